Source: an optimization exercise on an open RTL-to-GDS flow (aim: small area). Production flows keep margins and buffers that such runs may drop.
Where RTL was checked, it was by simulation tests only, not by an equivalence proof against the original.
The runs stand in the order in which they began. Some may have run side by side, so a run need not build on the results above it, and the first need not be the original design.
Not every run is shown, and edits may drop behaviour that the tests do not exercise.
The RTL of runs 4 to 9 was laid out without a check of its function.
Power and IR drop assume default switching activity.

File: flow/config.mk
export PLATFORM = sky130hd
export DESIGN_NAME = uart_16550
export DESIGN_NICKNAME = uart_16550
export VERILOG_FILES = /design/flow/design.v
export SDC_FILE = /design/flow/constraint.sdc
export NUM_CORES = 4
export LEC_CHECK = 0
export CAP_MARGIN = 20
export CORE_MARGIN = 2
export CORE_UTILIZATION = 40
export PLACE_DENSITY = 0.6
export SLEW_MARGIN = 20
File: flow/constraint.sdc
create_clock -name core_clock -period 6.0 [get_ports {clk}]
set_input_delay 1.2000 -clock core_clock [delete_from_list [all_inputs] [get_ports {clk}]]
set_output_delay 1.2000 -clock core_clock [all_outputs]
set_load 0.01 [all_outputs]
File: flow/design.v
module fifo_lite #(
    parameter WIDTH = 8,
    parameter DEPTH = 16,
    localparam ADDR_WIDTH = $clog2(DEPTH)
)(
    input  logic              clk,
    input  logic              rst,
    input  logic              wr_en,
    input  logic [WIDTH-1:0]  wr_data,
    input  logic              rd_en,
    output logic [WIDTH-1:0]  rd_data,
    output logic              rd_valid,
    output logic              empty,
    output logic              full
);
    logic [WIDTH-1:0] mem [0:DEPTH-1];
    logic [ADDR_WIDTH-1:0] wr_ptr, rd_ptr;
    logic [ADDR_WIDTH:0]   count;
    logic do_wr, do_rd;
    assign empty = (count == 0);
    assign full  = (count == DEPTH);
    assign do_wr = wr_en && !full;
    assign do_rd = rd_en && !empty;
    always_ff @(posedge clk) begin
        if (do_wr)
            mem[wr_ptr] <= wr_data;
    end
    always_ff @(posedge clk or posedge rst) begin
        if (rst) begin
            wr_ptr   <= 0;
            rd_ptr   <= 0;
            count    <= 0;
            rd_data  <= '0;
            rd_valid <= 0;
        end else begin
            rd_valid <= 0;
            if (do_wr)
                wr_ptr <= wr_ptr + 1;
            if (do_rd) begin
                rd_data  <= mem[rd_ptr];
                rd_ptr   <= rd_ptr + 1;
                rd_valid <= 1;
            end
            case ({do_wr, do_rd})
                2'b10: count <= count + 1;
                2'b01: count <= count - 1;
                default: count <= count;
            endcase
        end
    end
endmodule
module shift_mult #(
  parameter MULTIPLICAND_WIDTH = 16,
  parameter MULTIPLIER_WIDTH = 8,
  localparam PRODUCT_WIDTH = MULTIPLICAND_WIDTH + MULTIPLIER_WIDTH
) (
  input  logic [MULTIPLICAND_WIDTH-1:0] multiplicand,
  input  logic [MULTIPLIER_WIDTH-1:0]   multiplier,
  input  logic     start,
  input  logic     clk,
  input  logic     rst_n,
  output logic [PRODUCT_WIDTH-1:0] product,
  output logic     busy
);
  logic [PRODUCT_WIDTH-1:0]    cur_acc, nxt_acc;
  logic [PRODUCT_WIDTH-1:0]    cur_mcand, nxt_mcand;  
  logic [MULTIPLIER_WIDTH-1:0] cur_mplier, nxt_mplier;
  logic                        cur_op, nxt_op;
  always_ff @(posedge clk) begin
    cur_acc    <= nxt_acc;
    cur_mcand  <= nxt_mcand;
    cur_mplier <= nxt_mplier;
    cur_op     <= nxt_op;
  end
  always_comb begin
    nxt_acc    = cur_acc;
    nxt_mcand  = cur_mcand;
    nxt_mplier = cur_mplier;
    nxt_op     = cur_op;
    if (start) begin
      nxt_acc    = '0;
      nxt_mcand  = {{MULTIPLIER_WIDTH{1'b0}}, multiplicand};
      nxt_mplier = multiplier;
      if (multiplier > 0) nxt_op = 1'b1;
    end
    else if (nxt_op) begin
      if (nxt_mplier[0]) nxt_acc = nxt_acc + nxt_mcand;
      nxt_mcand  = nxt_mcand << 1;
      nxt_mplier = nxt_mplier >> 1;
      if (nxt_mplier == 0) nxt_op = 1'b0;
    end
    if (!rst_n) begin
      nxt_acc    = '0;
      nxt_mcand  = '0;
      nxt_mplier = '0;
      nxt_op     = 1'b0;
    end
  end
  assign product = cur_acc;
  assign busy    = cur_op;
endmodule
module baud_gen #(
	parameter DL_WIDTH = 16,
	parameter PSD_WIDTH = 4
) (
	input  logic                 clk,
	input  logic                 reset,              
	input  logic [DL_WIDTH-1:0]  divisor_latch,      
	input  logic [PSD_WIDTH-1:0] psd,                
	input  logic                 new_baud,           
	input  logic                 enable_sample,      
	input  logic                 enable_baud,        
	output logic        baud_tick,          
	output logic        sample_tick,        
	output logic        active              
);
	localparam SAMPLE_WIDTH  = DL_WIDTH + PSD_WIDTH + 1;
	localparam DIVISOR_WIDTH = SAMPLE_WIDTH + 4;
	logic [DIVISOR_WIDTH-1:0] baud_divisor;        
	logic [SAMPLE_WIDTH-1:0]  sample_divisor;      
	logic [DL_WIDTH:0]        dl_wrk;
	logic [PSD_WIDTH:0]       psd_wrk;
	logic start_mult;
	logic mult_busy;
	logic [DL_WIDTH+PSD_WIDTH+1:0] mult_full;
	logic [SAMPLE_WIDTH-1:0] mult_product;
	logic mult_done;
	logic stale;
	localparam logic [2:0] IDLE = 3'd0, MULT = 3'd1, PROC = 3'd2, DONE = 3'd3;
	logic [2:0] state, next_state;
	assign dl_wrk  = (divisor_latch == '0) ? {1'b1, {DL_WIDTH{1'b0}}} : {1'b0, divisor_latch};
	assign psd_wrk = {1'b0, psd} + 1'b1;
	shift_mult #(
		.MULTIPLICAND_WIDTH(DL_WIDTH + 1),
		.MULTIPLIER_WIDTH(PSD_WIDTH + 1)
	) mult1 (
		.multiplicand(dl_wrk),
		.multiplier(psd_wrk),
		.start(start_mult),
		.clk(clk),
		.rst_n(!reset),
		.product(mult_full),
		.busy(mult_busy)
	);
	assign mult_product = mult_full[SAMPLE_WIDTH-1:0];
	always_ff @(posedge clk)
		state <= next_state;
	always_comb begin
		next_state = state;
		start_mult = 0;
		case (state)
			IDLE:
				if (!mult_done) begin
					next_state = MULT;
					start_mult = 1;
				end
			MULT:
				if (!mult_busy)
					next_state = PROC;
			PROC:
				next_state = DONE;
			DONE:
				next_state = IDLE;
			default: ;
		endcase
		if (reset) next_state = IDLE;
	end
	always_ff @(posedge clk or posedge reset) begin
		if (reset) begin
			sample_divisor <= '0;
			baud_divisor   <= '0;
		end else if (state == PROC) begin
			sample_divisor <= mult_product - 1'b1;
			baud_divisor   <= {mult_product, 4'd0} - 1'b1;
		end
	end
	always_ff @(posedge clk or posedge reset) begin
		if (reset)
			stale <= 0;
		else if (state == IDLE)
			stale <= 0;
		else if (new_baud)
			stale <= 1;
	end
	always_ff @(posedge clk or posedge reset) begin
		if (reset)
			mult_done <= 0;
		else if (new_baud)
			mult_done <= 0;
		else if (state == DONE && !stale)
			mult_done <= 1;
	end
	assign active = (mult_done);
	logic [SAMPLE_WIDTH-1:0]  sample_counter;
	logic [DIVISOR_WIDTH-1:0] baud_counter;
	always_ff @(posedge clk or posedge reset) begin
		if (reset) begin
			sample_counter <= '0;
			baud_counter   <= '0;
			sample_tick    <= 0;
			baud_tick      <= 0;
		end else if (~active) begin
			sample_counter <= sample_divisor;
			baud_counter   <= baud_divisor;
			sample_tick    <= 0;
			baud_tick      <= 0;
		end else begin
			if (enable_sample) begin
				if (sample_counter == 0) begin
					sample_tick    <= 1;
					sample_counter <= sample_divisor;
				end else begin
					sample_tick    <= 0;
					sample_counter <= sample_counter - 1;
				end
			end
			else begin
				sample_counter <= sample_divisor;
			end
			if (enable_baud) begin
				if (baud_counter == 0) begin
					baud_tick    <= 1;
					baud_counter <= baud_divisor;
				end else begin
					baud_tick    <= 0;
					baud_counter <= baud_counter - 1;
				end
			end
			else begin
				baud_counter <= baud_divisor;
			end
		end
	end
endmodule
module uart_tx (
    input  logic        clk,
    input  logic        rst,
    input  logic [7:0]  tx_data,
    input  logic        tx_start,
    output logic        tx_busy,
    input  logic [3:0]  data_bits,
    input  logic        parity_en,
    input  logic        parity_even,
    input  logic [1:0]  stop_bits,
    input  logic        tick,
    output logic        txd,
    output logic        enable_baud
);
    localparam logic [2:0] IDLE = 3'd0, START = 3'd1, DATA = 3'd2, PARITY = 3'd3, STOP = 3'd4;
    logic [2:0] state;
    logic [7:0] shift_reg;
    logic [3:0] bit_cnt;
    logic       parity_bit;
    logic       stop_phase;
    logic       tx_pending;
    logic       tx_active;
    logic [7:0] data_mask;
    assign txd =
        (state == START)  ? 1'b0 :
        (state == DATA)   ? shift_reg[0] :
        (state == PARITY) ? parity_bit :
                            1'b1;
    assign tx_busy = tx_active || tx_pending;
    assign enable_baud = tx_busy;
    assign data_mask = 8'hFF >> (4'd8 - data_bits);
    always_ff @(posedge clk or posedge rst) begin
        if (rst) begin
            state       <= IDLE;
            shift_reg   <= 8'd0;
            bit_cnt     <= 0;
            parity_bit  <= 0;
            stop_phase  <= 0;
            tx_pending  <= 0;
            tx_active   <= 0;
        end else begin
            if (!tx_active && tx_start)
                tx_pending <= 1;
            if (tick) begin
                case (state)
                    IDLE: begin
                        if (tx_pending) begin
                            shift_reg  <= tx_data;
                            bit_cnt    <= 0;
                            parity_bit <= (^(tx_data & data_mask)) ^ !parity_even;
                            stop_phase <= 0;
                            tx_active  <= 1;
                            tx_pending <= 0;
                            state      <= START;
                        end
                    end
                    START: begin
                        state <= DATA;
                    end
                    DATA: begin
                        shift_reg <= {1'b0, shift_reg[7:1]};
                        bit_cnt <= bit_cnt + 1;
                        if (bit_cnt == data_bits - 1)
                            state <= (parity_en ? PARITY : STOP);
                    end
                    PARITY: begin
                        state <= STOP;
                    end
                    STOP: begin
                        if (stop_bits == 2'd2 && !stop_phase) begin
                            stop_phase <= 1;
                        end else begin
                            stop_phase <= 0;
                            tx_active  <= 0;
                            state      <= IDLE;
                        end
                    end
                    default: ;
                endcase
            end
        end
    end
endmodule
module uart_rx (
    input  logic        clk,
    input  logic        rst,
    input  logic        rxd,
    input  logic        sample_tick,
    input  logic        stop_bits,
    input  logic        parity_en,
    input  logic        parity_even,
    input  logic [3:0]  data_bits,
    input  logic        enable,
    output logic        enable_sample,
    output logic        data_ready,
    output logic [7:0]  data_out,
    output logic        parity_err,
    output logic        framing_err
);
    localparam logic [2:0] IDLE = 3'd0, START = 3'd1, DATA = 3'd2, PARITY = 3'd3, STOP = 3'd4;
    logic [2:0] state, next_state;
    logic [3:0] bit_count;
    logic [3:0] sample_count;
    logic [7:0] shift_reg;
    logic       sampled_parity;
    logic       stop_sampled;
    logic       stop_phase;
    logic [7:0] rx_word;
    logic       rx_parity;
    assign rx_word   = shift_reg >> (4'd8 - data_bits);
    assign rx_parity = (^rx_word) ^ !parity_even;
    always_ff @(posedge clk or posedge rst) begin
        if (rst)
            enable_sample <= 0;
        else if (state == IDLE && !rxd)
            enable_sample <= 1;
        else if (state == STOP && next_state == IDLE)
            enable_sample <= 0;
    end
    always_ff @(posedge clk)
        state <= next_state;
    always_ff @(posedge clk or posedge rst) begin
        if (rst) begin
            next_state      <= IDLE;
            bit_count       <= 0;
            sample_count    <= 0;
            shift_reg       <= 0;
            data_ready      <= 0;
            parity_err      <= 0;
            framing_err     <= 0;
            stop_sampled    <= 0;
            stop_phase      <= 0;
            data_out        <= 0;
            sampled_parity  <= 0;
        end else if (sample_tick) begin
            case (state)
                IDLE: begin
                    bit_count     <= 0;
                    sample_count  <= 0;
                    if (enable_sample)
                        next_state <= START;
                    else
                        next_state <= IDLE;
                end
                START: begin
                    if (sample_count == 7) begin
                        if (!rxd) begin
                            sample_count <= 0;
                            next_state <= DATA;
                        end else begin
                            next_state <= IDLE;
                        end
                    end else begin
                        sample_count <= sample_count + 1;
                        next_state <= START;
                    end
                end
                DATA: begin
                    if (sample_count == 15) begin
                        shift_reg <= {rxd, shift_reg[7:1]};
                        sample_count <= 0;
                        bit_count <= bit_count + 1;
                        if (bit_count == data_bits - 1)
                            next_state <= (parity_en ? PARITY : STOP);
                        else
                            next_state <= DATA;
                    end else begin
                        sample_count <= sample_count + 1;
                        next_state <= DATA;
                    end
                end
                PARITY: begin
                    if (sample_count == 15) begin
                        sampled_parity <= rxd;
                        sample_count <= 0;
                        next_state <= STOP;
                    end else begin
                        sample_count <= sample_count + 1;
                        next_state <= PARITY;
                    end
                end
                STOP: begin
                    if (sample_count == 15) begin
                        sample_count <= 0;
                        stop_sampled <= rxd;
                        stop_phase <= ~stop_phase;
                        if ((stop_bits && stop_phase == 1) || !stop_bits) begin
                            data_out <= rx_word;
                            if (stop_bits)
                                framing_err <= ~(stop_sampled & rxd);
                            else
                                framing_err <= ~rxd;
                            if (parity_en)
                                parity_err <= (sampled_parity != rx_parity);
                            else
                                parity_err <= 0;
                            data_ready   <= 1;
                            next_state   <= IDLE;
                            stop_phase   <= 0;
                            stop_sampled <= 0;
                        end else begin
                            next_state <= STOP;
                        end
                    end else begin
                        sample_count <= sample_count + 1;
                        next_state <= STOP;
                    end
                end
                default: ;
            endcase
        end else begin
            data_ready <= 0;
        end
    end
endmodule
module uart_top #(
    parameter DL_WIDTH = 16,
    parameter PSD_WIDTH = 4,
    parameter FIFO_DEPTH = 16
)(
    input  logic clk,
    input  logic rst,
    input  logic rxd,
    output logic txd,
    input  logic        wr_en,
    input  logic [7:0]  wr_data,
    output logic        tx_ready,
    input  logic        rd_en,
    output logic [7:0]  rd_data,
    output logic        rx_ready,
    output logic        rx_valid,
    output logic        parity_err,
    output logic        framing_err,
    output logic        overrun_err,
    input  logic [1:0]  stop_bits,
    input  logic        parity_en,
    input  logic        parity_even,
    input  logic [3:0]  data_bits,
    input  logic [DL_WIDTH-1:0]  divisor_latch,
    input  logic [PSD_WIDTH-1:0] psd,
    input  logic                 new_baud
);
    logic baud_tick, sample_tick;
    logic enable_baud, enable_sample;
    logic [7:0] tx_data;
    logic       tx_start, tx_busy;
    logic       tx_fifo_empty, tx_fifo_full;
    logic       tx_rd_valid;
    logic [7:0] tx_fifo_rd_data;
    logic [7:0] rx_data_out;
    logic       rx_data_ready;
    logic       rx_parity_err, rx_framing_err;
    logic       rx_fifo_full, rx_fifo_empty;
    logic         rx_fifo_wr_en; 
    logic [7:0] rx_fifo_rd_data;
    assign tx_ready = ~tx_fifo_full;
    assign rx_ready = ~rx_fifo_empty;
    assign rd_data  = rx_fifo_rd_data;
    assign tx_data  = tx_fifo_rd_data;
    assign rx_fifo_wr_en = rx_data_ready && ~rx_fifo_full;
    fifo_lite #(.WIDTH(8), .DEPTH(FIFO_DEPTH)) tx_fifo (
        .clk(clk),
        .rst(rst),
        .wr_en(wr_en),
        .wr_data(wr_data),
        .rd_en(tx_start),
        .rd_data(tx_fifo_rd_data),
        .rd_valid(tx_rd_valid),
        .full(tx_fifo_full),
        .empty(tx_fifo_empty)
    );
    fifo_lite #(.WIDTH(8), .DEPTH(FIFO_DEPTH)) rx_fifo (
        .clk(clk),
        .rst(rst),
        .wr_en(rx_fifo_wr_en),
        .wr_data(rx_data_out),
        .rd_en(rd_en),
        .rd_data(rx_fifo_rd_data),
        .rd_valid(rx_valid),
        .full(rx_fifo_full),
        .empty(rx_fifo_empty)
    );
    baud_gen #(
        .DL_WIDTH(DL_WIDTH),
        .PSD_WIDTH(PSD_WIDTH)
    ) baud_gen_inst (
        .clk(clk),
        .reset(rst),
        .divisor_latch(divisor_latch),
        .psd(psd),
        .new_baud(new_baud),
        .enable_sample(enable_sample),
        .enable_baud(enable_baud),
        .baud_tick(baud_tick),
        .sample_tick(sample_tick),
        .active()
    );
    uart_tx tx_inst (
        .clk(clk),
        .rst(rst),
        .tx_data(tx_data),
        .tx_start(tx_start),
        .tx_busy(tx_busy),
        .data_bits(data_bits),
        .parity_en(parity_en),
        .parity_even(parity_even),
        .stop_bits(stop_bits[0] ? 2'd2 : 2'd1),
        .tick(baud_tick),
        .txd(txd),
        .enable_baud(enable_baud)
    );
    uart_rx rx_inst (
        .clk(clk),
        .rst(rst),
        .rxd(rxd),
        .sample_tick(sample_tick),
        .stop_bits(stop_bits[0]),
        .parity_en(parity_en),
        .parity_even(parity_even),
        .data_bits(data_bits),
        .enable(1'b1),
        .enable_sample(enable_sample),
        .data_ready(rx_data_ready),
        .data_out(rx_data_out),
        .parity_err(rx_parity_err),
        .framing_err(rx_framing_err)
    );
    always_ff @(posedge clk or posedge rst) begin
        if (rst) begin
            tx_start <= 0;
        end else begin
            if (~tx_busy && ~tx_fifo_empty && !tx_start)
                tx_start <= 1;
            else
                tx_start <= 0;
        end
    end
    always_ff @(posedge clk or posedge rst) begin
        if (rst) begin
            parity_err   <= 0;
            framing_err  <= 0;
            overrun_err  <= 0;
        end else begin
            parity_err   <= rx_data_ready && rx_parity_err;
            framing_err  <= rx_data_ready && rx_framing_err;
            overrun_err  <= rx_data_ready && rx_fifo_full;
        end
    end
endmodule
module axi_ui #(
    parameter DL_WIDTH = 16,
    parameter PSD_WIDTH = 4,
    parameter FIFO_DEPTH = 16
)(
    input  logic clk,
    input  logic rst,
    input  logic [31:0] awaddr,
    input  logic        awvalid,
    output logic        awready,
    input  logic [31:0] wdata,
    input  logic [3:0]  wstrb,
    input  logic        wvalid,
    output logic        wready,
    output logic        bvalid,
    output logic [1:0]  bresp,
    input  logic        bready,
    input  logic [31:0] araddr,
    input  logic        arvalid,
    output logic        arready,
    output logic [31:0] rdata,
    output logic        rvalid,
    output logic [1:0]  rresp,
    input  logic        rready,
    output logic [7:0]  thr_out,
    output logic [7:0]  lcr_out,
    output logic [7:0]  dll_out,
    output logic [7:0]  dlm_out,
    output logic [7:0]  psd_out,
    output logic        wr_en,
    output logic        rd_en,
    input  logic [7:0]  rd_data,
    input  logic        tx_ready,
    input  logic        rx_ready,
    input  logic        rx_valid,
    input  logic        parity_err,
    input  logic        framing_err,
    input  logic        overrun_err,
    output logic        new_baud,
    output logic irq,
    output logic irq_n
);
    localparam logic [1:0] AXI_RESP_OKAY = 2'b00;
    logic [7:0] thr;     
    logic [7:0] ier;     
    logic [7:0] fcr;     
    logic [7:0] lcr;     
    logic [7:0] mcr;     
    logic [7:0] spr;     
    logic [7:0] dll;     
    logic [7:0] dlm;     
    logic [7:0] psd;     
    logic lsr_data_ready, lsr_overrun_err, lsr_parity_err, lsr_framing_err;
    logic lsr_thr_empty, lsr_tx_empty;
    logic [7:0] lsr;
    logic [3:0] isr_int_id;
    logic       isr_int_status;
    logic dlab;
    logic [2:0] axi_rd_addr;
    logic [7:0] axi_wr_data;
    logic axi_wr_en, axi_rd_en;
    logic [2:0] wr_addr_latched;
    logic wr_handshake;
    logic rhr_has_data;
    logic rhr_read;
    logic [7:0] reg_rd;
    assign dlab    = lcr[7];
    assign thr_out = thr;
    assign lcr_out = lcr;
    assign dll_out = dll;
    assign dlm_out = dlm;
    assign psd_out = psd;
    assign lsr = {1'b0, lsr_tx_empty, lsr_thr_empty, 1'b0,
                  lsr_framing_err, lsr_parity_err, lsr_overrun_err, lsr_data_ready};
    assign irq = (isr_int_id != 4'b0001);
    assign irq_n = ~irq;
    assign wr_handshake = awvalid && wvalid && awready && wready;
    assign rd_en = (rx_ready && !rhr_has_data && !rx_valid);
    always_comb begin
        case (axi_rd_addr)
            3'd0: reg_rd = dlab ? dll : rd_data;
            3'd1: reg_rd = dlab ? dlm : ier;
            3'd2: reg_rd = {3'b000, isr_int_id, isr_int_status};
            3'd3: reg_rd = lcr;
            3'd4: reg_rd = mcr;
            3'd5: reg_rd = dlab ? psd : lsr;
            3'd6: reg_rd = 8'h00;
            default: reg_rd = spr;
        endcase
    end
    assign rhr_read = axi_rd_en && (axi_rd_addr == 3'd0) && !dlab;
    always_ff @(posedge clk) begin
        if (wr_handshake) begin
            wr_addr_latched <= awaddr[2:0];
            axi_wr_data     <= wdata[7:0];
        end
    end
    always_ff @(posedge clk or posedge rst) begin
        if (rst) begin
            awready <= 0;
            wready  <= 0;
            bvalid  <= 0;
            bresp   <= AXI_RESP_OKAY;
            axi_wr_en <= 0;
            wr_en <= 0;
            new_baud <= 0;
            thr <= 8'h00;
            ier <= 8'h00;
            fcr <= 8'h00;
            lcr <= 8'h03;
            mcr <= 8'h00;
            spr <= 8'h00;
            dll <= 8'h01;
            dlm <= 8'h00;
            psd <= 8'h00;
        end else begin
            awready <= !awready && awvalid;
            wready  <= !wready  && wvalid;
            axi_wr_en <= wr_handshake;
            wr_en <= 0;
            new_baud <= 0;
            if (axi_wr_en) begin
                case (wr_addr_latched)
                    3'd0: if (dlab) dll <= axi_wr_data; else thr <= axi_wr_data;
                    3'd1: if (dlab) dlm <= axi_wr_data; else ier <= axi_wr_data;
                    3'd2: fcr <= axi_wr_data;
                    3'd3: lcr <= axi_wr_data;
                    3'd4: mcr <= axi_wr_data;
                    3'd5: if (dlab) psd <= axi_wr_data;
                    default: spr <= axi_wr_data;
                endcase
                if (wr_addr_latched == 3'd0 && !dlab)
                    wr_en <= 1;
                if (dlab && (wr_addr_latched == 3'd0 || wr_addr_latched == 3'd1 || wr_addr_latched == 3'd5))
                    new_baud <= 1;
            end
            if (axi_wr_en) begin
                bvalid <= 1;
                bresp  <= AXI_RESP_OKAY;
            end else if (bvalid && bready) begin
                bvalid <= 0;
            end
        end
    end
    always_ff @(posedge clk) begin
        if (arvalid && !arready)
            axi_rd_addr <= araddr[2:0];
    end
    always_ff @(posedge clk or posedge rst) begin
        if (rst) begin
            arready <= 0;
            rvalid  <= 0;
            rdata   <= 0;
            rresp   <= AXI_RESP_OKAY;
            axi_rd_en <= 0;
        end else begin
            arready <= arvalid && !arready;
            axi_rd_en <= arvalid && !arready;
            if (axi_rd_en) begin
                rvalid <= 1;
                rresp  <= AXI_RESP_OKAY;
                rdata  <= {24'd0, reg_rd};
            end else if (rvalid && rready) begin
                rvalid <= 0;
            end
        end
    end
    always_ff @(posedge clk or posedge rst) begin
        if (rst) begin
            rhr_has_data <= 0;
        end else if (rhr_read) begin
            rhr_has_data <= 0;
        end else if (rx_valid) begin
            rhr_has_data <= 1;
        end
    end
    always_ff @(posedge clk or posedge rst) begin
        if (rst) begin
            lsr_data_ready  <= 0;
            lsr_overrun_err <= 0;
            lsr_parity_err  <= 0;
            lsr_framing_err <= 0;
            lsr_thr_empty   <= 1;
            lsr_tx_empty    <= 1;
        end else begin
            lsr_data_ready  <= rhr_has_data;
            lsr_overrun_err <= overrun_err;
            lsr_parity_err  <= parity_err;
            lsr_framing_err <= framing_err;
            lsr_thr_empty   <= tx_ready;
            lsr_tx_empty    <= tx_ready;
        end
    end
    always_ff @(posedge clk or posedge rst) begin
        if (rst) begin
            isr_int_id     <= 4'b0001;
            isr_int_status <= 1'b1;
        end else begin
            if (ier[2] && (parity_err || framing_err || overrun_err)) begin
                isr_int_id     <= 4'b0110;
                isr_int_status <= 1'b0;
            end else if (ier[0] && rhr_has_data) begin
                isr_int_id     <= 4'b0100;
                isr_int_status <= 1'b0;
            end else if (ier[1] && tx_ready) begin
                isr_int_id     <= 4'b0010;
                isr_int_status <= 1'b0;
            end else begin
                isr_int_id     <= 4'b0001;
                isr_int_status <= 1'b1;
            end
        end
    end
endmodule
module uart_16550 #(
    parameter DL_WIDTH = 16,
    parameter PSD_WIDTH = 4,
    parameter FIFO_DEPTH = 16
)(
    input  logic clk,
    input  logic rst,
    input  logic [31:0] awaddr,
    input  logic        awvalid,
    output logic        awready,
    input  logic [31:0] wdata,
    input  logic [3:0]  wstrb,
    input  logic        wvalid,
    output logic        wready,
    output logic        bvalid,
    output logic [1:0]  bresp,
    input  logic        bready,
    input  logic [31:0] araddr,
    input  logic        arvalid,
    output logic        arready,
    output logic [31:0] rdata,
    output logic        rvalid,
    output logic [1:0]  rresp,
    input  logic        rready,
    output logic irq,
    output logic irq_n,
    input  logic rxd,
    output logic txd
);
    logic [7:0] thr, lcr, dll, dlm, psd;
    logic wr_en, rd_en;
    logic [7:0] rd_data;
    logic tx_ready, rx_ready, rx_valid;
    logic parity_err, framing_err, overrun_err;
    logic new_baud;
    logic [3:0] data_bits;
    assign data_bits = 4'd5 + {2'b00, lcr[1:0]};
    uart_top #(
        .DL_WIDTH(DL_WIDTH),
        .PSD_WIDTH(PSD_WIDTH),
        .FIFO_DEPTH(FIFO_DEPTH)
    ) uart_core (
        .clk(clk),
        .rst(rst),
        .rxd(rxd),
        .txd(txd),
        .wr_en(wr_en),
        .wr_data(thr),
        .tx_ready(tx_ready),
        .rd_en(rd_en),
        .rd_data(rd_data),
        .rx_ready(rx_ready),
        .rx_valid(rx_valid),
        .parity_err(parity_err),
        .framing_err(framing_err),
        .overrun_err(overrun_err),
        .stop_bits({1'b0, lcr[2]}),
        .parity_en(lcr[3]),
        .parity_even(lcr[4]),
        .data_bits(data_bits),
        .divisor_latch({dlm, dll}),
        .psd(psd[3:0]),
        .new_baud(new_baud)
    );
    axi_ui #(
        .DL_WIDTH(DL_WIDTH),
        .PSD_WIDTH(PSD_WIDTH),
        .FIFO_DEPTH(FIFO_DEPTH)
    ) ui (
        .clk(clk),
        .rst(rst),
        .awaddr(awaddr),
        .awvalid(awvalid),
        .awready(awready),
        .wdata(wdata),
        .wvalid(wvalid),
        .wstrb(wstrb),
        .wready(wready),
        .bvalid(bvalid),
        .bresp(bresp),
        .bready(bready),
        .araddr(araddr),
        .arvalid(arvalid),
        .arready(arready),
        .rdata(rdata),
        .rvalid(rvalid),
        .rresp(rresp),
        .rready(rready),
        .thr_out(thr),
        .lcr_out(lcr),
        .dll_out(dll),
        .dlm_out(dlm),
        .psd_out(psd),
        .wr_en(wr_en),
        .rd_en(rd_en),
        .rd_data(rd_data),
        .tx_ready(tx_ready),
        .rx_ready(rx_ready),
        .rx_valid(rx_valid),
        .parity_err(parity_err),
        .framing_err(framing_err),
        .overrun_err(overrun_err),
        .new_baud(new_baud),
        .irq(irq),
        .irq_n(irq_n)
    );
endmodule
File: flow/run.sh
#!/bin/bash
# synth_recipe.tcl (not shown) runs the flow's synth.tcl, then flattens the netlist and writes it again
# the make line also repeats each setting of config.mk as NAME=value (left out here)
make -C /OpenROAD-flow-scripts/flow DESIGN_CONFIG=/design/flow/config.mk WORK_HOME=/design/flow/orfs CLKGATE_MAP_FILE= SYNTH_SCRIPT=/design/flow/synth_recipe.tcl finish
==> qor.csv, run 1 <==
stage;metric;value;unit
status;status;no timing/DRC/antenna violations;
die;die width;260;um
flow_run;Max-Cap Viols;0;
clock_tree;PostCTS Resize Cnt;0;
yosys;Post-Syn Area;26200;sq um
global_routing;grt total ovfl;0;
global_routing;initial antenna violation count;0;
clock_tree;CTS Buffer Depth;3;
clock_tree;Root Buffer;clkbuf_16;
detailed_routing;DRT Wirelength;56.0;mm
sta;Final Skew;72.8;ps
worst_setup_path;CP max stage delay;910;ps
hold_path;HP Start;uart_core.overrun_err$_DFF_PP0_;
yosys;Adder-Cell Fraction of Synth Area;0.0280;
die;Die H;260;um
worst_setup_path;startpoint types;register;
worst_setup_path;CP max stage cell;dfrtp_1;
yosys;dominant synthesized flop cell;edfxtp_1;
worst_setup_path;reg2reg setup slack;2780;ps
worst_setup_path;critical path endpoint category;output port;
cells_and_area;most common cell after layout, fill and taps aside;edfxtp_1;
die;core area;64700;sq um
cells_and_area;fin nets;2222;
sta;max frequency;289;MHz
die;Top Ports;152;
detailed_routing;violation count after the first detailed-routing iteration;1122;
cells_and_area;filler cell count;5770;
cells_and_area;number of diodes;0;
yosys;asr flop ratio synth;0.447;
placement;DPL Wire Length;37.4;mm
cells_and_area;Regs by FF count;uart_core.rx_fifo.mem: 128 flops, uart_core.tx_fifo.mem: 128 flops, uart_core.baud_gen_inst.baud_counter: 25 flops;
worst_setup_path;R2R cell count;12;
pwr;Sw Pwr;0.00297;W
pwr;worst vdd ir;0.322;mV
cells_and_area;synth-to-layout area growth;12.1;%
detailed_routing;vias;15700;
die;Initial Util;0.406;
yosys;Yosys Warn Count;7;
worst_setup_path;worst-path fanout max;17;
sta;final critical-path share of the clock period;0.576;
global_routing;Global Route Usage Sum;0.167;
worst_setup_path;CP Cell Sequence;clkdlybuf4s50_1;
sta;Final Max Tran Viols;0;
detailed_routing;WL met1;25.8;mm
worst_setup_path;WS Path Type;reg2out;
detailed_routing;Via-to-Cell Ratio;5.31;
pwr;switching part of the total;0.283;
die;row count;93;
detailed_routing;routed wl met3;2.83;mm
worst_setup_path;worst r2r dst;uart_core.rx_fifo.count[4]$_DFFE_PP0P_;
yosys;Yosys cell types;76;
hold_path;end of the worst hold path;ui.lsr_overrun_err$_DFF_PP0_;
hold_path;hold crit path type;reg2reg;
sta;Final setup viols;0;
clock_tree;CTS Buf Count;61;
detailed_routing;Detail Route Antenna Nets;0;
clock_tree;Worst-path clk slew;60;ps
sta;final hold vios;0;
yosys;mux share of post-synthesis cell area;0.129;
yosys;XOR/XNOR Fraction of Synth Area;0.0394;
yosys;number of synthesized flops with an enable pin;270;
pwr;Total Power;0.0105;W
die;Die Area;67700;sq um
yosys;largest family of logic cells by synthesized area;multiplexers;
worst_setup_path;Reg-to-Reg Start;uart_core.rx_fifo.count[0]$_DFFE_PP0P_;
clock_tree;CTS HTree Levels;2;
clock_tree;CTS tree;yes;
hold_path;Worst Hold Path Cells;0;
detailed_routing;routed wl met2;26.0;mm
pwr;clock power share;0.367;
worst_setup_path;Worst EP required;4800;ps
detailed_routing;wire per inst;18.9;um
yosys;simple logic cell fraction of the synthesized area;0.0984;
detailed_routing;Post-route DRC;0;
pwr;Leak;11.1;nW
cells_and_area;layout cells sized above 1;0.158;
detailed_routing;Pre-antenna DRT Iters;5;
pwr;power share of the combinational group;0.165;
yosys;sequential share of the synthesized area;0.598;
sta;fin crit period;3460;ps
global_routing;largest net degree at the start of global routing;167;
detailed_routing;top routing layer in use;met4;
cells_and_area;post-route cell area;29400;sq um
worst_setup_path;CP arrival;2260;ps
placement;I/O Buffers;37;
sta;Slew @ Worst Pin;1070;ps
worst_setup_path;CP delay by family, top;flip-flops;
clock_tree;cts hold-fix bufs;0;
yosys;FF+latch count, synth;584;
sta;Max-slew headroom;0.280;
clock_tree;post-CTS setup buffer count;0;
global_routing;first-pass GRT wire length;88.5;mm
pwr;part of the power in registers;0.468;
worst_setup_path;critical path depth;1;
yosys;Post-Syn Instances;2032;
clock_tree;clock latency (worst-skew pair);670;ps
cells_and_area;most frequent cells in the layout;edfxtp_1 (270), dfrtp_1 (252), nand2_1 (202);
placement;Placer Congestion;0.862;
sta;RSZ-0062 raised after global routing;false;
pwr;PwrDens;356;nW/um^2
yosys;syn avg cell area;12.9;sq um
placement;Area after DPL;27300;sq um
sta;hold_ws;385;ps
global_routing;number of global-route vias before repair;15700;
pwr;P_int;0.00752;W
clock_tree;Clock Sinks;584;
yosys;Compound-Gate Fraction of Synth Area;0.0745;
worst_setup_path;crit path buf inv count;1;
## stage by stage
step | std cells | TNS, ps | worst slack, ps | util
3_3_place_gp | 2848 | 0 | 2070 | 0.422
4_1_cts | 2964 | 0 | 2510 | 0.454
2_1_floorplan | 2059 | -8090 | -597 | -
6_report | 2965 | 0 | 2540 | 0.455
3_5_place_dp | 2848 | 0 | 2060 | 0.423
5_1_grt | 2965 | 0 | 2470 | 0.455
## logic make-up after synthesis
| kind of cell | count (synthesis) |
|---|---|
| flip-flops | 584 |
| AND/OR/NAND/NOR | 542 |
| AO/OA/AOI/OAI | 331 |
| multiplexers | 217 |
| buffers and inverters | 182 |
| XOR/XNOR | 118 |
| adder cells (fa/ha/maj) | 57 |
| other | 1 |
## power by group through the flow
stage                     Clock (W)  Combinational [W]  Sequential [W]
final                       0.00385            0.00173         0.00490
after global routing        0.00409            0.00196         0.00495
after CTS                   0.00394            0.00176         0.00491
after detailed placement          0            0.00175         0.00498
after global placement            0            0.00170         0.00497
after floorplan                   0            0.00148         0.00484
## area by class of cell
class | count | area (sq um) | area share
tap | 855 | 1070 | 0.0364
clock inverter | 35 | 412 | 0.0140
clock buffer | 81 | 1650 | 0.0561
timing repair buffer | 57 | 533 | 0.0181
inverter | 60 | 229 | 0.00778
multi-input combinational | 1293 | 9810 | 0.333
sequential | 584 | 15700 | 0.534
## metal layers
layer | global-route usage | up-vias
li1 | - | 7417
met1 | 0.234 | 7910
met2 | 0.265 | 338
met3 | 0.0279 | 84
met4 | 0.0508 | 0
met5 | 0 | -
## synth_stat cells, drive strengths merged, types with 33 or more instances
master,instances,area (sq um)
mux4,87,1960
dfrtp,256,6410
mux2,97,1090
inv,60,225
a21oi,108,541
edfxtp,270,8110
nor3,36,190
mux2i,33,330
xor2,42,368
buf,55,373
nand2,202,758
clkbuf,67,251
o21ai,110,551
ha,54,676
dfxtp,53,1060
xnor2,76,666
nor2,147,554
## worst max path at each step
| stage | from | to |
|---|---|---|
| 2_1_floorplan | rst | uart_core.baud_gen_inst.mult1.cur_acc[19]$_SDFFE_PP0P_ |
| 3_3_place_gp | rst | uart_core.baud_gen_inst.mult1.cur_acc[19]$_SDFFE_PP0P_ |
| 3_5_place_dp | rst | uart_core.baud_gen_inst.mult1.cur_acc[19]$_SDFFE_PP0P_ |
| 4_1_cts | ui.arready$_DFF_PP0_ | arready |
| 5_1_grt | ui.arready$_DFF_PP0_ | arready |
| 6_report | ui.arready$_DFF_PP0_ | arready |
==> run 2: changes to the inputs <==
==> flow/design.v (replaced) <==
module fifo_lite #(
    parameter WIDTH = 8,
    parameter DEPTH = 16,
    localparam ADDR_WIDTH = $clog2(DEPTH)
)(
    input  logic              clk,
    input  logic              rst,
    input  logic              wr_en,
    input  logic [WIDTH-1:0]  wr_data,
    input  logic              rd_en,
    output logic [WIDTH-1:0]  head,      
    output logic              empty,
    output logic              full
);
    logic [WIDTH-1:0] mem [0:DEPTH-1];
    logic [ADDR_WIDTH:0] last;    
    logic do_wr, do_rd;
    assign empty = last[ADDR_WIDTH];
    assign full  = (last == DEPTH - 1);
    assign do_wr = wr_en && !full;
    assign do_rd = rd_en && !empty;
    assign head = mem[last[ADDR_WIDTH-1:0]];
    always_ff @(posedge clk) begin
        if (do_wr) begin
            mem[0] <= wr_data;
            for (int i = 1; i < DEPTH; i++)
                mem[i] <= mem[i-1];
        end
    end
    always_ff @(posedge clk or posedge rst) begin
        if (rst)
            last <= '1;
        else if (do_wr && !do_rd)
            last <= last + 1'b1;
        else if (do_rd && !do_wr)
            last <= last - 1'b1;
    end
endmodule
module baud_gen #(
	parameter DL_WIDTH = 16,
	parameter PSD_WIDTH = 4
) (
	input  logic                 clk,
	input  logic                 reset,              
	input  logic [DL_WIDTH-1:0]  divisor_latch,      
	input  logic [PSD_WIDTH-1:0] psd,                
	input  logic                 new_baud,           
	input  logic                 enable_sample,      
	input  logic                 enable_baud,        
	output logic        baud_tick,          
	output logic        sample_tick,        
	output logic        active              
);
	logic [3:0] seq;         
	logic       stale;
	logic       mult_done;
	logic [3:0] seq_len;
	always_comb begin
		casez (psd)
			4'b0000: seq_len = 4'd4;
			4'b000?: seq_len = 4'd5;
			4'b0010: seq_len = 4'd5;
			4'b0???: seq_len = (psd == 4'b0111) ? 4'd7 : 4'd6;
			4'b1111: seq_len = 4'd8;
			default: seq_len = 4'd7;
		endcase
	end
	always_ff @(posedge clk or posedge reset) begin
		if (reset)
			seq <= '0;
		else if (seq != 0)
			seq <= seq - 1'b1;
		else if (!mult_done)
			seq <= seq_len;
	end
	always_ff @(posedge clk or posedge reset) begin
		if (reset)
			stale <= 0;
		else if (seq == 0)
			stale <= 0;
		else if (new_baud)
			stale <= 1;
	end
	always_ff @(posedge clk or posedge reset) begin
		if (reset)
			mult_done <= 0;
		else if (new_baud)
			mult_done <= 0;
		else if (seq == 4'd1 && !stale)
			mult_done <= 1;
	end
	assign active = mult_done;
	logic [PSD_WIDTH-1:0] s_pc;
	logic [DL_WIDTH-1:0]  s_dc;
	logic s_pz, s_end;
	assign s_pz  = (s_pc == 0);
	assign s_end = s_pz && (s_dc == 1);
	always_ff @(posedge clk) begin
		if (!mult_done || !enable_sample || s_end) begin
			s_pc <= psd;
			s_dc <= divisor_latch;
		end else if (s_pz) begin
			s_pc <= psd;
			s_dc <= s_dc - 1'b1;
		end else begin
			s_pc <= s_pc - 1'b1;
		end
	end
	always_ff @(posedge clk) begin
		if (!mult_done)
			sample_tick <= 0;
		else if (enable_sample)
			sample_tick <= s_end;
	end
	logic [3:0]           b_sc;
	logic [PSD_WIDTH-1:0] b_pc;
	logic [DL_WIDTH-1:0]  b_dc;
	logic b_sz, b_pz, b_end;
	assign b_sz  = (b_sc == 0);
	assign b_pz  = b_sz && (b_pc == 0);
	assign b_end = b_pz && (b_dc == 1);
	always_ff @(posedge clk) begin
		if (!mult_done || !enable_baud || b_end) begin
			b_sc <= 4'd15;
			b_pc <= psd;
			b_dc <= divisor_latch;
		end else begin
			b_sc <= b_sc - 1'b1;
			if (b_sz)
				b_pc <= b_pz ? psd : b_pc - 1'b1;
			if (b_pz)
				b_dc <= b_dc - 1'b1;
		end
	end
	always_ff @(posedge clk) begin
		if (!mult_done)
			baud_tick <= 0;
		else if (enable_baud)
			baud_tick <= b_end;
	end
endmodule
module uart_tx (
    input  logic        clk,
    input  logic        rst,
    input  logic [7:0]  tx_data,       
    input  logic        fifo_empty,
    output logic        tx_start,      
    input  logic [1:0]  data_len,      
    input  logic        parity_en,
    input  logic        parity_even,
    input  logic        two_stop,
    input  logic        tick,
    output logic        txd,
    output logic        enable_baud
);
    localparam logic [2:0] IDLE = 3'd0, POP = 3'd1, PEND = 3'd3, START = 3'd2,
                           DATA = 3'd6, PARITY = 3'd7, STOP1 = 3'd5, STOP2 = 3'd4;
    logic [2:0] state;
    logic [7:0] shift_reg;
    logic [3:0] bit_cnt;
    logic       parity_bit;
    logic [7:0] data_mask;
    assign txd =
        (state == START)  ? 1'b0 :
        (state == DATA)   ? shift_reg[0] :
        (state == PARITY) ? parity_bit :
                            1'b1;
    assign tx_start    = (state == POP);
    assign enable_baud = (state != IDLE) && (state != POP);
    assign data_mask = {data_len == 2'd3, data_len[1], data_len != 2'd0, 5'h1F};
    always_ff @(posedge clk) begin
        if (tx_start)
            shift_reg <= tx_data;
        else if (tick && state == DATA)
            shift_reg <= {1'b0, shift_reg[7:1]};
    end
    always_ff @(posedge clk) begin
        if (tick && state == PEND) begin
            bit_cnt    <= 0;
            parity_bit <= (^(shift_reg & data_mask)) ^ !parity_even;
        end else if (tick && state == DATA) begin
            bit_cnt <= bit_cnt + 1;
        end
    end
    always_ff @(posedge clk or posedge rst) begin
        if (rst) begin
            state <= IDLE;
        end else begin
            case (state)
                IDLE: if (!fifo_empty) state <= POP;
                POP:  state <= PEND;
                default: ;
            endcase
            if (tick) begin
                case (state)
                    PEND: state <= START;
                    START: state <= DATA;
                    DATA: begin
                        if (bit_cnt == {2'b01, data_len})
                            state <= (parity_en ? PARITY : STOP1);
                    end
                    PARITY: state <= STOP1;
                    STOP1: state <= two_stop ? STOP2 : IDLE;
                    STOP2: state <= IDLE;
                    default: ;
                endcase
            end
        end
    end
endmodule
module uart_rx (
    input  logic        clk,
    input  logic        rst,
    input  logic        rxd,
    input  logic        sample_tick,
    input  logic        stop_bits,
    input  logic        parity_en,
    input  logic        parity_even,
    input  logic [3:0]  data_bits,
    input  logic        enable,
    output logic        enable_sample,
    output logic        data_ready,
    output logic [7:0]  data_out,
    output logic        parity_err,
    output logic        framing_err
);
    localparam logic [2:0] IDLE = 3'd0, START = 3'd1, DATA = 3'd2, PARITY = 3'd3, STOP = 3'd4;
    logic [2:0] state, next_state;
    logic [3:0] bit_count;
    logic [3:0] sample_count;
    logic [7:0] shift_reg;
    logic       sampled_parity;
    logic       stop_sampled;
    logic       stop_phase;
    logic [7:0] rx_word;
    logic       rx_parity;
    assign rx_word   = shift_reg >> (4'd8 - data_bits);
    assign rx_parity = (^rx_word) ^ !parity_even;
    always_ff @(posedge clk or posedge rst) begin
        if (rst)
            enable_sample <= 0;
        else if (state == IDLE && !rxd)
            enable_sample <= 1;
        else if (state == STOP && next_state == IDLE)
            enable_sample <= 0;
    end
    always_ff @(posedge clk)
        state <= next_state;
    always_ff @(posedge clk or posedge rst) begin
        if (rst) begin
            next_state      <= IDLE;
            bit_count       <= 0;
            sample_count    <= 0;
            shift_reg       <= 0;
            data_ready      <= 0;
            parity_err      <= 0;
            framing_err     <= 0;
            stop_sampled    <= 0;
            stop_phase      <= 0;
            data_out        <= 0;
            sampled_parity  <= 0;
        end else if (sample_tick) begin
            case (state)
                IDLE: begin
                    bit_count     <= 0;
                    sample_count  <= 0;
                    if (enable_sample)
                        next_state <= START;
                    else
                        next_state <= IDLE;
                end
                START: begin
                    if (sample_count == 7) begin
                        if (!rxd) begin
                            sample_count <= 0;
                            next_state <= DATA;
                        end else begin
                            next_state <= IDLE;
                        end
                    end else begin
                        sample_count <= sample_count + 1;
                        next_state <= START;
                    end
                end
                DATA: begin
                    if (sample_count == 15) begin
                        shift_reg <= {rxd, shift_reg[7:1]};
                        sample_count <= 0;
                        bit_count <= bit_count + 1;
                        if (bit_count == data_bits - 1)
                            next_state <= (parity_en ? PARITY : STOP);
                        else
                            next_state <= DATA;
                    end else begin
                        sample_count <= sample_count + 1;
                        next_state <= DATA;
                    end
                end
                PARITY: begin
                    if (sample_count == 15) begin
                        sampled_parity <= rxd;
                        sample_count <= 0;
                        next_state <= STOP;
                    end else begin
                        sample_count <= sample_count + 1;
                        next_state <= PARITY;
                    end
                end
                STOP: begin
                    if (sample_count == 15) begin
                        sample_count <= 0;
                        stop_sampled <= rxd;
                        stop_phase <= ~stop_phase;
                        if ((stop_bits && stop_phase == 1) || !stop_bits) begin
                            data_out <= rx_word;
                            if (stop_bits)
                                framing_err <= ~(stop_sampled & rxd);
                            else
                                framing_err <= ~rxd;
                            if (parity_en)
                                parity_err <= (sampled_parity != rx_parity);
                            else
                                parity_err <= 0;
                            data_ready   <= 1;
                            next_state   <= IDLE;
                            stop_phase   <= 0;
                            stop_sampled <= 0;
                        end else begin
                            next_state <= STOP;
                        end
                    end else begin
                        sample_count <= sample_count + 1;
                        next_state <= STOP;
                    end
                end
                default: ;
            endcase
        end else begin
            data_ready <= 0;
        end
    end
endmodule
module uart_top #(
    parameter DL_WIDTH = 16,
    parameter PSD_WIDTH = 4,
    parameter FIFO_DEPTH = 16
)(
    input  logic clk,
    input  logic rst,
    input  logic rxd,
    output logic txd,
    input  logic        wr_en,
    input  logic [7:0]  wr_data,
    output logic        tx_ready,
    input  logic        rd_en,
    output logic [7:0]  rd_data,
    output logic        rx_ready,
    output logic        rx_valid,
    output logic        parity_err,
    output logic        framing_err,
    output logic        overrun_err,
    input  logic [7:0]  lcr,
    input  logic [DL_WIDTH-1:0]  divisor_latch,
    input  logic [PSD_WIDTH-1:0] psd,
    input  logic                 new_baud
);
    logic baud_tick, sample_tick;
    logic enable_baud, enable_sample;
    logic       tx_start;
    logic       tx_fifo_empty, tx_fifo_full;
    logic [7:0] tx_head;
    logic [7:0] rx_data_out;
    logic       rx_data_ready;
    logic       rx_parity_err, rx_framing_err;
    logic       rx_fifo_full, rx_fifo_empty;
    logic       rx_fifo_wr_en;
    logic [7:0] rx_head;
    logic       do_rd;
    assign tx_ready = ~tx_fifo_full;
    assign rx_ready = ~rx_fifo_empty;
    assign rx_fifo_wr_en = rx_data_ready && ~rx_fifo_full;
    assign do_rd = rd_en && ~rx_fifo_empty;
    fifo_lite #(.WIDTH(8), .DEPTH(FIFO_DEPTH)) tx_fifo (
        .clk(clk),
        .rst(rst),
        .wr_en(wr_en),
        .wr_data(wr_data),
        .rd_en(tx_start),
        .head(tx_head),
        .full(tx_fifo_full),
        .empty(tx_fifo_empty)
    );
    fifo_lite #(.WIDTH(8), .DEPTH(FIFO_DEPTH)) rx_fifo (
        .clk(clk),
        .rst(rst),
        .wr_en(rx_fifo_wr_en),
        .wr_data(rx_data_out),
        .rd_en(rd_en),
        .head(rx_head),
        .full(rx_fifo_full),
        .empty(rx_fifo_empty)
    );
    always_ff @(posedge clk or posedge rst) begin
        if (rst) begin
            rd_data  <= '0;
            rx_valid <= 0;
        end else begin
            rx_valid <= do_rd;
            if (do_rd)
                rd_data <= rx_head;
        end
    end
    baud_gen #(
        .DL_WIDTH(DL_WIDTH),
        .PSD_WIDTH(PSD_WIDTH)
    ) baud_gen_inst (
        .clk(clk),
        .reset(rst),
        .divisor_latch(divisor_latch),
        .psd(psd),
        .new_baud(new_baud),
        .enable_sample(enable_sample),
        .enable_baud(enable_baud),
        .baud_tick(baud_tick),
        .sample_tick(sample_tick),
        .active()
    );
    uart_tx tx_inst (
        .clk(clk),
        .rst(rst),
        .tx_data(tx_head),
        .fifo_empty(tx_fifo_empty),
        .tx_start(tx_start),
        .data_len(lcr[1:0]),
        .parity_en(lcr[3]),
        .parity_even(lcr[4]),
        .two_stop(lcr[2]),
        .tick(baud_tick),
        .txd(txd),
        .enable_baud(enable_baud)
    );
    uart_rx rx_inst (
        .clk(clk),
        .rst(rst),
        .rxd(rxd),
        .sample_tick(sample_tick),
        .stop_bits(lcr[2]),
        .parity_en(lcr[3]),
        .parity_even(lcr[4]),
        .data_bits(4'd5 + {2'b00, lcr[1:0]}),
        .enable(1'b1),
        .enable_sample(enable_sample),
        .data_ready(rx_data_ready),
        .data_out(rx_data_out),
        .parity_err(rx_parity_err),
        .framing_err(rx_framing_err)
    );
    always_ff @(posedge clk or posedge rst) begin
        if (rst) begin
            parity_err   <= 0;
            framing_err  <= 0;
            overrun_err  <= 0;
        end else begin
            parity_err   <= rx_data_ready && rx_parity_err;
            framing_err  <= rx_data_ready && rx_framing_err;
            overrun_err  <= rx_data_ready && rx_fifo_full;
        end
    end
endmodule
module axi_ui #(
    parameter DL_WIDTH = 16,
    parameter PSD_WIDTH = 4,
    parameter FIFO_DEPTH = 16
)(
    input  logic clk,
    input  logic rst,
    input  logic [31:0] awaddr,
    input  logic        awvalid,
    output logic        awready,
    input  logic [31:0] wdata,
    input  logic [3:0]  wstrb,
    input  logic        wvalid,
    output logic        wready,
    output logic        bvalid,
    output logic [1:0]  bresp,
    input  logic        bready,
    input  logic [31:0] araddr,
    input  logic        arvalid,
    output logic        arready,
    output logic [31:0] rdata,
    output logic        rvalid,
    output logic [1:0]  rresp,
    input  logic        rready,
    output logic [7:0]  thr_out,
    output logic [7:0]  lcr_out,
    output logic [7:0]  dll_out,
    output logic [7:0]  dlm_out,
    output logic [7:0]  psd_out,
    output logic        wr_en,
    input  logic [7:0]  rd_data,
    input  logic        tx_ready,
    input  logic        rx_ready,
    input  logic        rx_valid,
    output logic        rd_en,
    input  logic        parity_err,
    input  logic        framing_err,
    input  logic        overrun_err,
    output logic        new_baud,
    output logic irq,
    output logic irq_n
);
    logic [7:0] ier;     
    logic [7:0] lcr;     
    logic [7:0] mcr;     
    logic [7:0] spr;     
    logic [7:0] dll;     
    logic [7:0] dlm;     
    logic [7:0] psd;     
    logic lsr_data_ready, lsr_overrun_err, lsr_parity_err, lsr_framing_err;
    logic lsr_thr_empty;
    logic [7:0] lsr;
    logic isr_a, isr_b, isr_none;
    logic dlab;
    logic [2:0] axi_rd_addr;
    logic [7:0] axi_wr_data;
    logic axi_wr_en, axi_rd_en;
    logic [2:0] wr_addr_latched;
    logic rhr_has_data;
    logic rhr_read;
    logic [7:0] reg_rd;
    assign dlab    = lcr[7];
    assign thr_out = axi_wr_data;
    assign lcr_out = lcr;
    assign dll_out = dll;
    assign dlm_out = dlm;
    assign psd_out = psd;
    assign lsr = {1'b0, lsr_thr_empty, lsr_thr_empty, 1'b0,
                  lsr_framing_err, lsr_parity_err, lsr_overrun_err, lsr_data_ready};
    assign isr_none = !(isr_a || isr_b);
    assign irq   = !isr_none;
    assign irq_n = isr_none;
    assign bresp = 2'b00;
    assign rresp = 2'b00;
    logic [7:0] rdata_q;
    assign rdata = {24'd0, rdata_q};
    assign wready = awready;
    assign rd_en = (rx_ready && !rhr_has_data && !rx_valid);
    always_comb begin
        case (axi_rd_addr)
            3'd0: reg_rd = dlab ? dll : rd_data;
            3'd1: reg_rd = dlab ? dlm : ier;
            3'd2: reg_rd = {3'b000, 1'b0, isr_a, isr_b, isr_none, isr_none};
            3'd3: reg_rd = lcr;
            3'd4: reg_rd = mcr;
            3'd5: reg_rd = dlab ? psd : lsr;
            3'd6: reg_rd = 8'h00;
            default: reg_rd = spr;
        endcase
    end
    assign rhr_read = axi_rd_en && (axi_rd_addr == 3'd0) && !dlab;
    always_ff @(posedge clk) begin
        if (awready) begin
            wr_addr_latched <= awaddr[2:0];
            axi_wr_data     <= wdata[7:0];
        end
    end
    always_ff @(posedge clk or posedge rst) begin
        if (rst) begin
            awready   <= 0;
            bvalid    <= 0;
            axi_wr_en <= 0;
            wr_en     <= 0;
            new_baud  <= 0;
        end else begin
            awready   <= !awready && awvalid;
            axi_wr_en <= awready;
            wr_en     <= axi_wr_en && wr_addr_latched == 3'd0 && !dlab;
            new_baud  <= axi_wr_en && dlab && (wr_addr_latched == 3'd0 || wr_addr_latched == 3'd1 || wr_addr_latched == 3'd5);
            if (axi_wr_en)
                bvalid <= 1;
            else if (bready)
                bvalid <= 0;
        end
    end
    always_ff @(posedge clk or posedge rst) begin
        if (rst) begin
            ier <= 8'h00;
            lcr <= 8'h03;
            mcr <= 8'h00;
            spr <= 8'h00;
            dll <= 8'h01;
            dlm <= 8'h00;
            psd <= 8'h00;
        end else if (axi_wr_en) begin
            case (wr_addr_latched)
                3'd0: if (dlab) dll <= axi_wr_data;
                3'd1: if (dlab) dlm <= axi_wr_data; else ier <= axi_wr_data;
                3'd2: ;
                3'd3: lcr <= axi_wr_data;
                3'd4: mcr <= axi_wr_data;
                3'd5: if (dlab) psd <= axi_wr_data;
                default: spr <= axi_wr_data;
            endcase
        end
    end
    always_ff @(posedge clk) begin
        if (arvalid && !arready)
            axi_rd_addr <= araddr[2:0];
    end
    assign axi_rd_en = arready;
    always_ff @(posedge clk or posedge rst) begin
        if (rst) begin
            arready    <= 0;
            rvalid     <= 0;
            rdata_q <= 0;
        end else begin
            arready <= arvalid && !arready;
            if (axi_rd_en) begin
                rvalid     <= 1;
                rdata_q <= reg_rd;
            end else if (rready) begin
                rvalid <= 0;
            end
        end
    end
    always_ff @(posedge clk or posedge rst) begin
        if (rst) begin
            rhr_has_data <= 0;
        end else if (rhr_read) begin
            rhr_has_data <= 0;
        end else if (rx_valid) begin
            rhr_has_data <= 1;
        end
    end
    always_ff @(posedge clk or posedge rst) begin
        if (rst) begin
            lsr_data_ready  <= 0;
            lsr_overrun_err <= 0;
            lsr_parity_err  <= 0;
            lsr_framing_err <= 0;
            lsr_thr_empty   <= 1;
        end else begin
            lsr_data_ready  <= rhr_has_data;
            lsr_overrun_err <= overrun_err;
            lsr_parity_err  <= parity_err;
            lsr_framing_err <= framing_err;
            lsr_thr_empty   <= tx_ready;
        end
    end
    always_ff @(posedge clk or posedge rst) begin
        if (rst) begin
            isr_a <= 0;
            isr_b <= 0;
        end else begin
            if (ier[2] && (parity_err || framing_err || overrun_err)) begin
                isr_a <= 1;
                isr_b <= 1;
            end else if (ier[0] && rhr_has_data) begin
                isr_a <= 1;
                isr_b <= 0;
            end else if (ier[1] && tx_ready) begin
                isr_a <= 0;
                isr_b <= 1;
            end else begin
                isr_a <= 0;
                isr_b <= 0;
            end
        end
    end
endmodule
module uart_16550 #(
    parameter DL_WIDTH = 16,
    parameter PSD_WIDTH = 4,
    parameter FIFO_DEPTH = 16
)(
    input  logic clk,
    input  logic rst,
    input  logic [31:0] awaddr,
    input  logic        awvalid,
    output logic        awready,
    input  logic [31:0] wdata,
    input  logic [3:0]  wstrb,
    input  logic        wvalid,
    output logic        wready,
    output logic        bvalid,
    output logic [1:0]  bresp,
    input  logic        bready,
    input  logic [31:0] araddr,
    input  logic        arvalid,
    output logic        arready,
    output logic [31:0] rdata,
    output logic        rvalid,
    output logic [1:0]  rresp,
    input  logic        rready,
    output logic irq,
    output logic irq_n,
    input  logic rxd,
    output logic txd
);
    logic [7:0] thr, lcr, dll, dlm, psd;
    logic wr_en, rd_en;
    logic [7:0] rd_data;
    logic tx_ready, rx_ready, rx_valid;
    logic parity_err, framing_err, overrun_err;
    logic new_baud;
    uart_top #(
        .DL_WIDTH(DL_WIDTH),
        .PSD_WIDTH(PSD_WIDTH),
        .FIFO_DEPTH(FIFO_DEPTH)
    ) uart_core (
        .clk(clk),
        .rst(rst),
        .rxd(rxd),
        .txd(txd),
        .wr_en(wr_en),
        .wr_data(thr),
        .tx_ready(tx_ready),
        .rd_en(rd_en),
        .rd_data(rd_data),
        .rx_ready(rx_ready),
        .rx_valid(rx_valid),
        .parity_err(parity_err),
        .framing_err(framing_err),
        .overrun_err(overrun_err),
        .lcr(lcr),
        .divisor_latch({dlm, dll}),
        .psd(psd[3:0]),
        .new_baud(new_baud)
    );
    axi_ui #(
        .DL_WIDTH(DL_WIDTH),
        .PSD_WIDTH(PSD_WIDTH),
        .FIFO_DEPTH(FIFO_DEPTH)
    ) ui (
        .clk(clk),
        .rst(rst),
        .awaddr(awaddr),
        .awvalid(awvalid),
        .awready(awready),
        .wdata(wdata),
        .wvalid(wvalid),
        .wstrb(wstrb),
        .wready(wready),
        .bvalid(bvalid),
        .bresp(bresp),
        .bready(bready),
        .araddr(araddr),
        .arvalid(arvalid),
        .arready(arready),
        .rdata(rdata),
        .rvalid(rvalid),
        .rresp(rresp),
        .rready(rready),
        .thr_out(thr),
        .lcr_out(lcr),
        .dll_out(dll),
        .dlm_out(dlm),
        .psd_out(psd),
        .wr_en(wr_en),
        .rd_en(rd_en),
        .rd_data(rd_data),
        .tx_ready(tx_ready),
        .rx_ready(rx_ready),
        .rx_valid(rx_valid),
        .parity_err(parity_err),
        .framing_err(framing_err),
        .overrun_err(overrun_err),
        .new_baud(new_baud),
        .irq(irq),
        .irq_n(irq_n)
    );
endmodule
==> qor.csv, run 2 <==
stage;metric;value;unit;change
detailed_routing;wire per inst;19.2;um;+1.6%
global_routing;Global Route Usage Sum;0.170;;+0.00333
yosys;sequential share of the synthesized area;0.635;;+0.0367
sta;Final Max Tran Viols;0;;unchanged
detailed_routing;vias;13200;;-16%
global_routing;initial antenna violation count;0;;unchanged
detailed_routing;Via-to-Cell Ratio;5.46;;+2.8%
hold_path;HP Start;uart_core.baud_gen_inst.b_sc[0]$_SDFF_PP1_;;
pwr;PwrDens;394;nW/um^2;+11%
sta;Slew @ Worst Pin;1030;ps;-38.3 ps
yosys;Post-Syn Instances;1664;;-18%
yosys;number of synthesized flops with an enable pin;315;;+17%
die;die width;234;um;-10%
die;Top Ports;152;;unchanged
clock_tree;Worst-path clk slew;60;ps;about the same
cells_and_area;most frequent cells in the layout;edfxtp_1 (315), nand2_1 (153), dfrtp_1 (130);;
placement;Placer Congestion;0.826;;-4.2%
yosys;Compound-Gate Fraction of Synth Area;0.109;;+0.0346
worst_setup_path;CP delay by family, top;flip-flops;;
sta;final hold vios;0;;unchanged
sta;final critical-path share of the clock period;0.600;;+0.0236
worst_setup_path;Worst EP required;6520;ps;+1720 ps
yosys;Post-Syn Area;21100;sq um;-19%
worst_setup_path;reg2reg setup slack;2400;ps;-380 ps
worst_setup_path;CP arrival;4120;ps;+1860 ps
sta;Final setup viols;0;;unchanged
clock_tree;post-CTS setup buffer count;0;;unchanged
worst_setup_path;crit path buf inv count;1;;unchanged
yosys;syn avg cell area;12.7;sq um;-1.7%
pwr;Leak;8.22;nW;-26%
worst_setup_path;startpoint types;register;;
clock_tree;cts hold-fix bufs;0;;unchanged
yosys;Adder-Cell Fraction of Synth Area;0.0161;;-0.0119
yosys;mux share of post-synthesis cell area;0.0812;;-0.0476
detailed_routing;violation count after the first detailed-routing iteration;1088;;-3.0%
worst_setup_path;critical path endpoint category;register;;
worst_setup_path;WS Path Type;reg2reg;;
yosys;most common cell in the netlist;edfxtp_1;;
yosys;simple logic cell fraction of the synthesized area;0.0964;;-0.00199
die;core area;52400;sq um;-19%
global_routing;largest net degree at the start of global routing;112;;-33%
yosys;dominant synthesized flop cell;edfxtp_1;;
worst_setup_path;Reg-to-Reg Start;uart_core.rx_fifo.last[0]$_DFFE_PP1P_;;
pwr;worst vdd ir;0.279;mV;-13%
sta;RSZ-0062 raised after global routing;false;;
global_routing;first-pass GRT wire length;72.8;mm;-18%
die;row count;84;;-9.7%
cells_and_area;most common cell after layout, fill and taps aside;edfxtp_1;;
sta;hold_ws;397;ps;+11.9 ps
clock_tree;CTS HTree Levels;2;;unchanged
cells_and_area;synth-to-layout area growth;12.3;%;
yosys;Synth area leaders;edfxtp_1 (45%), dfrtp_1 (15%), mux2_2 (4.9%);;
clock_tree;CTS Buf Count;50;;-18%
sta;fin crit period;3600;ps;+141 ps
cells_and_area;post-layout util;0.452;;-0.00234
worst_setup_path;worst-path fanout max;41;;+24
cells_and_area;fin nets;1813;;-18%
yosys;asr flop ratio synth;0.303;;-0.144
detailed_routing;Post-route DRC;0;;unchanged
status;status;no timing/DRC/antenna violations;;
detailed_routing;Pre-antenna DRT Iters;5;;unchanged
detailed_routing;Detail Route Antenna Nets;0;;unchanged
die;Initial Util;0.403;;-0.00280
yosys;Yosys Warn Count;7;;unchanged
yosys;leading area contributor after synthesis;edfxtp_1;;
sta;max frequency;278;MHz;-3.9%
die;Die Area;54700;sq um;-19%
flow_run;Max-Cap Viols;0;;unchanged
worst_setup_path;CP Cell Sequence;nand2_1, nor3_1, nor2_4, ha_1, inv_1, ha_1, a21o_1, a21oi_1, xnor2_1, nor2_1, xor2_1;;
placement;DPL Wire Length;30.1;mm;-20%
sta;Max-slew headroom;0.310;;+0.0298
worst_setup_path;CP max stage delay;1090;ps;+180 ps
sta;Final Skew;23.4;ps;-49.4 ps
yosys;Synth top area share;0.448;;+0.139
cells_and_area;number of diodes;0;;unchanged
worst_setup_path;CP max stage cell;dfstp_2;;
clock_tree;clock latency (worst-skew pair);600;ps;-70 ps
placement;I/O Buffers;36;;-2.7%
clock_tree;CTS Buffer Depth;3;;unchanged
yosys;FF+latch count, synth;476;;-18%
sta;Setup TNS;0;ps;unchanged
global_routing;number of global-route vias before repair;13000;;-18%
clock_tree;Clock Sinks;476;;-18%
hold_path;hold crit path type;reg2reg;;
yosys;Yosys cell types;72;;-5.3%
yosys;largest family of logic cells by synthesized area;compound AO/OA/AOI/OAI gates;;
worst_setup_path;Worst path most repeated cell;ha_1;;
clock_tree;Root Buffer;clkbuf_16;;
worst_setup_path;Critical Path Source;uart_core.rx_fifo.last[0]$_DFFE_PP1P_;;
cells_and_area;layout cells sized above 1;0.132;;-0.0253
detailed_routing;DRT Wirelength;46.3;mm;-17%
clock_tree;PostCTS Resize Cnt;0;;unchanged
yosys;top cells by count, synth;edfxtp_1 (315), nand2_1 (153), dfrtp_1 (130), nor2_1 (124), mux2_2 (92);;
pwr;Total Power;0.00935;W;-11%
yosys;XOR/XNOR Fraction of Synth Area;0.0277;;-0.0117
die;Die H;234;um;-10%
global_routing;grt total ovfl;0;;unchanged
clock_tree;CTS tree;yes;;
cells_and_area;Regs by FF count;uart_core.rx_fifo.mem: 128 flops, uart_core.tx_fifo.mem: 128 flops;;
## run 2: changes by cell type after synthesis, sizes merged, moves of 27 or more
| cell | previous run | this run |
|---|---|---|
| ha | 54 | 24 |
| dfrtp | 256 | 130 |
| a21oi | 108 | 78 |
| xnor2 | 76 | 49 |
| dfxtp | 53 | 17 |
| edfxtp | 270 | 315 |
| mux4 | 87 | 15 |
| nand2 | 202 | 153 |
## run 2: stage by stage
step                      setup slack (ps)  cells  instance area, sq um
after floorplan                        184   1691                 21200
after global placement                2420   2315                 22000
after detailed placement              2420   2315                 22000
after CTS                             2220   2409                 23700
after global routing                  2040   2409                 23700
final                                 2400   2409                 23700
## run 2: worst reg2reg max path: stages, from the launching register on
cell	delay, ps
dfstp_2	1090
nand2_1	350
nor3_1	370
nor2_4	260
ha_1	310
inv_1	150
ha_1	290
a21o_1	190
a21oi_1	160
xnor2_1	80
nor2_1	110
xor2_1	170
## run 2: layout make-up
| type | instances | area, sq um |
|---|---|---|
| tap | 688 | 861 |
| clock buffer | 76 | 1460 |
| timing repair buffer | 52 | 484 |
| sequential | 476 | 13400 |
| inverter | 41 | 161 |
| multi-input combinational | 1058 | 7100 |
| clock inverter | 18 | 238 |
| fill | 4727 | 28700 |
## run 2: final timing paths
| check | endpoint | cells after the start |
|---|---|---|
| max | uart_core.rx_fifo.last[4]$_DFFE_PP1P_ | 11 |
| min | uart_core.baud_gen_inst.b_sc[0]$_SDFF_PP1_ | 1 |
| max reg2reg | uart_core.rx_fifo.last[4]$_DFFE_PP1P_ | 11 |
| min reg2reg | uart_core.baud_gen_inst.b_sc[0]$_SDFF_PP1_ | 1 |
| max in group asynchronous | ui.lcr[1]$_DFFE_PP1P_ | 3 |
| min in group asynchronous | ui.spr[7]$_DFFE_PP0P_ | 2 |
## run 2: cells by family after synthesis
family | after synthesis
DFF | 476
muxes | 141
AOI/OAI and AO/OA | 358
and+or+nand+nor | 440
buffers and inverters | 157
other | 1
xor gates and xnor gates | 65
adders and majority gates | 26
## run 2: layer usage
| layer | GRT usage | routed length (um) |
|---|---|---|
| met1 | 0.246 | 21800 |
| met2 | 0.265 | 21400 |
| met5 | 0 | 0 |
| met3 | 0.0252 | 2010 |
| met4 | 0.0512 | 1100 |
## run 2: power breakdown
group / switching (W) / total (W) / internal, W
sequential: 0.000337 / 0.00426 / 0.00392
clock: 0.00128 / 0.00318 / 0.00189
combinational: 0.00112 / 0.00191 / 0.000782
==> run 3: changes to the inputs <==
--- a/flow/config.mk
+++ b/flow/config.mk
@@ -5,6 +5,7 @@
 export SDC_FILE = /design/flow/constraint.sdc
 export NUM_CORES = 4
 export LEC_CHECK = 0
+export ABC_AREA = 1
 export CAP_MARGIN = 20
 export CORE_MARGIN = 2
 export CORE_UTILIZATION = 40
==> qor.csv, run 3 <==
stage;metric;value;unit;change
status;status;no timing/DRC/antenna violations;;
yosys;mux share of post-synthesis cell area;0;;-0.0812
yosys;FF+latch count, synth;476;;unchanged
worst_setup_path;critical path endpoint category;register;;
sta;Final Skew;31.4;ps;+8.01 ps
clock_tree;Worst-path clk slew;60;ps;about the same
global_routing;Global Route Usage Sum;0.181;;+0.0112
clock_tree;Clock Sinks;476;;unchanged
global_routing;GR Util met1;0.259;;+0.0130
sta;RSZ-0062 raised after global routing;false;;
worst_setup_path;CP arrival;4680;ps;+560 ps
clock_tree;CTS HTree Levels;2;;unchanged
sta;final hold vios;0;;unchanged
die;row count;84;;unchanged
detailed_routing;vias;14600;;+11%
die;Initial Util;0.403;;about the same
detailed_routing;DRT Wirelength;48.6;mm;+4.9%
cells_and_area;layout cells sized above 1;0.0699;;-0.0626
yosys;number of synthesized flops with an enable pin;315;;unchanged
clock_tree;clock latency (worst-skew pair);620;ps;+20 ps
detailed_routing;Via-to-Cell Ratio;5.16;;-5.6%
flow_run;Max-Cap Viols;0;;unchanged
hold_path;hold crit path type;reg2reg;;
clock_tree;CTS tree;yes;;
yosys;Adder-Cell Fraction of Synth Area;0.0162;;+0.0000469
clock_tree;CTS Buf Count;52;;+4.0%
global_routing;grt total ovfl;0;;unchanged
yosys;top cells by count, synth;nand2_1 (525), edfxtp_1 (315), inv_1 (187), nand3_1 (172), o21ai_0 (155);;
clock_tree;Root Buffer;clkbuf_16;;
yosys;Yosys cell types;53;;-26%
cells_and_area;most frequent cells in the layout;nand2_1 (525), edfxtp_1 (315), inv_1 (186);;
yosys;simple logic cell fraction of the synthesized area;0.194;;+0.0980
global_routing;initial antenna violation count;0;;unchanged
sta;fin crit period;4130;ps;+536 ps
sta;max frequency;242;MHz;-13%
detailed_routing;violation count after the first detailed-routing iteration;1180;;+8.5%
clock_tree;PostCTS Resize Cnt;0;;unchanged
die;die width;234;um;-0.14%
yosys;dominant synthesized flop cell;edfxtp_1;;
sta;Setup TNS;0;ps;unchanged
detailed_routing;Detail Route Antenna Nets;0;;unchanged
die;core area;52300;sq um;-0.20%
yosys;asr flop ratio synth;0.303;;unchanged
global_routing;routing usage on met3;0.0322;;+0.00706
yosys;Compound-Gate Fraction of Synth Area;0.0763;;-0.0328
die;Top Ports;152;;unchanged
global_routing;first-pass GRT wire length;77.4;mm;+6.3%
yosys;largest family of logic cells by synthesized area;simple AND/OR/NAND/NOR gates;;
sta;Final setup viols;0;;unchanged
global_routing;GR Util met2;0.279;;+0.0144
yosys;Synth top area share;0.449;;+0.00130
cells_and_area;most common cell after layout, fill and taps aside;nand2_1;;
sta;final critical-path share of the clock period;0.689;;+0.0893
die;Die Area;54500;sq um;-0.29%
pwr;worst vdd ir;0.232;mV;-17%
global_routing;number of global-route vias before repair;14100;;+8.5%
yosys;sequential share of the synthesized area;0.637;;+0.00185
yosys;Yosys Warn Count;7;;unchanged
die;Die H;234;um;-0.14%
placement;cell count after placement;2736;;+18%
pwr;PwrDens;387;nW/um^2;-1.7%
yosys;Synth area leaders;edfxtp_1 (45%), dfrtp_1 (15%), nand2_1 (9.4%);;
yosys;Post-Syn Instances;2054;;+23%
cells_and_area;Final Non-Filler Cells;2835;;+18%
yosys;XOR/XNOR Fraction of Synth Area;0.0170;;-0.0106
placement;Placer Congestion;0.892;;+7.9%
sta;Final Max Tran Viols;0;;unchanged
detailed_routing;wire per inst;17.1;um;-11%
worst_setup_path;WS Path Type;reg2reg;;
global_routing;busiest grt layer;met2;;
worst_setup_path;worst-path fanout max;75;;+83%
cells_and_area;synth-to-layout area growth;12.8;%;
placement;I/O Buffers;36;;unchanged
yosys;leading area contributor after synthesis;edfxtp_1;;
sta;Max-slew headroom;0.317;;+0.00726
detailed_routing;Post-route DRC;0;;unchanged
clock_tree;CTS Buffer Depth;3;;unchanged
placement;DPL Wire Length;32.5;mm;+8.1%
cells_and_area;fin nets;2237;;+23%
pwr;Leak;9.11;nW;+11%
detailed_routing;Pre-antenna DRT Iters;8;;+3
worst_setup_path;startpoint types;register;;
yosys;most common cell in the netlist;nand2_1;;
cells_and_area;number of diodes;0;;unchanged
yosys;Post-Syn Area;21100;sq um;-0.29%
cells_and_area;Regs by FF count;uart_core.rx_fifo.mem: 128 flops, uart_core.tx_fifo.mem: 128 flops;;
global_routing;largest net degree at the start of global routing;111;;-0.89%
yosys;syn avg cell area;10.3;sq um;-19%
clock_tree;post-CTS setup buffer count;0;;unchanged
clock_tree;cts hold-fix bufs;0;;unchanged
worst_setup_path;Worst EP required;6550;ps;+30 ps
sta;Slew @ Worst Pin;1020;ps;-16.3 ps
run 3: cell count changes after synthesis, sizes merged, moves of 32 or more:
| cell | change |
|---|---|
| nand2 | +377 |
| inv | +158 |
| nand3 | +138 |
| mux2 | -94 |
| o21ai | +64 |
| clkbuf | -42 |
| nor2 | +38 |
| a21oi | -37 |
| mux2i | -32 |
run 3: report_power, final:
group | total [W] | internal, W | switching (W)
clock | 0.00323 | 0.00188 | 0.00135
sequential | 0.00422 | 0.00391 | 0.000311
combinational | 0.00175 | 0.000584 | 0.00116
total | 0.00920 | 0.00638 | 0.00282
run 3: per-layer routing:
layer	wire, um	vias to the layer above
met1	22600	7089
met4	1240	0
li1	-	7062
met3	2680	82
met2	22000	384
met5	0	-
run 3: stage by stage:
| step | cell area (sq um) | power (W) | util | hold WS, ps | worst slack, ps |
|---|---|---|---|---|---|
| 2_1_floorplan | 21200 | 0.00547 | - | 354 | 45.4 |
| 3_3_place_gp | 22000 | 0.00596 | 0.420 | 363 | 1920 |
| 5_1_grt | 23800 | 0.00971 | 0.454 | 392 | 1430 |
| 6_report | 23800 | 0.00920 | 0.454 | 372 | 1870 |
| 3_5_place_dp | 22000 | 0.00601 | 0.420 | 361 | 1860 |
| 4_1_cts | 23700 | 0.00927 | 0.453 | 374 | 1840 |
run 3: final cells by class:
| cell class | instances | area [sq um] |
|---|---|---|
| fill | 4878 | 28600 |
| timing repair buffer | 46 | 435 |
| clock inverter | 31 | 335 |
| sequential | 476 | 13400 |
| multi-input combinational | 1327 | 6540 |
| tap | 688 | 861 |
| clock buffer | 67 | 1410 |
| inverter | 200 | 758 |
run 3: worst paths after layout:
path / from / slack [ps] / cells after the start / endpoint
setup / recovery: uart_core.tx_fifo.last[0]$_DFFE_PP1P_ / 1870 / 15 / uart_core.tx_fifo.last[4]$_DFFE_PP1P_
hold / removal: uart_core.framing_err$_DFF_PP0_ / 370 / 0 / ui.lsr_framing_err$_DFF_PP0_
setup reg to reg: uart_core.tx_fifo.last[0]$_DFFE_PP1P_ / 1870 / 15 / uart_core.tx_fifo.last[4]$_DFFE_PP1P_
hold reg to reg: uart_core.framing_err$_DFF_PP0_ / 370 / 0 / ui.lsr_framing_err$_DFF_PP0_
max in group asynchronous: rst / 3740 / 3 / ui.lcr[1]$_DFFE_PP1P_
min in group asynchronous: rst / 1170 / 2 / uart_core.rx_inst.data_out[4]$_DFFE_PP0P_
run 3: worst max-delay path, cell delays in order (launching register included):
cell	delay, ps
dfstp_2	660
nand2_1	150
nor2_1	760
inv_1	120
nor2_1	430
nor2_4	30
buf_4	410
ha_1	360
inv_1	160
ha_1	290
a21oi_1	160
nor2_1	50
nor2_1	110
nor2_1	50
nor2_1	130
xor2_1	150
run 3: logic make-up (layout without fill, tap and decap cells):
logic type      Yosys count  in the layout
fa+ha+maj                26             26
compound gates          282            282
other cells               1             28
xor+xnor                 41             41
buf+inv                 278            344
flops                   476            476
simple gates            950            950
==> run 4: changes to the inputs <==
--- a/flow/design.v
+++ b/flow/design.v
@@ -234,8 +234,12 @@
     logic       stop_phase;
     logic [7:0] rx_word;
     logic       rx_parity;
+    logic       mid;           
+    logic       last_stop;     
     assign rx_word   = shift_reg >> (4'd8 - data_bits);
     assign rx_parity = (^rx_word) ^ !parity_even;
+    assign mid       = (sample_count == 15);
+    assign last_stop = (stop_bits && stop_phase == 1) || !stop_bits;
     always_ff @(posedge clk or posedge rst) begin
         if (rst)
             enable_sample <= 0;
@@ -249,69 +253,79 @@
     always_ff @(posedge clk or posedge rst) begin
         if (rst) begin
             next_state      <= IDLE;
-            bit_count       <= 0;
-            sample_count    <= 0;
             shift_reg       <= 0;
             data_ready      <= 0;
-            parity_err      <= 0;
-            framing_err     <= 0;
-            stop_sampled    <= 0;
             stop_phase      <= 0;
-            data_out        <= 0;
             sampled_parity  <= 0;
         end else if (sample_tick) begin
             case (state)
-                IDLE: begin
-                    bit_count     <= 0;
-                    sample_count  <= 0;
-                    if (enable_sample)
-                        next_state <= START;
+                IDLE:
+                    next_state <= enable_sample ? START : IDLE;
+                START:
+                    if (sample_count == 7)
+                        next_state <= rxd ? IDLE : DATA;
                     else
-                        next_state <= IDLE;
-                end
-                START: begin
-                    if (sample_count == 7) begin
-                        if (!rxd) begin
-                            sample_count <= 0;
-                            next_state <= DATA;
-                        end else begin
-                            next_state <= IDLE;
-                        end
-                    end else begin
-                        sample_count <= sample_count + 1;
                         next_state <= START;
-                    end
-                end
-                DATA: begin
-                    if (sample_count == 15) begin
+                DATA:
+                    if (mid) begin
                         shift_reg <= {rxd, shift_reg[7:1]};
-                        sample_count <= 0;
-                        bit_count <= bit_count + 1;
                         if (bit_count == data_bits - 1)
                             next_state <= (parity_en ? PARITY : STOP);
                         else
                             next_state <= DATA;
                     end else begin
-                        sample_count <= sample_count + 1;
                         next_state <= DATA;
                     end
-                end
-                PARITY: begin
-                    if (sample_count == 15) begin
+                PARITY:
+                    if (mid) begin
                         sampled_parity <= rxd;
-                        sample_count <= 0;
                         next_state <= STOP;
                     end else begin
-                        sample_count <= sample_count + 1;
                         next_state <= PARITY;
                     end
+                STOP:
+                    if (mid) begin
+                        stop_phase <= ~stop_phase;
+                        if (last_stop) begin
+                            data_ready <= 1;
+                            next_state <= IDLE;
+                            stop_phase <= 0;
+                        end else begin
+                            next_state <= STOP;
+                        end
+                    end else begin
+                        next_state <= STOP;
+                    end
+                default: ;
+            endcase
+        end else begin
+            data_ready <= 0;
+        end
+    end
+    always_ff @(posedge clk) begin
+        if (sample_tick) begin
+            case (state)
+                IDLE: begin
+                    bit_count    <= 0;
+                    sample_count <= 0;
+                end
+                START:
+                    if (sample_count == 7) begin
+                        if (!rxd)
+                            sample_count <= 0;
+                    end else begin
+                        sample_count <= sample_count + 1;
+                    end
+                DATA, PARITY: begin
+                    sample_count <= sample_count + 1;
+                    if (mid && state == DATA)
+                        bit_count <= bit_count + 1;
                 end
                 STOP: begin
-                    if (sample_count == 15) begin
-                        sample_count <= 0;
+                    sample_count <= sample_count + 1;
+                    if (mid) begin
                         stop_sampled <= rxd;
-                        stop_phase <= ~stop_phase;
-                        if ((stop_bits && stop_phase == 1) || !stop_bits) begin
+                        if (last_stop) begin
                             data_out <= rx_word;
                             if (stop_bits)
                                 framing_err <= ~(stop_sampled & rxd);
@@ -321,22 +335,12 @@
                                 parity_err <= (sampled_parity != rx_parity);
                             else
                                 parity_err <= 0;
-                            data_ready   <= 1;
-                            next_state   <= IDLE;
-                            stop_phase   <= 0;
                             stop_sampled <= 0;
-                        end else begin
-                            next_state <= STOP;
                         end
-                    end else begin
-                        sample_count <= sample_count + 1;
-                        next_state <= STOP;
                     end
                 end
                 default: ;
             endcase
-        end else begin
-            data_ready <= 0;
         end
     end
 endmodule
@@ -400,16 +404,14 @@
         .full(rx_fifo_full),
         .empty(rx_fifo_empty)
     );
-    always_ff @(posedge clk or posedge rst) begin
-        if (rst) begin
-            rd_data  <= '0;
-            rx_valid <= 0;
-        end else begin
-            rx_valid <= do_rd;
-            if (do_rd)
-                rd_data <= rx_head;
-        end
+    always_ff @(posedge clk) begin
+        if (rst)
+            rd_data <= '0;
+        else if (do_rd)
+            rd_data <= rx_head;
     end
+    always_ff @(posedge clk)
+        rx_valid <= do_rd;
     baud_gen #(
         .DL_WIDTH(DL_WIDTH),
         .PSD_WIDTH(PSD_WIDTH)
@@ -455,16 +457,10 @@
         .parity_err(rx_parity_err),
         .framing_err(rx_framing_err)
     );
-    always_ff @(posedge clk or posedge rst) begin
-        if (rst) begin
-            parity_err   <= 0;
-            framing_err  <= 0;
-            overrun_err  <= 0;
-        end else begin
-            parity_err   <= rx_data_ready && rx_parity_err;
-            framing_err  <= rx_data_ready && rx_framing_err;
-            overrun_err  <= rx_data_ready && rx_fifo_full;
-        end
+    always_ff @(posedge clk) begin
+        parity_err   <= rx_data_ready && rx_parity_err;
+        framing_err  <= rx_data_ready && rx_framing_err;
+        overrun_err  <= rx_data_ready && rx_fifo_full;
     end
 endmodule
 module axi_ui #(
@@ -582,7 +578,7 @@
                 bvalid <= 0;
         end
     end
-    always_ff @(posedge clk or posedge rst) begin
+    always_ff @(posedge clk) begin
         if (rst) begin
             ier <= 8'h00;
             lcr <= 8'h03;
@@ -632,20 +628,12 @@
             rhr_has_data <= 1;
         end
     end
-    always_ff @(posedge clk or posedge rst) begin
-        if (rst) begin
-            lsr_data_ready  <= 0;
-            lsr_overrun_err <= 0;
-            lsr_parity_err  <= 0;
-            lsr_framing_err <= 0;
-            lsr_thr_empty   <= 1;
-        end else begin
-            lsr_data_ready  <= rhr_has_data;
-            lsr_overrun_err <= overrun_err;
-            lsr_parity_err  <= parity_err;
-            lsr_framing_err <= framing_err;
-            lsr_thr_empty   <= tx_ready;
-        end
+    always_ff @(posedge clk) begin
+        lsr_data_ready  <= rhr_has_data;
+        lsr_overrun_err <= overrun_err;
+        lsr_parity_err  <= parity_err;
+        lsr_framing_err <= framing_err;
+        lsr_thr_empty   <= tx_ready;
     end
     always_ff @(posedge clk or posedge rst) begin
         if (rst) begin
--- a/flow/config.mk
+++ b/flow/config.mk
@@ -5,9 +5,9 @@
 export SDC_FILE = /design/flow/constraint.sdc
 export NUM_CORES = 4
 export LEC_CHECK = 0
-export ABC_AREA = 1
 export CAP_MARGIN = 20
 export CORE_MARGIN = 2
 export CORE_UTILIZATION = 40
+export CTS_BUF_LIST = sky130_fd_sc_hd__clkbuf_8
 export PLACE_DENSITY = 0.6
 export SLEW_MARGIN = 20
==> qor.csv, run 4 <==
stage;metric;value;unit;change
sta;max frequency;258;MHz;+6.6%
sta;hold_ws;387;ps;+14.6 ps
yosys;Synth area leaders;edfxtp_1 (48%), dfxtp_1 (8.6%), dfrtp_1 (5.0%);;
die;row count;83;;-1.2%
cells_and_area;area of the multi-input gates;7170;sq um;+9.6%
die;core area;51500;sq um;-1.6%
clock_tree;PostCTS Resize Cnt;0;;unchanged
die;Top Ports;152;;unchanged
worst_setup_path;CP Cell Sequence;inv_1, ha_1, or3b_1, o311a_1, or4_4, o311ai_2, a21oi_2, or4_1, a21boi_1;;
placement;DPL Wire Length;30.9;mm;-5.1%
cells_and_area;register area;13100;sq um;-2.1%
detailed_routing;DRT Wirelength;48.4;mm;-0.23%
status;status;no timing/DRC/antenna violations;;
die;Die Area;54200;sq um;-0.65%
global_routing;Global Route Usage Sum;0.181;;-0.000475
yosys;dominant synthesized flop cell;edfxtp_1;;
global_routing;grt total ovfl;0;;unchanged
global_routing;busiest grt layer;met2;;
clock_tree;CTS Buf Count;83;;+60%
global_routing;first-pass GRT wire length;76.4;mm;-1.3%
yosys;Yosys Warn Count;7;;unchanged
worst_setup_path;crit path buf inv count;1;;-2
detailed_routing;Post-route DRC;0;;unchanged
yosys;top cells by count, synth;edfxtp_1 (334), nor2_1 (183), nand2_1 (133), a21oi_1 (118), dfxtp_1 (90);;
worst_setup_path;CP max stage cell;dfxtp_1;;
clock_tree;clock latency (worst-skew pair);670;ps;+50 ps
pwr;worst vdd ir;0.190;mV;-18%
pwr;PwrDens;342;nW/um^2;-12%
placement;Area after DPL;21800;sq um;-0.64%
worst_setup_path;Worst EP required;6530;ps;-20 ps
yosys;leading area contributor after synthesis;edfxtp_1;;
worst_setup_path;WS Path Type;reg2reg;;
sta;Setup TNS;0;ps;unchanged
worst_setup_path;worst-path fanout max;17;;-77%
cells_and_area;fin nets;1897;;-15%
placement;I/O Buffers;36;;unchanged
detailed_routing;vias;13800;;-5.9%
sta;Final Max Tran Viols;0;;unchanged
sta;Final Skew;22.4;ps;-9.08 ps
yosys;Post-Syn Area;20900;sq um;-0.67%
detailed_routing;Detail Route Antenna Nets;0;;unchanged
cells_and_area;Regs by FF count;uart_core.rx_fifo.mem: 128 flops, uart_core.tx_fifo.mem: 128 flops;;
yosys;Yosys cell types;77;;+45%
global_routing;initial antenna violation count;0;;unchanged
sta;Max-slew headroom;0.304;;-0.0137
cells_and_area;most frequent cells in the layout;edfxtp_1 (334), nor2_1 (183), nand2_1 (133);;
detailed_routing;Pre-antenna DRT Iters;5;;-3
yosys;sequential share of the synthesized area;0.628;;-0.00889
global_routing;routing usage on met3;0.0373;;+0.00503
global_routing;largest net degree at the start of global routing;95;;-14%
cells_and_area;post-route cell area;23500;sq um;-1.2%
clock_tree;cts hold-fix bufs;0;;unchanged
cells_and_area;most common cell after layout, fill and taps aside;edfxtp_1;;
sta;fin crit period;3880;ps;-257 ps
placement;Placer Congestion;0.802;;-10%
cells_and_area;filler cell count;4717;;-3.3%
pwr;Leak;8.46;nW;-7.1%
detailed_routing;violation count after the first detailed-routing iteration;1142;;-3.2%
worst_setup_path;CP max stage delay;800;ps;+40 ps
global_routing;GR Util met1;0.258;;-0.00142
clock_tree;Root Buffer;clkbuf_8;;
sta;Slew @ Worst Pin;1040;ps;+25.8 ps
global_routing;GR Util met2;0.271;;-0.00847
clock_tree;post-CTS setup buffer count;0;;unchanged
cells_and_area;layout cells sized above 1;0.110;;+0.0404
cells_and_area;post-layout util;0.456;;+0.00183
yosys;Synth top area share;0.479;;+0.0303
global_routing;number of global-route vias before repair;13400;;-4.4%
detailed_routing;Via-to-Cell Ratio;5.47;;+6.2%
flow_run;Max-Cap Viols;0;;unchanged
yosys;most common cell in the netlist;edfxtp_1;;
die;die width;233;um;-0.33%
yosys;number of synthesized flops with an enable pin;334;;+6.0%
yosys;Post-Syn Instances;1715;;-17%
clock_tree;CTS HTree Levels;3;;+1
clock_tree;Clock Sinks;476;;unchanged
worst_setup_path;CP delay by family, top;simple AND/OR/NAND/NOR gates;;
yosys;syn avg cell area;12.2;sq um;+19%
detailed_routing;wire per inst;19.3;um;+13%
sta;RSZ-0062 raised after global routing;false;;
die;Die H;233;um;-0.33%
sta;setup ws final;2120;ps;+257 ps
clock_tree;CTS tree;yes;;
clock_tree;CTS Buffer Depth;3;;unchanged
cells_and_area;synth-to-layout area growth;12.2;%;
hold_path;hold crit path type;reg2reg;;
placement;pre-CTS WS;2080;ps;+223 ps
die;Initial Util;0.406;;+0.00377
worst_setup_path;CP arrival;4400;ps;-280 ps
yosys;asr flop ratio synth;0.109;;-0.193
sta;final hold vios;0;;unchanged
clock_tree;Worst-path clk slew;60;ps;about the same
sta;final critical-path share of the clock period;0.646;;-0.0429
worst_setup_path;critical path endpoint category;register;;
worst_setup_path;startpoint types;register;;
yosys;FF+latch count, synth;476;;unchanged
sta;Final setup viols;0;;unchanged
==> run 4: cells by family (layout without fill, tap and decap cells) <==
family                     Yosys count  count (layout)  share of synthesized area
buffers and inverters              169             259                     0.0358
DFF                                476             476                      0.628
other                                1              29                   0.000179
AOI/OAI and AO/OA                  355             355                      0.110
adders and majority gates           27              27                     0.0167
muxes                              129             129                     0.0722
xor gates and xnor gates            67              67                     0.0280
and+or+nand+nor                    491             491                      0.109
==> run 4: path summary, 6_finish.rpt <==
kind | from | endpoint | slack (ps) | cells after the start
worst max-delay path | ui.lcr[0]$_SDFFE_PP1P_ | uart_core.rx_inst.parity_err$_SDFFCE_PN0P_ | 2120 | 9
worst min register to register | uart_core.overrun_err$_DFF_P_ | ui.lsr_overrun_err$_DFF_P_ | 390 | 0
worst min-delay path | uart_core.overrun_err$_DFF_P_ | ui.lsr_overrun_err$_DFF_P_ | 390 | 0
worst max register to register | ui.lcr[0]$_SDFFE_PP1P_ | uart_core.rx_inst.parity_err$_SDFFCE_PN0P_ | 2120 | 9
min in group asynchronous | rst | ui.rvalid$_DFFE_PP0P_ | 1100 | 3
max in group asynchronous | rst | uart_core.rx_fifo.last[3]$_DFFE_PP1P_ | 3970 | 4
==> run 4: layer usage <==
metal	wire (um)	share of wire
met5	0	0
met4	1320	0.027
met1	22400	0.46
met3	2490	0.051
met2	22200	0.46
==> run 4: area by class of cell <==
cell class / instances / share of cell area
Antenna cell: 1 / 0.000107
Clock buffer: 94 / 0.0551
Timing Repair Buffer: 58 / 0.0223
Inverter: 47 / 0.00752
Tap cell: 680 / 0.0362
Multi-Input combinational cell: 1097 / 0.305
Sequential cell: 476 / 0.560
Clock inverter: 60 / 0.0134
==> run 4: power by group <==
part | total, W | internal [W] | switching (W)
registers | 0.00384 | 0.00370 | 0.000142
logic | 0.00132 | 0.000512 | 0.000808
clock network | 0.00287 | 0.00152 | 0.00134
total | 0.00803 | 0.00573 | 0.00229
==> run 4: per-stage QoR <==
stage	std cells	total power (W)
6_report	2513	0.00803
5_1_grt	2512	0.00843
3_5_place_dp	2358	0.00523
3_3_place_gp	2358	0.00519
4_1_cts	2512	0.00813
2_1_floorplan	1742	0.00485
==> run 5: changes to the inputs <==
--- a/flow/config.mk
+++ b/flow/config.mk
@@ -8,6 +8,6 @@
 export CAP_MARGIN = 20
 export CORE_MARGIN = 2
 export CORE_UTILIZATION = 40
-export CTS_BUF_LIST = sky130_fd_sc_hd__clkbuf_8
+export CTS_BUF_LIST = sky130_fd_sc_hd__clkbuf_4
 export PLACE_DENSITY = 0.6
 export SLEW_MARGIN = 20
==> qor.csv, run 5 <==
stage;metric;value;unit;change
clock_tree;cts hold-fix bufs;0;;unchanged
yosys;sequential share of the synthesized area;0.628;;unchanged
pwr;switching part of the total;0.282;;-0.00363
detailed_routing;Via-to-Cell Ratio;5.41;;-1.3%
global_routing;initial antenna violation count;2;;+2
die;core area;51500;sq um;unchanged
cells_and_area;Regs by FF count;uart_core.rx_fifo.mem: 128 flops, uart_core.tx_fifo.mem: 128 flops;;
yosys;dominant synthesized flop cell;edfxtp_1;;
sta;Setup TNS;0;ps;unchanged
yosys;Synth area leaders;edfxtp_1 (48%), dfxtp_1 (8.6%), dfrtp_1 (5.0%);;
pwr;Leak;8.57;nW;+1.2%
placement;Area after DPL;21800;sq um;unchanged
yosys;Yosys Warn Count;7;;unchanged
clock_tree;clock latency (worst-skew pair);940;ps;+270 ps
pwr;PwrDens;349;nW/um^2;+2.0%
cells_and_area;filler cell count;4769;;+1.1%
hold_path;hold crit path type;reg2reg;;
worst_setup_path;CP max stage cell;clkdlybuf4s50_1;;
sta;final hold vios;0;;unchanged
die;Die Area;54200;sq um;unchanged
sta;max frequency;246;MHz;-4.7%
yosys;Yosys cell types;77;;unchanged
die;Initial Util;0.406;;unchanged
global_routing;Global Route Usage Sum;0.184;;+0.00359
detailed_routing;Post-route DRC;0;;unchanged
die;Die H;233;um;unchanged
yosys;top cells by count, synth;edfxtp_1 (334), nor2_1 (183), nand2_1 (133), a21oi_1 (118), dfxtp_1 (90);;
worst_setup_path;worst r2r dst;uart_core.rx_inst.parity_err$_SDFFCE_PN0P_;;
worst_setup_path;CP endpoint;txd;;
clock_tree;CTS HTree Levels;4;;+1
yosys;syn avg cell area;12.2;sq um;unchanged
yosys;number of synthesized flops with an enable pin;334;;unchanged
global_routing;first-pass GRT wire length;77.0;mm;+0.90%
worst_setup_path;R2R cell count;9;;unchanged
cells_and_area;most frequent cells in the layout;edfxtp_1 (334), clkbuf_4 (203), nor2_1 (183);;
worst_setup_path;CP max stage delay;640;ps;-160 ps
clock_tree;Clock Sinks;476;;unchanged
cells_and_area;layout cells sized above 1;0.160;;+0.0494
detailed_routing;Pre-antenna DRT Iters;7;;+2
die;die width;233;um;unchanged
global_routing;largest net degree at the start of global routing;95;;unchanged
worst_setup_path;startpoint types;register;;
cells_and_area;synth-to-layout area growth;13.0;%;
yosys;Post-Syn Instances;1715;;unchanged
worst_setup_path;Reg-to-Reg Start;ui.lcr[0]$_SDFFE_PP1P_;;
yosys;FF+latch count, synth;476;;unchanged
flow_run;Max-Cap Viols;0;;unchanged
sta;fin crit period;4070;ps;+190 ps
worst_setup_path;CP Cell Sequence;inv_1, nor3b_1, o21ai_0, clkdlybuf4s50_1;;
sta;setup ws final;1930;ps;-190 ps
sta;Max-slew headroom;0.287;;-0.0164
detailed_routing;Detail Route Antenna Nets;0;;unchanged
worst_setup_path;critical path depth;4;;-5
yosys;Synth top area share;0.479;;unchanged
clock_tree;post-CTS setup buffer count;0;;unchanged
pwr;clock power share;0.374;;+0.017
yosys;leading area contributor after synthesis;edfxtp_1;;
worst_setup_path;critical path endpoint category;output port;;
sta;RSZ-0062 raised after global routing;false;;
worst_setup_path;Worst EP required;4800;ps;-1730 ps
worst_setup_path;Critical Path Source;uart_core.tx_inst.state[0]$_DFF_PP0_;;
pwr;power share of the combinational group;0.160;;-0.004
worst_setup_path;reg2reg setup slack;2110;ps;about the same
detailed_routing;wire per inst;18.8;um;-2.7%
global_routing;number of global-route vias before repair;13900;;+3.3%
clock_tree;CTS tree;yes;;
cells_and_area;most common cell after layout, fill and taps aside;edfxtp_1;;
placement;DPL Wire Length;30.9;mm;unchanged
sta;Slew @ Worst Pin;1070;ps;+24.5 ps
sta;Final Max Tran Viols;0;;unchanged
sta;Final Skew;56.0;ps;+33.6 ps
clock_tree;CTS Buffer Depth;3;;unchanged
clock_tree;Root Buffer;clkbuf_4;;
pwr;part of the power in registers;0.465;;-0.014
clock_tree;PostCTS Resize Cnt;0;;unchanged
detailed_routing;violation count after the first detailed-routing iteration;1219;;+6.7%
yosys;most common cell in the netlist;edfxtp_1;;
clock_tree;CTS Buf Count;132;;+59%
worst_setup_path;worst-path fanout max;14;;-3
detailed_routing;DRT Wirelength;48.8;mm;+0.66%
clock_tree;Worst-path clk slew;70;ps;about the same
worst_setup_path;WS Path Type;reg2out;;
global_routing;grt total ovfl;0;;unchanged
yosys;asr flop ratio synth;0.109;;unchanged
sta;Final setup viols;0;;unchanged
placement;pre-CTS WS;2080;ps;unchanged
yosys;Post-Syn Area;20900;sq um;unchanged
cells_and_area;fin nets;1946;;+2.6%
pwr;Sw Pwr;0.00233;W;+1.4%
status;status;no timing/DRC/antenna violations;;
worst_setup_path;crit path buf inv count;2;;+1
detailed_routing;vias;14100;;+2.2%
cells_and_area;post-layout util;0.459;;+0.00328
sta;final critical-path share of the clock period;0.678;;+0.0317
placement;I/O Buffers;36;;unchanged
pwr;P_int;0.00592;W;+3.3%
die;Top Ports;152;;unchanged
worst_setup_path;CP delay by family, top;buffers and inverters;;
placement;Placer Congestion;0.802;;unchanged
pwr;worst vdd ir;0.205;mV;+8.0%
die;row count;83;;unchanged
worst_setup_path;CP arrival;2870;ps;-1530 ps
cells_and_area;post-route cell area;23600;sq um;+0.72%
==> run 5: cell counts after synthesis <==
Identical to the previous run, type by type.
==> run 5: how the worst min path moves through the flow <==
stage / depth (start not counted) / startpoint / slack, ps / end
floorplan: 0 / uart_core.framing_err$_DFF_P_ / 330 / ui.lsr_framing_err$_DFF_P_
global placement: 0 / uart_core.framing_err$_DFF_P_ / 370 / ui.lsr_framing_err$_DFF_P_
detailed placement: 0 / uart_core.framing_err$_DFF_P_ / 370 / ui.lsr_framing_err$_DFF_P_
CTS: 0 / uart_core.parity_err$_DFF_P_ / 370 / ui.lsr_parity_err$_DFF_P_
global route: 0 / uart_core.overrun_err$_DFF_P_ / 370 / ui.lsr_overrun_err$_DFF_P_
finish: 0 / uart_core.parity_err$_DFF_P_ / 350 / ui.lsr_parity_err$_DFF_P_
==> run 5: layout make-up <==
cell class                      instances  area (sq um)  share of cell area
Sequential cell                       476         13100               0.556
Multi-Input combinational cell       1097          7170               0.303
Clock buffer                          203          1520              0.0645
Tap cell                              680           851              0.0360
Timing Repair Buffer                   58           524              0.0222
Clock inverter                         35           245              0.0104
Inverter                               47           176             0.00746
Antenna cell                            4          10.0            0.000423
==> run 5: layer usage <==
| metal | part of all wire | vias to the layer above | wire length [um] | track usage |
|---|---|---|---|---|
| li1 | - | 6581 | - | - |
| met1 | 0.46 | 6964 | 22300 | 0.255 |
| met2 | 0.45 | 405 | 22200 | 0.270 |
| met3 | 0.055 | 103 | 2670 | 0.0458 |
| met4 | 0.033 | 0 | 1600 | 0.0888 |
| met5 | 0 | - | 0 | 0 |
==> run 5: logic make-up after synthesis <==
family          after synthesis  share of synthesized area
flops                       476                      0.628
simple gates                491                      0.109
mux                         129                     0.0722
xor+xnor                     67                     0.0280
other cells                   1                   0.000179
buf+inv                     169                     0.0358
fa+ha+maj                    27                     0.0167
compound gates              355                      0.110
==> run 5: per-stage QoR <==
step | hold slack [ps] | std cells | total power, W
3_5_place_dp | 373 | 2358 | 0.00523
3_3_place_gp | 372 | 2358 | 0.00519
2_1_floorplan | 331 | 1742 | 0.00485
5_1_grt | 366 | 2598 | 0.00871
6_report | 352 | 2600 | 0.00825
4_1_cts | 371 | 2596 | 0.00837
==> run 5: power by group through the flow <==
stage	combinational (W)	sequential, W	clock [W]
2_1_floorplan	0.000981	0.00387	0
3_5_place_dp	0.00132	0.00391	0
3_3_place_gp	0.00129	0.00390	0
4_1_cts	0.00133	0.00384	0.00320
6_report	0.00132	0.00384	0.00309
5_1_grt	0.00147	0.00386	0.00337
==> run 6: changes to the inputs <==
--- a/flow/design.v
+++ b/flow/design.v
@@ -578,26 +578,28 @@
                 bvalid <= 0;
         end
     end
+    logic [7:0] wd_z;        
+    logic [7:0] wd_lcr;      
+    logic [7:0] wd_dll;      
+    logic       we_dll, we_dlm, we_ier, we_lcr, we_mcr, we_psd, we_spr;
+    assign wd_z   = axi_wr_data & {8{!rst}};
+    assign wd_lcr = {wd_z[7:2], axi_wr_data[1:0] | {2{rst}}};
+    assign wd_dll = {wd_z[7:1], axi_wr_data[0] | rst};
+    assign we_dll = rst || (axi_wr_en && wr_addr_latched == 3'd0 && dlab);
+    assign we_dlm = rst || (axi_wr_en && wr_addr_latched == 3'd1 && dlab);
+    assign we_ier = rst || (axi_wr_en && wr_addr_latched == 3'd1 && !dlab);
+    assign we_lcr = rst || (axi_wr_en && wr_addr_latched == 3'd3);
+    assign we_mcr = rst || (axi_wr_en && wr_addr_latched == 3'd4);
+    assign we_psd = rst || (axi_wr_en && wr_addr_latched == 3'd5 && dlab);
+    assign we_spr = rst || (axi_wr_en && wr_addr_latched[2:1] == 2'b11);
     always_ff @(posedge clk) begin
-        if (rst) begin
-            ier <= 8'h00;
-            lcr <= 8'h03;
-            mcr <= 8'h00;
-            spr <= 8'h00;
-            dll <= 8'h01;
-            dlm <= 8'h00;
-            psd <= 8'h00;
-        end else if (axi_wr_en) begin
-            case (wr_addr_latched)
-                3'd0: if (dlab) dll <= axi_wr_data;
-                3'd1: if (dlab) dlm <= axi_wr_data; else ier <= axi_wr_data;
-                3'd2: ;
-                3'd3: lcr <= axi_wr_data;
-                3'd4: mcr <= axi_wr_data;
-                3'd5: if (dlab) psd <= axi_wr_data;
-                default: spr <= axi_wr_data;
-            endcase
-        end
+        if (we_dll) dll <= wd_dll;
+        if (we_dlm) dlm <= wd_z;
+        if (we_ier) ier <= wd_z;
+        if (we_lcr) lcr <= wd_lcr;
+        if (we_mcr) mcr <= wd_z;
+        if (we_psd) psd <= wd_z;
+        if (we_spr) spr <= wd_z;
     end
     always_ff @(posedge clk) begin
         if (arvalid && !arready)
--- a/flow/config.mk
+++ b/flow/config.mk
@@ -8,6 +8,8 @@
 export CAP_MARGIN = 20
 export CORE_MARGIN = 2
 export CORE_UTILIZATION = 40
-export CTS_BUF_LIST = sky130_fd_sc_hd__clkbuf_4
+export CTS_BUF_LIST = sky130_fd_sc_hd__clkbuf_16
+export CTS_CLUSTER_DIAMETER = 80
+export CTS_CLUSTER_SIZE = 30
 export PLACE_DENSITY = 0.6
 export SLEW_MARGIN = 20
==> qor.csv, run 6 <==
stage;metric;value;unit;change
status;status;no timing/DRC/antenna violations;;
hold_path;hold crit path type;reg2reg;;
cells_and_area;layout cells sized above 1;0.0894;;-0.0703
placement;DPL Wire Length;30.4;mm;-1.5%
global_routing;routing usage on met3;0.0246;;-0.0213
detailed_routing;Via-to-Cell Ratio;5.57;;+3.1%
worst_setup_path;R2R cell count;8;;-1
die;Die H;232;um;-0.18%
cells_and_area;fin nets;1734;;-11%
placement;Placer Congestion;0.813;;+1.4%
worst_setup_path;Reg-to-Reg Start;ui.lcr[0]$_DFFE_PP_;;
clock_tree;Root Buffer;clkbuf_16;;
cells_and_area;area of the multi-input gates;6540;sq um;-8.8%
worst_setup_path;WS Path Type;reg2reg;;
yosys;top cells by count, synth;edfxtp_1 (390), nor2_1 (127), nand2_1 (105), a21oi_1 (93), o21ai_0 (64);;
detailed_routing;vias;12800;;-8.7%
yosys;asr flop ratio synth;0.109;;unchanged
worst_setup_path;crit path buf inv count;1;;-1
yosys;Post-Syn Area;20900;sq um;-0.37%
placement;cell count after placement;2249;;-4.6%
die;Initial Util;0.406;;-0.000688
yosys;Yosys Warn Count;7;;unchanged
placement;pre-CTS WS;2110;ps;+29.1 ps
cells_and_area;most frequent cells in the layout;edfxtp_1 (390), nor2_1 (127), nand2_1 (105);;
cells_and_area;synth-to-layout area growth;9.76;%;
worst_setup_path;worst-path fanout max;24;;+10
clock_tree;CTS HTree Levels;1;;-3
cells_and_area;Regs by FF count;uart_core.rx_fifo.mem: 128 flops, uart_core.tx_fifo.mem: 128 flops;;
worst_setup_path;critical path depth;8;;+4
global_routing;GR Util met1;0.255;;-0.000343
detailed_routing;Post-route DRC;0;;unchanged
worst_setup_path;CP max stage delay;940;ps;+300 ps
clock_tree;Worst-path clk slew;90;ps;+20 ps
yosys;number of synthesized flops with an enable pin;390;;+17%
clock_tree;clock latency (worst-skew pair);600;ps;-340 ps
pwr;worst vdd ir;0.244;mV;+19%
worst_setup_path;Critical Path Source;ui.lcr[0]$_DFFE_PP_;;
sta;setup ws final;2070;ps;+140 ps
yosys;leading area contributor after synthesis;edfxtp_1;;
sta;fin crit period;3930;ps;-140 ps
yosys;Synth top area share;0.562;;+0.0824
clock_tree;CTS tree;yes;;
sta;Final Skew;23.4;ps;-32.6 ps
sta;max frequency;255;MHz;+3.6%
yosys;Synth area leaders;edfxtp_1 (56%), dfrtp_1 (5.0%), dfxtp_1 (3.3%);;
global_routing;initial antenna violation count;1;;-1
global_routing;first-pass GRT wire length;71.8;mm;-6.9%
cells_and_area;filler cell count;4627;;-3.0%
detailed_routing;Detail Route Antenna Nets;0;;unchanged
worst_setup_path;reg2reg setup slack;2070;ps;-40 ps
yosys;sequential share of the synthesized area;0.657;;+0.0292
yosys;most common cell in the netlist;edfxtp_1;;
yosys;syn avg cell area;13.1;sq um;+7.1%
sta;Max-slew headroom;0.305;;+0.0173
clock_tree;CTS Buffer Depth;3;;unchanged
global_routing;number of global-route vias before repair;12300;;-11%
flow_run;Max-Cap Viols;0;;unchanged
sta;Final setup viols;0;;unchanged
global_routing;largest net degree at the start of global routing;96;;+1.1%
pwr;Leak;7.47;nW;-13%
detailed_routing;Pre-antenna DRT Iters;5;;-2
yosys;dominant synthesized flop cell;edfxtp_1;;
yosys;FF+latch count, synth;476;;unchanged
worst_setup_path;critical path endpoint category;register;;
yosys;Post-Syn Instances;1596;;-6.9%
sta;hold_ws;365;ps;+12.7 ps
cells_and_area;Final Non-Filler Cells;2302;;-11%
clock_tree;CTS Buf Count;29;;-78%
worst_setup_path;CP arrival;4260;ps;+1390 ps
global_routing;GR Util met2;0.256;;-0.0140
worst_setup_path;CP endpoint;uart_core.rx_inst.parity_err$_SDFFCE_PN0P_;;
clock_tree;Clock Sinks;476;;unchanged
sta;Slew @ Worst Pin;1040;ps;-27.2 ps
worst_setup_path;CP max stage cell;edfxtp_1;;
cells_and_area;register area;13700;sq um;+4.3%
die;Die Area;54000;sq um;-0.36%
yosys;Yosys cell types;80;;+3.9%
global_routing;Global Route Usage Sum;0.169;;-0.0153
cells_and_area;most common cell after layout, fill and taps aside;edfxtp_1;;
sta;final hold vios;0;;unchanged
clock_tree;post-CTS setup buffer count;0;;unchanged
die;Top Ports;152;;unchanged
pwr;PwrDens;350;nW/um^2;+0.46%
placement;I/O Buffers;36;;unchanged
detailed_routing;DRT Wirelength;45.8;mm;-6.1%
worst_setup_path;CP delay by family, top;flip-flops;;
global_routing;grt total ovfl;0;;unchanged
sta;Setup TNS;0;ps;unchanged
sta;final critical-path share of the clock period;0.655;;-0.0233
worst_setup_path;worst r2r dst;uart_core.rx_inst.parity_err$_SDFFCE_PN0P_;;
sta;RSZ-0062 raised after global routing;false;;
clock_tree;PostCTS Resize Cnt;0;;unchanged
die;die width;232;um;-0.18%
die;core area;51400;sq um;-0.20%
worst_setup_path;CP Cell Sequence;inv_1, ha_1, mux4_1, xor2_1, xnor2_2, xnor3_1, o21ai_0, o31ai_1;;
die;row count;83;;unchanged
worst_setup_path;Worst EP required;6340;ps;+1540 ps
detailed_routing;wire per inst;19.9;um;+6.0%
worst_setup_path;startpoint types;register;;
detailed_routing;violation count after the first detailed-routing iteration;1520;;+25%
global_routing;busiest grt layer;met2;;
cells_and_area;number of diodes;0;;-4
clock_tree;cts hold-fix bufs;0;;unchanged
sta;Final Max Tran Viols;0;;unchanged
-- run 6: worst min-delay path by stage --
stage                     slack (ps)                           from                          to  cells past startpoint
after floorplan                  330  uart_core.framing_err$_DFF_P_  ui.lsr_framing_err$_DFF_P_                      0
final                            360  uart_core.framing_err$_DFF_P_  ui.lsr_framing_err$_DFF_P_                      0
after global routing             370  uart_core.framing_err$_DFF_P_  ui.lsr_framing_err$_DFF_P_                      0
after detailed placement         360  uart_core.framing_err$_DFF_P_  ui.lsr_framing_err$_DFF_P_                      0
after CTS                        370  uart_core.framing_err$_DFF_P_  ui.lsr_framing_err$_DFF_P_                      0
after global placement           340   uart_core.parity_err$_DFF_P_   ui.lsr_parity_err$_DFF_P_                      0
-- run 6: cells by family (layout without fill, tap and decap cells) --
group / count (synthesis) / in the layout / synth area share
adders and majority gates: 26 / 26 / 0.0163
and+or+nand+nor: 436 / 436 / 0.103
muxes: 79 / 79 / 0.0458
buffers and inverters: 158 / 157 / 0.0358
xor gates and xnor gates: 65 / 65 / 0.0283
DFF: 476 / 476 / 0.657
AOI/OAI and AO/OA: 355 / 355 / 0.114
other: 1 / 28 / 0.000180
-- run 6: metal layers --
metal,vias to the layer above,wire (um)
met5,-,0
met1,6427,21100
li1,5965,-
met4,0,868
met3,48,3060
met2,387,20700
-- run 6: final cells by class --
type	count	area share
flip-flops and latches	476	0.599
clock buffers	29	0.0317
clock inverters	24	0.0166
repair buffers	54	0.0218
multi-input cells	989	0.286
well taps	680	0.0372
inverters	50	0.00820
-- run 6: per-stage QoR --
step / cell area (sq um) / util / total power, W
3_3_place_gp: 21800 / 0.423 / 0.00570
3_5_place_dp: 21800 / 0.423 / 0.00574
6_report: 22900 / 0.445 / 0.00802
4_1_cts: 22900 / 0.445 / 0.00810
2_1_floorplan: 21000 / - / 0.00528
5_1_grt: 22900 / 0.445 / 0.00842
-- run 6: report_power, final --
part | total, W | switching (W) | internal, W
logic | 0.00151 | 0.000913 | 0.000594
clock network | 0.00235 | 0.00125 | 0.00110
registers | 0.00416 | 0.000270 | 0.00389
total | 0.00802 | 0.00243 | 0.00559
==> run 7: changes to the inputs <==
--- a/flow/config.mk
+++ b/flow/config.mk
@@ -7,9 +7,9 @@
 export LEC_CHECK = 0
 export CAP_MARGIN = 20
 export CORE_MARGIN = 2
-export CORE_UTILIZATION = 40
+export CORE_UTILIZATION = 65
 export CTS_BUF_LIST = sky130_fd_sc_hd__clkbuf_16
 export CTS_CLUSTER_DIAMETER = 80
 export CTS_CLUSTER_SIZE = 30
-export PLACE_DENSITY = 0.6
+export PLACE_DENSITY = 0.75
 export SLEW_MARGIN = 20
==> qor.csv, run 7 <==
stage;metric;value;unit;change
hold_path;Worst Hold Path Cells;0;;unchanged
cells_and_area;Regs by FF count;uart_core.rx_fifo.mem: 128 flops, uart_core.tx_fifo.mem: 128 flops;;
global_routing;grt total ovfl;0;;unchanged
pwr;Leak;7.27;nW;-2.7%
cells_and_area;most common cell after layout, fill and taps aside;edfxtp_1;;
clock_tree;Clock Sinks;476;;unchanged
sta;Final Max Tran Viols;0;;unchanged
detailed_routing;Detail Route Antenna Nets;0;;unchanged
clock_tree;CTS tree;yes;;
worst_setup_path;CP max stage delay;1040;ps;+100 ps
yosys;syn avg cell area;13.1;sq um;unchanged
yosys;number of synthesized flops with an enable pin;390;;unchanged
worst_setup_path;CP max stage cell;dfstp_2;;
worst_setup_path;WS Path Type;reg2reg;;
pwr;worst vdd ir;0.305;mV;+25%
worst_setup_path;CP Cell Sequence;nand2_1, or3_1, and2_4, ha_1, inv_1, ha_1, a21o_1, a21oi_1, xnor2_1, nor2_1, xnor2_1;;
worst_setup_path;CP arrival;4360;ps;+100 ps
clock_tree;Worst-path clk slew;110;ps;+20 ps
yosys;dominant synthesized flop cell;edfxtp_1;;
die;die width;183;um;-21%
placement;I/O Buffers;36;;unchanged
clock_tree;CTS Buffer Depth;3;;unchanged
flow_run;Max-Cap Viols;0;;unchanged
hold_path;end of the worst hold path;ui.lsr_framing_err$_DFF_P_;;
detailed_routing;vias;12900;;+0.61%
yosys;Post-Syn Area;20900;sq um;unchanged
yosys;sequential share of the synthesized area;0.657;;unchanged
detailed_routing;Post-route DRC;0;;unchanged
worst_setup_path;CP delay by family, top;simple AND/OR/NAND/NOR gates;;
clock_tree;Root Buffer;clkbuf_16;;
detailed_routing;wire per inst;21.6;um;+8.8%
clock_tree;clock latency (worst-skew pair);550;ps;-50 ps
hold_path;HP Start;uart_core.framing_err$_DFF_P_;;
sta;fin crit period;3870;ps;-56.7 ps
yosys;Yosys cell types;80;;unchanged
worst_setup_path;worst r2r dst;uart_core.tx_fifo.last[4]$_DFFE_PP1P_;;
yosys;FF+latch count, synth;476;;unchanged
cells_and_area;filler cell count;2135;;-54%
status;status;no timing/DRC/antenna violations;;
yosys;Synth top area share;0.562;;unchanged
sta;Final Skew;18.6;ps;-4.75 ps
placement;Placer Congestion;0.855;;+5.1%
clock_tree;cts hold-fix bufs;0;;unchanged
die;Initial Util;0.661;;+0.255
worst_setup_path;startpoint types;register;;
sta;Slew @ Worst Pin;966;ps;-72.8 ps
global_routing;Global Route Usage Sum;0.261;;+0.0919
clock_tree;post-CTS setup buffer count;0;;unchanged
sta;RSZ-0062 raised after global routing;false;;
global_routing;initial antenna violation count;0;;-1
yosys;top cells by count, synth;edfxtp_1 (390), nor2_1 (127), nand2_1 (105), a21oi_1 (93), o21ai_0 (64);;
clock_tree;CTS Buf Count;21;;-28%
yosys;asr flop ratio synth;0.109;;unchanged
sta;final hold vios;0;;unchanged
detailed_routing;Via-to-Cell Ratio;6.44;;+16%
sta;Setup TNS;0;ps;unchanged
sta;max frequency;258;MHz;+1.5%
yosys;most common cell in the netlist;edfxtp_1;;
die;row count;65;;-22%
cells_and_area;number of diodes;0;;unchanged
die;Die H;183;um;-21%
clock_tree;CTS HTree Levels;1;;unchanged
die;core area;31600;sq um;-39%
global_routing;first-pass GRT wire length;68.2;mm;-4.9%
yosys;leading area contributor after synthesis;edfxtp_1;;
worst_setup_path;reg2reg setup slack;2130;ps;+60 ps
hold_path;hold crit path type;reg2reg;;
worst_setup_path;R2R cell count;11;;+3
yosys;Post-Syn Instances;1596;;unchanged
yosys;Synth area leaders;edfxtp_1 (56%), dfrtp_1 (5.0%), dfxtp_1 (3.3%);;
global_routing;number of global-route vias before repair;12200;;-0.72%
worst_setup_path;Reg-to-Reg Start;uart_core.tx_fifo.last[0]$_DFFE_PP1P_;;
worst_setup_path;Worst EP required;6490;ps;+150 ps
detailed_routing;violation count after the first detailed-routing iteration;1416;;-6.8%
cells_and_area;synth-to-layout area growth;5.66;%;
cells_and_area;layout cells sized above 1;0.0725;;-0.0169
die;Top Ports;152;;unchanged
placement;DPL Wire Length;29.2;mm;-3.9%
pwr;PwrDens;334;nW/um^2;-4.7%
detailed_routing;DRT Wirelength;43.4;mm;-5.3%
die;Die Area;33500;sq um;-38%
cells_and_area;fin nets;1720;;-0.81%
sta;Max-slew headroom;0.339;;+0.0344
worst_setup_path;worst-path fanout max;68;;+180%
sta;final critical-path share of the clock period;0.645;;-0.00945
worst_setup_path;crit path buf inv count;1;;unchanged
clock_tree;PostCTS Resize Cnt;0;;unchanged
global_routing;largest net degree at the start of global routing;75;;-22%
worst_setup_path;critical path endpoint category;register;;
detailed_routing;Pre-antenna DRT Iters;5;;unchanged
yosys;Yosys Warn Count;7;;unchanged
pwr;Total Power;0.00736;W;-8.3%
sta;Final setup viols;0;;unchanged
cells_and_area;most frequent cells in the layout;edfxtp_1 (390), nor2_1 (127), nand2_1 (105);;
## run 7: cell counts after synthesis
Identical to the previous run, type by type.
## run 7: kinds of logic (layout without fill, tap and decap cells)
| logic type | count (synthesis) | after routing | synth area share |
|---|---|---|---|
| flops | 476 | 476 | 0.657 |
| simple gates | 436 | 436 | 0.103 |
| compound gates | 355 | 355 | 0.114 |
| buf+inv | 158 | 136 | 0.0358 |
| mux | 79 | 79 | 0.0458 |
| xor+xnor | 65 | 65 | 0.0283 |
| fa+ha+maj | 26 | 26 | 0.0163 |
| other cells | 1 | 28 | 0.000180 |
## run 7: where the power goes
part	total (W)	switching (W)	leakage, nW	internal [W]
combinational	0.00139	0.000807	2.86	0.000583
sequential	0.00428	0.000381	4.06	0.00390
clock	0.00169	0.00102	0.351	0.000674
## run 7: layout make-up
cell class | count | area, sq um | share of cell area
tap | 402 | 503 | 0.0228
clock buffer | 21 | 526 | 0.0239
inverter | 50 | 188 | 0.00852
multi-input combinational | 989 | 6540 | 0.297
clock inverter | 17 | 125 | 0.00568
sequential | 476 | 13700 | 0.622
timing repair buffer | 48 | 450 | 0.0204
## run 7: worst max-delay path by stage
| stage | startpoint | to | slack [ps] | depth (start not counted) |
|---|---|---|---|---|
| floorplan | uart_core.tx_fifo.last[2]$_DFFE_PP1P_ | uart_core.tx_fifo.last[4]$_DFFE_PP1P_ | 80 | 14 |
| global placement | uart_core.tx_fifo.last[0]$_DFFE_PP1P_ | uart_core.tx_fifo.last[4]$_DFFE_PP1P_ | 2190 | 11 |
| detailed placement | uart_core.tx_fifo.last[0]$_DFFE_PP1P_ | uart_core.tx_fifo.last[4]$_DFFE_PP1P_ | 2130 | 11 |
| CTS | uart_core.tx_fifo.last[0]$_DFFE_PP1P_ | uart_core.tx_fifo.last[4]$_DFFE_PP1P_ | 2120 | 11 |
| global route | uart_core.tx_fifo.last[0]$_DFFE_PP1P_ | uart_core.tx_fifo.last[4]$_DFFE_PP1P_ | 1810 | 11 |
| finish | uart_core.tx_fifo.last[0]$_DFFE_PP1P_ | uart_core.tx_fifo.last[4]$_DFFE_PP1P_ | 2130 | 11 |
## run 7: stage by stage
step / hold slack, ps / setup slack (ps) / utilization / cells / cell area [sq um]
6_report: 363 / 2130 / 0.698 / 2003 / 22000
5_1_grt: 384 / 1810 / 0.698 / 2003 / 22000
4_1_cts: 367 / 2120 / 0.698 / 2003 / 22000
3_5_place_dp: 356 / 2130 / 0.677 / 1965 / 21400
3_3_place_gp: 355 / 2190 / 0.677 / 1965 / 21400
2_1_floorplan: 331 / 82.8 / - / 1623 / 21000
## run 7: per-layer routing
layer  share of wire  vias up  routed length (um)  GRT usage
li1                -     5912                   -          -
met1            0.45     6470               19500      0.402
met2            0.47      456               20200      0.406
met3           0.062       67                2700     0.0298
met4           0.021        0                 911     0.0608
met5               0        -                   0          0
==> run 8: changes to the inputs <==
--- a/flow/config.mk
+++ b/flow/config.mk
@@ -8,8 +8,8 @@
 export CAP_MARGIN = 20
 export CORE_MARGIN = 2
 export CORE_UTILIZATION = 65
-export CTS_BUF_LIST = sky130_fd_sc_hd__clkbuf_16
-export CTS_CLUSTER_DIAMETER = 80
-export CTS_CLUSTER_SIZE = 30
+export CTS_BUF_LIST = sky130_fd_sc_hd__clkbuf_8
+export CTS_CLUSTER_DIAMETER = 40
+export CTS_CLUSTER_SIZE = 16
 export PLACE_DENSITY = 0.75
 export SLEW_MARGIN = 20
==> qor.csv, run 8 <==
stage;metric;value;unit;change
status;status;no timing/DRC/antenna violations;;
worst_setup_path;Worst EP required;6560;ps;+70 ps
die;Die H;183;um;unchanged
worst_setup_path;CP max stage cell;dfstp_2;;
sta;hold_ws;374;ps;+11.6 ps
worst_setup_path;critical path endpoint category;register;;
global_routing;number of global-route vias before repair;12600;;+3.3%
cells_and_area;register area;13700;sq um;unchanged
cells_and_area;synth-to-layout area growth;8.21;%;
worst_setup_path;CP max stage delay;1080;ps;+40 ps
global_routing;Global Route Usage Sum;0.268;;+0.00719
pwr;worst vdd ir;0.325;mV;+6.3%
yosys;syn avg cell area;13.1;sq um;unchanged
yosys;asr flop ratio synth;0.109;;unchanged
cells_and_area;Regs by FF count;uart_core.rx_fifo.mem: 128 flops, uart_core.tx_fifo.mem: 128 flops;;
detailed_routing;Pre-antenna DRT Iters;5;;unchanged
cells_and_area;number of diodes;0;;unchanged
die;Top Ports;152;;unchanged
yosys;Post-Syn Area;20900;sq um;unchanged
worst_setup_path;CP delay by family, top;simple AND/OR/NAND/NOR gates;;
detailed_routing;violation count after the first detailed-routing iteration;1498;;+5.8%
clock_tree;CTS Buf Count;53;;+150%
clock_tree;Worst-path clk slew;90;ps;-20 ps
cells_and_area;post-route cell area;22600;sq um;+2.4%
die;core area;31600;sq um;unchanged
sta;Final Skew;33.9;ps;+15.3 ps
cells_and_area;filler cell count;2105;;-1.4%
hold_path;hold crit path type;reg2reg;;
cells_and_area;area of the multi-input gates;6540;sq um;unchanged
pwr;Leak;7.52;nW;+3.5%
detailed_routing;routed wl met3;3.05;mm;+13%
die;row count;65;;unchanged
global_routing;largest net degree at the start of global routing;75;;unchanged
detailed_routing;routed wl met2;20.3;mm;+0.56%
detailed_routing;Via-to-Cell Ratio;6.43;;-0.13%
clock_tree;CTS tree;yes;;
clock_tree;post-CTS setup buffer count;0;;unchanged
worst_setup_path;Critical Path Source;uart_core.tx_fifo.last[3]$_DFFE_PP1P_;;
yosys;FF+latch count, synth;476;;unchanged
detailed_routing;Post-route DRC;0;;unchanged
sta;Max-slew headroom;0.321;;-0.0180
yosys;Post-Syn Instances;1596;;unchanged
worst_setup_path;CP Cell Sequence;nand2_1, or3_1, and2_4, ha_1, inv_1, ha_1, a21o_1, a21oi_1, xnor2_1, nor2_1, xnor2_1;;
sta;Final setup viols;0;;unchanged
detailed_routing;wire per inst;21.5;um;-0.55%
sta;Setup TNS;0;ps;unchanged
yosys;sequential share of the synthesized area;0.657;;unchanged
sta;max frequency;258;MHz;-0.18%
clock_tree;CTS Buffer Depth;3;;unchanged
clock_tree;Root Buffer;clkbuf_8;;
detailed_routing;DRT Wirelength;44.4;mm;+2.5%
hold_path;HP Start;uart_core.parity_err$_DFF_P_;;
worst_setup_path;worst-path fanout max;68;;unchanged
placement;Area after DPL;21400;sq um;unchanged
placement;pre-CTS WS;2130;ps;unchanged
worst_setup_path;startpoint types;register;;
sta;fin crit period;3880;ps;+7.14 ps
yosys;dominant synthesized flop cell;edfxtp_1;;
yosys;most common cell in the netlist;edfxtp_1;;
yosys;top cells by count, synth;edfxtp_1 (390), nor2_1 (127), nand2_1 (105), a21oi_1 (93), o21ai_0 (64);;
sta;setup ws final;2120;ps;-7.14 ps
yosys;Yosys Warn Count;7;;unchanged
placement;DPL Wire Length;29.2;mm;unchanged
pwr;PwrDens;357;nW/um^2;+6.8%
worst_setup_path;Reg-to-Reg Start;uart_core.tx_fifo.last[3]$_DFFE_PP1P_;;
sta;RSZ-0062 raised after global routing;false;;
global_routing;initial antenna violation count;0;;unchanged
yosys;Synth area leaders;edfxtp_1 (56%), dfrtp_1 (5.0%), dfxtp_1 (3.3%);;
clock_tree;PostCTS Resize Cnt;0;;unchanged
global_routing;first-pass GRT wire length;69.9;mm;+2.4%
yosys;Synth top area share;0.562;;unchanged
yosys;number of synthesized flops with an enable pin;390;;unchanged
detailed_routing;vias;13300;;+2.9%
sta;Slew @ Worst Pin;1020;ps;+51.9 ps
cells_and_area;most common cell after layout, fill and taps aside;edfxtp_1;;
sta;Final Max Tran Viols;0;;unchanged
clock_tree;CTS HTree Levels;2;;+1
clock_tree;Clock Sinks;476;;unchanged
detailed_routing;WL met1;19.8;mm;+1.4%
worst_setup_path;WS Path Type;reg2reg;;
sta;final hold vios;0;;unchanged
clock_tree;clock latency (worst-skew pair);630;ps;+80 ps
detailed_routing;Detail Route Antenna Nets;0;;unchanged
flow_run;Max-Cap Viols;0;;unchanged
sta;final critical-path share of the clock period;0.646;;+0.00119
pwr;Total Power;0.00805;W;+9.4%
cells_and_area;layout cells sized above 1;0.110;;+0.0371
die;die width;183;um;unchanged
placement;Placer Congestion;0.855;;unchanged
global_routing;grt total ovfl;0;;unchanged
worst_setup_path;crit path buf inv count;1;;unchanged
placement;I/O Buffers;36;;unchanged
yosys;Yosys cell types;80;;unchanged
clock_tree;cts hold-fix bufs;0;;unchanged
die;Initial Util;0.661;;unchanged
detailed_routing;top routing layer in use;met4;;
die;Die Area;33500;sq um;unchanged
worst_setup_path;CP arrival;4430;ps;+70 ps
cells_and_area;fin nets;1752;;+1.9%
yosys;leading area contributor after synthesis;edfxtp_1;;
cells_and_area;most frequent cells in the layout;edfxtp_1 (390), nor2_1 (127), nand2_1 (105);;
## run 8: cell types whose count changed in the layout (fill, tap and decap cells not counted), sizes merged
cell      previous run  this run
inv                 57        66
bufinv               0         3
clkbuf              21        56
clkinvlp             0         5
clkinv              10        19
## run 8: cell families (layout without fill, tap and decap cells)
| kind of cell | count (synthesis) | in the layout | share of synthesized area |
|---|---|---|---|
| flip-flops | 476 | 476 | 0.657 |
| AND/OR/NAND/NOR | 436 | 436 | 0.103 |
| AO/OA/AOI/OAI | 355 | 355 | 0.114 |
| buffers and inverters | 158 | 197 | 0.0358 |
| multiplexers | 79 | 79 | 0.0458 |
| XOR/XNOR | 65 | 65 | 0.0283 |
| adder cells (fa/ha/maj) | 26 | 26 | 0.0163 |
| other | 1 | 28 | 0.000180 |
## run 8: power breakdown
group          total [W]  switching, W  leakage, nW  internal, W
Sequential       0.00428      0.000381         4.06      0.00390
Clock            0.00237       0.00130        0.604      0.00108
Combinational    0.00140      0.000813         2.86     0.000583
## run 8: area by class of cell
| type | count | share of cell area |
|---|---|---|
| timing repair buffer | 48 | 0.0200 |
| inverter | 50 | 0.00832 |
| tap | 402 | 0.0223 |
| multi-input combinational | 989 | 0.290 |
| sequential | 476 | 0.607 |
| clock buffer | 56 | 0.0342 |
| clock inverter | 43 | 0.0182 |
## run 8: metrics by stage
stage / cells / utilization
floorplan: 1623 / -
global placement: 1965 / 0.677
detailed placement: 1965 / 0.677
CTS: 2064 / 0.715
global route: 2064 / 0.715
finish: 2064 / 0.715
## run 8: layer usage
metal / global-route usage / up-vias
met3: 0.0381 / 91
met5: 0 / -
met1: 0.405 / 6589
met4: 0.0877 / 0
li1: - / 6011
met2: 0.408 / 590
## run 8: path summary, 6_finish.rpt
kind | end | slack (ps) | depth (start not counted)
min | ui.lsr_parity_err$_DFF_P_ | 370 | 0
max | uart_core.tx_fifo.last[4]$_DFFE_PP1P_ | 2120 | 11
max in group asynchronous | ui.arready$_DFF_PP0_ | 3580 | 3
min reg2reg | ui.lsr_parity_err$_DFF_P_ | 370 | 0
min in group asynchronous | ui.isr_b$_DFF_PP0_ | 1430 | 2
max reg2reg | uart_core.tx_fifo.last[4]$_DFFE_PP1P_ | 2120 | 11
==> run 9: changes to the inputs <==
--- a/flow/design.v
+++ b/flow/design.v
@@ -517,10 +517,9 @@
     logic [7:0] lsr;
     logic isr_a, isr_b, isr_none;
     logic dlab;
-    logic [2:0] axi_rd_addr;
+    logic [2:0] addr;        
     logic [7:0] axi_wr_data;
-    logic axi_wr_en, axi_rd_en;
-    logic [2:0] wr_addr_latched;
+    logic axi_wr_en, axi_wr_en_d, axi_rd_en;
     logic rhr_has_data;
     logic rhr_read;
     logic [7:0] reg_rd;
@@ -542,7 +541,7 @@
     assign wready = awready;
     assign rd_en = (rx_ready && !rhr_has_data && !rx_valid);
     always_comb begin
-        case (axi_rd_addr)
+        case (addr)
             3'd0: reg_rd = dlab ? dll : rd_data;
             3'd1: reg_rd = dlab ? dlm : ier;
             3'd2: reg_rd = {3'b000, 1'b0, isr_a, isr_b, isr_none, isr_none};
@@ -553,25 +552,27 @@
             default: reg_rd = spr;
         endcase
     end
-    assign rhr_read = axi_rd_en && (axi_rd_addr == 3'd0) && !dlab;
+    assign rhr_read = axi_rd_en && (addr == 3'd0) && !dlab;
     always_ff @(posedge clk) begin
-        if (awready) begin
-            wr_addr_latched <= awaddr[2:0];
-            axi_wr_data     <= wdata[7:0];
-        end
+        if (awready)
+            axi_wr_data <= wdata[7:0];
+        if (awready)
+            addr <= awaddr[2:0];
+        else if (arvalid && !arready)
+            addr <= araddr[2:0];
+    end
+    always_ff @(posedge clk) begin
+        axi_wr_en   <= awready;
+        axi_wr_en_d <= axi_wr_en;
     end
+    assign wr_en    = axi_wr_en_d && addr == 3'd0 && !dlab;
+    assign new_baud = axi_wr_en_d && dlab && (addr == 3'd0 || addr == 3'd1 || addr == 3'd5);
     always_ff @(posedge clk or posedge rst) begin
         if (rst) begin
-            awready   <= 0;
-            bvalid    <= 0;
-            axi_wr_en <= 0;
-            wr_en     <= 0;
-            new_baud  <= 0;
+            awready <= 0;
+            bvalid  <= 0;
         end else begin
-            awready   <= !awready && awvalid;
-            axi_wr_en <= awready;
-            wr_en     <= axi_wr_en && wr_addr_latched == 3'd0 && !dlab;
-            new_baud  <= axi_wr_en && dlab && (wr_addr_latched == 3'd0 || wr_addr_latched == 3'd1 || wr_addr_latched == 3'd5);
+            awready <= !awready && awvalid;
             if (axi_wr_en)
                 bvalid <= 1;
             else if (bready)
@@ -585,13 +586,13 @@
     assign wd_z   = axi_wr_data & {8{!rst}};
     assign wd_lcr = {wd_z[7:2], axi_wr_data[1:0] | {2{rst}}};
     assign wd_dll = {wd_z[7:1], axi_wr_data[0] | rst};
-    assign we_dll = rst || (axi_wr_en && wr_addr_latched == 3'd0 && dlab);
-    assign we_dlm = rst || (axi_wr_en && wr_addr_latched == 3'd1 && dlab);
-    assign we_ier = rst || (axi_wr_en && wr_addr_latched == 3'd1 && !dlab);
-    assign we_lcr = rst || (axi_wr_en && wr_addr_latched == 3'd3);
-    assign we_mcr = rst || (axi_wr_en && wr_addr_latched == 3'd4);
-    assign we_psd = rst || (axi_wr_en && wr_addr_latched == 3'd5 && dlab);
-    assign we_spr = rst || (axi_wr_en && wr_addr_latched[2:1] == 2'b11);
+    assign we_dll = rst || (axi_wr_en && addr == 3'd0 && dlab);
+    assign we_dlm = rst || (axi_wr_en && addr == 3'd1 && dlab);
+    assign we_ier = rst || (axi_wr_en && addr == 3'd1 && !dlab);
+    assign we_lcr = rst || (axi_wr_en && addr == 3'd3);
+    assign we_mcr = rst || (axi_wr_en && addr == 3'd4);
+    assign we_psd = rst || (axi_wr_en && addr == 3'd5 && dlab);
+    assign we_spr = rst || (axi_wr_en && addr[2:1] == 2'b11);
     always_ff @(posedge clk) begin
         if (we_dll) dll <= wd_dll;
         if (we_dlm) dlm <= wd_z;
@@ -601,10 +602,6 @@
         if (we_psd) psd <= wd_z;
         if (we_spr) spr <= wd_z;
     end
-    always_ff @(posedge clk) begin
-        if (arvalid && !arready)
-            axi_rd_addr <= araddr[2:0];
-    end
     assign axi_rd_en = arready;
     always_ff @(posedge clk or posedge rst) begin
         if (rst) begin
==> flow/flow/run.sh (new file) <==
#!/bin/bash
# The standard layout (standard.sh), with three changes:
#  - the logic is mapped by an area-oriented ABC script (flow/area.script);
#    synthesis is otherwise the standard flow's own (flow/synth_area.tcl repeats
#    synth_recipe.tcl and only swaps the ABC script),
#  - ports are buffered with the smallest buffer,
#  - clock tree synthesis inserts no dummy loads.
# Each tool's output goes to its ORFS log under orfs/logs; make's output
# goes to standard.log here.
set -euo pipefail
here=$(pwd)
diff <(tail -n +2 synth_recipe.tcl) <(grep -v '^ *#' flow/synth_area.tcl | sed -n '/^source/,$p') > synth_diff.log || true
bash standard.sh \
  SYNTH_SCRIPT=$here/flow/synth_area.tcl \
  "BUFFER_PORTS_ARGS=-buffer_cell sky130_fd_sc_hd__buf_1" \
  "CTS_ARGS=-sink_clustering_enable -repair_clock_nets -sink_clustering_size 30 -sink_clustering_max_diameter 80 -buf_list sky130_fd_sc_hd__clkbuf_16 -dont_use_dummy_load" \
  finish > standard.log 2>&1
==> flow/flow/area.script (new file) <==
strash
&get -n
&fraig -x
&put
scorr
dc2
dretime
strash
&get -n
&syn2
&dch -f
&nf -a -R 1000
&put
==> flow/flow/synth_area.tcl (new file) <==
proc synth {args} { yosys synth -nofsm -noshare {*}$args }
# Map the logic with an area-oriented ABC script (the flip-flops are mapped
# before this step and are left as the standard synthesis makes them)
set ::area_abc_script [file join [file dirname [file normalize [info script]]] area.script]
proc abc {args} {
  set i [lsearch -exact $args -script]
  if { $i >= 0 } { lset args [expr { $i + 1 }] $::area_abc_script }
  yosys abc {*}$args
}
source $::env(SCRIPTS_DIR)/synth.tcl
# left out here: clear keep_hierarchy, flatten, clean up, hide names made inside functions, write 1_2_yosys.v
==> flow/standard.sh (new file) <==
#!/bin/bash
# synth_recipe.tcl (not shown) runs the flow's synth.tcl, then flattens the netlist and writes it again
# the make line also repeats each setting of config.mk as NAME=value (left out here)
make -C /OpenROAD-flow-scripts/flow DESIGN_CONFIG=/design/flow/config.mk WORK_HOME=/design/flow/orfs CLKGATE_MAP_FILE= SYNTH_SCRIPT=/design/flow/synth_recipe.tcl "${@:-finish}"
--- a/flow/config.mk
+++ b/flow/config.mk
@@ -8,8 +8,8 @@
 export CAP_MARGIN = 20
 export CORE_MARGIN = 2
 export CORE_UTILIZATION = 65
-export CTS_BUF_LIST = sky130_fd_sc_hd__clkbuf_8
-export CTS_CLUSTER_DIAMETER = 40
-export CTS_CLUSTER_SIZE = 16
+export CTS_BUF_LIST = sky130_fd_sc_hd__clkbuf_16
+export CTS_CLUSTER_DIAMETER = 80
+export CTS_CLUSTER_SIZE = 30
 export PLACE_DENSITY = 0.75
 export SLEW_MARGIN = 20
removed: flow/run.sh
==> qor.csv, run 9 <==
stage;metric;value;unit;change
status;status;no timing/DRC/antenna violations;;
clock_tree;cts hold-fix bufs;0;;unchanged
clock_tree;CTS HTree Levels;1;;-1
pwr;worst vdd ir;0.236;mV;-27%
die;die width;178;um;-2.9%
yosys;asr flop ratio synth;0.104;;-0.00543
yosys;number of synthesized flops with an enable pin;387;;-0.77%
cells_and_area;register area;13600;sq um;-0.91%
sta;Final Max Tran Viols;0;;unchanged
placement;I/O Buffers;36;;unchanged
flow_run;Max-Cap Viols;0;;unchanged
clock_tree;PostCTS Resize Cnt;0;;unchanged
global_routing;first-pass GRT wire length;66.8;mm;-4.4%
worst_setup_path;WS Path Type;reg2reg;;
clock_tree;post-CTS setup buffer count;0;;unchanged
yosys;top cells by count, synth;edfxtp_1 (387), nor2_1 (123), nand2_1 (116), o21ai_0 (71), a21oi_1 (53);;
detailed_routing;vias;12300;;-7.1%
detailed_routing;DRT Wirelength;43.3;mm;-2.6%
worst_setup_path;startpoint types;register;;
sta;Final setup viols;0;;unchanged
sta;Max-slew headroom;0.261;;-0.0596
cells_and_area;layout cells sized above 1;0.0320;;-0.0776
worst_setup_path;Worst path most repeated cell;nor2_1;;
worst_setup_path;CP max stage delay;900;ps;-180 ps
cells_and_area;post-route cell area;20700;sq um;-8.2%
yosys;Synth area leaders;edfxtp_1 (59%), dfrtp_1 (5.0%), dfxtp_1 (3.7%);;
clock_tree;Worst-path clk slew;110;ps;+20 ps
detailed_routing;Post-route DRC;0;;unchanged
yosys;Yosys cell types;58;;-28%
detailed_routing;wire per inst;23.3;um;+8.0%
die;row count;63;;-3.1%
worst_setup_path;Worst EP required;6490;ps;-70 ps
detailed_routing;Detail Route Antenna Nets;0;;unchanged
yosys;Yosys Warn Count;7;;unchanged
detailed_routing;Pre-antenna DRT Iters;6;;+1
yosys;syn avg cell area;13.9;sq um;+6.6%
cells_and_area;area of the multi-input gates;5820;sq um;-11%
sta;hold_ws;359;ps;-15.3 ps
clock_tree;Clock Sinks;472;;-0.84%
die;Die Area;31600;sq um;-5.8%
die;core area;29600;sq um;-6.1%
hold_path;Worst Hold Path Cells;0;;unchanged
cells_and_area;synth-to-layout area growth;5.63;%;
cells_and_area;most frequent cells in the layout;edfxtp_1 (387), nor2_1 (122), nand2_1 (116);;
pwr;Leak;6.89;nW;-8.3%
detailed_routing;violation count after the first detailed-routing iteration;1648;;+10%
yosys;Synth top area share;0.593;;+0.0309
worst_setup_path;CP arrival;4540;ps;+110 ps
sta;Slew @ Worst Pin;1110;ps;+87.2 ps
worst_setup_path;critical path depth;11;;unchanged
cells_and_area;Regs by FF count;uart_core.rx_fifo.mem: 128 flops, uart_core.tx_fifo.mem: 128 flops;;
worst_setup_path;CP max stage cell;and3_4;;
worst_setup_path;R2R cell count;11;;unchanged
sta;final critical-path share of the clock period;0.674;;+0.0277
yosys;most common cell in the netlist;edfxtp_1;;
global_routing;grt total ovfl;0;;unchanged
yosys;Post-Syn Area;19600;sq um;-5.9%
cells_and_area;filler cell count;2044;;-2.9%
worst_setup_path;critical path endpoint category;register;;
cells_and_area;most common cell after layout, fill and taps aside;edfxtp_1;;
clock_tree;clock latency (worst-skew pair);540;ps;-90 ps
die;Initial Util;0.662;;+0.000942
sta;fin crit period;4040;ps;+166 ps
pwr;PwrDens;358;nW/um^2;+0.35%
placement;Placer Congestion;0.904;;+5.7%
clock_tree;CTS Buffer Depth;3;;unchanged
global_routing;initial antenna violation count;1;;+1
yosys;FF+latch count, synth;472;;-0.84%
hold_path;hold crit path type;reg2reg;;
clock_tree;CTS Buf Count;21;;-60%
global_routing;largest net degree at the start of global routing;79;;+5.3%
die;Die H;178;um;-2.9%
yosys;sequential share of the synthesized area;0.692;;+0.0351
sta;max frequency;247;MHz;-4.1%
global_routing;Global Route Usage Sum;0.278;;+0.0104
sta;RSZ-0062 raised after global routing;false;;
yosys;leading area contributor after synthesis;edfxtp_1;;
global_routing;number of global-route vias before repair;11700;;-6.9%
sta;final hold vios;0;;unchanged
placement;DPL Wire Length;29.5;mm;+1.0%
worst_setup_path;CP Cell Sequence;or3_1, nor2_1, and3_4, ha_1, clkinv_1, fa_1, a21o_1, a21oi_1, xnor2_1, nor2_1, xor2_1;;
detailed_routing;Via-to-Cell Ratio;6.63;;+3.0%
placement;Area after DPL;20200;sq um;-5.5%
worst_setup_path;CP delay by family, top;simple AND/OR/NAND/NOR gates;;
sta;Final Skew;36.4;ps;+2.51 ps
die;Top Ports;152;;unchanged
cells_and_area;number of diodes;0;;unchanged
yosys;dominant synthesized flop cell;edfxtp_1;;
clock_tree;CTS tree;yes;;
worst_setup_path;worst-path fanout max;78;;+15%
yosys;Post-Syn Instances;1408;;-12%
worst_setup_path;crit path buf inv count;1;;unchanged
clock_tree;Root Buffer;clkbuf_16;;
sta;Setup TNS;0;ps;unchanged
cells_and_area;fin nets;1606;;-8.3%
==> run 9: changes by cell type after synthesis, moves of 18 or more <==
| cell | change |
|---|---|
| clkinv_1 | +24 |
| a21oi_1 | -40 |
| mux2_2 | -37 |
| buf_2 | -26 |
| clkbuf_1 | -47 |
| nand3_1 | -18 |
| inv_1 | -45 |
| a22oi_1 | +20 |
| mux2_1 | +21 |
==> run 9: worst paths after layout <==
kind | startpoint | to | slack, ps
setup / recovery | ui.addr[1]$_DFFE_PP_ | uart_core.tx_fifo.last[4]$_DFFE_PP1P_ | 1960
hold / removal | uart_core.framing_err$_DFF_P_ | ui.lsr_framing_err$_DFF_P_ | 360
setup reg to reg | ui.addr[1]$_DFFE_PP_ | uart_core.tx_fifo.last[4]$_DFFE_PP1P_ | 1960
hold reg to reg | uart_core.framing_err$_DFF_P_ | ui.lsr_framing_err$_DFF_P_ | 360
max in group asynchronous | rst | uart_core.rx_fifo.last[4]$_DFFE_PP1P_ | 4130
min in group asynchronous | rst | ui.awready$_DFF_PP0_ | 930
==> run 9: kinds of logic after synthesis <==
kind of cell,share of synthesized area
AOI/OAI and AO/OA,0.117
xor gates and xnor gates,0.0284
adders and majority gates,0.0167
buffers and inverters,0.0167
DFF,0.692
muxes,0.0296
other,0.000191
and+or+nand+nor,0.0989
==> run 9: cell type report <==
class	instances	area share
multi-input cells	905	0.281
repair buffers	44	0.00942
well taps	390	0.0236
inverters	29	0.00525
flip-flops and latches	472	0.656
clock buffers	21	0.0254
==> run 9: power by group <==
part	total, W	leakage (nW)	internal [W]	switching, W
combinational	0.00146	2.16	0.000570	0.000894
sequential	0.00440	4.48	0.00394	0.000452
clock	0.00155	0.259	0.000631	0.000923
total	0.00741	6.89	0.00515	0.00227
==> run 9: per-layer routing <==
layer | vias to the layer above | wire [um] | GRT usage
met5 | - | 0 | 0
met4 | 0 | 1180 | 0.0844
met3 | 84 | 3380 | 0.0409
met2 | 590 | 20300 | 0.434
met1 | 6131 | 18400 | 0.412
li1 | 5529 | - | -
==> run 9: stage by stage <==
| stage | setup WS (ps) | utilization | power (W) | std cells |
|---|---|---|---|---|
| 5_1_grt | 1600 | 0.699 | 0.00777 | 1861 |
| 3_5_place_dp | 1930 | 0.681 | 0.00591 | 1840 |
| 3_3_place_gp | 2000 | 0.681 | 0.00584 | 1840 |
| 6_report | 1960 | 0.699 | 0.00741 | 1861 |
| 2_1_floorplan | 18.2 | - | 0.00539 | 1435 |
| 4_1_cts | 1930 | 0.699 | 0.00743 | 1861 |
==> run 10: changes to the inputs <==
--- a/flow/design.v
+++ b/flow/design.v
@@ -92,19 +92,19 @@
 	assign active = mult_done;
 	logic [PSD_WIDTH-1:0] s_pc;
 	logic [DL_WIDTH-1:0]  s_dc;
-	logic s_pz, s_end;
-	assign s_pz  = (s_pc == 0);
-	assign s_end = s_pz && (s_dc == 1);
+	logic s_dz, s_end, s_reload;
+	assign s_dz     = (s_dc == 1);
+	assign s_end    = s_dz && (s_pc == 0);
+	assign s_reload = !mult_done || !enable_sample || s_end;
 	always_ff @(posedge clk) begin
-		if (!mult_done || !enable_sample || s_end) begin
-			s_pc <= psd;
+		if (s_reload || s_dz)
 			s_dc <= divisor_latch;
-		end else if (s_pz) begin
-			s_pc <= psd;
+		else
 			s_dc <= s_dc - 1'b1;
-		end else begin
+		if (s_reload)
+			s_pc <= psd;
+		else if (s_dz)
 			s_pc <= s_pc - 1'b1;
-		end
 	end
 	always_ff @(posedge clk) begin
 		if (!mult_done)
@@ -115,22 +115,24 @@
 	logic [3:0]           b_sc;
 	logic [PSD_WIDTH-1:0] b_pc;
 	logic [DL_WIDTH-1:0]  b_dc;
-	logic b_sz, b_pz, b_end;
-	assign b_sz  = (b_sc == 0);
-	assign b_pz  = b_sz && (b_pc == 0);
-	assign b_end = b_pz && (b_dc == 1);
+	logic b_dz, b_pz, b_end, b_reload;
+	assign b_dz     = (b_dc == 1);
+	assign b_pz     = b_dz && (b_pc == 0);
+	assign b_end    = b_pz && (b_sc == 0);
+	assign b_reload = !mult_done || !enable_baud || b_end;
 	always_ff @(posedge clk) begin
-		if (!mult_done || !enable_baud || b_end) begin
-			b_sc <= 4'd15;
-			b_pc <= psd;
+		if (b_reload || b_dz)
 			b_dc <= divisor_latch;
-		end else begin
+		else
+			b_dc <= b_dc - 1'b1;
+		if (b_reload || b_pz)
+			b_pc <= psd;
+		else if (b_dz)
+			b_pc <= b_pc - 1'b1;
+		if (b_reload)
+			b_sc <= 4'd15;
+		else if (b_pz)
 			b_sc <= b_sc - 1'b1;
-			if (b_sz)
-				b_pc <= b_pz ? psd : b_pc - 1'b1;
-			if (b_pz)
-				b_dc <= b_dc - 1'b1;
-		end
 	end
 	always_ff @(posedge clk) begin
 		if (!mult_done)
==> flow/run.sh (new file) <==
#!/bin/bash
# synth_recipe.tcl (not shown) runs the flow's synth.tcl, then flattens the netlist and writes it again
# the make line also repeats each setting of config.mk as NAME=value (left out here)
make -C /OpenROAD-flow-scripts/flow DESIGN_CONFIG=/design/flow/config.mk WORK_HOME=/design/flow/orfs CLKGATE_MAP_FILE= SYNTH_SCRIPT=/design/flow/synth_recipe.tcl finish
removed: flow/flow/run.sh
removed: flow/flow/area.script
removed: flow/flow/synth_area.tcl
removed: flow/standard.sh
==> qor.csv, run 10 <==
stage;metric;value;unit;change
detailed_routing;Post-route DRC;0;;unchanged
sta;Slew @ Worst Pin;1120;ps;+15.0 ps
detailed_routing;DRT Wirelength;41.8;mm;-3.5%
clock_tree;CTS Buffer Depth;3;;unchanged
placement;DPL Wire Length;27.9;mm;-5.4%
die;Top Ports;152;;unchanged
detailed_routing;vias;12300;;+0.032%
yosys;most common cell in the netlist;edfxtp_1;;
detailed_routing;violation count after the first detailed-routing iteration;1487;;-9.8%
worst_setup_path;worst-path fanout max;63;;-19%
die;Die H;182;um;+2.2%
sta;Final Max Tran Viols;0;;unchanged
global_routing;number of global-route vias before repair;11900;;+1.5%
worst_setup_path;startpoint types;register;;
die;row count;65;;+3.2%
yosys;Yosys cell types;79;;+36%
yosys;simple logic cell fraction of the synthesized area;0.107;;+0.00810
die;Die Area;33000;sq um;+4.4%
clock_tree;Clock Sinks;472;;unchanged
status;status;no timing/DRC/antenna violations;;
sta;fin crit period;4150;ps;+102 ps
yosys;asr flop ratio synth;0.104;;unchanged
global_routing;grt total ovfl;0;;unchanged
worst_setup_path;Worst EP required;6480;ps;about the same
worst_setup_path;WS Path Type;reg2reg;;
yosys;mux share of post-synthesis cell area;0.0565;;+0.0268
yosys;top cells by count, synth;edfxtp_1 (359), nand2_1 (135), o21ai_0 (98), nor2_1 (83), dfxtp_1 (64);;
worst_setup_path;critical path endpoint category;register;;
cells_and_area;most frequent cells in the layout;edfxtp_1 (359), nand2_1 (134), o21ai_0 (94);;
hold_path;hold crit path type;reg2reg;;
global_routing;initial antenna violation count;1;;unchanged
clock_tree;Worst-path clk slew;110;ps;about the same
placement;I/O Buffers;36;;unchanged
placement;Area after DPL;21000;sq um;+4.0%
sta;Final Skew;19.2;ps;-17.2 ps
sta;final hold vios;0;;unchanged
cells_and_area;Regs by FF count;uart_core.rx_fifo.mem: 128 flops, uart_core.tx_fifo.mem: 128 flops;;
yosys;Yosys Warn Count;7;;unchanged
yosys;Adder-Cell Fraction of Synth Area;0.0172;;+0.000495
yosys;largest family of logic cells by synthesized area;simple AND/OR/NAND/NOR gates;;
cells_and_area;filler cell count;2110;;+3.2%
clock_tree;CTS Buf Count;20;;-4.8%
yosys;syn avg cell area;13.0;sq um;-6.8%
sta;final critical-path share of the clock period;0.691;;+0.0169
cells_and_area;layout cells sized above 1;0.0780;;+0.0460
cells_and_area;post-route cell area;21700;sq um;+4.7%
sta;RSZ-0062 raised after global routing;false;;
clock_tree;PostCTS Resize Cnt;0;;unchanged
sta;Max-slew headroom;0.251;;-0.0100
cells_and_area;number of diodes;0;;unchanged
pwr;worst vdd ir;0.234;mV;-0.79%
flow_run;Max-Cap Viols;0;;unchanged
clock_tree;Root Buffer;clkbuf_16;;
clock_tree;CTS HTree Levels;1;;unchanged
die;core area;31300;sq um;+5.6%
yosys;XOR/XNOR Fraction of Synth Area;0.0290;;+0.000660
yosys;FF+latch count, synth;472;;unchanged
yosys;sequential share of the synthesized area;0.649;;-0.0437
yosys;Post-Syn Area;20500;sq um;+4.5%
die;Initial Util;0.655;;-0.00694
global_routing;largest net degree at the start of global routing;87;;+10%
global_routing;first-pass GRT wire length;65.9;mm;-1.4%
yosys;Synth top area share;0.526;;-0.0667
cells_and_area;most common cell after layout, fill and taps aside;edfxtp_1;;
clock_tree;CTS tree;yes;;
detailed_routing;Detail Route Antenna Nets;0;;unchanged
cells_and_area;fin nets;1698;;+5.7%
sta;Final setup viols;0;;unchanged
worst_setup_path;CP arrival;4620;ps;+80 ps
detailed_routing;Via-to-Cell Ratio;6.23;;-5.9%
yosys;Post-Syn Instances;1579;;+12%
yosys;leading area contributor after synthesis;edfxtp_1;;
yosys;Compound-Gate Fraction of Synth Area;0.105;;-0.0117
pwr;PwrDens;338;nW/um^2;-5.6%
clock_tree;cts hold-fix bufs;0;;unchanged
cells_and_area;post-layout util;0.692;;-0.00654
cells_and_area;synth-to-layout area growth;5.75;%;
detailed_routing;wire per inst;21.1;um;-9.2%
sta;Setup TNS;0;ps;unchanged
pwr;Leak;7.36;nW;+6.8%
yosys;dominant synthesized flop cell;edfxtp_1;;
sta;max frequency;241;MHz;-2.5%
global_routing;Global Route Usage Sum;0.254;;-0.0246
clock_tree;post-CTS setup buffer count;0;;unchanged
yosys;number of synthesized flops with an enable pin;359;;-7.2%
clock_tree;clock latency (worst-skew pair);550;ps;about the same
die;die width;182;um;+2.2%
yosys;Synth area leaders;edfxtp_1 (53%), dfxtp_1 (6.2%), dfrtp_1 (4.8%);;
placement;Placer Congestion;0.867;;-4.0%
detailed_routing;Pre-antenna DRT Iters;5;;-1
## run 10: changes by cell type in the layout (fill, tap and decap cells not counted), sizes merged, moves of 24 or more
cell | previous run | this run
inv | 1 | 49
nor2 | 123 | 84
dfxtp | 36 | 64
o21ai | 71 | 98
nand3 | 21 | 46
clkdlybuf4s50 | 0 | 36
buf | 44 | 14
edfxtp | 387 | 359
clkinv | 28 | 4
## run 10: report_power, final
| group | internal, W | leakage (nW) | total, W | switching, W |
|---|---|---|---|---|
| clock network | 0.000767 | 0.360 | 0.00175 | 0.000978 |
| registers | 0.00377 | 4.13 | 0.00406 | 0.000294 |
| logic | 0.000620 | 2.87 | 0.00152 | 0.000897 |
## run 10: worst max-delay path, stage by stage, from the launching register on
cell	delay (ps)
dfstp_2	1030
and2_0	510
and2_1	340
nand2_1	200
and3_4	450
ha_1	340
inv_1	160
ha_1	290
a21o_1	190
a21oi_1	160
xnor2_1	150
nor2_1	70
xnor2_1	150
## run 10: path summary, 6_finish.rpt
| kind | start | to | slack (ps) | cells after the start |
|---|---|---|---|---|
| hold / removal | uart_core.framing_err$_DFF_P_ | ui.lsr_framing_err$_DFF_P_ | 380 | 0 |
| min in group asynchronous | rst | ui.rdata_q[3]$_DFFE_PP0P_ | 1260 | 3 |
| setup reg to reg | uart_core.tx_fifo.last[2]$_DFFE_PP1P_ | uart_core.tx_fifo.last[4]$_DFFE_PP1P_ | 1850 | 12 |
| setup / recovery | uart_core.tx_fifo.last[2]$_DFFE_PP1P_ | uart_core.tx_fifo.last[4]$_DFFE_PP1P_ | 1850 | 12 |
| hold reg to reg | uart_core.framing_err$_DFF_P_ | ui.lsr_framing_err$_DFF_P_ | 380 | 0 |
| max in group asynchronous | rst | uart_core.rx_inst.next_state[2]$_DFFE_PP0P_ | 3890 | 4 |
## run 10: cell type report
cell class / instances / area [sq um] / share of cell area
clock buffers: 22 / 551 / 0.0254
clock inverters: 14 / 126 / 0.00583
inverters: 41 / 154 / 0.00710
multi-input cells: 978 / 6580 / 0.304
flip-flops and latches: 472 / 13300 / 0.613
well taps: 402 / 503 / 0.0232
repair buffers: 50 / 465 / 0.0215
## run 10: cell families after synthesis
kind of cell,count (synthesis)
adder cells (fa/ha/maj),27
flip-flops,472
AO/OA/AOI/OAI,329
buffers and inverters,156
multiplexers,90
AND/OR/NAND/NOR,436
XOR/XNOR,68
other,1
## run 10: per-stage QoR
step / setup slack (ps) / total power (W) / cells / hold slack, ps
after floorplan: 19.7 / 0.00519 / 1606 / 331
after global placement: 2020 / 0.00557 / 1943 / 371
after detailed placement: 1910 / 0.00562 / 1943 / 369
after CTS: 1870 / 0.00735 / 1979 / 382
after global routing: 1590 / 0.00767 / 1979 / 390
final: 1850 / 0.00733 / 1979 / 383
## run 10: metal layers
layer,routed length (um),up-vias,track usage
met1,18400,6025,0.377
met2,19400,465,0.397
met3,2820,55,0.0375
li1,-,5791,-
met4,1030,2,0.0722
met5,13,-,0
==> run 11: changes to the inputs <==
==> flow/flow/run.sh (new file) <==
#!/bin/bash
# The standard layout (standard.sh), with three changes:
#  - the logic is mapped by an area-oriented ABC script (flow/area.script);
#    synthesis is otherwise the standard flow's own (flow/synth_area.tcl repeats
#    synth_recipe.tcl and only swaps the ABC script),
#  - ports are buffered with the smallest buffer,
#  - clock tree synthesis inserts no dummy loads.
# Each tool's output goes to its ORFS log under orfs/logs; make's output
# goes to standard.log here.
set -euo pipefail
here=$(pwd)
diff <(tail -n +2 synth_recipe.tcl) <(grep -v '^ *#' flow/synth_area.tcl | sed -n '/^source/,$p') > synth_diff.log || true
bash standard.sh \
  SYNTH_SCRIPT=$here/flow/synth_area.tcl \
  "BUFFER_PORTS_ARGS=-buffer_cell sky130_fd_sc_hd__buf_1" \
  "CTS_ARGS=-sink_clustering_enable -repair_clock_nets -sink_clustering_size 30 -sink_clustering_max_diameter 80 -buf_list sky130_fd_sc_hd__clkbuf_16 -dont_use_dummy_load" \
  finish > standard.log 2>&1
==> flow/flow/area.script (new file) <==
strash
&get -n
&fraig -x
&put
scorr
dc2
dretime
strash
&get -n
&syn2
&dch -f
&nf -a -R 1000
&put
==> flow/flow/synth_area.tcl (new file) <==
proc synth {args} { yosys synth -nofsm -noshare {*}$args }
# Map the logic with an area-oriented ABC script (the flip-flops are mapped
# before this step and are left as the standard synthesis makes them)
set ::area_abc_script [file join [file dirname [file normalize [info script]]] area.script]
proc abc {args} {
  set i [lsearch -exact $args -script]
  if { $i >= 0 } { lset args [expr { $i + 1 }] $::area_abc_script }
  yosys abc {*}$args
}
source $::env(SCRIPTS_DIR)/synth.tcl
# left out here: clear keep_hierarchy, flatten, clean up, hide names made inside functions, write 1_2_yosys.v
==> flow/standard.sh (new file) <==
#!/bin/bash
# synth_recipe.tcl (not shown) runs the flow's synth.tcl, then flattens the netlist and writes it again
# the make line also repeats each setting of config.mk as NAME=value (left out here)
make -C /OpenROAD-flow-scripts/flow DESIGN_CONFIG=/design/flow/config.mk WORK_HOME=/design/flow/orfs CLKGATE_MAP_FILE= SYNTH_SCRIPT=/design/flow/synth_recipe.tcl "${@:-finish}"
removed: flow/run.sh
==> qor.csv, run 11 <==
stage;metric;value;unit;change
cells_and_area;synth-to-layout area growth;6.12;%;
global_routing;largest net degree at the start of global routing;79;;-9.2%
placement;Area after DPL;20100;sq um;-4.2%
worst_setup_path;startpoint types;register;;
worst_setup_path;CP max stage delay;1000;ps;-30 ps
placement;Placer Congestion;0.907;;+4.5%
yosys;syn avg cell area;13.4;sq um;+3.3%
pwr;power share of the combinational group;0.189;;-0.018
detailed_routing;violation count after the first detailed-routing iteration;1467;;-1.3%
yosys;Yosys Warn Count;7;;unchanged
global_routing;initial antenna violation count;0;;-1
yosys;asr flop ratio synth;0.104;;unchanged
yosys;top cells by count, synth;edfxtp_1 (359), nor2_1 (150), nand2_1 (100), a21oi_1 (82), dfxtp_1 (64);;
cells_and_area;area of the multi-input gates;5900;sq um;-10%
placement;DPL Wire Length;29.4;mm;+5.2%
worst_setup_path;CP max stage cell;dfstp_2;;
hold_path;hold crit path type;reg2reg;;
yosys;sequential share of the synthesized area;0.685;;+0.0361
die;core area;29600;sq um;-5.6%
detailed_routing;Post-route DRC;0;;unchanged
cells_and_area;Regs by FF count;uart_core.rx_fifo.mem: 128 flops, uart_core.tx_fifo.mem: 128 flops;;
yosys;Yosys cell types;62;;-22%
placement;I/O Buffers;36;;unchanged
yosys;dominant synthesized flop cell;edfxtp_1;;
cells_and_area;layout cells sized above 1;0.0367;;-0.0413
sta;Final Skew;38.8;ps;+19.6 ps
detailed_routing;Detail Route Antenna Nets;0;;unchanged
cells_and_area;register area;13300;sq um;unchanged
cells_and_area;most common cell after layout, fill and taps aside;edfxtp_1;;
clock_tree;CTS tree;yes;;
detailed_routing;Via-to-Cell Ratio;6.51;;+4.4%
pwr;part of the power in registers;0.589;;+0.034
clock_tree;PostCTS Resize Cnt;0;;unchanged
clock_tree;Clock Sinks;472;;unchanged
clock_tree;clock latency (worst-skew pair);550;ps;about the same
clock_tree;Root Buffer;clkbuf_16;;
clock_tree;CTS Buf Count;20;;unchanged
detailed_routing;vias;12500;;+0.96%
pwr;Leak;6.73;nW;-8.6%
worst_setup_path;WS Path Type;reg2reg;;
yosys;Synth area leaders;edfxtp_1 (56%), dfxtp_1 (6.6%), dfrtp_1 (5.0%);;
pwr;clock power share;0.222;;-0.016
detailed_routing;wire per inst;22.6;um;+7.1%
die;Initial Util;0.657;;+0.00223
clock_tree;CTS HTree Levels;1;;unchanged
yosys;most common cell in the netlist;edfxtp_1;;
sta;final critical-path share of the clock period;0.704;;+0.0133
flow_run;Max-Cap Viols;0;;unchanged
worst_setup_path;worst r2r dst;uart_core.tx_fifo.last[4]$_DFFE_PP1P_;;
worst_setup_path;CP Cell Sequence;nand2_1, nor2_1, nand2_1, and3_4, ha_1, clkinv_1, ha_1, a21o_1, a21oi_1, xnor2_1, nor2_1, xnor2_1;;
worst_setup_path;Worst EP required;6470;ps;about the same
pwr;Total Power;0.00691;W;-5.6%
die;Die Area;31300;sq um;-5.2%
sta;Final Max Tran Viols;0;;unchanged
cells_and_area;post-route cell area;20600;sq um;-4.9%
sta;RSZ-0062 raised after global routing;false;;
global_routing;Global Route Usage Sum;0.277;;+0.0228
yosys;Post-Syn Area;19400;sq um;-5.3%
hold_path;end of the worst hold path;ui.lsr_parity_err$_DFF_P_;;
die;row count;63;;-3.1%
yosys;leading area contributor after synthesis;edfxtp_1;;
cells_and_area;most frequent cells in the layout;edfxtp_1 (359), nor2_1 (150), nand2_1 (100);;
worst_setup_path;critical path endpoint category;register;;
sta;Final setup viols;0;;unchanged
status;status;no timing/DRC/antenna violations;;
die;Die H;177;um;-2.6%
die;die width;177;um;-2.6%
pwr;switching part of the total;0.294;;-0.00228
detailed_routing;DRT Wirelength;43.3;mm;+3.6%
clock_tree;CTS Buffer Depth;3;;unchanged
clock_tree;Worst-path clk slew;110;ps;about the same
worst_setup_path;worst-path fanout max;52;;-17%
global_routing;first-pass GRT wire length;66.6;mm;+1.1%
die;Top Ports;152;;unchanged
sta;Slew @ Worst Pin;1110;ps;-15.1 ps
sta;Max-slew headroom;0.256;;+0.00479
hold_path;Worst Hold Path Cells;0;;unchanged
worst_setup_path;reg2reg setup slack;1770;ps;-80 ps
worst_setup_path;Reg-to-Reg Start;uart_core.tx_fifo.last[3]$_DFFE_PP1P_;;
yosys;number of synthesized flops with an enable pin;359;;unchanged
global_routing;grt total ovfl;0;;unchanged
yosys;FF+latch count, synth;472;;unchanged
sta;fin crit period;4230;ps;+80.0 ps
pwr;Sw Pwr;0.00203;W;-6.4%
clock_tree;post-CTS setup buffer count;0;;unchanged
sta;Setup TNS;0;ps;unchanged
hold_path;HP Start;uart_core.parity_err$_DFF_P_;;
clock_tree;cts hold-fix bufs;0;;unchanged
yosys;Post-Syn Instances;1448;;-8.3%
worst_setup_path;R2R cell count;12;;unchanged
sta;max frequency;237;MHz;-1.9%
worst_setup_path;CP arrival;4690;ps;+70 ps
pwr;P_int;0.00488;W;-5.3%
sta;final hold vios;0;;unchanged
cells_and_area;filler cell count;2087;;-1.1%
yosys;Synth top area share;0.555;;+0.0293
pwr;PwrDens;335;nW/um^2;-0.72%
detailed_routing;Pre-antenna DRT Iters;5;;unchanged
cells_and_area;number of diodes;0;;unchanged
cells_and_area;fin nets;1661;;-2.2%
global_routing;number of global-route vias before repair;11700;;-1.4%
pwr;worst vdd ir;0.298;mV;+27%
[run 11: final cells by class]
| type | count | area share |
|---|---|---|
| Sequential cell | 472 | 0.645 |
| Multi-Input combinational cell | 941 | 0.286 |
| Tap cell | 390 | 0.0237 |
| Clock buffer | 20 | 0.0243 |
| Inverter | 33 | 0.00601 |
| Timing Repair Buffer | 58 | 0.0146 |
[run 11: cell families after synthesis]
| group | count (synthesis) | synth area share |
|---|---|---|
| and+or+nand+nor | 445 | 0.108 |
| DFF | 472 | 0.685 |
| xor gates and xnor gates | 65 | 0.0293 |
| buffers and inverters | 62 | 0.0176 |
| AOI/OAI and AO/OA | 325 | 0.114 |
| other | 1 | 0.000193 |
| adders and majority gates | 27 | 0.0182 |
| muxes | 51 | 0.0279 |
[run 11: stage by stage]
stage | utilization | setup WS (ps) | hold slack (ps) | cells
6_report | 0.697 | 1770 | 365 | 1914
5_1_grt | 0.697 | 1610 | 378 | 1914
4_1_cts | 0.697 | 1850 | 368 | 1914
3_5_place_dp | 0.680 | 1870 | 353 | 1894
3_3_place_gp | 0.680 | 2040 | 348 | 1894
2_1_floorplan | - | 14.0 | 331 | 1475
[run 11: worst max-delay path: cells and delay by family, from the launching register on]
family          cells  cell delay [ps]
flops               1             1000
xor+xnor            2              290
fa+ha+maj           2              600
simple gates        5             1740
buf+inv             1              120
compound gates      2              380
[run 11: power groups by stage]
stage                     registers, W  clock network, W  logic [W]
final                          0.00407           0.00153    0.00131
after global placement         0.00412                 0    0.00124
after floorplan                0.00409                 0   0.000889
after CTS                      0.00406           0.00156    0.00129
after detailed placement       0.00414                 0    0.00128
after global routing           0.00411           0.00166    0.00145
[run 11: worst max path at each step]
stage / from / to / slack (ps) / cells past startpoint
after floorplan: uart_core.rx_fifo.last[3]$_DFFE_PP1P_ / uart_core.rx_fifo.last[4]$_DFFE_PP1P_ / 10 / 11
final: uart_core.tx_fifo.last[3]$_DFFE_PP1P_ / uart_core.tx_fifo.last[4]$_DFFE_PP1P_ / 1770 / 12
after global placement: uart_core.tx_fifo.last[3]$_DFFE_PP1P_ / uart_core.tx_fifo.last[4]$_DFFE_PP1P_ / 2040 / 12
after detailed placement: uart_core.tx_fifo.last[3]$_DFFE_PP1P_ / uart_core.tx_fifo.last[4]$_DFFE_PP1P_ / 1870 / 12
after CTS: uart_core.tx_fifo.last[3]$_DFFE_PP1P_ / uart_core.tx_fifo.last[4]$_DFFE_PP1P_ / 1850 / 12
after global routing: uart_core.tx_fifo.last[3]$_DFFE_PP1P_ / uart_core.tx_fifo.last[4]$_DFFE_PP1P_ / 1610 / 12
[run 11: metal layers]
| layer | global-route usage | up-vias | wire length, um |
|---|---|---|---|
| li1 | - | 5639 | - |
| met1 | 0.413 | 6139 | 18500 |
| met2 | 0.435 | 602 | 20300 |
| met3 | 0.0324 | 76 | 3320 |
| met4 | 0.0795 | 0 | 1170 |
| met5 | 0 | - | 0 |
==> run 12: changes to the inputs <==
--- a/flow/config.mk
+++ b/flow/config.mk
@@ -7,9 +7,9 @@
 export LEC_CHECK = 0
 export CAP_MARGIN = 20
 export CORE_MARGIN = 2
-export CORE_UTILIZATION = 65
+export CORE_UTILIZATION = 75
 export CTS_BUF_LIST = sky130_fd_sc_hd__clkbuf_16
 export CTS_CLUSTER_DIAMETER = 80
 export CTS_CLUSTER_SIZE = 30
-export PLACE_DENSITY = 0.75
+export PLACE_DENSITY = 0.85
 export SLEW_MARGIN = 20
==> qor.csv, run 12 <==
stage;metric;value;unit;change
global_routing;number of global-route vias before repair;11800;;+0.60%
yosys;leading area contributor after synthesis;edfxtp_1;;
pwr;worst vdd ir;0.335;mV;+12%
sta;Slew @ Worst Pin;1110;ps;+8.35 ps
clock_tree;clock latency (worst-skew pair);540;ps;about the same
pwr;PwrDens;336;nW/um^2;about the same
pwr;switching part of the total;0.294;;about the same
yosys;most common cell in the netlist;edfxtp_1;;
global_routing;GR Util met2;0.502;;+0.0663
global_routing;Global Route Usage Sum;0.318;;+0.0416
worst_setup_path;Reg-to-Reg Start;uart_core.tx_fifo.last[1]$_DFFE_PP1P_;;
pwr;clock power share;0.215;;-0.007
worst_setup_path;Worst EP required;6460;ps;about the same
die;Initial Util;0.767;;+0.110
detailed_routing;Via-to-Cell Ratio;6.91;;+6.2%
sta;Final Skew;14.4;ps;-24.4 ps
worst_setup_path;worst-path fanout max;64;;+23%
global_routing;grt total ovfl;0;;unchanged
die;row count;58;;-7.9%
yosys;FF+latch count, synth;472;;unchanged
pwr;Sw Pwr;0.00202;W;-0.47%
detailed_routing;wire per inst;23.4;um;+3.6%
yosys;Yosys Warn Count;7;;unchanged
cells_and_area;fin nets;1657;;-0.24%
pwr;P_int;0.00485;W;-0.57%
clock_tree;Worst-path clk slew;110;ps;about the same
cells_and_area;most common cell after layout, fill and taps aside;edfxtp_1;;
pwr;Total Power;0.00688;W;-0.54%
sta;max frequency;240;MHz;+1.4%
sta;Max-slew headroom;0.252;;-0.00448
clock_tree;cts hold-fix bufs;0;;unchanged
pwr;part of the power in registers;0.592;;+0.003
global_routing;routing usage on met3;0.0439;;+0.0115
flow_run;Max-Cap Viols;0;;unchanged
clock_tree;Root Buffer;clkbuf_16;;
yosys;asr flop ratio synth;0.104;;unchanged
worst_setup_path;CP arrival;4630;ps;-60 ps
yosys;Yosys cell types;62;;unchanged
detailed_routing;DRT Wirelength;43.3;mm;+0.14%
worst_setup_path;CP endpoint;uart_core.tx_fifo.last[4]$_DFFE_PP1P_;;
global_routing;busiest grt layer;met2;;
cells_and_area;synth-to-layout area growth;5.49;%;
status;status;no timing/DRC/antenna violations;;
yosys;Post-Syn Area;19400;sq um;unchanged
worst_setup_path;R2R cell count;12;;unchanged
worst_setup_path;WS Path Type;reg2reg;;
global_routing;GR Util met1;0.461;;+0.0474
clock_tree;Clock Sinks;472;;unchanged
sta;RSZ-0062 raised after global routing;false;;
detailed_routing;vias;12800;;+2.6%
cells_and_area;number of diodes;0;;unchanged
clock_tree;post-CTS setup buffer count;0;;unchanged
yosys;dominant synthesized flop cell;edfxtp_1;;
clock_tree;CTS HTree Levels;1;;unchanged
pwr;power share of the combinational group;0.193;;+0.004
yosys;number of synthesized flops with an enable pin;359;;unchanged
yosys;sequential share of the synthesized area;0.685;;unchanged
cells_and_area;layout cells sized above 1;0.0342;;-0.00253
sta;fin crit period;4170;ps;-58.5 ps
detailed_routing;Post-route DRC;0;;unchanged
die;core area;25300;sq um;-14%
worst_setup_path;Critical Path Source;uart_core.tx_fifo.last[1]$_DFFE_PP1P_;;
cells_and_area;Regs by FF count;uart_core.rx_fifo.mem: 128 flops, uart_core.tx_fifo.mem: 128 flops;;
cells_and_area;most frequent cells in the layout;edfxtp_1 (359), nor2_1 (150), nand2_1 (100);;
sta;Final setup viols;0;;unchanged
placement;Placer Congestion;0.931;;+2.7%
hold_path;hold crit path type;reg2reg;;
global_routing;initial antenna violation count;0;;unchanged
yosys;syn avg cell area;13.4;sq um;unchanged
sta;final hold vios;0;;unchanged
yosys;Synth top area share;0.555;;unchanged
detailed_routing;violation count after the first detailed-routing iteration;1715;;+17%
clock_tree;CTS Buffer Depth;3;;unchanged
sta;Setup TNS;0;ps;unchanged
clock_tree;CTS tree;yes;;
global_routing;first-pass GRT wire length;65.5;mm;-1.6%
detailed_routing;Pre-antenna DRT Iters;6;;+1
placement;DPL Wire Length;29.7;mm;+0.98%
sta;Final Max Tran Viols;0;;unchanged
worst_setup_path;critical path endpoint category;register;;
clock_tree;CTS Buf Count;19;;-5.0%
worst_setup_path;worst r2r dst;uart_core.tx_fifo.last[4]$_DFFE_PP1P_;;
pwr;Leak;6.70;nW;-0.38%
yosys;top cells by count, synth;edfxtp_1 (359), nor2_1 (150), nand2_1 (100), a21oi_1 (82), dfxtp_1 (64);;
placement;I/O Buffers;36;;unchanged
global_routing;largest net degree at the start of global routing;67;;-15%
die;Top Ports;152;;unchanged
worst_setup_path;reg2reg setup slack;1830;ps;+60 ps
detailed_routing;Detail Route Antenna Nets;0;;unchanged
worst_setup_path;startpoint types;register;;
hold_path;HP Start;uart_core.framing_err$_DFF_P_;;
die;Die H;165;um;-6.7%
yosys;Post-Syn Instances;1448;;unchanged
die;Die Area;27200;sq um;-13%
sta;final critical-path share of the clock period;0.694;;-0.00974
clock_tree;PostCTS Resize Cnt;0;;unchanged
die;die width;165;um;-6.7%
yosys;Synth area leaders;edfxtp_1 (56%), dfxtp_1 (6.6%), dfrtp_1 (5.0%);;
-- run 12: cell counts after synthesis --
No cell type changed its count.
-- run 12: metal layers --
layer / up-vias / share of wire
li1: 5626 / -
met1: 6210 / 0.40
met2: 814 / 0.47
met3: 135 / 0.094
met4: 0 / 0.039
met5: - / 0
-- run 12: metrics by stage --
step	setup slack, ps	cell area [sq um]	utilization	hold WS (ps)	instances
after floorplan	14.0	19500	-	331	1475
after global placement	2000	20000	0.790	352	1831
after detailed placement	1930	20000	0.790	353	1831
after CTS	1900	20500	0.809	374	1850
after global routing	1660	20500	0.809	377	1850
final	1830	20500	0.809	371	1850
-- run 12: cell type report --
class | count | area [sq um]
Clock buffer | 19 | 475
Fill cell | 1390 | 4840
Timing Repair Buffer | 55 | 278
Multi-Input combinational cell | 941 | 5900
Tap cell | 330 | 413
Inverter | 33 | 124
Sequential cell | 472 | 13300
-- run 12: logic make-up after synthesis --
kind of cell               share of synthesized area
AOI/OAI and AO/OA                              0.114
adders and majority gates                     0.0182
muxes                                         0.0279
buffers and inverters                         0.0176
DFF                                            0.685
xor gates and xnor gates                      0.0293
and+or+nand+nor                                0.108
other                                       0.000193
-- run 12: worst min-delay path by stage --
stage                                 endpoint  slack (ps)  cells after the start
floorplan           ui.lsr_framing_err$_DFF_P_         330                      0
global placement     ui.lsr_parity_err$_DFF_P_         350                      0
detailed placement  ui.lsr_framing_err$_DFF_P_         350                      0
CTS                 ui.lsr_framing_err$_DFF_P_         370                      0
global route         ui.lsr_parity_err$_DFF_P_         380                      0
finish              ui.lsr_framing_err$_DFF_P_         370                      0
-- run 12: worst max-delay path, cell delays in order, from the launching register on --
cell and delay (ps):
dfstp_2 940, nand2_1 250, nor2_1 690, nand2_1 240, and3_4 460, ha_1 340
clkinv_1 120, ha_1 290, a21o_1 190, a21oi_1 160, xnor2_1 140, nor2_1 70
xnor2_1 140
-- run 12: power groups by stage --
| stage | Combinational, W | Sequential, W | Clock, W |
|---|---|---|---|
| 4_1_cts | 0.00130 | 0.00406 | 0.00149 |
| 5_1_grt | 0.00145 | 0.00410 | 0.00158 |
| 2_1_floorplan | 0.000889 | 0.00409 | 0 |
| 6_report | 0.00133 | 0.00407 | 0.00148 |
| 3_5_place_dp | 0.00129 | 0.00413 | 0 |
| 3_3_place_gp | 0.00124 | 0.00411 | 0 |
==> run 13: changes to the inputs <==
--- a/flow/flow/run.sh
+++ b/flow/flow/run.sh
@@ -14,4 +14,5 @@
   SYNTH_SCRIPT=$here/flow/synth_area.tcl \
   "BUFFER_PORTS_ARGS=-buffer_cell sky130_fd_sc_hd__buf_1" \
   "CTS_ARGS=-sink_clustering_enable -repair_clock_nets -sink_clustering_size 30 -sink_clustering_max_diameter 80 -buf_list sky130_fd_sc_hd__clkbuf_16 -dont_use_dummy_load" \
+  RECOVER_POWER=100 SKIP_REPAIR_TIE_FANOUT=1 \
   finish > standard.log 2>&1
--- a/flow/config.mk
+++ b/flow/config.mk
@@ -7,9 +7,9 @@
 export LEC_CHECK = 0
 export CAP_MARGIN = 20
 export CORE_MARGIN = 2
-export CORE_UTILIZATION = 75
+export CORE_UTILIZATION = 65
 export CTS_BUF_LIST = sky130_fd_sc_hd__clkbuf_16
 export CTS_CLUSTER_DIAMETER = 80
 export CTS_CLUSTER_SIZE = 30
-export PLACE_DENSITY = 0.85
+export PLACE_DENSITY = 0.75
 export SLEW_MARGIN = 20
==> qor.csv, run 13 <==
stage;metric;value;unit;change
worst_setup_path;critical path endpoint category;register;;
sta;max frequency;201;MHz;-16%
yosys;mux share of post-synthesis cell area;0.0279;;unchanged
clock_tree;Worst-path clk slew;110;ps;about the same
pwr;Leak;6.57;nW;-1.9%
placement;DPL Wire Length;29.0;mm;-2.3%
worst_setup_path;startpoint types;register;;
hold_path;hold crit path type;reg2reg;;
worst_setup_path;CP arrival;4880;ps;+250 ps
die;core area;29600;sq um;+17%
global_routing;Global Route Usage Sum;0.275;;-0.0430
pwr;PwrDens;336;nW/um^2;+0.26%
yosys;asr flop ratio synth;0.104;;unchanged
global_routing;grt total ovfl;0;;unchanged
status;status;failed layout checks;;
yosys;number of synthesized flops with an enable pin;359;;unchanged
cells_and_area;most frequent cells in the layout;edfxtp_1 (359), nor2_1 (150), nand2_1 (100);;
sta;Slew @ Worst Pin;1860;ps;+742 ps
yosys;Compound-Gate Fraction of Synth Area;0.114;;unchanged
yosys;Yosys Warn Count;7;;unchanged
pwr;worst vdd ir;0.393;mV;+18%
global_routing;first-pass GRT wire length;66.2;mm;+1.0%
yosys;leading area contributor after synthesis;edfxtp_1;;
sta;Max-slew headroom;-0.237;;-0.489
placement;I/O Buffers;36;;unchanged
clock_tree;CTS Buffer Depth;3;;unchanged
sta;Final Max Tran Viols;171;;+171
global_routing;initial antenna violation count;1;;+1
yosys;largest family of logic cells by synthesized area;compound AO/OA/AOI/OAI gates;;
yosys;most common cell in the netlist;edfxtp_1;;
clock_tree;CTS HTree Levels;1;;unchanged
global_routing;largest net degree at the start of global routing;78;;+16%
yosys;Yosys cell types;62;;unchanged
die;die width;177;um;+7.2%
cells_and_area;Regs by FF count;uart_core.rx_fifo.mem: 128 flops, uart_core.tx_fifo.mem: 128 flops;;
placement;Placer Congestion;0.898;;-3.5%
flow_run;Max-Cap Viols;3;;+3
clock_tree;CTS Buf Count;20;;+1
yosys;Post-Syn Area;19400;sq um;unchanged
detailed_routing;Pre-antenna DRT Iters;5;;-1
cells_and_area;fin nets;1626;;-1.9%
yosys;simple logic cell fraction of the synthesized area;0.108;;unchanged
sta;Setup TNS;0;ps;unchanged
yosys;XOR/XNOR Fraction of Synth Area;0.0293;;unchanged
detailed_routing;vias;12300;;-3.5%
detailed_routing;DRT Wirelength;42.8;mm;-1.3%
yosys;Post-Syn Instances;1448;;unchanged
global_routing;number of global-route vias before repair;11800;;-0.52%
cells_and_area;layout cells sized above 1;0.0248;;-0.00936
yosys;FF+latch count, synth;472;;unchanged
sta;final critical-path share of the clock period;0.829;;+0.135
status;SO Viols;capacitance limit, slew limit;;
cells_and_area;synth-to-layout area growth;5.13;%;
detailed_routing;violation count after the first detailed-routing iteration;1556;;-9.3%
die;Die Area;31300;sq um;+15%
die;Initial Util;0.657;;-0.110
worst_setup_path;WS Path Type;reg2reg;;
yosys;Synth top area share;0.555;;unchanged
detailed_routing;wire per inst;22.8;um;-2.8%
die;Die H;177;um;+7.2%
clock_tree;cts hold-fix bufs;0;;unchanged
sta;RSZ-0062 raised after global routing;false;;
sta;fin crit period;4970;ps;+807 ps
worst_setup_path;Worst EP required;5900;ps;-560 ps
detailed_routing;Detail Route Antenna Nets;0;;unchanged
cells_and_area;number of diodes;0;;unchanged
clock_tree;Clock Sinks;472;;unchanged
yosys;syn avg cell area;13.4;sq um;unchanged
sta;setup ws final;1030;ps;-807 ps
sta;Final setup viols;0;;unchanged
sta;final hold vios;0;;unchanged
die;row count;63;;+8.6%
yosys;dominant synthesized flop cell;edfxtp_1;;
placement;pre-CTS WS;1870;ps;-60.6 ps
worst_setup_path;worst-path fanout max;77;;+20%
clock_tree;post-CTS setup buffer count;0;;unchanged
clock_tree;clock latency (worst-skew pair);550;ps;about the same
die;Top Ports;152;;unchanged
cells_and_area;most common cell after layout, fill and taps aside;edfxtp_1;;
yosys;sequential share of the synthesized area;0.685;;unchanged
yosys;Synth area leaders;edfxtp_1 (56%), dfxtp_1 (6.6%), dfrtp_1 (5.0%);;
detailed_routing;Post-route DRC;0;;unchanged
clock_tree;PostCTS Resize Cnt;0;;unchanged
yosys;Adder-Cell Fraction of Synth Area;0.0182;;unchanged
sta;Final Skew;40.2;ps;+25.8 ps
clock_tree;CTS tree;yes;;
yosys;top cells by count, synth;edfxtp_1 (359), nor2_1 (150), nand2_1 (100), a21oi_1 (82), dfxtp_1 (64);;
detailed_routing;Via-to-Cell Ratio;6.57;;-4.9%
clock_tree;Root Buffer;clkbuf_16;;
sta;hold_ws;364;ps;-7.06 ps
## run 13: cell counts after synthesis
Identical to the previous run, type by type.
## run 13: per-layer routing
metal  share of wire  global-route usage  up-vias
li1                -                   -     5604
met1            0.42               0.401     6065
met2            0.46               0.430      587
met3           0.088              0.0408       87
met4           0.033              0.0961        0
met5               0                   0        -
## run 13: layout make-up
type	instances	area, sq um
clock buffers	20	500
well taps	390	488
flip-flops and latches	472	13300
inverters	33	124
repair buffers	50	213
fillers	2116	9140
multi-input cells	914	5790
## run 13: through the flow
stage	power, W	util	instances	instance area (sq um)
finish	0.00687	0.691	1879	20400
CTS	0.00689	0.692	1879	20500
global route	0.00717	0.691	1879	20400
detailed placement	0.00540	0.675	1859	20000
global placement	0.00535	0.675	1858	19900
floorplan	0.00498	-	1448	19400
## run 13: kinds of logic (layout without fill, tap and decap cells)
family	Yosys count	count (layout)
buffers and inverters	62	103
AND/OR/NAND/NOR	445	445
multiplexers	51	51
XOR/XNOR	65	65
flip-flops	472	472
other	1	1
adder cells (fa/ha/maj)	27	27
AO/OA/AOI/OAI	325	325
## run 13: worst paths after layout
kind                                                        from  slack, ps                                             to  cells past startpoint
min in group asynchronous                                    rst       1040                    ui.rhr_has_data$_DFFE_PP0P_                      2
max in group asynchronous                                    rst       3850  uart_core.baud_gen_inst.mult_done$_DFFE_PP0P_                      3
max reg2reg                uart_core.tx_fifo.last[3]$_DFFE_PP1P_       1030         uart_core.tx_fifo.mem[12][7]$_DFFE_PP_                      5
max                        uart_core.tx_fifo.last[3]$_DFFE_PP1P_       1030         uart_core.tx_fifo.mem[12][7]$_DFFE_PP_                      5
min reg2reg                         uart_core.parity_err$_DFF_P_        360                      ui.lsr_parity_err$_DFF_P_                      0
min                                 uart_core.parity_err$_DFF_P_        360                      ui.lsr_parity_err$_DFF_P_                      0
## run 13: power by group
| group | total, W | internal (W) | switching, W |
|---|---|---|---|
| clock network | 0.00152 | 0.000602 | 0.000915 |
| logic | 0.00125 | 0.000480 | 0.000771 |
| registers | 0.00410 | 0.00378 | 0.000322 |
## run 13: worst max-delay path: stages (launching register included)
cell	delay, ps
dfstp_1	1330
nand2_1	420
nor2_1	670
nand2_1	290
and3_4	470
clkbuf_2	1060
==> run 14: changes to the inputs <==
--- a/flow/flow/run.sh
+++ b/flow/flow/run.sh
@@ -14,5 +14,4 @@
   SYNTH_SCRIPT=$here/flow/synth_area.tcl \
   "BUFFER_PORTS_ARGS=-buffer_cell sky130_fd_sc_hd__buf_1" \
   "CTS_ARGS=-sink_clustering_enable -repair_clock_nets -sink_clustering_size 30 -sink_clustering_max_diameter 80 -buf_list sky130_fd_sc_hd__clkbuf_16 -dont_use_dummy_load" \
-  RECOVER_POWER=100 SKIP_REPAIR_TIE_FANOUT=1 \
   finish > standard.log 2>&1
--- a/flow/config.mk
+++ b/flow/config.mk
@@ -11,5 +11,6 @@
 export CTS_BUF_LIST = sky130_fd_sc_hd__clkbuf_16
 export CTS_CLUSTER_DIAMETER = 80
 export CTS_CLUSTER_SIZE = 30
+export GPL_TIMING_DRIVEN = 0
 export PLACE_DENSITY = 0.75
 export SLEW_MARGIN = 20
==> qor.csv, run 14 <==
stage;metric;value;unit;change
worst_setup_path;Worst EP required;6470;ps;+570 ps
yosys;asr flop ratio synth;0.104;;unchanged
pwr;power share of the combinational group;0.178;;-0.004
global_routing;largest net degree at the start of global routing;57;;-27%
cells_and_area;post-route cell area;20900;sq um;+2.6%
hold_path;hold crit path type;reg2reg;;
clock_tree;cts hold-fix bufs;0;;unchanged
cells_and_area;Final Non-Filler Cells;1932;;+2.8%
worst_setup_path;startpoint types;register;;
detailed_routing;violation count after the first detailed-routing iteration;1487;;-4.4%
cells_and_area;register area;13300;sq um;unchanged
pwr;Sw Pwr;0.00202;W;+0.71%
cells_and_area;Regs by FF count;uart_core.rx_fifo.mem: 128 flops, uart_core.tx_fifo.mem: 128 flops;;
yosys;top cells by count, synth;edfxtp_1 (359), nor2_1 (150), nand2_1 (100), a21oi_1 (82), dfxtp_1 (64);;
die;die width;177;um;unchanged
yosys;Post-Syn Area;19400;sq um;unchanged
cells_and_area;area of the multi-input gates;5940;sq um;+2.5%
pwr;switching part of the total;0.292;;about the same
sta;fin crit period;4250;ps;-720 ps
placement;Area after DPL;20400;sq um;+2.5%
placement;cell count after placement;1912;;+2.9%
detailed_routing;Detail Route Antenna Nets;0;;unchanged
placement;I/O Buffers;36;;unchanged
worst_setup_path;WS Path Type;reg2reg;;
yosys;Yosys Warn Count;7;;unchanged
yosys;most common cell in the netlist;edfxtp_1;;
pwr;Leak;6.89;nW;+4.8%
yosys;number of synthesized flops with an enable pin;359;;unchanged
clock_tree;Clock Sinks;472;;unchanged
sta;Final Max Tran Viols;0;;-100%
yosys;Synth top area share;0.555;;unchanged
global_routing;number of global-route vias before repair;11800;;+0.28%
global_routing;grt total ovfl;0;;unchanged
global_routing;initial antenna violation count;0;;-1
detailed_routing;vias;12500;;+1.4%
sta;RSZ-0062 raised after global routing;false;;
clock_tree;post-CTS setup buffer count;0;;unchanged
detailed_routing;DRT Wirelength;42.8;mm;about the same
sta;Final Skew;35.2;ps;-4.99 ps
pwr;worst vdd ir;0.363;mV;-7.6%
pwr;Total Power;0.00691;W;+0.62%
yosys;sequential share of the synthesized area;0.685;;unchanged
die;row count;63;;unchanged
sta;max frequency;235;MHz;+17%
yosys;Yosys cell types;62;;unchanged
detailed_routing;wire per inst;22.2;um;-2.7%
detailed_routing;Post-route DRC;0;;unchanged
detailed_routing;Pre-antenna DRT Iters;5;;unchanged
yosys;syn avg cell area;13.4;sq um;unchanged
sta;final hold vios;0;;unchanged
detailed_routing;Via-to-Cell Ratio;6.48;;-1.4%
yosys;Synth area leaders;edfxtp_1 (56%), dfxtp_1 (6.6%), dfrtp_1 (5.0%);;
cells_and_area;most common cell after layout, fill and taps aside;edfxtp_1;;
clock_tree;CTS HTree Levels;1;;unchanged
clock_tree;CTS Buf Count;20;;unchanged
placement;Placer Congestion;0.900;;+0.22%
worst_setup_path;worst-path fanout max;36;;-53%
cells_and_area;most frequent cells in the layout;edfxtp_1 (359), nor2_1 (150), nand2_1 (100);;
clock_tree;CTS Buffer Depth;3;;unchanged
cells_and_area;synth-to-layout area growth;7.85;%;
sta;Slew @ Worst Pin;1050;ps;-802 ps
status;status;no timing/DRC/antenna violations;;
sta;Max-slew headroom;0.296;;+0.533
yosys;dominant synthesized flop cell;edfxtp_1;;
yosys;FF+latch count, synth;472;;unchanged
placement;DPL Wire Length;29.3;mm;+1.1%
die;Die Area;31300;sq um;unchanged
pwr;clock power share;0.222;;about the same
sta;Final setup viols;0;;unchanged
pwr;part of the power in registers;0.599;;+0.002
clock_tree;clock latency (worst-skew pair);550;ps;about the same
cells_and_area;filler cell count;2057;;-2.8%
clock_tree;CTS tree;yes;;
global_routing;Global Route Usage Sum;0.275;;about the same
cells_and_area;layout cells sized above 1;0.0525;;+0.0277
die;core area;29600;sq um;unchanged
worst_setup_path;critical path endpoint category;register;;
flow_run;Max-Cap Viols;0;;-3
cells_and_area;fin nets;1679;;+3.3%
clock_tree;Root Buffer;clkbuf_16;;
global_routing;first-pass GRT wire length;66.6;mm;+0.63%
die;Top Ports;152;;unchanged
sta;final critical-path share of the clock period;0.709;;-0.120
pwr;PwrDens;330;nW/um^2;-1.9%
die;Initial Util;0.657;;unchanged
clock_tree;Worst-path clk slew;110;ps;about the same
yosys;Post-Syn Instances;1448;;unchanged
cells_and_area;number of diodes;0;;unchanged
die;Die H;177;um;unchanged
clock_tree;PostCTS Resize Cnt;0;;unchanged
worst_setup_path;CP arrival;4720;ps;-160 ps
yosys;leading area contributor after synthesis;edfxtp_1;;
pwr;P_int;0.00489;W;+0.59%
[run 14: power groups by stage]
stage	registers (W)	clock network [W]	logic [W]
floorplan	0.00409	0	0.000889
global placement	0.00420	0	0.00116
detailed placement	0.00420	0	0.00122
CTS	0.00413	0.00156	0.00123
global route	0.00418	0.00166	0.00138
finish	0.00414	0.00154	0.00123
[run 14: worst paths after layout]
kind | depth (start not counted) | from | slack, ps | to
max reg2reg | 12 | uart_core.tx_fifo.last[2]$_DFFE_PP1P_ | 1750 | uart_core.tx_fifo.last[4]$_DFFE_PP1P_
max | 12 | uart_core.tx_fifo.last[2]$_DFFE_PP1P_ | 1750 | uart_core.tx_fifo.last[4]$_DFFE_PP1P_
min reg2reg | 0 | uart_core.overrun_err$_DFF_P_ | 370 | ui.lsr_overrun_err$_DFF_P_
min | 0 | uart_core.overrun_err$_DFF_P_ | 370 | ui.lsr_overrun_err$_DFF_P_
min in group asynchronous | 2 | rst | 1020 | ui.rdata_q[5]$_DFFE_PP0P_
max in group asynchronous | 3 | rst | 4330 | uart_core.tx_fifo.last[4]$_DFFE_PP1P_
[run 14: per-stage QoR]
stage / TNS (ps) / setup WS [ps] / util / hold WS [ps]
floorplan: 0 / 14.0 / - / 331
global placement: -5390 / -1500 / 0.682 / 343
detailed placement: 0 / 1890 / 0.691 / 342
CTS: 0 / 1820 / 0.708 / 372
global route: 0 / 1510 / 0.709 / 374
finish: 0 / 1750 / 0.709 / 369
[run 14: critical path: stages (launching register included)]
cell and delay (ps):
dfstp_2 1010, nand2_1 330, nor2_1 700, nand2_1 360, and3_4 390, ha_1 250, clkinv_1 110, ha_1 280
a21o_1 190, a21oi_1 170, xnor2_1 130, nor2_1 60, xnor2_1 140
[run 14: final cells by class]
class,count,area share
Clock buffer,20,0.0239
Multi-Input combinational cell,941,0.284
Buffer,29,0.0104
Sequential cell,472,0.635
Timing Repair Buffer,47,0.0179
Tap cell,390,0.0233
Inverter,33,0.00597
[run 14: cell families (layout without fill, tap and decap cells)]
family,count (synthesis),count (layout),share of synthesized area
AO/OA/AOI/OAI,325,325,0.114
XOR/XNOR,65,65,0.0293
adder cells (fa/ha/maj),27,27,0.0182
buffers and inverters,62,129,0.0176
flip-flops,472,472,0.685
multiplexers,51,51,0.0279
other,1,28,0.000193
AND/OR/NAND/NOR,445,445,0.108
[run 14: routing by layer]
metal,share of wire,up-vias,GRT usage,wire length (um)
met5,0,-,0,0
met3,0.084,92,0.0442,3600
met4,0.025,0,0.0771,1080
met2,0.46,618,0.420,19700
met1,0.43,6126,0.416,18400
li1,-,5683,-,-
==> run 15: changes to the inputs <==
--- a/flow/flow/run.sh
+++ b/flow/flow/run.sh
@@ -14,4 +14,5 @@
   SYNTH_SCRIPT=$here/flow/synth_area.tcl \
   "BUFFER_PORTS_ARGS=-buffer_cell sky130_fd_sc_hd__buf_1" \
   "CTS_ARGS=-sink_clustering_enable -repair_clock_nets -sink_clustering_size 30 -sink_clustering_max_diameter 80 -buf_list sky130_fd_sc_hd__clkbuf_16 -dont_use_dummy_load" \
+  SKIP_REPAIR_TIE_FANOUT=1 \
   finish > standard.log 2>&1
--- a/flow/config.mk
+++ b/flow/config.mk
@@ -11,6 +11,5 @@
 export CTS_BUF_LIST = sky130_fd_sc_hd__clkbuf_16
 export CTS_CLUSTER_DIAMETER = 80
 export CTS_CLUSTER_SIZE = 30
-export GPL_TIMING_DRIVEN = 0
 export PLACE_DENSITY = 0.75
 export SLEW_MARGIN = 20
==> qor.csv, run 15 <==
stage;metric;value;unit;change
yosys;dominant synthesized flop cell;edfxtp_1;;
pwr;PwrDens;336;nW/um^2;+1.9%
die;core area;29600;sq um;unchanged
yosys;top cells by count, synth;edfxtp_1 (359), nor2_1 (150), nand2_1 (100), a21oi_1 (82), dfxtp_1 (64);;
global_routing;number of global-route vias before repair;11800;;-0.28%
yosys;Post-Syn Area;19400;sq um;unchanged
sta;Final Max Tran Viols;0;;unchanged
sta;hold_ws;364;ps;-4.93 ps
detailed_routing;wire per inst;22.8;um;+2.9%
global_routing;first-pass GRT wire length;66.2;mm;-0.62%
worst_setup_path;Reg-to-Reg Start;uart_core.tx_fifo.last[3]$_DFFE_PP1P_;;
yosys;syn avg cell area;13.4;sq um;unchanged
yosys;Post-Syn Instances;1448;;unchanged
die;Die Area;31300;sq um;unchanged
detailed_routing;violation count after the first detailed-routing iteration;1478;;-0.61%
pwr;worst vdd ir;0.399;mV;+9.8%
hold_path;Worst Hold Path Cells;0;;unchanged
hold_path;hold crit path type;reg2reg;;
global_routing;Global Route Usage Sum;0.275;;about the same
detailed_routing;Via-to-Cell Ratio;6.58;;+1.5%
worst_setup_path;reg2reg setup slack;1770;ps;+20 ps
clock_tree;Root Buffer;clkbuf_16;;
clock_tree;cts hold-fix bufs;0;;unchanged
status;status;no timing/DRC/antenna violations;;
yosys;Synth top area share;0.555;;unchanged
worst_setup_path;Worst EP required;6470;ps;about the same
sta;Final Skew;45.1;ps;+9.93 ps
cells_and_area;number of diodes;0;;unchanged
die;Top Ports;152;;unchanged
worst_setup_path;Critical Path Source;uart_core.tx_fifo.last[3]$_DFFE_PP1P_;;
yosys;leading area contributor after synthesis;edfxtp_1;;
yosys;asr flop ratio synth;0.104;;unchanged
yosys;most common cell in the netlist;edfxtp_1;;
die;Die H;177;um;unchanged
clock_tree;post-CTS setup buffer count;0;;unchanged
clock_tree;clock latency (worst-skew pair);550;ps;about the same
cells_and_area;Regs by FF count;uart_core.rx_fifo.mem: 128 flops, uart_core.tx_fifo.mem: 128 flops;;
worst_setup_path;startpoint types;register;;
placement;Placer Congestion;0.898;;-0.22%
clock_tree;CTS Buffer Depth;3;;unchanged
sta;max frequency;236;MHz;+0.44%
placement;I/O Buffers;36;;unchanged
global_routing;initial antenna violation count;1;;+1
pwr;Leak;6.60;nW;-4.2%
clock_tree;Worst-path clk slew;100;ps;about the same
yosys;Yosys Warn Count;7;;unchanged
worst_setup_path;R2R cell count;12;;unchanged
worst_setup_path;critical path endpoint category;register;;
sta;Max-slew headroom;0.252;;-0.0438
worst_setup_path;CP endpoint;uart_core.tx_fifo.last[4]$_DFFE_PP1P_;;
clock_tree;CTS Buf Count;20;;unchanged
cells_and_area;filler cell count;2105;;+2.3%
detailed_routing;Detail Route Antenna Nets;0;;unchanged
cells_and_area;layout cells sized above 1;0.0329;;-0.0196
global_routing;grt total ovfl;0;;unchanged
worst_setup_path;WS Path Type;reg2reg;;
detailed_routing;vias;12400;;-1.3%
sta;Setup TNS;0;ps;unchanged
cells_and_area;synth-to-layout area growth;5.30;%;
yosys;Synth area leaders;edfxtp_1 (56%), dfxtp_1 (6.6%), dfrtp_1 (5.0%);;
sta;Final setup viols;0;;unchanged
sta;fin crit period;4230;ps;-18.8 ps
sta;Slew @ Worst Pin;1110;ps;+57.6 ps
detailed_routing;Pre-antenna DRT Iters;6;;+1
global_routing;largest net degree at the start of global routing;78;;+37%
detailed_routing;DRT Wirelength;42.8;mm;about the same
sta;final critical-path share of the clock period;0.706;;-0.00313
yosys;FF+latch count, synth;472;;unchanged
worst_setup_path;worst-path fanout max;53;;+47%
yosys;sequential share of the synthesized area;0.685;;unchanged
sta;RSZ-0062 raised after global routing;false;;
die;Initial Util;0.657;;unchanged
die;die width;177;um;unchanged
die;row count;63;;unchanged
yosys;number of synthesized flops with an enable pin;359;;unchanged
placement;DPL Wire Length;29.0;mm;-1.1%
cells_and_area;fin nets;1626;;-3.2%
detailed_routing;Post-route DRC;0;;unchanged
yosys;Yosys cell types;62;;unchanged
worst_setup_path;worst r2r dst;uart_core.tx_fifo.last[4]$_DFFE_PP1P_;;
clock_tree;PostCTS Resize Cnt;0;;unchanged
clock_tree;CTS HTree Levels;1;;unchanged
flow_run;Max-Cap Viols;0;;unchanged
clock_tree;CTS tree;yes;;
clock_tree;Clock Sinks;472;;unchanged
cells_and_area;most frequent cells in the layout;edfxtp_1 (359), nor2_1 (150), nand2_1 (100);;
worst_setup_path;CP arrival;4700;ps;-20 ps
sta;final hold vios;0;;unchanged
cells_and_area;most common cell after layout, fill and taps aside;edfxtp_1;;
## run 15: worst max-delay path, stage by stage, from the launching register on
cell	delay [ps]
dfstp_2	970
nand2_1	330
nor2_1	630
nand2_1	290
and3_4	470
ha_1	320
clkinv_1	110
ha_1	270
a21o_1	180
a21oi_1	170
xnor2_1	140
nor2_1	70
xnor2_1	130
## run 15: kinds of logic after synthesis
family          synth area share
compound gates             0.114
xor+xnor                  0.0293
fa+ha+maj                 0.0182
buf+inv                   0.0176
flops                      0.685
mux                       0.0279
other cells             0.000193
simple gates               0.108
## run 15: how the worst min path moves through the flow
| stage | startpoint | to |
|---|---|---|
| after floorplan | uart_core.framing_err$_DFF_P_ | ui.lsr_framing_err$_DFF_P_ |
| after global placement | uart_core.parity_err$_DFF_P_ | ui.lsr_parity_err$_DFF_P_ |
| after detailed placement | uart_core.parity_err$_DFF_P_ | ui.lsr_parity_err$_DFF_P_ |
| after CTS | uart_core.parity_err$_DFF_P_ | ui.lsr_parity_err$_DFF_P_ |
| after global routing | uart_core.parity_err$_DFF_P_ | ui.lsr_parity_err$_DFF_P_ |
| final | uart_core.parity_err$_DFF_P_ | ui.lsr_parity_err$_DFF_P_ |
## run 15: layout make-up
type / count / area (sq um) / share of cell area
inverter: 33 / 124 / 0.00606
multi-input combinational: 914 / 5800 / 0.284
clock buffer: 20 / 500 / 0.0245
tap: 390 / 488 / 0.0239
sequential: 472 / 13300 / 0.650
timing repair buffer: 50 / 238 / 0.0116
## run 15: metrics by stage
stage	setup WS, ps	instance area, sq um	cells	utilization	power [W]
after floorplan	14.0	19400	1448	-	0.00498
after global placement	1950	19900	1858	0.675	0.00535
after detailed placement	1870	20000	1859	0.675	0.00540
after CTS	1840	20500	1879	0.692	0.00689
after global routing	1540	20500	1879	0.692	0.00717
final	1770	20500	1879	0.692	0.00688
## run 15: per-layer routing
metal / wire length, um / share of wire / vias up / track usage
met2: 19800 / 0.46 / 592 / 0.430
li1: - / - / 5593 / -
met1: 18200 / 0.43 / 6078 / 0.401
met4: 1470 / 0.034 / 0 / 0.0961
met3: 3400 / 0.079 / 98 / 0.0408
met5: 0 / 0 / - / 0
## run 15: report_power, final
part | total, W | switching [W] | internal, W
clock network | 0.00152 | 0.000917 | 0.000602
registers | 0.00410 | 0.000322 | 0.00378
logic | 0.00126 | 0.000777 | 0.000480
total | 0.00688 | 0.00202 | 0.00486
==> run 16: changes to the inputs <==
--- a/flow/flow/run.sh
+++ b/flow/flow/run.sh
@@ -4,7 +4,8 @@
 #    synthesis is otherwise the standard flow's own (flow/synth_area.tcl repeats
 #    synth_recipe.tcl and only swaps the ABC script),
 #  - ports are buffered with the smallest buffer,
-#  - clock tree synthesis inserts no dummy loads.
+#  - clock tree synthesis inserts no dummy loads,
+#  - the constant outputs share one tie cell.
 # Each tool's output goes to its ORFS log under orfs/logs; make's output
 # goes to standard.log here.
 set -euo pipefail
==> qor.csv, run 16 <==
stage;metric;value;unit;change
status;status;no timing/DRC/antenna violations;;
clock_tree;post-CTS setup buffer count;0;;unchanged
yosys;top cells by count, synth;edfxtp_1 (359), nor2_1 (150), nand2_1 (100), a21oi_1 (82), dfxtp_1 (64);;
detailed_routing;wire per inst;22.8;um;unchanged
pwr;Leak;6.60;nW;unchanged
clock_tree;clock latency (worst-skew pair);550;ps;about the same
detailed_routing;Via-to-Cell Ratio;6.58;;unchanged
yosys;asr flop ratio synth;0.104;;unchanged
yosys;FF+latch count, synth;472;;unchanged
sta;final hold vios;0;;unchanged
cells_and_area;post-layout util;0.692;;unchanged
clock_tree;CTS HTree Levels;1;;unchanged
sta;Setup TNS;0;ps;unchanged
global_routing;first-pass GRT wire length;66.2;mm;unchanged
yosys;Yosys Warn Count;7;;unchanged
clock_tree;Root Buffer;clkbuf_16;;
die;Die Area;31300;sq um;unchanged
die;Initial Util;0.657;;unchanged
worst_setup_path;R2R cell count;12;;unchanged
worst_setup_path;critical path endpoint category;register;;
yosys;most common cell in the netlist;edfxtp_1;;
global_routing;number of global-route vias before repair;11800;;unchanged
sta;Slew @ Worst Pin;1110;ps;unchanged
sta;Final setup viols;0;;unchanged
cells_and_area;Regs by FF count;uart_core.rx_fifo.mem: 128 flops, uart_core.tx_fifo.mem: 128 flops;;
sta;Final Skew;45.1;ps;unchanged
worst_setup_path;Worst EP required;6470;ps;about the same
hold_path;Worst Hold Path Cells;0;;unchanged
cells_and_area;most frequent cells in the layout;edfxtp_1 (359), nor2_1 (150), nand2_1 (100);;
clock_tree;PostCTS Resize Cnt;0;;unchanged
placement;I/O Buffers;36;;unchanged
cells_and_area;Final Non-Filler Cells;1879;;unchanged
yosys;mux share of post-synthesis cell area;0.0279;;unchanged
worst_setup_path;startpoint types;register;;
yosys;syn avg cell area;13.4;sq um;unchanged
yosys;Compound-Gate Fraction of Synth Area;0.114;;unchanged
yosys;Post-Syn Instances;1448;;unchanged
yosys;Yosys cell types;62;;unchanged
yosys;number of synthesized flops with an enable pin;359;;unchanged
cells_and_area;layout cells sized above 1;0.0329;;unchanged
die;die width;177;um;unchanged
sta;Max-slew headroom;0.252;;unchanged
yosys;XOR/XNOR Fraction of Synth Area;0.0293;;unchanged
detailed_routing;Post-route DRC;0;;unchanged
global_routing;grt total ovfl;0;;unchanged
detailed_routing;vias;12400;;unchanged
detailed_routing;Detail Route Antenna Nets;0;;unchanged
cells_and_area;synth-to-layout area growth;5.30;%;unchanged
placement;cell count after placement;1859;;unchanged
worst_setup_path;CP arrival;4700;ps;about the same
detailed_routing;DRT Wirelength;42.8;mm;unchanged
placement;Placer Congestion;0.898;;unchanged
yosys;Adder-Cell Fraction of Synth Area;0.0182;;unchanged
yosys;sequential share of the synthesized area;0.685;;unchanged
yosys;Synth top area share;0.555;;unchanged
worst_setup_path;WS Path Type;reg2reg;;
worst_setup_path;worst-path fanout max;53;;unchanged
clock_tree;CTS tree;yes;;
die;core area;29600;sq um;unchanged
cells_and_area;most common cell after layout, fill and taps aside;edfxtp_1;;
pwr;PwrDens;336;nW/um^2;unchanged
cells_and_area;fin nets;1626;;unchanged
yosys;Synth area leaders;edfxtp_1 (56%), dfxtp_1 (6.6%), dfrtp_1 (5.0%);;
global_routing;largest net degree at the start of global routing;78;;unchanged
placement;DPL Wire Length;29.0;mm;unchanged
detailed_routing;violation count after the first detailed-routing iteration;1478;;unchanged
clock_tree;cts hold-fix bufs;0;;unchanged
global_routing;initial antenna violation count;1;;unchanged
cells_and_area;filler cell count;2105;;unchanged
clock_tree;Worst-path clk slew;100;ps;about the same
yosys;simple logic cell fraction of the synthesized area;0.108;;unchanged
clock_tree;CTS Buffer Depth;3;;unchanged
sta;final critical-path share of the clock period;0.706;;unchanged
flow_run;Max-Cap Viols;0;;unchanged
sta;fin crit period;4230;ps;unchanged
cells_and_area;number of diodes;0;;unchanged
hold_path;hold crit path type;reg2reg;;
sta;RSZ-0062 raised after global routing;false;;
yosys;leading area contributor after synthesis;edfxtp_1;;
pwr;worst vdd ir;0.399;mV;unchanged
global_routing;Global Route Usage Sum;0.275;;unchanged
die;Top Ports;152;;unchanged
detailed_routing;Pre-antenna DRT Iters;6;;unchanged
die;row count;63;;unchanged
yosys;dominant synthesized flop cell;edfxtp_1;;
sta;setup ws final;1770;ps;unchanged
die;Die H;177;um;unchanged
yosys;largest family of logic cells by synthesized area;compound AO/OA/AOI/OAI gates;;
clock_tree;CTS Buf Count;20;;unchanged
sta;Final Max Tran Viols;0;;unchanged
clock_tree;Clock Sinks;472;;unchanged
sta;max frequency;236;MHz;unchanged
placement;pre-CTS WS;1870;ps;unchanged
yosys;Post-Syn Area;19400;sq um;unchanged
sta;hold_ws;364;ps;unchanged
-- run 16: final timing paths --
path                                                       start                                       endpoint  slack, ps
min reg2reg                         uart_core.parity_err$_DFF_P_                      ui.lsr_parity_err$_DFF_P_        360
min                                 uart_core.parity_err$_DFF_P_                      ui.lsr_parity_err$_DFF_P_        360
min in group asynchronous                                    rst                    ui.rhr_has_data$_DFFE_PP0P_        920
max reg2reg                uart_core.tx_fifo.last[3]$_DFFE_PP1P_          uart_core.tx_fifo.last[4]$_DFFE_PP1P_       1770
max in group asynchronous                                    rst  uart_core.baud_gen_inst.mult_done$_DFFE_PP0P_       4090
max                        uart_core.tx_fifo.last[3]$_DFFE_PP1P_          uart_core.tx_fifo.last[4]$_DFFE_PP1P_       1770
-- run 16: metal layers --
layer / part of all wire / track usage
met5: 0 / 0
met2: 0.46 / 0.430
met1: 0.43 / 0.401
met4: 0.034 / 0.0961
met3: 0.079 / 0.0408
-- run 16: power breakdown --
part / internal, W / leakage, nW / total [W] / switching, W
Combinational: 0.000480 / 2.12 / 0.00126 / 0.000777
Clock: 0.000602 / 0.246 / 0.00152 / 0.000917
Sequential: 0.00378 / 4.23 / 0.00410 / 0.000322
Total: 0.00486 / 6.60 / 0.00688 / 0.00202
-- run 16: kinds of logic after synthesis --
kind of cell             Yosys count
multiplexers                      51
flip-flops                       472
XOR/XNOR                          65
other                              1
AND/OR/NAND/NOR                  445
AO/OA/AOI/OAI                    325
adder cells (fa/ha/maj)           27
buffers and inverters             62
-- run 16: layout make-up --
type | count | area, sq um | area share
Clock buffer | 20 | 500 | 0.0245
Inverter | 33 | 124 | 0.00606
Multi-Input combinational cell | 914 | 5800 | 0.284
Sequential cell | 472 | 13300 | 0.650
Tap cell | 390 | 488 | 0.0239
Timing Repair Buffer | 50 | 238 | 0.0116
-- run 16: metrics by stage --
step / instance area [sq um] / power, W
floorplan: 19400 / 0.00498
global placement: 19900 / 0.00535
detailed placement: 20000 / 0.00540
CTS: 20500 / 0.00689
global route: 20500 / 0.00717
finish: 20500 / 0.00688
-- run 16: worst max-delay path, stage by stage (launching register included) --
cell and delay [ps]:
dfstp_2 970, nand2_1 330, nor2_1 630, nand2_1 290
and3_4 470, ha_1 320, clkinv_1 110, ha_1 270
a21o_1 180, a21oi_1 170, xnor2_1 140, nor2_1 70
xnor2_1 130
==> run 17: changes to the inputs <==
--- a/flow/flow/run.sh
+++ b/flow/flow/run.sh
@@ -1,5 +1,5 @@
 #!/bin/bash
-# The standard layout (standard.sh), with three changes:
+# The standard layout (standard.sh), with four changes:
 #  - the logic is mapped by an area-oriented ABC script (flow/area.script);
 #    synthesis is otherwise the standard flow's own (flow/synth_area.tcl repeats
 #    synth_recipe.tcl and only swaps the ABC script),
--- a/flow/config.mk
+++ b/flow/config.mk
@@ -5,11 +5,11 @@
 export SDC_FILE = /design/flow/constraint.sdc
 export NUM_CORES = 4
 export LEC_CHECK = 0
-export CAP_MARGIN = 20
+export CAP_MARGIN = 5
 export CORE_MARGIN = 2
 export CORE_UTILIZATION = 65
 export CTS_BUF_LIST = sky130_fd_sc_hd__clkbuf_16
 export CTS_CLUSTER_DIAMETER = 80
 export CTS_CLUSTER_SIZE = 30
 export PLACE_DENSITY = 0.75
-export SLEW_MARGIN = 20
+export SLEW_MARGIN = 5
==> qor.csv, run 17 <==
stage;metric;value;unit;change
cells_and_area;number of diodes;0;;unchanged
worst_setup_path;CP max stage cell;dfstp_2;;
global_routing;number of global-route vias before repair;11800;;+0.034%
cells_and_area;synth-to-layout area growth;5.25;%;about the same
worst_setup_path;critical path endpoint category;register;;
clock_tree;clock latency (worst-skew pair);560;ps;about the same
global_routing;initial antenna violation count;0;;-1
sta;Final Skew;64.3;ps;+19.2 ps
cells_and_area;filler cell count;2110;;+0.24%
detailed_routing;Via-to-Cell Ratio;6.57;;about the same
yosys;Yosys Warn Count;7;;unchanged
sta;Slew @ Worst Pin;1280;ps;+171 ps
detailed_routing;vias;12300;;-0.15%
flow_run;Max-Cap Viols;0;;unchanged
cells_and_area;fin nets;1625;;-0.062%
die;Die H;177;um;unchanged
global_routing;first-pass GRT wire length;66.4;mm;+0.38%
worst_setup_path;Worst EP required;6460;ps;about the same
pwr;worst vdd ir;0.392;mV;-1.7%
worst_setup_path;CP max stage delay;960;ps;about the same
die;die width;177;um;unchanged
yosys;Post-Syn Instances;1448;;unchanged
cells_and_area;Regs by FF count;uart_core.rx_fifo.mem: 128 flops, uart_core.tx_fifo.mem: 128 flops;;
yosys;XOR/XNOR Fraction of Synth Area;0.0293;;unchanged
yosys;syn avg cell area;13.4;sq um;unchanged
yosys;mux share of post-synthesis cell area;0.0279;;unchanged
status;status;no timing/DRC/antenna violations;;
worst_setup_path;WS Path Type;reg2reg;;
detailed_routing;Detail Route Antenna Nets;0;;unchanged
clock_tree;Worst-path clk slew;110;ps;about the same
sta;final critical-path share of the clock period;0.720;;+0.0137
hold_path;HP Start;uart_core.parity_err$_DFF_P_;;
global_routing;largest net degree at the start of global routing;78;;unchanged
worst_setup_path;Critical Path Source;uart_core.tx_fifo.last[3]$_DFFE_PP1P_;;
clock_tree;Clock Sinks;472;;unchanged
detailed_routing;Pre-antenna DRT Iters;7;;+1
detailed_routing;routed wl met2;19.8;mm;+0.33%
sta;Setup TNS;0;ps;unchanged
pwr;P_int;0.00486;W;about the same
pwr;PwrDens;337;nW/um^2;about the same
sta;Max-slew headroom;0.136;;-0.116
pwr;Sw Pwr;0.00202;W;about the same
worst_setup_path;CP Cell Sequence;nand2_1, nor2_1, nand2_1, and3_4, ha_1, clkinv_1, ha_1, a21o_1, a21oi_1, xnor2_1, nor2_1, xnor2_1;;
yosys;Adder-Cell Fraction of Synth Area;0.0182;;unchanged
cells_and_area;layout cells sized above 1;0.0316;;-0.00132
clock_tree;CTS tree;yes;;
global_routing;Global Route Usage Sum;0.276;;+0.000559
pwr;Leak;6.60;nW;about the same
hold_path;hold crit path type;reg2reg;;
pwr;switching part of the total;0.293;;about the same
cells_and_area;post-layout util;0.692;;about the same
clock_tree;CTS Buffer Depth;3;;unchanged
clock_tree;post-CTS setup buffer count;0;;unchanged
yosys;Yosys cell types;62;;unchanged
yosys;number of synthesized flops with an enable pin;359;;unchanged
yosys;Synth top area share;0.555;;unchanged
detailed_routing;routed wl met3;3.48;mm;+2.5%
sta;RSZ-0062 raised after global routing;false;;
clock_tree;cts hold-fix bufs;0;;unchanged
yosys;Post-Syn Area;19400;sq um;unchanged
sta;max frequency;232;MHz;-1.9%
detailed_routing;DRT Wirelength;42.8;mm;-0.19%
yosys;top cells by count, synth;edfxtp_1 (359), nor2_1 (150), nand2_1 (100), a21oi_1 (82), dfxtp_1 (64);;
placement;I/O Buffers;36;;unchanged
sta;fin crit period;4320;ps;+82.3 ps
worst_setup_path;Reg-to-Reg Start;uart_core.tx_fifo.last[3]$_DFFE_PP1P_;;
yosys;FF+latch count, synth;472;;unchanged
cells_and_area;most frequent cells in the layout;edfxtp_1 (359), nor2_1 (150), nand2_1 (100);;
global_routing;grt total ovfl;0;;unchanged
placement;DPL Wire Length;29.0;mm;+0.12%
pwr;clock power share;0.222;;about the same
pwr;power share of the combinational group;0.182;;about the same
clock_tree;PostCTS Resize Cnt;0;;unchanged
yosys;most common cell in the netlist;edfxtp_1;;
die;Die Area;31300;sq um;unchanged
detailed_routing;top routing layer in use;met4;;
detailed_routing;wire per inst;22.8;um;-0.13%
worst_setup_path;worst-path fanout max;53;;unchanged
worst_setup_path;startpoint types;register;;
die;row count;63;;unchanged
die;Initial Util;0.657;;unchanged
detailed_routing;Post-route DRC;0;;unchanged
placement;Placer Congestion;0.898;;unchanged
worst_setup_path;CP arrival;4780;ps;+80 ps
sta;Final Max Tran Viols;0;;unchanged
yosys;largest family of logic cells by synthesized area;compound AO/OA/AOI/OAI gates;;
clock_tree;Root Buffer;clkbuf_16;;
yosys;leading area contributor after synthesis;edfxtp_1;;
sta;Final setup viols;0;;unchanged
clock_tree;CTS Buf Count;20;;unchanged
pwr;part of the power in registers;0.596;;about the same
detailed_routing;WL met1;18.1;mm;-0.42%
sta;final hold vios;0;;unchanged
yosys;asr flop ratio synth;0.104;;unchanged
yosys;Compound-Gate Fraction of Synth Area;0.114;;unchanged
yosys;Synth area leaders;edfxtp_1 (56%), dfxtp_1 (6.6%), dfrtp_1 (5.0%);;
yosys;dominant synthesized flop cell;edfxtp_1;;
cells_and_area;most common cell after layout, fill and taps aside;edfxtp_1;;
detailed_routing;violation count after the first detailed-routing iteration;1653;;+12%
yosys;sequential share of the synthesized area;0.685;;unchanged
die;core area;29600;sq um;unchanged
die;Top Ports;152;;unchanged
clock_tree;CTS HTree Levels;1;;unchanged
yosys;simple logic cell fraction of the synthesized area;0.108;;unchanged
[run 17: cell counts after synthesis]
No cell type changed its count.
[run 17: critical path: cells and delay by family (launching register included)]
| family | cells | cell delay [ps] |
|---|---|---|
| AND/OR/NAND/NOR | 5 | 1860 |
| AO/OA/AOI/OAI | 2 | 380 |
| buffers and inverters | 1 | 110 |
| flip-flops | 1 | 960 |
| adder cells (fa/ha/maj) | 2 | 600 |
| XOR/XNOR | 2 | 280 |
[run 17: power groups by stage]
stage	Combinational [W]	Sequential, W	Clock [W]
floorplan	0.000889	0.00409	0
global placement	0.00120	0.00415	0
detailed placement	0.00123	0.00416	0
CTS	0.00124	0.00409	0.00156
global route	0.00139	0.00414	0.00164
finish	0.00126	0.00410	0.00152
[run 17: stage by stage]
stage	hold WS [ps]	instance area [sq um]	total power (W)	setup slack (ps)	instances
floorplan	331	19400	0.00498	14.0	1448
global placement	345	19900	0.00535	1950	1858
detailed placement	349	19900	0.00540	1820	1858
CTS	367	20400	0.00689	1780	1878
global route	371	20400	0.00717	1440	1878
finish	366	20400	0.00688	1680	1878
[run 17: layout make-up]
cell class,count,area [sq um],share of cell area
Timing Repair Buffer,49,233,0.0114
Sequential cell,472,13300,0.651
Inverter,33,124,0.00606
Tap cell,390,488,0.0239
Multi-Input combinational cell,914,5800,0.284
Clock buffer,20,500,0.0245
[run 17: cell families (layout without fill, tap and decap cells)]
logic type,Yosys count,count (layout)
AOI/OAI and AO/OA,325,325
xor gates and xnor gates,65,65
adders and majority gates,27,27
buffers and inverters,62,102
DFF,472,472
muxes,51,51
other,1,1
and+or+nand+nor,445,445
[run 17: path summary, 6_finish.rpt]
check                           slack, ps  cells past startpoint                                         to
worst max-delay path                 1680                     12      uart_core.tx_fifo.last[4]$_DFFE_PP1P_
worst min-delay path                  370                      0                  ui.lsr_parity_err$_DFF_P_
worst max register to register       1680                     12      uart_core.tx_fifo.last[4]$_DFFE_PP1P_
worst min register to register        370                      0                  ui.lsr_parity_err$_DFF_P_
max in group asynchronous            4100                      3  uart_core.baud_gen_inst.stale$_DFFE_PP0P_
min in group asynchronous             920                      2                ui.rhr_has_data$_DFFE_PP0P_
[run 17: layer usage]
metal / vias to the layer above / GRT usage
li1: 5594 / -
met1: 6091 / 0.406
met2: 576 / 0.433
met3: 82 / 0.0346
met4: 0 / 0.0906
met5: - / 0
==> run 18: changes to the inputs <==
==> flow/config.mk (replaced) <==
export PLATFORM = sky130hd
export DESIGN_NAME = uart_16550
export DESIGN_NICKNAME = uart_16550
export VERILOG_FILES = /design/flow/design.v
export SDC_FILE = /design/flow/constraint.sdc
export NUM_CORES = 4
export LEC_CHECK = 0
export CAP_MARGIN = 20
export CORE_MARGIN = 2
export CORE_UTILIZATION = 72
export CTS_BUF_LIST = sky130_fd_sc_hd__clkbuf_16
export CTS_CLUSTER_DIAMETER = 80
export CTS_CLUSTER_SIZE = 30
export PLACE_DENSITY = 0.82
export SLEW_MARGIN = 20
==> qor.csv, run 18 <==
stage;metric;value;unit;change
sta;max frequency;252;MHz;+8.7%
hold_path;HP Start;uart_core.parity_err$_DFF_P_;;
yosys;Yosys cell types;62;;unchanged
die;Die H;168;um;-4.9%
placement;pre-CTS WS;2070;ps;+244 ps
detailed_routing;Pre-antenna DRT Iters;6;;-1
yosys;Post-Syn Instances;1448;;unchanged
cells_and_area;most frequent cells in the layout;edfxtp_1 (359), nor2_1 (150), nand2_1 (100);;
sta;Final Max Tran Viols;0;;unchanged
sta;setup ws final;2030;ps;+346 ps
pwr;PwrDens;335;nW/um^2;-0.37%
global_routing;grt total ovfl;0;;unchanged
global_routing;initial antenna violation count;0;;unchanged
clock_tree;Worst-path clk slew;110;ps;about the same
placement;Placer Congestion;0.902;;+0.42%
die;Top Ports;152;;unchanged
die;core area;26700;sq um;-9.6%
die;row count;60;;-4.8%
hold_path;hold crit path type;reg2reg;;
yosys;syn avg cell area;13.4;sq um;unchanged
cells_and_area;post-route cell area;20400;sq um;-0.36%
clock_tree;CTS Buf Count;19;;-5.0%
pwr;worst vdd ir;0.256;mV;-35%
worst_setup_path;startpoint types;register;;
sta;final critical-path share of the clock period;0.662;;-0.0576
worst_setup_path;worst-path fanout max;36;;-32%
detailed_routing;violation count after the first detailed-routing iteration;1584;;-4.2%
yosys;leading area contributor after synthesis;edfxtp_1;;
detailed_routing;Detail Route Antenna Nets;0;;unchanged
clock_tree;post-CTS setup buffer count;0;;unchanged
clock_tree;PostCTS Resize Cnt;0;;unchanged
sta;Final setup viols;0;;unchanged
pwr;Leak;6.59;nW;-0.11%
clock_tree;CTS Buffer Depth;3;;unchanged
placement;Area after DPL;19900;sq um;-0.27%
sta;Setup TNS;0;ps;unchanged
cells_and_area;fin nets;1625;;unchanged
global_routing;number of global-route vias before repair;11800;;+0.68%
cells_and_area;most common cell after layout, fill and taps aside;edfxtp_1;;
cells_and_area;number of diodes;0;;unchanged
sta;RSZ-0062 raised after global routing;false;;
sta;Final Skew;41.6;ps;-22.7 ps
yosys;Synth top area share;0.555;;unchanged
detailed_routing;vias;12600;;+2.0%
placement;I/O Buffers;36;;unchanged
clock_tree;CTS HTree Levels;1;;unchanged
yosys;Synth area leaders;edfxtp_1 (56%), dfxtp_1 (6.6%), dfrtp_1 (5.0%);;
yosys;top cells by count, synth;edfxtp_1 (359), nor2_1 (150), nand2_1 (100), a21oi_1 (82), dfxtp_1 (64);;
detailed_routing;Post-route DRC;0;;unchanged
yosys;dominant synthesized flop cell;edfxtp_1;;
die;die width;168;um;-4.9%
clock_tree;Clock Sinks;472;;unchanged
detailed_routing;DRT Wirelength;42.3;mm;-1.0%
global_routing;first-pass GRT wire length;65.9;mm;-0.75%
worst_setup_path;R2R cell count;12;;unchanged
hold_path;end of the worst hold path;ui.lsr_parity_err$_DFF_P_;;
placement;DPL Wire Length;29.0;mm;-0.19%
detailed_routing;wire per inst;23.1;um;+1.6%
worst_setup_path;worst r2r dst;uart_core.tx_fifo.last[4]$_DFFE_PP1P_;;
worst_setup_path;WS Path Type;reg2reg;;
cells_and_area;Regs by FF count;uart_core.rx_fifo.mem: 128 flops, uart_core.tx_fifo.mem: 128 flops;;
clock_tree;cts hold-fix bufs;0;;unchanged
yosys;number of synthesized flops with an enable pin;359;;unchanged
sta;Max-slew headroom;0.282;;+0.146
yosys;Yosys Warn Count;7;;unchanged
sta;Slew @ Worst Pin;1070;ps;-208 ps
sta;fin crit period;3970;ps;-346 ps
cells_and_area;post-layout util;0.762;;+0.0706
worst_setup_path;reg2reg setup slack;2030;ps;+350 ps
cells_and_area;synth-to-layout area growth;4.87;%;
worst_setup_path;Worst EP required;6480;ps;+20 ps
clock_tree;Root Buffer;clkbuf_16;;
yosys;FF+latch count, synth;472;;unchanged
flow_run;Max-Cap Viols;0;;unchanged
yosys;most common cell in the netlist;edfxtp_1;;
yosys;asr flop ratio synth;0.104;;unchanged
global_routing;largest net degree at the start of global routing;82;;+5.1%
status;status;no timing/DRC/antenna violations;;
worst_setup_path;CP arrival;4450;ps;-330 ps
die;Die Area;28300;sq um;-9.5%
sta;final hold vios;0;;unchanged
pwr;Total Power;0.00683;W;-0.73%
worst_setup_path;Reg-to-Reg Start;uart_core.tx_fifo.last[1]$_DFFE_PP1P_;;
die;Initial Util;0.727;;+0.0697
clock_tree;clock latency (worst-skew pair);540;ps;-20 ps
cells_and_area;layout cells sized above 1;0.0323;;+0.000672
clock_tree;CTS tree;yes;;
global_routing;Global Route Usage Sum;0.300;;+0.0243
yosys;Post-Syn Area;19400;sq um;unchanged
detailed_routing;Via-to-Cell Ratio;6.88;;+4.8%
yosys;sequential share of the synthesized area;0.685;;unchanged
worst_setup_path;critical path endpoint category;register;;
hold_path;Worst Hold Path Cells;0;;unchanged
## run 18: how the worst max path moves through the flow
stage                     slack, ps                               endpoint                                   from  depth (start not counted)
final                          2030  uart_core.tx_fifo.last[4]$_DFFE_PP1P_  uart_core.tx_fifo.last[1]$_DFFE_PP1P_                         12
after floorplan                  10  uart_core.rx_fifo.last[4]$_DFFE_PP1P_  uart_core.rx_fifo.last[3]$_DFFE_PP1P_                         11
after detailed placement       2070  uart_core.tx_fifo.last[4]$_DFFE_PP1P_  uart_core.tx_fifo.last[1]$_DFFE_PP1P_                         12
after CTS                      2030  uart_core.tx_fifo.last[4]$_DFFE_PP1P_  uart_core.tx_fifo.last[1]$_DFFE_PP1P_                         12
after global routing           1770  uart_core.tx_fifo.last[4]$_DFFE_PP1P_  uart_core.tx_fifo.last[1]$_DFFE_PP1P_                         12
after global placement         2180  uart_core.tx_fifo.last[4]$_DFFE_PP1P_  uart_core.tx_fifo.last[1]$_DFFE_PP1P_                         12
## run 18: routing by layer
metal	track usage	vias to the layer above	routed length, um
met5	0	-	0
met4	0.105	0	1530
met3	0.0383	99	3850
met2	0.469	742	19700
met1	0.445	6150	17200
li1	-	5601	-
## run 18: cell families (layout without fill, tap and decap cells)
logic type	Yosys count	count (layout)	synth area share
XOR/XNOR	65	65	0.0293
adder cells (fa/ha/maj)	27	27	0.0182
buffers and inverters	62	102	0.0176
AO/OA/AOI/OAI	325	325	0.114
AND/OR/NAND/NOR	445	445	0.108
multiplexers	51	51	0.0279
other	1	1	0.000193
flip-flops	472	472	0.685
## run 18: through the flow
| stage | hold slack (ps) | instances |
|---|---|---|
| after floorplan | 331 | 1448 |
| after global placement | 362 | 1810 |
| after detailed placement | 358 | 1810 |
| after CTS | 373 | 1829 |
| after global routing | 376 | 1829 |
| final | 375 | 1829 |
## run 18: worst max-delay path, cell delays in order (launching register included)
cell and delay (ps):
dfstp_2 950, nand2_1 300, nor2_1 610, nand2_1 250, and3_4 380, ha_1 280, clkinv_1 120, ha_1 280
a21o_1 190, a21oi_1 170, xnor2_1 130, nor2_1 70, xnor2_1 140
## run 18: final cells by class
cell class,instances,area (sq um)
fillers,1659,6360
clock buffers,19,475
inverters,33,124
well taps,341,427
multi-input cells,914,5800
flip-flops and latches,472,13300
repair buffers,50,240
## run 18: report_power, final
part	internal [W]	switching (W)
sequential	0.00378	0.000318
combinational	0.000481	0.000772
clock	0.000575	0.000905
total	0.00484	0.00199
==> run 19: changes to the inputs <==
==> flow/flow/area.script (replaced) <==
strash
&get -n
&fraig -x
&put
scorr
dc2
dretime
strash
&get -n
&syn2
&dch -f
&nf -a -R 1000
&put
&get -n
&dch -f
&nf -a -R 1000
&put
--- a/flow/config.mk
+++ b/flow/config.mk
@@ -7,9 +7,9 @@
 export LEC_CHECK = 0
 export CAP_MARGIN = 20
 export CORE_MARGIN = 2
-export CORE_UTILIZATION = 72
+export CORE_UTILIZATION = 65
 export CTS_BUF_LIST = sky130_fd_sc_hd__clkbuf_16
 export CTS_CLUSTER_DIAMETER = 80
 export CTS_CLUSTER_SIZE = 30
-export PLACE_DENSITY = 0.82
+export PLACE_DENSITY = 0.75
 export SLEW_MARGIN = 20
==> qor.csv, run 19 <==
stage;metric;value;unit;change
yosys;asr flop ratio synth;0.104;;unchanged
detailed_routing;DRT Wirelength;42.4;mm;+0.26%
detailed_routing;Pre-antenna DRT Iters;8;;+2
cells_and_area;most common cell after layout, fill and taps aside;edfxtp_1;;
worst_setup_path;critical path endpoint category;register;;
cells_and_area;layout cells sized above 1;0.0352;;+0.00291
detailed_routing;Post-route DRC;0;;unchanged
sta;max frequency;260;MHz;+3.3%
placement;pre-CTS WS;2260;ps;+194 ps
pwr;PwrDens;350;nW/um^2;+4.4%
yosys;Yosys cell types;56;;-9.7%
sta;Setup TNS;0;ps;unchanged
global_routing;grt total ovfl;0;;unchanged
worst_setup_path;Reg-to-Reg Start;uart_core.rx_fifo.last[3]$_DFFE_PP1P_;;
cells_and_area;synth-to-layout area growth;5.33;%;
die;Die Area;31000;sq um;+9.5%
status;status;no timing/DRC/antenna violations;;
worst_setup_path;worst-path fanout max;54;;+50%
worst_setup_path;Worst EP required;6460;ps;-20 ps
cells_and_area;number of diodes;0;;unchanged
clock_tree;CTS Buf Count;20;;+1
detailed_routing;wire per inst;23.1;um;about the same
yosys;Synth area leaders;edfxtp_1 (56%), dfxtp_1 (6.7%), dfrtp_1 (5.1%);;
yosys;most common cell in the netlist;edfxtp_1;;
clock_tree;cts hold-fix bufs;0;;unchanged
yosys;sequential share of the synthesized area;0.692;;+0.00668
global_routing;number of global-route vias before repair;11700;;-1.2%
worst_setup_path;worst r2r dst;uart_core.rx_fifo.last[4]$_DFFE_PP1P_;;
clock_tree;CTS HTree Levels;1;;unchanged
cells_and_area;post-layout util;0.700;;-0.0620
yosys;top cells by count, synth;edfxtp_1 (359), nor2_1 (117), nand2_1 (110), a21oi_1 (65), o21ai_0 (65);;
detailed_routing;Via-to-Cell Ratio;6.63;;-3.7%
hold_path;HP Start;uart_core.parity_err$_DFF_P_;;
die;row count;62;;+3.3%
yosys;Synth top area share;0.560;;+0.00542
sta;fin crit period;3850;ps;-126 ps
yosys;FF+latch count, synth;472;;unchanged
die;core area;28900;sq um;+8.3%
yosys;number of synthesized flops with an enable pin;359;;unchanged
clock_tree;clock latency (worst-skew pair);560;ps;+20 ps
yosys;Yosys Warn Count;7;;unchanged
detailed_routing;violation count after the first detailed-routing iteration;1684;;+6.3%
pwr;Leak;6.83;nW;+3.7%
sta;final critical-path share of the clock period;0.641;;-0.0210
flow_run;Max-Cap Viols;0;;unchanged
sta;Final setup viols;0;;unchanged
placement;I/O Buffers;36;;unchanged
die;Top Ports;152;;unchanged
detailed_routing;vias;12200;;-3.4%
clock_tree;CTS tree;yes;;
die;die width;176;um;+4.6%
yosys;dominant synthesized flop cell;edfxtp_1;;
detailed_routing;Detail Route Antenna Nets;0;;unchanged
cells_and_area;most frequent cells in the layout;edfxtp_1 (359), nor2_1 (117), nand2_1 (109);;
global_routing;Global Route Usage Sum;0.277;;-0.0226
worst_setup_path;reg2reg setup slack;2150;ps;+130 ps
sta;setup ws final;2150;ps;+126 ps
global_routing;largest net degree at the start of global routing;77;;-6.1%
worst_setup_path;Critical Path Source;uart_core.rx_fifo.last[3]$_DFFE_PP1P_;;
clock_tree;Clock Sinks;472;;unchanged
yosys;Post-Syn Area;19200;sq um;-0.97%
placement;DPL Wire Length;28.7;mm;-0.93%
global_routing;initial antenna violation count;0;;unchanged
sta;Max-slew headroom;0.167;;-0.115
sta;RSZ-0062 raised after global routing;false;;
sta;Final Max Tran Viols;0;;unchanged
die;Initial Util;0.665;;-0.0620
yosys;Post-Syn Instances;1408;;-2.8%
sta;Final Skew;47.6;ps;+6.05 ps
worst_setup_path;R2R cell count;12;;unchanged
worst_setup_path;WS Path Type;reg2reg;;
sta;Slew @ Worst Pin;1220;ps;+143 ps
pwr;worst vdd ir;0.267;mV;+4.6%
clock_tree;post-CTS setup buffer count;0;;unchanged
die;Die H;176;um;+4.6%
worst_setup_path;startpoint types;register;;
placement;Placer Congestion;0.891;;-1.2%
hold_path;hold crit path type;reg2reg;;
hold_path;end of the worst hold path;ui.lsr_parity_err$_DFF_P_;;
global_routing;first-pass GRT wire length;66.3;mm;+0.54%
yosys;syn avg cell area;13.7;sq um;+1.8%
yosys;leading area contributor after synthesis;edfxtp_1;;
sta;final hold vios;0;;unchanged
clock_tree;PostCTS Resize Cnt;0;;unchanged
cells_and_area;Regs by FF count;uart_core.rx_fifo.mem: 128 flops, uart_core.tx_fifo.mem: 128 flops;;
clock_tree;Root Buffer;clkbuf_16;;
cells_and_area;fin nets;1587;;-2.3%
hold_path;Worst Hold Path Cells;0;;unchanged
clock_tree;Worst-path clk slew;110;ps;about the same
worst_setup_path;CP arrival;4300;ps;-150 ps
clock_tree;CTS Buffer Depth;3;;unchanged
-- run 19: cell types whose count changed after synthesis, sizes merged, moves of 6 or more --
cell / change
nor2: -33
a21oi: -17
o21ai: +14
nor3: +13
a221oi: +11
nand3: -11
nand2: +10
a31oi: -7
a32oi: -7
nor2b: -6
-- run 19: routing by layer --
layer / share of wire / global-route usage
met1: 0.43 / 0.411
met2: 0.46 / 0.437
met3: 0.074 / 0.0345
met4: 0.034 / 0.0882
met5: 0 / 0
-- run 19: layout make-up --
| cell class | instances | area [sq um] |
|---|---|---|
| clock buffers | 20 | 500 |
| fillers | 1994 | 8680 |
| inverters | 29 | 109 |
| multi-input cells | 878 | 5630 |
| flip-flops and latches | 472 | 13300 |
| well taps | 384 | 480 |
| repair buffers | 51 | 240 |
-- run 19: critical path: stages (launching register included) --
cell	delay, ps
dfstp_2	1030
nand2_1	250
nor3_1	570
nor2b_4	60
buf_4	340
ha_1	330
clkinv_1	130
ha_1	280
a21o_1	190
a21oi_1	170
xnor2_1	90
nor2_1	110
xor2_1	170
-- run 19: logic make-up (layout without fill, tap and decap cells) --
logic type | count (synthesis) | in the layout | synth area share
DFF | 472 | 472 | 0.692
and+or+nand+nor | 417 | 417 | 0.102
AOI/OAI and AO/OA | 316 | 316 | 0.113
xor gates and xnor gates | 65 | 65 | 0.0296
buffers and inverters | 58 | 100 | 0.0170
muxes | 52 | 52 | 0.0287
adders and majority gates | 27 | 27 | 0.0183
other | 1 | 1 | 0.000195
-- run 19: worst max path at each step --
stage / end / slack, ps
floorplan: uart_core.rx_fifo.last[4]$_DFFE_PP1P_ / 50
CTS: uart_core.rx_fifo.last[4]$_DFFE_PP1P_ / 2220
detailed placement: uart_core.rx_fifo.last[4]$_DFFE_PP1P_ / 2260
global placement: uart_core.rx_fifo.last[4]$_DFFE_PP1P_ / 2350
finish: uart_core.rx_fifo.last[4]$_DFFE_PP1P_ / 2150
global route: uart_core.rx_fifo.last[4]$_DFFE_PP1P_ / 2010
-- run 19: report_power, final --
part,leakage [nW],total (W),switching (W),internal [W]
registers,4.43,0.00421,0.000384,0.00383
clock network,0.246,0.00153,0.000926,0.000603
logic,2.15,0.00135,0.000823,0.000530
-- run 19: metrics by stage --
stage                     area (sq um)  hold slack (ps)  instances  power, W
after global routing             20300              378       1834   0.00742
after detailed placement         19700              359       1814   0.00561
after global placement           19700              342       1811   0.00555
final                            20300              371       1834   0.00709
after CTS                        20200              374       1834   0.00710
after floorplan                  19200              331       1408   0.00517
==> run 20: changes to the inputs <==
--- a/flow/flow/run.sh
+++ b/flow/flow/run.sh
@@ -14,6 +14,6 @@
 bash standard.sh \
   SYNTH_SCRIPT=$here/flow/synth_area.tcl \
   "BUFFER_PORTS_ARGS=-buffer_cell sky130_fd_sc_hd__buf_1" \
-  "CTS_ARGS=-sink_clustering_enable -repair_clock_nets -sink_clustering_size 30 -sink_clustering_max_diameter 80 -buf_list sky130_fd_sc_hd__clkbuf_16 -dont_use_dummy_load" \
+  "CTS_ARGS=-sink_clustering_enable -repair_clock_nets -sink_clustering_size 34 -sink_clustering_max_diameter 60 -buf_list sky130_fd_sc_hd__clkbuf_16 -dont_use_dummy_load" \
   SKIP_REPAIR_TIE_FANOUT=1 \
   finish > standard.log 2>&1
==> qor.csv, run 20 <==
stage;metric;value;unit;change
status;status;no timing/DRC/antenna violations;;
worst_setup_path;critical path endpoint category;register;;
placement;cell count after placement;1814;;unchanged
yosys;Post-Syn Area;19200;sq um;unchanged
clock_tree;CTS Buffer Depth;3;;unchanged
detailed_routing;DRT Wirelength;43.1;mm;+1.6%
die;row count;62;;unchanged
yosys;asr flop ratio synth;0.104;;unchanged
worst_setup_path;R2R cell count;12;;unchanged
worst_setup_path;Worst path most repeated cell;ha_1;;
detailed_routing;wire per inst;23.3;um;+0.78%
cells_and_area;register area;13300;sq um;unchanged
placement;I/O Buffers;36;;unchanged
sta;final hold vios;0;;unchanged
die;Top Ports;152;;unchanged
cells_and_area;post-layout util;0.712;;+0.0121
cells_and_area;layout cells sized above 1;0.0444;;+0.00923
clock_tree;CTS tree;yes;;
die;core area;28900;sq um;unchanged
clock_tree;Root Buffer;clkbuf_16;;
cells_and_area;area of the multi-input gates;5630;sq um;unchanged
detailed_routing;vias;12400;;+2.0%
sta;Max-slew headroom;0.238;;+0.0715
die;die width;176;um;unchanged
yosys;Synth area leaders;edfxtp_1 (56%), dfxtp_1 (6.7%), dfrtp_1 (5.1%);;
sta;Final setup viols;0;;unchanged
worst_setup_path;CP arrival;4290;ps;about the same
yosys;sequential share of the synthesized area;0.692;;unchanged
pwr;Leak;7.01;nW;+2.5%
sta;Final Skew;36.7;ps;-10.9 ps
placement;Area after DPL;19700;sq um;unchanged
yosys;number of synthesized flops with an enable pin;359;;unchanged
sta;max frequency;261;MHz;+0.36%
global_routing;first-pass GRT wire length;67.5;mm;+1.8%
worst_setup_path;CP delay by family, top;simple AND/OR/NAND/NOR gates;;
detailed_routing;WL met1;18.2;mm;+0.23%
hold_path;Worst Hold Path Cells;0;;unchanged
sta;RSZ-0062 raised after global routing;false;;
cells_and_area;number of diodes;0;;unchanged
detailed_routing;Via-to-Cell Ratio;6.71;;+1.2%
global_routing;Global Route Usage Sum;0.283;;+0.00571
worst_setup_path;Worst EP required;6450;ps;about the same
yosys;dominant synthesized flop cell;edfxtp_1;;
clock_tree;Worst-path clk slew;90;ps;-20 ps
detailed_routing;Post-route DRC;0;;unchanged
cells_and_area;synth-to-layout area growth;7.15;%;
yosys;most common cell in the netlist;edfxtp_1;;
clock_tree;post-CTS setup buffer count;0;;unchanged
pwr;worst vdd ir;0.276;mV;+3.4%
detailed_routing;routed wl met3;3.50;mm;+11%
detailed_routing;violation count after the first detailed-routing iteration;1659;;-1.5%
cells_and_area;post-route cell area;20600;sq um;+1.7%
pwr;PwrDens;369;nW/um^2;+5.2%
yosys;leading area contributor after synthesis;edfxtp_1;;
placement;DPL Wire Length;28.7;mm;unchanged
cells_and_area;filler cell count;1941;;-2.7%
cells_and_area;most frequent cells in the layout;edfxtp_1 (359), nor2_1 (117), nand2_1 (109);;
worst_setup_path;crit path buf inv count;2;;unchanged
worst_setup_path;WS Path Type;reg2reg;;
yosys;Yosys cell types;56;;unchanged
yosys;top cells by count, synth;edfxtp_1 (359), nor2_1 (117), nand2_1 (110), a21oi_1 (65), o21ai_0 (65);;
worst_setup_path;CP Cell Sequence;nand2_1, nor3_1, nor2b_4, buf_4, ha_1, clkinv_1, ha_1, a21o_1, a21oi_1, xnor2_1, nor2_1, xor2_1;;
cells_and_area;most common cell after layout, fill and taps aside;edfxtp_1;;
global_routing;largest net degree at the start of global routing;77;;unchanged
detailed_routing;Pre-antenna DRT Iters;8;;unchanged
global_routing;number of global-route vias before repair;12000;;+2.8%
clock_tree;PostCTS Resize Cnt;0;;unchanged
clock_tree;clock latency (worst-skew pair);530;ps;-30 ps
clock_tree;Clock Sinks;472;;unchanged
cells_and_area;Regs by FF count;uart_core.rx_fifo.mem: 128 flops, uart_core.tx_fifo.mem: 128 flops;;
die;Die Area;31000;sq um;unchanged
worst_setup_path;worst-path fanout max;54;;unchanged
yosys;Post-Syn Instances;1408;;unchanged
yosys;Synth top area share;0.560;;unchanged
flow_run;Max-Cap Viols;0;;unchanged
sta;Setup TNS;0;ps;unchanged
yosys;FF+latch count, synth;472;;unchanged
cells_and_area;Final Non-Filler Cells;1848;;+0.76%
worst_setup_path;critical path depth;12;;unchanged
die;Initial Util;0.665;;unchanged
die;Die H;176;um;unchanged
sta;final critical-path share of the clock period;0.639;;-0.00228
worst_setup_path;CP max stage delay;980;ps;-50 ps
worst_setup_path;CP max stage cell;dfstp_2;;
clock_tree;CTS Buf Count;34;;+70%
clock_tree;CTS HTree Levels;2;;+1
worst_setup_path;startpoint types;register;;
cells_and_area;fin nets;1601;;+0.88%
detailed_routing;routed wl met2;19.8;mm;+0.55%
detailed_routing;Detail Route Antenna Nets;0;;unchanged
clock_tree;cts hold-fix bufs;0;;unchanged
sta;hold_ws;369;ps;-1.67 ps
sta;Final Max Tran Viols;0;;unchanged
global_routing;grt total ovfl;0;;unchanged
yosys;syn avg cell area;13.7;sq um;unchanged
global_routing;initial antenna violation count;0;;unchanged
sta;fin crit period;3830;ps;-13.7 ps
placement;Placer Congestion;0.891;;unchanged
yosys;Yosys Warn Count;7;;unchanged
hold_path;hold crit path type;reg2reg;;
detailed_routing;top routing layer in use;met4;;
sta;Slew @ Worst Pin;1110;ps;-105 ps
-- run 20: changes by cell type in the layout (fill, tap and decap cells not counted), sizes merged --
| cell | delta |
|---|---|
| clkbuf | +14 |
-- run 20: where the power goes --
group	leakage, nW	internal, W	switching, W
combinational	2.15	0.000531	0.000830
clock	0.419	0.00101	0.00101
sequential	4.43	0.00383	0.000384
-- run 20: layout make-up --
| class | instances | share of cell area |
|---|---|---|
| Inverter | 29 | 0.00528 |
| Multi-Input combinational cell | 878 | 0.273 |
| Sequential cell | 472 | 0.645 |
| Tap cell | 384 | 0.0233 |
| Clock buffer | 34 | 0.0413 |
| Timing Repair Buffer | 51 | 0.0117 |
-- run 20: cells by family after synthesis --
family,Yosys count,synth area share
DFF,472,0.692
buffers and inverters,58,0.0170
xor gates and xnor gates,65,0.0296
other,1,0.000195
and+or+nand+nor,417,0.102
muxes,52,0.0287
AOI/OAI and AO/OA,316,0.113
adders and majority gates,27,0.0183
-- run 20: worst paths after layout --
| check | start | slack [ps] | to |
|---|---|---|---|
| setup / recovery | uart_core.rx_fifo.last[2]$_DFFE_PP1P_ | 2170 | uart_core.rx_fifo.last[4]$_DFFE_PP1P_ |
| hold / removal | uart_core.parity_err$_DFF_P_ | 370 | ui.lsr_parity_err$_DFF_P_ |
| setup reg to reg | uart_core.rx_fifo.last[2]$_DFFE_PP1P_ | 2170 | uart_core.rx_fifo.last[4]$_DFFE_PP1P_ |
| hold reg to reg | uart_core.parity_err$_DFF_P_ | 370 | ui.lsr_parity_err$_DFF_P_ |
| max in group asynchronous | rst | 4050 | uart_core.tx_fifo.last[1]$_DFFE_PP1P_ |
| min in group asynchronous | rst | 1000 | ui.rdata_q[2]$_DFFE_PP0P_ |
-- run 20: layer usage --
layer  vias to the layer above  track usage
met1                      6120        0.417
met5                         -            0
met4                         0        0.102
li1                       5508            -
met2                       661        0.442
met3                       119       0.0377
-- run 20: through the flow --
step                power [W]  setup WS (ps)
detailed placement    0.00561           2260
finish                0.00759           2170
global route          0.00794           2010
floorplan             0.00517           45.5
global placement      0.00555           2350
CTS                   0.00760           2230
-- run 20: worst register-to-register path: stages, from the launching register on --
cell,delay (ps)
dfstp_2,980
nand2_1,260
nor3_1,600
nor2b_4,60
buf_4,340
ha_1,380
clkinv_1,130
ha_1,290
a21o_1,190
a21oi_1,170
xnor2_1,90
nor2_1,110
xor2_1,170
==> run 21: changes to the inputs <==
--- a/flow/flow/run.sh
+++ b/flow/flow/run.sh
@@ -14,6 +14,6 @@
 bash standard.sh \
   SYNTH_SCRIPT=$here/flow/synth_area.tcl \
   "BUFFER_PORTS_ARGS=-buffer_cell sky130_fd_sc_hd__buf_1" \
-  "CTS_ARGS=-sink_clustering_enable -repair_clock_nets -sink_clustering_size 34 -sink_clustering_max_diameter 60 -buf_list sky130_fd_sc_hd__clkbuf_16 -dont_use_dummy_load" \
+  "CTS_ARGS=-sink_clustering_enable -repair_clock_nets -sink_clustering_size 30 -sink_clustering_max_diameter 80 -buf_list sky130_fd_sc_hd__clkbuf_16 -dont_use_dummy_load" \
   SKIP_REPAIR_TIE_FANOUT=1 \
   finish > standard.log 2>&1
--- a/flow/config.mk
+++ b/flow/config.mk
@@ -7,9 +7,9 @@
 export LEC_CHECK = 0
 export CAP_MARGIN = 20
 export CORE_MARGIN = 2
-export CORE_UTILIZATION = 65
+export CORE_UTILIZATION = 72
 export CTS_BUF_LIST = sky130_fd_sc_hd__clkbuf_16
 export CTS_CLUSTER_DIAMETER = 80
 export CTS_CLUSTER_SIZE = 30
-export PLACE_DENSITY = 0.75
+export PLACE_DENSITY = 0.82
 export SLEW_MARGIN = 20
==> qor.csv, run 21 <==
stage;metric;value;unit;change
worst_setup_path;CP Cell Sequence;or3_1, nor2_1, and3_4, ha_1, clkinv_1, fa_1, a21o_1, a21oi_1, xnor2_1, nor2_1, xor2_1;;
global_routing;Global Route Usage Sum;0.297;;+0.0142
sta;max frequency;265;MHz;+1.6%
global_routing;grt total ovfl;0;;unchanged
worst_setup_path;critical path endpoint category;register;;
clock_tree;CTS HTree Levels;1;;-1
detailed_routing;violation count after the first detailed-routing iteration;1599;;-3.6%
yosys;sequential share of the synthesized area;0.692;;unchanged
cells_and_area;layout cells sized above 1;0.0325;;-0.0119
placement;Placer Congestion;0.916;;+2.8%
yosys;Post-Syn Area;19200;sq um;unchanged
worst_setup_path;CP arrival;4260;ps;-30 ps
sta;Final Max Tran Viols;0;;unchanged
yosys;Yosys cell types;56;;unchanged
detailed_routing;Post-route DRC;0;;unchanged
yosys;asr flop ratio synth;0.104;;unchanged
cells_and_area;most common cell after layout, fill and taps aside;edfxtp_1;;
pwr;Leak;6.81;nW;-2.8%
sta;Setup TNS;0;ps;unchanged
yosys;most common cell in the netlist;edfxtp_1;;
yosys;Synth area leaders;edfxtp_1 (56%), dfxtp_1 (6.7%), dfrtp_1 (5.1%);;
detailed_routing;DRT Wirelength;41.7;mm;-3.3%
detailed_routing;vias;12100;;-2.5%
placement;pre-CTS WS;2310;ps;+50.1 ps
placement;DPL Wire Length;28.2;mm;-1.5%
die;Initial Util;0.736;;+0.0713
yosys;number of synthesized flops with an enable pin;359;;unchanged
status;status;no timing/DRC/antenna violations;;
global_routing;initial antenna violation count;0;;unchanged
sta;Final setup viols;0;;unchanged
worst_setup_path;WS Path Type;reg2reg;;
placement;I/O Buffers;36;;unchanged
clock_tree;CTS Buf Count;19;;-44%
clock_tree;Clock Sinks;472;;unchanged
worst_setup_path;CP max stage cell;and3_4;;
clock_tree;Root Buffer;clkbuf_16;;
sta;setup ws final;2230;ps;+58.6 ps
sta;final critical-path share of the clock period;0.629;;-0.00977
pwr;PwrDens;349;nW/um^2;-5.2%
clock_tree;Worst-path clk slew;100;ps;about the same
detailed_routing;Pre-antenna DRT Iters;17;;+9
pwr;worst vdd ir;0.314;mV;+14%
yosys;FF+latch count, synth;472;;unchanged
die;Die Area;28000;sq um;-9.5%
worst_setup_path;Worst EP required;6490;ps;+40 ps
clock_tree;PostCTS Resize Cnt;0;;unchanged
yosys;top cells by count, synth;edfxtp_1 (359), nor2_1 (117), nand2_1 (110), a21oi_1 (65), o21ai_0 (65);;
sta;RSZ-0062 raised after global routing;false;;
yosys;leading area contributor after synthesis;edfxtp_1;;
cells_and_area;number of diodes;0;;unchanged
detailed_routing;Via-to-Cell Ratio;6.79;;+1.1%
global_routing;number of global-route vias before repair;11700;;-3.0%
die;Die H;167;um;-4.9%
worst_setup_path;worst-path fanout max;43;;-20%
clock_tree;post-CTS setup buffer count;0;;unchanged
clock_tree;CTS tree;yes;;
sta;fin crit period;3770;ps;-58.6 ps
worst_setup_path;crit path buf inv count;1;;-1
worst_setup_path;CP max stage delay;630;ps;-350 ps
die;row count;59;;-4.8%
yosys;dominant synthesized flop cell;edfxtp_1;;
detailed_routing;wire per inst;23.4;um;+0.38%
flow_run;Max-Cap Viols;0;;unchanged
global_routing;largest net degree at the start of global routing;88;;+14%
global_routing;first-pass GRT wire length;64.7;mm;-4.1%
cells_and_area;fin nets;1583;;-1.1%
sta;Slew @ Worst Pin;1140;ps;+26.6 ps
sta;hold_ws;370;ps;+0.452 ps
cells_and_area;most frequent cells in the layout;edfxtp_1 (359), nor2_1 (117), nand2_1 (109);;
worst_setup_path;startpoint types;register;;
die;die width;167;um;-4.9%
worst_setup_path;Worst path most repeated cell;nor2_1;;
sta;Final Skew;49.2;ps;+12.5 ps
sta;Max-slew headroom;0.234;;-0.00438
yosys;syn avg cell area;13.7;sq um;unchanged
yosys;Yosys Warn Count;7;;unchanged
yosys;Synth top area share;0.560;;unchanged
cells_and_area;Regs by FF count;uart_core.rx_fifo.mem: 128 flops, uart_core.tx_fifo.mem: 128 flops;;
cells_and_area;synth-to-layout area growth;4.80;%;
die;Top Ports;152;;unchanged
clock_tree;CTS Buffer Depth;3;;unchanged
hold_path;hold crit path type;reg2reg;;
yosys;Post-Syn Instances;1408;;unchanged
clock_tree;cts hold-fix bufs;0;;unchanged
die;core area;26100;sq um;-9.7%
clock_tree;clock latency (worst-skew pair);550;ps;+20 ps
sta;final hold vios;0;;unchanged
worst_setup_path;CP delay by family, top;simple AND/OR/NAND/NOR gates;;
detailed_routing;Detail Route Antenna Nets;0;;unchanged
-- run 21: cell counts after synthesis --
No cell type changed its count.
-- run 21: cell type report --
| cell class | count | area, sq um |
|---|---|---|
| inverter | 29 | 109 |
| fill | 1557 | 5980 |
| sequential | 472 | 13300 |
| tap | 335 | 419 |
| clock buffer | 19 | 475 |
| timing repair buffer | 48 | 225 |
| multi-input combinational | 878 | 5630 |
-- run 21: stage by stage --
stage	instance area, sq um	instances	total power [W]	util
after floorplan	19200	1408	0.00517	-
after global placement	19700	1762	0.00553	0.753
after detailed placement	19700	1762	0.00561	0.753
after CTS	20100	1781	0.00704	0.771
after global routing	20200	1781	0.00734	0.771
final	20200	1781	0.00704	0.771
-- run 21: cell families (layout without fill, tap and decap cells) --
logic type / count (synthesis) / in the layout / synth area share
and+or+nand+nor: 417 / 417 / 0.102
AOI/OAI and AO/OA: 316 / 316 / 0.113
buffers and inverters: 58 / 96 / 0.0170
muxes: 52 / 52 / 0.0287
adders and majority gates: 27 / 27 / 0.0183
other: 1 / 1 / 0.000195
xor gates and xnor gates: 65 / 65 / 0.0296
DFF: 472 / 472 / 0.692
-- run 21: final timing paths --
path / to / slack (ps) / from / cells after the start
setup / recovery: uart_core.tx_fifo.last[4]$_DFFE_PP1P_ / 2230 / ui.addr[1]$_DFFE_PP_ / 11
max in group asynchronous: uart_core.tx_fifo.last[0]$_DFFE_PP1P_ / 4070 / rst / 3
min in group asynchronous: ui.bvalid$_DFFE_PP0P_ / 1020 / rst / 2
setup reg to reg: uart_core.tx_fifo.last[4]$_DFFE_PP1P_ / 2230 / ui.addr[1]$_DFFE_PP_ / 11
hold / removal: ui.lsr_parity_err$_DFF_P_ / 370 / uart_core.parity_err$_DFF_P_ / 0
hold reg to reg: ui.lsr_parity_err$_DFF_P_ / 370 / uart_core.parity_err$_DFF_P_ / 0
-- run 21: worst register-to-register path, delay by kind of cell (launching register included) --
family                     cells  cell delay (ps)
AOI/OAI and AO/OA              2              350
and+or+nand+nor                4             1600
xor gates and xnor gates       2              230
buffers and inverters          1              170
adders and majority gates      2              810
DFF                            1              550
-- run 21: power breakdown --
group | switching, W | internal (W) | leakage [nW]
Clock | 0.000896 | 0.000574 | 0.234
Combinational | 0.000822 | 0.000531 | 2.14
Sequential | 0.000388 | 0.00383 | 4.43
-- run 21: routing by layer --
metal | wire length (um) | GRT usage
met5 | 0 | 0
met4 | 1310 | 0.0907
met3 | 3710 | 0.0442
met2 | 19600 | 0.478
met1 | 17100 | 0.431
==> run 22: changes to the inputs <==
--- a/flow/flow/run.sh
+++ b/flow/flow/run.sh
@@ -15,5 +15,5 @@
   SYNTH_SCRIPT=$here/flow/synth_area.tcl \
   "BUFFER_PORTS_ARGS=-buffer_cell sky130_fd_sc_hd__buf_1" \
   "CTS_ARGS=-sink_clustering_enable -repair_clock_nets -sink_clustering_size 30 -sink_clustering_max_diameter 80 -buf_list sky130_fd_sc_hd__clkbuf_16 -dont_use_dummy_load" \
-  SKIP_REPAIR_TIE_FANOUT=1 \
+  SKIP_REPAIR_TIE_FANOUT=1 ADDER_MAP_FILE= \
   finish > standard.log 2>&1
--- a/flow/config.mk
+++ b/flow/config.mk
@@ -7,9 +7,9 @@
 export LEC_CHECK = 0
 export CAP_MARGIN = 20
 export CORE_MARGIN = 2
-export CORE_UTILIZATION = 72
+export CORE_UTILIZATION = 65
 export CTS_BUF_LIST = sky130_fd_sc_hd__clkbuf_16
 export CTS_CLUSTER_DIAMETER = 80
 export CTS_CLUSTER_SIZE = 30
-export PLACE_DENSITY = 0.82
+export PLACE_DENSITY = 0.75
 export SLEW_MARGIN = 20
==> qor.csv, run 22 <==
stage;metric;value;unit;change
clock_tree;clock latency (worst-skew pair);530;ps;-20 ps
cells_and_area;post-route cell area;19300;sq um;-4.1%
worst_setup_path;reg2reg setup slack;2820;ps;+600 ps
die;row count;61;;+3.4%
sta;RSZ-0062 raised after global routing;false;;
die;Top Ports;152;;unchanged
hold_path;hold crit path type;reg2reg;;
sta;Final Skew;25.4;ps;-23.8 ps
yosys;Yosys Warn Count;7;;unchanged
yosys;simple logic cell fraction of the synthesized area;0.0947;;-0.00741
detailed_routing;Detail Route Antenna Nets;0;;unchanged
global_routing;number of global-route vias before repair;10400;;-11%
placement;Area after DPL;18800;sq um;-4.3%
global_routing;Global Route Usage Sum;0.273;;-0.0239
yosys;syn avg cell area;14.4;sq um;+5.3%
yosys;Post-Syn Instances;1265;;-10%
placement;DPL Wire Length;26.2;mm;-7.2%
yosys;mux share of post-synthesis cell area;0.0186;;-0.0101
worst_setup_path;R2R cell count;5;;-6
placement;I/O Buffers;36;;unchanged
pwr;worst vdd ir;0.269;mV;-14%
sta;Slew @ Worst Pin;1050;ps;-87.0 ps
detailed_routing;DRT Wirelength;39.5;mm;-5.3%
sta;Final setup viols;0;;unchanged
cells_and_area;most common cell after layout, fill and taps aside;edfxtp_1;;
sta;hold_ws;362;ps;-8.29 ps
yosys;Synth area leaders;edfxtp_1 (59%), dfxtp_1 (7.0%), dfrtp_1 (5.4%);;
clock_tree;Root Buffer;clkbuf_16;;
yosys;FF+latch count, synth;472;;unchanged
yosys;largest family of logic cells by synthesized area;compound AO/OA/AOI/OAI gates;;
worst_setup_path;CP delay by family, top;simple AND/OR/NAND/NOR gates;;
global_routing;largest net degree at the start of global routing;85;;-3.4%
sta;final hold vios;0;;unchanged
global_routing;first-pass GRT wire length;60.7;mm;-6.3%
yosys;asr flop ratio synth;0.104;;unchanged
status;status;no timing/DRC/antenna violations;;
sta;Final Max Tran Viols;0;;unchanged
pwr;Leak;6.36;nW;-6.6%
clock_tree;CTS HTree Levels;1;;unchanged
cells_and_area;synth-to-layout area growth;6.15;%;
detailed_routing;vias;11200;;-7.4%
yosys;dominant synthesized flop cell;edfxtp_1;;
pwr;Total Power;0.00633;W;-10%
die;Die Area;29400;sq um;+4.7%
yosys;top cells by count, synth;edfxtp_1 (359), nand2_1 (107), nor2_1 (102), o21ai_0 (67), dfxtp_1 (64);;
yosys;number of synthesized flops with an enable pin;359;;unchanged
global_routing;initial antenna violation count;0;;unchanged
worst_setup_path;crit path buf inv count;2;;+1
yosys;XOR/XNOR Fraction of Synth Area;0.0241;;-0.00554
worst_setup_path;CP max stage delay;620;ps;about the same
global_routing;grt total ovfl;0;;unchanged
worst_setup_path;CP max stage cell;edfxtp_1;;
die;die width;171;um;+2.3%
die;Initial Util;0.657;;-0.0790
yosys;Synth top area share;0.592;;+0.0318
hold_path;end of the worst hold path;ui.lsr_framing_err$_DFF_P_;;
hold_path;Worst Hold Path Cells;0;;unchanged
worst_setup_path;CP arrival;3360;ps;-900 ps
worst_setup_path;Reg-to-Reg Start;ui.addr[1]$_DFFE_PP_;;
sta;max frequency;315;MHz;+19%
yosys;Post-Syn Area;18200;sq um;-5.4%
clock_tree;Worst-path clk slew;110;ps;about the same
clock_tree;CTS Buffer Depth;3;;unchanged
pwr;PwrDens;328;nW/um^2;-6.2%
worst_setup_path;worst-path fanout max;63;;+47%
clock_tree;PostCTS Resize Cnt;0;;unchanged
cells_and_area;Regs by FF count;uart_core.rx_fifo.mem: 128 flops, uart_core.tx_fifo.mem: 128 flops;;
yosys;leading area contributor after synthesis;edfxtp_1;;
detailed_routing;violation count after the first detailed-routing iteration;2018;;+26%
detailed_routing;wire per inst;23.3;um;-0.61%
worst_setup_path;CP Cell Sequence;or3_1, nor2_1, and3_4, buf_16, buf_4;;
detailed_routing;Via-to-Cell Ratio;6.60;;-2.8%
clock_tree;post-CTS setup buffer count;0;;unchanged
die;core area;27700;sq um;+6.0%
yosys;sequential share of the synthesized area;0.731;;+0.0392
cells_and_area;post-layout util;0.697;;-0.0740
worst_setup_path;WS Path Type;reg2reg;;
clock_tree;CTS Buf Count;19;;unchanged
detailed_routing;Pre-antenna DRT Iters;8;;-9
worst_setup_path;critical path endpoint category;register;;
placement;Placer Congestion;0.904;;-1.2%
cells_and_area;number of diodes;0;;unchanged
worst_setup_path;worst r2r dst;uart_core.tx_fifo.mem[11][3]$_DFFE_PP_;;
worst_setup_path;Worst EP required;6180;ps;-310 ps
cells_and_area;layout cells sized above 1;0.0478;;+0.0153
clock_tree;Clock Sinks;472;;unchanged
yosys;most common cell in the netlist;edfxtp_1;;
flow_run;Max-Cap Viols;0;;unchanged
sta;final critical-path share of the clock period;0.529;;-0.0996
sta;Setup TNS;0;ps;unchanged
yosys;Compound-Gate Fraction of Synth Area;0.115;;+0.00267
cells_and_area;fin nets;1429;;-9.7%
yosys;Yosys cell types;52;;-7.1%
worst_setup_path;startpoint types;register;;
clock_tree;cts hold-fix bufs;0;;unchanged
yosys;Adder-Cell Fraction of Synth Area;0;;-0.0183
clock_tree;CTS tree;yes;;
die;Die H;171;um;+2.3%
sta;fin crit period;3180;ps;-598 ps
detailed_routing;Post-route DRC;0;;unchanged
hold_path;HP Start;uart_core.framing_err$_DFF_P_;;
sta;Max-slew headroom;0.295;;+0.0613
cells_and_area;most frequent cells in the layout;edfxtp_1 (359), nand2_1 (107), nor2_1 (102);;
run 22: cell count changes in the layout (fill, tap and decap cells not counted), moves of 17 or more:
cell / previous run / this run
ha_1: 25 / 0
a21oi_1: 65 / 42
mux2i_1: 27 / 9
a222oi_1: 3 / 53
a32oi_1: 20 / 3
run 22: worst max path at each step:
| stage | cells past startpoint | slack (ps) | endpoint | startpoint |
|---|---|---|---|---|
| floorplan | 7 | 640 | uart_core.tx_fifo.last[3]$_DFFE_PP1P_ | ui.addr[1]$_DFFE_PP_ |
| detailed placement | 4 | 2580 | uart_core.tx_fifo.mem[13][0]$_DFFE_PP_ | ui.addr[1]$_DFFE_PP_ |
| finish | 5 | 2820 | uart_core.tx_fifo.mem[11][3]$_DFFE_PP_ | ui.addr[1]$_DFFE_PP_ |
| CTS | 4 | 2570 | uart_core.tx_fifo.mem[1][0]$_DFFE_PP_ | ui.addr[1]$_DFFE_PP_ |
| global placement | 4 | 2650 | uart_core.tx_fifo.mem[12][5]$_DFFE_PP_ | ui.addr[1]$_DFFE_PP_ |
| global route | 5 | 2630 | uart_core.tx_fifo.mem[1][0]$_DFFE_PP_ | ui.addr[1]$_DFFE_PP_ |
run 22: cell families after synthesis:
| kind of cell | after synthesis |
|---|---|
| muxes | 31 |
| and+or+nand+nor | 368 |
| buffers and inverters | 51 |
| AOI/OAI and AO/OA | 292 |
| DFF | 472 |
| other | 1 |
| xor gates and xnor gates | 50 |
run 22: metal layers:
metal  global-route usage  routed length [um]  vias up  part of all wire
li1                     -                   -     5046                 -
met1                0.419               16900     5513              0.43
met2                0.425               18200      576              0.46
met3               0.0324                3390       60             0.086
met4               0.0704                 996        0             0.025
met5                    0                   0        -                 0
run 22: worst reg2reg max path: cells and delay by family (launching register included):
family | cells | cell delay [ps]
buf+inv | 2 | 920
flops | 1 | 620
simple gates | 3 | 1270
run 22: layout make-up:
cell class | instances | area, sq um
inverter | 22 | 82.6
tap | 378 | 473
timing repair buffer | 64 | 365
clock buffer | 19 | 475
fill | 1883 | 8380
sequential | 472 | 13300
multi-input combinational | 742 | 4620
run 22: where the power goes:
group          total (W)  internal (W)  switching (W)
sequential       0.00397       0.00374       0.000230
clock            0.00148      0.000575       0.000910
combinational   0.000872      0.000353       0.000519
run 22: metrics by stage:
stage / worst slack, ps / cells
2_1_floorplan: 638 / 1265
3_3_place_gp: 2650 / 1677
3_5_place_dp: 2580 / 1677
4_1_cts: 2570 / 1696
5_1_grt: 2630 / 1697
6_report: 2820 / 1697
==> run 23: changes to the inputs <==
--- a/flow/flow/run.sh
+++ b/flow/flow/run.sh
@@ -1,8 +1,9 @@
 #!/bin/bash
-# The standard layout (standard.sh), with four changes:
+# The standard layout (standard.sh), with these changes:
 #  - the logic is mapped by an area-oriented ABC script (flow/area.script);
 #    synthesis is otherwise the standard flow's own (flow/synth_area.tcl repeats
 #    synth_recipe.tcl and only swaps the ABC script),
+#  - adders are left to ABC (no full/half adder extraction),
 #  - ports are buffered with the smallest buffer,
 #  - clock tree synthesis inserts no dummy loads,
 #  - the constant outputs share one tie cell.
--- a/flow/config.mk
+++ b/flow/config.mk
@@ -7,9 +7,9 @@
 export LEC_CHECK = 0
 export CAP_MARGIN = 20
 export CORE_MARGIN = 2
-export CORE_UTILIZATION = 65
+export CORE_UTILIZATION = 72
 export CTS_BUF_LIST = sky130_fd_sc_hd__clkbuf_16
 export CTS_CLUSTER_DIAMETER = 80
 export CTS_CLUSTER_SIZE = 30
-export PLACE_DENSITY = 0.75
+export PLACE_DENSITY = 0.82
 export SLEW_MARGIN = 20
==> qor.csv, run 23 <==
stage;metric;value;unit;change
status;status;no timing/DRC/antenna violations;;
detailed_routing;violation count after the first detailed-routing iteration;2026;;+0.40%
pwr;Sw Pwr;0.00168;W;+1.5%
pwr;switching part of the total;0.265;;+0.00297
sta;Max-slew headroom;0.276;;-0.0189
worst_setup_path;CP arrival;3670;ps;+310 ps
placement;pre-CTS WS;2550;ps;-29.8 ps
clock_tree;PostCTS Resize Cnt;0;;unchanged
placement;I/O Buffers;36;;unchanged
detailed_routing;Pre-antenna DRT Iters;10;;+2
flow_run;Max-Cap Viols;0;;unchanged
worst_setup_path;Worst EP required;6150;ps;-30 ps
yosys;Synth top area share;0.592;;unchanged
pwr;power share of the combinational group;0.141;;+0.003
hold_path;HP Start;uart_core.parity_err$_DFF_P_;;
worst_setup_path;startpoint types;register;;
clock_tree;Worst-path clk slew;110;ps;about the same
cells_and_area;fin nets;1429;;unchanged
cells_and_area;Regs by FF count;uart_core.rx_fifo.mem: 128 flops, uart_core.tx_fifo.mem: 128 flops;;
pwr;PwrDens;330;nW/um^2;+0.88%
worst_setup_path;R2R cell count;4;;-1
cells_and_area;most frequent cells in the layout;edfxtp_1 (359), nand2_1 (107), nor2_1 (102);;
global_routing;initial antenna violation count;1;;+1
worst_setup_path;CP max stage cell;and3_4;;
sta;Final setup viols;0;;unchanged
sta;final hold vios;0;;unchanged
cells_and_area;layout cells sized above 1;0.0462;;-0.00152
die;die width;163;um;-4.9%
cells_and_area;filler cell count;1478;;-22%
hold_path;hold crit path type;reg2reg;;
placement;Placer Congestion;0.886;;-2.0%
sta;final critical-path share of the clock period;0.586;;+0.0566
worst_setup_path;WS Path Type;reg2reg;;
yosys;Post-Syn Instances;1265;;unchanged
pwr;Leak;6.35;nW;-0.12%
worst_setup_path;critical path endpoint category;register;;
sta;max frequency;284;MHz;-9.7%
global_routing;first-pass GRT wire length;60.8;mm;+0.17%
cells_and_area;synth-to-layout area growth;5.65;%;
pwr;clock power share;0.233;;-0.002
die;core area;25000;sq um;-9.9%
sta;hold_ws;381;ps;+19.0 ps
sta;Slew @ Worst Pin;1080;ps;+28.2 ps
yosys;leading area contributor after synthesis;edfxtp_1;;
yosys;syn avg cell area;14.4;sq um;unchanged
worst_setup_path;CP max stage delay;840;ps;+220 ps
worst_setup_path;reg2reg setup slack;2490;ps;-340 ps
clock_tree;CTS Buffer Depth;3;;unchanged
yosys;Synth area leaders;edfxtp_1 (59%), dfxtp_1 (7.0%), dfrtp_1 (5.4%);;
global_routing;grt total ovfl;0;;unchanged
clock_tree;clock latency (worst-skew pair);540;ps;about the same
yosys;Yosys cell types;52;;unchanged
cells_and_area;number of diodes;0;;unchanged
die;Die Area;26600;sq um;-9.5%
hold_path;end of the worst hold path;ui.lsr_parity_err$_DFF_P_;;
hold_path;Worst Hold Path Cells;0;;unchanged
worst_setup_path;Critical Path Source;ui.addr[1]$_DFFE_PP_;;
clock_tree;post-CTS setup buffer count;0;;unchanged
cells_and_area;most common cell after layout, fill and taps aside;edfxtp_1;;
detailed_routing;Detail Route Antenna Nets;0;;unchanged
yosys;top cells by count, synth;edfxtp_1 (359), nand2_1 (107), nor2_1 (102), o21ai_0 (67), dfxtp_1 (64);;
detailed_routing;Via-to-Cell Ratio;6.97;;+5.7%
sta;setup ws final;2490;ps;-339 ps
yosys;FF+latch count, synth;472;;unchanged
clock_tree;Clock Sinks;472;;unchanged
die;row count;58;;-4.9%
clock_tree;CTS HTree Levels;1;;unchanged
worst_setup_path;CP Cell Sequence;or3_1, nor2_1, and3_4, buf_4;;
sta;RSZ-0062 raised after global routing;false;;
die;Die H;163;um;-4.9%
yosys;dominant synthesized flop cell;edfxtp_1;;
global_routing;number of global-route vias before repair;10700;;+3.5%
clock_tree;CTS Buf Count;19;;unchanged
clock_tree;cts hold-fix bufs;0;;unchanged
clock_tree;Root Buffer;clkbuf_16;;
worst_setup_path;worst-path fanout max;69;;+9.5%
sta;fin crit period;3510;ps;+339 ps
sta;Final Max Tran Viols;0;;unchanged
sta;Final Skew;30.8;ps;+5.41 ps
detailed_routing;wire per inst;24.5;um;+5.2%
yosys;sequential share of the synthesized area;0.731;;unchanged
die;Initial Util;0.729;;+0.0721
global_routing;largest net degree at the start of global routing;70;;-18%
pwr;P_int;0.00467;W;about the same
detailed_routing;Post-route DRC;0;;unchanged
global_routing;Global Route Usage Sum;0.303;;+0.0300
pwr;part of the power in registers;0.626;;-0.002
detailed_routing;DRT Wirelength;40.4;mm;+2.2%
yosys;asr flop ratio synth;0.104;;unchanged
yosys;most common cell in the netlist;edfxtp_1;;
sta;Setup TNS;0;ps;unchanged
yosys;Post-Syn Area;18200;sq um;unchanged
worst_setup_path;CP delay by family, top;simple AND/OR/NAND/NOR gates;;
worst_setup_path;crit path buf inv count;1;;-1
worst_setup_path;Reg-to-Reg Start;ui.addr[1]$_DFFE_PP_;;
die;Top Ports;152;;unchanged
yosys;number of synthesized flops with an enable pin;359;;unchanged
pwr;worst vdd ir;0.256;mV;-4.8%
clock_tree;CTS tree;yes;;
yosys;Yosys Warn Count;7;;unchanged
pwr;Total Power;0.00635;W;+0.40%
detailed_routing;vias;11500;;+2.7%
worst_setup_path;worst r2r dst;uart_core.tx_fifo.mem[1][7]$_DFFE_PP_;;
placement;DPL Wire Length;26.5;mm;+1.3%
[run 23: metrics by stage]
stage | util | area [sq um] | std cells
2_1_floorplan | - | 18200 | 1265
3_3_place_gp | 0.751 | 18800 | 1630
3_5_place_dp | 0.751 | 18800 | 1630
4_1_cts | 0.770 | 19200 | 1649
5_1_grt | 0.770 | 19200 | 1649
6_report | 0.770 | 19200 | 1649
[run 23: cell type report]
| type | instances | area (sq um) | share of cell area |
|---|---|---|---|
| clock buffer | 19 | 475 | 0.0247 |
| inverter | 22 | 82.6 | 0.00429 |
| multi-input combinational | 742 | 4610 | 0.240 |
| sequential | 472 | 13300 | 0.692 |
| tap | 330 | 413 | 0.0215 |
| timing repair buffer | 64 | 345 | 0.0180 |
[run 23: routing by layer]
layer,wire (um),vias to the layer above,global-route usage
li1,-,5043,-
met1,15500,5546,0.446
met2,19000,792,0.482
met3,4500,112,0.0397
met4,1360,0,0.0994
met5,0,-,0
[run 23: how the worst max path moves through the flow]
stage	end	slack, ps	cells after the start
CTS	uart_core.tx_fifo.mem[9][7]$_DFFE_PP_	2570	4
detailed placement	uart_core.tx_fifo.mem[8][7]$_DFFE_PP_	2550	4
global route	uart_core.tx_fifo.mem[4][0]$_DFFE_PP_	2290	4
floorplan	uart_core.tx_fifo.last[3]$_DFFE_PP1P_	640	7
global placement	uart_core.tx_fifo.mem[11][7]$_DFFE_PP_	2710	4
finish	uart_core.tx_fifo.mem[1][7]$_DFFE_PP_	2490	4
[run 23: logic make-up (layout without fill, tap and decap cells)]
group | Yosys count | count (layout) | share of synthesized area
flops | 472 | 472 | 0.731
xor+xnor | 50 | 50 | 0.0241
compound gates | 292 | 292 | 0.115
buf+inv | 51 | 105 | 0.0165
mux | 31 | 31 | 0.0186
other cells | 1 | 1 | 0.000206
simple gates | 368 | 368 | 0.0947
[run 23: power groups by stage]
stage / logic, W / registers [W] / clock network, W
final: 0.000898 / 0.00398 / 0.00148
after CTS: 0.000883 / 0.00397 / 0.00148
after floorplan: 0.000629 / 0.00398 / 0
after detailed placement: 0.000877 / 0.00404 / 0
after global placement: 0.000834 / 0.00402 / 0
after global routing: 0.000981 / 0.00400 / 0.00158
==> run 24: changes to the inputs <==
==> flow/flow/area.script (replaced) <==
strash
&get -n
&fraig -x
&put
scorr
dc2
dretime
strash
&get -n
&syn4
&dch -f
&nf -a -R 1000
&put
&get -n
&dch -f
&nf -a -R 1000
&put
==> qor.csv, run 24 <==
stage;metric;value;unit;change
detailed_routing;Detail Route Antenna Nets;0;;unchanged
sta;final critical-path share of the clock period;0.584;;-0.00199
global_routing;initial antenna violation count;0;;-1
die;Die H;163;um;-0.17%
yosys;leading area contributor after synthesis;edfxtp_1;;
detailed_routing;Pre-antenna DRT Iters;8;;-2
worst_setup_path;CP max stage delay;620;ps;-220 ps
clock_tree;CTS Buf Count;19;;unchanged
placement;pre-CTS WS;2130;ps;-419 ps
yosys;number of synthesized flops with an enable pin;359;;unchanged
global_routing;Global Route Usage Sum;0.302;;-0.00184
detailed_routing;vias;11400;;-0.44%
pwr;PwrDens;318;nW/um^2;-3.7%
cells_and_area;register area;13300;sq um;unchanged
clock_tree;Clock Sinks;472;;unchanged
hold_path;hold crit path type;reg2reg;;
sta;RSZ-0062 raised after global routing;false;;
cells_and_area;layout cells sized above 1;0.0393;;-0.00699
detailed_routing;Post-route DRC;0;;unchanged
detailed_routing;Via-to-Cell Ratio;7.02;;+0.79%
yosys;Synth top area share;0.594;;+0.00212
worst_setup_path;critical path endpoint category;register;;
yosys;dominant synthesized flop cell;edfxtp_1;;
cells_and_area;synth-to-layout area growth;5.22;%;
clock_tree;PostCTS Resize Cnt;0;;unchanged
detailed_routing;wire per inst;24.5;um;+0.24%
yosys;FF+latch count, synth;472;;unchanged
sta;max frequency;285;MHz;+0.34%
cells_and_area;number of diodes;0;;unchanged
clock_tree;post-CTS setup buffer count;0;;unchanged
global_routing;first-pass GRT wire length;60.6;mm;-0.34%
placement;I/O Buffers;36;;unchanged
cells_and_area;Final Non-Filler Cells;1629;;-1.2%
yosys;syn avg cell area;14.4;sq um;+0.36%
worst_setup_path;Worst EP required;6440;ps;+290 ps
die;Die Area;26500;sq um;-0.35%
flow_run;Max-Cap Viols;0;;unchanged
detailed_routing;violation count after the first detailed-routing iteration;2186;;+7.9%
global_routing;number of global-route vias before repair;10900;;+1.1%
clock_tree;CTS Buffer Depth;3;;unchanged
worst_setup_path;CP arrival;3940;ps;+270 ps
sta;Final Skew;15.4;ps;-15.3 ps
yosys;Yosys Warn Count;7;;unchanged
worst_setup_path;CP max stage cell;or4_1;;
sta;Final setup viols;0;;unchanged
pwr;Leak;6.15;nW;-3.2%
worst_setup_path;worst-path fanout max;36;;-48%
sta;Slew @ Worst Pin;1070;ps;-7.95 ps
yosys;Synth area leaders;edfxtp_1 (59%), dfxtp_1 (7.1%), dfrtp_1 (5.4%);;
detailed_routing;DRT Wirelength;40.0;mm;-0.98%
yosys;Post-Syn Area;18100;sq um;-0.36%
yosys;top cells by count, synth;edfxtp_1 (359), nand2_1 (109), nor2_1 (106), a222oi_1 (69), o21ai_0 (66);;
cells_and_area;Regs by FF count;uart_core.rx_fifo.mem: 128 flops, uart_core.tx_fifo.mem: 128 flops;;
die;core area;25000;sq um;unchanged
yosys;asr flop ratio synth;0.104;;unchanged
clock_tree;clock latency (worst-skew pair);530;ps;about the same
sta;Setup TNS;0;ps;unchanged
yosys;most common cell in the netlist;edfxtp_1;;
worst_setup_path;WS Path Type;reg2reg;;
cells_and_area;fin nets;1409;;-1.4%
die;Initial Util;0.726;;-0.00261
sta;final hold vios;0;;unchanged
placement;Placer Congestion;0.875;;-1.2%
yosys;Post-Syn Instances;1256;;-0.71%
clock_tree;Worst-path clk slew;110;ps;about the same
yosys;sequential share of the synthesized area;0.733;;+0.00262
global_routing;largest net degree at the start of global routing;87;;+24%
die;Top Ports;152;;unchanged
global_routing;grt total ovfl;0;;unchanged
cells_and_area;post-layout util;0.764;;-0.00586
die;row count;58;;unchanged
clock_tree;Root Buffer;clkbuf_16;;
cells_and_area;most common cell after layout, fill and taps aside;edfxtp_1;;
cells_and_area;most frequent cells in the layout;edfxtp_1 (359), nand2_1 (109), nor2_1 (106);;
yosys;Yosys cell types;50;;-3.8%
clock_tree;CTS HTree Levels;1;;unchanged
sta;setup ws final;2500;ps;+12.0 ps
worst_setup_path;CP Cell Sequence;or4_1, nor4_1, nand3_1, or3_1, or3_1, o21ai_0, nand2b_2, a21oi_1, a21o_1;;
sta;hold_ws;374;ps;-6.74 ps
clock_tree;CTS tree;yes;;
clock_tree;cts hold-fix bufs;0;;unchanged
sta;fin crit period;3500;ps;-12.0 ps
sta;Max-slew headroom;0.283;;+0.00642
cells_and_area;filler cell count;1503;;+1.7%
status;status;no timing/DRC/antenna violations;;
sta;Final Max Tran Viols;0;;unchanged
die;die width;163;um;-0.17%
pwr;worst vdd ir;0.309;mV;+20%
placement;DPL Wire Length;26.5;mm;-0.25%
worst_setup_path;Worst path most repeated cell;or3_1;;
worst_setup_path;startpoint types;register;;
placement;cell count after placement;1610;;-1.2%
cells_and_area;area of the multi-input gates;4580;sq um;-0.73%
==> run 24: layout make-up <==
type                    count  share of cell area
well taps                 330              0.0216
flip-flops and latches    472               0.697
inverters                  14             0.00275
multi-input cells         741               0.240
clock buffers              19              0.0249
repair buffers             53              0.0138
==> run 24: metal layers <==
layer | vias up | GRT usage | wire, um
li1 | 5024 | - | -
met1 | 5584 | 0.437 | 15500
met2 | 741 | 0.489 | 19100
met3 | 94 | 0.0372 | 4030
met4 | 0 | 0.0977 | 1260
met5 | - | 0 | 0
==> run 24: cells by family (layout without fill, tap and decap cells) <==
group	Yosys count	count (layout)	share of synthesized area
AO/OA/AOI/OAI	297	297	0.120
XOR/XNOR	54	54	0.0261
buffers and inverters	43	86	0.0149
flip-flops	472	472	0.733
multiplexers	18	18	0.0109
other	1	1	0.000207
AND/OR/NAND/NOR	371	371	0.0949
==> run 24: path summary, 6_finish.rpt <==
path                                                    startpoint                                 endpoint  slack (ps)  depth (start not counted)
hold reg to reg                       uart_core.parity_err$_DFF_P_                ui.lsr_parity_err$_DFF_P_         370                          0
setup reg to reg           uart_core.baud_gen_inst.b_dc[1]$_DFF_P_  uart_core.baud_gen_inst.b_dc[6]$_DFF_P_        2500                          9
setup / recovery           uart_core.baud_gen_inst.b_dc[1]$_DFF_P_  uart_core.baud_gen_inst.b_dc[6]$_DFF_P_        2500                          9
max in group asynchronous                                      rst    uart_core.tx_fifo.last[0]$_DFFE_PP1P_        4170                          4
hold / removal                        uart_core.parity_err$_DFF_P_                ui.lsr_parity_err$_DFF_P_         370                          0
min in group asynchronous                                      rst                       ui.isr_a$_DFF_PP0_         950                          3
==> run 24: critical path: cells and delay by family (launching register included) <==
kind / cells / cell delay (ps)
AOI/OAI and AO/OA: 3 / 490
DFF: 1 / 370
and+or+nand+nor: 6 / 2540
==> run 24: report_power, final <==
part	internal [W]	switching (W)
clock	0.000575	0.000902
combinational	0.000264	0.000445
sequential	0.00369	0.000197
==> run 24: metrics by stage <==
step           total power (W)  instance area (sq um)
2_1_floorplan          0.00439                  18100
3_3_place_gp           0.00459                  18600
3_5_place_dp           0.00464                  18600
4_1_cts                0.00607                  19100
5_1_grt                0.00626                  19100
6_report               0.00607                  19100
==> run 25: changes to the inputs <==
--- a/flow/flow/area.script
+++ b/flow/flow/area.script
@@ -15,3 +15,7 @@
 &dch -f
 &nf -a -R 1000
 &put
+&get -n
+&dch -f
+&nf -a -R 1000
+&put
==> qor.csv, run 25 <==
stage;metric;value;unit;change
sta;Final Max Tran Viols;0;;unchanged
cells_and_area;most frequent cells in the layout;edfxtp_1 (359), nand2_1 (109), nor2_1 (102);;
die;row count;58;;unchanged
worst_setup_path;R2R cell count;10;;+1
placement;DPL Wire Length;26.6;mm;+0.39%
yosys;XOR/XNOR Fraction of Synth Area;0.0231;;-0.00293
clock_tree;CTS tree;yes;;
detailed_routing;vias;11600;;+1.3%
hold_path;Worst Hold Path Cells;0;;unchanged
cells_and_area;filler cell count;1485;;-1.2%
placement;Placer Congestion;0.909;;+3.9%
yosys;largest family of logic cells by synthesized area;compound AO/OA/AOI/OAI gates;;
yosys;top cells by count, synth;edfxtp_1 (359), nand2_1 (109), nor2_1 (102), a222oi_1 (65), dfxtp_1 (64);;
sta;Max-slew headroom;0.291;;+0.00811
worst_setup_path;worst r2r dst;uart_core.baud_gen_inst.b_dc[6]$_DFF_P_;;
yosys;simple logic cell fraction of the synthesized area;0.0989;;+0.00407
worst_setup_path;worst-path fanout max;30;;-17%
sta;RSZ-0062 raised after global routing;false;;
detailed_routing;Detail Route Antenna Nets;0;;unchanged
yosys;Post-Syn Instances;1263;;+0.56%
sta;final hold vios;0;;unchanged
die;Initial Util;0.728;;+0.00105
hold_path;hold crit path type;reg2reg;;
detailed_routing;Via-to-Cell Ratio;7.05;;+0.34%
sta;Final Skew;16.6;ps;+1.12 ps
yosys;Adder-Cell Fraction of Synth Area;0;;unchanged
worst_setup_path;WS Path Type;reg2reg;;
clock_tree;post-CTS setup buffer count;0;;unchanged
yosys;Yosys cell types;52;;+4.0%
worst_setup_path;critical path endpoint category;register;;
yosys;FF+latch count, synth;472;;unchanged
placement;I/O Buffers;36;;unchanged
worst_setup_path;Reg-to-Reg Start;uart_core.baud_gen_inst.b_dc[7]$_DFF_P_;;
clock_tree;cts hold-fix bufs;0;;unchanged
yosys;Post-Syn Area;18200;sq um;+0.14%
yosys;asr flop ratio synth;0.104;;unchanged
cells_and_area;synth-to-layout area growth;5.66;%;
pwr;PwrDens;316;nW/um^2;-0.78%
detailed_routing;Post-route DRC;0;;unchanged
sta;Final setup viols;0;;unchanged
die;core area;25000;sq um;unchanged
yosys;sequential share of the synthesized area;0.732;;-0.00106
worst_setup_path;CP max stage delay;520;ps;-100 ps
sta;max frequency;311;MHz;+9.1%
clock_tree;PostCTS Resize Cnt;0;;unchanged
die;die width;163;um;about the same
die;Top Ports;152;;unchanged
yosys;mux share of post-synthesis cell area;0.0120;;+0.00109
yosys;Synth top area share;0.594;;-0.000860
detailed_routing;DRT Wirelength;40.0;mm;+0.18%
worst_setup_path;reg2reg setup slack;2790;ps;+290 ps
clock_tree;Root Buffer;clkbuf_16;;
global_routing;first-pass GRT wire length;60.7;mm;+0.27%
cells_and_area;Final Non-Filler Cells;1644;;+0.92%
global_routing;initial antenna violation count;0;;unchanged
clock_tree;clock latency (worst-skew pair);530;ps;about the same
sta;Slew @ Worst Pin;1060;ps;-18.0 ps
clock_tree;CTS Buffer Depth;3;;unchanged
hold_path;end of the worst hold path;ui.lsr_parity_err$_DFF_P_;;
sta;Setup TNS;0;ps;unchanged
yosys;Synth area leaders;edfxtp_1 (59%), dfxtp_1 (7.1%), dfrtp_1 (5.4%);;
status;status;no timing/DRC/antenna violations;;
clock_tree;Clock Sinks;472;;unchanged
sta;fin crit period;3210;ps;-292 ps
global_routing;grt total ovfl;0;;unchanged
detailed_routing;violation count after the first detailed-routing iteration;2129;;-2.6%
die;Die H;163;um;about the same
yosys;dominant synthesized flop cell;edfxtp_1;;
worst_setup_path;Worst path most repeated cell;or3_1;;
pwr;worst vdd ir;0.261;mV;-15%
pwr;Leak;6.20;nW;+0.80%
cells_and_area;fin nets;1424;;+1.1%
detailed_routing;wire per inst;24.3;um;-0.74%
worst_setup_path;CP arrival;3650;ps;-290 ps
worst_setup_path;startpoint types;register;;
worst_setup_path;Worst EP required;6440;ps;about the same
hold_path;HP Start;uart_core.parity_err$_DFF_P_;;
clock_tree;Worst-path clk slew;110;ps;about the same
yosys;leading area contributor after synthesis;edfxtp_1;;
cells_and_area;layout cells sized above 1;0.0464;;+0.00716
global_routing;Global Route Usage Sum;0.300;;-0.00146
cells_and_area;number of diodes;0;;unchanged
sta;final critical-path share of the clock period;0.535;;-0.0487
flow_run;Max-Cap Viols;0;;unchanged
yosys;syn avg cell area;14.4;sq um;-0.41%
clock_tree;CTS HTree Levels;1;;unchanged
yosys;Yosys Warn Count;7;;unchanged
worst_setup_path;CP max stage cell;or3_1;;
worst_setup_path;CP Cell Sequence;nor4_1, nand2_1, or3_1, or3_1, or3_1, o21a_1, nand2_1, buf_8, a21oi_1, a21o_1;;
clock_tree;CTS Buf Count;19;;unchanged
yosys;Compound-Gate Fraction of Synth Area;0.118;;-0.00155
cells_and_area;Regs by FF count;uart_core.rx_fifo.mem: 128 flops, uart_core.tx_fifo.mem: 128 flops;;
yosys;number of synthesized flops with an enable pin;359;;unchanged
die;Die Area;26500;sq um;+0.14%
global_routing;number of global-route vias before repair;10900;;+0.66%
detailed_routing;Pre-antenna DRT Iters;7;;-1
yosys;most common cell in the netlist;edfxtp_1;;
global_routing;largest net degree at the start of global routing;72;;-17%
placement;cell count after placement;1624;;+0.87%
cells_and_area;most common cell after layout, fill and taps aside;edfxtp_1;;
==> run 25: changes by cell type after synthesis, sizes merged, moves of 4 or more <==
cell | before | now
a222oi | 69 | 65
a21oi | 37 | 52
nor2b | 18 | 23
o21ai | 66 | 59
nand3 | 31 | 23
xor2 | 23 | 18
nor3 | 30 | 40
nor2 | 106 | 102
a31oi | 25 | 19
nand4 | 8 | 13
==> run 25: per-layer routing <==
| metal | vias up | share of wire | track usage |
|---|---|---|---|
| met3 | 115 | 0.11 | 0.0494 |
| met2 | 766 | 0.47 | 0.477 |
| met1 | 5637 | 0.38 | 0.433 |
| li1 | 5070 | - | - |
| met4 | 0 | 0.037 | 0.102 |
| met5 | - | 0 | 0 |
==> run 25: cell families (layout without fill, tap and decap cells) <==
group | Yosys count | after routing
buffers and inverters | 45 | 96
AOI/OAI and AO/OA | 295 | 295
xor gates and xnor gates | 48 | 48
DFF | 472 | 472
other | 1 | 1
and+or+nand+nor | 382 | 382
muxes | 20 | 20
==> run 25: worst max-delay path: cells and delay by family (launching register included) <==
kind                   cells  cell delay, ps
flip-flops                 1             370
buffers and inverters      1             240
AO/OA/AOI/OAI              3             430
AND/OR/NAND/NOR            6            2070
==> run 25: per-stage QoR <==
step                       util  hold WS (ps)  cell area, sq um  setup WS, ps  power [W]
after floorplan               -           331             18200          30.3    0.00439
after global placement    0.749           340             18700          2580    0.00458
after detailed placement  0.749           344             18700          2480    0.00462
after CTS                 0.768           361             19200          2440    0.00604
after global routing      0.769           374             19200          2610    0.00626
final                     0.769           362             19200          2790    0.00606
==> run 25: how the worst max path moves through the flow <==
stage	endpoint	slack [ps]	cells past startpoint	from
after floorplan	uart_core.tx_fifo.last[2]$_DFFE_PP1P_	30	6	ui.addr[1]$_DFFE_PP_
after global placement	uart_core.baud_gen_inst.b_dc[10]$_DFF_P_	2580	9	uart_core.baud_gen_inst.b_dc[7]$_DFF_P_
after detailed placement	uart_core.baud_gen_inst.b_dc[3]$_DFF_P_	2480	8	uart_core.baud_gen_inst.b_dc[7]$_DFF_P_
after CTS	uart_core.baud_gen_inst.b_dc[3]$_DFF_P_	2440	8	uart_core.baud_gen_inst.b_dc[7]$_DFF_P_
after global routing	uart_core.baud_gen_inst.b_dc[6]$_DFF_P_	2610	10	uart_core.baud_gen_inst.b_dc[7]$_DFF_P_
final	uart_core.baud_gen_inst.b_dc[6]$_DFF_P_	2790	10	uart_core.baud_gen_inst.b_dc[7]$_DFF_P_
==> run 25: power breakdown <==
group / total (W) / internal (W) / switching [W]
registers: 0.00388 / 0.00369 / 0.000189
clock network: 0.00148 / 0.000575 / 0.000901
logic: 0.000703 / 0.000263 / 0.000440
==> run 25: area by class of cell <==
| class | count | area, sq um | area share |
|---|---|---|---|
| clock buffers | 19 | 475 | 0.0248 |
| inverters | 16 | 60.1 | 0.00313 |
| multi-input cells | 746 | 4610 | 0.240 |
| flip-flops and latches | 472 | 13300 | 0.693 |
| repair buffers | 61 | 330 | 0.0172 |
| well taps | 330 | 413 | 0.0215 |
==> run 26: changes to the inputs <==
==> flow/flow/area.script (replaced) <==
strash
&get -n
&fraig -x
&put
scorr
dc2
dretime
strash
&get -n
&syn4
&dch -f
&nf -a -R 1000
&put
&get -n
&dch -f
&nf -a -R 1000
&put
--- a/flow/config.mk
+++ b/flow/config.mk
@@ -7,9 +7,9 @@
 export LEC_CHECK = 0
 export CAP_MARGIN = 20
 export CORE_MARGIN = 2
-export CORE_UTILIZATION = 72
+export CORE_UTILIZATION = 78
 export CTS_BUF_LIST = sky130_fd_sc_hd__clkbuf_16
 export CTS_CLUSTER_DIAMETER = 80
 export CTS_CLUSTER_SIZE = 30
-export PLACE_DENSITY = 0.82
+export PLACE_DENSITY = 0.88
 export SLEW_MARGIN = 20
==> qor.csv, run 26 <==
stage;metric;value;unit;change
clock_tree;CTS HTree Levels;1;;unchanged
yosys;Yosys cell types;50;;-3.8%
clock_tree;CTS tree;yes;;
clock_tree;Clock Sinks;472;;unchanged
yosys;syn avg cell area;14.4;sq um;+0.41%
pwr;P_int;0.00452;W;-0.12%
global_routing;grt total ovfl;0;;unchanged
cells_and_area;layout cells sized above 1;0.0408;;-0.00562
detailed_routing;Post-route DRC;0;;unchanged
clock_tree;CTS Buffer Depth;3;;unchanged
yosys;number of synthesized flops with an enable pin;359;;unchanged
detailed_routing;wire per inst;24.9;um;+2.4%
sta;RSZ-0062 raised after global routing;false;;
status;status;no timing/DRC/antenna violations;;
detailed_routing;Detail Route Antenna Nets;0;;unchanged
sta;Setup TNS;0;ps;unchanged
cells_and_area;most common cell after layout, fill and taps aside;edfxtp_1;;
worst_setup_path;startpoint types;register;;
worst_setup_path;Worst EP required;6440;ps;about the same
placement;DPL Wire Length;26.5;mm;-0.45%
placement;I/O Buffers;36;;unchanged
yosys;top cells by count, synth;edfxtp_1 (359), nand2_1 (109), nor2_1 (106), a222oi_1 (69), o21ai_0 (66);;
clock_tree;Worst-path clk slew;110;ps;about the same
global_routing;initial antenna violation count;0;;unchanged
sta;max frequency;290;MHz;-7.0%
pwr;switching part of the total;0.252;;-0.000726
yosys;dominant synthesized flop cell;edfxtp_1;;
yosys;leading area contributor after synthesis;edfxtp_1;;
clock_tree;CTS Buf Count;19;;unchanged
pwr;power share of the combinational group;0.115;;about the same
global_routing;first-pass GRT wire length;60.2;mm;-0.86%
die;Die Area;24500;sq um;-7.6%
worst_setup_path;worst-path fanout max;36;;+20%
cells_and_area;post-layout util;0.838;;+0.0694
die;core area;22700;sq um;-9.0%
sta;final critical-path share of the clock period;0.576;;+0.0405
placement;Placer Congestion;0.916;;+0.80%
cells_and_area;fin nets;1409;;-1.1%
die;row count;55;;-5.2%
pwr;Sw Pwr;0.00152;W;-0.50%
pwr;part of the power in registers;0.643;;+0.003
yosys;sequential share of the synthesized area;0.733;;+0.00106
cells_and_area;Regs by FF count;uart_core.rx_fifo.mem: 128 flops, uart_core.tx_fifo.mem: 128 flops;;
detailed_routing;DRT Wirelength;39.5;mm;-1.4%
worst_setup_path;critical path endpoint category;register;;
detailed_routing;violation count after the first detailed-routing iteration;2081;;-2.3%
detailed_routing;Via-to-Cell Ratio;7.27;;+3.1%
die;Initial Util;0.799;;+0.0711
global_routing;Global Route Usage Sum;0.325;;+0.0244
yosys;asr flop ratio synth;0.104;;unchanged
sta;Final Skew;26.2;ps;+9.62 ps
yosys;most common cell in the netlist;edfxtp_1;;
clock_tree;Root Buffer;clkbuf_16;;
yosys;Yosys Warn Count;7;;unchanged
sta;fin crit period;3450;ps;+243 ps
global_routing;largest net degree at the start of global routing;77;;+6.9%
worst_setup_path;WS Path Type;reg2reg;;
yosys;Synth area leaders;edfxtp_1 (59%), dfxtp_1 (7.1%), dfrtp_1 (5.4%);;
die;die width;156;um;-3.9%
die;Top Ports;152;;unchanged
pwr;clock power share;0.242;;-0.002
yosys;Post-Syn Instances;1256;;-0.55%
clock_tree;clock latency (worst-skew pair);530;ps;about the same
yosys;Post-Syn Area;18100;sq um;-0.14%
yosys;Synth top area share;0.594;;+0.000860
sta;Final setup viols;0;;unchanged
clock_tree;post-CTS setup buffer count;0;;unchanged
placement;pre-CTS WS;2240;ps;-237 ps
yosys;FF+latch count, synth;472;;unchanged
sta;Max-slew headroom;0.212;;-0.0785
sta;Slew @ Worst Pin;1170;ps;+115 ps
sta;final hold vios;0;;unchanged
worst_setup_path;CP arrival;3890;ps;+240 ps
cells_and_area;number of diodes;0;;unchanged
cells_and_area;most frequent cells in the layout;edfxtp_1 (359), nand2_1 (109), nor2_1 (105);;
die;Die H;156;um;-3.9%
sta;setup ws final;2550;ps;-243 ps
global_routing;number of global-route vias before repair;11100;;+1.0%
clock_tree;PostCTS Resize Cnt;0;;unchanged
clock_tree;cts hold-fix bufs;0;;unchanged
sta;hold_ws;370;ps;+7.88 ps
sta;Final Max Tran Viols;0;;unchanged
cells_and_area;synth-to-layout area growth;4.95;%;
detailed_routing;Pre-antenna DRT Iters;9;;+2
hold_path;hold crit path type;reg2reg;;
detailed_routing;vias;11500;;-0.66%
pwr;PwrDens;318;nW/um^2;+0.61%
pwr;worst vdd ir;0.279;mV;+6.8%
flow_run;Max-Cap Viols;0;;unchanged
pwr;Leak;6.15;nW;-0.77%
run 26: changes by cell type after synthesis, moves of 4 or more:
| cell | before | now |
|---|---|---|
| a222oi_1 | 65 | 69 |
| nand3_1 | 23 | 31 |
| o21ai_0 | 59 | 66 |
| nor3_1 | 40 | 30 |
| xor2_1 | 18 | 23 |
| a31oi_1 | 19 | 25 |
| nor2b_1 | 23 | 18 |
| a21oi_1 | 52 | 37 |
| nand4_1 | 13 | 8 |
| nor2_1 | 102 | 106 |
run 26: through the flow:
stage | std cells | total power, W | area, sq um
floorplan | 1256 | 0.00439 | 18100
global placement | 1565 | 0.00459 | 18500
detailed placement | 1565 | 0.00463 | 18500
CTS | 1584 | 0.00603 | 19000
global route | 1584 | 0.00623 | 19000
finish | 1584 | 0.00605 | 19000
run 26: kinds of logic (layout without fill, tap and decap cells):
kind of cell | count (synthesis) | in the layout | synth area share
multiplexers | 18 | 18 | 0.0109
XOR/XNOR | 54 | 54 | 0.0261
buffers and inverters | 43 | 86 | 0.0149
AO/OA/AOI/OAI | 297 | 297 | 0.120
other | 1 | 1 | 0.000207
flip-flops | 472 | 472 | 0.733
AND/OR/NAND/NOR | 371 | 371 | 0.0949
run 26: final timing paths:
check                      cells after the start                               startpoint  slack [ps]                                      end
max                                            9  uart_core.baud_gen_inst.b_dc[1]$_DFF_P_        2550  uart_core.baud_gen_inst.b_dc[6]$_DFF_P_
min                                            0             uart_core.parity_err$_DFF_P_         370                ui.lsr_parity_err$_DFF_P_
max reg2reg                                    9  uart_core.baud_gen_inst.b_dc[1]$_DFF_P_        2550  uart_core.baud_gen_inst.b_dc[6]$_DFF_P_
min reg2reg                                    0             uart_core.parity_err$_DFF_P_         370                ui.lsr_parity_err$_DFF_P_
max in group asynchronous                      4                                      rst        4200    uart_core.tx_fifo.last[1]$_DFFE_PP1P_
min in group asynchronous                      3                                      rst         920                ui.rdata_q[5]$_DFFE_PP0P_
run 26: critical path: stages, from the launching register on:
cell      delay [ps]
dfxtp_1          360
or4_1            610
nor4_1           210
nand3_1          290
or3_1            460
or3_1            380
o21ai_0          210
nand2b_2         550
a21oi_1           80
a21o_1           170
run 26: area by class of cell:
class	count	area [sq um]
Timing Repair Buffer	53	263
Clock buffer	19	475
Fill cell	1121	3670
Inverter	14	52.6
Tap cell	285	357
Sequential cell	472	13300
Multi-Input combinational cell	741	4590
run 26: layer usage:
metal / track usage / vias up / share of wire
met5: 0 / - / 0
met4: 0.122 / 0 / 0.040
met3: 0.0529 / 127 / 0.12
met2: 0.519 / 876 / 0.47
met1: 0.462 / 5489 / 0.37
li1: - / 5020 / -
run 26: power by group through the flow:
stage | combinational [W] | sequential [W] | clock (W)
after CTS | 0.000686 | 0.00388 | 0.00147
final | 0.000698 | 0.00389 | 0.00146
after global routing | 0.000763 | 0.00391 | 0.00156
after floorplan | 0.000495 | 0.00390 | 0
after global placement | 0.000653 | 0.00393 | 0
after detailed placement | 0.000684 | 0.00395 | 0

[afterwards: timing with drivers on the ports]
The flow's constraints put no driver on any port. The routed layouts listed below were extracted and timed again, unchanged, in two steps. Step 1, drivers: a clkbuf_16 drives clk and a buf_2 each remaining input, both assumed. Step 2 times the ports against the registers' clock, not the clock port: input delays grow and output delays shrink by t, the midpoint of the rising clock arrivals with the driver on. a / b / c = ideal / step 1 / step 2; a / b = the first two.
run | shift t [ns] | setup slack, ns | worst slew at a driven data input, ns
run 1 | 0.692 | 2.543 / 2.480 / 2.113 | 0.06
run 2 | 0.638 | 2.401 / 2.376 / 2.401 | 0.04
run 3 | 0.658 | 1.866 / 1.866 / 1.866 | 0.04
run 4 | 0.716 | 2.123 / 2.123 / 2.123 | 0.04
run 5 | 0.979 | 1.933 / 1.878 / 2.107 | 0.04
run 6 | 0.645 | 2.073 / 2.073 / 2.073 | 0.03
run 7 | 0.601 | 2.130 / 2.130 / 2.130 | 0.03
run 8 | 0.670 | 2.122 / 2.122 / 2.122 | 0.03
run 9 | 0.587 | 1.957 / 1.957 / 1.957 | 0.04
run 10 | 0.592 | 1.855 / 1.855 / 1.855 | 0.04
run 11 | 0.587 | 1.775 / 1.775 / 1.775 | 0.03
run 12 | 0.578 | 1.833 / 1.833 / 1.833 | 0.03
run 13 | 0.580 | 1.026 / 1.026 / 1.026 | 0.04
run 14 | 0.587 | 1.746 / 1.746 / 1.746 | 0.03
run 15 | 0.583 | 1.765 / 1.765 / 1.765 | 0.04
run 16 | 0.583 | 1.765 / 1.765 / 1.765 | 0.04
run 17 | 0.573 | 1.683 / 1.683 / 1.683 | 0.04
run 18 | 0.576 | 2.029 / 2.029 / 2.029 | 0.04
run 19 | 0.591 | 2.155 / 2.155 / 2.155 | 0.04
run 20 | 0.564 | 2.168 / 2.168 / 2.168 | 0.04
run 21 | 0.579 | 2.227 / 2.227 / 2.227 | 0.04
run 22 | 0.583 | 2.824 / 2.824 / 2.824 | 0.03
run 23 | 0.580 | 2.485 / 2.485 / 2.485 | 0.03
run 24 | 0.573 | 2.497 / 2.497 / 2.497 | 0.04
run 25 | 0.570 | 2.789 / 2.789 / 2.789 | 0.04
run 26 | 0.564 | 2.547 / 2.547 / 2.547 | 0.04
For run 1, which loses most, drivers alone change the setup slack by -0.063 ns; drivers and shift together by -0.430 ns.
